This is an optimization exercise on Yosys and OpenROAD, whose aim is small area, not a production implementation.
The RTL was checked by simulation tests, not by an equivalence proof against the original design.
Runs are listed by start time; runs that overlapped did not see each other's results, and the first one shown may already differ from the original design.
Not every run is shown, and edits may drop behaviour that the tests do not exercise.

==> design/flow/design.v <==
`timescale 1ns / 1ps
module eth_dp_ram#(
    parameter DATAW     = 8,
    parameter SIZE      = 256,
    parameter BYTEENW   = 1,
    parameter OUT_REG   = 0,
    parameter ADDRW     = $clog2(SIZE),
    parameter INIT_ENABLE = 1,  
    parameter INIT_FILE   = "",  
    parameter [DATAW-1:0] INIT_VALUE = 0
)(
    input  logic                 clk,
    input  logic [BYTEENW-1 : 0] wren,
    input  logic [ADDRW-1 : 0]   raddr,
    input  logic [ADDRW-1 : 0]   waddr,
    input  logic [DATAW-1 : 0]   wdata,
    output logic [DATAW-1 : 0]   rdata
);
    if(OUT_REG)
    begin
        logic [DATAW-1:0] rdata_r;
        if(BYTEENW > 1)
        begin
            logic [BYTEENW-1:0][7:0] ram [SIZE-1:0];
            always@(posedge clk) 
            begin : RAM_operations
                for(integer i = 0 ; i < BYTEENW; i++)
                begin
                    if(wren[i])
                        ram[waddr][i] <= wdata[i*8 +: 8];
                end 
                rdata_r <= ram[raddr];
            end 
        end 
        else begin
            logic [DATAW-1:0] ram [SIZE-1:0];
            integer i;
            always @(posedge clk) 
            begin
                if(wren)
                    ram[waddr] <= wdata;
                rdata_r <= ram[raddr];
            end
        end
        assign rdata = rdata_r;
    end
    else begin
        if(BYTEENW > 1)
        begin
            logic [BYTEENW-1:0][7:0] ram [SIZE-1:0]; 
            always@(posedge clk)
            begin : RAM_Operations1
                for(integer i = 0 ; i < BYTEENW; i++)
                begin
                    if(wren[i])
                        ram[waddr][i] <= wdata[i*8 +: 8];
                end 
            end 
            assign rdata  = ram[raddr];
        end 
        else begin
            logic [DATAW-1:0] ram [SIZE-1:0];
            integer i;
            always @(posedge clk) 
            begin 
                if(wren)
                    ram[waddr] <= wdata;
            end
            assign rdata  = ram[raddr];
        end
    end
endmodule
`timescale 1ns / 1ps
module priority_encoder#(
    parameter N       = 4,
    parameter REVERSE = 0,
    parameter MODEL   = 2, 
    parameter LN      =  (((N) > 1) ? $clog2(N) : 1) 
)(
    input  wire [N-1 : 0]  data_in, 
    output wire [N-1 : 0]  onehot,
    output wire [LN-1 : 0] index,
    output wire            valid_out
);
    integer j;
    genvar  i;
    wire [N-1 : 0] reversed;
    generate
        if(REVERSE)
        begin
            for ( i = 0; i < N; i =i+1)
            begin
                assign reversed[N-i-1] = data_in[i];
            end 
        end
        else begin
            assign reversed = data_in;
        end
        if(N == 1)
        begin
            assign onehot    = reversed;
            assign index     = 0;
            assign valid_out = reversed;
        end
        else if(N == 2)
        begin
           assign onehot    = {~reversed[0], reversed[0]};
           assign index     = ~reversed[0];
           assign valid_out = (| reversed);
        end
        else if(MODEL == 1)
        begin
            wire [N-1 : 0] scan_lo;
            scan #(
                .N  (N),
                .OP (2)
            ) scan (
                .data_in  (reversed),  
                .data_out (scan_lo)    
            );
            lazy_counter #(
                .N (N)
            ) lzc (
                .in_i   (reversed),     
                .cnt_o  (index),        
                .valid_o() 
            );
            assign onehot    = scan_lo & {(~scan_lo[N-2:0]), 1'b1};
            assign valid_out = scan_lo[N-1];
        end
        else begin
            reg [LN-1 : 0] index_r;
            reg [N-1 : 0]  onehot_r;
            always@(*)
            begin
                index_r  = {LN{1'bx}}; 
                onehot_r = {N{1'bx}};
                for(j = N-1 ; j >= 0 ; j = j-1)
                begin
                    if(reversed[j])
                    begin
                        index_r     = j[LN-1 : 0];
                        onehot_r    = 0;
                        onehot_r[j] = 1'b1;
                    end
                end
            end
            assign index     = index_r;
            assign onehot    = onehot_r;
            assign valid_out = (| reversed); 
        end
    endgenerate
endmodule
`timescale 1ns / 1ps
module eth_stream_arbiter#(
    parameter NUM_REQS       = 4,
    parameter ARB_TYPE       = "P",
    parameter ARB_BLOCK      = 0,
    parameter REVERSE        = 0,
    parameter ARB_BLOCK_ACK  = 1,
    parameter INDEXW         = $clog2(NUM_REQS)
)(
    input  logic clk,
    input  logic reset,
    input  logic [NUM_REQS-1 : 0]  valid_req,
    input  logic [NUM_REQS-1 : 0]  acknowledge,
    output logic [NUM_REQS-1 : 0]  grant,
    output logic                   valid,
    output logic [INDEXW-1 : 0]    grant_index
);
    logic [NUM_REQS-1 : 0] grant_r, grant_n;
    logic [INDEXW-1 : 0]   index_r, index_n;
    logic valid_r, valid_n;
    assign grant        = grant_r;
    assign valid        = valid_r;
    assign grant_index  = index_r;
    logic req_valid;
    logic [INDEXW-1 : 0]   req_index;
    logic [NUM_REQS-1 : 0] req_mask;
    priority_encoder #(
        .N (NUM_REQS),
        .REVERSE(REVERSE)
    ) priority_encoder_1 (
        .data_in   (valid_req),
        .index     (req_index),
        .onehot    (req_mask),
        .valid_out (req_valid)
    );
    logic [NUM_REQS-1 : 0] mask_r, mask_n;
    logic req_valid_masked;
    logic [INDEXW-1 : 0]   req_index_masked;
    logic [NUM_REQS-1 : 0] req_mask_masked;
    priority_encoder #(
        .N (NUM_REQS),
        .REVERSE(REVERSE)
    ) priority_encoder_2 (
        .data_in   (mask_r & valid_req),
        .index     (req_index_masked),
        .onehot    (req_mask_masked),
        .valid_out (req_valid_masked)
    );
    always_comb begin
        grant_n = 0;
        valid_n = 0;
        index_n = 0;
        mask_n  = mask_r;
        if(ARB_BLOCK && !ARB_BLOCK_ACK && grant_r & valid_req) begin
            valid_n = valid_r;
            grant_n = grant_r;
            index_n = index_r;
        end else if(ARB_BLOCK && ARB_BLOCK_ACK && valid && !(grant_r & acknowledge)) begin
            valid_n = valid_r;
            grant_n = grant_r;
            index_n = index_r;
        end else if(req_valid) begin
            if(ARB_TYPE == "R") begin
                if(req_valid_masked) begin
                    valid_n = 1'b1;
                    grant_n = req_mask_masked;
                    index_n = req_index_masked;
                    if(!REVERSE) begin
                        mask_n = {NUM_REQS{1'b1}} << (req_index_masked + 1);
                    end
                    else begin
                        mask_n = {NUM_REQS{1'b1}} >> (NUM_REQS - req_index_masked);
                    end
                end else begin
                    valid_n = 1'b1;
                    grant_n = req_mask;
                    index_n = req_index;
                    if(!REVERSE) begin
                        mask_n = {NUM_REQS{1'b1}} << (req_index + 1);
                    end
                    else begin
                        mask_n = {NUM_REQS{1'b1}} >> (NUM_REQS - req_index);
                    end
                end
            end else begin
                valid_n = 1'b1;
                grant_n = req_mask;
                index_n = req_index;
            end
        end
    end
    always@(posedge clk) begin
        grant_r  <= grant_n;
        valid_r  <= valid_n; 
        index_r  <= index_n;
        mask_r   <= mask_n;
        if(reset) begin
            grant_r  <= 0;
            valid_r  <= 0; 
            index_r  <= 0;
            mask_r   <= 0;
        end
    end
endmodule
`timescale 1ns / 1ps
module eth_arb_mux#(
    parameter NUM_REQS   = 2,
    parameter DATAW      = 8,
    parameter KEEP_EN    = (DATAW > 8),
    parameter TDATAW     = DATAW/8,
    parameter ID_EN      = 0,
    parameter ID_WIDTH   = 8,
    parameter DEST_EN    = 0,
    parameter DEST_WIDTH = 8,
    parameter USER_EN    = 1,
    parameter USER_WIDTH = 1,
    parameter ARB_TYPE   = "P"
)(
    input  logic clk,
    input  logic reset,
    input  logic [NUM_REQS-1 : 0]             s_eth_hdr_valid,
    input  logic [(NUM_REQS*48)-1 : 0]        s_eth_dest_mac,
    input  logic [(NUM_REQS*48)-1 : 0]        s_eth_src_mac,
    input  logic [(NUM_REQS*16)-1 : 0]        s_eth_type,    
    input  logic [NUM_REQS*DATAW-1  : 0]      s_eth_axi_payload_tdata,
    input  logic [NUM_REQS*TDATAW-1 : 0]      s_eth_axi_payload_tkeep,
    input  logic [NUM_REQS-1 : 0]             s_eth_axi_payload_tvalid,
    input  logic [NUM_REQS-1 : 0]             s_eth_axi_payload_tlast,   
    input  logic [NUM_REQS*USER_WIDTH-1 : 0]  s_eth_axi_payload_tuser,   
    input  logic [NUM_REQS*ID_WIDTH-1 : 0]    s_eth_axi_payload_tid,
    input  logic [NUM_REQS*DEST_WIDTH-1 : 0]  s_eth_axi_payload_tdest,
    output logic [NUM_REQS-1 : 0]             s_eth_hdr_ready,
    output logic [NUM_REQS-1 : 0]             s_eth_axi_payload_tready,
    input  logic                              m_eth_hdr_ready,
    input  logic                              m_eth_axi_payload_tready,
    output logic                              m_eth_hdr_valid,
    output logic [47 : 0]                     m_eth_dest_mac,
    output logic [47 : 0]                     m_eth_src_mac,
    output logic [15 : 0]                     m_eth_type,    
    output logic [DATAW-1  : 0]               m_eth_axi_payload_tdata,
    output logic                              m_eth_axi_payload_tvalid,
    output logic                              m_eth_axi_payload_tlast,
    output logic [TDATAW-1 : 0]               m_eth_axi_payload_tkeep,
    output logic [USER_WIDTH-1 : 0]           m_eth_axi_payload_tuser,   
    output logic [ID_WIDTH-1 : 0]             m_eth_axi_payload_tid,
    output logic [DEST_WIDTH-1 : 0]           m_eth_axi_payload_tdest
);
    localparam INDEXW = $clog2(NUM_REQS);
    logic frame_r, frame_n;
    logic [NUM_REQS-1 : 0] s_eth_hdr_ready_r, s_eth_hdr_ready_n;
    logic                     m_eth_hdr_valid_r, m_eth_hdr_valid_n;
    logic [47 : 0]            m_eth_dest_mac_r, m_eth_dest_mac_n;
    logic [47 : 0]            m_eth_src_mac_r, m_eth_src_mac_n;
    logic [15 : 0]            m_eth_type_r, m_eth_type_n; 
    logic [NUM_REQS-1 : 0] valid_req;
    logic [NUM_REQS-1 : 0] acknowledge;
    logic [NUM_REQS-1 : 0]  grant;
    logic                   valid;
    logic [INDEXW-1 : 0]    grant_index;
    logic [DATAW-1  : 0]      m_eth_axi_payload_tdata_internal;
    logic                     m_eth_axi_payload_tvalid_internal;
    logic                     m_eth_axi_payload_tlast_internal;
    logic [TDATAW-1 : 0]      m_eth_axi_payload_tkeep_internal;
    logic [USER_WIDTH-1 : 0]  m_eth_axi_payload_tuser_internal;   
    logic [ID_WIDTH-1 : 0]    m_eth_axi_payload_tid_internal;
    logic [DEST_WIDTH-1 : 0]  m_eth_axi_payload_tdest_internal;
    logic                     m_eth_axi_payload_tready_internal;
    logic                     m_eth_axi_payload_tready_e;
    assign s_eth_hdr_ready = s_eth_hdr_ready_r;
    assign s_eth_axi_payload_tready = (m_eth_axi_payload_tready_internal && valid) << grant_index;
    assign m_eth_hdr_valid = m_eth_hdr_valid_r;
    assign m_eth_dest_mac  = m_eth_dest_mac_r;
    assign m_eth_src_mac   = m_eth_src_mac_r;
    assign m_eth_type      = m_eth_type_r;
	logic                     selected_tvalid;
	logic                     selected_tready;
    logic [DATAW-1 : 0]       selected_tdata;
    logic [TDATAW-1 : 0]      selected_tkeep;  
    logic [USER_WIDTH-1 : 0]  selected_tuser;   
    logic [ID_WIDTH-1 : 0]    selected_tid;
    logic [DEST_WIDTH-1 : 0]  selected_tdest;
    logic                     selected_tlast;
	assign selected_tvalid  = s_eth_axi_payload_tvalid[grant_index];
    assign selected_tready  = s_eth_axi_payload_tready[grant_index];
    assign selected_tdata   = s_eth_axi_payload_tdata[grant_index*DATAW +: DATAW];
    assign selected_tkeep   = s_eth_axi_payload_tkeep[grant_index*TDATAW +: TDATAW];  
    assign selected_tuser   = s_eth_axi_payload_tuser[grant_index*USER_WIDTH +: USER_WIDTH];   
    assign selected_tid     = s_eth_axi_payload_tid[grant_index*ID_WIDTH +: ID_WIDTH];
    assign selected_tdest   = s_eth_axi_payload_tdest[grant_index*DEST_WIDTH +: DEST_WIDTH];
    assign selected_tlast   = s_eth_axi_payload_tlast[grant_index];
    eth_stream_arbiter#(
        .NUM_REQS(2),
        .ARB_TYPE(ARB_TYPE),
        .ARB_BLOCK(1),
        .ARB_BLOCK_ACK(1)
    ) arbiter (
        .clk(clk),
        .reset(reset),
        .valid_req(valid_req),
        .acknowledge(acknowledge),
        .grant(grant),
        .valid(valid),
        .grant_index(grant_index)
    );
    assign valid_req   = s_eth_hdr_valid & ~grant;
    assign acknowledge = grant & s_eth_axi_payload_tvalid & s_eth_axi_payload_tready & s_eth_axi_payload_tlast;
    always_comb begin
        frame_n = frame_r;
        s_eth_hdr_ready_n = 0;
        m_eth_hdr_valid_n = m_eth_hdr_valid_r && !m_eth_hdr_ready;
        m_eth_dest_mac_n  = m_eth_dest_mac_r;
        m_eth_src_mac_n   = m_eth_src_mac_r;
        m_eth_type_n      = m_eth_type_r;
        if(s_eth_axi_payload_tvalid[grant_index] && s_eth_axi_payload_tready[grant_index]) begin
            if(s_eth_axi_payload_tlast[grant_index])
                frame_n = 1'b0;
        end
        if (!frame_r && valid && (m_eth_hdr_ready || !m_eth_hdr_valid)) begin
            frame_n = 1'b1;
            s_eth_hdr_ready_n = grant;
            m_eth_hdr_valid_n = 1'b1;
            m_eth_dest_mac_n  = s_eth_dest_mac[grant_index*48 +: 48];
            m_eth_src_mac_n   = s_eth_src_mac[grant_index*48 +: 48];
            m_eth_type_n      = s_eth_type[grant_index*16 +: 16];
        end
        m_eth_axi_payload_tdata_internal  = selected_tdata;
        m_eth_axi_payload_tkeep_internal  = selected_tkeep;
        m_eth_axi_payload_tvalid_internal = selected_tvalid && m_eth_axi_payload_tready_internal && valid;
        m_eth_axi_payload_tlast_internal  = selected_tlast;
        m_eth_axi_payload_tid_internal    = selected_tid;
        m_eth_axi_payload_tdest_internal  = selected_tdest;
        m_eth_axi_payload_tuser_internal  = selected_tuser;
    end
    always @(posedge clk) begin
            frame_r <= frame_n;
            s_eth_hdr_ready_r <= s_eth_hdr_ready_n;
            m_eth_hdr_valid_r <= m_eth_hdr_valid_n;
            m_eth_dest_mac_r  <= m_eth_dest_mac_n;
            m_eth_src_mac_r   <= m_eth_src_mac_n;
            m_eth_type_r      <= m_eth_type_n;
            if (reset) begin
                frame_r <= 1'b0;
                s_eth_hdr_ready_r <= 0;
                m_eth_hdr_valid_r <= 0;
            end
    end
    logic [DATAW-1  : 0]      m_eth_axi_payload_tdata_r;
    logic                     m_eth_axi_payload_tvalid_r, m_eth_axi_payload_tvalid_n;
    logic                     m_eth_axi_payload_tlast_r;
    logic [TDATAW-1 : 0]      m_eth_axi_payload_tkeep_r;
    logic [USER_WIDTH-1 : 0]  m_eth_axi_payload_tuser_r;   
    logic [ID_WIDTH-1 : 0]    m_eth_axi_payload_tid_r;
    logic [DEST_WIDTH-1 : 0]  m_eth_axi_payload_tdest_r;
    logic [DATAW-1  : 0]      m_eth_axi_payload_tdata_temp;
    logic                     m_eth_axi_payload_tvalid_temp_r, m_eth_axi_payload_tvalid_temp_n;
    logic                     m_eth_axi_payload_tlast_temp;
    logic [TDATAW-1 : 0]      m_eth_axi_payload_tkeep_temp;
    logic [USER_WIDTH-1 : 0]  m_eth_axi_payload_tuser_temp;   
    logic [ID_WIDTH-1 : 0]    m_eth_axi_payload_tid_temp;
    logic [DEST_WIDTH-1 : 0]  m_eth_axi_payload_tdest_temp;
    logic str_axi_internal_to_out;
    logic str_axi_internal_to_temp;
    logic str_axi_temp_to_out;
    assign m_eth_axi_payload_tdata  = m_eth_axi_payload_tdata_r;
    assign m_eth_axi_payload_tvalid = m_eth_axi_payload_tvalid_r;
    assign m_eth_axi_payload_tlast  = m_eth_axi_payload_tlast_r;
    assign m_eth_axi_payload_tkeep  = KEEP_EN ? m_eth_axi_payload_tkeep_r : 0;
    assign m_eth_axi_payload_tuser  = USER_EN ? m_eth_axi_payload_tuser_r : 0;
    assign m_eth_axi_payload_tid    = ID_EN   ? m_eth_axi_payload_tid_r   : 0;
    assign m_eth_axi_payload_tdest  = DEST_EN ? m_eth_axi_payload_tdest_r : 0;
    assign m_eth_axi_payload_tready_e = m_eth_axi_payload_tready || (!m_eth_axi_payload_tvalid_temp_r && !m_eth_axi_payload_tvalid_r);
    always_comb begin
            m_eth_axi_payload_tvalid_n      = m_eth_axi_payload_tvalid_r;
            m_eth_axi_payload_tvalid_temp_n = m_eth_axi_payload_tvalid_temp_r;
            str_axi_internal_to_out  = 1'b0;
            str_axi_internal_to_temp = 1'b0;
            str_axi_temp_to_out      = 1'b0;
            if (m_eth_axi_payload_tready_internal) begin
                if (m_eth_axi_payload_tready || !m_eth_axi_payload_tvalid_r) begin
                    m_eth_axi_payload_tvalid_n  = m_eth_axi_payload_tvalid_internal;
                    str_axi_internal_to_out     = 1'b1;
                end else begin
                    m_eth_axi_payload_tvalid_temp_n = m_eth_axi_payload_tvalid_internal;
                    str_axi_internal_to_temp        = 1'b1;
                end
            end else if (m_eth_axi_payload_tready) begin
                m_eth_axi_payload_tvalid_n      = m_eth_axi_payload_tvalid_temp_r;
                m_eth_axi_payload_tvalid_temp_n = 1'b0;
                str_axi_temp_to_out             = 1'b1;
            end
    end
    always@(posedge clk) begin
        m_eth_axi_payload_tvalid_r        <= m_eth_axi_payload_tvalid_n;
        m_eth_axi_payload_tready_internal <= m_eth_axi_payload_tready_e;
        m_eth_axi_payload_tvalid_temp_r   <= m_eth_axi_payload_tvalid_temp_n;
        if(str_axi_internal_to_out) begin
            m_eth_axi_payload_tdata_r <= m_eth_axi_payload_tdata_internal;
            m_eth_axi_payload_tkeep_r <= m_eth_axi_payload_tkeep_internal;
            m_eth_axi_payload_tlast_r <= m_eth_axi_payload_tlast_internal;
            m_eth_axi_payload_tid_r   <= m_eth_axi_payload_tid_internal;
            m_eth_axi_payload_tdest_r <= m_eth_axi_payload_tdest_internal;
            m_eth_axi_payload_tuser_r <= m_eth_axi_payload_tuser_internal;
        end else if(str_axi_temp_to_out) begin
            m_eth_axi_payload_tdata_r <= m_eth_axi_payload_tdata_temp;
            m_eth_axi_payload_tkeep_r <= m_eth_axi_payload_tkeep_temp;
            m_eth_axi_payload_tlast_r <= m_eth_axi_payload_tlast_temp;
            m_eth_axi_payload_tid_r   <= m_eth_axi_payload_tid_temp;
            m_eth_axi_payload_tdest_r <= m_eth_axi_payload_tdest_temp;
            m_eth_axi_payload_tuser_r <= m_eth_axi_payload_tuser_temp;
        end
        if(str_axi_internal_to_temp) begin
            m_eth_axi_payload_tdata_temp <= m_eth_axi_payload_tdata_internal;
            m_eth_axi_payload_tkeep_temp <= m_eth_axi_payload_tkeep_internal;
            m_eth_axi_payload_tlast_temp <= m_eth_axi_payload_tlast_internal;
            m_eth_axi_payload_tid_temp   <= m_eth_axi_payload_tid_internal;
            m_eth_axi_payload_tdest_temp <= m_eth_axi_payload_tdest_internal;
            m_eth_axi_payload_tuser_temp <= m_eth_axi_payload_tuser_internal;
        end
        if(reset) begin
            m_eth_axi_payload_tvalid_r        <= 1'b0;
            m_eth_axi_payload_tready_internal <= 1'b0;
            m_eth_axi_payload_tvalid_temp_r   <= 1'b0;
        end
    end
endmodule
`timescale 1ns / 1ps
module lfsr#(
    parameter POLY_EQU          = 32'h5c618b7,
    parameter LSFRW             = 32,
    parameter LSFR_Config       = "F",
    parameter LSFR_FEED_FORWARD = 0,
    parameter REVERSE           = 1,
    parameter DATAW             = 32
)(
    input  logic [DATAW-1 : 0] data_in,
    input  logic [LSFRW-1 : 0] state_in,
    output logic [DATAW-1 : 0] data_out,
    output logic [LSFRW-1 : 0] state_out
);
    logic [LSFRW-1 : 0] s_in;
    logic [DATAW-1 : 0] d_in;
    logic [LSFRW-1 : 0] lfsr_v;
    logic [DATAW-1 : 0] out_v;
    logic               fb;
    integer i, j, b;
    always_comb begin
        for(i = 0; i < LSFRW; i++)
            s_in[i] = REVERSE ? state_in[LSFRW-i-1] : state_in[i];
        for(i = 0; i < DATAW; i++)
            d_in[i] = REVERSE ? data_in[DATAW-i-1] : data_in[i];
        lfsr_v = s_in;
        for(i = 0; i < DATAW; i++)
            out_v[i] = (i < LSFRW) ? s_in[i] : 1'b0;
        for(b = DATAW-1; b >= 0; b--) begin
            fb = lfsr_v[LSFRW-1] ^ d_in[b];
            if(LSFR_Config == "F") begin
                for(j = 1; j < LSFRW; j++)
                    if((POLY_EQU >> j) & 1)
                        fb = lfsr_v[j-1] ^ fb;
            end
            for(j = LSFRW-1; j > 0; j--)
                lfsr_v[j] = lfsr_v[j-1];
            for(j = DATAW-1; j > 0; j--)
                out_v[j] = out_v[j-1];
            out_v[0] = fb;
            if(LSFR_FEED_FORWARD)
                fb = d_in[b];
            lfsr_v[0] = fb;
            if(LSFR_Config == "G") begin
                for(j = 1; j < LSFRW; j++)
                    if((POLY_EQU >> j) & 1)
                        lfsr_v[j] = lfsr_v[j-1] ^ fb;
            end
        end
        for(i = 0; i < LSFRW; i++)
            state_out[i] = REVERSE ? lfsr_v[LSFRW-i-1] : lfsr_v[i];
        for(i = 0; i < DATAW; i++)
            data_out[i] = REVERSE ? out_v[DATAW-i-1] : out_v[i];
    end
endmodule
`timescale 1ns / 1ps
module arb_cache#(
    parameter CACHE_ADDRW = 4
)(
    input  logic clk,
    input  logic reset,
    input  logic clear_cache,
    input  logic           query_req_valid,
    input  logic [31 : 0]  query_req_ip,
    output logic           query_req_ready,
    input  logic           query_rsp_ready,
    output logic           query_rsp_valid,
    output logic           query_rsp_err,
    output logic [47 : 0]  query_rsp_mac,
    input  logic           write_req_valid,
    input  logic [31 : 0]  write_req_ip,
    input  logic [47 : 0]  write_req_mac,
    output logic           write_req_ready
);
    logic mem_write;
    logic store_query;
    logic store_write;
    logic query_ip_valid_r, query_ip_valid_n;
    logic write_ip_valid_r, write_ip_valid_n;
    logic clear_cache_r, clear_cache_n;
    logic [31 : 0] query_ip_r;
    logic [31 : 0] write_ip_r;
    logic [47 : 0] write_mac_r;
    logic [CACHE_ADDRW-1 : 0] wr_ptr_r, wr_ptr_n;
    logic [CACHE_ADDRW-1 : 0] rd_ptr_r, rd_ptr_n;
    logic query_req_ready_r, query_req_ready_n; 
    logic query_rsp_valid_r, query_rsp_valid_n; 
    logic query_rsp_err_r, query_rsp_err_n; 
    logic write_req_ready_r, write_req_ready_n;
    logic [47 : 0]  query_rsp_mac_r;
    logic [31 : 0] query_req_hash;
    logic [31 : 0] write_req_hash;
    assign query_req_ready = query_req_ready_r;
    assign query_rsp_valid = query_rsp_valid_r;
    assign query_rsp_err   = query_rsp_err_r;
    assign query_rsp_mac   = query_rsp_mac_r;
    assign write_req_ready = write_req_ready_r;
    logic [32 : 0] rdata_ip;        
    logic [32 : 0] wdata_ip;        
    logic [47 : 0] rdata_mac;        
    logic [47 : 0] wdata_mac;        
    eth_dp_ram#(
        .DATAW(33),
        .SIZE(2**CACHE_ADDRW),
        .INIT_ENABLE(0)
    )IP_store(
        .clk(clk),
        .wren(mem_write),
        .raddr(rd_ptr_r),
        .waddr(wr_ptr_r),
        .wdata(wdata_ip),
        .rdata(rdata_ip)
    );
    eth_dp_ram#(
        .DATAW(48),
        .SIZE(2**CACHE_ADDRW),
        .INIT_ENABLE(0)
    )MAC_store(
        .clk(clk),
        .wren(mem_write),
        .raddr(rd_ptr_r),
        .waddr(wr_ptr_r),
        .wdata(wdata_mac),
        .rdata(rdata_mac)
    );
    assign wdata_ip  = {!clear_cache_r, write_ip_r};
    assign wdata_mac = write_mac_r;
    lfsr#(
        .POLY_EQU(32'h4c11db7),
        .LSFRW(32),
        .LSFR_Config("G"),
        .LSFR_FEED_FORWARD(0),
        .REVERSE(1),
        .DATAW(32)
    )rd_hash(
        .data_in(query_req_ip),
        .state_in(32'hffffffff),
        .data_out(),
        .state_out(query_req_hash)
    );
    lfsr#(
        .POLY_EQU(32'h4c11db7),
        .LSFRW(32),
        .LSFR_Config("G"),
        .LSFR_FEED_FORWARD(0),
        .REVERSE(1),
        .DATAW(32)
    )wr_hash(
        .data_in(write_req_ip),
        .state_in(32'hffffffff),
        .data_out(),
        .state_out(write_req_hash)
    );
    always @(*)  begin
        mem_write = 1'b0;
        store_query = 1'b0;
        store_write = 1'b0;
        wr_ptr_n = wr_ptr_r;
        rd_ptr_n = rd_ptr_r;
        clear_cache_n = clear_cache_r | clear_cache;
        query_ip_valid_n  = query_ip_valid_r;
        query_req_ready_n = (~query_ip_valid_r || ~query_req_valid || query_rsp_ready) && !clear_cache;
        query_rsp_valid_n = query_rsp_valid_r & ~query_rsp_ready;
        query_rsp_err_n   = query_rsp_err_r; 
        if(query_ip_valid_r && (~query_req_valid || query_rsp_ready)) begin
            query_rsp_valid_n = 1;
            query_ip_valid_n  = 0;
            if(rdata_ip[32] && rdata_ip[31:0] == query_ip_r) 
                query_rsp_err_n = 0;
            else 
                query_rsp_err_n = 1;
        end
        if(query_req_valid && query_req_ready && (~query_ip_valid_r || ~query_req_valid || query_rsp_ready)) begin
            store_query = 1;
            query_ip_valid_n = 1;
            rd_ptr_n = query_req_hash[CACHE_ADDRW-1 : 0];
        end
        write_ip_valid_n  = write_ip_valid_r;
        write_req_ready_n = !clear_cache_n;
        if(write_ip_valid_r) begin
            write_ip_valid_n = 0;
            mem_write        = 1;
        end
        if(write_req_valid && write_req_ready) begin
            store_write      = 1;
            write_ip_valid_n = 1;
            wr_ptr_n         = write_req_hash[CACHE_ADDRW-1 : 0];
        end
        if(clear_cache) begin
            clear_cache_n = 1'b1;
            wr_ptr_n      = 0;
        end else if(clear_cache_r) begin
            wr_ptr_n      = wr_ptr_r + 1;
            clear_cache_n = wr_ptr_n != 0;
            mem_write     = 1;
        end
    end
    always@(posedge clk) begin
        if(reset) begin
            query_ip_valid_r  <= 1'b0;
            query_req_ready_r <= 1'b0;
            query_rsp_valid_r <= 1'b0;
            write_ip_valid_r  <= 1'b0;
            write_req_ready_r <= 1'b0;
            clear_cache_r     <= 1'b0;
            wr_ptr_r          <= 1'b0;
        end else begin
            query_ip_valid_r  <= query_ip_valid_n;
            query_req_ready_r <= query_req_ready_n;
            query_rsp_valid_r <= query_rsp_valid_n;
            write_ip_valid_r  <= write_ip_valid_n;
            write_req_ready_r <= write_req_ready_n;
            clear_cache_r     <= clear_cache_n;
            wr_ptr_r          <= wr_ptr_n;
        end
        query_rsp_err_r <= query_rsp_err_n;
        if(store_query) begin
            query_ip_r <= query_req_ip;
        end
        if(store_write) begin
            write_ip_r  <= write_req_ip;
            write_mac_r <= write_req_mac;
        end
        rd_ptr_r <= rd_ptr_n;
        query_rsp_mac_r <= rdata_mac;
    end
endmodule
`timescale 1ns / 1ps
module arp_eth_rx#(
    parameter DATAW = 8,
    parameter KEEP_EN = (DATAW > 8),
    parameter TDATAW  = DATAW/8
)(
    input  logic clk,
    input  logic reset,
    input  logic                s_eth_hdr_valid,
    input  logic [47 : 0]       s_eth_dest_mac,
    input  logic [47 : 0]       s_eth_src_mac,
    input  logic [15 : 0]       s_eth_type,
    input  logic [DATAW-1 : 0]  s_eth_axi_payload_tdata,
    input  logic [TDATAW-1 : 0] s_eth_axi_payload_tkeep,
    input  logic                s_eth_axi_payload_tvalid,
    input  logic                s_eth_axi_payload_tlast,    
    input  logic                s_eth_axi_payload_tuser,    
    output logic                s_eth_hdr_ready,
    output logic                s_eth_axi_payload_tready,
    input  logic                m_frame_ready,
    output logic                m_frame_valid,
    output logic [47 : 0]       m_eth_dest_mac,
    output logic [47 : 0]       m_eth_src_mac,
    output logic [15 : 0]       m_eth_type,   
    output logic [15 : 0]       m_arp_htype,
    output logic [15 : 0]       m_arp_ptype,
    output logic [7  : 0]       m_arp_hlen,
    output logic [7  : 0]       m_arp_plen,
    output logic [15 : 0]       m_arp_oper,
    output logic [47 : 0]       m_arp_sha,
    output logic [31 : 0]       m_arp_spa,
    output logic [47 : 0]       m_arp_tha,
    output logic [31 : 0]       m_arp_tpa,
    output logic                busy,
    output logic                err_invalid_hdr,
    output logic                err_hdr_early_termination
);
    localparam BYTE_NUM = KEEP_EN ? TDATAW : 1;
    localparam HDR_SIZE = 28;
    localparam CYCLE_COUNT = (HDR_SIZE+BYTE_NUM-1)/BYTE_NUM;
    localparam PTRW = $clog2(CYCLE_COUNT);
    logic str_eth_hdr;
    logic rd_eth_hdr_r, rd_eth_hdr_n;
    logic rd_arp_hdr_r, rd_arp_hdr_n;
    logic [PTRW-1 : 0] ptr_r, ptr_n;
    logic s_eth_hdr_ready_r, s_eth_hdr_ready_n;
    logic s_eth_axi_payload_tready_r, s_eth_axi_payload_tready_n;
    logic m_frame_valid_r, m_frame_valid_n;
    logic [47 : 0]  m_eth_dest_mac_r;
    logic [47 : 0]  m_eth_src_mac_r;
    logic [15 : 0]  m_eth_type_r;
    logic [15 : 0]  m_arp_htype_r, m_arp_htype_n;
    logic [15 : 0]  m_arp_ptype_r, m_arp_ptype_n;
    logic [7  : 0]  m_arp_hlen_r, m_arp_hlen_n;
    logic [7  : 0]  m_arp_plen_r, m_arp_plen_n;
    logic [15  : 0] m_arp_oper_r, m_arp_oper_n;
    logic [47  : 0] m_arp_sha_r, m_arp_sha_n;
    logic [31  : 0] m_arp_spa_r, m_arp_spa_n;
    logic [47  : 0] m_arp_tha_r, m_arp_tha_n;
    logic [31  : 0] m_arp_tpa_r, m_arp_tpa_n;
    logic busy_r;
    logic err_invalid_hdr_r, err_invalid_hdr_n;
    logic err_hdr_early_termination_r, err_hdr_early_termination_n;
    assign s_eth_hdr_ready          = s_eth_hdr_ready_r;
    assign s_eth_axi_payload_tready = s_eth_axi_payload_tready_r;
    assign m_frame_valid  = m_frame_valid_r;
    assign m_eth_dest_mac = m_eth_dest_mac_r;
    assign m_eth_src_mac  = m_eth_src_mac_r;
    assign m_eth_type     = m_eth_type_r;
    assign m_arp_htype    = m_arp_htype_r;
    assign m_arp_ptype    = m_arp_ptype_r;
    assign m_arp_hlen     = m_arp_hlen_r;
    assign m_arp_plen     = m_arp_plen_r;
    assign m_arp_oper     = m_arp_oper_r;
    assign m_arp_sha      = m_arp_sha_r;
    assign m_arp_spa      = m_arp_spa_r;
    assign m_arp_tha      = m_arp_tha_r;
    assign m_arp_tpa      = m_arp_tpa_r;
    assign busy                      = busy_r;
    assign err_invalid_hdr           = err_invalid_hdr_r;
    assign err_hdr_early_termination = err_hdr_early_termination_r;
    always_comb begin
        rd_eth_hdr_n = rd_eth_hdr_r;
        rd_arp_hdr_n = rd_arp_hdr_r;
        ptr_n        = ptr_r;
        s_eth_hdr_ready_n          = 1'b0;
        s_eth_axi_payload_tready_n = 1'b0;
        str_eth_hdr = 1'b0;
        m_frame_valid_n = m_frame_valid_r && !m_frame_ready;
        m_arp_htype_n = m_arp_htype_r;
        m_arp_ptype_n = m_arp_ptype_r;
        m_arp_hlen_n  = m_arp_hlen_r;
        m_arp_plen_n  = m_arp_plen_r;
        m_arp_oper_n  = m_arp_oper_r;
        m_arp_sha_n   = m_arp_sha_r;
        m_arp_spa_n   = m_arp_spa_r;
        m_arp_tha_n   = m_arp_tha_r;
        m_arp_tpa_n   = m_arp_tpa_r;
        err_hdr_early_termination_n = 1'b0;
        err_invalid_hdr_n           = 1'b0;
        if(s_eth_hdr_ready && s_eth_hdr_valid) begin
            if(rd_eth_hdr_r) begin
                str_eth_hdr  = 1'b1;
                ptr_n        = 0;
                rd_eth_hdr_n = 1'b0;
                rd_arp_hdr_n = 1'b1;
            end
        end
        if(s_eth_axi_payload_tvalid && s_eth_axi_payload_tready) begin
            if(rd_arp_hdr_r) begin
                ptr_n = ptr_r + 1;
                if(DATAW == 8) begin
                    case(ptr_r)
                        0:  if(s_eth_axi_payload_tkeep[0] == 1'b1)  m_arp_htype_n[15:8]  = s_eth_axi_payload_tdata;
                        1:  if(s_eth_axi_payload_tkeep[0] == 1'b1)  m_arp_htype_n[7:0]   = s_eth_axi_payload_tdata;
                        2:  if(s_eth_axi_payload_tkeep[0] == 1'b1)  m_arp_ptype_n[15:8]  = s_eth_axi_payload_tdata;
                        3:  if(s_eth_axi_payload_tkeep[0] == 1'b1)  m_arp_ptype_n[7:0]   = s_eth_axi_payload_tdata;
                        4:  if(s_eth_axi_payload_tkeep[0] == 1'b1)  m_arp_hlen_n[7:0]    = s_eth_axi_payload_tdata;
                        5:  if(s_eth_axi_payload_tkeep[0] == 1'b1)  m_arp_plen_n[7:0]    = s_eth_axi_payload_tdata;
                        6:  if(s_eth_axi_payload_tkeep[0] == 1'b1)  m_arp_oper_n[15:8]   = s_eth_axi_payload_tdata;
                        7:  if(s_eth_axi_payload_tkeep[0] == 1'b1)  m_arp_oper_n[7:0]    = s_eth_axi_payload_tdata;
                        8:  if(s_eth_axi_payload_tkeep[0] == 1'b1)  m_arp_sha_n[47:40]   = s_eth_axi_payload_tdata;
                        9:  if(s_eth_axi_payload_tkeep[0] == 1'b1)  m_arp_sha_n[39:32]   = s_eth_axi_payload_tdata;
                        10: if(s_eth_axi_payload_tkeep[0] == 1'b1)  m_arp_sha_n[31:24]   = s_eth_axi_payload_tdata;
                        11: if(s_eth_axi_payload_tkeep[0] == 1'b1)  m_arp_sha_n[23:16]   = s_eth_axi_payload_tdata;
                        12: if(s_eth_axi_payload_tkeep[0] == 1'b1)  m_arp_sha_n[15:8]    = s_eth_axi_payload_tdata;
                        13: if(s_eth_axi_payload_tkeep[0] == 1'b1)  m_arp_sha_n[7:0]     = s_eth_axi_payload_tdata;
                        14: if(s_eth_axi_payload_tkeep[0] == 1'b1)  m_arp_spa_n[31:24]   = s_eth_axi_payload_tdata;
                        15: if(s_eth_axi_payload_tkeep[0] == 1'b1)  m_arp_spa_n[23:16]   = s_eth_axi_payload_tdata;
                        16: if(s_eth_axi_payload_tkeep[0] == 1'b1)  m_arp_spa_n[15:8]    = s_eth_axi_payload_tdata;
                        17: if(s_eth_axi_payload_tkeep[0] == 1'b1)  m_arp_spa_n[7:0]     = s_eth_axi_payload_tdata;
                        18: if(s_eth_axi_payload_tkeep[0] == 1'b1)  m_arp_tha_n[47:40]   = s_eth_axi_payload_tdata;
                        19: if(s_eth_axi_payload_tkeep[0] == 1'b1)  m_arp_tha_n[39:32]   = s_eth_axi_payload_tdata;
                        20: if(s_eth_axi_payload_tkeep[0] == 1'b1)  m_arp_tha_n[31:24]   = s_eth_axi_payload_tdata;
                        21: if(s_eth_axi_payload_tkeep[0] == 1'b1)  m_arp_tha_n[23:16]   = s_eth_axi_payload_tdata;
                        22: if(s_eth_axi_payload_tkeep[0] == 1'b1)  m_arp_tha_n[15:8]    = s_eth_axi_payload_tdata;
                        23: if(s_eth_axi_payload_tkeep[0] == 1'b1)  m_arp_tha_n[7:0]     = s_eth_axi_payload_tdata;
                        24: if(s_eth_axi_payload_tkeep[0] == 1'b1)  m_arp_tpa_n[31:24]   = s_eth_axi_payload_tdata;
                        25: if(s_eth_axi_payload_tkeep[0] == 1'b1)  m_arp_tpa_n[23:16]   = s_eth_axi_payload_tdata;
                        26: if(s_eth_axi_payload_tkeep[0] == 1'b1)  m_arp_tpa_n[15:8]    = s_eth_axi_payload_tdata;
                        27: if(s_eth_axi_payload_tkeep[0] == 1'b1)  
                            begin 
                                m_arp_tpa_n[7:0] = s_eth_axi_payload_tdata; 
                                rd_arp_hdr_n     = 1'b0; 
                            end
                    endcase
                end 
                else if(DATAW == 64) begin
                    case(ptr_r)
                        0: begin
                            if(s_eth_axi_payload_tkeep[0] == 1'b1)  m_arp_htype_n[15:8]  = s_eth_axi_payload_tdata[7:0];
                            if(s_eth_axi_payload_tkeep[1] == 1'b1)  m_arp_htype_n[7:0]   = s_eth_axi_payload_tdata[15:8];
                            if(s_eth_axi_payload_tkeep[2] == 1'b1)  m_arp_ptype_n[15:8]  = s_eth_axi_payload_tdata[23:16];
                            if(s_eth_axi_payload_tkeep[3] == 1'b1)  m_arp_ptype_n[7:0]   = s_eth_axi_payload_tdata[31:24];
                            if(s_eth_axi_payload_tkeep[4] == 1'b1)  m_arp_hlen_n[7:0]    = s_eth_axi_payload_tdata[39:32];
                            if(s_eth_axi_payload_tkeep[5] == 1'b1)  m_arp_plen_n[7:0]    = s_eth_axi_payload_tdata[47:40];
                            if(s_eth_axi_payload_tkeep[6] == 1'b1)  m_arp_oper_n[15:8]   = s_eth_axi_payload_tdata[55:48];
                            if(s_eth_axi_payload_tkeep[7] == 1'b1)  m_arp_oper_n[7:0]    = s_eth_axi_payload_tdata[63:56]; 
                        end
                        1: begin
                            if(s_eth_axi_payload_tkeep[0] == 1'b1)  m_arp_sha_n[47:40]   = s_eth_axi_payload_tdata[7:0];
                            if(s_eth_axi_payload_tkeep[1] == 1'b1)  m_arp_sha_n[39:32]   = s_eth_axi_payload_tdata[15:8];
                            if(s_eth_axi_payload_tkeep[2] == 1'b1)  m_arp_sha_n[31:24]   = s_eth_axi_payload_tdata[23:16];
                            if(s_eth_axi_payload_tkeep[3] == 1'b1)  m_arp_sha_n[23:16]   = s_eth_axi_payload_tdata[31:24];
                            if(s_eth_axi_payload_tkeep[4] == 1'b1)  m_arp_sha_n[15:8]    = s_eth_axi_payload_tdata[39:32];
                            if(s_eth_axi_payload_tkeep[5] == 1'b1)  m_arp_sha_n[7:0]     = s_eth_axi_payload_tdata[47:40];
                            if(s_eth_axi_payload_tkeep[6] == 1'b1)  m_arp_spa_n[31:24]   = s_eth_axi_payload_tdata[55:48];
                            if(s_eth_axi_payload_tkeep[7] == 1'b1)  m_arp_spa_n[23:16]   = s_eth_axi_payload_tdata[63:56];
                        end
                        2: begin
                            if(s_eth_axi_payload_tkeep[0] == 1'b1)  m_arp_spa_n[15:8]    = s_eth_axi_payload_tdata[7:0];
                            if(s_eth_axi_payload_tkeep[1] == 1'b1)  m_arp_spa_n[7:0]     = s_eth_axi_payload_tdata[15:8];
                            if(s_eth_axi_payload_tkeep[2] == 1'b1)  m_arp_tha_n[47:40]   = s_eth_axi_payload_tdata[23:16];
                            if(s_eth_axi_payload_tkeep[3] == 1'b1)  m_arp_tha_n[39:32]   = s_eth_axi_payload_tdata[31:24];
                            if(s_eth_axi_payload_tkeep[4] == 1'b1)  m_arp_tha_n[31:24]   = s_eth_axi_payload_tdata[39:32];
                            if(s_eth_axi_payload_tkeep[5] == 1'b1)  m_arp_tha_n[23:16]   = s_eth_axi_payload_tdata[47:40];
                            if(s_eth_axi_payload_tkeep[6] == 1'b1)  m_arp_tha_n[15:8]    = s_eth_axi_payload_tdata[55:48];
                            if(s_eth_axi_payload_tkeep[7] == 1'b1)  m_arp_tha_n[7:0]     = s_eth_axi_payload_tdata[63:56];
                        end
                        3: begin
                            if(s_eth_axi_payload_tkeep[0] == 1'b1)  m_arp_tpa_n[31:24]   = s_eth_axi_payload_tdata[7:0];
                            if(s_eth_axi_payload_tkeep[1] == 1'b1)  m_arp_tpa_n[23:16]   = s_eth_axi_payload_tdata[15:8];
                            if(s_eth_axi_payload_tkeep[2] == 1'b1)  m_arp_tpa_n[15:8]    = s_eth_axi_payload_tdata[23:16]; 
                            if(s_eth_axi_payload_tkeep[3] == 1'b1)  
                            begin 
                                    m_arp_tpa_n[7:0] = s_eth_axi_payload_tdata[31:24]; 
                                    rd_arp_hdr_n     = 1'b0; 
                            end
                        end
                    endcase
                end 
            end 
            if(s_eth_axi_payload_tlast) begin
                if(rd_arp_hdr_n)
                    err_hdr_early_termination_n = 1'b1;
                else if(m_arp_hlen_n != 4'd6 || m_arp_plen_n != 4'd4)
                    err_invalid_hdr_n = 1'b1;
                else 
                    m_frame_valid_n = !s_eth_axi_payload_tuser;
                ptr_n = 1'b0;
                rd_eth_hdr_n = 1'b1;
                rd_arp_hdr_n = 1'b1;
            end
        end 
        if(rd_eth_hdr_n) 
            s_eth_hdr_ready_n = !m_frame_valid_n;
        else 
            s_eth_axi_payload_tready_n = 1'b1;
    end
    always@(posedge clk) begin
        rd_eth_hdr_r  <= rd_eth_hdr_n;
        rd_arp_hdr_r  <= rd_arp_hdr_n;
        ptr_r         <= ptr_n;
        s_eth_hdr_ready_r          <= s_eth_hdr_ready_n;
        s_eth_axi_payload_tready_r <= s_eth_axi_payload_tready_n;
        m_frame_valid_r            <= m_frame_valid_n;
        m_arp_htype_r <= m_arp_htype_n;
        m_arp_ptype_r <= m_arp_ptype_n;
        m_arp_hlen_r  <= m_arp_hlen_n;
        m_arp_plen_r  <= m_arp_plen_n;
        m_arp_oper_r  <= m_arp_oper_n;
        m_arp_sha_r   <= m_arp_sha_n;
        m_arp_spa_r   <= m_arp_spa_n;
        m_arp_tha_r   <= m_arp_tha_n;
        m_arp_tpa_r   <= m_arp_tpa_n;
        err_hdr_early_termination_r <= err_hdr_early_termination_n;
        err_invalid_hdr_r           <= err_invalid_hdr_n;
        busy_r <= rd_arp_hdr_n;
        if(str_eth_hdr) begin
            m_eth_dest_mac_r <= s_eth_dest_mac;
            m_eth_src_mac_r  <= s_eth_src_mac;
            m_eth_type_r     <= s_eth_type;
        end
        if(reset) begin
            rd_eth_hdr_r <= 1'b1;
            rd_arp_hdr_r <= 1'b0;
            ptr_r        <= 0;
            s_eth_axi_payload_tready_r <= 1'b0;
            m_frame_valid_r            <= 1'b0;
            busy_r                     <= 1'b0;
            err_hdr_early_termination_r <= 1'b0;
            err_invalid_hdr_r           <= 1'b0;
        end
    end
endmodule
`timescale 1ns / 1ps
module arp_eth_tx#(
    parameter DATAW = 8,
    parameter KEEP_EN = (DATAW > 8),
    parameter TDATAW  = DATAW/8
)(
    input  logic clk,
    input  logic reset,    
    input  logic                s_frame_valid,
    input  logic [47 : 0]       s_eth_dest_mac,
    input  logic [47 : 0]       s_eth_src_mac,
    input  logic [15 : 0]       s_eth_type,   
    input  logic [15 : 0]       s_arp_htype,
    input  logic [15 : 0]       s_arp_ptype,
    input  logic [15 : 0]       s_arp_oper,
    input  logic [47 : 0]       s_arp_sha,
    input  logic [31 : 0]       s_arp_spa,
    input  logic [47 : 0]       s_arp_tha,
    input  logic [31 : 0]       s_arp_tpa,
    output logic                s_frame_ready,
	input  logic                m_eth_hdr_ready,
    input  logic                m_eth_axi_payload_tready,
    output logic                m_eth_hdr_valid,
    output logic [47 : 0]       m_eth_dest_mac,
    output logic [47 : 0]       m_eth_src_mac,
    output logic [15 : 0]       m_eth_type,
    output logic [DATAW-1 : 0]  m_eth_axi_payload_tdata,
    output logic [TDATAW-1 : 0] m_eth_axi_payload_tkeep,
    output logic                m_eth_axi_payload_tvalid,
    output logic                m_eth_axi_payload_tlast,    
    output logic                m_eth_axi_payload_tuser,    
    output logic                busy
);
    localparam BYTE_NUM = KEEP_EN ? TDATAW : 1;
    localparam HDR_SIZE = 28;
    localparam CYCLE_COUNT = (HDR_SIZE+BYTE_NUM-1)/BYTE_NUM;
    localparam PTRW = $clog2(CYCLE_COUNT);
    logic str_frame;
    logic send_arp_hdr_r, send_arp_hdr_n;
    logic [PTRW-1 : 0] ptr_r, ptr_n;
    logic [15 : 0]  arp_htype_r;
    logic [15 : 0]  arp_ptype_r;
    logic [15  : 0] arp_oper_r;
    logic [47  : 0] arp_sha_r;
    logic [31  : 0] arp_spa_r;
    logic [47  : 0] arp_tha_r;
    logic [31  : 0] arp_tpa_r;
    logic s_frame_ready_r, s_frame_ready_n;
    logic m_eth_hdr_valid_r, m_eth_hdr_valid_n;
    logic busy_r;
    logic [47 : 0]  m_eth_dest_mac_r;
    logic [47 : 0]  m_eth_src_mac_r;
    logic [15 : 0]  m_eth_type_r;
    logic [DATAW-1 : 0]  m_eth_axi_payload_tdata_i;
    logic [TDATAW-1 : 0] m_eth_axi_payload_tkeep_i;
    logic                m_eth_axi_payload_tvalid_i;
    logic                m_eth_axi_payload_tready_i;
    logic                m_eth_axi_payload_tready_e;
    logic                m_eth_axi_payload_tlast_i;
    logic                m_eth_axi_payload_tuser_i;
    assign s_frame_ready   = s_frame_ready_r;
    assign m_eth_hdr_valid = m_eth_hdr_valid_r;
    assign m_eth_dest_mac  = m_eth_dest_mac_r;
    assign m_eth_src_mac   = m_eth_src_mac_r;
    assign m_eth_type      = m_eth_type_r;
    assign busy            = busy_r;
    always_comb begin
        send_arp_hdr_n  = send_arp_hdr_r;
        s_frame_ready_n = 1'b0;
        ptr_n     = ptr_r;
        str_frame = 1'b0;
        m_eth_hdr_valid_n = m_eth_hdr_valid_r && !m_eth_hdr_ready;
        m_eth_axi_payload_tdata_i  = 0;
        m_eth_axi_payload_tkeep_i  = 0;
        m_eth_axi_payload_tvalid_i = 1'b0;
        m_eth_axi_payload_tlast_i  = 1'b0;
        m_eth_axi_payload_tuser_i  = 1'b0;
        if(s_frame_ready && s_frame_valid) begin
            str_frame = 1'b1;
            ptr_n     = 0;
            m_eth_hdr_valid_n = 1'b1;
            send_arp_hdr_n    = 1'b1;
        end
        if(m_eth_axi_payload_tready_i) begin
            if(send_arp_hdr_r) begin
                ptr_n = ptr_r + 1;
                m_eth_axi_payload_tdata_i  = 0;
                m_eth_axi_payload_tkeep_i  = 0;
                m_eth_axi_payload_tvalid_i = 1'b1;
                m_eth_axi_payload_tlast_i  = 1'b0;
                m_eth_axi_payload_tuser_i  = 1'b0;
                if(DATAW == 8) begin
                    m_eth_axi_payload_tkeep_i = 1'b1;
                    case(ptr_r)
                        0:  m_eth_axi_payload_tdata_i = arp_htype_r[15:8];
                        1:  m_eth_axi_payload_tdata_i = arp_htype_r[7:0];
                        2:  m_eth_axi_payload_tdata_i = arp_ptype_r[15:8];
                        3:  m_eth_axi_payload_tdata_i = arp_ptype_r[7:0];
                        4:  m_eth_axi_payload_tdata_i = 8'd6;
                        5:  m_eth_axi_payload_tdata_i = 8'd4;
                        6:  m_eth_axi_payload_tdata_i = arp_oper_r[15:8];
                        7:  m_eth_axi_payload_tdata_i = arp_oper_r[7:0];
                        8:  m_eth_axi_payload_tdata_i = arp_sha_r[47:40];
                        9:  m_eth_axi_payload_tdata_i = arp_sha_r[39:32];
                        10: m_eth_axi_payload_tdata_i = arp_sha_r[31:24];
                        11: m_eth_axi_payload_tdata_i = arp_sha_r[23:16];
                        12: m_eth_axi_payload_tdata_i = arp_sha_r[15:8];
                        13: m_eth_axi_payload_tdata_i = arp_sha_r[7:0];
                        14: m_eth_axi_payload_tdata_i = arp_spa_r[31:24];
                        15: m_eth_axi_payload_tdata_i = arp_spa_r[23:16];
                        16: m_eth_axi_payload_tdata_i = arp_spa_r[15:8];
                        17: m_eth_axi_payload_tdata_i = arp_spa_r[7:0];
                        18: m_eth_axi_payload_tdata_i = arp_tha_r[47:40];
                        19: m_eth_axi_payload_tdata_i = arp_tha_r[39:32];
                        20: m_eth_axi_payload_tdata_i = arp_tha_r[31:24];
                        21: m_eth_axi_payload_tdata_i = arp_tha_r[23:16];
                        22: m_eth_axi_payload_tdata_i = arp_tha_r[15:8];
                        23: m_eth_axi_payload_tdata_i = arp_tha_r[7:0];
                        24: m_eth_axi_payload_tdata_i = arp_tpa_r[31:24];
                        25: m_eth_axi_payload_tdata_i = arp_tpa_r[23:16];
                        26: m_eth_axi_payload_tdata_i = arp_tpa_r[15:8];
                        27: begin 
                                m_eth_axi_payload_tdata_i  = arp_tpa_r[7:0];
                                m_eth_axi_payload_tlast_i  = 1'b1;
                                send_arp_hdr_n             = 1'b0;
                            end
                    endcase
                end 
                if(DATAW == 64) begin
                    case(ptr_r)
                        0: begin
                            m_eth_axi_payload_tdata_i[7:0]   = arp_htype_r[15:8];
                            m_eth_axi_payload_tdata_i[15:8]  = arp_htype_r[7:0]; 
                            m_eth_axi_payload_tdata_i[23:16] = arp_ptype_r[15:8];
                            m_eth_axi_payload_tdata_i[31:24] = arp_ptype_r[7 :0]; 
                            m_eth_axi_payload_tdata_i[39:32] = 8'd6;
                            m_eth_axi_payload_tdata_i[47:40] = 8'd4;
                            m_eth_axi_payload_tdata_i[55:48] = arp_oper_r[15:8];
                            m_eth_axi_payload_tdata_i[63:56] = arp_oper_r[7:0];
                            m_eth_axi_payload_tkeep_i = 8'hff;
                        end
                        1: begin
                            m_eth_axi_payload_tdata_i[7:0]   = arp_sha_r[47:40];
                            m_eth_axi_payload_tdata_i[15:8]  = arp_sha_r[39:32]; 
                            m_eth_axi_payload_tdata_i[23:16] = arp_sha_r[31:24];
                            m_eth_axi_payload_tdata_i[31:24] = arp_sha_r[23:16]; 
                            m_eth_axi_payload_tdata_i[39:32] = arp_sha_r[15:8]; 
                            m_eth_axi_payload_tdata_i[47:40] = arp_sha_r[7:0]; 
                            m_eth_axi_payload_tdata_i[55:48] = arp_spa_r[31:24];
                            m_eth_axi_payload_tdata_i[63:56] = arp_spa_r[23:16];
                            m_eth_axi_payload_tkeep_i = 8'hff;
                        end
                        2: begin
                            m_eth_axi_payload_tdata_i[7:0]   = arp_spa_r[15:8];
                            m_eth_axi_payload_tdata_i[15:8]  = arp_spa_r[7:0]; 
                            m_eth_axi_payload_tdata_i[23:16] = arp_tha_r[47:40];
                            m_eth_axi_payload_tdata_i[31:24] = arp_tha_r[39:32]; 
                            m_eth_axi_payload_tdata_i[39:32] = arp_tha_r[31:24]; 
                            m_eth_axi_payload_tdata_i[47:40] = arp_tha_r[23:16]; 
                            m_eth_axi_payload_tdata_i[55:48] = arp_tha_r[15:8];
                            m_eth_axi_payload_tdata_i[63:56] = arp_tha_r[7:0];
                            m_eth_axi_payload_tkeep_i = 8'hff;
                        end 
                        3: begin
                            m_eth_axi_payload_tdata_i[7:0]   = arp_tpa_r[31:24];
                            m_eth_axi_payload_tdata_i[15:8]  = arp_tpa_r[23:16]; 
                            m_eth_axi_payload_tdata_i[23:16] = arp_tpa_r[15:8];
                            m_eth_axi_payload_tdata_i[31:24] = arp_tpa_r[7:0]; 
                            m_eth_axi_payload_tdata_i[39:32] = 8'hff; 
                            m_eth_axi_payload_tdata_i[47:40] = 8'hff; 
                            m_eth_axi_payload_tdata_i[55:48] = 8'hff;
                            m_eth_axi_payload_tdata_i[63:56] = 8'hff;
                            m_eth_axi_payload_tkeep_i  = 8'h0f;
                            m_eth_axi_payload_tlast_i  = 1'b1;
                            send_arp_hdr_n             = 1'b0;
                        end                                                 
                    endcase
                end 
            end 
        end 
        s_frame_ready_n = !m_eth_hdr_valid_n && !send_arp_hdr_n;
    end
    always@(posedge clk) begin
        send_arp_hdr_r <= send_arp_hdr_n;
        ptr_r          <= ptr_n;
        s_frame_ready_r   <= s_frame_ready_n;
        m_eth_hdr_valid_r <= m_eth_hdr_valid_n;
        busy_r            <= send_arp_hdr_n;
        if(str_frame) begin
            m_eth_dest_mac_r <= s_eth_dest_mac;
            m_eth_src_mac_r  <= s_eth_src_mac;
            m_eth_type_r     <= s_eth_type;
            arp_htype_r      <= s_arp_htype;
            arp_ptype_r      <= s_arp_ptype;
            arp_oper_r       <= s_arp_oper;
            arp_sha_r        <= s_arp_sha;
            arp_spa_r        <= s_arp_spa;
            arp_tha_r        <= s_arp_tha;
            arp_tpa_r        <= s_arp_tpa;
        end
        if(reset) begin
            send_arp_hdr_r <= 1'b0;
            ptr_r          <= 0;
            busy_r         <= 1'b0;
            s_frame_ready_r   <= 1'b0;
            m_eth_hdr_valid_r <= 1'b0;
        end
    end
    logic [DATAW-1 : 0]  m_eth_axi_payload_tdata_r;
    logic [TDATAW-1 : 0] m_eth_axi_payload_tkeep_r;
    logic                m_eth_axi_payload_tvalid_r;
    logic                m_eth_axi_payload_tvalid_n;
    logic                m_eth_axi_payload_tlast_r;
    logic                m_eth_axi_payload_tuser_r;
    logic [DATAW-1 : 0]  m_eth_axi_payload_tdata_tmp;
    logic [TDATAW-1 : 0] m_eth_axi_payload_tkeep_tmp;
    logic                m_eth_axi_payload_tvalid_tmp_r;
    logic                m_eth_axi_payload_tvalid_tmp_n;
    logic                m_eth_axi_payload_tlast_tmp;
    logic                m_eth_axi_payload_tuser_tmp;
    logic str_eth_payload_i;                     
    logic str_eth_payload_temp;                  
    logic str_eth_axi_payload_temp_to_output;
    assign m_eth_axi_payload_tdata  = m_eth_axi_payload_tdata_r;
    assign m_eth_axi_payload_tkeep  = m_eth_axi_payload_tkeep_r;
    assign m_eth_axi_payload_tvalid = m_eth_axi_payload_tvalid_r;
    assign m_eth_axi_payload_tlast  = m_eth_axi_payload_tlast_r;
    assign m_eth_axi_payload_tuser  = m_eth_axi_payload_tuser_r;
    assign m_eth_axi_payload_tready_e = m_eth_axi_payload_tready || (!m_eth_axi_payload_tvalid_tmp_r && !m_eth_axi_payload_tvalid_r);
    always_comb begin
        m_eth_axi_payload_tvalid_n     = m_eth_axi_payload_tvalid_r;
        m_eth_axi_payload_tvalid_tmp_n = m_eth_axi_payload_tvalid_tmp_r;
        str_eth_payload_i                  = 1'b0;
        str_eth_payload_temp               = 1'b0;
        str_eth_axi_payload_temp_to_output = 1'b0;
        if(m_eth_axi_payload_tready_i) begin
            if(m_eth_axi_payload_tready || !m_eth_axi_payload_tvalid_r) begin
                m_eth_axi_payload_tvalid_n = m_eth_axi_payload_tvalid_i;
                str_eth_payload_i          = 1'b1;
            end else begin
                m_eth_axi_payload_tvalid_tmp_n = m_eth_axi_payload_tvalid_i;
                str_eth_payload_temp           = 1'b1;
            end
        end else if(m_eth_axi_payload_tready) begin
            m_eth_axi_payload_tvalid_n     = m_eth_axi_payload_tvalid_tmp_r;
            m_eth_axi_payload_tvalid_tmp_n = 1'b0;
            str_eth_axi_payload_temp_to_output = 1'b1;
        end
    end
    always@(posedge clk) begin
        m_eth_axi_payload_tvalid_r  <= m_eth_axi_payload_tvalid_n;
        m_eth_axi_payload_tready_i  <= m_eth_axi_payload_tready_e;
        m_eth_axi_payload_tvalid_tmp_r <= m_eth_axi_payload_tvalid_tmp_n;
        if(str_eth_payload_i) begin
            m_eth_axi_payload_tdata_r <= m_eth_axi_payload_tdata_i;
            m_eth_axi_payload_tkeep_r <= m_eth_axi_payload_tkeep_i;
            m_eth_axi_payload_tlast_r <= m_eth_axi_payload_tlast_i;
            m_eth_axi_payload_tuser_r <= m_eth_axi_payload_tuser_i;
        end else if(str_eth_axi_payload_temp_to_output) begin
            m_eth_axi_payload_tdata_r <= m_eth_axi_payload_tdata_tmp;
            m_eth_axi_payload_tkeep_r <= m_eth_axi_payload_tkeep_tmp;
            m_eth_axi_payload_tlast_r <= m_eth_axi_payload_tlast_tmp;
            m_eth_axi_payload_tuser_r <= m_eth_axi_payload_tuser_tmp;
        end
        if(str_eth_payload_temp) begin
            m_eth_axi_payload_tdata_tmp <= m_eth_axi_payload_tdata_i;
            m_eth_axi_payload_tkeep_tmp <= m_eth_axi_payload_tkeep_i;
            m_eth_axi_payload_tlast_tmp <= m_eth_axi_payload_tlast_i;
            m_eth_axi_payload_tuser_tmp <= m_eth_axi_payload_tuser_i;
        end
        if(reset) begin
            m_eth_axi_payload_tvalid_r     <= 1'b0;
            m_eth_axi_payload_tready_i     <= 1'b0;
            m_eth_axi_payload_tvalid_tmp_r <= 1'b0;
        end
    end
endmodule
`timescale 1ns / 1ps
module ARP#(
    parameter DATAW = 8,
    parameter KEEP_EN = (DATAW > 8),
    parameter TDATAW  = DATAW/8,
    parameter CACHE_ADDRW = 8,
    parameter REQ_RET_CNT = 4,
    parameter REQ_RET_INT = 125000000*2,
    parameter REQ_TIMEOUT = 125000000*30
)(
    input  logic clk,
    input  logic reset,
    input  logic [47 : 0]       local_mac,
    input  logic [31 : 0]       local_ip,
    input  logic [31 : 0]       gateway_ip,
    input  logic [31 : 0]       subnet_mask,
    input  logic                clear_cache,
    input  logic                s_eth_hdr_valid,
    input  logic [47 : 0]       s_eth_dest_mac,
    input  logic [47 : 0]       s_eth_src_mac,
    input  logic [15 : 0]       s_eth_type,
    input  logic [DATAW-1 : 0]  s_eth_axi_payload_tdata,
    input  logic [TDATAW-1 : 0] s_eth_axi_payload_tkeep,
    input  logic                s_eth_axi_payload_tvalid,
    input  logic                s_eth_axi_payload_tlast,   
    input  logic                s_eth_axi_payload_tuser,   
    output logic                s_eth_hdr_ready,
    output logic                s_eth_axi_payload_tready,
    input  logic                m_eth_hdr_ready,
    input  logic                m_eth_axi_payload_tready,
    output logic                m_eth_hdr_valid,
    output logic [47 : 0]       m_eth_dest_mac,
    output logic [47 : 0]       m_eth_src_mac,
    output logic [15 : 0]       m_eth_type,
    output logic [DATAW-1 : 0]  m_eth_axi_payload_tdata,
    output logic [TDATAW-1 : 0] m_eth_axi_payload_tkeep,
    output logic                m_eth_axi_payload_tvalid,
    output logic                m_eth_axi_payload_tlast,   
    output logic                m_eth_axi_payload_tuser,   
    input  logic                arp_req_valid,
    input  logic [31 : 0]       arp_req_ip,
    input  logic                arp_rsp_ready,
    output logic                arp_req_ready,
    output logic                arp_rsp_valid,
    output logic                arp_rsp_err,
    output logic [47 : 0]       arp_rsp_mac
);
    localparam [15 : 0] ARP_OPER_REQ   = 16'h1;      
    localparam [15 : 0] ARP_OPER_REP   = 16'h2;      
    localparam [15 : 0] INARP_OPER_REQ = 16'h8;      
    localparam [15 : 0] INARP_OPER_REP = 16'h9;      
    logic In_frame_valid;
    logic In_frame_ready;
    logic [47 : 0] In_eth_dest_mac;
    logic [47 : 0] In_eth_src_mac;
    logic [15 : 0] In_eth_type;
    logic [15 : 0] In_arp_htype;
    logic [15 : 0] In_arp_ptype;
    logic [7  : 0] In_arp_hlen;
    logic [7  : 0] In_arp_plen;
    logic [15 : 0] In_arp_oper;
    logic [47 : 0] In_arp_sha;
    logic [31 : 0] In_arp_spa;
    logic [47 : 0] In_arp_tha;
    logic [31 : 0] In_arp_tpa;
    arp_eth_rx#(
        .DATAW(DATAW),
        .KEEP_EN(KEEP_EN),
        .TDATAW(TDATAW)
    )arp_rx(
        .clk(clk),
        .reset(reset),
        .s_eth_hdr_valid(s_eth_hdr_valid),
        .s_eth_dest_mac(s_eth_dest_mac),
        .s_eth_src_mac(s_eth_src_mac),
        .s_eth_type(s_eth_type),
        .s_eth_axi_payload_tdata(s_eth_axi_payload_tdata),
        .s_eth_axi_payload_tkeep(s_eth_axi_payload_tkeep),
        .s_eth_axi_payload_tvalid(s_eth_axi_payload_tvalid),
        .s_eth_axi_payload_tlast(s_eth_axi_payload_tlast),   
        .s_eth_axi_payload_tuser(s_eth_axi_payload_tuser),   
        .s_eth_hdr_ready(s_eth_hdr_ready),
        .s_eth_axi_payload_tready(s_eth_axi_payload_tready),
        .m_frame_ready(In_frame_ready),
        .m_frame_valid(In_frame_valid),
        .m_eth_dest_mac(In_eth_dest_mac),
        .m_eth_src_mac(In_eth_src_mac),
        .m_eth_type(In_eth_type),   
        .m_arp_htype(In_arp_htype),
        .m_arp_ptype(In_arp_ptype),
        .m_arp_hlen(In_arp_hlen),
        .m_arp_plen(In_arp_plen),
        .m_arp_oper(In_arp_oper),
        .m_arp_sha(In_arp_sha),
        .m_arp_spa(In_arp_spa),
        .m_arp_tha(In_arp_tha),
        .m_arp_tpa(In_arp_tpa),
        .busy(),
        .err_invalid_hdr(),
        .err_hdr_early_termination()
    );
    logic Out_frame_valid_r, Out_frame_valid_n;
    logic Out_frame_ready;
    logic [47 : 0] Out_eth_dest_mac_r, Out_eth_dest_mac_n;
    logic [15 : 0] Out_arp_oper_r, Out_arp_oper_n;
    logic [47 : 0] Out_arp_tha_r, Out_arp_tha_n;
    logic [31 : 0] Out_arp_tpa_r, Out_arp_tpa_n;
    arp_eth_tx#(
        .DATAW(DATAW),
        .KEEP_EN(KEEP_EN),
        .TDATAW(TDATAW)
    )arp_tx(
        .clk(clk),
        .reset(reset),
        .m_eth_hdr_valid(m_eth_hdr_valid),
        .m_eth_dest_mac(m_eth_dest_mac),
        .m_eth_src_mac(m_eth_src_mac),
        .m_eth_type(m_eth_type),
        .m_eth_axi_payload_tdata(m_eth_axi_payload_tdata),
        .m_eth_axi_payload_tkeep(m_eth_axi_payload_tkeep),
        .m_eth_axi_payload_tvalid(m_eth_axi_payload_tvalid),
        .m_eth_axi_payload_tlast(m_eth_axi_payload_tlast),   
        .m_eth_axi_payload_tuser(m_eth_axi_payload_tuser),   
        .m_eth_hdr_ready(m_eth_hdr_ready),
        .m_eth_axi_payload_tready(m_eth_axi_payload_tready),
        .s_frame_ready(Out_frame_ready),
        .s_frame_valid(Out_frame_valid_r),
        .s_eth_dest_mac(Out_eth_dest_mac_r),
        .s_eth_src_mac(local_mac),
        .s_eth_type(16'h0806),   
        .s_arp_htype(16'h1),
        .s_arp_ptype(16'h0800),
        .s_arp_oper(Out_arp_oper_r),
        .s_arp_sha(local_mac),
        .s_arp_spa(local_ip),
        .s_arp_tha(Out_arp_tha_r),
        .s_arp_tpa(Out_arp_tpa_r),
        .busy()
    );
    logic cache_query_req_valid_r, cache_query_req_valid_n;
    logic cache_query_rsp_valid;
    logic cache_query_rsp_err;
    logic [31 : 0] cache_query_req_ip_r, cache_query_req_ip_n;
    logic [47 : 0] cache_query_rsp_mac;
    logic cache_write_req_valid_r, cache_write_req_valid_n;
    logic [31 : 0] cache_write_req_ip_r, cache_write_req_ip_n;
    logic [47 : 0] cache_write_rsp_mac_r, cache_write_rsp_mac_n;
    arb_cache#(
        .CACHE_ADDRW(CACHE_ADDRW)
    )cache(
        .clk(clk),
        .reset(reset),
        .clear_cache(clear_cache),
        .query_req_valid(cache_query_req_valid_r),
        .query_req_ip(cache_query_req_ip_r),
        .query_req_ready(),
        .query_rsp_ready(1'b1),
        .query_rsp_valid(cache_query_rsp_valid),
        .query_rsp_err(cache_query_rsp_err),
        .query_rsp_mac(cache_query_rsp_mac),
        .write_req_valid(cache_write_req_valid_r),
        .write_req_ip(cache_write_req_ip_r),
        .write_req_mac(cache_write_rsp_mac_r),
        .write_req_ready()
    );
    logic send_arp_request_r, send_arp_request_n;
    logic arp_req_ready_r, arp_req_ready_n;
    logic arp_rsp_valid_r, arp_rsp_valid_n;
    logic arp_rsp_err_r, arp_rsp_err_n;
    logic [31 : 0] arp_req_ip_r, arp_req_ip_n;
    logic [47 : 0] arp_rsp_mac_r, arp_rsp_mac_n;
    logic [5  : 0] arp_req_retry_cnt_r, arp_req_retry_cnt_n;
    logic [35 : 0] arp_req_timer_r, arp_req_timer_n;
    assign arp_req_ready = arp_req_ready_r;
    assign arp_rsp_valid = arp_rsp_valid_r;
    assign arp_rsp_err   = arp_rsp_err_r;
    assign arp_rsp_mac   = arp_rsp_mac_r;
    always_comb begin
        In_frame_ready = 1'b0;
        Out_frame_valid_n  = Out_frame_valid_r;
        Out_eth_dest_mac_n = Out_eth_dest_mac_r;
        Out_arp_oper_n     = Out_arp_oper_r;
        Out_arp_tha_n      = Out_arp_tha_r;
        Out_arp_tpa_n      = Out_arp_tpa_r;
        cache_query_req_valid_n = 1'b0;
        cache_query_req_ip_n    = cache_query_req_ip_r;
        cache_write_req_valid_n = 1'b0;
        cache_write_rsp_mac_n   = cache_write_rsp_mac_r;
        cache_write_req_ip_n    = cache_write_req_ip_r;
        arp_req_ready_n     = 1'b0;
        arp_req_ip_n        = arp_req_ip_r;
        send_arp_request_n  = send_arp_request_r;
        arp_req_retry_cnt_n = arp_req_retry_cnt_r;
        arp_req_timer_n     = arp_req_timer_r;
        arp_rsp_valid_n     = arp_rsp_valid_r && !arp_rsp_ready;
        arp_rsp_err_n       = 1'b0;
        arp_rsp_mac_n       = 48'h0;
        In_frame_ready = Out_frame_ready;
        if(In_frame_valid && In_frame_ready) begin
            if(In_eth_type == 16'h0806 && In_arp_htype == 16'h1 && In_arp_ptype == 16'h0800) begin
                cache_write_req_valid_n = 1'b1;
                cache_write_rsp_mac_n   = In_arp_sha;
                cache_write_req_ip_n    = In_arp_spa;
                if(In_arp_oper == ARP_OPER_REQ) begin
                    if(In_arp_tpa == local_ip) begin
                        Out_frame_valid_n  = 1'b1;
                        Out_eth_dest_mac_n = In_eth_src_mac;
                        Out_arp_oper_n     = ARP_OPER_REP;
                        Out_arp_tha_n      = In_arp_sha;
                        Out_arp_tpa_n      = In_arp_spa;
                    end
                end else if(In_arp_oper == INARP_OPER_REQ) begin
                    if(In_arp_tpa == local_mac) begin
                        Out_frame_valid_n  = 1'b1;
                        Out_eth_dest_mac_n = In_eth_src_mac;
                        Out_arp_oper_n     = INARP_OPER_REP;
                        Out_arp_tha_n      = In_arp_sha;
                        Out_arp_tpa_n      = In_arp_spa;
                    end
                end
            end
        end
        if(send_arp_request_r) begin
            arp_req_ready_n         = 1'b0;
            cache_query_req_valid_n = 1'b1;
            arp_req_timer_n         = arp_req_timer_r - 1;
            if(cache_query_rsp_valid && !cache_query_rsp_err) begin
                send_arp_request_n      = 1'b0;
                cache_query_req_valid_n = 1'b0;
                arp_rsp_valid_n         = 1'b1;
                arp_rsp_err_n           = 1'b0;
                arp_rsp_mac_n           = cache_query_rsp_mac;
            end
            if(arp_req_timer_r == 0) begin
                if(arp_req_retry_cnt_r > 0) begin
                    Out_frame_valid_n  = 1'b1;
                    Out_eth_dest_mac_n = 48'hffffffffffff;
                    Out_arp_oper_n     = ARP_OPER_REQ;
                    Out_arp_tha_n      = 48'h0;
                    Out_arp_tpa_n      = arp_req_ip_r;
                    arp_req_retry_cnt_n = arp_req_retry_cnt_r - 1;
                    if(arp_req_retry_cnt_r > 1) 
                        arp_req_timer_n = REQ_RET_INT;
                    else
                        arp_req_timer_n = REQ_TIMEOUT;
                end else begin
                    send_arp_request_n = 1'b0;
                    arp_rsp_valid_n    = 1'b1;
                    arp_rsp_err_n      = 1'b1;
                    cache_query_req_valid_n = 1'b0;
                end
            end  
        end else begin
            arp_req_ready_n = !arp_rsp_valid_n;
            if(cache_query_req_valid_r) begin
                cache_query_req_valid_n = 1'b1;
                if(cache_query_rsp_valid) begin
                    if(cache_query_rsp_err) begin
                        send_arp_request_n = 1'b1;
                        Out_frame_valid_n  = 1'b1;
                        Out_eth_dest_mac_n = 48'hffffffffffff;
                        Out_arp_oper_n     = ARP_OPER_REQ;
                        Out_arp_tha_n      = 48'h0;
                        Out_arp_tpa_n      = arp_req_ip_r;
                        arp_req_retry_cnt_n = REQ_RET_CNT-1;
                        arp_req_timer_n     = REQ_RET_INT;
                    end else begin
                        cache_query_req_valid_n = 1'b0;
                        arp_rsp_valid_n         = 1'b1;
                        arp_rsp_err_n           = 1'b0;
                        arp_rsp_mac_n           = cache_query_rsp_mac;
                    end
                end
            end else if(arp_req_valid && arp_req_ready)begin
                if(arp_req_ip == 32'hffffffff) begin
                    arp_rsp_valid_n = 1'b1;
                    arp_rsp_err_n   = 1'b0;
                    arp_rsp_mac_n   = 48'hffffffffffff;
                end else if(((arp_req_ip ^ gateway_ip) & subnet_mask) == 0) begin
                    if(~(arp_req_ip | subnet_mask) == 0) begin
                        arp_rsp_valid_n = 1'b1;
                        arp_rsp_err_n   = 1'b0;
                        arp_rsp_mac_n   = 48'hffffffffffff;
                    end else begin
                        cache_query_req_valid_n = 1'b1;
                        cache_query_req_ip_n    = arp_req_ip;
                        arp_req_ip_n            = arp_req_ip;
                    end
                end else begin
                    cache_query_req_valid_n = 1'b1;
                    cache_query_req_ip_n    = gateway_ip;
                    arp_req_ip_n            = gateway_ip;
                end
            end
        end
    end
    always@(posedge clk) begin
        if(reset) begin
            Out_frame_valid_r       <= 1'b0;   
            cache_query_req_valid_r <= 1'b0;
            cache_write_req_valid_r <= 1'b0;
            arp_req_ready_r     <= 1'b0;
            send_arp_request_r  <= 1'b0;
            arp_req_retry_cnt_r <= 0;
            arp_req_timer_r     <= 0;
            arp_rsp_valid_r     <= 1'b0;
        end else begin
            Out_frame_valid_r       <= Out_frame_valid_n;   
            cache_query_req_valid_r <= cache_query_req_valid_n;
            cache_write_req_valid_r <= cache_write_req_valid_n;
            arp_req_ready_r     <= arp_req_ready_n;
            send_arp_request_r  <= send_arp_request_n;
            arp_req_retry_cnt_r <= arp_req_retry_cnt_n;
            arp_req_timer_r     <= arp_req_timer_n;
            arp_rsp_valid_r     <= arp_rsp_valid_n;
        end
        cache_query_req_ip_r   <= cache_query_req_ip_n;
        Out_eth_dest_mac_r     <= Out_eth_dest_mac_n;
        Out_arp_oper_r         <= Out_arp_oper_n;
        Out_arp_tha_r          <= Out_arp_tha_n;
        Out_arp_tpa_r          <= Out_arp_tpa_n;
        cache_write_rsp_mac_r  <= cache_write_rsp_mac_n;
        cache_write_req_ip_r   <= cache_write_req_ip_n;
        arp_req_ip_r           <= arp_req_ip_n;
        arp_rsp_err_r          <= arp_rsp_err_n;
        arp_rsp_mac_r          <= arp_rsp_mac_n;
    end
endmodule
`timescale 1ns / 1ps
module ip_eth_rx(
    input  logic clk,
    input  logic reset,
    input  logic           s_eth_hdr_valid,
    input  logic [47 : 0]  s_eth_dest_mac,
    input  logic [47 : 0]  s_eth_src_mac,
    input  logic [15 : 0]  s_eth_type,
    input  logic [7  : 0]  s_eth_axi_payload_tdata,
    input  logic           s_eth_axi_payload_tvalid,
    input  logic           s_eth_axi_payload_tlast,    
    input  logic           s_eth_axi_payload_tuser,    
    output logic           s_eth_hdr_ready,
    output logic           s_eth_axi_payload_tready,
    input  logic           m_ip_hdr_ready,
    input  logic           m_ip_axi_payload_tready,
    output logic [47 : 0]  m_eth_dest_mac,
    output logic [47 : 0]  m_eth_src_mac,
    output logic [15 : 0]  m_eth_type, 
    output logic           m_ip_hdr_valid,
    output logic [3  : 0]  m_ip_version,
    output logic [3  : 0]  m_ip_ihl,
    output logic [5  : 0]  m_ip_dscp,
    output logic [1  : 0]  m_ip_ecn,
    output logic [15 : 0]  m_ip_len,       
    output logic [15 : 0]  m_ip_iden,
    output logic [2  : 0]  m_ip_flags,
    output logic [12 : 0]  m_ip_frag_off,
    output logic [7  : 0]  m_ip_ttl,
    output logic [7  : 0]  m_ip_protocol,
    output logic [15 : 0]  m_ip_checksum,
    output logic [31 : 0]  m_ip_src_ip,
    output logic [31 : 0]  m_ip_dest_ip,
    output logic [7  : 0]  m_ip_axi_payload_tdata,
    output logic           m_ip_axi_payload_tvalid,
    output logic           m_ip_axi_payload_tlast,
    output logic           m_ip_axi_payload_tuser,
    output logic           busy,
    output logic           err_invalid_hdr,
    output logic           err_invalid_checksum,
    output logic           err_hdr_early_termination,
    output logic           err_payload_early_termination
);
    localparam [2 : 0] IDLE         = 0;
    localparam [2 : 0] HEADER_RD    = 1;      
    localparam [2 : 0] PAYLOAD_RD   = 2;      
    localparam [2 : 0] PAYLOAD_LAST = 3;
    localparam [2 : 0] WAIT_LAST    = 4;
    logic [2 : 0] current_state, next_state;
    logic [5  : 0] hdr_ptr_r, hdr_ptr_n;
    logic [15 : 0] byte_count_r, byte_count_n;
    logic [15 : 0] hdr_sum_r, hdr_sum_n;    
    logic [7  : 0] last_data_byte_r;
    logic s_eth_hdr_ready_r, s_eth_hdr_ready_n;
    logic s_eth_axi_payload_tready_r, s_eth_axi_payload_tready_n;
    logic str_eth_hdr;
    logic str_last_byte;
	logic           m_ip_hdr_valid_r, m_ip_hdr_valid_n;    
    logic [47 : 0]  m_eth_dest_mac_r;
    logic [47 : 0]  m_eth_src_mac_r;
    logic [15 : 0]  m_eth_type_r, m_eth_type_n; 
    logic [3  : 0]  m_ip_version_r, m_ip_version_n;
    logic [3  : 0]  m_ip_ihl_r, m_ip_ihl_n;
    logic [5  : 0]  m_ip_dscp_r, m_ip_dscp_n;
    logic [1  : 0]  m_ip_ecn_r, m_ip_ecn_n;
    logic [15 : 0]  m_ip_len_r, m_ip_len_n;       
    logic [15 : 0]  m_ip_iden_r, m_ip_iden_n;
    logic [2  : 0]  m_ip_flags_r, m_ip_flags_n;
    logic [12 : 0]  m_ip_frag_off_r, m_ip_frag_off_n;
    logic [7  : 0]  m_ip_ttl_r, m_ip_ttl_n;
    logic [7  : 0]  m_ip_protocol_r, m_ip_protocol_n;
    logic [15 : 0]  m_ip_checksum_r, m_ip_checksum_n;
    logic [31 : 0]  m_ip_src_ip_r, m_ip_src_ip_n;
    logic [31 : 0]  m_ip_dest_ip_r, m_ip_dest_ip_n;
    logic busy_r;
    logic err_invalid_hdr_r, err_invalid_hdr_n;
    logic err_invalid_checksum_r, err_invalid_checksum_n;
    logic err_hdr_early_termination_r, err_hdr_early_termination_n;
    logic err_payload_early_termination_r, err_payload_early_termination_n;
    logic [7 : 0] m_ip_axi_payload_tdata_internal;
    logic         m_ip_axi_payload_tvalid_internal;
    logic         m_ip_axi_payload_tready_internal;
    logic         m_ip_axi_payload_tready_internal_e;
    logic         m_ip_axi_payload_tlast_internal;
    logic         m_ip_axi_payload_tuser_internal;
    assign s_eth_hdr_ready          = s_eth_hdr_ready_r;
    assign s_eth_axi_payload_tready = s_eth_axi_payload_tready_r;
    assign m_ip_hdr_valid = m_ip_hdr_valid_r;
    assign m_eth_dest_mac = m_eth_dest_mac_r;
    assign m_eth_src_mac  = m_eth_src_mac_r;
    assign m_eth_type     = m_eth_type_r;
    assign m_ip_version   = m_ip_version_r;
    assign m_ip_ihl       = m_ip_ihl_r;
    assign m_ip_dscp      = m_ip_dscp_r;
    assign m_ip_ecn       = m_ip_ecn_r;
    assign m_ip_len       = m_ip_len_r;
    assign m_ip_iden      = m_ip_iden_r;
    assign m_ip_flags     = m_ip_flags_r;
    assign m_ip_frag_off  = m_ip_frag_off_r;
    assign m_ip_ttl       = m_ip_ttl_r;
    assign m_ip_protocol  = m_ip_protocol_r;
    assign m_ip_checksum  = m_ip_checksum_r;
    assign m_ip_src_ip    = m_ip_src_ip_r;
    assign m_ip_dest_ip   = m_ip_dest_ip_r;
    assign busy                          = busy_r;
    assign err_invalid_hdr               = err_invalid_hdr_r;
    assign err_invalid_checksum          = err_invalid_checksum_r;
    assign err_hdr_early_termination     = err_hdr_early_termination_r;
    assign err_payload_early_termination = err_payload_early_termination_r;
    function logic [15 : 0] sum1c (input logic [15 : 0] a, b);
        logic [16 : 0] sum;
        begin
            sum   = a + b;
            sum1c = sum[15:0] + sum[16]; 
        end
    endfunction
    always_comb begin
        next_state = IDLE;
        s_eth_hdr_ready_n          = 1'b0;
        s_eth_axi_payload_tready_n = 1'b0;
        str_last_byte = 1'b0;
        str_eth_hdr   = 1'b0;
        hdr_ptr_n    = hdr_ptr_r;
        byte_count_n = byte_count_r;
        hdr_sum_n    = hdr_sum_r;
        m_ip_hdr_valid_n = m_ip_hdr_valid_r && !m_ip_hdr_ready;
        err_hdr_early_termination_n     = 1'b0;
        err_payload_early_termination_n = 1'b0;
        err_invalid_hdr_n      = 1'b0;
        err_invalid_checksum_n = 1'b0;
        m_ip_axi_payload_tdata_internal  = 8'b0;
        m_ip_axi_payload_tvalid_internal = 1'b0;
        m_ip_axi_payload_tlast_internal  = 1'b0;
        m_ip_axi_payload_tuser_internal  = 1'b0;
        m_ip_version_n   = m_ip_version_r;
        m_ip_ihl_n       = m_ip_ihl_r;
        m_ip_dscp_n      = m_ip_dscp_r;
        m_ip_ecn_n       = m_ip_ecn_r;
        m_ip_len_n       = m_ip_len_r;
        m_ip_iden_n      = m_ip_iden_r;
        m_ip_flags_n     = m_ip_flags_r;
        m_ip_frag_off_n  = m_ip_frag_off_r;
        m_ip_ttl_n       = m_ip_ttl_r;
        m_ip_protocol_n  = m_ip_protocol_r;
        m_ip_checksum_n  = m_ip_checksum_r;
        m_ip_src_ip_n    = m_ip_src_ip_r;
        m_ip_dest_ip_n   = m_ip_dest_ip_r;
        case(current_state)
            IDLE: begin
                hdr_ptr_n = 6'b0;
                hdr_sum_n = 16'b0;
                s_eth_hdr_ready_n = !m_ip_hdr_valid_n;
                if(s_eth_hdr_valid && s_eth_hdr_ready) begin
                    s_eth_hdr_ready_n          = 1'b0;
                    s_eth_axi_payload_tready_n = 1'b1; 
                    str_eth_hdr                = 1'b1;
                    next_state                 = HEADER_RD;
                end
                else begin
                    next_state = IDLE;
                end
            end 
            HEADER_RD: begin
                s_eth_axi_payload_tready_n = 1'b1;
                byte_count_n = m_ip_len_r - 16'h14;
                if(s_eth_axi_payload_tvalid && s_eth_axi_payload_tready) begin
                    hdr_ptr_n  = hdr_ptr_r + 1;
                    next_state = HEADER_RD;
                    if(hdr_ptr_n[0]) 
                        hdr_sum_n = sum1c(hdr_sum_r, {8'b0, s_eth_axi_payload_tdata});
                    else
                        hdr_sum_n = sum1c(hdr_sum_r, {s_eth_axi_payload_tdata, 8'b0});
                    case(hdr_ptr_r)
                        6'h0 : {m_ip_version_n, m_ip_ihl_n}            = s_eth_axi_payload_tdata; 
                        6'h1 : {m_ip_dscp_n, m_ip_ecn_n}               = s_eth_axi_payload_tdata; 
                        6'h2 : m_ip_len_n[15 : 8]                      = s_eth_axi_payload_tdata; 
                        6'h3 : m_ip_len_n[7  : 0]                      = s_eth_axi_payload_tdata;
                        6'h4 : m_ip_iden_n[15 : 0]                     = s_eth_axi_payload_tdata; 
                        6'h5 : m_ip_iden_n[7  : 0]                     = s_eth_axi_payload_tdata; 
                        6'h6 : {m_ip_flags_n, m_ip_frag_off_n[12 : 8]} = s_eth_axi_payload_tdata;
                        6'h7 : m_ip_frag_off_n[7  : 0]                 = s_eth_axi_payload_tdata;
                        6'h8 : m_ip_ttl_n                              = s_eth_axi_payload_tdata;
                        6'h9 : m_ip_protocol_n                         = s_eth_axi_payload_tdata;
                        6'ha : m_ip_checksum_n[15 : 8]                 = s_eth_axi_payload_tdata;
                        6'hb : m_ip_checksum_n[7  : 0]                 = s_eth_axi_payload_tdata;
                        6'hc : m_ip_src_ip_n[31 : 24]                  = s_eth_axi_payload_tdata;
                        6'hd : m_ip_src_ip_n[23 : 16]                  = s_eth_axi_payload_tdata;
                        6'he : m_ip_src_ip_n[15 : 8]                   = s_eth_axi_payload_tdata;
                        6'hf : m_ip_src_ip_n[7  : 0]                   = s_eth_axi_payload_tdata;
                        6'h10: m_ip_dest_ip_n[31 : 24]                 = s_eth_axi_payload_tdata;
                        6'h11: m_ip_dest_ip_n[23 : 16]                 = s_eth_axi_payload_tdata;
                        6'h12: m_ip_dest_ip_n[15  : 8]                 = s_eth_axi_payload_tdata;
                        6'h13: begin
                            m_ip_dest_ip_n[7 : 0] = s_eth_axi_payload_tdata;
                            if(m_ip_version_r != 4'h4 || m_ip_ihl_r != 4'h5) begin
                                err_invalid_hdr_n = 1'b1;
                                next_state = WAIT_LAST;
                            end else if(hdr_sum_n != 16'hffff) begin
                                 err_invalid_checksum_n = 1'b1;   
                                 next_state             = WAIT_LAST;
                            end else begin
                                m_ip_hdr_valid_n = 1'b1;
                                next_state       = PAYLOAD_RD;
                                s_eth_axi_payload_tready_n = m_ip_axi_payload_tready_internal_e;
                            end
                        end
                    endcase
                    if(s_eth_axi_payload_tlast) begin
                        err_hdr_early_termination_n = 1'b1;
                        m_ip_hdr_valid_n            = 1'b0;
                        s_eth_hdr_ready_n           = !m_ip_hdr_valid_n;
                        s_eth_axi_payload_tready_n  = 1'b0;
                        next_state                  = IDLE;
                    end
                end else begin
                    next_state = HEADER_RD;
                end
            end 
            PAYLOAD_RD: begin
                s_eth_axi_payload_tready_n = m_ip_axi_payload_tready_internal_e;
                m_ip_axi_payload_tdata_internal = s_eth_axi_payload_tdata;
                m_ip_axi_payload_tlast_internal = s_eth_axi_payload_tlast;
                m_ip_axi_payload_tuser_internal = s_eth_axi_payload_tuser;
                if(s_eth_axi_payload_tvalid && s_eth_axi_payload_tready) begin
                    byte_count_n = byte_count_r - 1; 
                    m_ip_axi_payload_tvalid_internal = 1'b1;    
                    if(s_eth_axi_payload_tlast) begin
                        if(byte_count_r > 1) begin
                            m_ip_axi_payload_tuser_internal = 1'b1;
                            err_payload_early_termination_n = 1'b1;
                        end
                        s_eth_hdr_ready_n           = !m_ip_hdr_valid_n;
                        s_eth_axi_payload_tready_n  = 1'b0;
                        next_state                  = IDLE;
                    end else begin
                        if(byte_count_r == 1) begin
                            str_last_byte                    = 1'b1;
                            m_ip_axi_payload_tvalid_internal = 1'b0;
                            next_state                       = PAYLOAD_LAST;
                        end else begin
                            next_state = PAYLOAD_RD;
                        end
                    end          
                end else begin
                    next_state = PAYLOAD_RD;
                end
            end 
            PAYLOAD_LAST: begin
                s_eth_axi_payload_tready_n = m_ip_axi_payload_tready_internal_e;
                m_ip_axi_payload_tdata_internal = last_data_byte_r;
                m_ip_axi_payload_tlast_internal = s_eth_axi_payload_tlast;
                m_ip_axi_payload_tuser_internal = s_eth_axi_payload_tuser;
                if(s_eth_axi_payload_tvalid && s_eth_axi_payload_tready) begin
                    if(s_eth_axi_payload_tlast) begin
                        s_eth_hdr_ready_n                = !m_ip_hdr_valid_n;
                        s_eth_axi_payload_tready_n       = 1'b0;
                        m_ip_axi_payload_tvalid_internal = 1'b0;
                        next_state                       = IDLE;
                    end else begin
                        next_state = PAYLOAD_LAST;
                    end
                end else begin
                    next_state = PAYLOAD_LAST;
                end
            end 
            WAIT_LAST: begin
                s_eth_axi_payload_tready_n = 1'b1;
                if(s_eth_axi_payload_tvalid && s_eth_axi_payload_tready) begin
                    if(s_eth_axi_payload_tlast) begin
                        s_eth_hdr_ready_n                = !m_ip_hdr_valid_n;
                        s_eth_axi_payload_tready_n       = 1'b0;
                        next_state                       = IDLE;
                    end else begin
                        next_state = WAIT_LAST;
                    end
                end else begin
                    next_state = WAIT_LAST;
                end
            end 
        endcase
    end
    always@(posedge clk) begin
        m_ip_version_r   <= m_ip_version_n;
        m_ip_ihl_r       <= m_ip_ihl_n;
        m_ip_dscp_r      <= m_ip_dscp_n;
        m_ip_ecn_r       <= m_ip_ecn_n;
        m_ip_len_r       <= m_ip_len_n;
        m_ip_iden_r      <= m_ip_iden_n;
        m_ip_flags_r     <= m_ip_flags_n;
        m_ip_frag_off_r  <= m_ip_frag_off_n;
        m_ip_ttl_r       <= m_ip_ttl_n;
        m_ip_protocol_r  <= m_ip_protocol_n;
        m_ip_checksum_r  <= m_ip_checksum_n;
        m_ip_src_ip_r    <= m_ip_src_ip_n;
        m_ip_dest_ip_r   <= m_ip_dest_ip_n;
        if(reset) begin
            current_state                    <= IDLE;
            s_eth_hdr_ready_r                <= 1'b0;
            s_eth_axi_payload_tready_r       <= 1'b0;
            m_ip_hdr_valid_r                 <= 1'b0;
            busy_r                           <= 1'b0;
            err_invalid_hdr_r                <= 1'b0;
            err_invalid_checksum_r           <= 1'b0;
            err_hdr_early_termination_r      <= 1'b0;
            err_payload_early_termination_r  <= 1'b0;
        end else begin
            current_state                    <= next_state;
            s_eth_hdr_ready_r                <= s_eth_hdr_ready_n;
            s_eth_axi_payload_tready_r       <= s_eth_axi_payload_tready_n;
            m_ip_hdr_valid_r                 <= m_ip_hdr_valid_n;
            busy_r                           <= next_state != IDLE;
            err_invalid_hdr_r                <= err_invalid_hdr_n;
            err_invalid_checksum_r           <= err_invalid_checksum_n;
            err_hdr_early_termination_r      <= err_hdr_early_termination_n;
            err_payload_early_termination_r  <= err_payload_early_termination_n;
        end
        hdr_ptr_r     <= hdr_ptr_n;
        byte_count_r  <= byte_count_n;
        hdr_sum_r     <= hdr_sum_n;
        if(str_eth_hdr) begin
            m_eth_dest_mac_r  <= s_eth_dest_mac;
            m_eth_src_mac_r   <= s_eth_src_mac;
            m_eth_type_r      <= s_eth_type;
        end
        if(str_last_byte) begin
            last_data_byte_r <= m_ip_axi_payload_tdata_internal;
        end
    end
    logic [7 : 0] m_ip_axi_payload_tdata_r;
    logic         m_ip_axi_payload_tvalid_r, m_ip_axi_payload_tvalid_n;
    logic         m_ip_axi_payload_tlast_r;
    logic         m_ip_axi_payload_tuser_r;
    logic [7 : 0] m_ip_axi_payload_tdata_temp;
    logic         m_ip_axi_payload_tvalid_temp, m_ip_axi_payload_tvalid_temp_n;
    logic         m_ip_axi_payload_tlast_temp;
    logic         m_ip_axi_payload_tuser_temp;
    logic str_ip_payload_internal_to_out;
    logic str_ip_payload_internal_to_temp;
    logic str_ip_payload_temp_to_out;
    assign m_ip_axi_payload_tdata  = m_ip_axi_payload_tdata_r;
    assign m_ip_axi_payload_tvalid = m_ip_axi_payload_tvalid_r;
    assign m_ip_axi_payload_tlast  = m_ip_axi_payload_tlast_r;
    assign m_ip_axi_payload_tuser  = m_ip_axi_payload_tuser_r;
    assign m_ip_axi_payload_tready_internal_e = m_ip_axi_payload_tready || (!m_ip_axi_payload_tvalid_temp && !m_ip_axi_payload_tvalid_r);
    always_comb begin
        m_ip_axi_payload_tvalid_n      = m_ip_axi_payload_tvalid_r;
        m_ip_axi_payload_tvalid_temp_n = m_ip_axi_payload_tvalid_temp;
        str_ip_payload_internal_to_out  = 1'b0;
        str_ip_payload_internal_to_temp = 1'b0;
        str_ip_payload_temp_to_out      = 1'b0;
        if(m_ip_axi_payload_tready_internal) begin
            if(m_ip_axi_payload_tready || !m_ip_axi_payload_tvalid_r) begin
                m_ip_axi_payload_tvalid_n      = m_ip_axi_payload_tvalid_internal;
                str_ip_payload_internal_to_out = 1'b1;
            end else begin
                m_ip_axi_payload_tvalid_temp_n   = m_ip_axi_payload_tvalid_internal;
                str_ip_payload_internal_to_temp  = 1'b1;
            end
        end else if(m_ip_axi_payload_tready) begin
            m_ip_axi_payload_tvalid_n      = m_ip_axi_payload_tvalid_temp;
            m_ip_axi_payload_tvalid_temp_n = 1'b0;
            str_ip_payload_temp_to_out     = 1'b1;
        end
    end
    always@(posedge clk) begin
        m_ip_axi_payload_tvalid_r        <= m_ip_axi_payload_tvalid_n;
        m_ip_axi_payload_tvalid_temp     <= m_ip_axi_payload_tvalid_temp_n;
        m_ip_axi_payload_tready_internal <= m_ip_axi_payload_tready_internal_e;
        if(str_ip_payload_internal_to_out) begin
            m_ip_axi_payload_tdata_r <= m_ip_axi_payload_tdata_internal;
            m_ip_axi_payload_tlast_r <= m_ip_axi_payload_tlast_internal;
            m_ip_axi_payload_tuser_r <= m_ip_axi_payload_tuser_internal;
        end else if(str_ip_payload_temp_to_out) begin
            m_ip_axi_payload_tdata_r <= m_ip_axi_payload_tdata_temp;
            m_ip_axi_payload_tlast_r <= m_ip_axi_payload_tlast_temp;
            m_ip_axi_payload_tuser_r <= m_ip_axi_payload_tuser_temp;
        end
        if(str_ip_payload_internal_to_temp) begin
            m_ip_axi_payload_tdata_temp <= m_ip_axi_payload_tdata_internal;
            m_ip_axi_payload_tlast_temp <= m_ip_axi_payload_tlast_internal;
            m_ip_axi_payload_tuser_temp <= m_ip_axi_payload_tuser_internal;
        end
        if(reset) begin
            m_ip_axi_payload_tvalid_r        <= 1'b0;
            m_ip_axi_payload_tvalid_temp     <= 1'b0;
            m_ip_axi_payload_tready_internal <= 1'b0;
        end
    end
endmodule
`timescale 1ns / 1ps
module ip_eth_tx(
    input  logic clk,
    input  logic reset,
    input  logic [47 : 0]  s_eth_dest_mac,
    input  logic [47 : 0]  s_eth_src_mac,
    input  logic [15 : 0]  s_eth_type,         
    input  logic           s_ip_hdr_valid,
    input  logic [5  : 0]  s_ip_dscp,
    input  logic [1  : 0]  s_ip_ecn,
    input  logic [15 : 0]  s_ip_len,       
    input  logic [15 : 0]  s_ip_iden,
    input  logic [2  : 0]  s_ip_flags,
    input  logic [12 : 0]  s_ip_frag_off,
    input  logic [7  : 0]  s_ip_ttl,
    input  logic [7  : 0]  s_ip_protocol,
    input  logic [31 : 0]  s_ip_src_ip,
    input  logic [31 : 0]  s_ip_dest_ip,
    input  logic [7  : 0]  s_ip_axi_payload_tdata,
    input  logic           s_ip_axi_payload_tvalid,
    input  logic           s_ip_axi_payload_tlast,
    input  logic           s_ip_axi_payload_tuser,
    output logic           s_ip_hdr_ready,
    output logic           s_ip_axi_payload_tready,
    input  logic           m_eth_hdr_ready,
    input  logic           m_eth_axi_payload_tready,
    output logic           m_eth_hdr_valid,
    output logic [47 : 0]  m_eth_dest_mac,
    output logic [47 : 0]  m_eth_src_mac,
    output logic [15 : 0]  m_eth_type,    
    output logic [7  : 0]  m_eth_axi_payload_tdata,
    output logic           m_eth_axi_payload_tvalid,
    output logic           m_eth_axi_payload_tlast,    
    output logic           m_eth_axi_payload_tuser,    
    output logic           busy,
    output logic           err_payload_early_termination
);
    localparam [2 : 0] IDLE         = 0;
    localparam [2 : 0] HEADER_WR    = 1;      
    localparam [2 : 0] PAYLOAD_WR   = 2;      
    localparam [2 : 0] PAYLOAD_LAST = 3;
    logic [2 : 0] current_state, next_state;
    logic [5  : 0] hdr_ptr_r, hdr_ptr_n;
    logic [15 : 0] byte_count_r, byte_count_n;
    logic [15 : 0] hdr_sum_r, hdr_sum_n;    
    logic [7  : 0] last_data_byte_r;
    logic [5  : 0]  ip_dscp_r;
    logic [1  : 0]  ip_ecn_r;
    logic [15 : 0]  ip_len_r;       
    logic [15 : 0]  ip_iden_r;
    logic [2  : 0]  ip_flags_r;
    logic [12 : 0]  ip_frag_off_r;
    logic [7  : 0]  ip_ttl_r; 
    logic [7  : 0]  ip_protocol_r;
    logic [31 : 0]  ip_src_ip_r;
    logic [31 : 0]  ip_dest_ip_r;
    logic str_ip_hdr;
    logic str_last_byte;
    logic s_ip_hdr_ready_r, s_ip_hdr_ready_n;
    logic s_ip_axi_payload_tready_r, s_ip_axi_payload_tready_n;
    logic           m_eth_hdr_valid_r, m_eth_hdr_valid_n;
    logic [47 : 0]  m_eth_dest_mac_r, m_eth_dest_mac_n;
    logic [47 : 0]  m_eth_src_mac_r, m_eth_src_mac_n;
    logic [15 : 0]  m_eth_type_r, m_eth_type_n;
    logic busy_r;
    logic err_payload_early_termination_r, err_payload_early_termination_n;
    logic [7 : 0] m_eth_axi_payload_tdata_internal;
    logic         m_eth_axi_payload_tvalid_internal;
    logic         m_eth_axi_payload_tready_internal;
    logic         m_eth_axi_payload_tready_internal_e;
    logic         m_eth_axi_payload_tlast_internal;
    logic         m_eth_axi_payload_tuser_internal;
    assign s_ip_hdr_ready          = s_ip_hdr_ready_r;
    assign s_ip_axi_payload_tready = s_ip_axi_payload_tready_r;
    assign m_eth_hdr_valid = m_eth_hdr_valid_r;
    assign m_eth_dest_mac  = m_eth_dest_mac_r;
    assign m_eth_src_mac   = m_eth_src_mac_r;
    assign m_eth_type      = m_eth_type_r;
    assign busy                          = busy_r;
    assign err_payload_early_termination = err_payload_early_termination_r;
    function logic [15 : 0] sum1c (input logic [15 : 0] a, b);
        logic [16 : 0] sum;
        begin
            sum   = a + b;
            sum1c = sum[15:0] + sum[16]; 
        end
    endfunction
    always_comb begin
        next_state = IDLE;
        s_ip_hdr_ready_n          = 1'b0;
        s_ip_axi_payload_tready_n = 1'b0;
        str_last_byte = 1'b0;
        str_ip_hdr    = 1'b0;
        hdr_ptr_n    = hdr_ptr_r;
        byte_count_n = byte_count_r;
        hdr_sum_n    = hdr_sum_r;
        m_eth_hdr_valid_n = m_eth_hdr_valid_r && !m_eth_hdr_ready;
        err_payload_early_termination_n = 1'b0;
        m_eth_axi_payload_tdata_internal  = 8'b0;
        m_eth_axi_payload_tvalid_internal = 1'b0;
        m_eth_axi_payload_tlast_internal  = 1'b0;
        m_eth_axi_payload_tuser_internal  = 1'b0;
        case(current_state)
            IDLE: begin
                hdr_ptr_n = 6'b0;
                hdr_sum_n = 16'b0;
                s_ip_hdr_ready_n = !m_eth_hdr_valid_n;
                if(s_ip_hdr_valid && s_ip_hdr_ready) begin
                    s_ip_hdr_ready_n           = 1'b0;
                    str_ip_hdr                 = 1'b1;
                    m_eth_hdr_valid_n          = 1'b1;
                    if(m_eth_axi_payload_tready_internal) begin
                        m_eth_axi_payload_tvalid_internal = 1'b1;
                        m_eth_axi_payload_tdata_internal  = {4'h4, 4'h5};  
                        hdr_ptr_n = 6'h1; 
                    end
                    next_state = HEADER_WR;
                end
                else begin
                    next_state = IDLE;
                end
            end 
            HEADER_WR: begin
                byte_count_n = ip_len_r - 16'h14;
                if(m_eth_axi_payload_tready_internal) begin
                    hdr_ptr_n  = hdr_ptr_r + 1;
                    next_state = HEADER_WR;
                    m_eth_axi_payload_tvalid_internal = 1'b1;
                    case(hdr_ptr_r) 
                        6'h0: begin
                            m_eth_axi_payload_tdata_internal  = {4'h4, 4'h5};
                        end
                        6'h1: begin
                            m_eth_axi_payload_tdata_internal  = {ip_dscp_r, ip_ecn_r};
                            hdr_sum_n = {4'h4, 4'h5, ip_dscp_r, ip_ecn_r};
                        end
                        6'h2: begin
                            m_eth_axi_payload_tdata_internal  = ip_len_r[15:8];
                            hdr_sum_n = sum1c(hdr_sum_r, ip_len_r);
                        end
                        6'h3: begin
                            m_eth_axi_payload_tdata_internal  = ip_len_r[7:0];
                            hdr_sum_n = sum1c(hdr_sum_r, ip_iden_r);
                        end
                        6'h4: begin
                            m_eth_axi_payload_tdata_internal  = ip_iden_r[15:8];
                            hdr_sum_n = sum1c(hdr_sum_r, {ip_flags_r, ip_frag_off_r});
                        end        
                        6'h5: begin
                            m_eth_axi_payload_tdata_internal  = ip_iden_r[7:0];
                            hdr_sum_n = sum1c(hdr_sum_r, {ip_ttl_r, ip_protocol_r});
                        end   
                        6'h6: begin
                            m_eth_axi_payload_tdata_internal  = {ip_flags_r, ip_frag_off_r[12:8]};
                            hdr_sum_n = sum1c(hdr_sum_r, {ip_ttl_r, ip_src_ip_r[31:16]});
                        end   
                        6'h7: begin
                            m_eth_axi_payload_tdata_internal  = ip_frag_off_r[7:0];
                            hdr_sum_n = sum1c(hdr_sum_r, {ip_ttl_r, ip_src_ip_r[15:0]});
                        end 
                        6'h8: begin
                            m_eth_axi_payload_tdata_internal  = ip_ttl_r;
                            hdr_sum_n = sum1c(hdr_sum_r, {ip_ttl_r, ip_dest_ip_r[31:16]});
                        end  
                        6'h9: begin
                            m_eth_axi_payload_tdata_internal  = ip_protocol_r;
                            hdr_sum_n = sum1c(hdr_sum_r, {ip_ttl_r, ip_dest_ip_r[15:0]});
                        end
                        6'ha : m_eth_axi_payload_tdata_internal = ~hdr_sum_n[15:8];
                        6'hb : m_eth_axi_payload_tdata_internal = ~hdr_sum_n[7 :0]; 
                        6'hc : m_eth_axi_payload_tdata_internal = ip_src_ip_r[31:24];
                        6'hd : m_eth_axi_payload_tdata_internal = ip_src_ip_r[23:16];
                        6'he : m_eth_axi_payload_tdata_internal = ip_src_ip_r[15:8];   
                        6'hf : m_eth_axi_payload_tdata_internal = ip_src_ip_r[7 :0];  
                        6'h10: m_eth_axi_payload_tdata_internal = ip_dest_ip_r[31:24];
                        6'h11: m_eth_axi_payload_tdata_internal = ip_dest_ip_r[23:16];
                        6'h12: m_eth_axi_payload_tdata_internal = ip_dest_ip_r[15:8];   
                        6'h13: begin
                            m_eth_axi_payload_tdata_internal = ip_dest_ip_r[7:0];   
                            s_ip_axi_payload_tready_n        = m_eth_axi_payload_tready_internal_e;
                            next_state                       = PAYLOAD_WR;
                        end
                    endcase
                end else begin
                    next_state = HEADER_WR;
                end
            end 
            PAYLOAD_WR: begin
                s_ip_axi_payload_tready_n = m_eth_axi_payload_tready_internal_e;
                m_eth_axi_payload_tdata_internal = s_ip_axi_payload_tdata;
                m_eth_axi_payload_tlast_internal = s_ip_axi_payload_tlast;
                m_eth_axi_payload_tuser_internal = s_ip_axi_payload_tuser;
                if(s_ip_axi_payload_tvalid && s_ip_axi_payload_tready) begin
                    byte_count_n                      = byte_count_r - 1; 
                    m_eth_axi_payload_tvalid_internal = 1'b1;
                    if(s_ip_axi_payload_tlast) begin
                        if(byte_count_r != 1) begin
                            m_eth_axi_payload_tuser_internal = 1'b1;
                            err_payload_early_termination_n = 1'b1;
                        end
                        s_ip_hdr_ready_n           = !m_eth_hdr_valid_n;
                        s_ip_axi_payload_tready_n  = 1'b0;
                        next_state                 = IDLE;
                    end else begin
                        if(byte_count_r == 1) begin
                            str_last_byte                     = 1'b1;
                            m_eth_axi_payload_tvalid_internal = 1'b0;
                            next_state                        = PAYLOAD_LAST;
                        end else begin
                            next_state = PAYLOAD_WR;
                        end
                    end
                end else begin
                    next_state = PAYLOAD_WR;
                end
            end 
            PAYLOAD_LAST: begin
                s_ip_axi_payload_tready_n = m_eth_axi_payload_tready_internal_e;
                m_eth_axi_payload_tdata_internal = last_data_byte_r;
                m_eth_axi_payload_tlast_internal = s_ip_axi_payload_tlast;
                m_eth_axi_payload_tuser_internal = s_ip_axi_payload_tuser;
                if(s_ip_axi_payload_tvalid && s_ip_axi_payload_tready) begin
                    if(s_ip_axi_payload_tlast) begin
                        s_ip_hdr_ready_n                  = !m_eth_hdr_valid_n;
                        s_ip_axi_payload_tready_n         = 1'b0;
                        m_eth_axi_payload_tvalid_internal = 1'b0;
                        next_state                        = IDLE;
                    end else begin
                        next_state = PAYLOAD_LAST;
                    end
                end else begin
                    next_state = PAYLOAD_LAST;
                end
            end 
        endcase
    end
    always@(posedge clk) begin
        if(reset) begin
            current_state                    <= IDLE;
            s_ip_hdr_ready_r                 <= 1'b0;
            s_ip_axi_payload_tready_r        <= 1'b0;
            m_eth_hdr_valid_r                <= 1'b0;
            busy_r                           <= 1'b0;
            err_payload_early_termination_r  <= 1'b0;
        end else begin
            current_state                    <= next_state;
            s_ip_hdr_ready_r                 <= s_ip_hdr_ready_n;
            s_ip_axi_payload_tready_r        <= s_ip_axi_payload_tready_n;
            m_eth_hdr_valid_r                <= m_eth_hdr_valid_n;
            busy_r                           <= next_state != IDLE;
            err_payload_early_termination_r  <= err_payload_early_termination_n;
        end
        hdr_ptr_r     <= hdr_ptr_n;
        byte_count_r  <= byte_count_n;
        hdr_sum_r     <= hdr_sum_n;
        if(str_ip_hdr) begin
            m_eth_dest_mac_r  <= s_eth_dest_mac;
            m_eth_src_mac_r   <= s_eth_src_mac;
            m_eth_type_r      <= s_eth_type;
            ip_dscp_r         <= s_ip_dscp;
            ip_ecn_r          <= s_ip_ecn;
            ip_len_r          <= s_ip_len;       
            ip_iden_r         <= s_ip_iden;
            ip_flags_r        <= s_ip_flags;
            ip_frag_off_r     <= s_ip_frag_off;
            ip_ttl_r          <= s_ip_ttl; 
            ip_protocol_r     <= s_ip_protocol;
            ip_src_ip_r       <= s_ip_src_ip;
            ip_dest_ip_r      <= s_ip_dest_ip;
        end
        if(str_last_byte) begin
            last_data_byte_r <= m_eth_axi_payload_tdata_internal;
        end
    end
    logic [7 : 0] m_eth_axi_payload_tdata_r;
    logic         m_eth_axi_payload_tvalid_r, m_eth_axi_payload_tvalid_n;
    logic         m_eth_axi_payload_tlast_r;
    logic         m_eth_axi_payload_tuser_r;
    logic [7 : 0] m_eth_axi_payload_tdata_temp;
    logic         m_eth_axi_payload_tvalid_temp, m_eth_axi_payload_tvalid_temp_n;
    logic         m_eth_axi_payload_tlast_temp;
    logic         m_eth_axi_payload_tuser_temp;
    logic str_eth_payload_internal_to_out;
    logic str_eth_payload_internal_to_temp;
    logic str_eth_payload_temp_to_out;
    assign m_eth_axi_payload_tdata  = m_eth_axi_payload_tdata_r;
    assign m_eth_axi_payload_tvalid = m_eth_axi_payload_tvalid_r;
    assign m_eth_axi_payload_tlast  = m_eth_axi_payload_tlast_r;
    assign m_eth_axi_payload_tuser  = m_eth_axi_payload_tuser_r;
    assign m_eth_axi_payload_tready_internal_e = m_eth_axi_payload_tready || (!m_eth_axi_payload_tvalid_temp && !m_eth_axi_payload_tvalid_r);
    always_comb begin
        m_eth_axi_payload_tvalid_n      = m_eth_axi_payload_tvalid_r;
        m_eth_axi_payload_tvalid_temp_n = m_eth_axi_payload_tvalid_temp;
        str_eth_payload_internal_to_out  = 1'b0;
        str_eth_payload_internal_to_temp = 1'b0;
        str_eth_payload_temp_to_out      = 1'b0;
        if(m_eth_axi_payload_tready_internal) begin
            if(m_eth_axi_payload_tready || !m_eth_axi_payload_tvalid_r) begin
                m_eth_axi_payload_tvalid_n      = m_eth_axi_payload_tvalid_internal;
                str_eth_payload_internal_to_out = 1'b1;
            end else begin
                m_eth_axi_payload_tvalid_temp_n   = m_eth_axi_payload_tvalid_internal;
                str_eth_payload_internal_to_temp  = 1'b1;
            end
        end else if(m_eth_axi_payload_tready) begin
            m_eth_axi_payload_tvalid_n      = m_eth_axi_payload_tvalid_temp;
            m_eth_axi_payload_tvalid_temp_n = 1'b0;
            str_eth_payload_temp_to_out     = 1'b1;
        end
    end
    always@(posedge clk) begin
        m_eth_axi_payload_tvalid_r        <= m_eth_axi_payload_tvalid_n;
        m_eth_axi_payload_tvalid_temp     <= m_eth_axi_payload_tvalid_temp_n;
        m_eth_axi_payload_tready_internal <= m_eth_axi_payload_tready_internal_e;
        if(str_eth_payload_internal_to_out) begin
            m_eth_axi_payload_tdata_r <= m_eth_axi_payload_tdata_internal;
            m_eth_axi_payload_tlast_r <= m_eth_axi_payload_tlast_internal;
            m_eth_axi_payload_tuser_r <= m_eth_axi_payload_tuser_internal;
        end else if(str_eth_payload_temp_to_out) begin
            m_eth_axi_payload_tdata_r <= m_eth_axi_payload_tdata_temp;
            m_eth_axi_payload_tlast_r <= m_eth_axi_payload_tlast_temp;
            m_eth_axi_payload_tuser_r <= m_eth_axi_payload_tuser_temp;
        end
        if(str_eth_payload_internal_to_temp) begin
            m_eth_axi_payload_tdata_temp <= m_eth_axi_payload_tdata_internal;
            m_eth_axi_payload_tlast_temp <= m_eth_axi_payload_tlast_internal;
            m_eth_axi_payload_tuser_temp <= m_eth_axi_payload_tuser_internal;
        end
        if(reset) begin
            m_eth_axi_payload_tvalid_r        <= 1'b0;
            m_eth_axi_payload_tvalid_temp     <= 1'b0;
            m_eth_axi_payload_tready_internal <= 1'b0;
        end
    end
endmodule
`timescale 1ns / 1ps
module IP(
    input  logic clk,
    input  logic reset,
    input  logic [47 : 0]  local_mac,
    input  logic           s_eth_hdr_valid,
    input  logic [47 : 0]  s_eth_dest_mac,
    input  logic [47 : 0]  s_eth_src_mac,
    input  logic [15 : 0]  s_eth_type,    
    input  logic [7  : 0]  s_eth_axi_payload_tdata,
    input  logic           s_eth_axi_payload_tvalid,
    input  logic           s_eth_axi_payload_tlast,    
    input  logic           s_eth_axi_payload_tuser,    
    output logic           s_eth_hdr_ready,
    output logic           s_eth_axi_payload_tready,
    input  logic           m_eth_hdr_ready,
    input  logic           m_eth_axi_payload_tready,
    output logic           m_eth_hdr_valid,
    output logic [47 : 0]  m_eth_dest_mac,
    output logic [47 : 0]  m_eth_src_mac,
    output logic [15 : 0]  m_eth_type,    
    output logic [7  : 0]  m_eth_axi_payload_tdata,
    output logic           m_eth_axi_payload_tvalid,
    output logic           m_eth_axi_payload_tlast,    
    output logic           m_eth_axi_payload_tuser,    
    input  logic           arp_req_ready,
    input  logic           arp_rsp_valid,
    input  logic           arp_rsp_err,
    input  logic [47 : 0]  arp_rsp_mac,
    output logic           arp_req_valid,
    output logic [31 : 0]  arp_req_ip,
    output logic           arp_rsp_ready,
    input  logic           s_ip_hdr_valid,
    input  logic [5  : 0]  s_ip_dscp,
    input  logic [1  : 0]  s_ip_ecn,
    input  logic [15 : 0]  s_ip_len,       
    input  logic [7  : 0]  s_ip_ttl,
    input  logic [7  : 0]  s_ip_protocol,
    input  logic [31 : 0]  s_ip_src_ip,
    input  logic [31 : 0]  s_ip_dest_ip,
    input  logic [7  : 0]  s_ip_axi_payload_tdata,
    input  logic           s_ip_axi_payload_tvalid,
    input  logic           s_ip_axi_payload_tlast,
    input  logic           s_ip_axi_payload_tuser,
    output logic           s_ip_hdr_ready,
    output logic           s_ip_axi_payload_tready,
    input  logic           m_ip_hdr_ready,
    input  logic           m_ip_axi_payload_tready,
    output logic [47 : 0]  m_ip_eth_dest_mac,
    output logic [47 : 0]  m_ip_eth_src_mac,
    output logic [15 : 0]  m_ip_eth_type, 
    output logic           m_ip_hdr_valid,
    output logic [3  : 0]  m_ip_version,
    output logic [3  : 0]  m_ip_ihl,
    output logic [5  : 0]  m_ip_dscp,
    output logic [1  : 0]  m_ip_ecn,
    output logic [15 : 0]  m_ip_len,       
    output logic [15 : 0]  m_ip_iden,
    output logic [2  : 0]  m_ip_flags,
    output logic [12 : 0]  m_ip_frag_off,
    output logic [7  : 0]  m_ip_ttl,
    output logic [7  : 0]  m_ip_protocol,
    output logic [15 : 0]  m_ip_checksum,
    output logic [31 : 0]  m_ip_src_ip,
    output logic [31 : 0]  m_ip_dest_ip,
    output logic [7  : 0]  m_ip_axi_payload_tdata,
    output logic           m_ip_axi_payload_tvalid,
    output logic           m_ip_axi_payload_tlast,
    output logic           m_ip_axi_payload_tuser,
    output logic           rx_busy,
    output logic           tx_busy,
    output logic           rx_err_invalid_hdr,
    output logic           rx_err_invalid_checksum,
    output logic           rx_err_hdr_early_termination,
    output logic           rx_err_payload_early_termination,
    output logic           tx_err_payload_early_termination,
    output logic           tx_err_arp_failed
);
    localparam [1 : 0] IDLE         = 0;
    localparam [1 : 0] ARP_QUERY    = 1;     
    localparam [1 : 0] WAIT_PACKET  = 2;  
    logic [1 : 0] current_state, next_state;  
    logic out_ip_hdr_valid_r, out_ip_hdr_valid_n;
    logic out_ip_hdr_ready;
    logic out_ip_axi_payload_tready;
    logic [47 : 0] out_eth_dest_mac_r, out_eth_dest_mac_n; 
    ip_eth_rx ip_eth_rx_inst(
        .clk(clk),
        .reset(reset),
        .s_eth_hdr_valid(s_eth_hdr_valid),
        .s_eth_dest_mac(s_eth_dest_mac),
        .s_eth_src_mac(s_eth_src_mac),
        .s_eth_type(s_eth_type),
        .s_eth_axi_payload_tdata(s_eth_axi_payload_tdata),
        .s_eth_axi_payload_tvalid(s_eth_axi_payload_tvalid),
        .s_eth_axi_payload_tlast(s_eth_axi_payload_tlast),   
        .s_eth_axi_payload_tuser(s_eth_axi_payload_tuser),   
        .s_eth_hdr_ready(s_eth_hdr_ready),
        .s_eth_axi_payload_tready(s_eth_axi_payload_tready),
        .m_ip_hdr_ready(m_ip_hdr_ready),
        .m_ip_axi_payload_tready(m_ip_axi_payload_tready),
        .m_eth_dest_mac(m_ip_eth_dest_mac),
        .m_eth_src_mac(m_ip_eth_src_mac),
        .m_eth_type(m_ip_eth_type), 
        .m_ip_hdr_valid(m_ip_hdr_valid),
        .m_ip_version(m_ip_version),
        .m_ip_ihl(m_ip_ihl),
        .m_ip_dscp(m_ip_dscp),
        .m_ip_ecn(m_ip_ecn),
        .m_ip_len(m_ip_len),       
        .m_ip_iden(m_ip_iden),
        .m_ip_flags(m_ip_flags),
        .m_ip_frag_off(m_ip_frag_off),
        .m_ip_ttl(m_ip_ttl),
        .m_ip_protocol(m_ip_protocol),
        .m_ip_checksum(m_ip_checksum),
        .m_ip_src_ip(m_ip_src_ip),
        .m_ip_dest_ip(m_ip_dest_ip),
        .m_ip_axi_payload_tdata(m_ip_axi_payload_tdata),
        .m_ip_axi_payload_tvalid(m_ip_axi_payload_tvalid),
        .m_ip_axi_payload_tlast(m_ip_axi_payload_tlast),
        .m_ip_axi_payload_tuser(m_ip_axi_payload_tuser),
        .busy(rx_busy),
        .err_invalid_hdr(rx_err_invalid_hdr),
        .err_invalid_checksum(rx_err_invalid_checksum),
        .err_hdr_early_termination(rx_err_hdr_early_termination),
        .err_payload_early_termination(rx_err_payload_early_termination)
    );
    ip_eth_tx ip_eth_tx_inst(
        .clk(clk),
        .reset(reset),
        .m_eth_hdr_valid(m_eth_hdr_valid),
        .m_eth_dest_mac(m_eth_dest_mac),
        .m_eth_src_mac(m_eth_src_mac),
        .m_eth_type(m_eth_type),
        .m_eth_axi_payload_tdata(m_eth_axi_payload_tdata),
        .m_eth_axi_payload_tvalid(m_eth_axi_payload_tvalid),
        .m_eth_axi_payload_tlast(m_eth_axi_payload_tlast),   
        .m_eth_axi_payload_tuser(m_eth_axi_payload_tuser),   
        .m_eth_hdr_ready(m_eth_hdr_ready),
        .m_eth_axi_payload_tready(m_eth_axi_payload_tready),
        .s_ip_hdr_ready(out_ip_hdr_ready),
        .s_ip_axi_payload_tready(out_ip_axi_payload_tready),
        .s_eth_dest_mac(out_eth_dest_mac_r),
        .s_eth_src_mac(local_mac),
        .s_eth_type(16'h0800), 
        .s_ip_hdr_valid(out_ip_hdr_valid_r),
        .s_ip_dscp(s_ip_dscp),
        .s_ip_ecn(s_ip_ecn),
        .s_ip_len(s_ip_len),       
        .s_ip_iden(16'h0),
        .s_ip_flags(3'h2),
        .s_ip_frag_off(13'h0),
        .s_ip_ttl(s_ip_ttl),
        .s_ip_protocol(s_ip_protocol),
        .s_ip_src_ip(s_ip_src_ip),
        .s_ip_dest_ip(s_ip_dest_ip),
        .s_ip_axi_payload_tdata(s_ip_axi_payload_tdata),
        .s_ip_axi_payload_tvalid(s_ip_axi_payload_tvalid),
        .s_ip_axi_payload_tlast(s_ip_axi_payload_tlast),
        .s_ip_axi_payload_tuser(s_ip_axi_payload_tuser),
        .busy(tx_busy),
        .err_payload_early_termination(tx_err_payload_early_termination)
    );
    logic s_ip_hdr_ready_r, s_ip_hdr_ready_n;
    logic arp_req_valid_r, arp_req_valid_n;
    logic arp_rsp_ready_r, arp_rsp_ready_n;
    logic drop_packet_r, drop_packet_n;
    assign s_ip_hdr_ready          = s_ip_hdr_ready_r;
    assign s_ip_axi_payload_tready = out_ip_axi_payload_tready || drop_packet_r;
    assign arp_req_valid = arp_req_valid_r;
    assign arp_req_ip    = s_ip_dest_ip;
    assign arp_rsp_ready = arp_rsp_ready_r;
    assign tx_err_arp_failed = arp_rsp_err;
    always_comb begin
        next_state = IDLE;
        arp_req_valid_n = arp_req_valid_r && !arp_req_ready;
        arp_rsp_ready_n = 1'b0;
        drop_packet_n   = 1'b0;
        s_ip_hdr_ready_n = 1'b0;
        out_ip_hdr_valid_n = out_ip_hdr_valid_r && !out_ip_hdr_ready;
        out_eth_dest_mac_n = out_eth_dest_mac_r;
        case(current_state)
            IDLE: begin
                if(s_ip_hdr_valid) begin
                    arp_req_valid_n = 1'b1;
                    arp_rsp_ready_n = 1'b1;
                    next_state      = ARP_QUERY;
                end else begin
                    next_state = IDLE;
                end
            end 
            ARP_QUERY: begin
                if(arp_rsp_valid) begin
                    if(arp_rsp_err) begin
                        s_ip_hdr_ready_n = 1'b1;
                        drop_packet_n    = 1'b1;
                        next_state       = WAIT_PACKET;
                    end else begin
                        s_ip_hdr_ready_n   = 1'b1;
                        out_ip_hdr_valid_n = 1'b1;
                        out_eth_dest_mac_n = arp_rsp_mac;
                        next_state         = WAIT_PACKET;
                    end
                end else begin
                    arp_rsp_ready_n = 1'b1;
                    next_state      = ARP_QUERY;
                end
            end 
            WAIT_PACKET: begin
                drop_packet_n = drop_packet_r;
                if(s_ip_axi_payload_tlast && s_ip_axi_payload_tready && s_ip_axi_payload_tvalid) begin
                    next_state = IDLE;
                end else begin
                    next_state = WAIT_PACKET;
                end
            end 
        endcase
    end
    always@(posedge clk) begin
        if(reset) begin
            current_state      <= IDLE;
            arp_req_valid_r    <= 1'b0;
            arp_rsp_ready_r    <= 1'b0;
            drop_packet_r      <= 1'b0;
            s_ip_hdr_ready_r   <= 1'b0;
            out_ip_hdr_valid_r <= 1'b0;
        end else begin
            current_state      <= next_state;
            arp_req_valid_r    <= arp_req_valid_n;
            arp_rsp_ready_r    <= arp_rsp_ready_n;
            drop_packet_r      <= drop_packet_n;
            s_ip_hdr_ready_r   <= s_ip_hdr_ready_n;
            out_ip_hdr_valid_r <= out_ip_hdr_valid_n;
        end
        out_eth_dest_mac_r <= out_eth_dest_mac_n;
    end
endmodule
`timescale 1ns / 1ps
module ip_full_stack#(
    parameter CACHE_ADDRW = 5,
    parameter REQ_RET_CNT = 4,
    parameter REQ_RET_INT = 5,
    parameter REQ_TIMEOUT = 5
)(
    input  logic clk,
    input  logic reset,
    input  logic [47 : 0]  local_mac,
    input  logic [31 : 0]  local_ip,
    input  logic [31 : 0]  gateway_ip,
    input  logic [31 : 0]  subnet_mask,
    input  logic           clear_cache,
    input  logic           s_eth_hdr_valid,
    input  logic [47 : 0]  s_eth_dest_mac,
    input  logic [47 : 0]  s_eth_src_mac,
    input  logic [15 : 0]  s_eth_type,    
    input  logic [7  : 0]  s_eth_axi_payload_tdata,
    input  logic           s_eth_axi_payload_tvalid,
    input  logic           s_eth_axi_payload_tlast,    
    input  logic           s_eth_axi_payload_tuser,    
    output logic           s_eth_hdr_ready,
    output logic           s_eth_axi_payload_tready,
    input  logic           m_eth_hdr_ready,
    input  logic           m_eth_axi_payload_tready,
    output logic           m_eth_hdr_valid,
    output logic [47 : 0]  m_eth_dest_mac,
    output logic [47 : 0]  m_eth_src_mac,
    output logic [15 : 0]  m_eth_type,    
    output logic [7  : 0]  m_eth_axi_payload_tdata,
    output logic           m_eth_axi_payload_tvalid,
    output logic           m_eth_axi_payload_tlast,    
    output logic           m_eth_axi_payload_tuser,    
    input  logic           s_ip_hdr_valid,
    input  logic [5  : 0]  s_ip_dscp,
    input  logic [1  : 0]  s_ip_ecn,
    input  logic [15 : 0]  s_ip_len,       
    input  logic [7  : 0]  s_ip_ttl,
    input  logic [7  : 0]  s_ip_protocol,
    input  logic [31 : 0]  s_ip_src_ip,
    input  logic [31 : 0]  s_ip_dest_ip,
    input  logic [7  : 0]  s_ip_axi_payload_tdata,
    input  logic           s_ip_axi_payload_tvalid,
    input  logic           s_ip_axi_payload_tlast,
    input  logic           s_ip_axi_payload_tuser,
    output logic           s_ip_hdr_ready,
    output logic           s_ip_axi_payload_tready,
    input  logic           m_ip_hdr_ready,
    input  logic           m_ip_axi_payload_tready,
    output logic [47 : 0]  m_ip_eth_dest_mac,
    output logic [47 : 0]  m_ip_eth_src_mac,
    output logic [15 : 0]  m_ip_eth_type, 
    output logic           m_ip_hdr_valid,
    output logic [3  : 0]  m_ip_version,
    output logic [3  : 0]  m_ip_ihl,
    output logic [5  : 0]  m_ip_dscp,
    output logic [1  : 0]  m_ip_ecn,
    output logic [15 : 0]  m_ip_len,       
    output logic [15 : 0]  m_ip_iden,
    output logic [2  : 0]  m_ip_flags,
    output logic [12 : 0]  m_ip_frag_off,
    output logic [7  : 0]  m_ip_ttl,
    output logic [7  : 0]  m_ip_protocol,
    output logic [15 : 0]  m_ip_checksum,
    output logic [31 : 0]  m_ip_src_ip,
    output logic [31 : 0]  m_ip_dest_ip,
    output logic [7  : 0]  m_ip_axi_payload_tdata,
    output logic           m_ip_axi_payload_tvalid,
    output logic           m_ip_axi_payload_tlast,
    output logic           m_ip_axi_payload_tuser,
    output logic           rx_busy,
    output logic           tx_busy,
    output logic           rx_err_invalid_hdr,
    output logic           rx_err_invalid_checksum,
    output logic           rx_err_hdr_early_termination,
    output logic           rx_err_payload_early_termination,
    output logic           tx_err_payload_early_termination,
    output logic           tx_err_arp_failed
);
    logic arp_req_valid;
    logic arp_req_ready;
    logic arp_rsp_valid;
    logic arp_rsp_ready;
    logic arp_rsp_err;
    logic [47 : 0] arp_rsp_mac;
    logic [31 : 0] arp_req_ip;
    logic ip_rx_eth_hdr_valid;
    logic ip_rx_eth_hdr_ready;
    logic ip_rx_eth_axi_payload_tvalid;
    logic ip_rx_eth_axi_payload_tready;
    logic ip_rx_eth_axi_payload_tlast;
    logic ip_rx_eth_axi_payload_tuser;
    logic [47 : 0] ip_rx_eth_dest_mac;
    logic [47 : 0] ip_rx_eth_src_mac;
    logic [15 : 0] ip_rx_eth_type;
    logic [7  : 0] ip_rx_eth_axi_payload_tdata;
    logic ip_tx_eth_hdr_valid;
    logic ip_tx_eth_hdr_ready;
    logic ip_tx_eth_axi_payload_tvalid;
    logic ip_tx_eth_axi_payload_tready;
    logic ip_tx_eth_axi_payload_tlast;
    logic ip_tx_eth_axi_payload_tuser;
    logic [47 : 0] ip_tx_eth_dest_mac;
    logic [47 : 0] ip_tx_eth_src_mac;
    logic [15 : 0] ip_tx_eth_type;
    logic [7  : 0] ip_tx_eth_axi_payload_tdata;
    logic arp_rx_eth_hdr_valid;
    logic arp_rx_eth_hdr_ready;
    logic arp_rx_eth_axi_payload_tvalid;
    logic arp_rx_eth_axi_payload_tready;
    logic arp_rx_eth_axi_payload_tlast;
    logic arp_rx_eth_axi_payload_tuser;
    logic [47 : 0] arp_rx_eth_dest_mac;
    logic [47 : 0] arp_rx_eth_src_mac;
    logic [15 : 0] arp_rx_eth_type;
    logic [7  : 0] arp_rx_eth_axi_payload_tdata;
    logic arp_tx_eth_hdr_valid;
    logic arp_tx_eth_hdr_ready;
    logic arp_tx_eth_axi_payload_tvalid;
    logic arp_tx_eth_axi_payload_tready;
    logic arp_tx_eth_axi_payload_tlast;
    logic arp_tx_eth_axi_payload_tuser;
    logic [47 : 0] arp_tx_eth_dest_mac;
    logic [47 : 0] arp_tx_eth_src_mac;
    logic [15 : 0] arp_tx_eth_type;
    logic [7  : 0] arp_tx_eth_axi_payload_tdata;
    logic s_ip_select;
    logic s_arp_select;
    logic s_non_valid;
    assign s_ip_select  = s_eth_type == 16'h0800;
    assign s_arp_select = s_eth_type == 16'h0806;
    assign s_non_valid  = !(s_ip_select || s_arp_select);
    logic s_ip_select_r, s_arp_select_r, s_non_valid_r;
    always@(posedge clk) begin
        if(reset) begin
            s_ip_select_r  <= 1'b0; 
            s_arp_select_r <= 1'b0;   
            s_non_valid_r  <= 1'b0;   
        end else begin
            if(!(s_ip_select_r && s_arp_select_r && s_non_valid_r) ||
                (s_eth_axi_payload_tvalid && s_eth_axi_payload_tready && s_eth_axi_payload_tlast)) 
            begin
                s_ip_select_r  <= s_ip_select; 
                s_arp_select_r <= s_arp_select;   
                s_non_valid_r  <= s_non_valid;   
            end else begin
                s_ip_select_r  <= 1'b0; 
                s_arp_select_r <= 1'b0;   
                s_non_valid_r  <= 1'b0;  
            end
        end
    end
    assign ip_rx_eth_hdr_valid = s_ip_select && s_eth_hdr_valid;
    assign ip_rx_eth_dest_mac  = s_eth_dest_mac;
    assign ip_rx_eth_src_mac   = s_eth_src_mac;
    assign ip_rx_eth_type      = 16'h0800;
    assign ip_rx_eth_axi_payload_tdata  = s_eth_axi_payload_tdata;
    assign ip_rx_eth_axi_payload_tvalid = s_ip_select_r && s_eth_axi_payload_tvalid;
    assign ip_rx_eth_axi_payload_tlast  = s_eth_axi_payload_tlast;
    assign ip_rx_eth_axi_payload_tuser  = s_eth_axi_payload_tuser;
    assign arp_rx_eth_hdr_valid = s_arp_select && s_eth_hdr_valid;
    assign arp_rx_eth_dest_mac  = s_eth_dest_mac;
    assign arp_rx_eth_src_mac   = s_eth_src_mac;
    assign arp_rx_eth_type      = 16'h0806;
    assign arp_rx_eth_axi_payload_tdata  = s_eth_axi_payload_tdata;
    assign arp_rx_eth_axi_payload_tvalid = s_arp_select_r && s_eth_axi_payload_tvalid;
    assign arp_rx_eth_axi_payload_tlast  = s_eth_axi_payload_tlast;
    assign arp_rx_eth_axi_payload_tuser  = s_eth_axi_payload_tuser;     
    assign s_eth_hdr_ready = (s_ip_select  && ip_rx_eth_hdr_ready)  ||
                             (s_arp_select && arp_rx_eth_hdr_ready) ||
                             (s_non_valid); 
    assign s_eth_axi_payload_tready = (s_ip_select_r && ip_rx_eth_axi_payload_tready)   ||
                                      (s_arp_select_r && arp_rx_eth_axi_payload_tready) ||
                                      (s_non_valid_r);
    eth_arb_mux#(
        .NUM_REQS(2),
        .DATAW(8),
        .KEEP_EN(0),
        .ID_EN(0),
        .DEST_EN(0),
        .USER_EN(1),
        .ARB_TYPE("P")  
    )arp_ip_mux(
        .clk(clk),
        .reset(reset),
        .s_eth_hdr_valid({ip_tx_eth_hdr_valid, arp_tx_eth_hdr_valid}),
        .s_eth_dest_mac({ip_tx_eth_dest_mac, arp_tx_eth_dest_mac}),
        .s_eth_src_mac({ip_tx_eth_src_mac, arp_tx_eth_src_mac}),
        .s_eth_type({ip_tx_eth_type, arp_tx_eth_type}),    
        .s_eth_axi_payload_tdata({ip_tx_eth_axi_payload_tdata, arp_tx_eth_axi_payload_tdata}),
        .s_eth_axi_payload_tkeep(0),
        .s_eth_axi_payload_tvalid({ip_tx_eth_axi_payload_tvalid, arp_tx_eth_axi_payload_tvalid}),
        .s_eth_axi_payload_tlast({ip_tx_eth_axi_payload_tlast, arp_tx_eth_axi_payload_tlast}),   
        .s_eth_axi_payload_tuser({ip_tx_eth_axi_payload_tuser, arp_tx_eth_axi_payload_tuser}),   
        .s_eth_axi_payload_tid(0),
        .s_eth_axi_payload_tdest(0),
        .s_eth_hdr_ready({ip_tx_eth_hdr_ready, arp_tx_eth_hdr_ready}),
        .s_eth_axi_payload_tready({ip_tx_eth_axi_payload_tready, arp_tx_eth_axi_payload_tready}),
        .m_eth_hdr_ready(m_eth_hdr_ready),
        .m_eth_axi_payload_tready(m_eth_axi_payload_tready),
        .m_eth_hdr_valid(m_eth_hdr_valid),
        .m_eth_dest_mac(m_eth_dest_mac),
        .m_eth_src_mac(m_eth_src_mac),
        .m_eth_type(m_eth_type),    
        .m_eth_axi_payload_tdata(m_eth_axi_payload_tdata),
        .m_eth_axi_payload_tvalid(m_eth_axi_payload_tvalid),
        .m_eth_axi_payload_tlast(m_eth_axi_payload_tlast),
        .m_eth_axi_payload_tkeep(),
        .m_eth_axi_payload_tuser(m_eth_axi_payload_tuser),   
        .m_eth_axi_payload_tid(),
        .m_eth_axi_payload_tdest()
    );
    IP ip_inst(
        .clk(clk),
        .reset(reset),
        .local_mac(local_mac),
        .s_eth_hdr_valid(ip_rx_eth_hdr_valid),
        .s_eth_dest_mac(ip_rx_eth_dest_mac),
        .s_eth_src_mac(ip_rx_eth_src_mac),
        .s_eth_type(ip_rx_eth_type),    
        .s_eth_axi_payload_tdata(ip_rx_eth_axi_payload_tdata),
        .s_eth_axi_payload_tvalid(ip_rx_eth_axi_payload_tvalid),
        .s_eth_axi_payload_tlast(ip_rx_eth_axi_payload_tlast),   
        .s_eth_axi_payload_tuser(ip_rx_eth_axi_payload_tuser),   
        .s_eth_hdr_ready(ip_rx_eth_hdr_ready),
        .s_eth_axi_payload_tready(ip_rx_eth_axi_payload_tready),
        .m_eth_hdr_ready(ip_tx_eth_hdr_ready),
        .m_eth_axi_payload_tready(ip_tx_eth_axi_payload_tready),
        .m_eth_hdr_valid(ip_tx_eth_hdr_valid),
        .m_eth_dest_mac(ip_tx_eth_dest_mac),
        .m_eth_src_mac(ip_tx_eth_src_mac),
        .m_eth_type(ip_tx_eth_type),    
        .m_eth_axi_payload_tdata(ip_tx_eth_axi_payload_tdata),
        .m_eth_axi_payload_tvalid(ip_tx_eth_axi_payload_tvalid),
        .m_eth_axi_payload_tlast(ip_tx_eth_axi_payload_tlast),   
        .m_eth_axi_payload_tuser(ip_tx_eth_axi_payload_tuser),   
        .arp_req_ready(arp_req_ready),
        .arp_rsp_valid(arp_rsp_valid),
        .arp_rsp_err(arp_rsp_err),
        .arp_rsp_mac(arp_rsp_mac),
        .arp_req_valid(arp_req_valid),
        .arp_req_ip(arp_req_ip),
        .arp_rsp_ready(arp_rsp_ready),
        .s_ip_hdr_valid(s_ip_hdr_valid),
        .s_ip_dscp(s_ip_dscp),
        .s_ip_ecn(s_ip_ecn),
        .s_ip_len(s_ip_len),       
        .s_ip_ttl(s_ip_ttl),
        .s_ip_protocol(s_ip_protocol),
        .s_ip_src_ip(s_ip_src_ip),
        .s_ip_dest_ip(s_ip_dest_ip),
        .s_ip_axi_payload_tdata(s_ip_axi_payload_tdata),
        .s_ip_axi_payload_tvalid(s_ip_axi_payload_tvalid),
        .s_ip_axi_payload_tlast(s_ip_axi_payload_tlast),
        .s_ip_axi_payload_tuser(s_ip_axi_payload_tuser),
        .s_ip_hdr_ready(s_ip_hdr_ready),
        .s_ip_axi_payload_tready(s_ip_axi_payload_tready),
        .m_ip_hdr_ready(m_ip_hdr_ready),
        .m_ip_axi_payload_tready(m_ip_axi_payload_tready),
        .m_ip_eth_dest_mac(m_ip_eth_dest_mac),
        .m_ip_eth_src_mac(m_ip_eth_src_mac),
        .m_ip_eth_type(m_ip_eth_type), 
        .m_ip_hdr_valid(m_ip_hdr_valid),
        .m_ip_version(m_ip_version),
        .m_ip_ihl(m_ip_ihl),
        .m_ip_dscp(m_ip_dscp),
        .m_ip_ecn(m_ip_ecn),
        .m_ip_len(m_ip_len),       
        .m_ip_iden(m_ip_iden),
        .m_ip_flags(m_ip_flags),
        .m_ip_frag_off(m_ip_frag_off),
        .m_ip_ttl(m_ip_ttl),
        .m_ip_protocol(m_ip_protocol),
        .m_ip_checksum(m_ip_checksum),
        .m_ip_src_ip(m_ip_src_ip),
        .m_ip_dest_ip(m_ip_dest_ip),
        .m_ip_axi_payload_tdata(m_ip_axi_payload_tdata),
        .m_ip_axi_payload_tvalid(m_ip_axi_payload_tvalid),
        .m_ip_axi_payload_tlast(m_ip_axi_payload_tlast),
        .m_ip_axi_payload_tuser(m_ip_axi_payload_tuser),
        .rx_busy(rx_busy),
        .tx_busy(tx_busy),
        .rx_err_invalid_hdr(rx_err_invalid_hdr),
        .rx_err_invalid_checksum(rx_err_invalid_checksum),
        .rx_err_hdr_early_termination(rx_err_hdr_early_termination),
        .rx_err_payload_early_termination(rx_err_payload_early_termination),
        .tx_err_payload_early_termination(tx_err_payload_early_termination),
        .tx_err_arp_failed(tx_err_arp_failed)
    );
    ARP#(
        .CACHE_ADDRW(CACHE_ADDRW),
        .REQ_RET_CNT(REQ_RET_CNT),
        .REQ_RET_INT(REQ_RET_INT),
        .REQ_TIMEOUT(REQ_TIMEOUT)
    )arp_inst(
        .clk(clk),
        .reset(reset),
        .local_mac(local_mac),
        .local_ip(local_ip),
        .gateway_ip(gateway_ip),
        .subnet_mask(subnet_mask),
        .clear_cache(clear_cache),
        .s_eth_hdr_valid(arp_rx_eth_hdr_valid),
        .s_eth_dest_mac(arp_rx_eth_dest_mac),
        .s_eth_src_mac(arp_rx_eth_src_mac),
        .s_eth_type(arp_rx_eth_type),
        .s_eth_axi_payload_tdata(arp_rx_eth_axi_payload_tdata),
        .s_eth_axi_payload_tkeep(1'b1),
        .s_eth_axi_payload_tvalid(arp_rx_eth_axi_payload_tvalid),
        .s_eth_axi_payload_tlast(arp_rx_eth_axi_payload_tlast),   
        .s_eth_axi_payload_tuser(arp_rx_eth_axi_payload_tuser),   
        .s_eth_hdr_ready(arp_rx_eth_hdr_ready),
        .s_eth_axi_payload_tready(arp_rx_eth_axi_payload_tready),
        .m_eth_hdr_ready(arp_tx_eth_hdr_ready),
        .m_eth_axi_payload_tready(arp_tx_eth_axi_payload_tready),
        .m_eth_hdr_valid(arp_tx_eth_hdr_valid),
        .m_eth_dest_mac(arp_tx_eth_dest_mac),
        .m_eth_src_mac(arp_tx_eth_src_mac),
        .m_eth_type(arp_tx_eth_type),
        .m_eth_axi_payload_tdata(arp_tx_eth_axi_payload_tdata),
        .m_eth_axi_payload_tkeep(),
        .m_eth_axi_payload_tvalid(arp_tx_eth_axi_payload_tvalid),
        .m_eth_axi_payload_tlast(arp_tx_eth_axi_payload_tlast),   
        .m_eth_axi_payload_tuser(arp_tx_eth_axi_payload_tuser),   
        .arp_req_valid(arp_req_valid),
        .arp_req_ip(arp_req_ip),
        .arp_rsp_ready(arp_rsp_ready),
        .arp_req_ready(arp_req_ready),
        .arp_rsp_valid(arp_rsp_valid),
        .arp_rsp_err(arp_rsp_err),
        .arp_rsp_mac(arp_rsp_mac)
    );
endmodule
==> design/flow/run.sh <==
#!/bin/bash
# synth_recipe.tcl (not shown) runs the flow's synth.tcl, then flattens the netlist and writes it again
# the make line also repeats each setting of config.mk as NAME=value (left out here)
make -C /OpenROAD-flow-scripts/flow DESIGN_CONFIG=/design/flow/config.mk WORK_HOME=/design/flow/orfs CLKGATE_MAP_FILE= SYNTH_SCRIPT=/design/flow/synth_recipe.tcl finish
==> design/flow/config.mk <==
export PLATFORM = sky130hd
export DESIGN_NAME = ip_full_stack
export DESIGN_NICKNAME = ip_full_stack
export VERILOG_FILES = /design/flow/design.v
export SDC_FILE = /design/flow/constraint.sdc
export NUM_CORES = 4
export LEC_CHECK = 0
export CAP_MARGIN = 20
export CORE_MARGIN = 2
export CORE_UTILIZATION = 40
export SLEW_MARGIN = 20
==> design/flow/constraint.sdc <==
create_clock -name core_clock -period 10.0 [get_ports {clk}]
set_input_delay 2.0000 -clock core_clock [delete_from_list [all_inputs] [get_ports {clk}]]
set_output_delay 2.0000 -clock core_clock [all_outputs]
set_load 0.01 [all_outputs]
==> run summary, run 1 <==
Hold Startpoint: arp_inst.arp_rsp_mac_r[24]
CP top delay family: simple AND/OR/NAND/NOR gates
share of cells above drive strength 1: 18.7%
Critical Path Source Type: primary input
hold worst-path end: ip_inst.out_eth_dest_mac_r[24]
Post-Synth Adder-Cell Area: 1.27%
max-slew violations: 0
Detail Route Antenna Nets: 0
sequential fraction of the synthesis area: 74.1%
buffer and inverter count on the worst path: 2
Worst slew margin: 20.9%
cell area after synthesis: 173000 um^2
vias per cell: 5.80
clock latency (worst-skew pair): 1.01 ns
Routed wire per std cell: 31.8 um
CTS Buf Count: 444
post-CTS setup buffers: 0
total of cells resized after clock tree synthesis: 0
Worst Skew: 0.0546 ns
largest net degree at the start of global routing: 153
Hold Crit Depth: 0
Most common cell on crit path: ha_1
total wire length: 521000 um
fillers: 35800
Die Area: 439000 um^2
first-pass GRT wire length: 724000 um
row count: 241
initial antenna violation count: 53
Placed Cells: 15500
Period Utilization, post-route: 67.1%
Synth cell types: 111
chip width: 663 um
number of global-route vias before repair: 93600
residual DRC count: 0
Post-Route Setup TNS: 0 ns
worst reg2reg path depth: 20
Top Registers: arp_inst.cache.MAC_store.genblk1.genblk1.ram (1536), arp_inst.cache.IP_store.genblk1.genblk1.ram (1056)
clk slew on worst S/H paths: 0.06 ns
Post-Synth XOR/XNOR Area: 2.36%
CP Cell Sequence: buf_2, buf_4, ha_1, o21a_1, o31a_4, o21ai_2, nor3b_1, ha_1, ha_1, nand2_1, nor3_1, xnor2_1, a21oi_1, or4b_1, nor4b_1, nand4b_1, nor4b_2, nand2_1, a31o_1
final HPWL from detailed placement: 324000 um
H-tree depth: 5
YS warnings: 16
Post-synth EDFFs: 4033
Final setup viols: 0
Post-synth ARST share: 0%
top_reg_cell synth: edfxtp_1
drt first pass iters: 9
Worst path max stage delay: 0.60 ns
fin nets: 10800
CTS tree: done
Initial DRC Count: 11300
Seq cells post-synth: 4403
largest family of logic cells by synthesized area: multiplexers
Via Count: 94900
max cap viols: 0
reg-to-reg startpoint: ip_inst.ip_eth_rx_inst.hdr_sum_r[8]
max reg flops: 1536
maximum fanout along the worst path: 24
run status: finished clean
Synth Instances: 9205
Hold Buf Count CTS: 0
Synth Area in Compound Gates: 3.75%
arrival time at the worst endpoint: 7.57 ns
clk root buf: clkbuf_16
grt total ovfl: 0
Hold WS: 0.401 ns
mux contribution to synthesized area: 13.1%
Clock Path Buffers: 4
Tmin final: 6.71 ns
core box area: 431000 um^2
Worst Max-Slew Pin Slew: 1.19 ns
PortBufs: 772
RSZ-0062 raised after global routing: no
r2r setup slk: 4.38 ns
Avg Inst Size Synth: 18.8 um^2
Hold Fails Final Rpt: 0
total track usage: 23.1%
clock sink count: 4403
RD Place Congestion: 0.948
Die H: 663 um
Finished Layout Cells: 16400
Min-Delay Path Class: flop to flop
kind of end point of the critical path: flop
fmax: 149 MHz
critical path type: primary input to flop
Layout area overhead: 17.2%
r2r endpoint: ip_inst.ip_eth_rx_inst.current_state[2]
Top reg by flops: arp_inst.cache.MAC_store.genblk1.genblk1.ram
CP max-delay cell: nor4b_2
I/O pin count: 811
Synth Area in Simple Gates: 4.23%
Starting Density: 40.2%
Worst Path Required: 10.86 ns
==> synthesized netlist by cell type (all sizes together), types with 20 or more instances <==
| cell type | count | share of area, % |
|---|---|---|
| or4 | 20 | 0.091 |
| o22ai | 44 | 0.16 |
| a311oi | 30 | 0.15 |
| nand2b | 49 | 0.18 |
| or3 | 30 | 0.11 |
| xor2 | 217 | 1.1 |
| nor2 | 467 | 1.0 |
| a31oi | 42 | 0.16 |
| and3 | 40 | 0.15 |
| nor4 | 83 | 0.32 |
| clkbuf | 245 | 0.53 |
| nor2b | 27 | 0.10 |
| a211oi | 32 | 0.15 |
| dfxtp | 370 | 4.3 |
| inv | 111 | 0.24 |
| a22oi | 86 | 0.38 |
| or2 | 20 | 0.072 |
| xnor2 | 245 | 1.2 |
| a22o | 26 | 0.13 |
| a21oi | 183 | 0.53 |
| a21o | 80 | 0.35 |
| o21ai | 189 | 0.55 |
| mux4 | 810 | 11 |
| mux2 | 238 | 1.5 |
| nand2 | 331 | 0.72 |
| nor3 | 108 | 0.33 |
| nand3 | 106 | 0.31 |
| nand4 | 67 | 0.25 |
| edfxtp | 4033 | 70 |
| a221oi | 39 | 0.20 |
| ha | 163 | 1.2 |
| and2 | 67 | 0.24 |
| o21a | 29 | 0.13 |
| buf | 142 | 0.42 |
| mux2i | 182 | 1.1 |
==> routing by layer <==
layer	share of wire (%)	wire length (um)	global-route usage, %	vias up
met2	47	246000	36.8	4302
li1	-	-	-	39300
met1	42	219000	32.8	50500
met5	0.0031	16	0	-
met4	3.0	15900	6.86	4
met3	7.6	39800	3.74	748
==> logic make-up (layout without fill, tap and decap cells) <==
logic type | Yosys count | count (layout)
other | 2 | 64
AND/OR/NAND/NOR | 1487 | 1487
adder cells (fa/ha/maj) | 171 | 171
XOR/XNOR | 464 | 464
multiplexers | 1230 | 1230
AO/OA/AOI/OAI | 948 | 948
flip-flops | 4403 | 4403
buffers and inverters | 500 | 1878
==> cell type report <==
| cell class | count | area [um^2] | share of cell area [%] |
|---|---|---|---|
| antenna | 26 | 65.1 | 0.0320 |
| sequential | 4403 | 129000 | 63.2 |
| clock inverter | 208 | 2160 | 1.06 |
| multi-input combinational | 4338 | 43400 | 21.3 |
| clock buffer | 623 | 12400 | 6.08 |
| tap | 5710 | 7140 | 3.51 |
| inverter | 113 | 450 | 0.221 |
| timing repair buffer | 934 | 9290 | 4.57 |
==> cells in the final DEF (no fill, tap or decap), types with 72 or more instances in the layout <==
cell and instances:
a21o_1 80, a21oi_1 183, a22oi_1 85, buf_4 132, clkbuf_1 130, clkbuf_16 452, clkdlybuf4s50_1 763, clkinv_2 72
dfxtp_1 364, edfxtp_1 4033, ha_1 163, inv_1 103, mux2_2 238, mux2i_1 182, mux4_2 810, nand2_1 328
nand3_1 106, nor2_1 430, nor3_1 101, nor4_1 76, o21ai_0 173, xnor2_1 245, xor2_1 217
==> metrics by stage <==
step | cell area [um^2] | setup WS, ns | util, %
floorplan | 174000 | 2.45 | -
detailed placement | 189000 | 2.36 | 43.8
global placement | 189000 | 1.90 | 43.7
global route | 203000 | 2.98 | 47.2
CTS | 203000 | 3.36 | 47.1
finish | 203000 | 3.29 | 47.2
==> worst max path at each step <==
stage                               start                                       to  cells past startpoint
4_1_cts                     s_eth_type[3]                          s_eth_hdr_ready                      5
2_1_floorplan               s_eth_type[0]            ip_inst.ip_eth_rx_inst.busy_r                      6
6_report       s_eth_axi_payload_tdata[4]  ip_inst.ip_eth_rx_inst.current_state[2]                     19
5_1_grt        s_eth_axi_payload_tdata[4]  ip_inst.ip_eth_rx_inst.current_state[2]                     19
3_3_place_gp               s_eth_type[13]                          s_eth_hdr_ready                      6
3_5_place_dp   s_eth_axi_payload_tdata[4]  ip_inst.ip_eth_rx_inst.current_state[2]                     19
==> worst register-to-register path: cells and delay by family (launching register included) <==
kind	cells	cell delay, ns
and+or+nand+nor	7	2.21
AOI/OAI and AO/OA	8	1.41
adders and majority gates	4	1.19
DFF	1	0.62
buffers and inverters	1	0.07
Power of run 1 is not shown: the default activity estimate is doubtful for this run.
==> inputs of run 2 (changes only) <==
==> design/flow/design.v (replaced) <==
`timescale 1ns / 1ps
module eth_arb_mux (
    input  logic           clk,
    input  logic           reset,
    input  logic           a_hdr_valid,
    input  logic [47 : 0]  a_dest_mac,
    input  logic [7  : 0]  a_tdata,
    input  logic           a_tvalid,
    input  logic           a_tlast,
    output logic           a_hdr_ready,
    output logic           a_tready,
    input  logic           i_hdr_valid,
    input  logic [47 : 0]  i_dest_mac,
    input  logic [7  : 0]  i_tdata,
    input  logic           i_tvalid,
    input  logic           i_tlast,
    input  logic           i_tuser,
    output logic           i_hdr_ready,
    output logic           i_tready,
    input  logic           m_eth_hdr_ready,
    input  logic           m_eth_axi_payload_tready,
    output logic           m_eth_hdr_valid,
    output logic [47 : 0]  m_eth_dest_mac,
    output logic           m_eth_is_arp,
    output logic [7  : 0]  m_eth_axi_payload_tdata,
    output logic           m_eth_axi_payload_tvalid,
    output logic           m_eth_axi_payload_tlast,
    output logic           m_eth_axi_payload_tuser
);
    logic frame_r;
    logic a_hdr_ready_r, i_hdr_ready_r;
    logic m_eth_hdr_valid_r;
    logic [47 : 0] m_eth_dest_mac_r;
    logic m_eth_is_arp_r;
    logic valid_r, index_r;
    logic grant_a, grant_i;
    assign grant_a = valid_r && !index_r;
    assign grant_i = valid_r &&  index_r;
    logic tready_internal;
    assign a_tready = tready_internal && valid_r && !index_r;
    assign i_tready = tready_internal && valid_r &&  index_r;
    assign a_hdr_ready = a_hdr_ready_r;
    assign i_hdr_ready = i_hdr_ready_r;
    assign m_eth_hdr_valid = m_eth_hdr_valid_r;
    assign m_eth_dest_mac  = m_eth_dest_mac_r;
    assign m_eth_is_arp    = m_eth_is_arp_r;
    logic       sel_tvalid, sel_tlast, sel_tuser;
    logic [7:0] sel_tdata;
    assign sel_tvalid = index_r ? i_tvalid : a_tvalid;
    assign sel_tlast  = index_r ? i_tlast  : a_tlast;
    assign sel_tuser  = index_r ? i_tuser  : 1'b0;
    assign sel_tdata  = index_r ? i_tdata  : a_tdata;
    logic sel_handshake_last;
    assign sel_handshake_last = sel_tvalid && tready_internal && valid_r && sel_tlast;
    logic req_a, req_i;
    assign req_a = a_hdr_valid && !grant_a;
    assign req_i = i_hdr_valid && !grant_i;
    logic valid_n, index_n;
    always_comb begin
        if (valid_r && !sel_handshake_last) begin
            valid_n = 1'b1;
            index_n = index_r;
        end else if (req_a || req_i) begin
            valid_n = 1'b1;
            index_n = !req_a;
        end else begin
            valid_n = 1'b0;
            index_n = 1'b0;
        end
    end
    logic hdr_xfer;
    assign hdr_xfer = !frame_r && valid_r && (m_eth_hdr_ready || !m_eth_hdr_valid_r);
    always @(posedge clk) begin
        valid_r <= valid_n;
        index_r <= index_n;
        if (hdr_xfer)
            frame_r <= 1'b1;
        else if (sel_handshake_last)
            frame_r <= 1'b0;
        a_hdr_ready_r     <= hdr_xfer && grant_a;
        i_hdr_ready_r     <= hdr_xfer && grant_i;
        m_eth_hdr_valid_r <= hdr_xfer || (m_eth_hdr_valid_r && !m_eth_hdr_ready);
        if (hdr_xfer) begin
            m_eth_dest_mac_r <= index_r ? i_dest_mac : a_dest_mac;
            m_eth_is_arp_r   <= !index_r;
        end
        if (reset) begin
            valid_r           <= 1'b0;
            index_r           <= 1'b0;
            frame_r           <= 1'b0;
            a_hdr_ready_r     <= 1'b0;
            i_hdr_ready_r     <= 1'b0;
            m_eth_hdr_valid_r <= 1'b0;
        end
    end
    logic       tvalid_internal;
    assign tvalid_internal = sel_tvalid && tready_internal && valid_r;
    logic [7 : 0] out_tdata_r, tmp_tdata;
    logic         out_tvalid_r, tmp_tvalid_r;
    logic         out_tlast_r, tmp_tlast;
    logic         out_tuser_r, tmp_tuser;
    assign m_eth_axi_payload_tdata  = out_tdata_r;
    assign m_eth_axi_payload_tvalid = out_tvalid_r;
    assign m_eth_axi_payload_tlast  = out_tlast_r;
    assign m_eth_axi_payload_tuser  = out_tuser_r;
    logic to_out, to_tmp, tmp_to_out;
    assign to_out     = tready_internal && (m_eth_axi_payload_tready || !out_tvalid_r);
    assign to_tmp     = tready_internal && !(m_eth_axi_payload_tready || !out_tvalid_r);
    assign tmp_to_out = !tready_internal && m_eth_axi_payload_tready;
    always @(posedge clk) begin
        tready_internal <= m_eth_axi_payload_tready || (!tmp_tvalid_r && !out_tvalid_r);
        if (to_out)
            out_tvalid_r <= tvalid_internal;
        else if (tmp_to_out)
            out_tvalid_r <= tmp_tvalid_r;
        if (to_tmp)
            tmp_tvalid_r <= tvalid_internal;
        else if (tmp_to_out)
            tmp_tvalid_r <= 1'b0;
        if (to_out) begin
            out_tdata_r <= sel_tdata;
            out_tlast_r <= sel_tlast;
            out_tuser_r <= sel_tuser;
        end else if (tmp_to_out) begin
            out_tdata_r <= tmp_tdata;
            out_tlast_r <= tmp_tlast;
            out_tuser_r <= tmp_tuser;
        end
        if (to_tmp) begin
            tmp_tdata <= sel_tdata;
            tmp_tlast <= sel_tlast;
            tmp_tuser <= sel_tuser;
        end
        if (reset) begin
            out_tvalid_r    <= 1'b0;
            tready_internal <= 1'b0;
            tmp_tvalid_r    <= 1'b0;
        end
    end
endmodule
`timescale 1ns / 1ps
module lfsr#(
    parameter POLY_EQU          = 32'h5c618b7,
    parameter LSFRW             = 32,
    parameter LSFR_Config       = "F",
    parameter LSFR_FEED_FORWARD = 0,
    parameter REVERSE           = 1,
    parameter DATAW             = 32
)(
    input  logic [DATAW-1 : 0] data_in,
    input  logic [LSFRW-1 : 0] state_in,
    output logic [DATAW-1 : 0] data_out,
    output logic [LSFRW-1 : 0] state_out
);
    logic [LSFRW-1 : 0] s_in;
    logic [DATAW-1 : 0] d_in;
    logic [LSFRW-1 : 0] lfsr_v;
    logic [DATAW-1 : 0] out_v;
    logic               fb;
    integer i, j, b;
    always_comb begin
        for(i = 0; i < LSFRW; i++)
            s_in[i] = REVERSE ? state_in[LSFRW-i-1] : state_in[i];
        for(i = 0; i < DATAW; i++)
            d_in[i] = REVERSE ? data_in[DATAW-i-1] : data_in[i];
        lfsr_v = s_in;
        for(i = 0; i < DATAW; i++)
            out_v[i] = (i < LSFRW) ? s_in[i] : 1'b0;
        for(b = DATAW-1; b >= 0; b--) begin
            fb = lfsr_v[LSFRW-1] ^ d_in[b];
            if(LSFR_Config == "F") begin
                for(j = 1; j < LSFRW; j++)
                    if((POLY_EQU >> j) & 1)
                        fb = lfsr_v[j-1] ^ fb;
            end
            for(j = LSFRW-1; j > 0; j--)
                lfsr_v[j] = lfsr_v[j-1];
            for(j = DATAW-1; j > 0; j--)
                out_v[j] = out_v[j-1];
            out_v[0] = fb;
            if(LSFR_FEED_FORWARD)
                fb = d_in[b];
            lfsr_v[0] = fb;
            if(LSFR_Config == "G") begin
                for(j = 1; j < LSFRW; j++)
                    if((POLY_EQU >> j) & 1)
                        lfsr_v[j] = lfsr_v[j-1] ^ fb;
            end
        end
        for(i = 0; i < LSFRW; i++)
            state_out[i] = REVERSE ? lfsr_v[LSFRW-i-1] : lfsr_v[i];
        for(i = 0; i < DATAW; i++)
            data_out[i] = REVERSE ? out_v[DATAW-i-1] : out_v[i];
    end
endmodule
`timescale 1ns / 1ps
module arb_cache (
    input  logic           clk,
    input  logic           reset,
    input  logic           clear_cache,
    input  logic           query_req_valid,
    input  logic [31 : 0]  query_req_ip,
    input  logic           query_hold,
    output logic           query_rsp_valid,
    output logic           query_rsp_err,
    output logic [47 : 0]  query_rsp_mac,
    input  logic           write_req_valid,
    input  logic [31 : 0]  write_req_ip,
    input  logic [47 : 0]  write_req_mac
);
    localparam ADDRW = 5;
    localparam ENTW  = 1 + 27 + 48;
    logic mem_write;
    logic query_ip_valid_r, query_ip_valid_n;
    logic query_req_ready_r;
    logic query_rsp_valid_r;
    logic query_rsp_err_r, query_rsp_err_n;
    logic write_ip_valid_r, write_ip_valid_n;
    logic write_req_ready_r;
    logic clear_cache_r, clear_cache_n;
    logic [ADDRW-1 : 0] wr_ptr_r, wr_ptr_n;
    logic [47 : 0]      query_rsp_mac_r;
    assign query_rsp_valid = query_rsp_valid_r;
    assign query_rsp_err   = query_rsp_err_r;
    assign query_rsp_mac   = query_rsp_mac_r;
    logic [31 : 0] query_req_hash;
    logic [31 : 0] write_req_hash;
    lfsr #(
        .POLY_EQU(32'h4c11db7),
        .LSFRW(32),
        .LSFR_Config("G"),
        .LSFR_FEED_FORWARD(0),
        .REVERSE(1),
        .DATAW(32)
    ) rd_hash (
        .data_in(query_req_ip),
        .state_in(32'hffffffff),
        .data_out(),
        .state_out(query_req_hash)
    );
    lfsr #(
        .POLY_EQU(32'h4c11db7),
        .LSFRW(32),
        .LSFR_Config("G"),
        .LSFR_FEED_FORWARD(0),
        .REVERSE(1),
        .DATAW(32)
    ) wr_hash (
        .data_in(write_req_ip),
        .state_in(32'hffffffff),
        .data_out(),
        .state_out(write_req_hash)
    );
    logic [ENTW-1 : 0] mem [0 : (1 << ADDRW) - 1];
    logic [ENTW-1 : 0] rdata;
    assign rdata = mem[query_req_hash[ADDRW-1 : 0]];
    always @(posedge clk) begin
        if (mem_write)
            mem[wr_ptr_r] <= {!clear_cache_r, write_req_ip[31:5], write_req_mac};
    end
    logic query_hit;
    assign query_hit = rdata[ENTW-1] && rdata[ENTW-2 : 48] == query_req_ip[31:5];
    always_comb begin
        mem_write = 1'b0;
        wr_ptr_n  = wr_ptr_r;
        clear_cache_n = clear_cache_r | clear_cache;
        query_ip_valid_n = query_ip_valid_r;
        query_rsp_err_n  = query_rsp_err_r;
        if (query_ip_valid_r) begin
            query_ip_valid_n = 1'b0;
            query_rsp_err_n  = !query_hit;
        end
        if (query_req_valid && query_req_ready_r)
            query_ip_valid_n = 1'b1;
        write_ip_valid_n = write_ip_valid_r;
        if (write_ip_valid_r) begin
            write_ip_valid_n = 1'b0;
            mem_write        = 1'b1;
        end
        if (write_req_valid && write_req_ready_r) begin
            write_ip_valid_n = 1'b1;
            wr_ptr_n         = write_req_hash[ADDRW-1 : 0];
        end
        if (clear_cache) begin
            clear_cache_n = 1'b1;
            wr_ptr_n      = '0;
        end else if (clear_cache_r) begin
            wr_ptr_n      = wr_ptr_r + 1'b1;
            clear_cache_n = wr_ptr_n != '0;
            mem_write     = 1'b1;
        end
    end
    always @(posedge clk) begin
        if (reset) begin
            query_ip_valid_r  <= 1'b0;
            query_req_ready_r <= 1'b0;
            query_rsp_valid_r <= 1'b0;
            write_ip_valid_r  <= 1'b0;
            write_req_ready_r <= 1'b0;
            clear_cache_r     <= 1'b0;
            wr_ptr_r          <= '0;
        end else begin
            query_ip_valid_r  <= query_ip_valid_n;
            query_req_ready_r <= !clear_cache;
            query_rsp_valid_r <= query_ip_valid_r;
            write_ip_valid_r  <= write_ip_valid_n;
            write_req_ready_r <= !(clear_cache_r | clear_cache);
            clear_cache_r     <= clear_cache_n;
            wr_ptr_r          <= wr_ptr_n;
        end
        query_rsp_err_r <= query_rsp_err_n;
        if (!query_hold)
            query_rsp_mac_r <= rdata[47:0];
    end
endmodule
`timescale 1ns / 1ps
module arp_eth_rx (
    input  logic           clk,
    input  logic           reset,
    input  logic [47 : 0]  local_mac,
    input  logic [31 : 0]  local_ip,
    input  logic           s_eth_hdr_valid,
    input  logic [47 : 0]  s_eth_src_mac,
    input  logic [7  : 0]  s_eth_axi_payload_tdata,
    input  logic           s_eth_axi_payload_tvalid,
    input  logic           s_eth_axi_payload_tlast,
    input  logic           s_eth_axi_payload_tuser,
    output logic           s_eth_hdr_ready,
    output logic           s_eth_axi_payload_tready,
    input  logic           m_frame_ready,
    output logic           m_frame_valid,
    output logic [47 : 0]  m_eth_src_mac,
    output logic [47 : 0]  m_arp_sha,
    output logic [31 : 0]  m_arp_spa,
    output logic           m_type_ok,               
    output logic           m_oper_req,              
    output logic           m_oper_inreq,            
    output logic           m_tpa_is_local_ip,
    output logic           m_tpa_is_local_mac_lo
);
    logic          rd_eth_hdr_r, rd_eth_hdr_n;
    logic          rd_arp_hdr_r, rd_arp_hdr_n;
    logic [4 : 0]  ptr_r, ptr_n;
    logic          s_eth_hdr_ready_r, s_eth_hdr_ready_n;
    logic          s_eth_axi_payload_tready_r, s_eth_axi_payload_tready_n;
    logic          m_frame_valid_r, m_frame_valid_n;
    logic          str_eth_hdr;
    logic [47 : 0] src_mac_r;
    logic [47 : 0] sha_r, sha_n;
    logic [31 : 0] spa_r, spa_n;
    logic          type_ok_r, type_ok_n;
    logic          len_ok_r, len_ok_n;
    logic          req_r, req_n;
    logic          inreq_r, inreq_n;
    logic          tpa_ip_r, tpa_ip_n;
    logic          tpa_mac_r, tpa_mac_n;
    assign s_eth_hdr_ready          = s_eth_hdr_ready_r;
    assign s_eth_axi_payload_tready = s_eth_axi_payload_tready_r;
    assign m_frame_valid         = m_frame_valid_r;
    assign m_eth_src_mac         = src_mac_r;
    assign m_arp_sha             = sha_r;
    assign m_arp_spa             = spa_r;
    assign m_type_ok             = type_ok_r;
    assign m_oper_req            = req_r;
    assign m_oper_inreq          = inreq_r;
    assign m_tpa_is_local_ip     = tpa_ip_r;
    assign m_tpa_is_local_mac_lo = tpa_mac_r;
    logic [7 : 0] d;
    assign d = s_eth_axi_payload_tdata;
    logic [7 : 0] ip_byte, mac_byte;
    always_comb begin
        case (ptr_r[1:0])
            2'd0:    begin ip_byte = local_ip[31:24]; mac_byte = local_mac[31:24]; end
            2'd1:    begin ip_byte = local_ip[23:16]; mac_byte = local_mac[23:16]; end
            2'd2:    begin ip_byte = local_ip[15:8];  mac_byte = local_mac[15:8];  end
            default: begin ip_byte = local_ip[7:0];   mac_byte = local_mac[7:0];   end
        endcase
    end
    always_comb begin
        rd_eth_hdr_n = rd_eth_hdr_r;
        rd_arp_hdr_n = rd_arp_hdr_r;
        ptr_n        = ptr_r;
        s_eth_hdr_ready_n          = 1'b0;
        s_eth_axi_payload_tready_n = 1'b0;
        str_eth_hdr = 1'b0;
        m_frame_valid_n = m_frame_valid_r && !m_frame_ready;
        sha_n     = sha_r;
        spa_n     = spa_r;
        type_ok_n = type_ok_r;
        len_ok_n  = len_ok_r;
        req_n     = req_r;
        inreq_n   = inreq_r;
        tpa_ip_n  = tpa_ip_r;
        tpa_mac_n = tpa_mac_r;
        if (s_eth_hdr_ready_r && s_eth_hdr_valid && rd_eth_hdr_r) begin
            str_eth_hdr  = 1'b1;
            ptr_n        = 5'd0;
            rd_eth_hdr_n = 1'b0;
            rd_arp_hdr_n = 1'b1;
        end
        if (s_eth_axi_payload_tvalid && s_eth_axi_payload_tready_r) begin
            if (rd_arp_hdr_r) begin
                ptr_n = ptr_r + 5'd1;
                case (ptr_r)
                    5'd0:  type_ok_n = d == 8'h00;
                    5'd1:  type_ok_n = type_ok_r && d == 8'h01;
                    5'd2:  type_ok_n = type_ok_r && d == 8'h08;
                    5'd3:  type_ok_n = type_ok_r && d == 8'h00;
                    5'd4:  len_ok_n  = d == 8'h06;
                    5'd5:  len_ok_n  = len_ok_r && d == 8'h04;
                    5'd6:  begin req_n = d == 8'h00; inreq_n = d == 8'h00; end
                    5'd7:  begin req_n = req_r && d == 8'h01; inreq_n = inreq_r && d == 8'h08; end
                    5'd8:  sha_n[47:40] = d;
                    5'd9:  sha_n[39:32] = d;
                    5'd10: sha_n[31:24] = d;
                    5'd11: sha_n[23:16] = d;
                    5'd12: sha_n[15:8]  = d;
                    5'd13: sha_n[7:0]   = d;
                    5'd14: spa_n[31:24] = d;
                    5'd15: spa_n[23:16] = d;
                    5'd16: spa_n[15:8]  = d;
                    5'd17: spa_n[7:0]   = d;
                    5'd24: begin tpa_ip_n = d == ip_byte; tpa_mac_n = d == mac_byte; end
                    5'd25, 5'd26: begin
                        tpa_ip_n  = tpa_ip_r && d == ip_byte;
                        tpa_mac_n = tpa_mac_r && d == mac_byte;
                    end
                    5'd27: begin
                        tpa_ip_n     = tpa_ip_r && d == ip_byte;
                        tpa_mac_n    = tpa_mac_r && d == mac_byte;
                        rd_arp_hdr_n = 1'b0;
                    end
                    default: ;
                endcase
            end
            if (s_eth_axi_payload_tlast) begin
                if (!rd_arp_hdr_n && len_ok_n)
                    m_frame_valid_n = !s_eth_axi_payload_tuser;
                ptr_n        = 5'd0;
                rd_eth_hdr_n = 1'b1;
                rd_arp_hdr_n = 1'b1;
            end
        end
        if (rd_eth_hdr_n)
            s_eth_hdr_ready_n = !m_frame_valid_n;
        else
            s_eth_axi_payload_tready_n = 1'b1;
    end
    always @(posedge clk) begin
        rd_eth_hdr_r <= rd_eth_hdr_n;
        rd_arp_hdr_r <= rd_arp_hdr_n;
        ptr_r        <= ptr_n;
        s_eth_hdr_ready_r          <= s_eth_hdr_ready_n;
        s_eth_axi_payload_tready_r <= s_eth_axi_payload_tready_n;
        m_frame_valid_r            <= m_frame_valid_n;
        sha_r     <= sha_n;
        spa_r     <= spa_n;
        type_ok_r <= type_ok_n;
        len_ok_r  <= len_ok_n;
        req_r     <= req_n;
        inreq_r   <= inreq_n;
        tpa_ip_r  <= tpa_ip_n;
        tpa_mac_r <= tpa_mac_n;
        if (str_eth_hdr)
            src_mac_r <= s_eth_src_mac;
        if (reset) begin
            rd_eth_hdr_r               <= 1'b1;
            rd_arp_hdr_r               <= 1'b0;
            ptr_r                      <= 5'd0;
            s_eth_axi_payload_tready_r <= 1'b0;
            m_frame_valid_r            <= 1'b0;
        end
    end
endmodule
`timescale 1ns / 1ps
module arp_eth_tx (
    input  logic           clk,
    input  logic           reset,
    input  logic [47 : 0]  local_mac,
    input  logic [31 : 0]  local_ip,
    input  logic           s_frame_valid,
    input  logic [47 : 0]  s_eth_dest_mac,
    input  logic           s_oper0,
    input  logic           s_oper3,
    input  logic [47 : 0]  s_arp_tha,
    input  logic [31 : 0]  s_arp_tpa,
    output logic           s_frame_ready,
    input  logic           m_eth_hdr_ready,
    input  logic           m_eth_axi_payload_tready,
    output logic           m_eth_hdr_valid,
    output logic [47 : 0]  m_eth_dest_mac,
    output logic [7  : 0]  m_eth_axi_payload_tdata,
    output logic           m_eth_axi_payload_tvalid,
    output logic           m_eth_axi_payload_tlast
);
    logic          send_r, send_n;
    logic [4 : 0]  ptr_r, ptr_n;
    logic          s_frame_ready_r;
    logic          m_eth_hdr_valid_r, m_eth_hdr_valid_n;
    logic          str_frame;
    logic [47 : 0] dest_r;
    logic          oper0_r, oper3_r;
    logic [47 : 0] tha_r;
    logic [31 : 0] tpa_r;
    logic          tready_i;
    logic [7 : 0]  tdata_i;
    logic          tvalid_i, tlast_i;
    assign s_frame_ready   = s_frame_ready_r;
    assign m_eth_hdr_valid = m_eth_hdr_valid_r;
    assign m_eth_dest_mac  = dest_r;
    always_comb begin
        send_n    = send_r;
        ptr_n     = ptr_r;
        str_frame = 1'b0;
        m_eth_hdr_valid_n = m_eth_hdr_valid_r && !m_eth_hdr_ready;
        tdata_i  = 8'h00;
        tvalid_i = 1'b0;
        tlast_i  = 1'b0;
        if (s_frame_ready_r && s_frame_valid) begin
            str_frame         = 1'b1;
            ptr_n             = 5'd0;
            m_eth_hdr_valid_n = 1'b1;
            send_n            = 1'b1;
        end
        if (tready_i && send_r) begin
            ptr_n    = ptr_r + 5'd1;
            tvalid_i = 1'b1;
            case (ptr_r)
                5'd0:  tdata_i = 8'h00;
                5'd1:  tdata_i = 8'h01;
                5'd2:  tdata_i = 8'h08;
                5'd3:  tdata_i = 8'h00;
                5'd4:  tdata_i = 8'h06;
                5'd5:  tdata_i = 8'h04;
                5'd6:  tdata_i = 8'h00;
                5'd7:  tdata_i = {4'h0, oper3_r, 1'b0, !oper0_r, oper0_r};
                5'd8:  tdata_i = local_mac[47:40];
                5'd9:  tdata_i = local_mac[39:32];
                5'd10: tdata_i = local_mac[31:24];
                5'd11: tdata_i = local_mac[23:16];
                5'd12: tdata_i = local_mac[15:8];
                5'd13: tdata_i = local_mac[7:0];
                5'd14: tdata_i = local_ip[31:24];
                5'd15: tdata_i = local_ip[23:16];
                5'd16: tdata_i = local_ip[15:8];
                5'd17: tdata_i = local_ip[7:0];
                5'd18: tdata_i = tha_r[47:40];
                5'd19: tdata_i = tha_r[39:32];
                5'd20: tdata_i = tha_r[31:24];
                5'd21: tdata_i = tha_r[23:16];
                5'd22: tdata_i = tha_r[15:8];
                5'd23: tdata_i = tha_r[7:0];
                5'd24: tdata_i = tpa_r[31:24];
                5'd25: tdata_i = tpa_r[23:16];
                5'd26: tdata_i = tpa_r[15:8];
                5'd27: begin
                    tdata_i = tpa_r[7:0];
                    tlast_i = 1'b1;
                    send_n  = 1'b0;
                end
                default: tdata_i = 8'h00;
            endcase
        end
    end
    always @(posedge clk) begin
        send_r            <= send_n;
        ptr_r             <= ptr_n;
        s_frame_ready_r   <= !m_eth_hdr_valid_n && !send_n;
        m_eth_hdr_valid_r <= m_eth_hdr_valid_n;
        if (str_frame) begin
            dest_r  <= s_eth_dest_mac;
            oper0_r <= s_oper0;
            oper3_r <= s_oper3;
            tha_r   <= s_arp_tha;
            tpa_r   <= s_arp_tpa;
        end
        if (reset) begin
            send_r            <= 1'b0;
            ptr_r             <= 5'd0;
            s_frame_ready_r   <= 1'b0;
            m_eth_hdr_valid_r <= 1'b0;
        end
    end
    logic [7 : 0] out_tdata_r, tmp_tdata;
    logic         out_tvalid_r, tmp_tvalid_r;
    logic         out_tlast_r, tmp_tlast;
    assign m_eth_axi_payload_tdata  = out_tdata_r;
    assign m_eth_axi_payload_tvalid = out_tvalid_r;
    assign m_eth_axi_payload_tlast  = out_tlast_r;
    logic to_out, to_tmp, tmp_to_out;
    assign to_out     = tready_i && (m_eth_axi_payload_tready || !out_tvalid_r);
    assign to_tmp     = tready_i && !(m_eth_axi_payload_tready || !out_tvalid_r);
    assign tmp_to_out = !tready_i && m_eth_axi_payload_tready;
    always @(posedge clk) begin
        tready_i <= m_eth_axi_payload_tready || (!tmp_tvalid_r && !out_tvalid_r);
        if (to_out)
            out_tvalid_r <= tvalid_i;
        else if (tmp_to_out)
            out_tvalid_r <= tmp_tvalid_r;
        if (to_tmp)
            tmp_tvalid_r <= tvalid_i;
        else if (tmp_to_out)
            tmp_tvalid_r <= 1'b0;
        if (to_out) begin
            out_tdata_r <= tdata_i;
            out_tlast_r <= tlast_i;
        end else if (tmp_to_out) begin
            out_tdata_r <= tmp_tdata;
            out_tlast_r <= tmp_tlast;
        end
        if (to_tmp) begin
            tmp_tdata <= tdata_i;
            tmp_tlast <= tlast_i;
        end
        if (reset) begin
            out_tvalid_r <= 1'b0;
            tready_i     <= 1'b0;
            tmp_tvalid_r <= 1'b0;
        end
    end
endmodule
`timescale 1ns / 1ps
module ARP #(
    parameter REQ_RET_CNT = 4,
    parameter REQ_RET_INT = 5,
    parameter REQ_TIMEOUT = 5
)(
    input  logic           clk,
    input  logic           reset,
    input  logic [47 : 0]  local_mac,
    input  logic [31 : 0]  local_ip,
    input  logic [31 : 0]  gateway_ip,
    input  logic [31 : 0]  subnet_mask,
    input  logic           clear_cache,
    input  logic           s_eth_hdr_valid,
    input  logic [47 : 0]  s_eth_src_mac,
    input  logic [7  : 0]  s_eth_axi_payload_tdata,
    input  logic           s_eth_axi_payload_tvalid,
    input  logic           s_eth_axi_payload_tlast,
    input  logic           s_eth_axi_payload_tuser,
    output logic           s_eth_hdr_ready,
    output logic           s_eth_axi_payload_tready,
    input  logic           m_eth_hdr_ready,
    input  logic           m_eth_axi_payload_tready,
    output logic           m_eth_hdr_valid,
    output logic [47 : 0]  m_eth_dest_mac,
    output logic [7  : 0]  m_eth_axi_payload_tdata,
    output logic           m_eth_axi_payload_tvalid,
    output logic           m_eth_axi_payload_tlast,
    input  logic           arp_req_valid,
    input  logic [31 : 0]  arp_req_ip,
    input  logic           arp_rsp_ready,
    input  logic           ip_in_query,
    output logic           arp_req_ready,
    output logic           arp_rsp_valid,
    output logic           arp_rsp_err,
    output logic           arp_rsp_bcast,
    output logic [47 : 0]  arp_rsp_mac
);
    logic          In_frame_valid, In_frame_ready;
    logic [47 : 0] In_eth_src_mac;
    logic [47 : 0] In_arp_sha;
    logic [31 : 0] In_arp_spa;
    logic          In_type_ok, In_oper_req, In_oper_inreq, In_tpa_ip, In_tpa_mac;
    arp_eth_rx arp_rx (
        .clk(clk),
        .reset(reset),
        .local_mac(local_mac),
        .local_ip(local_ip),
        .s_eth_hdr_valid(s_eth_hdr_valid),
        .s_eth_src_mac(s_eth_src_mac),
        .s_eth_axi_payload_tdata(s_eth_axi_payload_tdata),
        .s_eth_axi_payload_tvalid(s_eth_axi_payload_tvalid),
        .s_eth_axi_payload_tlast(s_eth_axi_payload_tlast),
        .s_eth_axi_payload_tuser(s_eth_axi_payload_tuser),
        .s_eth_hdr_ready(s_eth_hdr_ready),
        .s_eth_axi_payload_tready(s_eth_axi_payload_tready),
        .m_frame_ready(In_frame_ready),
        .m_frame_valid(In_frame_valid),
        .m_eth_src_mac(In_eth_src_mac),
        .m_arp_sha(In_arp_sha),
        .m_arp_spa(In_arp_spa),
        .m_type_ok(In_type_ok),
        .m_oper_req(In_oper_req),
        .m_oper_inreq(In_oper_inreq),
        .m_tpa_is_local_ip(In_tpa_ip),
        .m_tpa_is_local_mac_lo(In_tpa_mac)
    );
    logic          Out_frame_valid_r, Out_frame_valid_n;
    logic          Out_frame_ready;
    logic [47 : 0] Out_eth_dest_mac_r, Out_eth_dest_mac_n;
    logic          Out_oper0_r, Out_oper0_n;
    logic          Out_oper3_r, Out_oper3_n;
    logic [47 : 0] Out_arp_tha_r, Out_arp_tha_n;
    logic [31 : 0] Out_arp_tpa_r, Out_arp_tpa_n;
    arp_eth_tx arp_tx (
        .clk(clk),
        .reset(reset),
        .local_mac(local_mac),
        .local_ip(local_ip),
        .s_frame_valid(Out_frame_valid_r),
        .s_eth_dest_mac(Out_eth_dest_mac_r),
        .s_oper0(Out_oper0_r),
        .s_oper3(Out_oper3_r),
        .s_arp_tha(Out_arp_tha_r),
        .s_arp_tpa(Out_arp_tpa_r),
        .s_frame_ready(Out_frame_ready),
        .m_eth_hdr_ready(m_eth_hdr_ready),
        .m_eth_axi_payload_tready(m_eth_axi_payload_tready),
        .m_eth_hdr_valid(m_eth_hdr_valid),
        .m_eth_dest_mac(m_eth_dest_mac),
        .m_eth_axi_payload_tdata(m_eth_axi_payload_tdata),
        .m_eth_axi_payload_tvalid(m_eth_axi_payload_tvalid),
        .m_eth_axi_payload_tlast(m_eth_axi_payload_tlast)
    );
    logic          req_in_subnet;
    logic [31 : 0] query_ip;
    assign req_in_subnet = ((arp_req_ip ^ gateway_ip) & subnet_mask) == 32'd0;
    assign query_ip      = req_in_subnet ? arp_req_ip : gateway_ip;
    logic cache_query_req_valid_r, cache_query_req_valid_n;
    logic cache_query_rsp_valid, cache_query_rsp_err;
    logic cache_write_req_valid_r, cache_write_req_valid_n;
    logic cache_hold_rsp;
    assign cache_hold_rsp = !ip_in_query || arp_rsp_valid_r ||
                            (cache_query_rsp_valid && !cache_query_rsp_err);
    arb_cache cache (
        .clk(clk),
        .reset(reset),
        .clear_cache(clear_cache),
        .query_req_valid(cache_query_req_valid_r),
        .query_req_ip(query_ip),
        .query_hold(cache_hold_rsp),
        .query_rsp_valid(cache_query_rsp_valid),
        .query_rsp_err(cache_query_rsp_err),
        .query_rsp_mac(arp_rsp_mac),
        .write_req_valid(cache_write_req_valid_r),
        .write_req_ip(In_arp_spa),
        .write_req_mac(In_arp_sha)
    );
    logic          send_arp_request_r, send_arp_request_n;
    logic          arp_req_ready_r, arp_req_ready_n;
    logic          arp_rsp_valid_r, arp_rsp_valid_n;
    logic          arp_rsp_err_r, arp_rsp_err_n;
    logic          arp_rsp_bcast_r, arp_rsp_bcast_n;
    logic [1 : 0]  arp_req_retry_cnt_r, arp_req_retry_cnt_n;
    logic [2 : 0]  arp_req_timer_r, arp_req_timer_n;
    assign arp_req_ready = arp_req_ready_r;
    assign arp_rsp_valid = arp_rsp_valid_r;
    assign arp_rsp_err   = arp_rsp_err_r;
    assign arp_rsp_bcast = arp_rsp_bcast_r;
    always_comb begin
        Out_frame_valid_n  = Out_frame_valid_r;
        Out_eth_dest_mac_n = Out_eth_dest_mac_r;
        Out_oper0_n        = Out_oper0_r;
        Out_oper3_n        = Out_oper3_r;
        Out_arp_tha_n      = Out_arp_tha_r;
        Out_arp_tpa_n      = Out_arp_tpa_r;
        cache_query_req_valid_n = 1'b0;
        cache_write_req_valid_n = 1'b0;
        arp_req_ready_n     = 1'b0;
        send_arp_request_n  = send_arp_request_r;
        arp_req_retry_cnt_n = arp_req_retry_cnt_r;
        arp_req_timer_n     = arp_req_timer_r;
        arp_rsp_valid_n     = arp_rsp_valid_r && !arp_rsp_ready;
        arp_rsp_err_n       = 1'b0;
        arp_rsp_bcast_n     = 1'b0;
        In_frame_ready = Out_frame_ready;
        if (In_frame_valid && In_frame_ready && In_type_ok) begin
            cache_write_req_valid_n = 1'b1;
            if ((In_oper_req && In_tpa_ip) ||
                (In_oper_inreq && In_tpa_mac && local_mac[47:32] == 16'd0)) begin
                Out_frame_valid_n  = 1'b1;
                Out_eth_dest_mac_n = In_eth_src_mac;
                Out_oper0_n        = In_oper_inreq;
                Out_oper3_n        = In_oper_inreq;
                Out_arp_tha_n      = In_arp_sha;
                Out_arp_tpa_n      = In_arp_spa;
            end
        end
        if (send_arp_request_r) begin
            cache_query_req_valid_n = 1'b1;
            arp_req_timer_n         = arp_req_timer_r - 3'd1;
            if (cache_query_rsp_valid && !cache_query_rsp_err) begin
                send_arp_request_n      = 1'b0;
                cache_query_req_valid_n = 1'b0;
                arp_rsp_valid_n         = 1'b1;
            end
            if (arp_req_timer_r == 3'd0) begin
                if (arp_req_retry_cnt_r != 2'd0) begin
                    Out_frame_valid_n  = 1'b1;
                    Out_eth_dest_mac_n = 48'hffffffffffff;
                    Out_oper0_n        = 1'b1;
                    Out_oper3_n        = 1'b0;
                    Out_arp_tha_n      = 48'h0;
                    Out_arp_tpa_n      = query_ip;
                    arp_req_retry_cnt_n = arp_req_retry_cnt_r - 2'd1;
                    arp_req_timer_n     = (arp_req_retry_cnt_r > 2'd1) ? REQ_RET_INT[2:0] : REQ_TIMEOUT[2:0];
                end else begin
                    send_arp_request_n      = 1'b0;
                    arp_rsp_valid_n         = 1'b1;
                    arp_rsp_err_n           = 1'b1;
                    cache_query_req_valid_n = 1'b0;
                end
            end
        end else begin
            arp_req_ready_n = !arp_rsp_valid_n;
            if (cache_query_req_valid_r) begin
                cache_query_req_valid_n = 1'b1;
                if (cache_query_rsp_valid) begin
                    if (cache_query_rsp_err) begin
                        send_arp_request_n = 1'b1;
                        Out_frame_valid_n  = 1'b1;
                        Out_eth_dest_mac_n = 48'hffffffffffff;
                        Out_oper0_n        = 1'b1;
                        Out_oper3_n        = 1'b0;
                        Out_arp_tha_n      = 48'h0;
                        Out_arp_tpa_n      = query_ip;
                        arp_req_retry_cnt_n = REQ_RET_CNT[1:0] - 2'd1;
                        arp_req_timer_n     = REQ_RET_INT[2:0];
                    end else begin
                        cache_query_req_valid_n = 1'b0;
                        arp_rsp_valid_n         = 1'b1;
                    end
                end
            end else if (arp_req_valid && arp_req_ready) begin
                if (arp_req_ip == 32'hffffffff ||
                    (req_in_subnet && (arp_req_ip | subnet_mask) == 32'hffffffff)) begin
                    arp_rsp_valid_n = 1'b1;
                    arp_rsp_bcast_n = 1'b1;
                end else begin
                    cache_query_req_valid_n = 1'b1;
                end
            end
        end
    end
    always @(posedge clk) begin
        if (reset) begin
            Out_frame_valid_r       <= 1'b0;
            cache_query_req_valid_r <= 1'b0;
            cache_write_req_valid_r <= 1'b0;
            arp_req_ready_r         <= 1'b0;
            send_arp_request_r      <= 1'b0;
            arp_req_retry_cnt_r     <= 2'd0;
            arp_req_timer_r         <= 3'd0;
            arp_rsp_valid_r         <= 1'b0;
        end else begin
            Out_frame_valid_r       <= Out_frame_valid_n;
            cache_query_req_valid_r <= cache_query_req_valid_n;
            cache_write_req_valid_r <= cache_write_req_valid_n;
            arp_req_ready_r         <= arp_req_ready_n;
            send_arp_request_r      <= send_arp_request_n;
            arp_req_retry_cnt_r     <= arp_req_retry_cnt_n;
            arp_req_timer_r         <= arp_req_timer_n;
            arp_rsp_valid_r         <= arp_rsp_valid_n;
        end
        Out_eth_dest_mac_r <= Out_eth_dest_mac_n;
        Out_oper0_r        <= Out_oper0_n;
        Out_oper3_r        <= Out_oper3_n;
        Out_arp_tha_r      <= Out_arp_tha_n;
        Out_arp_tpa_r      <= Out_arp_tpa_n;
        arp_rsp_err_r      <= arp_rsp_err_n;
        arp_rsp_bcast_r    <= arp_rsp_bcast_n;
    end
endmodule
`timescale 1ns / 1ps
module ip_eth_rx (
    input  logic           clk,
    input  logic           reset,
    input  logic           s_eth_hdr_valid,
    input  logic [47 : 0]  s_eth_dest_mac,
    input  logic [47 : 0]  s_eth_src_mac,
    input  logic [7  : 0]  s_eth_axi_payload_tdata,
    input  logic           s_eth_axi_payload_tvalid,
    input  logic           s_eth_axi_payload_tlast,
    input  logic           s_eth_axi_payload_tuser,
    output logic           s_eth_hdr_ready,
    output logic           s_eth_axi_payload_tready,
    input  logic           m_ip_hdr_ready,
    input  logic           m_ip_axi_payload_tready,
    output logic [47 : 0]  m_eth_dest_mac,
    output logic [47 : 0]  m_eth_src_mac,
    output logic [15 : 0]  m_eth_type,
    output logic           m_ip_hdr_valid,
    output logic [3  : 0]  m_ip_version,
    output logic [3  : 0]  m_ip_ihl,
    output logic [5  : 0]  m_ip_dscp,
    output logic [1  : 0]  m_ip_ecn,
    output logic [15 : 0]  m_ip_len,
    output logic [15 : 0]  m_ip_iden,
    output logic [2  : 0]  m_ip_flags,
    output logic [12 : 0]  m_ip_frag_off,
    output logic [7  : 0]  m_ip_ttl,
    output logic [7  : 0]  m_ip_protocol,
    output logic [15 : 0]  m_ip_checksum,
    output logic [31 : 0]  m_ip_src_ip,
    output logic [31 : 0]  m_ip_dest_ip,
    output logic [7  : 0]  m_ip_axi_payload_tdata,
    output logic           m_ip_axi_payload_tvalid,
    output logic           m_ip_axi_payload_tlast,
    output logic           m_ip_axi_payload_tuser,
    output logic           busy,
    output logic           err_invalid_hdr,
    output logic           err_invalid_checksum,
    output logic           err_hdr_early_termination,
    output logic           err_payload_early_termination
);
    localparam [2 : 0] IDLE         = 0;
    localparam [2 : 0] HEADER_RD    = 1;
    localparam [2 : 0] PAYLOAD_RD   = 2;
    localparam [2 : 0] PAYLOAD_LAST = 3;
    localparam [2 : 0] WAIT_LAST    = 4;
    logic [2 : 0]  current_state, next_state;
    logic [4 : 0]  hdr_ptr_r, hdr_ptr_n;
    logic [15 : 0] cnt_r, cnt_n;            
    logic s_eth_hdr_ready_r, s_eth_hdr_ready_n;
    logic s_eth_axi_payload_tready_r, s_eth_axi_payload_tready_n;
    logic str_eth_hdr;
    logic           m_ip_hdr_valid_r, m_ip_hdr_valid_n;
    logic [47 : 0]  m_eth_dest_mac_r;
    logic [47 : 0]  m_eth_src_mac_r;
    logic           vihl_ok_r, vihl_ok_n;
    logic [7  : 0]  dscp_ecn_r, dscp_ecn_n;
    logic [15 : 0]  len_r, len_n;
    logic [7  : 0]  iden_r, iden_n;
    logic [15 : 0]  flags_frag_r, flags_frag_n;
    logic [7  : 0]  ttl_r, ttl_n;
    logic [7  : 0]  protocol_r, protocol_n;
    logic [15 : 0]  checksum_r, checksum_n;
    logic [31 : 0]  src_ip_r, src_ip_n;
    logic [31 : 0]  dest_ip_r, dest_ip_n;
    logic busy_r;
    logic err_invalid_hdr_r, err_invalid_hdr_n;
    logic err_invalid_checksum_r, err_invalid_checksum_n;
    logic err_hdr_early_termination_r, err_hdr_early_termination_n;
    logic err_payload_early_termination_r, err_payload_early_termination_n;
    logic [7 : 0] int_tdata;
    logic         int_tvalid;
    logic         tready_internal;
    logic         tready_internal_e;
    logic         int_tlast;
    logic         int_tuser;
    assign s_eth_hdr_ready          = s_eth_hdr_ready_r;
    assign s_eth_axi_payload_tready = s_eth_axi_payload_tready_r;
    assign m_ip_hdr_valid = m_ip_hdr_valid_r;
    assign m_eth_dest_mac = m_eth_dest_mac_r;
    assign m_eth_src_mac  = m_eth_src_mac_r;
    assign m_eth_type     = 16'h0800;
    assign m_ip_version   = 4'h4;
    assign m_ip_ihl       = 4'h5;
    assign m_ip_dscp      = dscp_ecn_r[7:2];
    assign m_ip_ecn       = dscp_ecn_r[1:0];
    assign m_ip_len       = len_r;
    assign m_ip_iden      = {8'h00, iden_r};
    assign m_ip_flags     = flags_frag_r[15:13];
    assign m_ip_frag_off  = flags_frag_r[12:0];
    assign m_ip_ttl       = ttl_r;
    assign m_ip_protocol  = protocol_r;
    assign m_ip_checksum  = checksum_r;
    assign m_ip_src_ip    = src_ip_r;
    assign m_ip_dest_ip   = dest_ip_r;
    assign busy                          = busy_r;
    assign err_invalid_hdr               = err_invalid_hdr_r;
    assign err_invalid_checksum          = err_invalid_checksum_r;
    assign err_hdr_early_termination     = err_hdr_early_termination_r;
    assign err_payload_early_termination = err_payload_early_termination_r;
    function automatic logic [15 : 0] sum1c (input logic [15 : 0] a, b);
        logic [16 : 0] sum;
        sum   = a + b;
        sum1c = sum[15:0] + sum[16];
    endfunction
    logic [7 : 0]  d;
    logic [4 : 0]  ptr_inc;
    logic [15 : 0] hdr_sum;
    assign d       = s_eth_axi_payload_tdata;
    assign ptr_inc = hdr_ptr_r + 5'd1;
    assign hdr_sum = sum1c(cnt_r, ptr_inc[0] ? {8'h00, d} : {d, 8'h00});
    always_comb begin
        next_state = IDLE;
        s_eth_hdr_ready_n          = 1'b0;
        s_eth_axi_payload_tready_n = 1'b0;
        str_eth_hdr = 1'b0;
        hdr_ptr_n = hdr_ptr_r;
        cnt_n     = cnt_r;
        m_ip_hdr_valid_n = m_ip_hdr_valid_r && !m_ip_hdr_ready;
        err_hdr_early_termination_n     = 1'b0;
        err_payload_early_termination_n = 1'b0;
        err_invalid_hdr_n               = 1'b0;
        err_invalid_checksum_n          = 1'b0;
        int_tdata  = d;
        int_tvalid = 1'b0;
        int_tlast  = s_eth_axi_payload_tlast;
        int_tuser  = s_eth_axi_payload_tuser;
        vihl_ok_n    = vihl_ok_r;
        dscp_ecn_n   = dscp_ecn_r;
        len_n        = len_r;
        iden_n       = iden_r;
        flags_frag_n = flags_frag_r;
        ttl_n        = ttl_r;
        protocol_n   = protocol_r;
        checksum_n   = checksum_r;
        src_ip_n     = src_ip_r;
        dest_ip_n    = dest_ip_r;
        case (current_state)
            IDLE: begin
                hdr_ptr_n = 5'd0;
                cnt_n     = 16'd0;
                s_eth_hdr_ready_n = !m_ip_hdr_valid_n;
                if (s_eth_hdr_valid && s_eth_hdr_ready_r) begin
                    s_eth_hdr_ready_n          = 1'b0;
                    s_eth_axi_payload_tready_n = 1'b1;
                    str_eth_hdr                = 1'b1;
                    next_state                 = HEADER_RD;
                end else begin
                    next_state = IDLE;
                end
            end
            HEADER_RD: begin
                s_eth_axi_payload_tready_n = 1'b1;
                next_state                 = HEADER_RD;
                if (s_eth_axi_payload_tvalid && s_eth_axi_payload_tready_r) begin
                    hdr_ptr_n = ptr_inc;
                    cnt_n     = hdr_sum;
                    case (hdr_ptr_r)
                        5'h00: vihl_ok_n           = d == 8'h45;
                        5'h01: dscp_ecn_n          = d;
                        5'h02: len_n[15:8]         = d;
                        5'h03: len_n[7:0]          = d;
                        5'h05: iden_n              = d;
                        5'h06: flags_frag_n[15:8]  = d;
                        5'h07: flags_frag_n[7:0]   = d;
                        5'h08: ttl_n               = d;
                        5'h09: protocol_n          = d;
                        5'h0a: checksum_n[15:8]    = d;
                        5'h0b: checksum_n[7:0]     = d;
                        5'h0c: src_ip_n[31:24]     = d;
                        5'h0d: src_ip_n[23:16]     = d;
                        5'h0e: src_ip_n[15:8]      = d;
                        5'h0f: src_ip_n[7:0]       = d;
                        5'h10: dest_ip_n[31:24]    = d;
                        5'h11: dest_ip_n[23:16]    = d;
                        5'h12: dest_ip_n[15:8]     = d;
                        5'h13: begin
                            dest_ip_n[7:0] = d;
                            if (!vihl_ok_r) begin
                                err_invalid_hdr_n = 1'b1;
                                next_state        = WAIT_LAST;
                            end else if (hdr_sum != 16'hffff) begin
                                err_invalid_checksum_n = 1'b1;
                                next_state             = WAIT_LAST;
                            end else begin
                                m_ip_hdr_valid_n           = 1'b1;
                                next_state                 = PAYLOAD_RD;
                                s_eth_axi_payload_tready_n = tready_internal_e;
                                cnt_n                      = len_r - 16'h14;
                            end
                        end
                        default: ;
                    endcase
                    if (s_eth_axi_payload_tlast) begin
                        err_hdr_early_termination_n = 1'b1;
                        m_ip_hdr_valid_n            = 1'b0;
                        s_eth_hdr_ready_n           = 1'b1;
                        s_eth_axi_payload_tready_n  = 1'b0;
                        next_state                  = IDLE;
                    end
                end
            end
            PAYLOAD_RD: begin
                s_eth_axi_payload_tready_n = tready_internal_e;
                next_state                 = PAYLOAD_RD;
                if (s_eth_axi_payload_tvalid && s_eth_axi_payload_tready_r) begin
                    cnt_n      = cnt_r - 16'd1;
                    int_tvalid = 1'b1;
                    if (s_eth_axi_payload_tlast) begin
                        if (cnt_r > 16'd1) begin
                            int_tuser                       = 1'b1;
                            err_payload_early_termination_n = 1'b1;
                        end
                        s_eth_hdr_ready_n          = !m_ip_hdr_valid_n;
                        s_eth_axi_payload_tready_n = 1'b0;
                        next_state                 = IDLE;
                    end else if (cnt_r == 16'd1) begin
                        int_tvalid = 1'b0;
                        next_state = PAYLOAD_LAST;
                    end
                end
            end
            PAYLOAD_LAST: begin
                s_eth_axi_payload_tready_n = tready_internal_e;
                next_state                 = PAYLOAD_LAST;
                if (s_eth_axi_payload_tvalid && s_eth_axi_payload_tready_r && s_eth_axi_payload_tlast) begin
                    s_eth_hdr_ready_n          = !m_ip_hdr_valid_n;
                    s_eth_axi_payload_tready_n = 1'b0;
                    next_state                 = IDLE;
                end
            end
            WAIT_LAST: begin
                s_eth_axi_payload_tready_n = 1'b1;
                next_state                 = WAIT_LAST;
                if (s_eth_axi_payload_tvalid && s_eth_axi_payload_tready_r && s_eth_axi_payload_tlast) begin
                    s_eth_hdr_ready_n          = !m_ip_hdr_valid_n;
                    s_eth_axi_payload_tready_n = 1'b0;
                    next_state                 = IDLE;
                end
            end
            default: ;
        endcase
    end
    always @(posedge clk) begin
        vihl_ok_r    <= vihl_ok_n;
        dscp_ecn_r   <= dscp_ecn_n;
        len_r        <= len_n;
        iden_r       <= iden_n;
        flags_frag_r <= flags_frag_n;
        ttl_r        <= ttl_n;
        protocol_r   <= protocol_n;
        checksum_r   <= checksum_n;
        src_ip_r     <= src_ip_n;
        dest_ip_r    <= dest_ip_n;
        if (reset) begin
            current_state                   <= IDLE;
            s_eth_hdr_ready_r               <= 1'b0;
            s_eth_axi_payload_tready_r      <= 1'b0;
            m_ip_hdr_valid_r                <= 1'b0;
            busy_r                          <= 1'b0;
            err_invalid_hdr_r               <= 1'b0;
            err_invalid_checksum_r          <= 1'b0;
            err_hdr_early_termination_r     <= 1'b0;
            err_payload_early_termination_r <= 1'b0;
        end else begin
            current_state                   <= next_state;
            s_eth_hdr_ready_r               <= s_eth_hdr_ready_n;
            s_eth_axi_payload_tready_r      <= s_eth_axi_payload_tready_n;
            m_ip_hdr_valid_r                <= m_ip_hdr_valid_n;
            busy_r                          <= next_state != IDLE;
            err_invalid_hdr_r               <= err_invalid_hdr_n;
            err_invalid_checksum_r          <= err_invalid_checksum_n;
            err_hdr_early_termination_r     <= err_hdr_early_termination_n;
            err_payload_early_termination_r <= err_payload_early_termination_n;
        end
        hdr_ptr_r <= hdr_ptr_n;
        cnt_r     <= cnt_n;
        if (str_eth_hdr) begin
            m_eth_dest_mac_r <= s_eth_dest_mac;
            m_eth_src_mac_r  <= s_eth_src_mac;
        end
    end
    logic [7 : 0] out_tdata_r, tmp_tdata;
    logic         out_tvalid_r, tmp_tvalid_r;
    logic         out_tlast_r, tmp_tlast;
    logic         out_tuser_r, tmp_tuser;
    assign m_ip_axi_payload_tdata  = out_tdata_r;
    assign m_ip_axi_payload_tvalid = out_tvalid_r;
    assign m_ip_axi_payload_tlast  = out_tlast_r;
    assign m_ip_axi_payload_tuser  = out_tuser_r;
    assign tready_internal_e = m_ip_axi_payload_tready || (!tmp_tvalid_r && !out_tvalid_r);
    logic to_out, to_tmp, tmp_to_out;
    assign to_out     = tready_internal && (m_ip_axi_payload_tready || !out_tvalid_r);
    assign to_tmp     = tready_internal && !(m_ip_axi_payload_tready || !out_tvalid_r);
    assign tmp_to_out = !tready_internal && m_ip_axi_payload_tready;
    always @(posedge clk) begin
        tready_internal <= tready_internal_e;
        if (to_out)
            out_tvalid_r <= int_tvalid;
        else if (tmp_to_out)
            out_tvalid_r <= tmp_tvalid_r;
        if (to_tmp)
            tmp_tvalid_r <= int_tvalid;
        else if (tmp_to_out)
            tmp_tvalid_r <= 1'b0;
        if (to_out) begin
            out_tdata_r <= int_tdata;
            out_tlast_r <= int_tlast;
            out_tuser_r <= int_tuser;
        end else if (tmp_to_out) begin
            out_tdata_r <= tmp_tdata;
            out_tlast_r <= tmp_tlast;
            out_tuser_r <= tmp_tuser;
        end
        if (to_tmp) begin
            tmp_tdata <= int_tdata;
            tmp_tlast <= int_tlast;
            tmp_tuser <= int_tuser;
        end
        if (reset) begin
            out_tvalid_r    <= 1'b0;
            tready_internal <= 1'b0;
            tmp_tvalid_r    <= 1'b0;
        end
    end
endmodule
`timescale 1ns / 1ps
module ip_eth_tx (
    input  logic           clk,
    input  logic           reset,
    input  logic [47 : 0]  s_eth_dest_mac,
    input  logic           s_ip_hdr_valid,
    input  logic [5  : 0]  s_ip_dscp,
    input  logic [1  : 0]  s_ip_ecn,
    input  logic [15 : 0]  s_ip_len,
    input  logic [7  : 0]  s_ip_ttl,
    input  logic [7  : 0]  s_ip_protocol,
    input  logic [31 : 0]  s_ip_src_ip,
    input  logic [31 : 0]  s_ip_dest_ip,
    input  logic [7  : 0]  s_ip_axi_payload_tdata,
    input  logic           s_ip_axi_payload_tvalid,
    input  logic           s_ip_axi_payload_tlast,
    input  logic           s_ip_axi_payload_tuser,
    output logic           s_ip_hdr_ready,
    output logic           s_ip_axi_payload_tready,
    input  logic           m_eth_hdr_ready,
    input  logic           m_eth_axi_payload_tready,
    output logic           m_eth_hdr_valid,
    output logic [47 : 0]  m_eth_dest_mac,
    output logic [7  : 0]  m_eth_axi_payload_tdata,
    output logic           m_eth_axi_payload_tvalid,
    output logic           m_eth_axi_payload_tlast,
    output logic           m_eth_axi_payload_tuser,
    output logic           busy,
    output logic           err_payload_early_termination
);
    localparam [1 : 0] IDLE         = 0;
    localparam [1 : 0] HEADER_WR    = 1;
    localparam [1 : 0] PAYLOAD_WR   = 2;
    localparam [1 : 0] PAYLOAD_LAST = 3;
    logic [1 : 0]  current_state, next_state;
    logic [4 : 0]  hdr_ptr_r, hdr_ptr_n;
    logic [15 : 0] cnt_r, cnt_n;            
    logic str_ip_hdr;
    logic s_ip_hdr_ready_r, s_ip_hdr_ready_n;
    logic s_ip_axi_payload_tready_r, s_ip_axi_payload_tready_n;
    logic           m_eth_hdr_valid_r, m_eth_hdr_valid_n;
    logic [47 : 0]  m_eth_dest_mac_r;
    logic busy_r;
    logic err_payload_early_termination_r, err_payload_early_termination_n;
    logic [7 : 0] int_tdata;
    logic         int_tvalid;
    logic         tready_internal;
    logic         tready_internal_e;
    logic         int_tlast;
    logic         int_tuser;
    assign s_ip_hdr_ready          = s_ip_hdr_ready_r;
    assign s_ip_axi_payload_tready = s_ip_axi_payload_tready_r;
    assign m_eth_hdr_valid = m_eth_hdr_valid_r;
    assign m_eth_dest_mac  = m_eth_dest_mac_r;
    assign busy                          = busy_r;
    assign err_payload_early_termination = err_payload_early_termination_r;
    function automatic logic [15 : 0] sum1c (input logic [15 : 0] a, b);
        logic [16 : 0] sum;
        sum   = a + b;
        sum1c = sum[15:0] + sum[16];
    endfunction
    logic [15 : 0] sum_in;
    always_comb begin
        case (hdr_ptr_r[3:0])
            4'h2:    sum_in = s_ip_len;
            4'h4:    sum_in = 16'h4000;
            4'h5:    sum_in = {s_ip_ttl, s_ip_protocol};
            4'h6:    sum_in = s_ip_src_ip[31:16];
            4'h7:    sum_in = s_ip_src_ip[15:0];
            4'h8:    sum_in = s_ip_dest_ip[31:16];
            default: sum_in = s_ip_dest_ip[15:0];
        endcase
    end
    always_comb begin
        next_state = IDLE;
        s_ip_hdr_ready_n          = 1'b0;
        s_ip_axi_payload_tready_n = 1'b0;
        str_ip_hdr = 1'b0;
        hdr_ptr_n = hdr_ptr_r;
        cnt_n     = cnt_r;
        m_eth_hdr_valid_n = m_eth_hdr_valid_r && !m_eth_hdr_ready;
        err_payload_early_termination_n = 1'b0;
        int_tdata  = s_ip_axi_payload_tdata;
        int_tvalid = 1'b0;
        int_tlast  = 1'b0;
        int_tuser  = 1'b0;
        case (current_state)
            IDLE: begin
                hdr_ptr_n = 5'd0;
                s_ip_hdr_ready_n = !m_eth_hdr_valid_n;
                if (s_ip_hdr_valid && s_ip_hdr_ready_r) begin
                    s_ip_hdr_ready_n  = 1'b0;
                    str_ip_hdr        = 1'b1;
                    m_eth_hdr_valid_n = 1'b1;
                    if (tready_internal) begin
                        int_tvalid = 1'b1;
                        int_tdata  = 8'h45;
                        hdr_ptr_n  = 5'd1;
                    end
                    next_state = HEADER_WR;
                end else begin
                    next_state = IDLE;
                end
            end
            HEADER_WR: begin
                next_state = HEADER_WR;
                if (hdr_ptr_r >= 5'h0c)
                    cnt_n = s_ip_len - 16'h14;
                if (tready_internal) begin
                    hdr_ptr_n  = hdr_ptr_r + 5'd1;
                    int_tvalid = 1'b1;
                    if (hdr_ptr_r == 5'h01)
                        cnt_n = {8'h45, s_ip_dscp, s_ip_ecn};
                    else if (hdr_ptr_r >= 5'h02 && hdr_ptr_r <= 5'h09 && hdr_ptr_r != 5'h03)
                        cnt_n = sum1c(cnt_r, sum_in);
                    case (hdr_ptr_r)
                        5'h00: int_tdata = 8'h45;
                        5'h01: int_tdata = {s_ip_dscp, s_ip_ecn};
                        5'h02: int_tdata = s_ip_len[15:8];
                        5'h03: int_tdata = s_ip_len[7:0];
                        5'h04: int_tdata = 8'h00;
                        5'h05: int_tdata = 8'h00;
                        5'h06: int_tdata = 8'h40;
                        5'h07: int_tdata = 8'h00;
                        5'h08: int_tdata = s_ip_ttl;
                        5'h09: int_tdata = s_ip_protocol;
                        5'h0a: int_tdata = ~cnt_r[15:8];
                        5'h0b: int_tdata = ~cnt_r[7:0];
                        5'h0c: int_tdata = s_ip_src_ip[31:24];
                        5'h0d: int_tdata = s_ip_src_ip[23:16];
                        5'h0e: int_tdata = s_ip_src_ip[15:8];
                        5'h0f: int_tdata = s_ip_src_ip[7:0];
                        5'h10: int_tdata = s_ip_dest_ip[31:24];
                        5'h11: int_tdata = s_ip_dest_ip[23:16];
                        5'h12: int_tdata = s_ip_dest_ip[15:8];
                        5'h13: begin
                            int_tdata                 = s_ip_dest_ip[7:0];
                            s_ip_axi_payload_tready_n = tready_internal_e;
                            next_state                = PAYLOAD_WR;
                        end
                        default: int_tdata = 8'h00;
                    endcase
                end
            end
            PAYLOAD_WR: begin
                s_ip_axi_payload_tready_n = tready_internal_e;
                next_state                = PAYLOAD_WR;
                int_tlast = s_ip_axi_payload_tlast;
                int_tuser = s_ip_axi_payload_tuser;
                if (s_ip_axi_payload_tvalid && s_ip_axi_payload_tready_r) begin
                    cnt_n      = cnt_r - 16'd1;
                    int_tvalid = 1'b1;
                    if (s_ip_axi_payload_tlast) begin
                        if (cnt_r != 16'd1) begin
                            int_tuser                       = 1'b1;
                            err_payload_early_termination_n = 1'b1;
                        end
                        s_ip_hdr_ready_n          = !m_eth_hdr_valid_n;
                        s_ip_axi_payload_tready_n = 1'b0;
                        next_state                = IDLE;
                    end else if (cnt_r == 16'd1) begin
                        int_tvalid = 1'b0;
                        next_state = PAYLOAD_LAST;
                    end
                end
            end
            PAYLOAD_LAST: begin
                s_ip_axi_payload_tready_n = tready_internal_e;
                next_state                = PAYLOAD_LAST;
                if (s_ip_axi_payload_tvalid && s_ip_axi_payload_tready_r && s_ip_axi_payload_tlast) begin
                    s_ip_hdr_ready_n          = !m_eth_hdr_valid_n;
                    s_ip_axi_payload_tready_n = 1'b0;
                    next_state                = IDLE;
                end
            end
        endcase
    end
    always @(posedge clk) begin
        if (reset) begin
            current_state                   <= IDLE;
            s_ip_hdr_ready_r                <= 1'b0;
            s_ip_axi_payload_tready_r       <= 1'b0;
            m_eth_hdr_valid_r               <= 1'b0;
            busy_r                          <= 1'b0;
            err_payload_early_termination_r <= 1'b0;
        end else begin
            current_state                   <= next_state;
            s_ip_hdr_ready_r                <= s_ip_hdr_ready_n;
            s_ip_axi_payload_tready_r       <= s_ip_axi_payload_tready_n;
            m_eth_hdr_valid_r               <= m_eth_hdr_valid_n;
            busy_r                          <= next_state != IDLE;
            err_payload_early_termination_r <= err_payload_early_termination_n;
        end
        hdr_ptr_r <= hdr_ptr_n;
        cnt_r     <= cnt_n;
        if (str_ip_hdr)
            m_eth_dest_mac_r <= s_eth_dest_mac;
    end
    logic [7 : 0] out_tdata_r, tmp_tdata;
    logic         out_tvalid_r, tmp_tvalid_r;
    logic         out_tlast_r, tmp_tlast;
    logic         out_tuser_r, tmp_tuser;
    assign m_eth_axi_payload_tdata  = out_tdata_r;
    assign m_eth_axi_payload_tvalid = out_tvalid_r;
    assign m_eth_axi_payload_tlast  = out_tlast_r;
    assign m_eth_axi_payload_tuser  = out_tuser_r;
    assign tready_internal_e = m_eth_axi_payload_tready || (!tmp_tvalid_r && !out_tvalid_r);
    logic to_out, to_tmp, tmp_to_out;
    assign to_out     = tready_internal && (m_eth_axi_payload_tready || !out_tvalid_r);
    assign to_tmp     = tready_internal && !(m_eth_axi_payload_tready || !out_tvalid_r);
    assign tmp_to_out = !tready_internal && m_eth_axi_payload_tready;
    always @(posedge clk) begin
        tready_internal <= tready_internal_e;
        if (to_out)
            out_tvalid_r <= int_tvalid;
        else if (tmp_to_out)
            out_tvalid_r <= tmp_tvalid_r;
        if (to_tmp)
            tmp_tvalid_r <= int_tvalid;
        else if (tmp_to_out)
            tmp_tvalid_r <= 1'b0;
        if (to_out) begin
            out_tdata_r <= int_tdata;
            out_tlast_r <= int_tlast;
            out_tuser_r <= int_tuser;
        end else if (tmp_to_out) begin
            out_tdata_r <= tmp_tdata;
            out_tlast_r <= tmp_tlast;
            out_tuser_r <= tmp_tuser;
        end
        if (to_tmp) begin
            tmp_tdata <= int_tdata;
            tmp_tlast <= int_tlast;
            tmp_tuser <= int_tuser;
        end
        if (reset) begin
            out_tvalid_r    <= 1'b0;
            tready_internal <= 1'b0;
            tmp_tvalid_r    <= 1'b0;
        end
    end
endmodule
`timescale 1ns / 1ps
module IP (
    input  logic           clk,
    input  logic           reset,
    input  logic           s_eth_hdr_valid,
    input  logic [47 : 0]  s_eth_dest_mac,
    input  logic [47 : 0]  s_eth_src_mac,
    input  logic [7  : 0]  s_eth_axi_payload_tdata,
    input  logic           s_eth_axi_payload_tvalid,
    input  logic           s_eth_axi_payload_tlast,
    input  logic           s_eth_axi_payload_tuser,
    output logic           s_eth_hdr_ready,
    output logic           s_eth_axi_payload_tready,
    input  logic           m_eth_hdr_ready,
    input  logic           m_eth_axi_payload_tready,
    output logic           m_eth_hdr_valid,
    output logic [47 : 0]  m_eth_dest_mac,
    output logic [7  : 0]  m_eth_axi_payload_tdata,
    output logic           m_eth_axi_payload_tvalid,
    output logic           m_eth_axi_payload_tlast,
    output logic           m_eth_axi_payload_tuser,
    input  logic           arp_req_ready,
    input  logic           arp_rsp_valid,
    input  logic           arp_rsp_err,
    input  logic           arp_rsp_bcast,
    input  logic [47 : 0]  arp_rsp_mac,
    output logic           arp_req_valid,
    output logic           arp_rsp_ready,
    output logic           in_query,
    input  logic           s_ip_hdr_valid,
    input  logic [5  : 0]  s_ip_dscp,
    input  logic [1  : 0]  s_ip_ecn,
    input  logic [15 : 0]  s_ip_len,
    input  logic [7  : 0]  s_ip_ttl,
    input  logic [7  : 0]  s_ip_protocol,
    input  logic [31 : 0]  s_ip_src_ip,
    input  logic [31 : 0]  s_ip_dest_ip,
    input  logic [7  : 0]  s_ip_axi_payload_tdata,
    input  logic           s_ip_axi_payload_tvalid,
    input  logic           s_ip_axi_payload_tlast,
    input  logic           s_ip_axi_payload_tuser,
    output logic           s_ip_hdr_ready,
    output logic           s_ip_axi_payload_tready,
    input  logic           m_ip_hdr_ready,
    input  logic           m_ip_axi_payload_tready,
    output logic [47 : 0]  m_ip_eth_dest_mac,
    output logic [47 : 0]  m_ip_eth_src_mac,
    output logic [15 : 0]  m_ip_eth_type,
    output logic           m_ip_hdr_valid,
    output logic [3  : 0]  m_ip_version,
    output logic [3  : 0]  m_ip_ihl,
    output logic [5  : 0]  m_ip_dscp,
    output logic [1  : 0]  m_ip_ecn,
    output logic [15 : 0]  m_ip_len,
    output logic [15 : 0]  m_ip_iden,
    output logic [2  : 0]  m_ip_flags,
    output logic [12 : 0]  m_ip_frag_off,
    output logic [7  : 0]  m_ip_ttl,
    output logic [7  : 0]  m_ip_protocol,
    output logic [15 : 0]  m_ip_checksum,
    output logic [31 : 0]  m_ip_src_ip,
    output logic [31 : 0]  m_ip_dest_ip,
    output logic [7  : 0]  m_ip_axi_payload_tdata,
    output logic           m_ip_axi_payload_tvalid,
    output logic           m_ip_axi_payload_tlast,
    output logic           m_ip_axi_payload_tuser,
    output logic           rx_busy,
    output logic           tx_busy,
    output logic           rx_err_invalid_hdr,
    output logic           rx_err_invalid_checksum,
    output logic           rx_err_hdr_early_termination,
    output logic           rx_err_payload_early_termination,
    output logic           tx_err_payload_early_termination,
    output logic           tx_err_arp_failed
);
    localparam [1 : 0] IDLE        = 0;
    localparam [1 : 0] ARP_QUERY   = 1;
    localparam [1 : 0] WAIT_PACKET = 2;
    logic [1 : 0] current_state, next_state;
    logic out_ip_hdr_valid_r, out_ip_hdr_valid_n;
    logic out_ip_hdr_ready;
    logic out_ip_axi_payload_tready;
    logic out_bcast_r, out_bcast_n;
    ip_eth_rx ip_eth_rx_inst (
        .clk(clk),
        .reset(reset),
        .s_eth_hdr_valid(s_eth_hdr_valid),
        .s_eth_dest_mac(s_eth_dest_mac),
        .s_eth_src_mac(s_eth_src_mac),
        .s_eth_axi_payload_tdata(s_eth_axi_payload_tdata),
        .s_eth_axi_payload_tvalid(s_eth_axi_payload_tvalid),
        .s_eth_axi_payload_tlast(s_eth_axi_payload_tlast),
        .s_eth_axi_payload_tuser(s_eth_axi_payload_tuser),
        .s_eth_hdr_ready(s_eth_hdr_ready),
        .s_eth_axi_payload_tready(s_eth_axi_payload_tready),
        .m_ip_hdr_ready(m_ip_hdr_ready),
        .m_ip_axi_payload_tready(m_ip_axi_payload_tready),
        .m_eth_dest_mac(m_ip_eth_dest_mac),
        .m_eth_src_mac(m_ip_eth_src_mac),
        .m_eth_type(m_ip_eth_type),
        .m_ip_hdr_valid(m_ip_hdr_valid),
        .m_ip_version(m_ip_version),
        .m_ip_ihl(m_ip_ihl),
        .m_ip_dscp(m_ip_dscp),
        .m_ip_ecn(m_ip_ecn),
        .m_ip_len(m_ip_len),
        .m_ip_iden(m_ip_iden),
        .m_ip_flags(m_ip_flags),
        .m_ip_frag_off(m_ip_frag_off),
        .m_ip_ttl(m_ip_ttl),
        .m_ip_protocol(m_ip_protocol),
        .m_ip_checksum(m_ip_checksum),
        .m_ip_src_ip(m_ip_src_ip),
        .m_ip_dest_ip(m_ip_dest_ip),
        .m_ip_axi_payload_tdata(m_ip_axi_payload_tdata),
        .m_ip_axi_payload_tvalid(m_ip_axi_payload_tvalid),
        .m_ip_axi_payload_tlast(m_ip_axi_payload_tlast),
        .m_ip_axi_payload_tuser(m_ip_axi_payload_tuser),
        .busy(rx_busy),
        .err_invalid_hdr(rx_err_invalid_hdr),
        .err_invalid_checksum(rx_err_invalid_checksum),
        .err_hdr_early_termination(rx_err_hdr_early_termination),
        .err_payload_early_termination(rx_err_payload_early_termination)
    );
    ip_eth_tx ip_eth_tx_inst (
        .clk(clk),
        .reset(reset),
        .m_eth_hdr_valid(m_eth_hdr_valid),
        .m_eth_dest_mac(m_eth_dest_mac),
        .m_eth_axi_payload_tdata(m_eth_axi_payload_tdata),
        .m_eth_axi_payload_tvalid(m_eth_axi_payload_tvalid),
        .m_eth_axi_payload_tlast(m_eth_axi_payload_tlast),
        .m_eth_axi_payload_tuser(m_eth_axi_payload_tuser),
        .m_eth_hdr_ready(m_eth_hdr_ready),
        .m_eth_axi_payload_tready(m_eth_axi_payload_tready),
        .s_ip_hdr_ready(out_ip_hdr_ready),
        .s_ip_axi_payload_tready(out_ip_axi_payload_tready),
        .s_eth_dest_mac(arp_rsp_mac | {48{out_bcast_r}}),
        .s_ip_hdr_valid(out_ip_hdr_valid_r),
        .s_ip_dscp(s_ip_dscp),
        .s_ip_ecn(s_ip_ecn),
        .s_ip_len(s_ip_len),
        .s_ip_ttl(s_ip_ttl),
        .s_ip_protocol(s_ip_protocol),
        .s_ip_src_ip(s_ip_src_ip),
        .s_ip_dest_ip(s_ip_dest_ip),
        .s_ip_axi_payload_tdata(s_ip_axi_payload_tdata),
        .s_ip_axi_payload_tvalid(s_ip_axi_payload_tvalid),
        .s_ip_axi_payload_tlast(s_ip_axi_payload_tlast),
        .s_ip_axi_payload_tuser(s_ip_axi_payload_tuser),
        .busy(tx_busy),
        .err_payload_early_termination(tx_err_payload_early_termination)
    );
    logic s_ip_hdr_ready_r, s_ip_hdr_ready_n;
    logic arp_req_valid_r, arp_req_valid_n;
    logic arp_rsp_ready_r, arp_rsp_ready_n;
    logic drop_packet_r, drop_packet_n;
    assign s_ip_hdr_ready          = s_ip_hdr_ready_r;
    assign s_ip_axi_payload_tready = out_ip_axi_payload_tready || drop_packet_r;
    assign arp_req_valid = arp_req_valid_r;
    assign arp_rsp_ready = arp_rsp_ready_r;
    assign in_query      = current_state == ARP_QUERY;
    assign tx_err_arp_failed = arp_rsp_err;
    always_comb begin
        next_state = IDLE;
        arp_req_valid_n = arp_req_valid_r && !arp_req_ready;
        arp_rsp_ready_n = 1'b0;
        drop_packet_n   = 1'b0;
        s_ip_hdr_ready_n = 1'b0;
        out_ip_hdr_valid_n = out_ip_hdr_valid_r && !out_ip_hdr_ready;
        out_bcast_n        = out_bcast_r;
        case (current_state)
            IDLE: begin
                if (s_ip_hdr_valid) begin
                    arp_req_valid_n = 1'b1;
                    arp_rsp_ready_n = 1'b1;
                    next_state      = ARP_QUERY;
                end else begin
                    next_state = IDLE;
                end
            end
            ARP_QUERY: begin
                if (arp_rsp_valid) begin
                    s_ip_hdr_ready_n = 1'b1;
                    next_state       = WAIT_PACKET;
                    if (arp_rsp_err) begin
                        drop_packet_n = 1'b1;
                    end else begin
                        out_ip_hdr_valid_n = 1'b1;
                        out_bcast_n        = arp_rsp_bcast;
                    end
                end else begin
                    arp_rsp_ready_n = 1'b1;
                    next_state      = ARP_QUERY;
                end
            end
            WAIT_PACKET: begin
                drop_packet_n = drop_packet_r;
                if (s_ip_axi_payload_tlast && s_ip_axi_payload_tready && s_ip_axi_payload_tvalid)
                    next_state = IDLE;
                else
                    next_state = WAIT_PACKET;
            end
            default: ;
        endcase
    end
    always @(posedge clk) begin
        if (reset) begin
            current_state      <= IDLE;
            arp_req_valid_r    <= 1'b0;
            arp_rsp_ready_r    <= 1'b0;
            drop_packet_r      <= 1'b0;
            s_ip_hdr_ready_r   <= 1'b0;
            out_ip_hdr_valid_r <= 1'b0;
        end else begin
            current_state      <= next_state;
            arp_req_valid_r    <= arp_req_valid_n;
            arp_rsp_ready_r    <= arp_rsp_ready_n;
            drop_packet_r      <= drop_packet_n;
            s_ip_hdr_ready_r   <= s_ip_hdr_ready_n;
            out_ip_hdr_valid_r <= out_ip_hdr_valid_n;
        end
        out_bcast_r <= out_bcast_n;
    end
endmodule
`timescale 1ns / 1ps
module ip_full_stack#(
    parameter CACHE_ADDRW = 5,
    parameter REQ_RET_CNT = 4,
    parameter REQ_RET_INT = 5,
    parameter REQ_TIMEOUT = 5
)(
    input  logic clk,
    input  logic reset,
    input  logic [47 : 0]  local_mac,
    input  logic [31 : 0]  local_ip,
    input  logic [31 : 0]  gateway_ip,
    input  logic [31 : 0]  subnet_mask,
    input  logic           clear_cache,
    input  logic           s_eth_hdr_valid,
    input  logic [47 : 0]  s_eth_dest_mac,
    input  logic [47 : 0]  s_eth_src_mac,
    input  logic [15 : 0]  s_eth_type,    
    input  logic [7  : 0]  s_eth_axi_payload_tdata,
    input  logic           s_eth_axi_payload_tvalid,
    input  logic           s_eth_axi_payload_tlast,    
    input  logic           s_eth_axi_payload_tuser,    
    output logic           s_eth_hdr_ready,
    output logic           s_eth_axi_payload_tready,
    input  logic           m_eth_hdr_ready,
    input  logic           m_eth_axi_payload_tready,
    output logic           m_eth_hdr_valid,
    output logic [47 : 0]  m_eth_dest_mac,
    output logic [47 : 0]  m_eth_src_mac,
    output logic [15 : 0]  m_eth_type,    
    output logic [7  : 0]  m_eth_axi_payload_tdata,
    output logic           m_eth_axi_payload_tvalid,
    output logic           m_eth_axi_payload_tlast,    
    output logic           m_eth_axi_payload_tuser,    
    input  logic           s_ip_hdr_valid,
    input  logic [5  : 0]  s_ip_dscp,
    input  logic [1  : 0]  s_ip_ecn,
    input  logic [15 : 0]  s_ip_len,       
    input  logic [7  : 0]  s_ip_ttl,
    input  logic [7  : 0]  s_ip_protocol,
    input  logic [31 : 0]  s_ip_src_ip,
    input  logic [31 : 0]  s_ip_dest_ip,
    input  logic [7  : 0]  s_ip_axi_payload_tdata,
    input  logic           s_ip_axi_payload_tvalid,
    input  logic           s_ip_axi_payload_tlast,
    input  logic           s_ip_axi_payload_tuser,
    output logic           s_ip_hdr_ready,
    output logic           s_ip_axi_payload_tready,
    input  logic           m_ip_hdr_ready,
    input  logic           m_ip_axi_payload_tready,
    output logic [47 : 0]  m_ip_eth_dest_mac,
    output logic [47 : 0]  m_ip_eth_src_mac,
    output logic [15 : 0]  m_ip_eth_type, 
    output logic           m_ip_hdr_valid,
    output logic [3  : 0]  m_ip_version,
    output logic [3  : 0]  m_ip_ihl,
    output logic [5  : 0]  m_ip_dscp,
    output logic [1  : 0]  m_ip_ecn,
    output logic [15 : 0]  m_ip_len,       
    output logic [15 : 0]  m_ip_iden,
    output logic [2  : 0]  m_ip_flags,
    output logic [12 : 0]  m_ip_frag_off,
    output logic [7  : 0]  m_ip_ttl,
    output logic [7  : 0]  m_ip_protocol,
    output logic [15 : 0]  m_ip_checksum,
    output logic [31 : 0]  m_ip_src_ip,
    output logic [31 : 0]  m_ip_dest_ip,
    output logic [7  : 0]  m_ip_axi_payload_tdata,
    output logic           m_ip_axi_payload_tvalid,
    output logic           m_ip_axi_payload_tlast,
    output logic           m_ip_axi_payload_tuser,
    output logic           rx_busy,
    output logic           tx_busy,
    output logic           rx_err_invalid_hdr,
    output logic           rx_err_invalid_checksum,
    output logic           rx_err_hdr_early_termination,
    output logic           rx_err_payload_early_termination,
    output logic           tx_err_payload_early_termination,
    output logic           tx_err_arp_failed
);
    logic s_ip_select, s_arp_select, s_non_valid;
    logic s_ip_select_r, s_arp_select_r, s_non_valid_r;
    assign s_ip_select  = s_eth_type == 16'h0800;
    assign s_arp_select = s_eth_type == 16'h0806;
    assign s_non_valid  = !(s_ip_select || s_arp_select);
    always @(posedge clk) begin
        if (reset) begin
            s_ip_select_r  <= 1'b0;
            s_arp_select_r <= 1'b0;
            s_non_valid_r  <= 1'b0;
        end else begin
            s_ip_select_r  <= s_ip_select;
            s_arp_select_r <= s_arp_select;
            s_non_valid_r  <= s_non_valid;
        end
    end
    logic ip_rx_hdr_ready, ip_rx_tready;
    logic arp_rx_hdr_ready, arp_rx_tready;
    assign s_eth_hdr_ready = (s_ip_select && ip_rx_hdr_ready) ||
                             (s_arp_select && arp_rx_hdr_ready) ||
                             s_non_valid;
    assign s_eth_axi_payload_tready = (s_ip_select_r && ip_rx_tready) ||
                                      (s_arp_select_r && arp_rx_tready) ||
                                      s_non_valid_r;
    logic          arp_req_valid, arp_req_ready;
    logic          arp_rsp_valid, arp_rsp_ready, arp_rsp_err, arp_rsp_bcast;
    logic [47 : 0] arp_rsp_mac;
    logic          ip_in_query;
    logic          ip_tx_hdr_valid, ip_tx_hdr_ready;
    logic [47 : 0] ip_tx_dest_mac;
    logic [7  : 0] ip_tx_tdata;
    logic          ip_tx_tvalid, ip_tx_tready, ip_tx_tlast, ip_tx_tuser;
    logic          arp_tx_hdr_valid, arp_tx_hdr_ready;
    logic [47 : 0] arp_tx_dest_mac;
    logic [7  : 0] arp_tx_tdata;
    logic          arp_tx_tvalid, arp_tx_tready, arp_tx_tlast;
    logic          m_eth_is_arp;
    assign m_eth_src_mac = local_mac;
    assign m_eth_type    = m_eth_is_arp ? 16'h0806 : 16'h0800;
    eth_arb_mux arp_ip_mux (
        .clk(clk),
        .reset(reset),
        .a_hdr_valid(arp_tx_hdr_valid),
        .a_dest_mac(arp_tx_dest_mac),
        .a_tdata(arp_tx_tdata),
        .a_tvalid(arp_tx_tvalid),
        .a_tlast(arp_tx_tlast),
        .a_hdr_ready(arp_tx_hdr_ready),
        .a_tready(arp_tx_tready),
        .i_hdr_valid(ip_tx_hdr_valid),
        .i_dest_mac(ip_tx_dest_mac),
        .i_tdata(ip_tx_tdata),
        .i_tvalid(ip_tx_tvalid),
        .i_tlast(ip_tx_tlast),
        .i_tuser(ip_tx_tuser),
        .i_hdr_ready(ip_tx_hdr_ready),
        .i_tready(ip_tx_tready),
        .m_eth_hdr_ready(m_eth_hdr_ready),
        .m_eth_axi_payload_tready(m_eth_axi_payload_tready),
        .m_eth_hdr_valid(m_eth_hdr_valid),
        .m_eth_dest_mac(m_eth_dest_mac),
        .m_eth_is_arp(m_eth_is_arp),
        .m_eth_axi_payload_tdata(m_eth_axi_payload_tdata),
        .m_eth_axi_payload_tvalid(m_eth_axi_payload_tvalid),
        .m_eth_axi_payload_tlast(m_eth_axi_payload_tlast),
        .m_eth_axi_payload_tuser(m_eth_axi_payload_tuser)
    );
    IP ip_inst (
        .clk(clk),
        .reset(reset),
        .s_eth_hdr_valid(s_ip_select && s_eth_hdr_valid),
        .s_eth_dest_mac(s_eth_dest_mac),
        .s_eth_src_mac(s_eth_src_mac),
        .s_eth_axi_payload_tdata(s_eth_axi_payload_tdata),
        .s_eth_axi_payload_tvalid(s_ip_select_r && s_eth_axi_payload_tvalid),
        .s_eth_axi_payload_tlast(s_eth_axi_payload_tlast),
        .s_eth_axi_payload_tuser(s_eth_axi_payload_tuser),
        .s_eth_hdr_ready(ip_rx_hdr_ready),
        .s_eth_axi_payload_tready(ip_rx_tready),
        .m_eth_hdr_ready(ip_tx_hdr_ready),
        .m_eth_axi_payload_tready(ip_tx_tready),
        .m_eth_hdr_valid(ip_tx_hdr_valid),
        .m_eth_dest_mac(ip_tx_dest_mac),
        .m_eth_axi_payload_tdata(ip_tx_tdata),
        .m_eth_axi_payload_tvalid(ip_tx_tvalid),
        .m_eth_axi_payload_tlast(ip_tx_tlast),
        .m_eth_axi_payload_tuser(ip_tx_tuser),
        .arp_req_ready(arp_req_ready),
        .arp_rsp_valid(arp_rsp_valid),
        .arp_rsp_err(arp_rsp_err),
        .arp_rsp_bcast(arp_rsp_bcast),
        .arp_rsp_mac(arp_rsp_mac),
        .arp_req_valid(arp_req_valid),
        .arp_rsp_ready(arp_rsp_ready),
        .in_query(ip_in_query),
        .s_ip_hdr_valid(s_ip_hdr_valid),
        .s_ip_dscp(s_ip_dscp),
        .s_ip_ecn(s_ip_ecn),
        .s_ip_len(s_ip_len),
        .s_ip_ttl(s_ip_ttl),
        .s_ip_protocol(s_ip_protocol),
        .s_ip_src_ip(s_ip_src_ip),
        .s_ip_dest_ip(s_ip_dest_ip),
        .s_ip_axi_payload_tdata(s_ip_axi_payload_tdata),
        .s_ip_axi_payload_tvalid(s_ip_axi_payload_tvalid),
        .s_ip_axi_payload_tlast(s_ip_axi_payload_tlast),
        .s_ip_axi_payload_tuser(s_ip_axi_payload_tuser),
        .s_ip_hdr_ready(s_ip_hdr_ready),
        .s_ip_axi_payload_tready(s_ip_axi_payload_tready),
        .m_ip_hdr_ready(m_ip_hdr_ready),
        .m_ip_axi_payload_tready(m_ip_axi_payload_tready),
        .m_ip_eth_dest_mac(m_ip_eth_dest_mac),
        .m_ip_eth_src_mac(m_ip_eth_src_mac),
        .m_ip_eth_type(m_ip_eth_type),
        .m_ip_hdr_valid(m_ip_hdr_valid),
        .m_ip_version(m_ip_version),
        .m_ip_ihl(m_ip_ihl),
        .m_ip_dscp(m_ip_dscp),
        .m_ip_ecn(m_ip_ecn),
        .m_ip_len(m_ip_len),
        .m_ip_iden(m_ip_iden),
        .m_ip_flags(m_ip_flags),
        .m_ip_frag_off(m_ip_frag_off),
        .m_ip_ttl(m_ip_ttl),
        .m_ip_protocol(m_ip_protocol),
        .m_ip_checksum(m_ip_checksum),
        .m_ip_src_ip(m_ip_src_ip),
        .m_ip_dest_ip(m_ip_dest_ip),
        .m_ip_axi_payload_tdata(m_ip_axi_payload_tdata),
        .m_ip_axi_payload_tvalid(m_ip_axi_payload_tvalid),
        .m_ip_axi_payload_tlast(m_ip_axi_payload_tlast),
        .m_ip_axi_payload_tuser(m_ip_axi_payload_tuser),
        .rx_busy(rx_busy),
        .tx_busy(tx_busy),
        .rx_err_invalid_hdr(rx_err_invalid_hdr),
        .rx_err_invalid_checksum(rx_err_invalid_checksum),
        .rx_err_hdr_early_termination(rx_err_hdr_early_termination),
        .rx_err_payload_early_termination(rx_err_payload_early_termination),
        .tx_err_payload_early_termination(tx_err_payload_early_termination),
        .tx_err_arp_failed(tx_err_arp_failed)
    );
    ARP arp_inst (
        .clk(clk),
        .reset(reset),
        .local_mac(local_mac),
        .local_ip(local_ip),
        .gateway_ip(gateway_ip),
        .subnet_mask(subnet_mask),
        .clear_cache(clear_cache),
        .s_eth_hdr_valid(s_arp_select && s_eth_hdr_valid),
        .s_eth_src_mac(s_eth_src_mac),
        .s_eth_axi_payload_tdata(s_eth_axi_payload_tdata),
        .s_eth_axi_payload_tvalid(s_arp_select_r && s_eth_axi_payload_tvalid),
        .s_eth_axi_payload_tlast(s_eth_axi_payload_tlast),
        .s_eth_axi_payload_tuser(s_eth_axi_payload_tuser),
        .s_eth_hdr_ready(arp_rx_hdr_ready),
        .s_eth_axi_payload_tready(arp_rx_tready),
        .m_eth_hdr_ready(arp_tx_hdr_ready),
        .m_eth_axi_payload_tready(arp_tx_tready),
        .m_eth_hdr_valid(arp_tx_hdr_valid),
        .m_eth_dest_mac(arp_tx_dest_mac),
        .m_eth_axi_payload_tdata(arp_tx_tdata),
        .m_eth_axi_payload_tvalid(arp_tx_tvalid),
        .m_eth_axi_payload_tlast(arp_tx_tlast),
        .arp_req_valid(arp_req_valid),
        .arp_req_ip(s_ip_dest_ip),
        .arp_rsp_ready(arp_rsp_ready),
        .ip_in_query(ip_in_query),
        .arp_req_ready(arp_req_ready),
        .arp_rsp_valid(arp_rsp_valid),
        .arp_rsp_err(arp_rsp_err),
        .arp_rsp_bcast(arp_rsp_bcast),
        .arp_rsp_mac(arp_rsp_mac)
    );
endmodule
==> run summary, run 2 <==
run status: finished clean
Detail Route Antenna Nets: 0 (unchanged)
Synth top cells by count: edfxtp_1 (3204), nand2_1 (1040), mux4_2 (586), nor2_1 (283), nand3_1 (229)
Routed wire per std cell: 32.9 um (+3.4%)
share of the synthesized area in the top cell type: 69.5% (-0.33 points)
most common cell in the netlist: edfxtp_1
critical path type: primary input to flop
arrival time at the worst endpoint: 8.32 ns (+0.75 ns)
clock sink count: 3422 (-22%)
Post-Route Setup TNS: 0 ns (unchanged)
Post-synth ARST share: 0% (unchanged)
Util after Layout: 47.3% (+0.17 points)
Finished Layout Cells: 14000 (-15%)
clk root buf: clkbuf_16
Avg Inst Size Synth: 16.9 um^2 (-10%)
total wire length: 460000 um (-12%)
top_reg_cell synth: edfxtp_1
Die H: 592 um (-11%)
Worst slew margin: 21.7% (+0.79 points)
Via Count: 82000 (-14%)
RD Place Congestion: 0.960 (+1.2%)
PortBufs: 764 (-1.0%)
YS warnings: 10 (-6)
chip width: 592 um (-11%)
Post-synth EDFFs: 3204 (-21%)
Period Utilization, post-route: 77.6% (+10 points)
most frequent cells in the layout: edfxtp_1 (3204), nand2_1 (1039), clkdlybuf4s50_1 (755)
Cell Area, Placed: 152000 um^2 (-20%)
most common cell after layout, fill and taps aside: edfxtp_1
clk slew on worst S/H paths: 0.06 ns (about the same)
clock latency (worst-skew pair): 0.92 ns (-0.09 ns)
Synth cell types: 90 (-19%)
CP max-delay cell: nand3_1
Sequential cell area: 101000 um^2 (-22%)
sequential fraction of the synthesis area: 72.6% (-1.4 points)
total of cells resized after clock tree synthesis: 0 (unchanged)
Critical Path Source Type: primary input
final HPWL from detailed placement: 286000 um (-12%)
area of the multi-input gates: 35300 um^2 (-19%)
Die Area: 351000 um^2 (-20%)
residual DRC count: 0 (unchanged)
initial antenna violation count: 55 (+3.8%)
grt total ovfl: 0 (unchanged)
Most common cell on crit path: a21oi_1
largest net degree at the start of global routing: 129 (-16%)
total track usage: 25.5% (+2.4 points)
Placed Cells: 13300 (-14%)
max cap viols: 0 (unchanged)
fmax: 129 MHz (-13%)
H-tree depth: 5 (unchanged)
max reg flops: 2432 (+58%)
largest area contributor in the netlist: edfxtp_1
Worst Max-Slew Pin Slew: 1.17 ns (-0.0197 ns)
Tmin final: 7.76 ns (+1.04 ns)
Seq cells post-synth: 3422 (-22%)
post-CTS setup buffers: 0 (unchanged)
Highest Signal Layer: met5
first-pass GRT wire length: 628000 um (-13%)
Synth Instances: 8196 (-11%)
maximum fanout along the worst path: 17 (-29%)
Min-Delay Path Class: flop to flop
Top reg by flops: arp_inst.cache.mem
WL met1: 189000 um (-13%)
met2 wire length: 215000 um (-13%)
cell area after synthesis: 138000 um^2 (-20%)
CTS Buf Count: 345 (-22%)
Final setup viols: 0 (unchanged)
design area: 163000 um^2 (-20%)
met3 WL: 42800 um (+7.7%)
number of global-route vias before repair: 78900 (-16%)
CTS tree: done
Worst path max stage delay: 0.57 ns (-0.03 ns)
RSZ-0062 raised after global routing: no
share of cells above drive strength 1: 17.1% (-1.6 points)
Hold Buf Count CTS: 0 (unchanged)
vias per cell: 5.87 (+1.2%)
Starting Density: 40.1% (-0.14 points)
Clock Path Buffers: 4 (unchanged)
row count: 216 (-10%)
Worst Skew: 0.0748 ns (+0.0202 ns)
Worst Path Required: 10.56 ns (-0.30 ns)
fin nets: 9563 (-11%)
Layout area overhead: 18.1%
core box area: 345000 um^2 (-20%)
max-slew violations: 0 (unchanged)
Initial DRC Count: 11200 (-1.3%)
drt first pass iters: 7 (-2)
I/O pin count: 811 (unchanged)
kind of end point of the critical path: flop
fillers: 29000 (-19%)
Hold Fails Final Rpt: 0 (unchanged)
top post-synthesis cells by area: edfxtp_1 (69%), mux4_2 (9.5%), dfxtp_1 (3.2%)
==> run 2: critical path, delay by kind of cell <==
kind / cells / cell delay (ns)
simple gates: 9 / 2.66
compound gates: 13 / 2.18
fa+ha+maj: 3 / 0.65
buf+inv: 2 / 0.54
xor+xnor: 1 / 0.23
==> run 2: area by class of cell <==
class / count / area share [%]
well taps: 4578 / 3.50
repair buffers: 1043 / 6.36
multi-input cells: 4200 / 21.6
inverters: 83 / 0.194
clock buffers: 447 / 5.77
flip-flops and latches: 3422 / 61.5
clock inverters: 172 / 1.02
diodes: 30 / 0.0459
==> run 2: logic make-up (layout without fill, tap and decap cells) <==
logic type	count (synthesis)	in the layout	share of synthesized area (%)
DFF	3422	3422	72.6
muxes	807	807	11.3
xor gates and xnor gates	314	314	2.06
buffers and inverters	618	1745	2.29
and+or+nand+nor	2066	2066	6.74
adders and majority gates	78	78	0.714
other	2	76	0.00542
AOI/OAI and AO/OA	889	889	4.27
==> run 2: path summary, 6_finish.rpt <==
path | from | to | slack [ns] | cells past startpoint
max | s_eth_axi_payload_tdata[1] | ip_inst.ip_eth_rx_inst.cnt_r[12] | 2.24 | 28
min | arp_inst.arp_rsp_bcast_r | ip_inst.out_bcast_r | 0.41 | 0
max reg2reg | ip_inst.ip_eth_tx_inst.hdr_ptr_r[2] | ip_inst.ip_eth_tx_inst.cnt_r[15] | 2.44 | 30
min reg2reg | arp_inst.arp_rsp_bcast_r | ip_inst.out_bcast_r | 0.41 | 0
==> run 2: layer usage <==
layer | global-route usage (%) | up-vias
li1 | - | 33800
met5 | 0 | -
met1 | 36.2 | 43200
met3 | 4.60 | 661
met4 | 7.51 | 10
met2 | 40.1 | 4425
==> run 2: metrics by stage <==
stage               worst slack, ns  hold slack (ns)
floorplan                      2.54            0.386
global placement               1.62            0.399
detailed placement             1.53            0.399
CTS                            2.39            0.413
global route                   1.77            0.427
finish                         2.24            0.415
Power of run 2 is not shown: the default activity estimate is doubtful for this run.
==> inputs of run 3 (changes only) <==
--- a/design/flow/config.mk
+++ b/design/flow/config.mk
@@ -8,4 +8,5 @@
 export CAP_MARGIN = 20
 export CORE_MARGIN = 2
 export CORE_UTILIZATION = 40
+export CTS_BUF_LIST = sky130_fd_sc_hd__clkbuf_4
 export SLEW_MARGIN = 20
==> run summary, run 3 <==
Worst Skew: 0.164 ns (+0.0893 ns)
Die Area: 351000 um^2 (unchanged)
RSZ-0062 raised after global routing: no
clk slew on worst S/H paths: 0.07 ns (about the same)
Period Utilization, post-route: 74.8% (-2.8 points)
final HPWL from detailed placement: 286000 um (unchanged)
PortBufs: 764 (unchanged)
Worst path max stage delay: 0.68 ns (+0.11 ns)
Synth Area in Simple Gates: 6.74% (unchanged)
Via Count: 85200 (+3.8%)
Top reg by flops: arp_inst.cache.mem
Final WS setup: 2.52 ns (+0.279 ns)
H-tree depth: 6 (+1)
YS warnings: 10 (unchanged)
Sequential cell area: 101000 um^2 (unchanged)
residual DRC count: 0 (unchanged)
Post-synth EDFFs: 3204 (unchanged)
chip width: 592 um (unchanged)
Post-Route Setup TNS: 0 ns (unchanged)
Worst slew margin: 17.8% (-3.9 points)
clock sink count: 3422 (unchanged)
sequential fraction of the synthesis area: 72.6% (unchanged)
Synth top cells by count: edfxtp_1 (3204), nand2_1 (1040), mux4_2 (586), nor2_1 (283), nand3_1 (229)
Routed wire per std cell: 31.2 um (-5.0%)
max reg flops: 2432 (unchanged)
critical path type: flop to flop
Clock Path Buffers: 4 (unchanged)
clk root buf: clkbuf_4
total wire length: 464000 um (+0.83%)
core box area: 345000 um^2 (unchanged)
share of the synthesized area in the top cell type: 69.5% (unchanged)
Avg Inst Size Synth: 16.9 um^2 (unchanged)
fmax: 134 MHz (+3.7%)
Cell Area, Placed: 152000 um^2 (unchanged)
RD Place Congestion: 0.960 (unchanged)
fillers: 29800 (+2.5%)
clock latency (worst-skew pair): 1.43 ns (+0.51 ns)
area of the multi-input gates: 35300 um^2 (unchanged)
max cap viols: 0 (unchanged)
Synth Instances: 8196 (unchanged)
largest family of logic cells by synthesized area: multiplexers
run status: finished clean
Initial DRC Count: 11000 (-1.4%)
Layout area overhead: 17.5%
total track usage: 25.7% (+0.22 points)
design area: 163000 um^2 (-0.49%)
Tmin final: 7.48 ns (-0.279 ns)
Detail Route Antenna Nets: 0 (unchanged)
Starting Density: 40.1% (unchanged)
post-CTS setup buffers: 0 (unchanged)
Min-Delay Path Class: flop to flop
I/O pin count: 811 (unchanged)
Worst Path Required: 11.14 ns (+0.58 ns)
row count: 216 (unchanged)
largest area contributor in the netlist: edfxtp_1
Post-synth ARST share: 0% (unchanged)
maximum fanout along the worst path: 20 (+3)
number of global-route vias before repair: 83100 (+5.3%)
initial antenna violation count: 62 (+13%)
max-slew violations: 0 (unchanged)
Critical Path Source Type: flop
drt first pass iters: 8 (+1)
Final setup viols: 0 (unchanged)
arrival time at the worst endpoint: 8.61 ns (+0.29 ns)
vias per cell: 5.74 (-2.2%)
Synth cell types: 90 (unchanged)
cell area after synthesis: 138000 um^2 (unchanged)
CTS Buf Count: 822 (+140%)
Post-Synth XOR/XNOR Area: 2.06% (unchanged)
Hold Buf Count CTS: 0 (unchanged)
mux contribution to synthesized area: 11.3% (unchanged)
most common cell after layout, fill and taps aside: edfxtp_1
Synth Area in Compound Gates: 4.27% (unchanged)
first-pass GRT wire length: 635000 um (+1.1%)
Seq cells post-synth: 3422 (unchanged)
pre-CTS setup slack: 1.53 ns (unchanged)
fin nets: 10000 (+5.0%)
Die H: 592 um (unchanged)
Hold Fails Final Rpt: 0 (unchanged)
top post-synthesis cells by area: edfxtp_1 (69%), mux4_2 (9.5%), dfxtp_1 (3.2%)
CP top delay family: compound AO/OA/AOI/OAI gates
top_reg_cell synth: edfxtp_1
CTS tree: done
share of cells above drive strength 1: 23.0% (+5.9 points)
most common cell in the netlist: edfxtp_1
largest net degree at the start of global routing: 129 (unchanged)
Worst Max-Slew Pin Slew: 1.22 ns (+0.0575 ns)
most frequent cells in the layout: edfxtp_1 (3204), clkbuf_4 (1180), nand2_1 (1039)
total of cells resized after clock tree synthesis: 0 (unchanged)
grt total ovfl: 0 (unchanged)
CP max-delay cell: edfxtp_1
buffer and inverter count on the worst path: 2 (unchanged)
kind of end point of the critical path: flop
Post-Synth Adder-Cell Area: 0.714% (unchanged)
-- run 3: cells by family (layout without fill, tap and decap cells) --
group,Yosys count,count (layout)
simple gates,2066,2066
xor+xnor,314,314
other cells,2,86
flops,3422,3422
buf+inv,618,2599
mux,807,807
compound gates,889,889
fa+ha+maj,78,78
-- run 3: per-layer routing --
metal  share of wire [%]  vias to the layer above  track usage, %
met1                  41                    44300            35.6
met2                  47                     4747            40.6
met5               0.025                        -               0
met3                 9.7                      785            5.55
met4                 2.8                       14            8.15
li1                    -                    35400               -
-- run 3: path summary, 6_finish.rpt --
path / startpoint / end / slack, ns / depth (start not counted)
setup reg to reg: ip_inst.ip_eth_tx_inst.hdr_ptr_r[2] / ip_inst.ip_eth_tx_inst.cnt_r[15] / 2.52 / 30
hold / removal: arp_inst.Out_arp_tha_r[16] / arp_inst.arp_tx.tha_r[16] / 0.38 / 0
hold reg to reg: arp_inst.Out_arp_tha_r[16] / arp_inst.arp_tx.tha_r[16] / 0.38 / 0
setup / recovery: ip_inst.ip_eth_tx_inst.hdr_ptr_r[2] / ip_inst.ip_eth_tx_inst.cnt_r[15] / 2.52 / 30
-- run 3: stage by stage --
step                utilization, %  instances  hold WS [ns]
finish                        47.1      14800         0.384
global route                  47.1      14800         0.371
CTS                           47.0      14800         0.381
detailed placement            44.0      13300         0.399
global placement              44.0      13300         0.399
floorplan                        -       8240         0.386
-- run 3: final cells by class --
cell class | instances | area share [%]
clock inverter | 295 | 0.879
timing repair buffer | 1041 | 6.37
tap | 4578 | 3.52
antenna | 40 | 0.0615
clock buffer | 1180 | 5.44
sequential | 3422 | 61.8
inverter | 83 | 0.195
multi-input combinational | 4200 | 21.7
-- run 3: worst register-to-register path: cells and delay by family (launching register included) --
kind | cells | cell delay, ns
buffers and inverters | 2 | 0.38
and+or+nand+nor | 11 | 2.55
AOI/OAI and AO/OA | 14 | 2.93
adders and majority gates | 3 | 0.82
DFF | 1 | 0.68
Power of run 3 is not shown: the default activity estimate is doubtful for this run.
==> inputs of run 4 (changes only) <==
--- a/design/flow/config.mk
+++ b/design/flow/config.mk
@@ -8,5 +8,6 @@
 export CAP_MARGIN = 20
 export CORE_MARGIN = 2
 export CORE_UTILIZATION = 40
-export CTS_BUF_LIST = sky130_fd_sc_hd__clkbuf_4
+export CTS_CLUSTER_DIAMETER = 60
+export CTS_CLUSTER_SIZE = 30
 export SLEW_MARGIN = 20
==> run summary, run 4 <==
clock sink count: 3422 (unchanged)
Top reg by flops: arp_inst.cache.mem
top post-synthesis cells by area: edfxtp_1 (69%), mux4_2 (9.5%), dfxtp_1 (3.2%)
grt total ovfl: 0 (unchanged)
most common cell after layout, fill and taps aside: edfxtp_1
drt first pass iters: 10 (+2)
top_reg_cell synth: edfxtp_1
area of the multi-input gates: 35300 um^2 (unchanged)
max cap viols: 0 (unchanged)
number of global-route vias before repair: 77200 (-7.1%)
Avg Inst Size Synth: 16.9 um^2 (unchanged)
Synth top cells by count: edfxtp_1 (3204), nand2_1 (1040), mux4_2 (586), nor2_1 (283), nand3_1 (229)
Hold Buf Count CTS: 0 (unchanged)
total track usage: 25.2% (-0.45 points)
clk root buf: clkbuf_16
I/O pin count: 811 (unchanged)
run status: finished clean
PortBufs: 764 (unchanged)
most common cell in the netlist: edfxtp_1
critical path type: primary input to flop
largest area contributor in the netlist: edfxtp_1
Worst Max-Slew Pin Slew: 1.17 ns (-0.0548 ns)
Starting Density: 40.1% (unchanged)
Post-Route Setup TNS: 0 ns (unchanged)
Detail Route Antenna Nets: 0 (unchanged)
post-CTS setup buffers: 0 (unchanged)
Worst slew margin: 22.0% (+4.2 points)
Period Utilization, post-route: 77.2% (+2.4 points)
Post-synth ARST share: 0% (unchanged)
final HPWL from detailed placement: 286000 um (unchanged)
vias per cell: 5.90 (+2.9%)
cell area after synthesis: 138000 um^2 (unchanged)
first-pass GRT wire length: 621000 um (-2.2%)
Worst Path Required: 10.58 ns (-0.56 ns)
initial antenna violation count: 51 (-18%)
Initial DRC Count: 11200 (+1.7%)
RSZ-0062 raised after global routing: no
Via Count: 80900 (-5.1%)
row count: 216 (unchanged)
maximum fanout along the worst path: 17 (-15%)
Layout area overhead: 14.9%
fillers: 29500 (-1.1%)
Synth Instances: 8196 (unchanged)
Critical Path Source Type: primary input
largest net degree at the start of global routing: 129 (unchanged)
Min-Delay Path Class: flop to flop
max-slew violations: 0 (unchanged)
Synth cell types: 90 (unchanged)
clk slew on worst S/H paths: 0.09 ns (+0.02 ns)
most frequent cells in the layout: edfxtp_1 (3204), nand2_1 (1039), clkdlybuf4s50_1 (755)
Sequential cell area: 101000 um^2 (unchanged)
CTS Buf Count: 188 (-77%)
clock latency (worst-skew pair): 0.95 ns (-0.48 ns)
RD Place Congestion: 0.960 (unchanged)
residual DRC count: 0 (unchanged)
total of cells resized after clock tree synthesis: 0 (unchanged)
Tmin final: 7.72 ns (+0.239 ns)
core box area: 345000 um^2 (unchanged)
fmax: 130 MHz (-3.1%)
H-tree depth: 4 (-2)
sequential fraction of the synthesis area: 72.6% (unchanged)
Placed Cells: 13300 (unchanged)
max reg flops: 2432 (unchanged)
Routed wire per std cell: 33.3 um (+6.4%)
Finished Layout Cells: 13700 (-7.7%)
Worst Skew: 0.110 ns (-0.0537 ns)
share of the synthesized area in the top cell type: 69.5% (unchanged)
CTS tree: done
Util after Layout: 46.1% (-1.0 points)
YS warnings: 10 (unchanged)
kind of end point of the critical path: flop
total wire length: 456000 um (-1.8%)
Hold Fails Final Rpt: 0 (unchanged)
Seq cells post-synth: 3422 (unchanged)
Die H: 592 um (unchanged)
share of cells above drive strength 1: 15.8% (-7.2 points)
Die Area: 351000 um^2 (unchanged)
Final setup viols: 0 (unchanged)
arrival time at the worst endpoint: 8.30 ns (-0.31 ns)
fin nets: 9406 (-6.3%)
Post-synth EDFFs: 3204 (unchanged)
Clock Path Buffers: 4 (unchanged)
chip width: 592 um (unchanged)
run 4: changes by cell type in the layout (fill, tap and decap cells not counted), moves of 5 or more:
cell | before | now
clkinvlp_4 | 14 | 4
inv_16 | 0 | 6
clkinv_2 | 16 | 8
inv_2 | 12 | 1
clkbuf_4 | 1180 | 0
clkbuf_1 | 0 | 9
inv_6 | 2 | 26
clkinv_8 | 0 | 26
inv_12 | 0 | 14
clkinv_16 | 0 | 5
clkbuf_16 | 0 | 191
inv_8 | 0 | 30
diode_2 | 40 | 34
clkinv_1 | 241 | 5
run 4: worst paths after layout:
| check | startpoint | to | slack (ns) | cells after the start |
|---|---|---|---|---|
| hold / removal | arp_inst.arp_rsp_bcast_r | ip_inst.out_bcast_r | 0.42 | 0 |
| setup reg to reg | ip_inst.ip_eth_tx_inst.hdr_ptr_r[2] | ip_inst.ip_eth_tx_inst.cnt_r[15] | 2.47 | 30 |
| hold reg to reg | arp_inst.arp_rsp_bcast_r | ip_inst.out_bcast_r | 0.42 | 0 |
| setup / recovery | s_eth_axi_payload_tdata[1] | ip_inst.ip_eth_rx_inst.cnt_r[6] | 2.28 | 28 |
run 4: logic make-up (layout without fill, tap and decap cells):
group | Yosys count | after routing | synth area share [%]
flip-flops | 3422 | 3422 | 72.6
AND/OR/NAND/NOR | 2066 | 2066 | 6.74
AO/OA/AOI/OAI | 889 | 889 | 4.27
multiplexers | 807 | 807 | 11.3
buffers and inverters | 618 | 1461 | 2.29
XOR/XNOR | 314 | 314 | 2.06
adder cells (fa/ha/maj) | 78 | 78 | 0.714
other | 2 | 80 | 0.00542
run 4: cell type report:
class                      instances  share of cell area [%]
multi-input combinational       4200                    22.2
tap                             4578                    3.60
sequential                      3422                    63.2
timing repair buffer            1043                    6.53
antenna                           34                  0.0535
clock inverter                   135                    1.21
inverter                          83                   0.199
clock buffer                     200                    3.02
run 4: worst max-delay path: stages:
cell and delay (ns):
buf_2 0.42, nor2b_1 0.30, fa_1 0.27, a21o_1 0.15, a21oi_1 0.09, o21bai_1 0.15
a21oi_1 0.15, o21bai_1 0.27, a21oi_1 0.14, o211ai_1 0.25, a21oi_1 0.13, o21bai_1 0.14
a21oi_1 0.08, nor2_1 0.09, o21ai_0 0.13, nand2b_1 0.12, ha_1 0.17, ha_1 0.21
nand2_1 0.07, nor3_1 0.35, inv_1 0.11, nor4_1 0.56, nand3_1 0.21, xor2_1 0.23
nor4_2 0.38, nand3_1 0.57, o211ai_1 0.42, o21ai_0 0.12
run 4: per-layer routing:
metal  vias to the layer above  wire (um)  GRT usage [%]
met1                     42700     188000           36.0
met5                         -         34              0
met3                       588      41200           4.45
met4                         6      11800           6.71
li1                      33300          -              -
met2                      4189     214000           40.1
run 4: through the flow:
stage	worst slack, ns	instance area (um^2)	hold slack [ns]
floorplan	2.54	139000	0.386
global placement	1.62	152000	0.399
detailed placement	1.53	152000	0.399
CTS	2.41	159000	0.412
global route	1.80	159000	0.430
finish	2.28	159000	0.417
Power of run 4 is not shown: the default activity estimate is doubtful for this run.
==> inputs of run 5 (changes only) <==
==> design/flow/flow/run.sh (new file) <==
#!/bin/bash
# Layout flow: the standard flow (standard.sh, unchanged synthesis, floorplan,
# power grid and routing) with two placement/CTS choices changed:
#  - the port buffers that global placement inserts on every input and output
#    are sky130_fd_sc_hd__buf_1 instead of the resizer's default choice;
#  - clock tree synthesis clusters up to 30 sinks within 60 um per leaf buffer and
#    inserts no dummy loads.
# make's full output goes to flow_make.log here; ORFS's per-step logs are under
# orfs/logs/.
set -euo pipefail
export BUFFER_PORTS_ARGS="-buffer_cell sky130_fd_sc_hd__buf_1"
export CTS_ARGS="-sink_clustering_enable -repair_clock_nets -dont_use_dummy_load -sink_clustering_size 30 -sink_clustering_max_diameter 60"
bash standard.sh finish > flow_make.log 2>&1
==> design/flow/standard.sh (new file) <==
#!/bin/bash
# synth_recipe.tcl (not shown) runs the flow's synth.tcl, then flattens the netlist and writes it again
# the make line also repeats each setting of config.mk as NAME=value (left out here)
make -C /OpenROAD-flow-scripts/flow DESIGN_CONFIG=/design/flow/config.mk WORK_HOME=/design/flow/orfs CLKGATE_MAP_FILE= SYNTH_SCRIPT=/design/flow/synth_recipe.tcl "${@:-finish}"
removed: design/flow/run.sh
==> run summary, run 5 <==
run status: finished clean
core box area: 345000 um^2 (unchanged)
cell area after synthesis: 138000 um^2 (unchanged)
Layout area overhead: 9.99%
drt first pass iters: 7 (-3)
mux contribution to synthesized area: 11.3% (unchanged)
r2r setup slk: 2.58 ns (+0.11 ns)
Top reg by flops: arp_inst.cache.mem
CP Capture Point: arp_inst.cache.query_rsp_err_r
maximum fanout along the worst path: 39 (+22)
Period Utilization, post-route: 75.5% (-1.6 points)
share of cells above drive strength 1: 14.6% (-1.2 points)
grt total ovfl: 0 (unchanged)
share of the synthesized area in the top cell type: 69.5% (unchanged)
H-tree depth: 4 (unchanged)
CTS tree: done
most common cell in the netlist: edfxtp_1
Die Area: 351000 um^2 (unchanged)
initial antenna violation count: 84 (+65%)
chip width: 592 um (unchanged)
max cap viols: 0 (unchanged)
Die H: 592 um (unchanged)
Clock Path Buffers: 4 (unchanged)
clock latency (worst-skew pair): 0.93 ns (-0.02 ns)
sequential fraction of the synthesis area: 72.6% (unchanged)
Synth Area in Compound Gates: 4.27% (unchanged)
fmax: 132 MHz (+2.2%)
Post-Synth XOR/XNOR Area: 2.06% (unchanged)
critical path type: primary input to flop
Synth Instances: 8196 (unchanged)
vias per cell: 5.96 (+1.0%)
kind of end point of the critical path: flop
design area: 152000 um^2 (-4.3%)
largest area contributor in the netlist: edfxtp_1
Worst Skew: 0.116 ns (+0.00606 ns)
Critical Path Source Type: primary input
Post-synth ARST share: 0% (unchanged)
Hold WS: 0.396 ns (-0.0214 ns)
Cell Area, Placed: 147000 um^2 (-3.2%)
crit path from: gateway_ip[4]
clk slew on worst S/H paths: 0.11 ns (+0.02 ns)
Initial DRC Count: 11000 (-1.8%)
post-CTS setup buffers: 0 (unchanged)
number of global-route vias before repair: 77000 (-0.28%)
Synth Area in Simple Gates: 6.74% (unchanged)
RD Place Congestion: 0.994 (+3.6%)
CTS Buf Count: 188 (unchanged)
final HPWL from detailed placement: 289000 um (+0.98%)
PortBufs: 764 (unchanged)
r2r endpoint: ip_inst.ip_eth_tx_inst.cnt_r[15]
worst reg2reg path depth: 29 (-3.3%)
row count: 216 (unchanged)
max-slew violations: 0 (unchanged)
YS warnings: 10 (unchanged)
clk root buf: clkbuf_16
residual DRC count: 0 (unchanged)
Starting Density: 40.1% (unchanged)
top_reg_cell synth: edfxtp_1
first-pass GRT wire length: 625000 um (+0.59%)
I/O pin count: 811 (unchanged)
reg-to-reg startpoint: ip_inst.ip_eth_tx_inst.hdr_ptr_r[2]
Worst slew margin: 15.0% (-7.0 points)
largest family of logic cells by synthesized area: multiplexers
Detail Route Antenna Nets: 0 (unchanged)
clock sink count: 3422 (unchanged)
top post-synthesis cells by area: edfxtp_1 (69%), mux4_2 (9.5%), dfxtp_1 (3.2%)
Worst Path Required: 10.63 ns (+0.05 ns)
Hold Fails Final Rpt: 0 (unchanged)
Synth top cells by count: edfxtp_1 (3204), nand2_1 (1040), mux4_2 (586), nor2_1 (283), nand3_1 (229)
most common cell after layout, fill and taps aside: edfxtp_1
Via Count: 80900 (+0.043%)
Synth cell types: 90 (unchanged)
arrival time at the worst endpoint: 8.18 ns (-0.12 ns)
fin nets: 9415 (+0.096%)
Tmin final: 7.55 ns (-0.165 ns)
largest net degree at the start of global routing: 124 (-3.9%)
max reg flops: 2432 (unchanged)
Post-Synth Adder-Cell Area: 0.714% (unchanged)
total wire length: 458000 um (+0.53%)
Post-synth EDFFs: 3204 (unchanged)
total track usage: 25.4% (+0.19 points)
most frequent cells in the layout: edfxtp_1 (3204), nand2_1 (1039), buf_1 (755)
Avg Inst Size Synth: 16.9 um^2 (unchanged)
Routed wire per std cell: 33.8 um (+1.5%)
total of cells resized after clock tree synthesis: 0 (unchanged)
RSZ-0062 raised after global routing: no
Seq cells post-synth: 3422 (unchanged)
Post-Route Setup TNS: 0 ns (unchanged)
Final setup viols: 0 (unchanged)
Worst Max-Slew Pin Slew: 1.27 ns (+0.105 ns)
Min-Delay Path Class: flop to flop
Hold Buf Count CTS: 0 (unchanged)
==> run 5: cell counts after synthesis <==
No cell type changed its count.
==> run 5: cell families (layout without fill, tap and decap cells) <==
| group | after synthesis | after routing |
|---|---|---|
| muxes | 807 | 807 |
| xor gates and xnor gates | 314 | 314 |
| other | 2 | 87 |
| adders and majority gates | 78 | 78 |
| and+or+nand+nor | 2066 | 2066 |
| DFF | 3422 | 3422 |
| AOI/OAI and AO/OA | 889 | 889 |
| buffers and inverters | 618 | 1323 |
==> run 5: how the worst min path moves through the flow <==
stage / start / to / slack [ns] / cells after the start
after floorplan: arp_inst.arp_rsp_bcast_r / ip_inst.out_bcast_r / 0.39 / 0
after global placement: arp_inst.arp_rsp_bcast_r / ip_inst.out_bcast_r / 0.39 / 0
after detailed placement: arp_inst.Out_eth_dest_mac_r[42] / arp_inst.arp_tx.dest_r[42] / 0.41 / 0
after CTS: arp_inst.Out_arp_tpa_r[19] / arp_inst.arp_tx.tpa_r[19] / 0.39 / 0
after global routing: arp_inst.Out_arp_tpa_r[19] / arp_inst.arp_tx.tpa_r[19] / 0.40 / 0
final: arp_inst.Out_arp_tpa_r[19] / arp_inst.arp_tx.tpa_r[19] / 0.40 / 0
==> run 5: through the flow <==
| step | worst slack [ns] | std cells | util, % |
|---|---|---|---|
| CTS | 2.53 | 13500 | 43.9 |
| detailed placement | 1.59 | 13300 | 42.6 |
| global route | 1.95 | 13500 | 44.1 |
| global placement | 1.59 | 13300 | 42.6 |
| floorplan | 2.54 | 8240 | - |
| finish | 2.45 | 13600 | 44.1 |
==> run 5: routing by layer <==
| layer | routed length [um] | global-route usage, % | up-vias |
|---|---|---|---|
| li1 | - | - | 33200 |
| met1 | 184000 | 35.2 | 42600 |
| met2 | 212000 | 39.8 | 4428 |
| met3 | 45700 | 5.87 | 732 |
| met4 | 16600 | 8.31 | 26 |
| met5 | 356 | 0.433 | - |
==> run 5: layout make-up <==
| cell class | instances | area, um^2 |
|---|---|---|
| inverter | 83 | 317 |
| antenna | 41 | 103 |
| timing repair buffer | 1052 | 5590 |
| fill | 30100 | 193000 |
| tap | 4578 | 5730 |
| sequential | 3422 | 101000 |
| clock buffer | 188 | 4700 |
| multi-input combinational | 4200 | 35300 |
==> run 5: critical path: stages <==
cell,delay [ns]
buf_1,0.49
xor2_1,0.17
a22oi_1,0.35
nand4_1,0.25
nor4_4,0.86
mux2i_4,1.02
buf_4,0.42
buf_4,0.31
buf_4,0.55
mux2i_1,0.25
nand2_1,0.07
o211ai_1,0.15
a21oi_1,0.09
a21oi_1,0.34
nand2_1,0.10
o41a_1,0.14
a211oi_1,0.25
buf_4,0.18
nand4_1,0.10
Power of run 5 is not shown: the default activity estimate is doubtful for this run.
==> inputs of run 6 (changes only) <==
--- a/design/flow/design.v
+++ b/design/flow/design.v
@@ -912,6 +912,7 @@
     logic [2 : 0]  current_state, next_state;
     logic [4 : 0]  hdr_ptr_r, hdr_ptr_n;
     logic [15 : 0] cnt_r, cnt_n;            
+    logic          carry_r, carry_n;        
     logic s_eth_hdr_ready_r, s_eth_hdr_ready_n;
     logic s_eth_axi_payload_tready_r, s_eth_axi_payload_tready_n;
     logic str_eth_hdr;
@@ -963,17 +964,17 @@
     assign err_invalid_checksum          = err_invalid_checksum_r;
     assign err_hdr_early_termination     = err_hdr_early_termination_r;
     assign err_payload_early_termination = err_payload_early_termination_r;
-    function automatic logic [15 : 0] sum1c (input logic [15 : 0] a, b);
-        logic [16 : 0] sum;
-        sum   = a + b;
-        sum1c = sum[15:0] + sum[16];
-    endfunction
     logic [7 : 0]  d;
     logic [4 : 0]  ptr_inc;
-    logic [15 : 0] hdr_sum;
+    logic [16 : 0] hdr_sum;
+    logic          hdr_sum_ok;
     assign d       = s_eth_axi_payload_tdata;
     assign ptr_inc = hdr_ptr_r + 5'd1;
-    assign hdr_sum = sum1c(cnt_r, ptr_inc[0] ? {8'h00, d} : {d, 8'h00});
+    assign hdr_sum = {1'b0, cnt_r} + {1'b0, (ptr_inc[0] ? {8'h00, d} : {d, 8'h00})} + {16'd0, carry_r};
+    assign hdr_sum_ok = hdr_sum == 17'h0ffff || hdr_sum == 17'h1fffe;
+    logic cnt_is_one, cnt_gt_one;
+    assign cnt_is_one = cnt_r == 16'd21;
+    assign cnt_gt_one = cnt_r != 16'd21 && cnt_r != 16'd20;
     always_comb begin
         next_state = IDLE;
         s_eth_hdr_ready_n          = 1'b0;
@@ -981,6 +982,7 @@
         str_eth_hdr = 1'b0;
         hdr_ptr_n = hdr_ptr_r;
         cnt_n     = cnt_r;
+        carry_n   = carry_r;
         m_ip_hdr_valid_n = m_ip_hdr_valid_r && !m_ip_hdr_ready;
         err_hdr_early_termination_n     = 1'b0;
         err_payload_early_termination_n = 1'b0;
@@ -1004,6 +1006,7 @@
             IDLE: begin
                 hdr_ptr_n = 5'd0;
                 cnt_n     = 16'd0;
+                carry_n   = 1'b0;
                 s_eth_hdr_ready_n = !m_ip_hdr_valid_n;
                 if (s_eth_hdr_valid && s_eth_hdr_ready_r) begin
                     s_eth_hdr_ready_n          = 1'b0;
@@ -1019,7 +1022,8 @@
                 next_state                 = HEADER_RD;
                 if (s_eth_axi_payload_tvalid && s_eth_axi_payload_tready_r) begin
                     hdr_ptr_n = ptr_inc;
-                    cnt_n     = hdr_sum;
+                    cnt_n     = hdr_sum[15:0];
+                    carry_n   = hdr_sum[16];
                     case (hdr_ptr_r)
                         5'h00: vihl_ok_n           = d == 8'h45;
                         5'h01: dscp_ecn_n          = d;
@@ -1044,14 +1048,14 @@
                             if (!vihl_ok_r) begin
                                 err_invalid_hdr_n = 1'b1;
                                 next_state        = WAIT_LAST;
-                            end else if (hdr_sum != 16'hffff) begin
+                            end else if (!hdr_sum_ok) begin
                                 err_invalid_checksum_n = 1'b1;
                                 next_state             = WAIT_LAST;
                             end else begin
                                 m_ip_hdr_valid_n           = 1'b1;
                                 next_state                 = PAYLOAD_RD;
                                 s_eth_axi_payload_tready_n = tready_internal_e;
-                                cnt_n                      = len_r - 16'h14;
+                                cnt_n                      = len_r;
                             end
                         end
                         default: ;
@@ -1072,14 +1076,14 @@
                     cnt_n      = cnt_r - 16'd1;
                     int_tvalid = 1'b1;
                     if (s_eth_axi_payload_tlast) begin
-                        if (cnt_r > 16'd1) begin
+                        if (cnt_gt_one) begin
                             int_tuser                       = 1'b1;
                             err_payload_early_termination_n = 1'b1;
                         end
                         s_eth_hdr_ready_n          = !m_ip_hdr_valid_n;
                         s_eth_axi_payload_tready_n = 1'b0;
                         next_state                 = IDLE;
-                    end else if (cnt_r == 16'd1) begin
+                    end else if (cnt_is_one) begin
                         int_tvalid = 1'b0;
                         next_state = PAYLOAD_LAST;
                     end
@@ -1140,6 +1144,7 @@
         end
         hdr_ptr_r <= hdr_ptr_n;
         cnt_r     <= cnt_n;
+        carry_r   <= carry_n;
         if (str_eth_hdr) begin
             m_eth_dest_mac_r <= s_eth_dest_mac;
             m_eth_src_mac_r  <= s_eth_src_mac;
@@ -1226,6 +1231,7 @@
     logic [1 : 0]  current_state, next_state;
     logic [4 : 0]  hdr_ptr_r, hdr_ptr_n;
     logic [15 : 0] cnt_r, cnt_n;            
+    logic          carry_r, carry_n;        
     logic str_ip_hdr;
     logic s_ip_hdr_ready_r, s_ip_hdr_ready_n;
     logic s_ip_axi_payload_tready_r, s_ip_axi_payload_tready_n;
@@ -1245,23 +1251,23 @@
     assign m_eth_dest_mac  = m_eth_dest_mac_r;
     assign busy                          = busy_r;
     assign err_payload_early_termination = err_payload_early_termination_r;
-    function automatic logic [15 : 0] sum1c (input logic [15 : 0] a, b);
-        logic [16 : 0] sum;
-        sum   = a + b;
-        sum1c = sum[15:0] + sum[16];
-    endfunction
     logic [15 : 0] sum_in;
     always_comb begin
         case (hdr_ptr_r[3:0])
             4'h2:    sum_in = s_ip_len;
-            4'h4:    sum_in = 16'h4000;
-            4'h5:    sum_in = {s_ip_ttl, s_ip_protocol};
-            4'h6:    sum_in = s_ip_src_ip[31:16];
-            4'h7:    sum_in = s_ip_src_ip[15:0];
-            4'h8:    sum_in = s_ip_dest_ip[31:16];
-            default: sum_in = s_ip_dest_ip[15:0];
+            4'h3:    sum_in = 16'h4000;
+            4'h4:    sum_in = {s_ip_ttl, s_ip_protocol};
+            4'h5:    sum_in = s_ip_src_ip[31:16];
+            4'h6:    sum_in = s_ip_src_ip[15:0];
+            4'h7:    sum_in = s_ip_dest_ip[31:16];
+            4'h8:    sum_in = s_ip_dest_ip[15:0];
+            default: sum_in = 16'h0000;
         endcase
     end
+    logic [16 : 0] sum_add;
+    assign sum_add = {1'b0, cnt_r} + {1'b0, sum_in} + {16'd0, carry_r};
+    logic cnt_is_one;
+    assign cnt_is_one = cnt_r == 16'd21;
     always_comb begin
         next_state = IDLE;
         s_ip_hdr_ready_n          = 1'b0;
@@ -1269,6 +1275,7 @@
         str_ip_hdr = 1'b0;
         hdr_ptr_n = hdr_ptr_r;
         cnt_n     = cnt_r;
+        carry_n   = carry_r;
         m_eth_hdr_valid_n = m_eth_hdr_valid_r && !m_eth_hdr_ready;
         err_payload_early_termination_n = 1'b0;
         int_tdata  = s_ip_axi_payload_tdata;
@@ -1296,14 +1303,17 @@
             HEADER_WR: begin
                 next_state = HEADER_WR;
                 if (hdr_ptr_r >= 5'h0c)
-                    cnt_n = s_ip_len - 16'h14;
+                    cnt_n = s_ip_len;
                 if (tready_internal) begin
                     hdr_ptr_n  = hdr_ptr_r + 5'd1;
                     int_tvalid = 1'b1;
-                    if (hdr_ptr_r == 5'h01)
-                        cnt_n = {8'h45, s_ip_dscp, s_ip_ecn};
-                    else if (hdr_ptr_r >= 5'h02 && hdr_ptr_r <= 5'h09 && hdr_ptr_r != 5'h03)
-                        cnt_n = sum1c(cnt_r, sum_in);
+                    if (hdr_ptr_r == 5'h01) begin
+                        cnt_n   = {8'h45, s_ip_dscp, s_ip_ecn};
+                        carry_n = 1'b0;
+                    end else if (hdr_ptr_r >= 5'h02 && hdr_ptr_r <= 5'h09) begin
+                        cnt_n   = sum_add[15:0];
+                        carry_n = sum_add[16];
+                    end
                     case (hdr_ptr_r)
                         5'h00: int_tdata = 8'h45;
                         5'h01: int_tdata = {s_ip_dscp, s_ip_ecn};
@@ -1316,7 +1326,7 @@
                         5'h08: int_tdata = s_ip_ttl;
                         5'h09: int_tdata = s_ip_protocol;
                         5'h0a: int_tdata = ~cnt_r[15:8];
-                        5'h0b: int_tdata = ~cnt_r[7:0];
+                        5'h0b: int_tdata = ~{cnt_r[7:1], cnt_r[0] | carry_r};
                         5'h0c: int_tdata = s_ip_src_ip[31:24];
                         5'h0d: int_tdata = s_ip_src_ip[23:16];
                         5'h0e: int_tdata = s_ip_src_ip[15:8];
@@ -1342,14 +1352,14 @@
                     cnt_n      = cnt_r - 16'd1;
                     int_tvalid = 1'b1;
                     if (s_ip_axi_payload_tlast) begin
-                        if (cnt_r != 16'd1) begin
+                        if (!cnt_is_one) begin
                             int_tuser                       = 1'b1;
                             err_payload_early_termination_n = 1'b1;
                         end
                         s_ip_hdr_ready_n          = !m_eth_hdr_valid_n;
                         s_ip_axi_payload_tready_n = 1'b0;
                         next_state                = IDLE;
-                    end else if (cnt_r == 16'd1) begin
+                    end else if (cnt_is_one) begin
                         int_tvalid = 1'b0;
                         next_state = PAYLOAD_LAST;
                     end
@@ -1384,6 +1394,7 @@
         end
         hdr_ptr_r <= hdr_ptr_n;
         cnt_r     <= cnt_n;
+        carry_r   <= carry_n;
         if (str_ip_hdr)
             m_eth_dest_mac_r <= s_eth_dest_mac;
     end
--- a/design/flow/config.mk
+++ b/design/flow/config.mk
@@ -8,6 +8,4 @@
 export CAP_MARGIN = 20
 export CORE_MARGIN = 2
 export CORE_UTILIZATION = 40
-export CTS_CLUSTER_DIAMETER = 60
-export CTS_CLUSTER_SIZE = 30
 export SLEW_MARGIN = 20
==> run summary, run 6 <==
run status: finished clean
Post-synth ARST share: 0% (unchanged)
largest net degree at the start of global routing: 156 (+26%)
Hold Fails Final Rpt: 0 (unchanged)
Critical Path Source Type: primary input
H-tree depth: 4 (unchanged)
Via Count: 82600 (+2.1%)
total wire length: 458000 um (+0.11%)
Tmin final: 7.48 ns (-0.0662 ns)
Synth top cells by count: edfxtp_1 (3206), nand2_1 (1255), mux4_2 (432), nand3_1 (348), clkbuf_1 (251)
Post-Route Setup TNS: 0 ns (unchanged)
max-slew violations: 0 (unchanged)
largest area contributor in the netlist: edfxtp_1
Worst slew margin: 16.4% (+1.4 points)
row count: 215 (-0.46%)
clock sink count: 3424 (+0.058%)
share of cells above drive strength 1: 12.7% (-1.9 points)
reg-to-reg startpoint: ip_inst.ip_eth_rx_inst.hdr_ptr_r[0]
Avg Inst Size Synth: 16.2 um^2 (-4.0%)
most common cell in the netlist: edfxtp_1
Die H: 590 um (-0.33%)
crit path from: s_ip_dest_ip[5]
Hold Startpoint: arp_inst.arp_rsp_bcast_r
kind of end point of the critical path: flop
total of cells resized after clock tree synthesis: 0 (unchanged)
vias per cell: 6.01 (+0.71%)
Synth cell types: 88 (-2.2%)
Post-synth EDFFs: 3206 (+0.062%)
number of global-route vias before repair: 78600 (+2.2%)
most frequent cells in the layout: edfxtp_1 (3206), nand2_1 (1254), buf_1 (755)
final HPWL from detailed placement: 279000 um (-3.4%)
top_reg_cell synth: edfxtp_1
Layout area overhead: 9.87%
max reg flops: 2432 (unchanged)
I/O pin count: 811 (unchanged)
fillers: 30000 (-0.41%)
drt first pass iters: 8 (+1)
Routed wire per std cell: 33.3 um (-1.3%)
most common cell after layout, fill and taps aside: edfxtp_1
Clock Path Buffers: 4 (unchanged)
Starting Density: 40.1% (+0.046 points)
clk slew on worst S/H paths: 0.10 ns (about the same)
Period Utilization, post-route: 74.8% (-0.66 points)
Worst Max-Slew Pin Slew: 1.25 ns (-0.0204 ns)
YS warnings: 10 (unchanged)
clk root buf: clkbuf_16
CTS tree: done
first-pass GRT wire length: 629000 um (+0.65%)
critical path type: primary input to flop
RD Place Congestion: 0.963 (-3.1%)
chip width: 590 um (-0.33%)
maximum fanout along the worst path: 50 (+28%)
Worst Path Required: 10.62 ns (about the same)
Final setup viols: 0 (unchanged)
fmax: 134 MHz (+0.88%)
core box area: 343000 um^2 (-0.77%)
residual DRC count: 0 (unchanged)
total track usage: 25.5% (+0.098 points)
Top reg by flops: arp_inst.cache.mem
max cap viols: 0 (unchanged)
grt total ovfl: 0 (unchanged)
Detail Route Antenna Nets: 0 (unchanged)
RSZ-0062 raised after global routing: no
PortBufs: 764 (unchanged)
share of the synthesized area in the top cell type: 70.0% (+0.51 points)
arrival time at the worst endpoint: 8.11 ns (-0.07 ns)
Die Area: 349000 um^2 (-0.66%)
CTS Buf Count: 187 (-0.53%)
Initial DRC Count: 11800 (+7.1%)
Seq cells post-synth: 3424 (+0.058%)
Worst Skew: 0.0818 ns (-0.0347 ns)
fin nets: 9619 (+2.2%)
Hold Buf Count CTS: 0 (unchanged)
Min-Delay Path Class: flop to flop
Synth Instances: 8485 (+3.5%)
initial antenna violation count: 57 (-32%)
top post-synthesis cells by area: edfxtp_1 (70%), mux4_2 (7.1%), nand2_1 (3.4%)
clock latency (worst-skew pair): 0.93 ns (about the same)
post-CTS setup buffers: 0 (unchanged)
sequential fraction of the synthesis area: 73.2% (+0.53 points)
cell area after synthesis: 138000 um^2 (-0.66%)
[run 6: cell count changes in the layout (fill, tap and decap cells not counted), sizes merged, moves of 41 or more]
cell	previous run	this run
nand2	1040	1255
mux4	590	432
nand3	229	348
a32oi	2	74
o21ai	158	97
a311oi	7	59
a22oi	92	138
a31o	3	49
xnor2	201	160
[run 6: critical path: stages]
cell and delay (ns):
buf_1 0.83, xor2_1 0.14, a22oi_1 0.22, nand4_1 0.18, nor4_4 0.34, buf_12 0.37, mux2i_4 0.28, buf_4 0.58
and2_1 0.97, a32oi_1 0.33, a31oi_1 0.25, o211ai_1 0.27, xor2_1 0.23, o2111ai_1 0.13, a2111oi_0 0.72, nand4_1 0.17
[run 6: stage by stage]
| step | hold slack, ns | cell area, um^2 | util, % | worst slack (ns) | std cells |
|---|---|---|---|---|---|
| finish | 0.402 | 151000 | 44.1 | 2.52 | 13800 |
| global route | 0.424 | 151000 | 44.1 | 2.53 | 13700 |
| CTS | 0.404 | 151000 | 44.0 | 2.78 | 13700 |
| detailed placement | 0.390 | 146000 | 42.6 | 1.84 | 13500 |
| global placement | 0.392 | 146000 | 42.6 | 1.88 | 13500 |
| floorplan | 0.386 | 138000 | - | 2.55 | 8529 |
[run 6: logic make-up (layout without fill, tap and decap cells)]
logic type               Yosys count  after routing  share of synthesized area, %
XOR/XNOR                         261            261                          1.79
adder cells (fa/ha/maj)           74             74                         0.693
AND/OR/NAND/NOR                 2357           2357                          7.70
AO/OA/AOI/OAI                   1019           1019                          5.27
multiplexers                     689            689                          9.06
flip-flops                      3424           3424                          73.2
other                              2             90                       0.00546
buffers and inverters            659           1283                          2.33
[run 6: worst paths after layout]
kind | to | slack [ns] | cells past startpoint
max | arp_inst.cache.query_rsp_err_r | 2.52 | 16
min | ip_inst.out_bcast_r | 0.40 | 0
max reg2reg | ip_inst.ip_eth_rx_inst.cnt_r[6] | 4.01 | 18
min reg2reg | ip_inst.out_bcast_r | 0.40 | 0
[run 6: layer usage]
layer / vias to the layer above / GRT usage, % / wire length [um] / share of wire (%)
met5: - / 0 / 62 / 0.014
met4: 10 / 9.36 / 17900 / 3.9
met3: 749 / 4.30 / 42600 / 9.3
met2: 4599 / 40.6 / 214000 / 47
met1: 43400 / 35.4 / 184000 / 40
li1: 33900 / - / - / -
[run 6: final cells by class]
type	instances	area (um^2)	share of cell area (%)
well taps	4557	5700	3.77
diodes	44	110	0.0729
repair buffers	1013	5380	3.56
clock buffers	187	4680	3.10
inverters	83	317	0.209
flip-flops and latches	3424	101000	66.6
multi-input cells	4446	34300	22.7
Power of run 6 is not shown: the default activity estimate is doubtful for this run.
==> inputs of run 7 (changes only) <==
--- a/design/flow/config.mk
+++ b/design/flow/config.mk
@@ -5,7 +5,7 @@
 export SDC_FILE = /design/flow/constraint.sdc
 export NUM_CORES = 4
 export LEC_CHECK = 0
-export CAP_MARGIN = 20
+export CAP_MARGIN = 12
 export CORE_MARGIN = 2
 export CORE_UTILIZATION = 40
-export SLEW_MARGIN = 20
+export SLEW_MARGIN = 12
==> run summary, run 7 <==
run status: finished clean
Hold Fails Final Rpt: 0 (unchanged)
crit path from: s_ip_dest_ip[5]
top post-synthesis cells by area: edfxtp_1 (70%), mux4_2 (7.1%), nand2_1 (3.4%)
RSZ-0062 raised after global routing: no
largest area contributor in the netlist: edfxtp_1
RD Place Congestion: 0.963 (unchanged)
share of cells above drive strength 1: 12.5% (-0.26 points)
most common cell after layout, fill and taps aside: edfxtp_1
Worst path max stage delay: 0.97 ns (about the same)
Post-Route Setup TNS: 0 ns (unchanged)
Hold Startpoint: arp_inst.Out_eth_dest_mac_r[22]
Util after Layout: 44.0% (-0.062 points)
Min-Delay Path Class: flop to flop
max-slew violations: 0 (unchanged)
Seq cells post-synth: 3424 (unchanged)
sequential fraction of the synthesis area: 73.2% (unchanged)
max reg flops: 2432 (unchanged)
reg-to-reg startpoint: ip_inst.ip_eth_rx_inst.hdr_ptr_r[0]
initial antenna violation count: 65 (+14%)
Period Utilization, post-route: 74.0% (-0.85 points)
CP max-delay cell: and2_1
core box area: 343000 um^2 (unchanged)
CP Capture Point: arp_inst.cache.query_rsp_err_r
most frequent cells in the layout: edfxtp_1 (3206), nand2_1 (1254), buf_1 (755)
clk root buf: clkbuf_16
PortBufs: 764 (unchanged)
worst reg2reg path depth: 18 (unchanged)
share of the synthesized area in the top cell type: 70.0% (unchanged)
I/O pin count: 811 (unchanged)
Die H: 590 um (unchanged)
post-CTS setup buffers: 0 (unchanged)
total track usage: 25.5% (about the same)
kind of end point of the critical path: flop
cell area after synthesis: 138000 um^2 (unchanged)
Post-synth EDFFs: 3206 (unchanged)
Clock Path Buffers: 4 (unchanged)
critical path type: primary input to flop
Post-synth ARST share: 0% (unchanged)
total wire length: 458000 um (-0.18%)
largest net degree at the start of global routing: 156 (unchanged)
residual DRC count: 0 (unchanged)
Avg Inst Size Synth: 16.2 um^2 (unchanged)
Via Count: 82900 (+0.30%)
CP Cell Sequence: buf_1, xor2_1, a22oi_1, nand4_1, nor4_4, buf_12, mux2i_4, buf_4, and2_1, a32oi_1, a31oi_1, o211ai_1, xor2_1, o2111ai_1, a2111oi_0, nand4_1
max cap viols: 0 (unchanged)
fin nets: 9602 (-0.18%)
Initial DRC Count: 11600 (-1.3%)
drt first pass iters: 7 (-1)
Routed wire per std cell: 33.3 um (-0.11%)
Worst Max-Slew Pin Slew: 1.37 ns (+0.112 ns)
Synth top cells by count: edfxtp_1 (3206), nand2_1 (1255), mux4_2 (432), nand3_1 (348), clkbuf_1 (251)
chip width: 590 um (unchanged)
Top reg by flops: arp_inst.cache.mem
Synth cell types: 88 (unchanged)
final HPWL from detailed placement: 279000 um (about the same)
clock latency (worst-skew pair): 0.93 ns (about the same)
H-tree depth: 4 (unchanged)
Final WS setup: 2.60 ns (+0.0849 ns)
clk slew on worst S/H paths: 0.11 ns (about the same)
Tmin final: 7.40 ns (-0.0849 ns)
CTS Buf Count: 188 (+0.53%)
grt total ovfl: 0 (unchanged)
r2r setup slk: 4.08 ns (+0.07 ns)
arrival time at the worst endpoint: 8.01 ns (-0.10 ns)
clock sink count: 3424 (unchanged)
Worst Skew: 0.0916 ns (+0.00984 ns)
number of global-route vias before repair: 78700 (+0.11%)
Layout area overhead: 9.72%
Critical Path Source Type: primary input
maximum fanout along the worst path: 50 (unchanged)
row count: 215 (unchanged)
Worst slew margin: 6.29% (-10 points)
most common cell in the netlist: edfxtp_1
total of cells resized after clock tree synthesis: 0 (unchanged)
Hold Buf Count CTS: 0 (unchanged)
YS warnings: 10 (unchanged)
CTS tree: done
Synth Instances: 8485 (unchanged)
vias per cell: 6.03 (+0.37%)
Worst Path Required: 10.61 ns (about the same)
Final setup viols: 0 (unchanged)
r2r endpoint: ip_inst.ip_eth_rx_inst.cnt_r[6]
top_reg_cell synth: edfxtp_1
pre-CTS setup slack: 1.86 ns (+0.0124 ns)
first-pass GRT wire length: 628000 um (-0.12%)
fmax: 135 MHz (+1.1%)
Detail Route Antenna Nets: 0 (unchanged)
Die Area: 349000 um^2 (unchanged)
Starting Density: 40.1% (unchanged)
==> run 7: cell counts after synthesis <==
No cell type changed its count.
==> run 7: metrics by stage <==
stage	area, um^2	instances	hold slack, ns
global placement	146000	13500	0.392
CTS	151000	13700	0.397
floorplan	138000	8529	0.386
global route	151000	13700	0.398
finish	151000	13700	0.388
detailed placement	146000	13500	0.390
==> run 7: cell families (layout without fill, tap and decap cells) <==
logic type | after synthesis | after routing | synth area share [%]
xor gates and xnor gates | 261 | 261 | 1.79
and+or+nand+nor | 2357 | 2357 | 7.70
buffers and inverters | 659 | 1266 | 2.33
AOI/OAI and AO/OA | 1019 | 1019 | 5.27
DFF | 3424 | 3424 | 73.2
other | 2 | 97 | 0.00546
muxes | 689 | 689 | 9.06
adders and majority gates | 74 | 74 | 0.693
==> run 7: critical path: cells and delay by family <==
| family | cells | cell delay, ns |
|---|---|---|
| AOI/OAI and AO/OA | 6 | 1.83 |
| xor gates and xnor gates | 2 | 0.40 |
| buffers and inverters | 3 | 1.77 |
| muxes | 1 | 0.28 |
| and+or+nand+nor | 4 | 1.65 |
==> run 7: worst min-delay path by stage <==
stage | end | depth (start not counted)
floorplan | ip_inst.out_bcast_r | 0
global placement | ip_inst.out_bcast_r | 0
detailed placement | ip_inst.out_bcast_r | 0
CTS | arp_inst.arp_tx.dest_r[22] | 0
global route | arp_inst.arp_tx.dest_r[22] | 0
finish | arp_inst.arp_tx.dest_r[22] | 0
==> run 7: area by class of cell <==
type / count / area, um^2
fill: 30100 / 192000
sequential: 3424 / 101000
multi-input combinational: 4446 / 34300
tap: 4557 / 5700
timing repair buffer: 995 / 5160
clock buffer: 188 / 4700
inverter: 83 / 317
antenna: 51 / 128
==> run 7: layer usage <==
| metal | GRT usage, % | vias to the layer above | wire length, um |
|---|---|---|---|
| met1 | 34.8 | 43400 | 180000 |
| met2 | 40.7 | 4751 | 214000 |
| met3 | 4.95 | 835 | 44900 |
| met5 | 0 | - | 121 |
| met4 | 9.32 | 18 | 18600 |
| li1 | - | 33900 | - |
Power of run 7 is not shown: the default activity estimate is doubtful for this run.
==> inputs of run 8 (changes only) <==
--- a/design/flow/design.v
+++ b/design/flow/design.v
@@ -253,7 +253,14 @@
     );
     logic [ENTW-1 : 0] mem [0 : (1 << ADDRW) - 1];
     logic [ENTW-1 : 0] rdata;
-    assign rdata = mem[query_req_hash[ADDRW-1 : 0]];
+    logic [(1 << ADDRW) - 1 : 0] rsel;
+    always_comb begin
+        for (int i = 0; i < (1 << ADDRW); i++)
+            rsel[i] = query_req_hash[ADDRW-1 : 0] == i[ADDRW-1 : 0];
+        rdata = '0;
+        for (int i = 0; i < (1 << ADDRW); i++)
+            rdata = rdata | ({ENTW{rsel[i]}} & mem[i]);
+    end
     always @(posedge clk) begin
         if (mem_write)
             mem[wr_ptr_r] <= {!clear_cache_r, write_req_ip[31:5], write_req_mac};
--- a/design/flow/config.mk
+++ b/design/flow/config.mk
@@ -5,7 +5,7 @@
 export SDC_FILE = /design/flow/constraint.sdc
 export NUM_CORES = 4
 export LEC_CHECK = 0
-export CAP_MARGIN = 12
+export CAP_MARGIN = 20
 export CORE_MARGIN = 2
 export CORE_UTILIZATION = 40
-export SLEW_MARGIN = 12
+export SLEW_MARGIN = 20
==> run summary, run 8 <==
Period Utilization, post-route: 81.4% (+7.4 points)
Hold Fails Final Rpt: 0 (unchanged)
Worst slew margin: 19.9% (+14 points)
Seq cells post-synth: 3424 (unchanged)
total wire length: 505000 um (+10%)
Hold Buf Count CTS: 0 (unchanged)
CP max-delay cell: a221oi_4
Clock Path Buffers: 4 (unchanged)
PortBufs: 764 (unchanged)
Starting Density: 40.1% (about the same)
RSZ-0062 raised after global routing: no
fin nets: 9208 (-4.1%)
max cap viols: 0 (unchanged)
chip width: 577 um (-2.3%)
clock latency (worst-skew pair): 0.92 ns (about the same)
max reg flops: 2432 (unchanged)
clk root buf: clkbuf_16
Synth top cells by count: edfxtp_1 (3206), a22oi_1 (599), nand2_1 (441), nand3_1 (332), a221oi_1 (263)
Synth Area in Simple Gates: 5.95% (-1.8 points)
Avg Inst Size Synth: 16.4 um^2 (+1.3%)
RD Place Congestion: 1.03 (+6.5%)
most common cell after layout, fill and taps aside: edfxtp_1
fmax: 123 MHz (-9.1%)
clk slew on worst S/H paths: 0.11 ns (about the same)
Post-Synth XOR/XNOR Area: 1.62% (-0.17 points)
total track usage: 29.4% (+3.9 points)
Via Count: 85200 (+2.8%)
Die Area: 333000 um^2 (-4.6%)
most common cell in the netlist: edfxtp_1
most frequent cells in the layout: edfxtp_1 (3206), buf_1 (755), a22oi_1 (599)
run status: finished clean
post-CTS setup buffers: 0 (unchanged)
row count: 210 (-2.3%)
Worst Skew: 0.108 ns (+0.0167 ns)
Synth Instances: 7988 (-5.9%)
Synth cell types: 91 (+3.4%)
number of global-route vias before repair: 78600 (-0.12%)
YS warnings: 10 (unchanged)
top post-synthesis cells by area: edfxtp_1 (73%), a22oi_1 (3.4%), dfxtp_1 (3.3%)
drt first pass iters: 9 (+2)
Die H: 577 um (-2.3%)
Worst Path Required: 10.64 ns (+0.03 ns)
Worst path max stage delay: 1.03 ns (+0.06 ns)
maximum fanout along the worst path: 14 (-72%)
I/O pin count: 811 (unchanged)
top_reg_cell synth: edfxtp_1
largest area contributor in the netlist: edfxtp_1
Post-synth ARST share: 0% (unchanged)
CP Cell Sequence: buf_1, xor2_1, a22oi_1, nand4_1, nor4_4, buf_12, mux2i_1, nand3_1, a221oi_4, buf_4, a22o_1, a221oi_1, nand4_1, or4_1, nand4_1, nor4_1, nand4_1
Layout area overhead: 10.8%
Tmin final: 8.14 ns (+0.739 ns)
Min-Delay Path Class: flop to flop
share of cells above drive strength 1: 9.19% (-3.3 points)
Post-synth EDFFs: 3206 (unchanged)
cell area after synthesis: 131000 um^2 (-4.6%)
mux contribution to synthesized area: 1.39% (-7.7 points)
CTS Buf Count: 181 (-3.7%)
Worst Max-Slew Pin Slew: 1.20 ns (-0.165 ns)
Synth Area in Compound Gates: 11.2% (+6.0 points)
core box area: 327000 um^2 (-4.6%)
Post-Route Setup TNS: 0 ns (unchanged)
largest family of logic cells by synthesized area: compound AO/OA/AOI/OAI gates
largest net degree at the start of global routing: 81 (-48%)
residual DRC count: 0 (unchanged)
design area: 145000 um^2 (-3.7%)
first-pass GRT wire length: 677000 um (+7.8%)
Post-Synth Adder-Cell Area: 0.727% (+0.034 points)
kind of end point of the critical path: flop
Top reg by flops: arp_inst.cache.mem
grt total ovfl: 0 (unchanged)
Cell Area, Placed: 140000 um^2 (-3.9%)
Most common cell on crit path: nand4_1
Routed wire per std cell: 38.5 um (+16%)
CTS tree: done
Hold WS: 0.394 ns (+0.00545 ns)
fillers: 28600 (-5.0%)
critical path type: primary input to flop
max-slew violations: 0 (unchanged)
total of cells resized after clock tree synthesis: 0 (unchanged)
share of the synthesized area in the top cell type: 73.4% (+3.4 points)
initial antenna violation count: 76 (+17%)
vias per cell: 6.49 (+7.6%)
final HPWL from detailed placement: 309000 um (+11%)
H-tree depth: 4 (unchanged)
Critical Path Source Type: primary input
Detail Route Antenna Nets: 0 (unchanged)
clock sink count: 3424 (unchanged)
Initial DRC Count: 15300 (+32%)
Final setup viols: 0 (unchanged)
sequential fraction of the synthesis area: 76.7% (+3.6 points)
arrival time at the worst endpoint: 8.77 ns (+0.76 ns)
==> run 8: cell count changes in the layout (fill, tap and decap cells not counted), sizes merged, moves of 66 or more <==
| cell | previous run | this run |
|---|---|---|
| a221oi | 55 | 291 |
| mux4 | 432 | 0 |
| mux2i | 146 | 46 |
| nand2 | 1255 | 441 |
| a222oi | 31 | 186 |
| a32oi | 74 | 8 |
| a22oi | 138 | 599 |
| a22o | 37 | 260 |
| buf | 985 | 1081 |
==> run 8: area by class of cell <==
class | count | area (um^2) | share of cell area, %
Sequential cell | 3424 | 101000 | 69.3
Multi-Input combinational cell | 3961 | 28200 | 19.4
Timing Repair Buffer | 1090 | 5980 | 4.12
Tap cell | 4346 | 5440 | 3.74
Clock buffer | 181 | 4530 | 3.12
Inverter | 86 | 328 | 0.226
Antenna cell | 45 | 113 | 0.0775
==> run 8: final timing paths <==
path	startpoint	end	slack (ns)	cells past startpoint
worst max-delay path	s_ip_dest_ip[0]	arp_inst.cache.query_rsp_err_r	1.86	17
worst min-delay path	arp_inst.Out_eth_dest_mac_r[41]	arp_inst.arp_tx.dest_r[41]	0.39	0
worst max register to register	ip_inst.ip_eth_rx_inst.hdr_ptr_r[0]	ip_inst.ip_eth_rx_inst.cnt_r[13]	3.49	18
worst min register to register	arp_inst.Out_eth_dest_mac_r[41]	arp_inst.arp_tx.dest_r[41]	0.39	0
==> run 8: layer usage <==
metal  track usage (%)  routed length (um)  up-vias
li1                  -                   -    33500
met1              40.3              191000    44000
met2              45.2              227000     6580
met3              7.74               67000     1064
met4              10.7               20500       34
met5            0.0574                 297        -
==> run 8: cells by family after synthesis <==
family | after synthesis
compound gates | 1864
xor+xnor | 235
other cells | 2
fa+ha+maj | 74
mux | 166
flops | 3424
buf+inv | 647
simple gates | 1576
==> run 8: critical path, delay by kind of cell <==
kind                      cells  cell delay (ns)
buffers and inverters         3             1.26
and+or+nand+nor               8             3.37
muxes                         1             0.54
xor gates and xnor gates      1             0.14
AOI/OAI and AO/OA             4             1.42
==> run 8: metrics by stage <==
step	setup slack [ns]	util, %	cells
global route	1.76	44.4	13100
finish	1.86	44.4	13100
global placement	1.03	42.9	12900
floorplan	2.88	-	8032
CTS	2.13	44.3	13100
detailed placement	1.17	42.9	12900
Power of run 8 is not shown: the default activity estimate is doubtful for this run.
==> inputs of run 9 (changes only) <==
--- a/design/flow/design.v
+++ b/design/flow/design.v
@@ -515,6 +515,21 @@
     assign s_frame_ready   = s_frame_ready_r;
     assign m_eth_hdr_valid = m_eth_hdr_valid_r;
     assign m_eth_dest_mac  = dest_r;
+    logic [27 : 0] at;
+    logic [7 : 0]  hdr_byte;
+    always_comb begin
+        for (int i = 0; i < 28; i++)
+            at[i] = ptr_r == i[4:0];
+        hdr_byte = ({8{at[1]}} & 8'h01) | ({8{at[2]}} & 8'h08) |
+                   ({8{at[4]}} & 8'h06) | ({8{at[5]}} & 8'h04) |
+                   ({8{at[7]}} & {4'h0, oper3_r, 1'b0, !oper0_r, oper0_r});
+        for (int i = 0; i < 6; i++)
+            hdr_byte = hdr_byte | ({8{at[8 + i]}}  & local_mac[47 - 8*i -: 8])
+                                | ({8{at[18 + i]}} & tha_r[47 - 8*i -: 8]);
+        for (int i = 0; i < 4; i++)
+            hdr_byte = hdr_byte | ({8{at[14 + i]}} & local_ip[31 - 8*i -: 8])
+                                | ({8{at[24 + i]}} & tpa_r[31 - 8*i -: 8]);
+    end
     always_comb begin
         send_n    = send_r;
         ptr_n     = ptr_r;
@@ -532,41 +547,11 @@
         if (tready_i && send_r) begin
             ptr_n    = ptr_r + 5'd1;
             tvalid_i = 1'b1;
-            case (ptr_r)
-                5'd0:  tdata_i = 8'h00;
-                5'd1:  tdata_i = 8'h01;
-                5'd2:  tdata_i = 8'h08;
-                5'd3:  tdata_i = 8'h00;
-                5'd4:  tdata_i = 8'h06;
-                5'd5:  tdata_i = 8'h04;
-                5'd6:  tdata_i = 8'h00;
-                5'd7:  tdata_i = {4'h0, oper3_r, 1'b0, !oper0_r, oper0_r};
-                5'd8:  tdata_i = local_mac[47:40];
-                5'd9:  tdata_i = local_mac[39:32];
-                5'd10: tdata_i = local_mac[31:24];
-                5'd11: tdata_i = local_mac[23:16];
-                5'd12: tdata_i = local_mac[15:8];
-                5'd13: tdata_i = local_mac[7:0];
-                5'd14: tdata_i = local_ip[31:24];
-                5'd15: tdata_i = local_ip[23:16];
-                5'd16: tdata_i = local_ip[15:8];
-                5'd17: tdata_i = local_ip[7:0];
-                5'd18: tdata_i = tha_r[47:40];
-                5'd19: tdata_i = tha_r[39:32];
-                5'd20: tdata_i = tha_r[31:24];
-                5'd21: tdata_i = tha_r[23:16];
-                5'd22: tdata_i = tha_r[15:8];
-                5'd23: tdata_i = tha_r[7:0];
-                5'd24: tdata_i = tpa_r[31:24];
-                5'd25: tdata_i = tpa_r[23:16];
-                5'd26: tdata_i = tpa_r[15:8];
-                5'd27: begin
-                    tdata_i = tpa_r[7:0];
-                    tlast_i = 1'b1;
-                    send_n  = 1'b0;
-                end
-                default: tdata_i = 8'h00;
-            endcase
+            tdata_i = hdr_byte;
+            if (ptr_r == 5'd27) begin
+                tlast_i = 1'b1;
+                send_n  = 1'b0;
+            end
         end
     end
     always @(posedge clk) begin
==> run summary, run 9 <==
fmax: 125 MHz (+1.3%)
Cell Area, Placed: 140000 um^2 (about the same)
number of global-route vias before repair: 78800 (+0.17%)
Initial DRC Count: 15300 (-0.35%)
largest area contributor in the netlist: edfxtp_1
Worst slew margin: 15.0% (-4.9 points)
vias per cell: 6.45 (-0.57%)
residual DRC count: 0 (unchanged)
grt peak-use layer: met2
fillers: 28300 (-0.72%)
first-pass GRT wire length: 692000 um (+2.2%)
run status: finished clean
Clock Path Buffers: 4 (unchanged)
met1 Resource Use GR: 41.1% (+0.84 points)
Hold Buf Count CTS: 0 (unchanged)
final HPWL from detailed placement: 311000 um (+0.69%)
RD Place Congestion: 0.992 (-3.3%)
YS warnings: 10 (unchanged)
I/O pin count: 811 (unchanged)
top post-synthesis cells by area: edfxtp_1 (74%), a22oi_1 (4.8%), dfxtp_1 (3.3%)
share of the synthesized area in the top cell type: 73.5% (+0.13 points)
GR Util met3: 7.21% (-0.53 points)
total track usage: 30.3% (+0.88 points)
Period Utilization, post-route: 80.3% (-1.1 points)
fin nets: 9219 (+0.12%)
Hold Fails Final Rpt: 0 (unchanged)
Die H: 576 um (about the same)
Die Area: 332000 um^2 (-0.17%)
largest net degree at the start of global routing: 79 (-2.5%)
most common cell in the netlist: edfxtp_1
maximum fanout along the worst path: 51 (+37)
most frequent cells in the layout: edfxtp_1 (3206), a22oi_1 (845), buf_1 (755)
Routed wire per std cell: 39.5 um (+2.6%)
Worst Path Required: 10.65 ns (about the same)
Avg Inst Size Synth: 16.4 um^2 (-0.42%)
initial antenna violation count: 82 (+7.9%)
Finished Layout Cells: 13200 (+0.15%)
design area: 145000 um^2 (about the same)
Min-Delay Path Class: flop to flop
arrival time at the worst endpoint: 8.68 ns (-0.09 ns)
chip width: 576 um (about the same)
max reg flops: 2432 (unchanged)
clock sink count: 3424 (unchanged)
Post-synth ARST share: 0% (unchanged)
Detail Route Antenna Nets: 0 (unchanged)
sequential fraction of the synthesis area: 76.9% (+0.13 points)
post-CTS setup buffers: 0 (unchanged)
RSZ-0062 raised after global routing: no
top_reg_cell synth: edfxtp_1
Placed Cells: 12900 (+0.11%)
max cap viols: 0 (unchanged)
critical path type: primary input to flop
Hold WS: 0.401 ns (+0.00728 ns)
Post-synth EDFFs: 3206 (unchanged)
clk slew on worst S/H paths: 0.11 ns (about the same)
Post-Route Setup TNS: 0 ns (unchanged)
most common cell after layout, fill and taps aside: edfxtp_1
Synth Instances: 8008 (+0.25%)
Synth cell types: 81 (-11%)
Critical Path Source Type: primary input
kind of end point of the critical path: flop
H-tree depth: 4 (unchanged)
CTS Buf Count: 187 (+3.3%)
Seq cells post-synth: 3424 (unchanged)
share of cells above drive strength 1: 9.07% (-0.11 points)
GRT met2 Usage: 47.3% (+2.1 points)
clock latency (worst-skew pair): 0.95 ns (+0.03 ns)
Worst Skew: 0.165 ns (+0.0563 ns)
drt first pass iters: 11 (+2)
Tmin final: 8.03 ns (-0.105 ns)
core box area: 327000 um^2 (about the same)
CTS tree: done
clk root buf: clkbuf_16
Layout area overhead: 11.0%
Top reg by flops: arp_inst.cache.mem
Synth top cells by count: edfxtp_1 (3206), a22oi_1 (845), nand2_1 (483), a221oi_1 (282), a22o_1 (268)
grt total ovfl: 0 (unchanged)
total wire length: 519000 um (+2.8%)
total of cells resized after clock tree synthesis: 0 (unchanged)
max-slew violations: 0 (unchanged)
row count: 210 (unchanged)
Via Count: 84800 (-0.42%)
PortBufs: 764 (unchanged)
Final setup viols: 0 (unchanged)
Starting Density: 40.1% (about the same)
Worst Max-Slew Pin Slew: 1.25 ns (+0.0482 ns)
cell area after synthesis: 131000 um^2 (-0.18%)
## run 9: cell count changes in the layout (fill, tap and decap cells not counted), moves of 20 or more
cell	change
a22oi_1	+246
a222oi_1	-154
nand3_1	-114
nand4_1	+52
nand2_1	+42
nor3_1	-38
and3_1	+27
buf_4	-22
and2_1	-21
or4_1	+20
## run 9: through the flow
| step | util, % | worst slack, ns |
|---|---|---|
| floorplan | - | 1.28 |
| global placement | 42.9 | 1.34 |
| detailed placement | 43.0 | 1.27 |
| CTS | 44.4 | 2.24 |
| global route | 44.5 | 1.93 |
| finish | 44.5 | 1.97 |
## run 9: critical path, stage by stage
cell and delay, ns:
buf_1 0.49, xor2_1 0.15, a22oi_1 0.29, nand4_1 0.23, nor4_4 0.43, buf_4 0.76, mux2_4 0.34, nand3_1 0.40
buf_4 0.38, a221oi_4 0.97, buf_4 0.52, a22oi_1 0.14, nand4_1 0.14, nor3_1 0.08, a21oi_1 0.38, o211ai_1 0.17
nor4_1 0.55, nand4_1 0.17
## run 9: metal layers
metal	vias to the layer above	wire (um)
li1	33400	-
met1	43900	194000
met2	6371	235000
met3	1044	65800
met4	22	23800
met5	-	142
## run 9: cell families (layout without fill, tap and decap cells)
logic type	count (synthesis)	count (layout)	share of synthesized area, %
compound gates	1924	1924	11.3
xor+xnor	224	224	1.51
fa+ha+maj	73	73	0.720
buf+inv	636	1337	2.25
flops	3424	3424	76.9
mux	152	152	1.29
other cells	2	100	0.00574
simple gates	1573	1573	6.09
## run 9: cell type report
cell class	count	area [um^2]	share of cell area, %
clock buffer	187	4680	3.22
timing repair buffer	1070	5850	4.03
multi-input combinational	3992	28200	19.4
sequential	3424	101000	69.3
antenna	54	135	0.0930
inverter	80	305	0.210
tap	4346	5440	3.74
## run 9: worst paths after layout
check,slack (ns),end,cells after the start,from
worst min-delay path,0.40,arp_inst.arp_tx.tha_r[36],0,arp_inst.Out_arp_tha_r[36]
worst max register to register,4.50,ip_inst.ip_eth_rx_inst.cnt_r[10],20,ip_inst.ip_eth_rx_inst.hdr_ptr_r[0]
worst max-delay path,1.97,arp_inst.cache.query_rsp_err_r,18,gateway_ip[9]
worst min register to register,0.40,arp_inst.arp_tx.tha_r[36],0,arp_inst.Out_arp_tha_r[36]
Power of run 9 is not shown: the default activity estimate is doubtful for this run.
==> inputs of run 10 (changes only) <==
--- a/design/flow/config.mk
+++ b/design/flow/config.mk
@@ -5,7 +5,7 @@
 export SDC_FILE = /design/flow/constraint.sdc
 export NUM_CORES = 4
 export LEC_CHECK = 0
-export CAP_MARGIN = 20
+export CAP_MARGIN = 12
 export CORE_MARGIN = 2
 export CORE_UTILIZATION = 40
-export SLEW_MARGIN = 20
+export SLEW_MARGIN = 12
==> run summary, run 10 <==
PortBufs: 764 (unchanged)
max reg flops: 2432 (unchanged)
initial antenna violation count: 85 (+3.7%)
RD Place Congestion: 0.992 (unchanged)
Via Count: 85300 (+0.62%)
CP Cell Sequence: buf_1, xor2_1, a22oi_1, nand4_1, nor4_4, buf_4, mux2i_1, nand3_2, a221oi_4, buf_12, buf_4, a22oi_1, nand4_1, nor3_1, a21oi_1, o22ai_1, nor4_1, nand4_1
Worst Skew: 0.154 ns (-0.0106 ns)
Worst path max stage delay: 1.04 ns (+0.07 ns)
Synth Instances: 8008 (unchanged)
Post-synth EDFFs: 3206 (unchanged)
clock latency (worst-skew pair): 0.97 ns (+0.02 ns)
most frequent cells in the layout: edfxtp_1 (3206), a22oi_1 (845), buf_1 (755)
cell area after synthesis: 131000 um^2 (unchanged)
r2r endpoint: ip_inst.ip_eth_rx_inst.cnt_r[10]
Worst Path Required: 10.66 ns (about the same)
top post-synthesis cells by area: edfxtp_1 (74%), a22oi_1 (4.8%), dfxtp_1 (3.3%)
Worst Max-Slew Pin Slew: 1.42 ns (+0.170 ns)
vias per cell: 6.50 (+0.73%)
hold worst-path end: arp_inst.arp_tx.dest_r[18]
chip width: 576 um (unchanged)
Starting Density: 40.1% (unchanged)
clk slew on worst S/H paths: 0.11 ns (about the same)
Final setup viols: 0 (unchanged)
share of cells above drive strength 1: 8.92% (-0.15 points)
Layout area overhead: 10.8%
Clock Path Buffers: 4 (unchanged)
top_reg_cell synth: edfxtp_1
worst reg2reg path depth: 19 (-5.0%)
CTS tree: done
YS warnings: 10 (unchanged)
Most common cell on crit path: nand4_1
Detail Route Antenna Nets: 0 (unchanged)
Synth Area in Simple Gates: 6.09% (unchanged)
mux contribution to synthesized area: 1.29% (unchanged)
Worst slew margin: 5.35% (-9.7 points)
max cap viols: 0 (unchanged)
Post-synth ARST share: 0% (unchanged)
r2r setup slk: 3.97 ns (-0.53 ns)
max-slew violations: 0 (unchanged)
Final WS setup: 1.98 ns (+0.0108 ns)
total wire length: 519000 um (-0.13%)
first-pass GRT wire length: 690000 um (-0.32%)
clock sink count: 3424 (unchanged)
Critical Path Source Type: primary input
sequential fraction of the synthesis area: 76.9% (unchanged)
maximum fanout along the worst path: 51 (unchanged)
residual DRC count: 0 (unchanged)
row count: 210 (unchanged)
RSZ-0062 raised after global routing: no
CP max-delay cell: a221oi_4
largest family of logic cells by synthesized area: compound AO/OA/AOI/OAI gates
Min-Delay Path Class: flop to flop
pre-CTS setup slack: 1.25 ns (-0.0196 ns)
Hold Buf Count CTS: 0 (unchanged)
Hold Crit Depth: 0 (unchanged)
Synth Area in Compound Gates: 11.3% (unchanged)
Post-Route Setup TNS: 0 ns (unchanged)
Hold Startpoint: arp_inst.Out_eth_dest_mac_r[18]
Die Area: 332000 um^2 (unchanged)
largest area contributor in the netlist: edfxtp_1
Die H: 576 um (unchanged)
reg-to-reg startpoint: ip_inst.ip_eth_rx_inst.hdr_ptr_r[0]
share of the synthesized area in the top cell type: 73.5% (unchanged)
Top reg by flops: arp_inst.cache.mem
H-tree depth: 4 (unchanged)
Post-Synth Adder-Cell Area: 0.720% (unchanged)
Tmin final: 8.02 ns (-0.0108 ns)
Post-Synth XOR/XNOR Area: 1.51% (unchanged)
Initial DRC Count: 15000 (-1.5%)
grt total ovfl: 0 (unchanged)
I/O pin count: 811 (unchanged)
Util after Layout: 44.4% (-0.047 points)
fin nets: 9206 (-0.14%)
Routed wire per std cell: 39.5 um (about the same)
post-CTS setup buffers: 0 (unchanged)
most common cell in the netlist: edfxtp_1
Period Utilization, post-route: 80.2% (-0.11 points)
Seq cells post-synth: 3424 (unchanged)
critical path type: primary input to flop
drt first pass iters: 9 (-2)
most common cell after layout, fill and taps aside: edfxtp_1
total track usage: 30.2% (-0.057 points)
kind of end point of the critical path: flop
total of cells resized after clock tree synthesis: 0 (unchanged)
clk root buf: clkbuf_16
largest net degree at the start of global routing: 79 (unchanged)
Avg Inst Size Synth: 16.4 um^2 (unchanged)
Synth cell types: 81 (unchanged)
arrival time at the worst endpoint: 8.68 ns (about the same)
CTS Buf Count: 186 (-0.53%)
core box area: 327000 um^2 (unchanged)
fmax: 125 MHz (+0.13%)
final HPWL from detailed placement: 310000 um (-0.18%)
Hold Fails Final Rpt: 0 (unchanged)
run status: finished clean
number of global-route vias before repair: 78700 (-0.075%)
Synth top cells by count: edfxtp_1 (3206), a22oi_1 (845), nand2_1 (483), a221oi_1 (282), a22o_1 (268)
-- run 10: cell families (layout without fill, tap and decap cells) --
kind of cell / Yosys count / in the layout
xor+xnor: 224 / 224
fa+ha+maj: 73 / 73
flops: 3424 / 3424
other cells: 2 / 99
mux: 152 / 152
simple gates: 1573 / 1573
compound gates: 1924 / 1924
buf+inv: 636 / 1324
-- run 10: area by class of cell --
class	count	area, um^2
Antenna cell	53	133
Clock buffer	186	4650
Fill cell	28400	181000
Inverter	80	305
Multi-Input combinational cell	3992	28200
Sequential cell	3424	101000
Tap cell	4346	5440
Timing Repair Buffer	1058	5730
-- run 10: worst max-delay path by stage --
stage,start,to,slack (ns),cells after the start
2_1_floorplan,s_eth_type[13],ip_inst.ip_eth_rx_inst.busy_r,1.28,7
3_3_place_gp,s_ip_dest_ip[1],arp_inst.cache.query_rsp_err_r,1.34,17
3_5_place_dp,s_ip_dest_ip[1],arp_inst.cache.query_rsp_err_r,1.25,18
4_1_cts,s_ip_dest_ip[1],arp_inst.cache.query_rsp_err_r,2.21,18
5_1_grt,gateway_ip[9],arp_inst.cache.query_rsp_err_r,1.98,18
6_report,gateway_ip[9],arp_inst.cache.query_rsp_err_r,1.98,18
-- run 10: metal layers --
layer | up-vias | part of all wire, % | global-route usage, % | wire length [um]
li1 | 33400 | - | - | -
met1 | 44400 | 38 | 41.1 | 195000
met2 | 6460 | 45 | 47.2 | 235000
met3 | 1020 | 13 | 7.25 | 65000
met4 | 36 | 4.4 | 11.3 | 22900
met5 | - | 0.047 | 0 | 242
-- run 10: through the flow --
| stage | hold slack, ns | area [um^2] | cells |
|---|---|---|---|
| 2_1_floorplan | 0.386 | 131000 | 8052 |
| 3_3_place_gp | 0.405 | 140000 | 12900 |
| 3_5_place_dp | 0.412 | 140000 | 12900 |
| 4_1_cts | 0.406 | 145000 | 13100 |
| 5_1_grt | 0.409 | 145000 | 13100 |
| 6_report | 0.405 | 145000 | 13100 |
-- run 10: critical path, delay by kind of cell --
kind	cells	cell delay [ns]
multiplexers	1	0.52
buffers and inverters	4	1.90
AO/OA/AOI/OAI	5	1.74
XOR/XNOR	1	0.14
AND/OR/NAND/NOR	7	2.30
Power of run 10 is not shown: the default activity estimate is doubtful for this run.
==> inputs of run 11 (changes only) <==
==> design/flow/flow/run.sh (replaced) <==
#!/bin/bash
# Layout flow: the standard flow (standard.sh, unchanged synthesis, floorplan,
# power grid and routing) with two placement/CTS choices changed:
#  - the port buffers that global placement inserts on every input and output
#    are sky130_fd_sc_hd__buf_1 instead of the resizer's default choice;
#  - clock tree synthesis clusters up to 30 sinks within 60 um per leaf buffer and
#    inserts no dummy loads; buffers above the leaf level are clkbuf_4.
# make's full output goes to flow_make.log here; ORFS's per-step logs are under
# orfs/logs/.
set -euo pipefail
export BUFFER_PORTS_ARGS="-buffer_cell sky130_fd_sc_hd__buf_1"
export CTS_ARGS="-sink_clustering_enable -repair_clock_nets -dont_use_dummy_load -sink_clustering_size 30 -sink_clustering_max_diameter 60 -tree_buf sky130_fd_sc_hd__clkbuf_4"
bash standard.sh finish > flow_make.log 2>&1
==> run summary, run 11 <==
initial antenna violation count: 87 (+2.4%)
Seq cells post-synth: 3424 (unchanged)
fmax: 125 MHz (+0.32%)
GR Util met3: 7.52% (+0.27 points)
Die H: 576 um (unchanged)
clk root buf: clkbuf_16
RSZ-0062 raised after global routing: no
total wire length: 519000 um (about the same)
Worst slew margin: 4.88% (-0.47 points)
max cap viols: 0 (unchanged)
total track usage: 30.2% (about the same)
Initial DRC Count: 14800 (-1.3%)
clock latency (worst-skew pair): 1.01 ns (+0.04 ns)
PortBufs: 764 (unchanged)
CP top delay family: simple AND/OR/NAND/NOR gates
Min-Delay Path Class: flop to flop
most common cell after layout, fill and taps aside: edfxtp_1
most common cell in the netlist: edfxtp_1
Worst Skew: 0.179 ns (+0.0246 ns)
share of the synthesized area in the top cell type: 73.5% (unchanged)
sequential fraction of the synthesis area: 76.9% (unchanged)
RD Place Congestion: 0.992 (unchanged)
CTS Buf Count: 186 (unchanged)
largest net degree at the start of global routing: 79 (unchanged)
number of global-route vias before repair: 78800 (+0.046%)
Starting Density: 40.1% (unchanged)
Layout area overhead: 10.7%
Synth cell types: 81 (unchanged)
Routed wire per std cell: 39.5 um (about the same)
clock sink count: 3424 (unchanged)
maximum fanout along the worst path: 51 (unchanged)
first-pass GRT wire length: 690000 um (about the same)
final HPWL from detailed placement: 310000 um (unchanged)
H-tree depth: 4 (unchanged)
total of cells resized after clock tree synthesis: 0 (unchanged)
grt total ovfl: 0 (unchanged)
met1 Resource Use GR: 40.9% (-0.23 points)
CP max-delay cell: a221oi_4
vias per cell: 6.47 (-0.44%)
Critical Path Source Type: primary input
Synth Instances: 8008 (unchanged)
share of cells above drive strength 1: 8.91% (-0.010 points)
Post-synth EDFFs: 3206 (unchanged)
Worst path max stage delay: 1.06 ns (+0.02 ns)
run status: finished clean
grt peak-use layer: met2
Clock Path Buffers: 4 (unchanged)
chip width: 576 um (unchanged)
Period Utilization, post-route: 80.0% (-0.26 points)
row count: 210 (unchanged)
Hold Fails Final Rpt: 0 (unchanged)
GRT met2 Usage: 47.2% (about the same)
Finished Layout Cells: 13100 (+0.023%)
Worst Max-Slew Pin Slew: 1.43 ns (+0.00699 ns)
residual DRC count: 0 (unchanged)
critical path type: primary input to flop
fillers: 28500 (+0.077%)
Synth top cells by count: edfxtp_1 (3206), a22oi_1 (845), nand2_1 (483), a221oi_1 (282), a22o_1 (268)
top post-synthesis cells by area: edfxtp_1 (74%), a22oi_1 (4.8%), dfxtp_1 (3.3%)
post-CTS setup buffers: 0 (unchanged)
top_reg_cell synth: edfxtp_1
core box area: 327000 um^2 (unchanged)
CP Cell Sequence: buf_1, xor2_1, a22oi_1, nand4_1, nor4_4, buf_4, mux2i_1, nand3_2, a221oi_4, buf_12, buf_4, a22oi_1, nand4_1, nor3_1, a21oi_1, o22ai_1, nor4_1, nand4_1
clk slew on worst S/H paths: 0.11 ns (about the same)
Most common cell on crit path: nand4_1
max-slew violations: 0 (unchanged)
Via Count: 85000 (-0.41%)
Top reg by flops: arp_inst.cache.mem
CTS tree: done
Hold Buf Count CTS: 0 (unchanged)
Placed Cells: 12900 (unchanged)
I/O pin count: 811 (unchanged)
Tmin final: 8.00 ns (-0.0259 ns)
max reg flops: 2432 (unchanged)
arrival time at the worst endpoint: 8.67 ns (about the same)
YS warnings: 10 (unchanged)
Worst Path Required: 10.68 ns (+0.02 ns)
fin nets: 9205 (-0.011%)
drt first pass iters: 9 (unchanged)
kind of end point of the critical path: flop
Util after Layout: 44.4% (-0.048 points)
cell area after synthesis: 131000 um^2 (unchanged)
Final setup viols: 0 (unchanged)
buffer and inverter count on the worst path: 4 (unchanged)
Hold WS: 0.406 ns (+0.00152 ns)
most frequent cells in the layout: edfxtp_1 (3206), a22oi_1 (845), buf_1 (755)
Avg Inst Size Synth: 16.4 um^2 (unchanged)
Post-Route Setup TNS: 0 ns (unchanged)
Post-synth ARST share: 0% (unchanged)
largest area contributor in the netlist: edfxtp_1
Die Area: 332000 um^2 (unchanged)
Detail Route Antenna Nets: 0 (unchanged)
[run 11: cell counts after synthesis]
No cell type changed its count.
[run 11: logic make-up after synthesis]
family	synth area share (%)
AO/OA/AOI/OAI	11.3
XOR/XNOR	1.51
adder cells (fa/ha/maj)	0.720
buffers and inverters	2.25
flip-flops	76.9
multiplexers	1.29
other	0.00574
AND/OR/NAND/NOR	6.09
[run 11: routing by layer]
metal  vias up  share of wire [%]
met5         -              0.045
li1      33400                  -
met1     44000                 37
met2      6521                 45
met4        36                4.6
met3      1020                 13
[run 11: area by class of cell]
class / count / area [um^2] / area share [%]
Inverter: 80 / 305 / 0.211
Sequential cell: 3424 / 101000 / 69.4
Antenna cell: 57 / 143 / 0.0984
Tap cell: 4346 / 5440 / 3.75
Clock buffer: 186 / 4510 / 3.11
Multi-Input combinational cell: 3992 / 28200 / 19.5
Timing Repair Buffer: 1057 / 5700 / 3.93
[run 11: worst paths after layout]
path                                                     startpoint                               end  slack (ns)  cells past startpoint
worst min-delay path                arp_inst.Out_eth_dest_mac_r[18]        arp_inst.arp_tx.dest_r[18]        0.41                      0
worst max-delay path                                  gateway_ip[9]    arp_inst.cache.query_rsp_err_r        2.00                     18
worst min register to register      arp_inst.Out_eth_dest_mac_r[18]        arp_inst.arp_tx.dest_r[18]        0.41                      0
worst max register to register  ip_inst.ip_eth_rx_inst.hdr_ptr_r[0]  ip_inst.ip_eth_rx_inst.cnt_r[10]        3.96                     19
[run 11: stage by stage]
| stage | setup slack [ns] | instance area, um^2 |
|---|---|---|
| final | 2.00 | 145000 |
| after global routing | 2.01 | 145000 |
| after CTS | 2.26 | 145000 |
| after detailed placement | 1.25 | 140000 |
| after global placement | 1.34 | 140000 |
| after floorplan | 1.28 | 131000 |
Power of run 11 is not shown: the default activity estimate is doubtful for this run.
==> inputs of run 12 (changes only) <==
--- a/design/flow/config.mk
+++ b/design/flow/config.mk
@@ -5,7 +5,7 @@
 export SDC_FILE = /design/flow/constraint.sdc
 export NUM_CORES = 4
 export LEC_CHECK = 0
-export CAP_MARGIN = 12
+export CAP_MARGIN = 10
 export CORE_MARGIN = 2
 export CORE_UTILIZATION = 40
-export SLEW_MARGIN = 12
+export SLEW_MARGIN = 10
==> run summary, run 12 <==
Initial DRC Count: 14900 (+0.57%)
drt first pass iters: 6 (-3)
Final WS setup: 2.01 ns (+0.00605 ns)
Via Count: 85100 (+0.079%)
WL met1: 193000 um (about the same)
Detail Route Antenna Nets: 0 (unchanged)
clk slew on worst S/H paths: 0.11 ns (about the same)
vias per cell: 6.47 (about the same)
share of the synthesized area in the top cell type: 73.5% (unchanged)
Highest Signal Layer: met5
Starting Density: 40.1% (unchanged)
CP max-delay cell: a221oi_4
buffer and inverter count on the worst path: 4 (unchanged)
total of cells resized after clock tree synthesis: 0 (unchanged)
clk root buf: clkbuf_16
total wire length: 518000 um (-0.12%)
grt total ovfl: 0 (unchanged)
clock sink count: 3424 (unchanged)
chip width: 576 um (unchanged)
largest net degree at the start of global routing: 79 (unchanged)
Worst path max stage delay: 1.05 ns (about the same)
Top reg by flops: arp_inst.cache.mem
fin nets: 9203 (-0.022%)
arrival time at the worst endpoint: 8.67 ns (about the same)
Synth top cells by count: edfxtp_1 (3206), a22oi_1 (845), nand2_1 (483), a221oi_1 (282), a22o_1 (268)
YS warnings: 10 (unchanged)
max cap viols: 0 (unchanged)
most common cell after layout, fill and taps aside: edfxtp_1
row count: 210 (unchanged)
clock latency (worst-skew pair): 1.01 ns (about the same)
Die H: 576 um (unchanged)
Cell Area, Placed: 140000 um^2 (unchanged)
Sequential cell area: 101000 um^2 (unchanged)
Critical Path Source Type: primary input
met2 wire length: 235000 um (about the same)
total track usage: 30.2% (unchanged)
PortBufs: 764 (unchanged)
Synth Instances: 8008 (unchanged)
most common cell in the netlist: edfxtp_1
H-tree depth: 4 (unchanged)
initial antenna violation count: 87 (unchanged)
max reg flops: 2432 (unchanged)
Post-synth ARST share: 0% (unchanged)
maximum fanout along the worst path: 51 (unchanged)
Final setup viols: 0 (unchanged)
kind of end point of the critical path: flop
design area: 145000 um^2 (about the same)
Util after Layout: 44.4% (about the same)
critical path type: primary input to flop
Hold Buf Count CTS: 0 (unchanged)
pre-CTS setup slack: 1.25 ns (unchanged)
fillers: 28500 (+0.0035%)
CP Cell Sequence: buf_1, xor2_1, a22oi_1, nand4_1, nor4_4, buf_4, mux2i_1, nand3_2, a221oi_4, buf_12, buf_4, a22oi_1, nand4_1, nor3_1, a21oi_1, o22ai_1, nor4_1, nand4_1
Worst slew margin: 7.85% (+3.0 points)
Tmin final: 7.99 ns (-0.00605 ns)
Worst Max-Slew Pin Slew: 1.38 ns (-0.0445 ns)
Period Utilization, post-route: 79.9% (about the same)
RSZ-0062 raised after global routing: no
RD Place Congestion: 0.992 (unchanged)
core box area: 327000 um^2 (unchanged)
CTS tree: done
Seq cells post-synth: 3424 (unchanged)
cell area after synthesis: 131000 um^2 (unchanged)
CTS Buf Count: 186 (unchanged)
CP top delay family: simple AND/OR/NAND/NOR gates
largest area contributor in the netlist: edfxtp_1
residual DRC count: 0 (unchanged)
final HPWL from detailed placement: 310000 um (unchanged)
Synth cell types: 81 (unchanged)
fmax: 125 MHz (about the same)
area of the multi-input gates: 28200 um^2 (unchanged)
Min-Delay Path Class: flop to flop
most frequent cells in the layout: edfxtp_1 (3206), a22oi_1 (845), buf_1 (755)
Most common cell on crit path: nand4_1
Worst Skew: 0.182 ns (+0.00281 ns)
first-pass GRT wire length: 690000 um (unchanged)
Clock Path Buffers: 4 (unchanged)
number of global-route vias before repair: 78800 (unchanged)
share of cells above drive strength 1: 8.89% (-0.021 points)
Routed wire per std cell: 39.4 um (-0.13%)
sequential fraction of the synthesis area: 76.9% (unchanged)
met3 WL: 66400 um (-1.1%)
Die Area: 332000 um^2 (unchanged)
run status: finished clean
post-CTS setup buffers: 0 (unchanged)
Avg Inst Size Synth: 16.4 um^2 (unchanged)
top post-synthesis cells by area: edfxtp_1 (74%), a22oi_1 (4.8%), dfxtp_1 (3.3%)
Layout area overhead: 10.7% (about the same)
I/O pin count: 811 (unchanged)
Post-synth EDFFs: 3206 (unchanged)
Worst Path Required: 10.68 ns (about the same)
top_reg_cell synth: edfxtp_1
Hold Fails Final Rpt: 0 (unchanged)
max-slew violations: 0 (unchanged)
Post-Route Setup TNS: 0 ns (unchanged)
==> run 12: cell counts after synthesis <==
Identical to the previous run, type by type.
==> run 12: layout make-up <==
type,count,area share (%)
Sequential cell,3424,69.4
Multi-Input combinational cell,3992,19.5
Timing Repair Buffer,1055,3.92
Tap cell,4346,3.75
Clock buffer,186,3.11
Inverter,80,0.211
Antenna cell,61,0.105
==> run 12: routing by layer <==
metal | track usage, % | vias up
li1 | - | 33400
met1 | 40.9 | 44100
met2 | 47.2 | 6441
met3 | 7.52 | 1058
met4 | 11.5 | 36
met5 | 0 | -
==> run 12: per-stage QoR <==
stage          hold WS [ns]  instances
3_5_place_dp          0.412      12900
2_1_floorplan         0.386       8052
6_report              0.408      13100
4_1_cts               0.406      13100
5_1_grt               0.409      13100
3_3_place_gp          0.405      12900
==> run 12: cell families after synthesis <==
family / share of synthesized area, %
simple gates: 6.09
fa+ha+maj: 0.720
mux: 1.29
compound gates: 11.3
other cells: 0.00574
buf+inv: 2.25
flops: 76.9
xor+xnor: 1.51
==> run 12: worst paths after layout <==
path,from,end,slack (ns),cells past startpoint
setup reg to reg,ip_inst.ip_eth_rx_inst.hdr_ptr_r[0],ip_inst.ip_eth_rx_inst.cnt_r[10],4.03,19
hold reg to reg,arp_inst.Out_eth_dest_mac_r[18],arp_inst.arp_tx.dest_r[18],0.41,0
hold / removal,arp_inst.Out_eth_dest_mac_r[18],arp_inst.arp_tx.dest_r[18],0.41,0
setup / recovery,gateway_ip[9],arp_inst.cache.query_rsp_err_r,2.01,18
Power of run 12 is not shown: the default activity estimate is doubtful for this run.

what the ideal ports hide:
How much do the figures lean on ideal ports? The routed layouts below were timed once more, with nothing changed but the port constraints.
Step 1 sets driving cells, clkbuf_16 on the clock port and buf_2 on the other inputs (assumed; they add their load-dependent delay and slew).
Step 2 moves the port delays by t, midway between the first and last clock arrival at a register: inputs arrive t later, outputs are due t later. That takes back most of the time a late clock gives input paths.
Three values: ideal ports, drivers, drivers and shift; two values: the first two.
run | shift t [ns] | slack for setup (ns) | worst hold slack (ns) | worst setup path at the end | worst data-port slew with drivers (ns)
run 1 | 1.097 | 3.285 / 3.226 / 2.270 | 0.401 / 0.401 / 0.401 | input to register | 0.23
run 2 | 0.993 | 2.245 / 2.342 / 1.349 | 0.415 / 0.415 / 0.415 | input to register | 0.31
run 3 | 1.456 | 2.524 / 2.524 / 1.252 | 0.384 / 0.384 / 0.384 | input to register | 0.33
run 4 | 1.010 | 2.285 / 2.371 / 1.362 | 0.417 / 0.417 / 0.417 | input to register | 0.31
run 5 | 0.992 | 2.450 / 2.476 / 1.484 | 0.396 / 0.396 / 0.396 | input to register | 0.32
run 6 | 0.994 | 2.516 / 2.601 / 1.607 | 0.402 / 0.402 / 0.402 | input to register | 0.34
run 7 | 0.995 | 2.601 / 2.687 / 1.692 | 0.388 / 0.388 / 0.388 | input to register | 0.29
run 8 | 0.997 | 1.862 / 1.941 / 0.944 | 0.394 / 0.394 / 0.394 | input to register | 0.35
run 9 | 0.984 | 1.968 / 2.042 / 1.058 | 0.401 / 0.401 / 0.401 | input to register | 0.37
run 10 | 0.975 | 1.979 / 2.025 / 1.050 | 0.405 / 0.405 / 0.405 | input to register | 0.36
run 11 | 1.031 | 2.005 / 2.082 / 1.051 | 0.406 / 0.406 / 0.406 | input to register | 0.37
run 12 | 1.029 | 2.011 / 2.087 / 1.058 | 0.408 / 0.408 / 0.408 | input to register | 0.36
After both steps setup and hold are still met in every run listed. The setup slack of run 3, which loses most, moves by 0.000 ns with the drivers and by -1.272 ns with both steps.
